Source: an optimization exercise on an open RTL-to-GDS flow (aim: small area and a short achievable clock period). Production flows keep margins and buffers that such runs may drop.
At most, simulation tests tie the RTL to the original design; equivalence was not proved.
The runs stand in the order in which they began. Some may have run side by side, so a run need not build on the results above it, and the first need not be the original design.
Not every run is shown, and edits may drop behaviour that the tests do not exercise.
Function not checked in runs 3 to 8, 11, 16, 19, 25 to 31, 36 and 37: the RTL went through the layout flow alone.

`flow/design.v`:
```
module winograd(inp10, inp11, inp12, inp13 ,inp20,inp21,inp22,inp23,inp30,inp31,
inp32,inp33,inp40,inp41,inp42,inp43,ker10,ker11,ker12,ker20,ker21,ker22,
ker30,ker31,ker32,out10,out11,out20,out21);
input [7:0] inp10, inp11, inp12, inp13;
input [7:0] inp20, inp21, inp22, inp23;
input [7:0] inp30, inp31, inp32, inp33;
input [7:0] inp40, inp41, inp42, inp43;
input [7:0] ker10, ker11, ker12;
input [7:0] ker20, ker21, ker22;
input [7:0] ker30, ker31, ker32;
output reg [7:0] out10,out11;
output reg [7:0] out20,out21;
reg [7:0] pre1 [1:0];
reg [7:0] pre2 [1:0];
reg [7:0] pre_out1 [1:0];
reg [7:0] pre_out2 [1:0];
reg [7:0] p1 [2:0];
reg [7:0] p2 [2:0];
reg [7:0] p3 [2:0];
reg [7:0] p4 [2:0];
reg [7:0] q1 [3:0];
reg [7:0] q2 [3:0];
reg [7:0] q3 [3:0];
reg [7:0] q4 [3:0];
reg [7:0] s1 [3:0];
reg [7:0] s2 [3:0];
reg [7:0] s3 [3:0];
reg [7:0] s4 [3:0];
reg [7:0] t1 [3:0];
reg [7:0] t2 [3:0];
reg [7:0] t3 [3:0];
reg [7:0] t4 [3:0];
reg [7:0] qt1 [3:0];
reg [7:0] qt2 [3:0];
reg [7:0] qt3 [3:0];
reg [7:0] qt4 [3:0];
reg [7:0] y1 [3:0];
reg [7:0] y2 [3:0];
localparam [7:0] a1_0 = 8'h01;
localparam [7:0] a1_1 = 8'h00;
localparam [7:0] a2_0 = 8'h01;
localparam [7:0] a2_1 = 8'h01;
localparam [7:0] a3_0 = 8'h01;
localparam [7:0] a3_1 = 8'hFF;
localparam [7:0] a4_0 = 8'h00;
localparam [7:0] a4_1 = 8'hFF;
localparam [7:0] b1_0 = 8'h01;
localparam [7:0] b1_1 = 8'h00;
localparam [7:0] b1_2 = 8'hFF;
localparam [7:0] b1_3 = 8'h00;
localparam [7:0] b2_0 = 8'h00;
localparam [7:0] b2_1 = 8'h01;
localparam [7:0] b2_2 = 8'h01;
localparam [7:0] b2_3 = 8'h00;
localparam [7:0] b3_0 = 8'h00;
localparam [7:0] b3_1 = 8'hFF;
localparam [7:0] b3_2 = 8'h01;
localparam [7:0] b3_3 = 8'h00;
localparam [7:0] b4_0 = 8'h00;
localparam [7:0] b4_1 = 8'h01;
localparam [7:0] b4_2 = 8'h00;
localparam [7:0] b4_3 = 8'hFF;
localparam [7:0] bT1_0 = 8'h01;
localparam [7:0] bT1_1 = 8'h00;
localparam [7:0] bT1_2 = 8'h00;
localparam [7:0] bT1_3 = 8'h00;
localparam [7:0] bT2_0 = 8'h00;
localparam [7:0] bT2_1 = 8'h01;
localparam [7:0] bT2_2 = 8'hFF;
localparam [7:0] bT2_3 = 8'h01;
localparam [7:0] bT3_0 = 8'hFF;
localparam [7:0] bT3_1 = 8'h01;
localparam [7:0] bT3_2 = 8'h01;
localparam [7:0] bT3_3 = 8'h00;
localparam [7:0] bT4_0 = 8'h00;
localparam [7:0] bT4_1 = 8'h00;
localparam [7:0] bT4_2 = 8'h00;
localparam [7:0] bT4_3 = 8'hFF;
localparam [7:0] g1_0 = 8'h02;
localparam [7:0] g1_1 = 8'h00;
localparam [7:0] g1_2 = 8'h00;
localparam [7:0] g2_0 = 8'h01;
localparam [7:0] g2_1 = 8'h01;
localparam [7:0] g2_2 = 8'h01;
localparam [7:0] g3_0 = 8'h01;
localparam [7:0] g3_1 = 8'hFF;
localparam [7:0] g3_2 = 8'h01;
localparam [7:0] g4_0 = 8'h00;
localparam [7:0] g4_1 = 8'h00;
localparam [7:0] g4_2 = 8'h02;
localparam [7:0] gT1_0 = 8'h02;
localparam [7:0] gT1_1 = 8'h01;
localparam [7:0] gT1_2 = 8'h01;
localparam [7:0] gT1_3 = 8'h00;
localparam [7:0] gT2_0 = 8'h00;
localparam [7:0] gT2_1 = 8'h01;
localparam [7:0] gT2_2 = 8'hFF;
localparam [7:0] gT2_3 = 8'h00;
localparam [7:0] gT3_0 = 8'h00;
localparam [7:0] gT3_1 = 8'h01;
localparam [7:0] gT3_2 = 8'h01;
localparam [7:0] gT3_3 = 8'h02;
localparam [7:0] aT1_0 = 8'h01;
localparam [7:0] aT1_1 = 8'h01;
localparam [7:0] aT1_2 = 8'h01;
localparam [7:0] aT1_3 = 8'h00;
localparam [7:0] aT2_0 = 8'h00;
localparam [7:0] aT2_1 = 8'h01;
localparam [7:0] aT2_2 = 8'hFF;
localparam [7:0] aT2_3 = 8'hFF;
always @(*)
begin
p1[0] = g1_2*ker10 + g1_1*ker20 + g1_0*ker30;
p1[1] = g1_2*ker11 + g1_1*ker21 + g1_0*ker31;
p1[2] = g1_2*ker12 + g1_1*ker22 + g1_0*ker32;
p2[0] = g2_2*ker10 + g2_1*ker20 + g2_0*ker30;
p2[1] = g2_2*ker11 + g2_1*ker21 + g2_0*ker31;
p2[2] = g2_2*ker12 + g2_1*ker22 + g2_0*ker32;
p3[0] = g3_2*ker10 + g3_1*ker20 + g3_0*ker30;
p3[1] = g3_2*ker11 + g3_1*ker21 + g3_0*ker31;
p3[2] = g3_2*ker12 + g3_1*ker22 + g3_0*ker32;
p4[0] = g4_2*ker10 + g4_1*ker20 + g4_0*ker30;
p4[1] = g4_2*ker11 + g4_1*ker21 + g4_0*ker31;
p4[2] = g4_2*ker12 + g4_1*ker22 + g4_0*ker32;
end
always @(*)
begin
q1[3] = p1[2]*gT1_3 + p1[1]*gT2_3 + p1[0]*gT3_3;
q1[2] = p1[2]*gT1_2 + p1[1]*gT2_2 + p1[0]*gT3_2;
q1[1] = p1[2]*gT1_1 + p1[1]*gT2_1 + p1[0]*gT3_1;
q1[0] = p1[2]*gT1_0 + p1[1]*gT2_0 + p1[0]*gT3_0;
q2[3] = p2[2]*gT1_3 + p2[1]*gT2_3 + p2[0]*gT3_3;
q2[2] = p2[2]*gT1_2 + p2[1]*gT2_2 + p2[0]*gT3_2;
q2[1] = p2[2]*gT1_1 + p2[1]*gT2_1 + p2[0]*gT3_1;
q2[0] = p2[2]*gT1_0 + p2[1]*gT2_0 + p2[0]*gT3_0;
q3[3] = p3[2]*gT1_3 + p3[1]*gT2_3 + p3[0]*gT3_3;
q3[2] = p3[2]*gT1_2 + p3[1]*gT2_2 + p3[0]*gT3_2;
q3[1] = p3[2]*gT1_1 + p3[1]*gT2_1 + p3[0]*gT3_1;
q3[0] = p3[2]*gT1_0 + p3[1]*gT2_0 + p3[0]*gT3_0;
q4[3] = p4[2]*gT1_3 + p4[1]*gT2_3 + p4[0]*gT3_3;
q4[2] = p4[2]*gT1_2 + p4[1]*gT2_2 + p4[0]*gT3_2;
q4[1] = p4[2]*gT1_1 + p4[1]*gT2_1 + p4[0]*gT3_1;
q4[0] = p4[2]*gT1_0 + p4[1]*gT2_0 + p4[0]*gT3_0;
end
always @(*)
begin
s1[3] = bT1_3*inp10 + bT1_2*inp20 + bT1_1*inp30 + bT1_0*inp40;
s1[2] = bT1_3*inp11 + bT1_2*inp21 + bT1_1*inp31 + bT1_0*inp41;
s1[1] = bT1_3*inp12 + bT1_2*inp22 + bT1_1*inp32 + bT1_0*inp42;
s1[0] = bT1_3*inp13 + bT1_2*inp23 + bT1_1*inp33 + bT1_0*inp43;
s2[3] = bT2_3*inp10 + bT2_2*inp20 + bT2_1*inp30 + bT2_0*inp40;
s2[2] = bT2_3*inp11 + bT2_2*inp21 + bT2_1*inp31 + bT2_0*inp41;
s2[1] = bT2_3*inp12 + bT2_2*inp22 + bT2_1*inp32 + bT2_0*inp42;
s2[0] = bT2_3*inp13 + bT2_2*inp23 + bT2_1*inp33 + bT2_0*inp43;
s3[3] = bT3_3*inp10 + bT3_2*inp20 + bT3_1*inp30 + bT3_0*inp40;
s3[2] = bT3_3*inp11 + bT3_2*inp21 + bT3_1*inp31 + bT3_0*inp41;
s3[1] = bT3_3*inp12 + bT3_2*inp22 + bT3_1*inp32 + bT3_0*inp42;
s3[0] = bT3_3*inp13 + bT3_2*inp23 + bT3_1*inp33 + bT3_0*inp43;
s4[3] = bT4_3*inp10 + bT4_2*inp20 + bT4_1*inp30 + bT4_0*inp40;
s4[2] = bT4_3*inp11 + bT4_2*inp21 + bT4_1*inp31 + bT4_0*inp41;
s4[1] = bT4_3*inp12 + bT4_2*inp22 + bT4_1*inp32 + bT4_0*inp42;
s4[0] = bT4_3*inp13 + bT4_2*inp23 + bT4_1*inp33 + bT4_0*inp43;
end
always @(*)
begin
t1[3] = s1[3]*b1_3 + s1[2]*b2_3 + s1[1]*b3_3 + s1[0]*b4_3;
t1[2] = s1[3]*b1_2 + s1[2]*b2_2 + s1[1]*b3_2 + s1[0]*b4_2;
t1[1] = s1[3]*b1_1 + s1[2]*b2_1 + s1[1]*b3_1 + s1[0]*b4_1;
t1[0] = s1[3]*b1_0 + s1[2]*b2_0 + s1[1]*b3_0 + s1[0]*b4_0;
t2[3] = s2[3]*b1_3 + s2[2]*b2_3 + s2[1]*b3_3 + s2[0]*b4_3;
t2[2] = s2[3]*b1_2 + s2[2]*b2_2 + s2[1]*b3_2 + s2[0]*b4_2;
t2[1] = s2[3]*b1_1 + s2[2]*b2_1 + s2[1]*b3_1 + s2[0]*b4_1;
t2[0] = s2[3]*b1_0 + s2[2]*b2_0 + s2[1]*b3_0 + s2[0]*b4_0;
t3[3] = s3[3]*b1_3 + s3[2]*b2_3 + s3[1]*b3_3 + s3[0]*b4_3;
t3[2] = s3[3]*b1_2 + s3[2]*b2_2 + s3[1]*b3_2 + s3[0]*b4_2;
t3[1] = s3[3]*b1_1 + s3[2]*b2_1 + s3[1]*b3_1 + s3[0]*b4_1;
t3[0] = s3[3]*b1_0 + s3[2]*b2_0 + s3[1]*b3_0 + s3[0]*b4_0;
t4[3] = s4[3]*b1_3 + s4[2]*b2_3 + s4[1]*b3_3 + s4[0]*b4_3;
t4[2] = s4[3]*b1_2 + s4[2]*b2_2 + s4[1]*b3_2 + s4[0]*b4_2;
t4[1] = s4[3]*b1_1 + s4[2]*b2_1 + s4[1]*b3_1 + s4[0]*b4_1;
t4[0] = s4[3]*b1_0 + s4[2]*b2_0 + s4[1]*b3_0 + s4[0]*b4_0;
end
always @(*)
begin
qt1[0] = q1[0]*t1[0];
qt1[1] = q1[1]*t1[1];
qt1[2] = q1[2]*t1[2];
qt1[3] = q1[3]*t1[3];
qt2[0] = q2[0]*t2[0];
qt2[1] = q2[1]*t2[1];
qt2[2] = q2[2]*t2[2];
qt2[3] = q2[3]*t2[3];
qt3[0] = q3[0]*t3[0];
qt3[1] = q3[1]*t3[1];
qt3[2] = q3[2]*t3[2];
qt3[3] = q3[3]*t3[3];
qt4[0] = q4[0]*t4[0];
qt4[1] = q4[1]*t4[1];
qt4[2] = q4[2]*t4[2];
qt4[3] = q4[3]*t4[3];
y1[3] = aT1_3*qt1[3] + aT1_2*qt2[3] + aT1_1*qt3[3] + aT1_0*qt4[3];
y1[2] = aT1_3*qt1[2] + aT1_2*qt2[2] + aT1_1*qt3[2] + aT1_0*qt4[2];
y1[1] = aT1_3*qt1[1] + aT1_2*qt2[1] + aT1_1*qt3[1] + aT1_0*qt4[1];
y1[0] = aT1_3*qt1[0] + aT1_2*qt2[0] + aT1_1*qt3[0] + aT1_0*qt4[0];
y2[3] = aT2_3*qt1[3] + aT2_2*qt2[3] + aT2_1*qt3[3] + aT2_0*qt4[3];
y2[2] = aT2_3*qt1[2] + aT2_2*qt2[2] + aT2_1*qt3[2] + aT2_0*qt4[2];
y2[1] = aT2_3*qt1[1] + aT2_2*qt2[1] + aT2_1*qt3[1] + aT2_0*qt4[1];
y2[0] = aT2_3*qt1[0] + aT2_2*qt2[0] + aT2_1*qt3[0] + aT2_0*qt4[0];
pre_out1[1] = y1[3]*a1_1 + y1[2]*a2_1 + y1[1]*a3_1 + y1[0]*a4_1;
pre_out1[0] = y1[3]*a1_0 + y1[2]*a2_0 + y1[1]*a3_0 + y1[0]*a4_0;
pre_out2[1] = y2[3]*a1_1 + y2[2]*a2_1 + y2[1]*a3_1 + y2[0]*a4_1;
pre_out2[0] = y2[3]*a1_0 + y2[2]*a2_0 + y2[1]*a3_0 + y2[0]*a4_0;
pre1[1] = pre_out1[1]/4;
pre1[0] = pre_out1[0]/4;
pre2[1] = pre_out2[1]/4;
pre2[0] = pre_out2[0]/4;
 out10 = (pre1[1][5] == 1'b1)? {2'b11,pre1[1][5:0]} : (pre1[1]);
 out11 = (pre1[0][5] == 1'b1)? {2'b11,pre1[0][5:0]} : (pre1[0]);
  out20 = (pre2[1][5] == 1'b1)? {2'b11,pre2[1][5:0]} : (pre2[1]);
  out21 = (pre2[0][5] == 1'b1)? {2'b11,pre2[0][5:0]} : (pre2[0]);
end
endmodule
module winograd_top(clk, rst_n, in_valid,
    inp10, inp11, inp12, inp13, inp20, inp21, inp22, inp23,
    inp30, inp31, inp32, inp33, inp40, inp41, inp42, inp43,
    ker10, ker11, ker12, ker20, ker21, ker22, ker30, ker31, ker32,
    out_valid, out10, out11, out20, out21);
    input clk, rst_n, in_valid;
    input [7:0] inp10, inp11, inp12, inp13;
    input [7:0] inp20, inp21, inp22, inp23;
    input [7:0] inp30, inp31, inp32, inp33;
    input [7:0] inp40, inp41, inp42, inp43;
    input [7:0] ker10, ker11, ker12;
    input [7:0] ker20, ker21, ker22;
    input [7:0] ker30, ker31, ker32;
    output reg out_valid;
    output reg [7:0] out10, out11, out20, out21;
    wire [7:0] w10, w11, w20, w21;
    winograd core(inp10, inp11, inp12, inp13, inp20, inp21, inp22, inp23,
                  inp30, inp31, inp32, inp33, inp40, inp41, inp42, inp43,
                  ker10, ker11, ker12, ker20, ker21, ker22, ker30, ker31, ker32,
                  w10, w11, w20, w21);
    always @(posedge clk) begin
        if (rst_n == 1'b0)
            out_valid <= 1'b0;
        else
            out_valid <= in_valid;
        out10 <= w10;
        out11 <= w11;
        out20 <= w20;
        out21 <= w21;
    end
endmodule
```
`flow/run.sh`:
```
#!/bin/bash
# synth_recipe.tcl (not shown) runs the flow's synth.tcl, then flattens the netlist and writes it again
# the make line also repeats each setting of config.mk as NAME=value (left out here)
make -C /OpenROAD-flow-scripts/flow DESIGN_CONFIG=/design/flow/config.mk WORK_HOME=/design/flow/orfs CLKGATE_MAP_FILE= SYNTH_SCRIPT=/design/flow/synth_recipe.tcl finish
```
`flow/config.mk`:
```
export PLATFORM = sky130hd
export DESIGN_NAME = winograd_top
export DESIGN_NICKNAME = winograd_top
export VERILOG_FILES = /design/flow/design.v
export SDC_FILE = /design/flow/constraint.sdc
export NUM_CORES = 4
export LEC_CHECK = 0
export CAP_MARGIN = 20
export CORE_MARGIN = 2
export CORE_UTILIZATION = 40
export SLEW_MARGIN = 20
```
`flow/constraint.sdc`:
```
create_clock -name core_clock -period 15.5 [get_ports {clk}]
set_input_delay 3.1000 -clock core_clock [delete_from_list [all_inputs] [get_ports {clk}]]
set_output_delay 3.1000 -clock core_clock [all_outputs]
set_load 0.01 [all_outputs]
```
==> results_dict.tcl, run 1 <==
set metrics [dict create \
    initial_core_util 0.402 \
    diodes 0 \
    coreArea_sq_mm 0.0756 \
    grt_antenna_before_repair 1 \
    die_x_microns 280 \
    period_needed_ps 15120 \
    maxCapViolations 0 \
    hold_viol_final 0 \
    slew-limit-headroom 0.305 \
    hold_path.class "primary input to flip-flop" \
    synth_edf_count 0 \
    ys_ff_latch 25 \
    post-route-cell-area_sq_mm 0.0375 \
    cts_buffer_depth 2 \
    drive_gt1_frac 0.123 \
    via_count 24300 \
    clk_pin_slew_ps 80 \
    finalCritPeriodShare 0.975 \
    fmax_mhz 66.2 \
    setup_violations 0 \
    grt_pass1_vias 24700 \
    grt_pass1_wl_microns 149000 \
    htree_levels 1 \
    viasPerCell 4.80 \
    clkSinkCount 25 \
    firstDrtPassIters 5 \
    min_path_cells 2 \
    io-pin-count 236 \
    syn_area_sq_mm 0.0304 \
    nets 5282 \
    cp.required_ps 15650 \
    outcome "timing/DRC/antenna clean" \
    holdBufCountCts 0 \
    arrival_ps 15270 \
    yosys_warnings 28 \
    netlist_instances 3492 \
    slew_viol_final 0 \
    die_h_microns 280 \
    wl_per_cell_microns 19.7 \
    grt_max_degree 16 \
    routed-wl-met3_microns 4090 \
    ys_seq_area_frac 0.0165 \
    port-buffer-count 227 \
    worstSetupStartpointType "primary input" \
    tritoncts "yes" \
    critical_path.most_common_cell "fa_1" \
    numCtsBuffers 3 \
    rows 101 \
    postRouteAntennaNets 0 \
    cp_slowest_cell "fa_1" \
    dr.max_layer_used "met4" \
    crit_path_start "ker32[1]" \
    cp-endpoint "out11[6]$_DFF_P_" \
    cp_max_fo 5 \
    gp_routability_congestion 1.01 \
    dieArea_sq_mm 0.0782 \
    dr_wl_met2_microns 46700 \
    synth.avg_cell_area_sq_um 8.71 \
    drc 0 \
    synth.distinct_cells 47 \
    synthFlopType "dfxtp_1" \
    grt_overflow 0 \
    root_buffer "clkbuf_16" \
    drt_iter0_drc 1375 \
    cp-end-kind "flip-flop" \
    hp-start "in_valid" \
    wl_met1_microns 44300 \
    syn_nets 4690 \
    placed_area_sq_mm 0.0366 \
    dpl.hpwl_microns 92300 \
    critical_path_class "primary input to flip-flop" \
    synthArstFlopShare 0 \
    worst_pin_slew_ps 1030 \
    grtUsageTotal 0.257 \
    areaGrowthSynthToFinish_pct 23.4 \
    totalWireLength_microns 99800 \
    critPathMaxStageDelay_ps 680 \
]
[final cells by class]
cell class                      count  area [sq um]
Fill cell                        7263         38000
Multi-Input combinational cell   2517         27000
Timing Repair Buffer              603          5200
Inverter                          934          3510
Tap cell                          978          1220
Sequential cell                    25           500
Clock buffer                        3          75.1
Clock inverter                      1          5.00
[stage by stage]
stage                     cells  setup TNS [ps]  worst slack, ps  hold slack, ps  utilization
final                      5061               0              383            3390        0.497
after global routing       5061           -38.4            -38.4            3400        0.497
after CTS                  5053               0            0.801            3390        0.490
after detailed placement   5045           -1010             -934            3680        0.484
after global placement     5045            -849             -840            3670        0.484
after floorplan            3492               0              445            3220            -
[critical path, delay by kind of cell]
family	cells	cell delay [ps]
AO/OA/AOI/OAI	2	390
XOR/XNOR	8	1390
adder cells (fa/ha/maj)	19	8410
buffers and inverters	15	1830
AND/OR/NAND/NOR	1	110
[cells in the final DEF (no fill, tap or decap), types with 4 or more instances in the layout]
cell type          n
a21o_1            89
a21oi_1          146
a21oi_2           19
and2_1           127
and3_1             5
buf_12             5
buf_4            368
clkdlybuf4s50_1  213
dfxtp_1           25
dlymetal6s2s_1    12
fa_1             446
fa_2               7
ha_1             519
ha_2               6
ha_4              17
inv_1            922
inv_2             12
nand2_1          189
nand2b_1          24
nand3_1            9
nor2_1           143
nor2_2             4
nor2b_1           36
nor3_1            24
o21a_1            13
o21ai_0           23
o21bai_1          54
or3_1              6
xnor2_1          404
xnor2_2           20
xnor3_1           22
xor2_1           102
xor2_2             4
[state kept, by name, indices dropped and copies added, names as in the netlist]
register / cells
out10: 6
out21: 6
out11: 6
out20: 6
out_valid: 1
[repair_timing]
action	in CTS	in global routing
endpoints found under the hold margin	0	0
buffers inserted	4	10
resized for setup	57	86
setup endpoints to repair	1	2
pin swaps	35	54
[synthesized netlist by cell type (5+ instances only)]
library cell,number,area share
inv_1,934,0.12
ha_1,542,0.22
fa_1,453,0.30
xnor2_1,427,0.12
nand2_1,189,0.023
a21oi_1,167,0.027
nor2_1,147,0.018
and2_1,127,0.026
xor2_1,108,0.031
a21o_1,89,0.022
o21bai_1,56,0.014
nor2b_1,38,0.0078
nor3_1,27,0.0044
dfxtp_1,25,0.016
o21ai_0,25,0.0041
nand2b_1,24,0.0049
xnor3_1,22,0.016
o21a_1,13,0.0032
nand3_1,9,0.0015
buf_4,8,0.0020
clkbuf_1,8,0.00099
or3_1,6,0.0012
and3_1,5,0.0010
[routing by layer]
layer	track usage	vias up
met2	0.432	583
met5	0	-
met4	0.0964	0
met3	0.00634	100
li1	-	11700
met1	0.354	11900
[worst min path at each step]
stage	endpoint	slack [ps]
after floorplan	out_valid$_SDFF_PN0_	3220
after global placement	out_valid$_SDFF_PN0_	3670
after detailed placement	out_valid$_SDFF_PN0_	3680
after CTS	out_valid$_SDFF_PN0_	3390
after global routing	out_valid$_SDFF_PN0_	3400
final	out_valid$_SDFF_PN0_	3390
[kinds of logic after synthesis]
kind of cell               after synthesis  synth area share
adders and majority gates              995             0.521
AOI/OAI and AO/OA                      371            0.0763
and+or+nand+nor                        587            0.0927
xor gates and xnor gates               562             0.174
DFF                                     25            0.0165
buffers and inverters                  950             0.118
muxes                                    2          0.000658
Power of run 1 is left out: the tool's default activity adds up to more than one toggle a clock period on the data nets, which glitch-free logic cannot reach.
--- run 2: outline of the changes from run 1 ---
flow/design.v: 253 -> 3297 lines; modules unchanged: 0
  winograd: edited, 222 -> 3263 lines, shown in part
  wino_fa: new, 6 lines
  winograd_top: edited, 31 -> 28 lines
==> module winograd as of run 2, first 73 of 3263 lines <==
module winograd(clk, inp10, inp11, inp12, inp13, inp20, inp21, inp22, inp23, inp30, inp31, inp32, inp33, inp40, inp41, inp42, inp43, ker10, ker11, ker12, ker20, ker21, ker22, ker30, ker31, ker32, oout10, oout11, oout20, oout21);
input clk;
input [7:0] inp10;
input [7:0] inp11;
input [7:0] inp12;
input [7:0] inp13;
input [7:0] inp20;
input [7:0] inp21;
input [7:0] inp22;
input [7:0] inp23;
input [7:0] inp30;
input [7:0] inp31;
input [7:0] inp32;
input [7:0] inp33;
input [7:0] inp40;
input [7:0] inp41;
input [7:0] inp42;
input [7:0] inp43;
input [7:0] ker10;
input [7:0] ker11;
input [7:0] ker12;
input [7:0] ker20;
input [7:0] ker21;
input [7:0] ker22;
input [7:0] ker30;
input [7:0] ker31;
input [7:0] ker32;
output [7:0] oout10;
output [7:0] oout11;
output [7:0] oout20;
output [7:0] oout21;
reg r1_ker10_3;
reg r1_ker30_3;
reg r1_n6;
reg r1_ker10_4;
reg r1_ker30_4;
reg r1_ker10_5;
reg r1_ker30_5;
reg r1_ker10_6;
reg r1_ker30_6;
reg r1_n15;
reg r1_ker20_2;
reg r1_n5;
reg r1_n20;
reg r1_ker20_3;
reg r1_ker20_4;
reg r1_ker20_5;
reg r1_ker20_6;
reg r1_ker20_7;
reg r1_ker20_1;
reg r1_n34;
reg r1_n3;
reg r1_ker11_3;
reg r1_ker31_3;
reg r1_n54;
reg r1_ker11_4;
reg r1_ker31_4;
reg r1_ker11_5;
reg r1_ker31_5;
reg r1_ker11_6;
reg r1_ker31_6;
reg r1_n63;
reg r1_ker21_2;
reg r1_n53;
reg r1_n68;
reg r1_ker21_3;
reg r1_ker21_4;
reg r1_ker21_5;
reg r1_ker21_6;
reg r1_ker21_7;
reg r1_ker21_1;
reg r1_n82;
reg r1_n51;
==> module wino_fa as of run 2 <==
module wino_fa(a, b, c, s, co);
input a, b, c;
output s, co;
assign s = a ^ b ^ c;
assign co = (a & b) | (a & c) | (b & c);
endmodule
==> module winograd_top as of run 2 <==
module winograd_top(clk, rst_n, in_valid,
    inp10, inp11, inp12, inp13, inp20, inp21, inp22, inp23,
    inp30, inp31, inp32, inp33, inp40, inp41, inp42, inp43,
    ker10, ker11, ker12, ker20, ker21, ker22, ker30, ker31, ker32,
    out_valid, out10, out11, out20, out21);
    input clk, rst_n, in_valid;
    input [7:0] inp10, inp11, inp12, inp13;
    input [7:0] inp20, inp21, inp22, inp23;
    input [7:0] inp30, inp31, inp32, inp33;
    input [7:0] inp40, inp41, inp42, inp43;
    input [7:0] ker10, ker11, ker12;
    input [7:0] ker20, ker21, ker22;
    input [7:0] ker30, ker31, ker32;
    output out_valid;
    output [7:0] out10, out11, out20, out21;
    reg [2:0] vld;
    always @(posedge clk) begin
        if (rst_n == 1'b0)
            vld <= {3{1'b0}};
        else
            vld <= {vld[1:0], in_valid};
    end
    assign out_valid = vld[2];
    winograd core(clk, inp10, inp11, inp12, inp13, inp20, inp21, inp22, inp23,
                  inp30, inp31, inp32, inp33, inp40, inp41, inp42, inp43,
                  ker10, ker11, ker12, ker20, ker21, ker22, ker30, ker31, ker32,
                  out10, out11, out20, out21);
endmodule
--- a/flow/config.mk
+++ b/flow/config.mk
@@ -9,3 +9,4 @@
 export CORE_MARGIN = 2
 export CORE_UTILIZATION = 40
 export SLEW_MARGIN = 20
+export SYNTH_HIERARCHICAL = 1
==> results_dict.tcl, run 2 <==
set metrics [dict create \
    io-pin-count 236 \
    crit_path_start "core.r1_n554$_DFF_P_" \
    hold_path.class "flip-flop to flip-flop" \
    placed_area_sq_mm 0.0327 \
    clk_pin_slew_ps 60 \
    yosys_warnings 8 \
    coreArea_sq_mm 0.0727 \
    final_cell_mix "fa_1, dfxtp_1, nand2_1" \
    htree_levels 2 \
    layout_commonest_cell "fa_1" \
    synth_top_area_share 0.405 \
    hold_viol_final 0 \
    syn_area_sq_mm 0.0293 \
    wl_per_cell_microns 22.9 \
    rows 99 \
    synth_edf_count 0 \
    fmax_mhz 172 \
    slew_viol_final 0 \
    cp-endpoint "core.r2_n1778$_DFF_P_" \
    n_fill_cell 6487 \
    final_cells 3652 \
    ys_seq_area_frac 0.316 \
    cp_max_fo 4 \
    dp.cells 3554 \
    grt_pass1_wl_microns 123000 \
    grtUsageTotal 0.232 \
    synth_most_common_cell "fa_1" \
    insertion_delay_ps 630 \
    totalWireLength_microns 83600 \
    port-buffer-count 235 \
    netlist_instances 2385 \
    numCtsBuffers 53 \
    largest_reg_flops 3 \
    finalCritPeriodShare 0.374 \
    worst_pin_slew_ps 799 \
    drt_iter0_drc 1132 \
    maxCapViolations 0 \
    initial_core_util 0.403 \
    ys_ff_latch 462 \
    nets 3596 \
    worstSetupStartpointType "flip-flop" \
    skew_ps 35.4 \
    synth.area.top_cells "fa_1, dfxtp_1, xnor2_1" \
    viasPerCell 4.63 \
    grt_antenna_before_repair 3 \
    outcome "timing/DRC/antenna clean" \
    clkSinkCount 462 \
    root_buffer "clkbuf_16" \
    grt_max_degree 32 \
    firstDrtPassIters 6 \
    r2r_cells 16 \
    timing.rr.start "core.r1_n554$_DFF_P_" \
    tritoncts "yes" \
    postRouteAntennaNets 0 \
    drc 0 \
    dpl.hpwl_microns 73800 \
    post_cts_buffers 0 \
    setup_violations 0 \
    rsz0062_at_grt "no" \
    period_needed_ps 5800 \
    grt_pass1_vias 19000 \
    die_x_microns 275 \
    post_cts_resized 0 \
    grt_overflow 0 \
    cp-end-kind "flip-flop" \
    slew-limit-headroom 0.464 \
    reg2reg_slack_ps 9700 \
    seq_area_sq_mm 0.00925 \
    regMostFlops "vld" \
    drive_gt1_frac 0.0357 \
    setup_tns_ps 0 \
    via_count 16900 \
    gp_routability_congestion 0.919 \
    die_h_microns 275 \
    critical_path_class "flip-flop to flip-flop" \
    cp.required_ps 15950 \
    post-route-cell-area_sq_mm 0.0346 \
    dieArea_sq_mm 0.0755 \
    syn_nets 3331 \
    areaGrowthSynthToFinish_pct 18.1 \
    synth.avg_cell_area_sq_um 12.3 \
    cts_buffer_depth 3 \
    synthFlopType "dfxtp_1" \
    synth.distinct_cells 19 \
    synth_commonest_cells "fa_1, dfxtp_1, nand2_1" \
    synth_top_area_cell "fa_1" \
    synthArstFlopShare 0 \
    arrival_ps 6250 \
    reg2reg_to "core.r2_n1778$_DFF_P_" \
    holdBufCountCts 0 \
    multi_input_area_sq_mm 0.0184 \
]
[run 2: changes by cell type after synthesis, moves of 147 or more]
cell | previous run | this run
xnor2_1 | 427 | 253
nand2_1 | 189 | 399
dfxtp_1 | 25 | 462
a21oi_1 | 167 | 0
nor2_1 | 147 | 0
ha_1 | 542 | 150
inv_1 | 934 | 387
[run 2: layer usage]
layer,vias to the layer above,share of wire,wire length [microns],track usage
li1,7481,-,-,-
met4,0,0.065,5470,0.130
met3,160,0.061,5110,0.0397
met5,-,0,0,0
met1,8649,0.41,34300,0.302
met2,612,0.46,38700,0.368
[run 2: logic make-up after synthesis]
kind of cell | Yosys count | synth area share
xor gates and xnor gates | 308 | 0.0958
adders and majority gates | 743 | 0.469
buffers and inverters | 413 | 0.0554
DFF | 462 | 0.316
and+or+nand+nor | 459 | 0.0642
[run 2: how the worst min path moves through the flow]
stage                          from  cells after the start                      end
6_report          vld[1]$_SDFF_PN0_                      1        vld[2]$_SDFF_PN0_
5_1_grt           vld[0]$_SDFF_PN0_                      1        vld[1]$_SDFF_PN0_
4_1_cts           vld[1]$_SDFF_PN0_                      1        vld[2]$_SDFF_PN0_
3_5_place_dp      vld[0]$_SDFF_PN0_                      1        vld[1]$_SDFF_PN0_
3_3_place_gp      vld[0]$_SDFF_PN0_                      1        vld[1]$_SDFF_PN0_
2_1_floorplan  core.r1_n647$_DFF_P_                      0  core.r2_r1_n647$_DFF_P_
[run 2: metrics by stage]
stage | setup WS (ps) | hold slack (ps) | utilization
2_1_floorplan | 10520 | 391 | -
5_1_grt | 9500 | 458 | 0.476
4_1_cts | 9650 | 440 | 0.476
3_5_place_dp | 9720 | 423 | 0.450
6_report | 9700 | 436 | 0.476
3_3_place_gp | 9730 | 415 | 0.450
[run 2: per-module statistics from Yosys (local to each module, per instance)]
module / times used / flip-flops and latches / cells / area [sq um]
winograd: 1 / 459 / 1786 / 17400
wino_fa: 593 / 0 / 1 / 20.0
winograd_top: 1 / 3 / 6 / 78.8
[run 2: area by class of cell]
| type | count | area share |
|---|---|---|
| timing repair buffer | 236 | 0.0682 |
| inverter | 387 | 0.0420 |
| sequential | 462 | 0.267 |
| multi-input combinational | 1510 | 0.533 |
| clock buffer | 76 | 0.0452 |
| tap | 959 | 0.0347 |
| clock inverter | 21 | 0.0100 |
| antenna | 1 | 0.0000723 |
[run 2: worst max-delay path, cell delays in order (launching register included)]
cell and delay, ps:
dfxtp_1 310, fa_1 430, fa_1 440, fa_1 730, nand2_1 140, fa_1 520
fa_1 430, fa_1 410, fa_1 510, inv_1 40, ha_1 210, xnor2_1 140
xnor2_1 220, xnor2_1 160, xnor3_1 250, xnor2_1 430, xnor2_1 220
Power of run 2 is left out for the same reason.
==> run 3: too many edits to list; what changed since run 2 <==
flow/design.v: 3297 -> 3295 lines; modules unchanged: 1
  winograd: edited, 3263 -> 3261 lines, shown in part
  winograd_top: edited, 28 -> 28 lines
==> module winograd, changes in run 3, first 82 of 4916 lines <==
@@ -1,4 +1,4 @@
-module winograd(clk, inp10, inp11, inp12, inp13, inp20, inp21, inp22, inp23, inp30, inp31, inp32, inp33, inp40, inp41, inp42, inp43, ker10, ker11, ker12, ker20, ker21, ker22, ker30, ker31, ker32, oout10, oout11, oout20, oout21);
+module winograd(clk, inp10, inp11, inp12, inp13, inp20, inp21, inp22, inp23, inp30, inp31, inp32, inp33, inp40, inp41, inp42, inp43, ker10, ker11, ker12, ker20, ker21, ker22, ker30, ker31, ker32, out10, out11, out20, out21);
 input clk;
 input [7:0] inp10;
 input [7:0] inp11;
@@ -25,13 +25,19 @@
 input [7:0] ker30;
 input [7:0] ker31;
 input [7:0] ker32;
-output [7:0] oout10;
-output [7:0] oout11;
-output [7:0] oout20;
-output [7:0] oout21;
+output [7:0] out10;
+output [7:0] out11;
+output [7:0] out20;
+output [7:0] out21;
+reg r1_ker10_0;
+reg r1_ker30_0;
+reg r1_ker10_1;
+reg r1_ker30_1;
+reg r1_ker10_2;
+reg r1_ker30_2;
+reg r1_n4;
 reg r1_ker10_3;
 reg r1_ker30_3;
-reg r1_n6;
 reg r1_ker10_4;
 reg r1_ker30_4;
 reg r1_ker10_5;
@@ -39,20 +45,25 @@
 reg r1_ker10_6;
 reg r1_ker30_6;
 reg r1_n15;
+reg r1_ker20_1;
+reg r1_n18;
+reg r1_n3;
 reg r1_ker20_2;
-reg r1_n5;
-reg r1_n20;
 reg r1_ker20_3;
 reg r1_ker20_4;
 reg r1_ker20_5;
 reg r1_ker20_6;
 reg r1_ker20_7;
-reg r1_ker20_1;
 reg r1_n34;
-reg r1_n3;
+reg r1_ker11_0;
+reg r1_ker31_0;
+reg r1_ker11_1;
+reg r1_ker31_1;
+reg r1_n50;
+reg r1_ker11_2;
+reg r1_ker31_2;
 reg r1_ker11_3;
 reg r1_ker31_3;
-reg r1_n54;
 reg r1_ker11_4;
 reg r1_ker31_4;
 reg r1_ker11_5;
@@ -60,20 +71,24 @@
 reg r1_ker11_6;
 reg r1_ker31_6;
 reg r1_n63;
+reg r1_ker21_0;
+reg r1_n49;
+reg r1_ker21_1;
 reg r1_ker21_2;
-reg r1_n53;
-reg r1_n68;
 reg r1_ker21_3;
 reg r1_ker21_4;
 reg r1_ker21_5;
 reg r1_ker21_6;
 reg r1_ker21_7;
-reg r1_ker21_1;
-reg r1_n82;
-reg r1_n51;
+reg r1_ker12_0;
+reg r1_ker32_0;
==> module winograd_top, changes in run 3 <==
@@ -13,14 +13,14 @@
     input [7:0] ker30, ker31, ker32;
     output out_valid;
     output [7:0] out10, out11, out20, out21;
-    reg [2:0] vld;
+    reg [4:1] vld;
     always @(posedge clk) begin
         if (rst_n == 1'b0)
-            vld <= {3{1'b0}};
+            vld <= {4{1'b0}};
         else
-            vld <= {vld[1:0], in_valid};
+            vld <= {vld[3:1], in_valid};
     end
-    assign out_valid = vld[2];
+    assign out_valid = vld[4];
     winograd core(clk, inp10, inp11, inp12, inp13, inp20, inp21, inp22, inp23,
                   inp30, inp31, inp32, inp33, inp40, inp41, inp42, inp43,
                   ker10, ker11, ker12, ker20, ker21, ker22, ker30, ker31, ker32,
==> results_dict.tcl, run 3 <==
set metrics [dict create \
    synth_edf_count 0 \
    grt_antenna_before_repair 5 \
    seq_area_sq_mm 0.00937 \
    die_x_microns 276 \
    slew-limit-headroom 0.369 \
    arrival_ps 5880 \
    wl_per_cell_microns 22.5 \
    skew_ps 31.8 \
    ys_ff_latch 468 \
    tritoncts "yes" \
    synth.distinct_cells 17 \
    slew_viol_final 0 \
    clk_pin_slew_ps 60 \
    cp-end-kind "flip-flop" \
    synthArstFlopShare 0 \
    drt_iter0_drc 1012 \
    multi_input_area_sq_mm 0.0186 \
    drive_gt1_frac 0.0379 \
    coreArea_sq_mm 0.0732 \
    largest_reg_flops 4 \
    cp.required_ps 15960 \
    cts_buffer_depth 3 \
    dp.cells 3577 \
    worst_pin_slew_ps 940 \
    netlist_instances 2400 \
    hold_path.class "flip-flop to flip-flop" \
    final_cells 3680 \
    fmax_mhz 185 \
    dpl.hpwl_microns 73300 \
    drc 0 \
    critical_path_class "flip-flop to flip-flop" \
    yosys_warnings 8 \
    io-pin-count 236 \
    post_cts_buffers 0 \
    hold_viol_final 0 \
    period_needed_ps 5420 \
    final_util 0.477 \
    n_fill_cell 6479 \
    synth_commonest_cells "fa_1, dfxtp_1, inv_1" \
    dieArea_sq_mm 0.0764 \
    htree_levels 2 \
    grtUsageTotal 0.224 \
    finalCritPeriodShare 0.350 \
    regMostFlops "vld" \
    via_count 17000 \
    initial_core_util 0.405 \
    grt_pass1_wl_microns 123000 \
    synth_top_area_cell "fa_1" \
    synth_top_area_share 0.400 \
    grt_max_degree 33 \
    synth.area.top_cells "fa_1, dfxtp_1, ha_1" \
    setup_violations 0 \
    synth_most_common_cell "fa_1" \
    placed_area_sq_mm 0.0331 \
    totalWireLength_microns 82900 \
    areaGrowthSynthToFinish_pct 17.8 \
    layout_commonest_cell "fa_1" \
    holdBufCountCts 0 \
    synth.avg_cell_area_sq_um 12.4 \
    worstSetupStartpointType "flip-flop" \
    firstDrtPassIters 7 \
    final_cell_mix "fa_1, dfxtp_1, inv_1" \
    numCtsBuffers 54 \
    setup_tns_ps 0 \
    ys_seq_area_frac 0.316 \
    root_buffer "clkbuf_16" \
    postRouteAntennaNets 0 \
    syn_area_sq_mm 0.0297 \
    gp_routability_congestion 0.978 \
    viasPerCell 4.61 \
    die_h_microns 276 \
    synthFlopType "dfxtp_1" \
    maxCapViolations 0 \
    clkSinkCount 468 \
    outcome "timing/DRC/antenna clean" \
    post_cts_resized 0 \
    post-route-cell-area_sq_mm 0.0349 \
    grt_pass1_vias 19300 \
    rows 99 \
    syn_nets 3346 \
    cp_max_fo 7 \
    grt_overflow 0 \
    nets 3620 \
    rsz0062_at_grt "no" \
    port-buffer-count 235 \
    insertion_delay_ps 630 \
]
-- run 3: final cells by class --
cell class / instances / area share
Multi-Input combinational cell: 1498 / 0.533
Sequential cell: 468 / 0.268
Timing Repair Buffer: 236 / 0.0675
Inverter: 416 / 0.0447
Clock buffer: 64 / 0.0415
Tap cell: 959 / 0.0343
Clock inverter: 38 / 0.0108
Antenna cell: 1 / 0.0000716
-- run 3: logic make-up (layout without fill, tap and decap cells) --
logic type | Yosys count | after routing | share of synthesized area
buffers and inverters | 434 | 754 | 0.0563
XOR/XNOR | 295 | 295 | 0.0987
flip-flops | 468 | 468 | 0.316
AND/OR/NAND/NOR | 460 | 460 | 0.0656
other | 0 | 1 | 0
adder cells (fa/ha/maj) | 743 | 743 | 0.463
-- run 3: modules after synthesis, one instance, submodules excluded --
| module | copies in the design | flops+latches |
|---|---|---|
| winograd | 1 | 464 |
| winograd_top | 1 | 4 |
| wino_fa | 593 | 0 |
-- run 3: per-stage QoR --
step | setup WS [ps] | hold slack [ps]
after floorplan | 10720 | 310
after global placement | 10110 | 312
after detailed placement | 10170 | 312
after CTS | 10120 | 327
after global routing | 9950 | 332
final | 10080 | 326
-- run 3: critical path, cell delays in order, from the launching register on --
cell	delay [ps]
dfxtp_1	530
inv_1	150
ha_1	250
fa_1	410
fa_1	390
fa_1	610
nand2b_1	110
fa_1	480
fa_1	410
fa_1	430
fa_1	440
xor2_1	160
xnor2_1	190
xnor2_1	160
xnor2_1	110
xnor2_1	410
-- run 3: worst paths after layout --
path,start,to,slack (ps),cells past startpoint
setup / recovery,core.r1_inp10_0$_DFF_P_,core.r2_n1676$_DFF_P_,10080,15
hold / removal,core.r3_n2111$_DFF_P_,core.r4_n2111$_DFF_P_,330,0
setup reg to reg,core.r1_inp10_0$_DFF_P_,core.r2_n1676$_DFF_P_,10080,15
hold reg to reg,core.r3_n2111$_DFF_P_,core.r4_n2111$_DFF_P_,330,0
-- run 3: layer usage --
layer  wire length [microns]  share of wire  GRT usage
met5                      18        0.00022          0
met4                    4540          0.055      0.110
met1                   32900           0.40      0.276
met3                    5680          0.068     0.0536
met2                   39800           0.48      0.371
Power of run 3 is left out for the same reason.
--- run 4: outline of the changes from run 3 ---
flow/design.v: 3295 -> 3073 lines; modules unchanged: 1
  winograd: edited, 3261 -> 3039 lines, shown in part
  winograd_top: edited, 28 -> 28 lines
==> module winograd, changes in run 4, first 115 of 2988 lines <==
@@ -35,35 +35,35 @@
 reg r1_ker30_1;
 reg r1_ker10_2;
 reg r1_ker30_2;
-reg r1_n4;
 reg r1_ker10_3;
 reg r1_ker30_3;
 reg r1_ker10_4;
 reg r1_ker30_4;
+reg r1_n8;
 reg r1_ker10_5;
 reg r1_ker30_5;
 reg r1_ker10_6;
 reg r1_ker30_6;
 reg r1_n15;
-reg r1_ker20_1;
-reg r1_n18;
-reg r1_n3;
 reg r1_ker20_2;
+reg r1_n5;
+reg r1_n20;
 reg r1_ker20_3;
+reg r1_n7;
 reg r1_ker20_4;
 reg r1_ker20_5;
 reg r1_ker20_6;
 reg r1_ker20_7;
-reg r1_n34;
+reg r1_n36;
 reg r1_ker11_0;
 reg r1_ker31_0;
 reg r1_ker11_1;
 reg r1_ker31_1;
-reg r1_n50;
 reg r1_ker11_2;
 reg r1_ker31_2;
 reg r1_ker11_3;
 reg r1_ker31_3;
+reg r1_n54;
 reg r1_ker11_4;
 reg r1_ker31_4;
 reg r1_ker11_5;
@@ -71,64 +71,66 @@
 reg r1_ker11_6;
 reg r1_ker31_6;
 reg r1_n63;
-reg r1_ker21_0;
-reg r1_n49;
 reg r1_ker21_1;
+reg r1_n66;
+reg r1_n51;
 reg r1_ker21_2;
+reg r1_n53;
 reg r1_ker21_3;
 reg r1_ker21_4;
 reg r1_ker21_5;
 reg r1_ker21_6;
 reg r1_ker21_7;
+reg r1_n82;
 reg r1_ker12_0;
 reg r1_ker32_0;
 reg r1_ker12_1;
 reg r1_ker32_1;
 reg r1_ker12_2;
 reg r1_ker32_2;
-reg r1_n100;
 reg r1_ker12_3;
 reg r1_ker32_3;
 reg r1_ker12_4;
 reg r1_ker32_4;
+reg r1_n104;
 reg r1_ker12_5;
 reg r1_ker32_5;
 reg r1_ker12_6;
 reg r1_ker32_6;
 reg r1_n111;
-reg r1_ker22_1;
-reg r1_n114;
-reg r1_n99;
 reg r1_ker22_2;
+reg r1_n101;
+reg r1_n116;
 reg r1_ker22_3;
+reg r1_n103;
 reg r1_ker22_4;
 reg r1_ker22_5;
 reg r1_ker22_6;
 reg r1_ker22_7;
-reg r1_n130;
-reg r1_n148;
-reg r1_n145;
-reg r1_n147;
-reg r1_n190;
-reg r1_n187;
-reg r1_n189;
+reg r1_n132;
 reg r1_n17;
 reg r1_n113;
+reg r1_n230;
+reg r1_n19;
+reg r1_n115;
+reg r1_n65;
+reg r1_n229;
 reg r1_n33;
 reg r1_n129;
+reg r1_n35;
+reg r1_n131;
+reg r1_n81;
 reg r1_inp13_0;
 reg r1_inp13_1;
 reg r1_inp13_2;
-reg r1_n330;
-reg r1_n333;
-reg r1_n332;
 reg r1_inp13_3;
==> module winograd_top, changes in run 4 <==
@@ -13,14 +13,14 @@
     input [7:0] ker30, ker31, ker32;
     output out_valid;
     output [7:0] out10, out11, out20, out21;
-    reg [4:1] vld;
+    reg [3:1] vld;
     always @(posedge clk) begin
         if (rst_n == 1'b0)
-            vld <= {4{1'b0}};
+            vld <= {3{1'b0}};
         else
-            vld <= {vld[3:1], in_valid};
+            vld <= {vld[2:1], in_valid};
     end
-    assign out_valid = vld[4];
+    assign out_valid = vld[3];
     winograd core(clk, inp10, inp11, inp12, inp13, inp20, inp21, inp22, inp23,
                   inp30, inp31, inp32, inp33, inp40, inp41, inp42, inp43,
                   ker10, ker11, ker12, ker20, ker21, ker22, ker30, ker31, ker32,
==> results_dict.tcl, run 4 <==
set metrics [dict create \
    outcome "timing/DRC/antenna clean" \
    cts_buffer_depth 3 \
    dpl.hpwl_microns 69600 \
    pre_cts_ws_ps 9860 \
    final_cell_mix "fa_1, inv_1, nand2_1" \
    gp_routability_congestion 0.911 \
    grtUsageTotal 0.232 \
    grt_max_degree 17 \
    syn_nets 3253 \
    synth.distinct_cells 18 \
    initial_core_util 0.405 \
    synth_edf_count 0 \
    postRouteAntennaNets 0 \
    skew_ps 19.2 \
    setup_tns_ps 0 \
    die_x_microns 265 \
    htree_levels 2 \
    seq_area_sq_mm 0.00715 \
    largest_reg_flops 3 \
    finalCritPeriodShare 0.363 \
    firstDrtPassIters 5 \
    viasPerCell 4.63 \
    synth_commonest_cells "fa_1, inv_1, nand2_1" \
    grt_overflow 0 \
    synth_top_area_cell "fa_1" \
    nets 3516 \
    slew_viol_final 0 \
    drive_gt1_frac 0.0289 \
    coreArea_sq_mm 0.0674 \
    layout_commonest_cell "fa_1" \
    post-route-cell-area_sq_mm 0.0322 \
    synth.area.mux_share 0 \
    netlist_instances 2304 \
    post_cts_resized 0 \
    maxCapViolations 0 \
    die_h_microns 265 \
    n_fill_cell 6005 \
    grt_antenna_before_repair 1 \
    clkSinkCount 357 \
    placed_area_sq_mm 0.0307 \
    regMostFlops "vld" \
    wl_per_cell_microns 22.5 \
    multi_input_area_sq_mm 0.0185 \
    synth-simple-area-share 0.0705 \
    synth_most_common_cell "fa_1" \
    cp_max_fo 4 \
    synthArstFlopShare 0 \
    synth_top_area_share 0.435 \
    syn_area_sq_mm 0.0273 \
    fmax_mhz 178 \
    rsz0062_at_grt "no" \
    areaGrowthSynthToFinish_pct 17.7 \
    arrival_ps 6070 \
    io-pin-count 236 \
    synth_xor_area_frac 0.101 \
    hold_path.class "flip-flop to flip-flop" \
    root_buffer "clkbuf_16" \
    numCtsBuffers 43 \
    synthFlopType "dfxtp_1" \
    synth.avg_cell_area_sq_um 11.9 \
    setup_violations 0 \
    period_needed_ps 5630 \
    totalWireLength_microns 78000 \
    synth.area.top_cells "fa_1, dfxtp_1, xnor2_1" \
    critical_path_class "flip-flop to flip-flop" \
    synth_top_family_by_area "adder cells" \
    port-buffer-count 235 \
    insertion_delay_ps 580 \
    ys_ff_latch 357 \
    ys_seq_area_frac 0.262 \
    yosys_warnings 8 \
    holdBufCountCts 0 \
    dieArea_sq_mm 0.0704 \
    grt_pass1_wl_microns 118000 \
    cp-end-kind "flip-flop" \
    cp.required_ps 15940 \
    slew-limit-headroom 0.478 \
    setup_ws_ps 9870 \
    post_cts_buffers 0 \
    hold_viol_final 0 \
    worstSetupStartpointType "flip-flop" \
    via_count 16100 \
    grt_pass1_vias 18600 \
    synth_compound_area_frac 0 \
    rows 95 \
    tritoncts "yes" \
    drc 0 \
    synth_adder_area_share 0.505 \
    drt_iter0_drc 1001 \
    clk_pin_slew_ps 60 \
    worst_pin_slew_ps 777 \
]
[run 4: final cells by class]
cell class | count | area share
multi-input combinational | 1507 | 0.575
sequential | 357 | 0.222
timing repair buffer | 235 | 0.0731
inverter | 423 | 0.0494
clock buffer | 54 | 0.0366
tap | 873 | 0.0340
clock inverter | 22 | 0.00984
antenna | 2 | 0.000156
[run 4: metrics by stage]
| step | utilization | std cells | hold slack [ps] |
|---|---|---|---|
| 6_report | 0.477 | 3473 | 324 |
| 5_1_grt | 0.477 | 3471 | 335 |
| 4_1_cts | 0.477 | 3471 | 325 |
| 3_5_place_dp | 0.455 | 3395 | 312 |
| 3_3_place_gp | 0.455 | 3395 | 314 |
| 2_1_floorplan | - | 2304 | 310 |
[run 4: final timing paths]
check | startpoint | to | slack, ps | depth (start not counted)
min | core.r2_n1714$_DFF_P_ | core.r3_n1714$_DFF_P_ | 320 | 0
min reg2reg | core.r2_n1714$_DFF_P_ | core.r3_n1714$_DFF_P_ | 320 | 0
max reg2reg | core.r1_ker22_2$_DFF_P_ | core.r2_n2176$_DFF_P_ | 9870 | 18
max | core.r1_ker22_2$_DFF_P_ | core.r2_n2176$_DFF_P_ | 9870 | 18
[run 4: cells by family after synthesis]
| group | after synthesis |
|---|---|
| fa+ha+maj | 746 |
| simple gates | 459 |
| buf+inv | 440 |
| flops | 357 |
| xor+xnor | 302 |
[run 4: per-module statistics from Yosys (local to each module, per instance)]
module        cells inside  area [sq um]  flops+latches  times used
winograd_top             6          78.8              3           1
wino_fa                  1          20.0              0         593
winograd              1705         15400            354           1
[run 4: routing by layer]
layer	vias up	GRT usage	wire, microns
met5	-	0	0
met4	0	0.0924	3500
met3	106	0.0299	3970
met2	493	0.392	38200
met1	8291	0.305	32300
li1	7198	-	-
[run 4: critical path, stage by stage (launching register included)]
cell	delay, ps
dfxtp_1	330
fa_1	430
fa_1	390
fa_1	640
nand2_1	120
fa_1	470
fa_1	400
fa_1	560
inv_1	50
ha_1	280
inv_1	110
fa_1	440
fa_1	390
xor2_1	160
xnor2_1	180
xnor2_1	160
xnor2_1	150
xnor2_1	150
xnor2_1	80
Power of run 4 is left out for the same reason.
--- run 5: outline of the changes from run 4 ---
flow/design.v: 3073 -> 4041 lines; modules unchanged: 2
  winograd: edited, 3039 -> 3976 lines, not shown
  wino_andn: new, 5 lines
  wino_ha: new, 6 lines
  wino_nand: new, 5 lines
  wino_nandn: new, 5 lines
  wino_nor: new, 5 lines
  wino_x2: new, 5 lines
==> module wino_andn as of run 5 <==
module wino_andn(an, b, y);
input an, b;
output y;
assign y = ~an & b;
endmodule
==> module wino_ha as of run 5 <==
module wino_ha(a, b, s, c);
input a, b;
output s, c;
assign s = a ^ b;
assign c = a & b;
endmodule
==> module wino_nand as of run 5 <==
module wino_nand(a, b, y);
input a, b;
output y;
assign y = ~(a & b);
endmodule
==> module wino_nandn as of run 5 <==
module wino_nandn(an, b, y);
input an, b;
output y;
assign y = ~(an & ~b);
endmodule
==> module wino_nor as of run 5 <==
module wino_nor(a, b, y);
input a, b;
output y;
assign y = ~(a | b);
endmodule
==> module wino_x2 as of run 5 <==
module wino_x2(a, b, y);
input a, b;
output y;
assign y = a ^ b;
endmodule
==> results_dict.tcl, run 5 <==
set metrics [dict create \
    outcome "timing/DRC/antenna clean" \
    cp-endpoint "core.r2_n1822$_DFF_P_" \
    drc 0 \
    finalCritPeriodShare 0.333 \
    rsz0062_at_grt "no" \
    grt_pass1_vias 18300 \
    cp_slowest_cell "fa_1" \
    setup_ws_ps 10350 \
    ys_seq_area_frac 0.258 \
    n_fill_cell 6175 \
    post_cts_buffers 0 \
    post-route-cell-area_sq_mm 0.0327 \
    initial_core_util 0.405 \
    insertion_delay_ps 600 \
    synth_compound_area_frac 0 \
    grt_antenna_before_repair 2 \
    syn_nets 3120 \
    io-pin-count 236 \
    drt_iter0_drc 884 \
    worstSetupStartpointType "flip-flop" \
    worst-path-stages 11 \
    firstDrtPassIters 5 \
    final_cells 3494 \
    postRouteAntennaNets 0 \
    placed_area_sq_mm 0.0312 \
    nets 3369 \
    dp.cells 3418 \
    crit_path_start "core.r1_n551$_DFF_P_" \
    die_h_microns 268 \
    dieArea_sq_mm 0.0719 \
    synth.area.mux_share 0 \
    numCtsBuffers 43 \
    fmax_mhz 194 \
    setup_tns_ps 0 \
    cts_buffer_depth 3 \
    slew_viol_final 0 \
    synth-simple-area-share 0.118 \
    coreArea_sq_mm 0.0688 \
    arrival_ps 5600 \
    critical_path_class "flip-flop to flip-flop" \
    rows 96 \
    drive_gt1_frac 0.0694 \
    synth_adder_area_share 0.444 \
    grt_overflow 0 \
    yosys_warnings 8 \
    synth_top_family_by_area "adder cells" \
    port-buffer-count 235 \
    setup_violations 0 \
    synth_xor_area_frac 0.140 \
    cp-end-kind "flip-flop" \
    syn_area_sq_mm 0.0279 \
    skew_ps 35.8 \
    synth.area.top_cells "fa_1, dfxtp_1, xor2_1" \
    reg2reg_slack_ps 10350 \
    hold_path.class "flip-flop to flip-flop" \
    wl_per_cell_microns 22.1 \
    critPathMaxStageDelay_ps 990 \
    slew-limit-headroom 0.304 \
    dpl.hpwl_microns 69400 \
    regMostFlops "vld" \
    pre_cts_ws_ps 10320 \
    path_delay_family "adder cells" \
    final_cell_mix "fa_1, xor2_1, nand2_1" \
    grt_max_degree 16 \
    clkSinkCount 359 \
    synthFlopType "dfxtp_1" \
    die_x_microns 268 \
    r2r_cells 11 \
    synth_top_area_cell "fa_1" \
    via_count 16000 \
    synth_top_area_share 0.426 \
    hold_viol_final 0 \
    cp.required_ps 15940 \
    largest_reg_flops 3 \
    grtUsageTotal 0.224 \
    timing.rr.start "core.r1_n551$_DFF_P_" \
    viasPerCell 4.59 \
    critical_path.most_common_cell "fa_1" \
    period_needed_ps 5150 \
    post_cts_resized 0 \
    layout_commonest_cell "fa_1" \
    synth_commonest_cells "fa_1, xor2_1, nand2_1" \
    gp_routability_congestion 0.934 \
    synth_edf_count 0 \
    synthArstFlopShare 0 \
    netlist_instances 2283 \
    totalWireLength_microns 77300 \
    holdBufCountCts 0 \
    cp_cell_sequence "nor2_1, fa_1, fa_1, inv_1, fa_1, nor2b_4, fa_1, xor2_1, fa_1, fa_1, fa_1" \
    maxCapViolations 0 \
    synth.distinct_cells 11 \
    ys_ff_latch 359 \
    diodes 0 \
    cp_max_fo 9 \
    reg2reg_to "core.r2_n1822$_DFF_P_" \
    clk_pin_slew_ps 60 \
    htree_levels 2 \
    grt_pass1_wl_microns 114000 \
    tritoncts "yes" \
    areaGrowthSynthToFinish_pct 17.3 \
    root_buffer "clkbuf_16" \
    synth_most_common_cell "fa_1" \
    worst_pin_slew_ps 1040 \
    synth.avg_cell_area_sq_um 12.2 \
    path_buf_inv 1 \
]
-- run 5: final cells by class --
cell class / count / area (sq um) / area share
multi-input cells: 1652 / 19600 / 0.598
clock buffers: 54 / 1210 / 0.0369
clock inverters: 22 / 327 / 0.00998
repair buffers: 236 / 2360 / 0.0721
well taps: 931 / 1160 / 0.0356
flip-flops and latches: 359 / 7190 / 0.220
inverters: 240 / 901 / 0.0275
-- run 5: metal layers --
metal,up-vias,part of all wire,global-route usage,wire (microns)
li1,7181,-,-,-
met1,8178,0.40,0.277,31000
met2,549,0.48,0.369,36800
met3,132,0.072,0.0520,5540
met4,4,0.051,0.108,3980
met5,-,0.00031,0,24
-- run 5: worst min path at each step --
stage,end,startpoint,cells after the start,slack [ps]
5_1_grt,core.r3_n2288$_DFF_P_,core.r2_n2288$_DFF_P_,0,340
3_3_place_gp,core.r3_n2291$_DFF_P_,core.r2_n2291$_DFF_P_,0,320
3_5_place_dp,core.r3_n2288$_DFF_P_,core.r2_n2288$_DFF_P_,0,320
4_1_cts,core.r3_n2291$_DFF_P_,core.r2_n2291$_DFF_P_,0,340
2_1_floorplan,core.r3_n2288$_DFF_P_,core.r2_n2288$_DFF_P_,0,310
6_report,core.r3_n2291$_DFF_P_,core.r2_n2291$_DFF_P_,0,330
-- run 5: stage by stage --
step                hold slack (ps)  utilization
floorplan                       310            -
global placement                319        0.453
detailed placement              325        0.453
CTS                             339        0.475
global route                    343        0.475
finish                          333        0.475
-- run 5: cells by family after synthesis --
family | after synthesis
xor+xnor | 445
fa+ha+maj | 634
buf+inv | 272
flops | 359
simple gates | 573
-- run 5: per-module statistics from Yosys (local to each module, per instance), a selection --
| module | flip-flops and latches | times used | cells |
|---|---|---|---|
| wino_nor | 0 | 44 | 1 |
| winograd_top | 3 | 1 | 6 |
| wino_nandn | 0 | 33 | 1 |
| wino_ha | 0 | 41 | 1 |
| wino_fa | 0 | 593 | 1 |
| wino_nand | 0 | 389 | 1 |
| wino_andn | 0 | 104 | 1 |
Power of run 5 is left out for the same reason.
==> run 6: too many edits to list; what changed since run 5 <==
flow/design.v: 4041 -> 4034 lines; modules unchanged: 8
  winograd: edited, 3976 -> 3959 lines, shown in part
  wino_and: new, 5 lines
  wino_xn: new, 5 lines
==> module winograd, changes in run 6, first 115 of 3790 lines <==
@@ -71,8 +71,6 @@
 reg r1_ker11_6;
 reg r1_ker31_6;
 reg r1_n63;
-reg r1_ker21_0;
-reg r1_n49;
 reg r1_ker21_1;
 reg r1_n66;
 reg r1_n51;
@@ -83,6 +81,7 @@
 reg r1_ker21_5;
 reg r1_ker21_6;
 reg r1_ker21_7;
+reg r1_n82;
 reg r1_ker12_0;
 reg r1_ker32_0;
 reg r1_ker12_1;
@@ -120,6 +119,7 @@
 reg r1_n129;
 reg r1_n35;
 reg r1_n131;
+reg r1_n81;
 reg r1_inp13_0;
 reg r1_inp13_1;
 reg r1_inp13_2;
@@ -152,8 +152,6 @@
 reg r1_inp12_1;
 reg r1_inp12_2;
 reg r1_inp12_3;
-reg r1_inp22_3;
-reg r1_inp32_3;
 reg r1_n398;
 reg r1_n401;
 reg r1_n400;
@@ -171,8 +169,10 @@
 reg r1_inp42_2;
 reg r1_inp42_3;
 reg r1_n430;
+reg r1_n433;
 reg r1_n432;
 reg r1_inp42_4;
+reg r1_n434;
 reg r1_inp42_5;
 reg r1_n445;
 reg r1_n451;
@@ -208,8 +208,6 @@
 reg r1_inp10_1;
 reg r1_inp10_2;
 reg r1_inp10_3;
-reg r1_inp20_3;
-reg r1_inp30_3;
 reg r1_n526;
 reg r1_n529;
 reg r1_n528;
@@ -227,8 +225,10 @@
 reg r1_inp40_2;
 reg r1_inp40_3;
 reg r1_n558;
+reg r1_n561;
 reg r1_n560;
 reg r1_inp40_4;
+reg r1_n562;
 reg r1_inp40_5;
 reg r1_n573;
 reg r1_n579;
@@ -247,10 +247,10 @@
 reg r1_n331;
 reg r1_n335;
 reg r1_n551;
-reg r1_n645;
+reg r1_n646;
+reg r1_n648;
 reg r1_n491;
 reg r1_n427;
-reg r1_n646;
 reg r1_n555;
 reg r1_n495;
 reg r1_n431;
@@ -283,61 +283,60 @@
 reg r2_n1286;
 reg r2_n1307;
 reg r2_n1308;
-reg r2_n1367;
-reg r2_n1374;
+reg r1_n647;
 reg r2_n1382;
 reg r2_n1375;
 reg r2_n1384;
+reg r2_n1377;
 reg r2_n1398;
 reg r2_n1399;
-reg r2_n1528;
-reg r2_n944;
 reg r2_n1275;
 reg r2_n1535;
 reg r2_n1530;
+reg r2_n1537;
+reg r2_n1538;
 reg r2_n954;
 reg r2_n1285;
 reg r2_n1547;
 reg r2_n1561;
 reg r2_n1577;
-reg r2_n1627;
 reg r2_n1035;
-reg r2_n1366;
-reg r2_n1634;
 reg r2_n1629;
+reg r2_n1636;
 reg r2_n1646;
+reg r2_n1637;
+reg r2_n1376;
 reg r2_n1045;
 reg r2_n1660;
 reg r2_n1676;
==> module wino_and as of run 6 <==
module wino_and(a, b, y);
input a, b;
output y;
assign y = a & b;
endmodule
==> module wino_xn as of run 6 <==
module wino_xn(a, b, y);
input a, b;
output y;
assign y = ~(a ^ b);
endmodule
==> results_dict.tcl, run 6 <==
set metrics [dict create \
    cp_max_fo 9 \
    slew-limit-headroom 0.359 \
    synthArstFlopShare 0 \
    n_fill_cell 6253 \
    setup_violations 0 \
    root_buffer "clkbuf_16" \
    layout_commonest_cell "fa_1" \
    grt_pass1_vias 18600 \
    cp-endpoint "core.r2_n2031$_DFF_P_" \
    synth.area.mux_share 0 \
    maxCapViolations 0 \
    nets 3336 \
    timing.rr.start "core.r1_n33$_DFF_P_" \
    synth_top_area_share 0.425 \
    synth_compound_area_frac 0 \
    drt_iter0_drc 948 \
    placed_area_sq_mm 0.0312 \
    synth.avg_cell_area_sq_um 12.4 \
    netlist_instances 2263 \
    htree_levels 2 \
    critical_path.most_common_cell "fa_1" \
    arrival_ps 5670 \
    skew_ps 24.5 \
    grt_max_degree 14 \
    path_delay_family "adder cells" \
    post_cts_resized 0 \
    totalWireLength_microns 80200 \
    cts_buffer_depth 3 \
    largest_reg_flops 3 \
    fmax_mhz 192 \
    slew_viol_final 0 \
    tritoncts "yes" \
    ys_seq_area_frac 0.257 \
    synth_top_family_by_area "adder cells" \
    wl_per_cell_microns 23.0 \
    multi_input_area_sq_mm 0.0197 \
    via_count 16100 \
    synth_edf_count 0 \
    syn_area_sq_mm 0.0280 \
    post_cts_buffers 0 \
    firstDrtPassIters 4 \
    synth.distinct_cells 12 \
    dpl.hpwl_microns 71800 \
    syn_nets 3087 \
    viasPerCell 4.62 \
    final_util 0.474 \
    clk_pin_slew_ps 60 \
    initial_core_util 0.406 \
    gp_routability_congestion 0.915 \
    synth-simple-area-share 0.126 \
    crit_path_start "core.r1_n33$_DFF_P_" \
    yosys_warnings 8 \
    postRouteAntennaNets 0 \
    setup_tns_ps 0 \
    synth.area.top_cells "fa_1, dfxtp_1, xor2_1" \
    die_x_microns 268 \
    grt_pass1_wl_microns 119000 \
    outcome "timing/DRC/antenna clean" \
    cp.required_ps 15960 \
    reg2reg_slack_ps 10290 \
    worstSetupStartpointType "flip-flop" \
    grtUsageTotal 0.233 \
    insertion_delay_ps 600 \
    hold_path.class "flip-flop to flip-flop" \
    port-buffer-count 235 \
    worst_pin_slew_ps 959 \
    drc 0 \
    synthFlopType "dfxtp_1" \
    period_needed_ps 5210 \
    holdBufCountCts 0 \
    cp_cell_sequence "nor2_1, fa_1, fa_1, fa_1, fa_1, and2_1, fa_1, nor2b_4, fa_1, xor2_1, fa_1" \
    synth_xor_area_frac 0.143 \
    critical_path_class "flip-flop to flip-flop" \
    areaGrowthSynthToFinish_pct 17.0 \
    drive_gt1_frac 0.0527 \
    post-route-cell-area_sq_mm 0.0327 \
    final_cell_mix "fa_1, dfxtp_1, xor2_1" \
    critPathMaxStageDelay_ps 780 \
    cp-end-kind "flip-flop" \
    grt_overflow 0 \
    worst-path-stages 11 \
    cp_slowest_cell "dfxtp_1" \
    r2r_cells 11 \
    rsz0062_at_grt "no" \
    ys_ff_latch 359 \
    io-pin-count 236 \
    hold_slack_ps 325 \
    grt_antenna_before_repair 4 \
    synth_commonest_cells "fa_1, dfxtp_1, xor2_1" \
    synth_most_common_cell "fa_1" \
    hold_viol_final 0 \
    clkSinkCount 359 \
    regMostFlops "vld" \
    path_buf_inv 0 \
    dieArea_sq_mm 0.0720 \
    numCtsBuffers 44 \
    die_h_microns 268 \
    synth_top_area_cell "fa_1" \
    coreArea_sq_mm 0.0689 \
    rows 96 \
    finalCritPeriodShare 0.336 \
    synth_adder_area_share 0.437 \
    seq_area_sq_mm 0.00719 \
    reg2reg_to "core.r2_n2031$_DFF_P_" \
]
[run 6: changes by cell type after synthesis, sizes merged, moves of 13 or more]
cell,before,now
nand2,389,199
inv,240,209
nand2b,33,46
xor2,445,290
and2,3,231
ha,41,28
xnor2,0,166
nor2b,104,64
[run 6: stage by stage]
stage,setup slack [ps],instances
3_3_place_gp,10310,3397
6_report,10290,3479
3_5_place_dp,10280,3397
5_1_grt,10030,3475
4_1_cts,10250,3475
2_1_floorplan,10770,2263
[run 6: how the worst min path moves through the flow]
| stage | startpoint | endpoint | slack [ps] | depth (start not counted) |
|---|---|---|---|---|
| after detailed placement | core.r2_n1714$_DFF_P_ | core.r3_n1714$_DFF_P_ | 310 | 0 |
| after CTS | core.r2_n1714$_DFF_P_ | core.r3_n1714$_DFF_P_ | 330 | 0 |
| after floorplan | core.r2_n1714$_DFF_P_ | core.r3_n1714$_DFF_P_ | 310 | 0 |
| after global placement | core.r2_n1714$_DFF_P_ | core.r3_n1714$_DFF_P_ | 310 | 0 |
| after global routing | core.r2_n2217$_DFF_P_ | core.r3_n2217$_DFF_P_ | 340 | 0 |
| final | core.r2_n1714$_DFF_P_ | core.r3_n1714$_DFF_P_ | 330 | 0 |
[run 6: layout make-up]
cell class	instances	share of cell area
Clock buffer	63	0.0392
Inverter	209	0.0240
Tap cell	931	0.0356
Clock inverter	15	0.00520
Antenna cell	4	0.000306
Sequential cell	359	0.220
Timing Repair Buffer	235	0.0719
Multi-Input combinational cell	1663	0.604
[run 6: logic make-up after synthesis]
| group | after synthesis |
|---|---|
| buffers and inverters | 241 |
| adder cells (fa/ha/maj) | 621 |
| XOR/XNOR | 456 |
| flip-flops | 359 |
| AND/OR/NAND/NOR | 586 |
[run 6: modules after synthesis (local to each module, per instance)]
module / cells / cell area (sq um) / flops+latches / copies in the design
winograd: 597 / 8150 / 356 / 1
winograd_top: 6 / 78.8 / 3 / 1
wino_fa: 1 / 20.0 / 0 / 593
wino_andn: 1 / 13.8 / 0 / 64
wino_ha: 1 / 12.5 / 0 / 28
wino_x2: 1 / 8.76 / 0 / 290
wino_xn: 1 / 8.76 / 0 / 166
wino_and: 1 / 6.26 / 0 / 228
wino_nandn: 1 / 6.26 / 0 / 46
wino_nand: 1 / 3.75 / 0 / 199
wino_nor: 1 / 3.75 / 0 / 46
[run 6: metal layers]
layer | global-route usage | vias to the layer above | part of all wire
li1 | - | 7136 | -
met1 | 0.303 | 8339 | 0.42
met2 | 0.403 | 504 | 0.50
met3 | 0.0364 | 96 | 0.058
met4 | 0.0679 | 2 | 0.027
met5 | 0 | - | 0.00014
Power of run 6 is left out for the same reason.
## Run 7: large edit since run 6, in outline
flow/design.v: 4034 -> 4045 lines; modules unchanged: 8
  winograd: edited, 3959 -> 3980 lines, shown in part
  removed: wino_and, wino_andn
==> module winograd, changes in run 7, first 119 of 4222 lines <==
@@ -271,120 +271,121 @@
 reg r2_n955;
 reg r2_n978;
 reg r1_n583;
-reg r2_n1051;
-reg r2_n1044;
-reg r2_n1053;
-reg r2_n1046;
-reg r2_n1069;
+reg r2_n1057;
+reg r2_n1050;
+reg r2_n1059;
+reg r2_n1052;
+reg r2_n1073;
+reg r2_n1074;
 reg r1_n679;
+reg r2_n1298;
 reg r2_n1291;
-reg r2_n1284;
+reg r2_n1300;
 reg r2_n1293;
-reg r2_n1286;
-reg r2_n1307;
-reg r2_n1308;
+reg r2_n1314;
+reg r2_n1315;
 reg r1_n647;
+reg r2_n1389;
 reg r2_n1382;
-reg r2_n1375;
+reg r2_n1391;
 reg r2_n1384;
-reg r2_n1377;
-reg r2_n1398;
-reg r2_n1399;
-reg r2_n1275;
-reg r2_n1535;
-reg r2_n1530;
+reg r2_n1405;
+reg r2_n1406;
+reg r2_n1544;
+reg r2_n944;
+reg r2_n1282;
 reg r2_n1537;
-reg r2_n1538;
+reg r2_n1539;
+reg r2_n1556;
 reg r2_n954;
-reg r2_n1285;
-reg r2_n1547;
-reg r2_n1561;
-reg r2_n1577;
-reg r2_n1035;
-reg r2_n1629;
+reg r2_n1292;
+reg r2_n1570;
+reg r2_n1586;
+reg r2_n1643;
+reg r2_n1373;
+reg r2_n1041;
 reg r2_n1636;
-reg r2_n1646;
+reg r2_n1638;
+reg r2_n1655;
+reg r2_n1383;
+reg r2_n1051;
+reg r2_n1669;
+reg r2_n1685;
+reg r2_n1724;
+reg r2_n1538;
+reg r2_n1729;
 reg r2_n1637;
-reg r2_n1376;
-reg r2_n1045;
-reg r2_n1660;
-reg r2_n1676;
-reg r2_n1715;
-reg r2_n1720;
-reg r2_n1529;
-reg r2_n1628;
+reg r2_n1739;
 reg r2_n1730;
-reg r2_n1721;
-reg r2_n1744;
-reg r2_n1760;
-reg r2_n1779;
-reg r2_n1822;
-reg r2_n1830;
-reg r2_n1823;
-reg r2_n1842;
-reg r2_n1138;
+reg r2_n1753;
+reg r2_n1769;
+reg r2_n1787;
+reg r2_n1770;
+reg r2_n1831;
+reg r2_n1839;
+reg r2_n1832;
+reg r2_n1851;
+reg r2_n1861;
+reg r2_n1863;
 reg r2_n1852;
-reg r2_n1843;
-reg r2_n1854;
-reg r2_n1872;
-reg r2_n1925;
+reg r2_n1881;
 reg r2_n1932;
-reg r2_n1942;
-reg r2_n1933;
-reg r2_n1956;
-reg r2_n1972;
-reg r2_n2024;
+reg r2_n1934;
+reg r2_n1939;
+reg r2_n1951;
+reg r2_n1965;
+reg r2_n1981;
 reg r2_n2031;
==> results_dict.tcl, run 7 <==
set metrics [dict create \
    drt_iter0_drc 1009 \
    ys_seq_area_frac 0.268 \
    numCtsBuffers 42 \
    insertion_delay_ps 590 \
    post_cts_resized 0 \
    outcome "timing/DRC/antenna clean" \
    netlist_instances 2307 \
    dpl.hpwl_microns 67700 \
    grtUsageTotal 0.225 \
    syn_area_sq_mm 0.0269 \
    rows 95 \
    setup_violations 0 \
    skew_ps 33.8 \
    worstSetupStartpointType "flip-flop" \
    n_fill_cell 6073 \
    die_h_microns 263 \
    cp_cell_sequence "ha_1, fa_1, fa_1, fa_1, nand2_1, xnor2_1, fa_1, fa_1, fa_1, fa_1, xor2_1" \
    reg2reg_slack_ps 10330 \
    holdBufCountCts 0 \
    critical_path.most_common_cell "fa_1" \
    clkSinkCount 360 \
    synthFlopType "dfxtp_1" \
    synthArstFlopShare 0 \
    viasPerCell 4.71 \
    path_buf_inv 0 \
    regMostFlops "vld" \
    wl_per_cell_microns 21.8 \
    fmax_mhz 193 \
    tritoncts "yes" \
    coreArea_sq_mm 0.0669 \
    dieArea_sq_mm 0.0693 \
    synth_commonest_cells "fa_1, nand2_1, dfxtp_1" \
    cp-end-kind "flip-flop" \
    ys_ff_latch 360 \
    rsz0062_at_grt "no" \
    layout_commonest_cell "fa_1" \
    nets 3379 \
    synth_edf_count 0 \
    root_buffer "clkbuf_16" \
    die_x_microns 263 \
    drive_gt1_frac 0.0286 \
    setup_ws_ps 10330 \
    synth_top_area_cell "fa_1" \
    grt_antenna_before_repair 3 \
    finalCritPeriodShare 0.334 \
    synth.area.top_cells "fa_1, dfxtp_1, xor2_1" \
    synth_top_area_share 0.441 \
    setup_tns_ps 0 \
    cp.required_ps 15910 \
    hold_viol_final 0 \
    port-buffer-count 235 \
    final_cell_mix "fa_1, nand2_1, dfxtp_1" \
    grt_pass1_wl_microns 113000 \
    drc 0 \
    cp_max_fo 7 \
    arrival_ps 5580 \
    post_cts_buffers 0 \
    path_delay_family "adder cells" \
    via_count 16300 \
    htree_levels 2 \
    yosys_warnings 8 \
    areaGrowthSynthToFinish_pct 17.4 \
    grt_max_degree 16 \
    postRouteAntennaNets 0 \
    synth.avg_cell_area_sq_um 11.7 \
    period_needed_ps 5170 \
    critical_path_class "flip-flop to flip-flop" \
    cts_buffer_depth 3 \
    slew_viol_final 0 \
    grt_overflow 0 \
    maxCapViolations 0 \
    firstDrtPassIters 7 \
    pre_cts_ws_ps 10330 \
    largest_reg_flops 3 \
    totalWireLength_microns 75600 \
    synth_most_common_cell "fa_1" \
    slew-limit-headroom 0.412 \
    critPathMaxStageDelay_ps 670 \
    cp_slowest_cell "dfxtp_1" \
    gp_routability_congestion 0.938 \
    synth.distinct_cells 11 \
    syn_nets 3132 \
    worst_pin_slew_ps 878 \
    initial_core_util 0.402 \
    grt_pass1_vias 18200 \
    io-pin-count 236 \
    hold_path.class "flip-flop to flip-flop" \
    clk_pin_slew_ps 60 \
]
run 7: final timing paths:
kind	cells past startpoint	end	start
max	11	core.r2_n1586$_DFF_P_	core.r1_ker12_0$_DFF_P_
min	0	core.r3_n1723$_DFF_P_	core.r2_n1723$_DFF_P_
max reg2reg	11	core.r2_n1586$_DFF_P_	core.r1_ker12_0$_DFF_P_
min reg2reg	0	core.r3_n1723$_DFF_P_	core.r2_n1723$_DFF_P_
run 7: Yosys stat by module, one instance, submodules excluded, a selection:
module	flops+latches	cells inside	area (sq um)	copies in the design
wino_nandn	0	1	6.26	31
wino_xn	0	1	8.76	144
wino_x2	0	1	8.76	311
winograd_top	3	6	78.8	1
wino_ha	0	1	12.5	29
wino_fa	0	1	20.0	593
wino_nor	0	1	3.75	95
run 7: metrics by stage:
stage          utilization  cells  area [sq um]  hold slack, ps
3_5_place_dp         0.450   3383         30100             313
4_1_cts              0.472   3461         31600             327
2_1_floorplan            -   2307         26900             310
6_report             0.472   3462         31600             325
5_1_grt              0.472   3461         31600             331
3_3_place_gp         0.450   3383         30100             317
run 7: worst reg2reg max path: cells and delay by family (launching register included):
| family | cells | cell delay [ps] |
|---|---|---|
| xor gates and xnor gates | 2 | 680 |
| adders and majority gates | 8 | 3520 |
| and+or+nand+nor | 1 | 130 |
| DFF | 1 | 670 |
run 7: cells by family (layout without fill, tap and decap cells):
kind of cell,count (synthesis),after routing,synth area share
fa+ha+maj,622,622,0.455
simple gates,585,585,0.0848
other cells,0,1,0
buf+inv,285,566,0.0442
xor+xnor,455,455,0.148
flops,360,360,0.268
run 7: layout make-up:
type,instances,area [sq um],area share
inverter,253,950,0.0301
multi-input combinational,1662,18500,0.586
clock buffer,52,1160,0.0367
antenna,1,2.50,0.0000792
sequential,360,7210,0.228
tap,873,1090,0.0346
timing repair buffer,235,2350,0.0745
clock inverter,26,323,0.0102
run 7: routing by layer:
| metal | global-route usage | part of all wire |
|---|---|---|
| met1 | 0.287 | 0.40 |
| met2 | 0.378 | 0.48 |
| met3 | 0.0394 | 0.069 |
| met4 | 0.0948 | 0.044 |
| met5 | 0 | 0 |
Power of run 7 is left out for the same reason.
==> run 8: too many edits to list; what changed since run 7 <==
flow/design.v: 4045 -> 4101 lines; modules unchanged: 8
  winograd: edited, 3980 -> 4036 lines, shown in part
==> module winograd, changes in run 8, first 114 of 1990 lines <==
@@ -37,9 +37,9 @@
 reg r1_ker30_2;
 reg r1_ker10_3;
 reg r1_ker30_3;
+reg r1_n6;
 reg r1_ker10_4;
 reg r1_ker30_4;
-reg r1_n8;
 reg r1_ker10_5;
 reg r1_ker30_5;
 reg r1_ker10_6;
@@ -49,7 +49,6 @@
 reg r1_n5;
 reg r1_n20;
 reg r1_ker20_3;
-reg r1_n7;
 reg r1_ker20_4;
 reg r1_ker20_5;
 reg r1_ker20_6;
@@ -61,9 +60,9 @@
 reg r1_ker31_1;
 reg r1_ker11_2;
 reg r1_ker31_2;
+reg r1_n52;
 reg r1_ker11_3;
 reg r1_ker31_3;
-reg r1_n54;
 reg r1_ker11_4;
 reg r1_ker31_4;
 reg r1_ker11_5;
@@ -71,11 +70,11 @@
 reg r1_ker11_6;
 reg r1_ker31_6;
 reg r1_n63;
+reg r1_ker21_0;
+reg r1_n49;
 reg r1_ker21_1;
-reg r1_n66;
 reg r1_n51;
 reg r1_ker21_2;
-reg r1_n53;
 reg r1_ker21_3;
 reg r1_ker21_4;
 reg r1_ker21_5;
@@ -90,9 +89,9 @@
 reg r1_ker32_2;
 reg r1_ker12_3;
 reg r1_ker32_3;
+reg r1_n102;
 reg r1_ker12_4;
 reg r1_ker32_4;
-reg r1_n104;
 reg r1_ker12_5;
 reg r1_ker32_5;
 reg r1_ker12_6;
@@ -102,19 +101,19 @@
 reg r1_n101;
 reg r1_n116;
 reg r1_ker22_3;
-reg r1_n103;
 reg r1_ker22_4;
 reg r1_ker22_5;
 reg r1_ker22_6;
 reg r1_ker22_7;
 reg r1_n132;
+reg r1_n146;
+reg r1_n145;
+reg r1_n188;
+reg r1_n187;
 reg r1_n17;
 reg r1_n113;
-reg r1_n230;
 reg r1_n19;
 reg r1_n115;
-reg r1_n65;
-reg r1_n229;
 reg r1_n33;
 reg r1_n129;
 reg r1_n35;
@@ -123,10 +122,12 @@
 reg r1_inp13_0;
 reg r1_inp13_1;
 reg r1_inp13_2;
+reg r1_n330;
+reg r1_n333;
+reg r1_n332;
 reg r1_inp13_3;
 reg r1_n334;
 reg r1_n337;
-reg r1_n336;
 reg r1_inp13_4;
 reg r1_inp23_4;
 reg r1_inp33_4;
@@ -139,22 +140,25 @@
 reg r1_inp43_0;
 reg r1_inp43_1;
 reg r1_inp43_2;
+reg r1_n362;
+reg r1_n365;
+reg r1_n364;
 reg r1_inp43_3;
 reg r1_n366;
 reg r1_n369;
-reg r1_n368;
 reg r1_inp43_4;
 reg r1_n370;
 reg r1_inp43_5;
 reg r1_n381;
 reg r1_n387;
 reg r1_inp12_0;
-reg r1_inp12_1;
 reg r1_inp12_2;
+reg r1_n394;
+reg r1_n397;
==> results_dict.tcl, run 8 <==
set metrics [dict create \
    drt_iter0_drc 1065 \
    port-buffer-count 235 \
    worst_pin_slew_ps 827 \
    slew-limit-headroom 0.447 \
    synth_top_area_cell "fa_1" \
    drive_gt1_frac 0.0320 \
    coreArea_sq_mm 0.0682 \
    synth_top_area_share 0.432 \
    root_buffer "clkbuf_16" \
    die_x_microns 266 \
    setup_violations 0 \
    period_needed_ps 5120 \
    initial_core_util 0.402 \
    ys_ff_latch 388 \
    regMostFlops "vld" \
    synthFlopType "dfxtp_1" \
    tritoncts "yes" \
    synth_commonest_cells "fa_1, nand2_1, dfxtp_1" \
    die_h_microns 266 \
    timing.rr.start "core.r1_ker20_2$_DFF_P_" \
    finalCritPeriodShare 0.331 \
    yosys_warnings 8 \
    cp.required_ps 15950 \
    wl_per_cell_microns 22.7 \
    fmax_mhz 195 \
    n_fill_cell 6237 \
    rsz0062_at_grt "no" \
    arrival_ps 5580 \
    maxCapViolations 0 \
    reg2reg_slack_ps 10380 \
    clk_pin_slew_ps 60 \
    gp_routability_congestion 0.952 \
    synthArstFlopShare 0 \
    syn_area_sq_mm 0.0275 \
    hp-start "core.r2_n1825$_DFF_P_" \
    io-pin-count 236 \
    slew_viol_final 0 \
    post_cts_buffers 0 \
    dr_wl_met2_microns 38500 \
    grt_antenna_before_repair 2 \
    cts_buffer_depth 3 \
    ys_seq_area_frac 0.283 \
    final_cell_mix "fa_1, nand2_1, dfxtp_1" \
    areaGrowthSynthToFinish_pct 17.7 \
    reg2reg_to "core.r2_n1831$_DFF_P_" \
    final_util 0.474 \
    nets 3411 \
    r2r_cells 10 \
    numCtsBuffers 47 \
    synth.area.top_cells "fa_1, dfxtp_1, xor2_1" \
    syn_nets 3158 \
    synth.avg_cell_area_sq_um 11.8 \
    setup_tns_ps 0 \
    skew_ps 34.2 \
    viasPerCell 4.73 \
    critical_path_class "flip-flop to flip-flop" \
    clkSinkCount 388 \
    dpl.hpwl_microns 71300 \
    grt_pass1_vias 18500 \
    outcome "timing/DRC/antenna clean" \
    synth_edf_count 0 \
    synth.distinct_cells 11 \
    hold_path.class "flip-flop to flip-flop" \
    routed-wl-met3_microns 4900 \
    hold_slack_ps 366 \
    hold_viol_final 0 \
    grt_pass1_wl_microns 117000 \
    drc 0 \
    insertion_delay_ps 600 \
    cp-end-kind "flip-flop" \
    hold_end "core.r3_n2297$_DFF_P_" \
    holdBufCountCts 0 \
    rows 96 \
    largest_reg_flops 3 \
    wl_met1_microns 32400 \
    totalWireLength_microns 79700 \
    firstDrtPassIters 5 \
    dr.max_layer_used "met5" \
    grt_max_degree 15 \
    via_count 16600 \
    synth_most_common_cell "fa_1" \
    postRouteAntennaNets 0 \
    worstSetupStartpointType "flip-flop" \
    grt_overflow 0 \
    htree_levels 2 \
    dieArea_sq_mm 0.0707 \
    post_cts_resized 0 \
    layout_commonest_cell "fa_1" \
    cp_max_fo 6 \
    grtUsageTotal 0.233 \
    min_path_cells 1 \
    netlist_instances 2333 \
]
==> run 8: changes by cell type in the layout (fill, tap and decap cells not counted), moves of 2 or more <==
cell,previous run,this run
clkbuf_16,43,47
clkinv_2,5,9
inv_6,2,5
dfxtp_1,360,388
inv_1,253,251
clkinv_4,3,1
==> run 8: worst max-delay path by stage <==
| stage | to | slack [ps] | from | cells past startpoint |
|---|---|---|---|---|
| 2_1_floorplan | core.r2_n1831$_DFF_P_ | 10970 | core.r1_ker22_2$_DFF_P_ | 10 |
| 3_3_place_gp | core.r1_n115$_DFF_P_ | 10280 | ker32[0] | 4 |
| 3_5_place_dp | core.r1_n131$_DFF_P_ | 10290 | ker32[0] | 4 |
| 4_1_cts | core.r2_n1831$_DFF_P_ | 10370 | core.r1_ker20_2$_DFF_P_ | 10 |
| 5_1_grt | core.r2_n1831$_DFF_P_ | 10150 | core.r1_ker20_2$_DFF_P_ | 10 |
| 6_report | core.r2_n1831$_DFF_P_ | 10380 | core.r1_ker20_2$_DFF_P_ | 10 |
==> run 8: metrics by stage <==
step	std cells	setup WS [ps]	instance area, sq um
after floorplan	2333	10970	27500
after global placement	3419	10280	30700
after detailed placement	3419	10290	30700
after CTS	3505	10370	32300
after global routing	3505	10150	32300
final	3506	10380	32300
==> run 8: routing by layer <==
| layer | up-vias | GRT usage |
|---|---|---|
| met3 | 141 | 0.0405 |
| met5 | - | 0 |
| met2 | 620 | 0.392 |
| li1 | 7333 | - |
| met1 | 8488 | 0.297 |
| met4 | 2 | 0.0990 |
==> run 8: logic make-up (layout without fill, tap and decap cells) <==
| group | after synthesis | after routing | synth area share |
|---|---|---|---|
| xor gates and xnor gates | 455 | 455 | 0.145 |
| adders and majority gates | 622 | 622 | 0.446 |
| buffers and inverters | 283 | 573 | 0.0431 |
| DFF | 388 | 388 | 0.283 |
| other | 0 | 1 | 0 |
| and+or+nand+nor | 585 | 585 | 0.0831 |
==> run 8: critical path, cell delays in order (launching register included) <==
cell     delay [ps]
dfxtp_1         360
inv_1            70
fa_1            830
fa_1            540
fa_1            680
nand2_1         110
fa_1            530
xor2_1          440
fa_1            550
fa_1            430
fa_1            430
==> run 8: modules after synthesis, one instance, submodules excluded <==
module	cell area, sq um	times used
wino_xn	8.76	144
winograd_top	78.8	1
wino_nandn	6.26	31
wino_fa	20.0	593
wino_x2	8.76	311
wino_nand	3.75	456
winograd	8890	1
wino_ha	12.5	29
wino_nor	3.75	95
==> run 8: area by class of cell <==
cell class / count / area, sq um / share of cell area
Clock inverter: 30 / 363 / 0.0112
Antenna cell: 1 / 2.50 / 0.0000775
Multi-Input combinational cell: 1662 / 18500 / 0.573
Tap cell: 882 / 1100 / 0.0342
Inverter: 251 / 942 / 0.0292
Timing Repair Buffer: 236 / 2360 / 0.0730
Clock buffer: 56 / 1270 / 0.0393
Sequential cell: 388 / 7770 / 0.240
Power of run 8 is left out for the same reason.
==> run 9: too many edits to list; what changed since run 8 <==
flow/design.v: 4101 -> 4045 lines; modules unchanged: 8
  winograd: edited, 4036 -> 3980 lines, shown in part
==> module winograd, changes in run 9, first 114 of 2690 lines <==
@@ -37,9 +37,9 @@
 reg r1_ker30_2;
 reg r1_ker10_3;
 reg r1_ker30_3;
-reg r1_n6;
 reg r1_ker10_4;
 reg r1_ker30_4;
+reg r1_n8;
 reg r1_ker10_5;
 reg r1_ker30_5;
 reg r1_ker10_6;
@@ -49,6 +49,7 @@
 reg r1_n5;
 reg r1_n20;
 reg r1_ker20_3;
+reg r1_n7;
 reg r1_ker20_4;
 reg r1_ker20_5;
 reg r1_ker20_6;
@@ -80,7 +81,6 @@
 reg r1_ker21_5;
 reg r1_ker21_6;
 reg r1_ker21_7;
-reg r1_n82;
 reg r1_ker12_0;
 reg r1_ker32_0;
 reg r1_ker12_1;
@@ -106,10 +106,6 @@
 reg r1_ker22_6;
 reg r1_ker22_7;
 reg r1_n132;
-reg r1_n146;
-reg r1_n145;
-reg r1_n188;
-reg r1_n187;
 reg r1_n17;
 reg r1_n113;
 reg r1_n19;
@@ -118,7 +114,6 @@
 reg r1_n129;
 reg r1_n35;
 reg r1_n131;
-reg r1_n81;
 reg r1_inp13_0;
 reg r1_inp13_1;
 reg r1_inp13_2;
@@ -152,62 +147,54 @@
 reg r1_n381;
 reg r1_n387;
 reg r1_inp12_0;
+reg r1_inp12_1;
 reg r1_inp12_2;
-reg r1_n394;
-reg r1_n397;
-reg r1_n396;
 reg r1_inp12_3;
+reg r1_inp22_3;
+reg r1_inp32_3;
 reg r1_n398;
-reg r1_n401;
+reg r1_n400;
 reg r1_inp12_4;
 reg r1_inp22_4;
 reg r1_inp32_4;
-reg r1_n402;
 reg r1_inp12_5;
 reg r1_inp22_5;
 reg r1_inp32_5;
 reg r1_n413;
 reg r1_n419;
 reg r1_inp42_0;
+reg r1_inp42_1;
 reg r1_inp42_2;
-reg r1_n426;
-reg r1_n429;
-reg r1_n428;
 reg r1_inp42_3;
 reg r1_n430;
-reg r1_n433;
+reg r1_n432;
 reg r1_inp42_4;
-reg r1_n434;
 reg r1_inp42_5;
 reg r1_n445;
 reg r1_n451;
 reg r1_inp11_0;
+reg r1_inp11_1;
 reg r1_inp11_2;
-reg r1_n458;
-reg r1_n461;
-reg r1_n460;
 reg r1_inp11_3;
+reg r1_inp21_3;
+reg r1_inp31_3;
 reg r1_n462;
-reg r1_n465;
+reg r1_n464;
 reg r1_inp11_4;
 reg r1_inp21_4;
 reg r1_inp31_4;
-reg r1_n466;
 reg r1_inp11_5;
 reg r1_inp21_5;
 reg r1_inp31_5;
 reg r1_n477;
 reg r1_n483;
 reg r1_inp41_0;
+reg r1_inp41_1;
 reg r1_inp41_2;
-reg r1_n490;
-reg r1_n493;
-reg r1_n492;
 reg r1_inp41_3;
 reg r1_n494;
==> results_dict.tcl, run 9 <==
set metrics [dict create \
    grt_antenna_before_repair 1 \
    insertion_delay_ps 590 \
    path_buf_inv 2 \
    holdBufCountCts 0 \
    synth.avg_cell_area_sq_um 11.7 \
    synth.distinct_cells 11 \
    outcome "timing/DRC/antenna clean" \
    wl_per_cell_microns 21.6 \
    drc 0 \
    dpl.hpwl_microns 66200 \
    timing.rr.start "core.r1_ker20_2$_DFF_P_" \
    syn_nets 3130 \
    grt_overflow 0 \
    reg2reg_slack_ps 10450 \
    htree_levels 2 \
    ys_seq_area_frac 0.268 \
    post_cts_resized 0 \
    period_needed_ps 5050 \
    cp.required_ps 15960 \
    gp_routability_congestion 0.915 \
    cp_cell_sequence "inv_1, fa_1, fa_1, fa_1, nand2_1, fa_1, fa_1, fa_1, ha_1, fa_1, inv_1, fa_1" \
    diodes 0 \
    arrival_ps 5510 \
    path_delay_family "adder cells" \
    netlist_instances 2305 \
    synth.area.top_cells "fa_1, dfxtp_1, xor2_1" \
    syn_area_sq_mm 0.0269 \
    hold_viol_final 0 \
    slew-limit-headroom 0.444 \
    n_fill_cell 6053 \
    cp_slowest_cell "fa_1" \
    nets 3381 \
    reg2reg_to "core.r2_n1865$_DFF_P_" \
    skew_ps 35.6 \
    synth_top_area_cell "fa_1" \
    viasPerCell 4.65 \
    grtUsageTotal 0.225 \
    numCtsBuffers 43 \
    dieArea_sq_mm 0.0693 \
    totalWireLength_microns 74700 \
    synthFlopType "dfxtp_1" \
    grt_pass1_vias 18200 \
    clkSinkCount 360 \
    r2r_cells 12 \
    io-pin-count 236 \
    rows 95 \
    synthArstFlopShare 0 \
    fmax_mhz 198 \
    tritoncts "yes" \
    critical_path.most_common_cell "fa_1" \
    regMostFlops "vld" \
    synth_commonest_cells "fa_1, nand2_1, dfxtp_1" \
    port-buffer-count 235 \
    final_cell_mix "fa_1, nand2_1, dfxtp_1" \
    cts_buffer_depth 3 \
    finalCritPeriodShare 0.326 \
    die_x_microns 263 \
    grt_pass1_wl_microns 113000 \
    firstDrtPassIters 6 \
    rsz0062_at_grt "no" \
    crit_path_start "core.r1_ker20_2$_DFF_P_" \
    critPathMaxStageDelay_ps 720 \
    coreArea_sq_mm 0.0668 \
    synth_top_area_share 0.441 \
    hold_path.class "flip-flop to flip-flop" \
    setup_violations 0 \
    via_count 16100 \
    layout_commonest_cell "fa_1" \
    initial_core_util 0.403 \
    clk_pin_slew_ps 60 \
    worst_pin_slew_ps 828 \
    areaGrowthSynthToFinish_pct 17.7 \
    yosys_warnings 8 \
    synth_edf_count 0 \
    grt_max_degree 15 \
    root_buffer "clkbuf_16" \
    critical_path_class "flip-flop to flip-flop" \
    ys_ff_latch 360 \
    hp-start "core.r2_n2297$_DFF_P_" \
    cp-end-kind "flip-flop" \
    synth_most_common_cell "fa_1" \
    die_h_microns 263 \
    hold_end "core.r3_n2297$_DFF_P_" \
    cp_max_fo 4 \
    maxCapViolations 0 \
    slew_viol_final 0 \
    worstSetupStartpointType "flip-flop" \
    postRouteAntennaNets 0 \
    post_cts_buffers 0 \
    min_path_cells 0 \
    drt_iter0_drc 983 \
    drive_gt1_frac 0.0297 \
    largest_reg_flops 3 \
    setup_tns_ps 0 \
]
==> run 9: layout make-up <==
type,instances,area [sq um],area share
clock buffer,56,1200,0.0381
clock inverter,23,334,0.0106
inverter,251,942,0.0298
multi-input combinational,1662,18500,0.584
sequential,360,7210,0.228
tap,873,1090,0.0345
timing repair buffer,238,2370,0.0750
==> run 9: per-stage QoR <==
stage,cells,setup slack [ps],hold WS [ps],instance area [sq um],util
CTS,3463,10450,326,31700,0.474
global route,3463,10270,333,31700,0.474
finish,3463,10450,325,31700,0.474
floorplan,2305,10870,310,26900,-
global placement,3384,10380,316,30100,0.451
detailed placement,3384,10350,313,30100,0.451
==> run 9: cells by family (layout without fill, tap and decap cells) <==
family	Yosys count	in the layout	synth area share
buffers and inverters	283	568	0.0440
flip-flops	360	360	0.268
adder cells (fa/ha/maj)	622	622	0.455
AND/OR/NAND/NOR	585	585	0.0848
XOR/XNOR	455	455	0.148
==> run 9: per-layer routing <==
| metal | global-route usage | part of all wire | vias to the layer above |
|---|---|---|---|
| met4 | 0.0941 | 0.046 | 2 |
| li1 | - | - | 7227 |
| met2 | 0.377 | 0.48 | 533 |
| met5 | 0 | 0.00015 | - |
| met1 | 0.285 | 0.40 | 8206 |
| met3 | 0.0442 | 0.068 | 121 |
==> run 9: worst max-delay path by stage <==
stage,end,slack (ps),cells past startpoint
floorplan,core.r2_n1865$_DFF_P_,10870,11
global placement,core.r1_n463$_DFF_P_,10380,5
detailed placement,core.r1_n463$_DFF_P_,10350,5
CTS,core.r2_n1865$_DFF_P_,10450,12
global route,core.r2_n1381$_DFF_P_,10270,11
finish,core.r2_n1865$_DFF_P_,10450,12
==> run 9: Yosys stat by module (local to each module, per instance) <==
module	cells	times used
wino_nandn	1	31
wino_nand	1	456
wino_xn	1	145
winograd_top	6	1
winograd	640	1
wino_ha	1	29
wino_fa	1	593
wino_x2	1	310
wino_nor	1	95
Power of run 9 is left out for the same reason.
## Run 10: large edit since run 9, in outline
flow/design.v: 4045 -> 4075 lines; modules unchanged: 8
  winograd: edited, 3980 -> 4010 lines, shown in part
==> module winograd, changes in run 10, first 116 of 2404 lines <==
@@ -45,25 +45,23 @@
 reg r1_ker10_6;
 reg r1_ker30_6;
 reg r1_n15;
-reg r1_ker20_2;
-reg r1_n5;
-reg r1_n20;
 reg r1_ker20_3;
 reg r1_n7;
+reg r1_n22;
 reg r1_ker20_4;
 reg r1_ker20_5;
 reg r1_ker20_6;
 reg r1_ker20_7;
-reg r1_n36;
+reg r1_n38;
 reg r1_ker11_0;
 reg r1_ker31_0;
 reg r1_ker11_1;
 reg r1_ker31_1;
 reg r1_ker11_2;
 reg r1_ker31_2;
-reg r1_n52;
 reg r1_ker11_3;
 reg r1_ker31_3;
+reg r1_n54;
 reg r1_ker11_4;
 reg r1_ker31_4;
 reg r1_ker11_5;
@@ -71,16 +69,15 @@
 reg r1_ker11_6;
 reg r1_ker31_6;
 reg r1_n63;
-reg r1_ker21_0;
-reg r1_n49;
-reg r1_ker21_1;
-reg r1_n51;
 reg r1_ker21_2;
+reg r1_n53;
+reg r1_n68;
 reg r1_ker21_3;
 reg r1_ker21_4;
 reg r1_ker21_5;
 reg r1_ker21_6;
 reg r1_ker21_7;
+reg r1_n84;
 reg r1_ker12_0;
 reg r1_ker32_0;
 reg r1_ker12_1;
@@ -89,128 +86,138 @@
 reg r1_ker32_2;
 reg r1_ker12_3;
 reg r1_ker32_3;
-reg r1_n102;
 reg r1_ker12_4;
 reg r1_ker32_4;
+reg r1_n104;
 reg r1_ker12_5;
 reg r1_ker32_5;
 reg r1_ker12_6;
 reg r1_ker32_6;
 reg r1_n111;
-reg r1_ker22_2;
-reg r1_n101;
-reg r1_n116;
 reg r1_ker22_3;
+reg r1_n103;
+reg r1_n118;
 reg r1_ker22_4;
 reg r1_ker22_5;
 reg r1_ker22_6;
 reg r1_ker22_7;
-reg r1_n132;
+reg r1_n134;
+reg r1_n146;
+reg r1_n145;
+reg r1_n188;
+reg r1_n187;
 reg r1_n17;
 reg r1_n113;
+reg r1_n230;
 reg r1_n19;
 reg r1_n115;
-reg r1_n33;
+reg r1_n21;
+reg r1_n117;
+reg r1_n65;
+reg r1_n229;
+reg r1_n67;
 reg r1_n129;
+reg r1_n278;
 reg r1_n35;
 reg r1_n131;
+reg r1_n37;
+reg r1_n133;
+reg r1_n81;
+reg r1_n277;
+reg r1_n83;
 reg r1_inp13_0;
 reg r1_inp13_1;
 reg r1_inp13_2;
-reg r1_n330;
-reg r1_n333;
-reg r1_n332;
 reg r1_inp13_3;
 reg r1_n334;
 reg r1_n337;
+reg r1_n336;
 reg r1_inp13_4;
-reg r1_inp23_4;
-reg r1_inp33_4;
 reg r1_n338;
+reg r1_n341;
 reg r1_inp13_5;
 reg r1_inp23_5;
 reg r1_inp33_5;
removed: flow/run.sh
==> flow/flow/run.sh (new file) <==
#!/bin/bash
# Own layout flow: the standard flow (standard.sh) unchanged, except that
# the port buffers use a small buffer cell (buf_2) instead of the default choice.
export BUFFER_PORTS_ARGS="-buffer_cell sky130_fd_sc_hd__buf_2"
bash standard.sh > standard.log 2>&1
==> flow/standard.sh (new file) <==
#!/bin/bash
# synth_recipe.tcl (not shown) runs the flow's synth.tcl, then flattens the netlist and writes it again
# the make line also repeats each setting of config.mk as NAME=value (left out here)
make -C /OpenROAD-flow-scripts/flow DESIGN_CONFIG=/design/flow/config.mk WORK_HOME=/design/flow/orfs CLKGATE_MAP_FILE= SYNTH_SCRIPT=/design/flow/synth_recipe.tcl "${@:-finish}"
==> results_dict.tcl, run 10 <==
set metrics [dict create \
    cts_buffer_depth 3 \
    synthArstFlopShare 0 \
    yosys_warnings 8 \
    finalCritPeriodShare 0.317 \
    dieArea_sq_mm 0.0701 \
    rsz0062_at_grt "no" \
    grt_overflow 0 \
    grtUsageTotal 0.230 \
    arrival_ps 5380 \
    cp-end-kind "flip-flop" \
    post_cts_buffers 0 \
    multi_input_area_sq_mm 0.0185 \
    coreArea_sq_mm 0.0673 \
    regMostFlops "vld" \
    grt_pass1_vias 18400 \
    diodes 0 \
    die_x_microns 265 \
    synth.area.top_cells "fa_1, dfxtp_1, xor2_1" \
    setup_tns_ps 0 \
    slew-limit-headroom 0.362 \
    clkSinkCount 375 \
    layout_commonest_cell "fa_1" \
    port-buffer-count 235 \
    grt_use_met2 0.393 \
    firstDrtPassIters 7 \
    post_cts_resized 0 \
    syn_area_sq_mm 0.0272 \
    initial_core_util 0.404 \
    final_cell_mix "fa_1, nand2_1, dfxtp_1" \
    numCtsBuffers 46 \
    setup_violations 0 \
    met3_usage 0.0344 \
    hold_path.class "flip-flop to flip-flop" \
    cp.required_ps 15960 \
    syn_nets 3144 \
    synth_most_common_cell "fa_1" \
    drive_gt1_frac 0.120 \
    insertion_delay_ps 600 \
    synth_top_area_cell "fa_1" \
    dpl.hpwl_microns 69500 \
    synth_edf_count 0 \
    grtUsageMet1 0.300 \
    wl_per_cell_microns 22.4 \
    clk_pin_slew_ps 60 \
    cp_max_fo 4 \
    via_count 16200 \
    io-pin-count 236 \
    htree_levels 2 \
    period_needed_ps 4910 \
    rows 95 \
    grt_antenna_before_repair 1 \
    totalWireLength_microns 77900 \
    largest_reg_flops 3 \
    critical_path_class "flip-flop to flip-flop" \
    worst_pin_slew_ps 950 \
    seq_area_sq_mm 0.00751 \
    netlist_instances 2319 \
    ys_seq_area_frac 0.276 \
    grt_busiest_layer "met2" \
    die_h_microns 265 \
    areaGrowthSynthToFinish_pct 13.3 \
    drt_iter0_drc 1152 \
    synth_commonest_cells "fa_1, nand2_1, dfxtp_1" \
    nets 3395 \
    tritoncts "yes" \
    slew_viol_final 0 \
    postRouteAntennaNets 0 \
    n_fill_cell 6207 \
    viasPerCell 4.66 \
    gp_routability_congestion 0.933 \
    worstSetupStartpointType "flip-flop" \
    skew_ps 30.5 \
    synth.avg_cell_area_sq_um 11.7 \
    grt_pass1_wl_microns 115000 \
    fmax_mhz 203 \
    maxCapViolations 0 \
    synthFlopType "dfxtp_1" \
    ys_ff_latch 375 \
    root_buffer "clkbuf_16" \
    drc 0 \
    hold_viol_final 0 \
    grt_max_degree 14 \
    synth.distinct_cells 11 \
    outcome "timing/DRC/antenna clean" \
    holdBufCountCts 0 \
    synth_top_area_share 0.437 \
]
## run 10: cell types whose count changed after synthesis, sizes merged
| cell | delta |
|---|---|
| dfxtp | +15 |
| inv | -1 |
## run 10: cells by family (layout without fill, tap and decap cells)
family / after synthesis / after routing / share of synthesized area
xor+xnor: 455 / 455 / 0.147
fa+ha+maj: 622 / 622 / 0.450
buf+inv: 282 / 570 / 0.0434
flops: 375 / 375 / 0.276
simple gates: 585 / 585 / 0.0839
## run 10: path summary, 6_finish.rpt
| check | from | to | slack (ps) | depth (start not counted) |
|---|---|---|---|---|
| setup / recovery | core.r1_ker30_4$_DFF_P_ | core.r2_n1865$_DFF_P_ | 10590 | 10 |
| hold / removal | core.r2_n1825$_DFF_P_ | core.r3_n2297$_DFF_P_ | 370 | 1 |
| setup reg to reg | core.r1_ker30_4$_DFF_P_ | core.r2_n1865$_DFF_P_ | 10590 | 10 |
| hold reg to reg | core.r2_n1825$_DFF_P_ | core.r3_n2297$_DFF_P_ | 370 | 1 |
## run 10: final cells by class
cell class / count / share of cell area
flip-flops and latches: 375 / 0.244
clock buffers: 61 / 0.0422
repair buffers: 235 / 0.0382
well taps: 873 / 0.0355
clock inverters: 24 / 0.00914
multi-input cells: 1662 / 0.601
inverters: 250 / 0.0305
## run 10: layer usage
metal	part of all wire	wire length, microns
met5	0	0
met3	0.062	4820
met1	0.41	32300
met2	0.49	38000
met4	0.036	2830
## run 10: modules after synthesis, one instance, submodules excluded, excerpt
module / times used / cell area [sq um]
wino_fa: 593 / 20.0
wino_ha: 29 / 12.5
wino_nandn: 31 / 6.26
wino_nor: 95 / 3.75
wino_x2: 310 / 8.76
winograd_top: 1 / 78.8
## run 10: worst max-delay path: stages (launching register included)
cell,delay [ps]
dfxtp_1,610
fa_1,560
fa_1,690
nand2_1,120
fa_1,480
fa_1,430
fa_1,500
ha_1,350
fa_1,550
inv_1,50
fa_1,440
## run 10: through the flow
step	hold slack (ps)	std cells	area (sq um)	worst slack (ps)	utilization
after CTS	366	3480	30800	10540	0.458
after floorplan	338	2319	27200	10750	-
after global routing	376	3480	30800	10430	0.458
after global placement	345	3395	29200	10450	0.434
final	368	3480	30800	10590	0.458
after detailed placement	353	3395	29200	10430	0.434
Power of run 10 is left out for the same reason.
--- run 11: outline of the changes from run 10 ---
flow/design.v: 4075 -> 4199 lines; modules unchanged: 7
  winograd: edited, 4010 -> 4134 lines, shown in part
  winograd_top: edited, 28 -> 28 lines
==> module winograd, changes in run 11, first 116 of 2201 lines <==
@@ -45,23 +45,25 @@
 reg r1_ker10_6;
 reg r1_ker30_6;
 reg r1_n15;
+reg r1_ker20_2;
+reg r1_n5;
+reg r1_n20;
 reg r1_ker20_3;
 reg r1_n7;
-reg r1_n22;
 reg r1_ker20_4;
 reg r1_ker20_5;
 reg r1_ker20_6;
 reg r1_ker20_7;
-reg r1_n38;
+reg r1_n36;
 reg r1_ker11_0;
 reg r1_ker31_0;
 reg r1_ker11_1;
 reg r1_ker31_1;
 reg r1_ker11_2;
 reg r1_ker31_2;
+reg r1_n52;
 reg r1_ker11_3;
 reg r1_ker31_3;
-reg r1_n54;
 reg r1_ker11_4;
 reg r1_ker31_4;
 reg r1_ker11_5;
@@ -69,15 +71,16 @@
 reg r1_ker11_6;
 reg r1_ker31_6;
 reg r1_n63;
+reg r1_ker21_0;
+reg r1_n49;
+reg r1_ker21_1;
+reg r1_n51;
 reg r1_ker21_2;
-reg r1_n53;
-reg r1_n68;
 reg r1_ker21_3;
 reg r1_ker21_4;
 reg r1_ker21_5;
 reg r1_ker21_6;
 reg r1_ker21_7;
-reg r1_n84;
 reg r1_ker12_0;
 reg r1_ker32_0;
 reg r1_ker12_1;
@@ -94,37 +97,30 @@
 reg r1_ker12_6;
 reg r1_ker32_6;
 reg r1_n111;
+reg r1_ker22_2;
+reg r1_n101;
+reg r1_n116;
 reg r1_ker22_3;
 reg r1_n103;
-reg r1_n118;
 reg r1_ker22_4;
 reg r1_ker22_5;
 reg r1_ker22_6;
 reg r1_ker22_7;
-reg r1_n134;
-reg r1_n146;
+reg r1_n132;
+reg r1_n148;
 reg r1_n145;
-reg r1_n188;
+reg r1_n147;
+reg r1_n190;
 reg r1_n187;
+reg r1_n189;
 reg r1_n17;
 reg r1_n113;
-reg r1_n230;
 reg r1_n19;
 reg r1_n115;
-reg r1_n21;
-reg r1_n117;
-reg r1_n65;
-reg r1_n229;
-reg r1_n67;
+reg r1_n33;
 reg r1_n129;
-reg r1_n278;
 reg r1_n35;
 reg r1_n131;
-reg r1_n37;
-reg r1_n133;
-reg r1_n81;
-reg r1_n277;
-reg r1_n83;
 reg r1_inp13_0;
 reg r1_inp13_1;
 reg r1_inp13_2;
@@ -133,12 +129,12 @@
 reg r1_n337;
 reg r1_n336;
 reg r1_inp13_4;
+reg r1_inp23_4;
+reg r1_inp33_4;
 reg r1_n338;
-reg r1_n341;
 reg r1_inp13_5;
 reg r1_inp23_5;
 reg r1_inp33_5;
-reg r1_n342;
 reg r1_n349;
 reg r1_n355;
 reg r1_inp43_0;
@@ -150,27 +146,23 @@
 reg r1_n368;
 reg r1_inp43_4;
 reg r1_n370;
-reg r1_n373;
==> module winograd_top, changes in run 11 <==
@@ -13,14 +13,14 @@
     input [7:0] ker30, ker31, ker32;
     output out_valid;
     output [7:0] out10, out11, out20, out21;
-    reg [3:1] vld;
+    reg [4:1] vld;
     always @(posedge clk) begin
         if (rst_n == 1'b0)
-            vld <= {3{1'b0}};
+            vld <= {4{1'b0}};
         else
-            vld <= {vld[2:1], in_valid};
+            vld <= {vld[3:1], in_valid};
     end
-    assign out_valid = vld[3];
+    assign out_valid = vld[4];
     winograd core(clk, inp10, inp11, inp12, inp13, inp20, inp21, inp22, inp23,
                   inp30, inp31, inp32, inp33, inp40, inp41, inp42, inp43,
                   ker10, ker11, ker12, ker20, ker21, ker22, ker30, ker31, ker32,
==> results_dict.tcl, run 11 <==
set metrics [dict create \
    ys_ff_latch 438 \
    synth_adder_area_share 0.430 \
    via_count 16700 \
    hold_path.class "flip-flop to flip-flop" \
    cp_max_fo 8 \
    synthFlopType "dfxtp_1" \
    drt_iter0_drc 867 \
    firstDrtPassIters 5 \
    synth.avg_cell_area_sq_um 11.9 \
    n_fill_cell 6460 \
    root_buffer "clkbuf_16" \
    critPathMaxStageDelay_ps 680 \
    worst_pin_slew_ps 827 \
    numCtsBuffers 49 \
    drive_gt1_frac 0.119 \
    worstSetupStartpointType "flip-flop" \
    synth_top_area_cell "fa_1" \
    die_x_microns 271 \
    synth_edf_count 0 \
    post_cts_resized 0 \
    grtUsageTotal 0.222 \
    synth.area.top_cells "fa_1, dfxtp_1, xor2_1" \
    wl_per_cell_microns 21.9 \
    setup_ws_ps 10700 \
    nets 3462 \
    port-buffer-count 235 \
    yosys_warnings 8 \
    grt_pass1_wl_microns 118000 \
    slew-limit-headroom 0.447 \
    synth-simple-area-share 0.0804 \
    synth_commonest_cells "fa_1, nand2_1, dfxtp_1" \
    maxCapViolations 0 \
    gp_routability_congestion 0.948 \
    clkSinkCount 438 \
    seq_area_sq_mm 0.00877 \
    dpl.hpwl_microns 70300 \
    critical_path_class "flip-flop to flip-flop" \
    final_cell_mix "fa_1, nand2_1, dfxtp_1" \
    drc 0 \
    synth.area.mux_share 0 \
    netlist_instances 2383 \
    fmax_mhz 208 \
    crit_path_start "core.r1_n327$_DFF_P_" \
    initial_core_util 0.405 \
    finalCritPeriodShare 0.310 \
    slew_viol_final 0 \
    holdBufCountCts 0 \
    cp-end-kind "flip-flop" \
    syn_nets 3208 \
    grt_antenna_before_repair 1 \
    rows 97 \
    synth_compound_area_frac 0 \
    cp_slowest_cell "fa_1" \
    hp-start "core.r3_n2190$_DFF_P_" \
    timing.rr.start "core.r1_n327$_DFF_P_" \
    post_cts_buffers 0 \
    coreArea_sq_mm 0.0703 \
    cp_cell_sequence "ha_1, fa_1, fa_1, fa_1, fa_1, fa_1, fa_1, fa_1, nand2_1, fa_1" \
    rsz0062_at_grt "no" \
    syn_area_sq_mm 0.0285 \
    synth_top_family_by_area "adder cells" \
    synthArstFlopShare 0 \
    cp.required_ps 15950 \
    grt_overflow 0 \
    arrival_ps 5250 \
    ys_seq_area_frac 0.308 \
    largest_reg_flops 4 \
    grt_pass1_vias 19000 \
    areaGrowthSynthToFinish_pct 13.6 \
    hold_viol_final 0 \
    viasPerCell 4.62 \
    tritoncts "yes" \
    period_needed_ps 4800 \
    dieArea_sq_mm 0.0733 \
    cts_buffer_depth 3 \
    synth.distinct_cells 11 \
    synth_top_area_share 0.417 \
    outcome "timing/DRC/antenna clean" \
    postRouteAntennaNets 0 \
    synth_xor_area_frac 0.140 \
    io-pin-count 236 \
    insertion_delay_ps 610 \
    skew_ps 34.2 \
    critical_path.most_common_cell "fa_1" \
    grt_max_degree 14 \
    multi_input_area_sq_mm 0.0185 \
    htree_levels 2 \
    layout_commonest_cell "fa_1" \
    synth_most_common_cell "fa_1" \
    die_h_microns 271 \
    setup_tns_ps 0 \
    pre_cts_ws_ps 10650 \
    setup_violations 0 \
    totalWireLength_microns 79300 \
    clk_pin_slew_ps 60 \
    regMostFlops "vld" \
]
-- run 11: worst paths after layout --
check / slack (ps) / endpoint / depth (start not counted)
setup / recovery: 10700 / core.r2_n960$_DFF_P_ / 10
hold reg to reg: 330 / core.r4_n2190$_DFF_P_ / 0
hold / removal: 330 / core.r4_n2190$_DFF_P_ / 0
setup reg to reg: 10700 / core.r2_n960$_DFF_P_ / 10
-- run 11: kinds of logic after synthesis --
family / after synthesis
buffers and inverters: 282
AND/OR/NAND/NOR: 586
flip-flops: 438
XOR/XNOR: 455
adder cells (fa/ha/maj): 622
-- run 11: per-layer routing --
| layer | GRT usage | up-vias | routed length, microns |
|---|---|---|---|
| met2 | 0.386 | 513 | 39400 |
| met4 | 0.0711 | 0 | 2620 |
| met5 | 0 | - | 0 |
| met1 | 0.281 | 8586 | 32800 |
| met3 | 0.0389 | 104 | 4510 |
| li1 | - | 7485 | - |
-- run 11: stage by stage --
step / hold WS (ps) / utilization / area (sq um) / instances
2_1_floorplan: 310 / - / 28500 / 2383
4_1_cts: 327 / 0.460 / 32300 / 3614
5_1_grt: 329 / 0.460 / 32300 / 3614
6_report: 325 / 0.460 / 32300 / 3615
3_5_place_dp: 312 / 0.435 / 30600 / 3526
3_3_place_gp: 316 / 0.435 / 30600 / 3526
-- run 11: Yosys stat by module (local to each module, per instance) --
module,copies in the design,flip-flops and latches
winograd,1,434
winograd_top,1,4
wino_fa,593,0
wino_ha,29,0
wino_x2,310,0
wino_xn,145,0
wino_nandn,31,0
wino_nand,456,0
wino_nor,95,0
-- run 11: cell type report --
| cell class | instances | area share |
|---|---|---|
| tap | 940 | 0.0364 |
| timing repair buffer | 235 | 0.0364 |
| antenna | 1 | 0.0000774 |
| multi-input combinational | 1663 | 0.573 |
| inverter | 250 | 0.0290 |
| sequential | 438 | 0.271 |
| clock buffer | 65 | 0.0432 |
| clock inverter | 23 | 0.0109 |
-- run 11: critical path, delay by kind of cell, from the launching register on --
family,cells,cell delay (ps)
AND/OR/NAND/NOR,1,120
flip-flops,1,580
adder cells (fa/ha/maj),9,3940
Power of run 11 is left out for the same reason.
==> run 12: changes to the inputs <==
==> flow/design.v: back to that of run 10 <==
==> flow/flow/run.sh (replaced) <==
#!/bin/bash
# Own layout flow: the standard flow (standard.sh) with two changes:
#  - the port buffers use a small buffer cell (buf_2) instead of the default choice;
#  - timing repair aims for 10.7 ns of setup slack, i.e. it works on every path
#    longer than 4.8 ns (the clock period stays 15.5 ns).
export BUFFER_PORTS_ARGS="-buffer_cell sky130_fd_sc_hd__buf_2"
export SETUP_SLACK_MARGIN=10.7
bash standard.sh > standard.log 2>&1
==> results_dict.tcl, run 12 <==
set metrics [dict create \
    outcome "timing/DRC/antenna clean" \
    synth.area.top_cells "fa_1, dfxtp_1, xor2_1" \
    cp_cell_sequence "xor2_1, nor2_1, fa_1, fa_1, fa_1, nand2_1, fa_1, fa_1, fa_1, fa_1, xor2_1" \
    worst_pin_slew_ps 969 \
    largest_reg_flops 3 \
    drt_iter0_drc 1043 \
    drive_gt1_frac 0.128 \
    die_x_microns 265 \
    netlist_instances 2319 \
    htree_levels 2 \
    placed_area_sq_mm 0.0292 \
    synth.avg_cell_area_sq_um 11.7 \
    root_buffer "clkbuf_16" \
    cp_max_fo 4 \
    grt_overflow 0 \
    synth_top_area_cell "fa_1" \
    coreArea_sq_mm 0.0673 \
    hp-start "core.r2_n1825$_DFF_P_" \
    rows 95 \
    clkSinkCount 375 \
    postRouteAntennaNets 0 \
    period_needed_ps 4710 \
    hold_end "core.r3_n2297$_DFF_P_" \
    regMostFlops "vld" \
    final_cells 3481 \
    setup_violations 0 \
    path_delay_family "adder cells" \
    gp_routability_congestion 0.933 \
    drc 0 \
    wl_per_cell_microns 22.4 \
    setup_tns_ps 0 \
    critPathMaxStageDelay_ps 750 \
    syn_area_sq_mm 0.0272 \
    skew_ps 30.9 \
    hold_viol_final 0 \
    dp.cells 3395 \
    diodes 0 \
    path_buf_inv 0 \
    holdBufCountCts 0 \
    clk_pin_slew_ps 60 \
    ys_seq_area_frac 0.276 \
    synth_most_common_cell "fa_1" \
    grt_pass1_wl_microns 115000 \
    fmax_mhz 212 \
    totalWireLength_microns 78000 \
    post-route-cell-area_sq_mm 0.0309 \
    syn_nets 3144 \
    dieArea_sq_mm 0.0701 \
    nets 3396 \
    firstDrtPassIters 5 \
    synth_top_area_share 0.437 \
    viasPerCell 4.66 \
    r2r_cells 11 \
    worstSetupStartpointType "flip-flop" \
    yosys_warnings 8 \
    ys_ff_latch 375 \
    dpl.hpwl_microns 69500 \
    grt_max_degree 14 \
    hold_path.class "flip-flop to flip-flop" \
    synth_edf_count 0 \
    tritoncts "yes" \
    cts_buffer_depth 3 \
    reg2reg_to "core.r2_n2080$_DFF_P_" \
    die_h_microns 265 \
    initial_core_util 0.404 \
    reg2reg_slack_ps 10790 \
    insertion_delay_ps 600 \
    synth_commonest_cells "fa_1, nand2_1, dfxtp_1" \
    grtUsageTotal 0.231 \
    areaGrowthSynthToFinish_pct 13.6 \
    final_cell_mix "fa_1, nand2_1, dfxtp_1" \
    critical_path.most_common_cell "fa_1" \
    synthArstFlopShare 0 \
    cp.required_ps 15970 \
    cp-end-kind "flip-flop" \
    numCtsBuffers 46 \
    grt_antenna_before_repair 1 \
    via_count 16200 \
    timing.rr.start "core.r1_inp41_0$_DFF_P_" \
    synth.distinct_cells 11 \
    maxCapViolations 0 \
    slew_viol_final 0 \
    finalCritPeriodShare 0.304 \
    cp_slowest_cell "fa_1" \
    slew-limit-headroom 0.349 \
    min_path_cells 1 \
    synthFlopType "dfxtp_1" \
    critical_path_class "flip-flop to flip-flop" \
    arrival_ps 5180 \
    rsz0062_at_grt "no" \
    crit_path_start "core.r1_inp41_0$_DFF_P_" \
    io-pin-count 236 \
    port-buffer-count 235 \
    layout_commonest_cell "fa_1" \
    grt_pass1_vias 18400 \
]
run 12: worst max-delay path by stage:
stage | end | slack, ps | depth (start not counted)
2_1_floorplan | core.r1_n117$_DFF_P_ | 10750 | 4
3_3_place_gp | core.r1_n133$_DFF_P_ | 10450 | 5
3_5_place_dp | core.r1_n133$_DFF_P_ | 10430 | 5
4_1_cts | core.r2_n1865$_DFF_P_ | 10690 | 10
5_1_grt | core.r2_n1049$_DFF_P_ | 10700 | 8
6_report | core.r2_n2080$_DFF_P_ | 10790 | 11
run 12: through the flow:
stage,setup slack (ps),hold WS (ps),utilization
5_1_grt,10700,376,0.459
3_3_place_gp,10450,345,0.434
6_report,10790,368,0.459
2_1_floorplan,10750,338,-
3_5_place_dp,10430,353,0.434
4_1_cts,10690,366,0.458
run 12: area by class of cell:
| type | instances | area, sq um |
|---|---|---|
| clock buffer | 61 | 1300 |
| clock inverter | 24 | 282 |
| fill | 6204 | 36400 |
| inverter | 250 | 938 |
| multi-input combinational | 1662 | 18600 |
| sequential | 375 | 7520 |
| tap | 873 | 1090 |
| timing repair buffer | 236 | 1180 |
run 12: per-layer routing:
metal	GRT usage	wire, microns	up-vias
li1	-	-	7276
met1	0.300	32500	8327
met2	0.393	38100	527
met3	0.0344	4590	101
met4	0.0823	2820	0
met5	0	0	-
run 12: timing repair:
| item | 4_1_cts | 5_1_grt |
|---|---|---|
| gates resized for setup | 5 | 17 |
| buffers inserted | 0 | 1 |
| pin swaps | 0 | 1 |
| endpoints found under the setup margin | 5 | 10 |
run 12: cell families (layout without fill, tap and decap cells):
kind of cell | count (synthesis) | after routing | share of synthesized area
fa+ha+maj | 622 | 622 | 0.450
simple gates | 585 | 585 | 0.0839
xor+xnor | 455 | 455 | 0.147
flops | 375 | 375 | 0.276
buf+inv | 282 | 571 | 0.0434
run 12: per-module statistics from Yosys, one instance, submodules excluded:
module        times used  cells  cell area (sq um)
winograd               1    654               8630
winograd_top           1      6               78.8
wino_fa              593      1               20.0
wino_ha               29      1               12.5
wino_x2              310      1               8.76
wino_xn              145      1               8.76
wino_nandn            31      1               6.26
wino_nand            456      1               3.75
wino_nor              95      1               3.75
Power of run 12 is left out for the same reason.
==> run 13: changes to the inputs <==
==> flow/flow/run.sh (replaced) <==
#!/bin/bash
# Own layout flow: the standard flow (standard.sh) with two changes:
#  - the port buffers use a small buffer cell (buf_2) instead of the default choice;
#  - timing repair aims for 11.0 ns of setup slack, i.e. it works on every path
#    longer than 4.5 ns (the clock period stays 15.5 ns).
export BUFFER_PORTS_ARGS="-buffer_cell sky130_fd_sc_hd__buf_2"
export SETUP_SLACK_MARGIN=11.0
bash standard.sh > standard.log 2>&1
==> results_dict.tcl, run 13 <==
set metrics [dict create \
    die_h_microns 265 \
    grt_antenna_before_repair 3 \
    netlist_instances 2319 \
    areaGrowthSynthToFinish_pct 16.5 \
    clk_pin_slew_ps 70 \
    syn_nets 3144 \
    die_x_microns 265 \
    min_path_cells 1 \
    cp-end-kind "flip-flop" \
    via_count 16500 \
    finalCritPeriodShare 0.288 \
    maxCapViolations 0 \
    setup_tns_ps 0 \
    dpl.hpwl_microns 70400 \
    critical_path_class "flip-flop to flip-flop" \
    r2r_cells 10 \
    period_needed_ps 4470 \
    ys_ff_latch 375 \
    final_util 0.471 \
    insertion_delay_ps 600 \
    initial_core_util 0.404 \
    synth_most_common_cell "fa_1" \
    largest_reg_flops 3 \
    fmax_mhz 224 \
    grt_pass1_wl_microns 117000 \
    wl_per_cell_microns 22.7 \
    synth.distinct_cells 11 \
    gp_routability_congestion 0.934 \
    drt_iter0_drc 1015 \
    dr.max_layer_used "met5" \
    io-pin-count 236 \
    cp-endpoint "core.r2_n977$_DFF_P_" \
    cts_buffer_depth 3 \
    n_fill_cell 6109 \
    slew_viol_final 0 \
    dieArea_sq_mm 0.0701 \
    worst_pin_slew_ps 788 \
    synthFlopType "dfxtp_1" \
    drc 0 \
    arrival_ps 4920 \
    synth_edf_count 0 \
    grtUsageTotal 0.233 \
    dr_wl_met2_microns 37800 \
    setup_violations 0 \
    yosys_warnings 8 \
    ys_seq_area_frac 0.276 \
    layout_commonest_cell "fa_1" \
    synthArstFlopShare 0 \
    grt_pass1_vias 18600 \
    cp.required_ps 15960 \
    synth_top_area_cell "fa_1" \
    synth.avg_cell_area_sq_um 11.7 \
    placed_area_sq_mm 0.0293 \
    synth_commonest_cells "fa_1, nand2_1, dfxtp_1" \
    nets 3425 \
    holdBufCountCts 0 \
    tritoncts "yes" \
    reg2reg_slack_ps 11030 \
    post-route-cell-area_sq_mm 0.0317 \
    outcome "timing/DRC/antenna clean" \
    root_buffer "clkbuf_16" \
    final_cell_mix "fa_1, nand2_1, dfxtp_1" \
    totalWireLength_microns 79800 \
    drive_gt1_frac 0.193 \
    wl_met1_microns 33600 \
    rows 95 \
    regMostFlops "vld" \
    firstDrtPassIters 5 \
    grt_overflow 0 \
    htree_levels 2 \
    grt_max_degree 16 \
    hold_path.class "flip-flop to flip-flop" \
    clkSinkCount 375 \
    reg2reg_to "core.r2_n977$_DFF_P_" \
    syn_area_sq_mm 0.0272 \
    hold_viol_final 0 \
    crit_path_start "core.r1_n335$_DFF_P_" \
    synth_top_area_share 0.437 \
    slew-limit-headroom 0.471 \
    port-buffer-count 235 \
    rsz0062_at_grt "yes" \
    viasPerCell 4.71 \
    skew_ps 35.7 \
    worstSetupStartpointType "flip-flop" \
    cp_max_fo 6 \
    synth.area.top_cells "fa_1, dfxtp_1, xor2_1" \
    routed-wl-met3_microns 5130 \
    timing.rr.start "core.r1_n335$_DFF_P_" \
    postRouteAntennaNets 0 \
    numCtsBuffers 45 \
    coreArea_sq_mm 0.0673 \
]
==> run 13: final cells by class <==
class | count | area [sq um] | area share
diodes | 1 | 2.50 | 0.0000790
clock buffers | 58 | 1250 | 0.0393
repair buffers | 266 | 1420 | 0.0449
flip-flops and latches | 375 | 7600 | 0.240
well taps | 873 | 1090 | 0.0345
clock inverters | 23 | 392 | 0.0124
inverters | 250 | 938 | 0.0296
multi-input cells | 1662 | 19000 | 0.599
==> run 13: logic make-up after synthesis <==
kind of cell / Yosys count / share of synthesized area
XOR/XNOR: 455 / 0.147
adder cells (fa/ha/maj): 622 / 0.450
flip-flops: 375 / 0.276
buffers and inverters: 282 / 0.0434
AND/OR/NAND/NOR: 585 / 0.0839
==> run 13: modules after synthesis, one instance, submodules excluded <==
module | cell area, sq um | cells inside
wino_fa | 20.0 | 1
wino_ha | 12.5 | 1
wino_nand | 3.75 | 1
wino_nandn | 6.26 | 1
wino_nor | 3.75 | 1
wino_x2 | 8.76 | 1
wino_xn | 8.76 | 1
winograd | 8630 | 654
winograd_top | 78.8 | 6
==> run 13: worst min-delay path by stage <==
stage / start / end / slack [ps]
floorplan: core.r2_n1825$_DFF_P_ / core.r3_n2297$_DFF_P_ / 340
global placement: core.r2_n1825$_DFF_P_ / core.r3_n2297$_DFF_P_ / 350
detailed placement: core.r2_n1825$_DFF_P_ / core.r3_n2297$_DFF_P_ / 360
CTS: core.r2_n1825$_DFF_P_ / core.r3_n2297$_DFF_P_ / 370
global route: core.r2_n1825$_DFF_P_ / core.r3_n2297$_DFF_P_ / 390
finish: core.r2_n1825$_DFF_P_ / core.r3_n2297$_DFF_P_ / 370
==> run 13: metrics by stage <==
stage	hold slack [ps]	worst slack [ps]	cells
after floorplan	338	10800	2319
after global placement	348	10520	3396
after detailed placement	355	10480	3396
after CTS	368	10960	3486
after global routing	392	10920	3507
final	367	11030	3508
==> run 13: routing by layer <==
metal / track usage / up-vias
met4: 0.0861 / 2
li1: - / 7320
met1: 0.311 / 8485
met5: 0 / -
met2: 0.386 / 607
met3: 0.0359 / 113
==> run 13: what timing repair did <==
item                                   in CTS  in global routing
gates cloned                                0                  0
setup endpoints to repair                  41                 34
resized for setup                          78                 96
pin swaps                                  14                 46
endpoints found under the hold margin       0                  0
setup buffers                               9                 21
==> run 13: worst max-delay path, cell delays in order, from the launching register on <==
cell     delay [ps]
dfxtp_1         640
fa_1            530
fa_1            410
fa_1            440
fa_2            400
fa_1            440
fa_2            630
nand2_1         100
fa_1            440
xnor2_2         160
xnor2_1         130
Power of run 13 is left out for the same reason.
==> run 14: changes to the inputs <==
==> flow/flow/run.sh (replaced) <==
#!/bin/bash
# Own layout flow: the standard flow (standard.sh) with two changes:
#  - the port buffers use a small buffer cell (buf_2) instead of the default choice;
#  - timing repair aims for 11.2 ns of setup slack, i.e. it works on every path
#    longer than 4.3 ns (the clock period stays 15.5 ns).
export BUFFER_PORTS_ARGS="-buffer_cell sky130_fd_sc_hd__buf_2"
export SETUP_SLACK_MARGIN=11.2
bash standard.sh > standard.log 2>&1
==> results_dict.tcl, run 14 <==
set metrics [dict create \
    cp_slowest_cell "fa_2" \
    hold_slack_ps 367 \
    dieArea_sq_mm 0.0701 \
    synthArstFlopShare 0 \
    viasPerCell 4.74 \
    synth.avg_cell_area_sq_um 11.7 \
    cp-end-kind "flip-flop" \
    critical_path.most_common_cell "fa_2" \
    setup_tns_ps 0 \
    ys_ff_latch 375 \
    path_delay_family "adder cells" \
    totalWireLength_microns 77700 \
    regMostFlops "vld" \
    tritoncts "yes" \
    hp-start "core.r2_n1825$_DFF_P_" \
    skew_ps 46.0 \
    synth_edf_count 0 \
    grt_pass1_wl_microns 116000 \
    synth_top_area_share 0.437 \
    arrival_ps 4820 \
    grt_pass1_vias 19100 \
    worst_pin_slew_ps 856 \
    areaGrowthSynthToFinish_pct 18.8 \
    drc 0 \
    htree_levels 2 \
    insertion_delay_ps 610 \
    r2r_cells 9 \
    drive_gt1_frac 0.257 \
    numCtsBuffers 44 \
    critPathMaxStageDelay_ps 600 \
    synth.distinct_cells 11 \
    synth_most_common_cell "fa_1" \
    layout_commonest_cell "nand2_1" \
    hold_path.class "flip-flop to flip-flop" \
    yosys_warnings 8 \
    synth_commonest_cells "fa_1, nand2_1, dfxtp_1" \
    wl_per_cell_microns 22.0 \
    io-pin-count 236 \
    gp_routability_congestion 0.918 \
    reg2reg_slack_ps 11120 \
    via_count 16700 \
    period_needed_ps 4380 \
    worstSetupStartpointType "flip-flop" \
    setup_ws_ps 11120 \
    initial_core_util 0.404 \
    cp_cell_sequence "fa_2, fa_2, fa_2, buf_6, fa_1, fa_2, nand2_1, fa_1, fa_1" \
    slew_viol_final 0 \
    pre_cts_ws_ps 10480 \
    min_path_cells 1 \
    firstDrtPassIters 5 \
    critical_path_class "flip-flop to flip-flop" \
    grt_max_degree 14 \
    cts_buffer_depth 3 \
    maxCapViolations 0 \
    holdBufCountCts 0 \
    synth_top_area_cell "fa_1" \
    reg2reg_to "core.r2_n1290$_DFF_P_" \
    cp_max_fo 3 \
    setup_violations 0 \
    final_util 0.480 \
    coreArea_sq_mm 0.0673 \
    timing.rr.start "core.r1_ker30_4$_DFF_P_" \
    hold_end "core.r3_n2297$_DFF_P_" \
    syn_area_sq_mm 0.0272 \
    ys_seq_area_frac 0.276 \
    cp.required_ps 15940 \
    port-buffer-count 235 \
    fmax_mhz 228 \
    netlist_instances 2319 \
    largest_reg_flops 3 \
    grt_overflow 0 \
    dpl.hpwl_microns 67900 \
    syn_nets 3144 \
    path_buf_inv 1 \
    outcome "timing/DRC/antenna clean" \
    finalCritPeriodShare 0.283 \
    synthFlopType "dfxtp_1" \
    nets 3449 \
    synth.area.top_cells "fa_1, dfxtp_1, xor2_1" \
    drt_iter0_drc 966 \
    die_h_microns 265 \
    clk_pin_slew_ps 60 \
    root_buffer "clkbuf_16" \
    final_cell_mix "nand2_1, fa_1, dfxtp_1" \
    postRouteAntennaNets 0 \
    rows 95 \
    slew-limit-headroom 0.428 \
    grtUsageTotal 0.230 \
    die_x_microns 265 \
    hold_viol_final 0 \
    rsz0062_at_grt "yes" \
    grt_antenna_before_repair 4 \
    clkSinkCount 375 \
]
-- run 14: cell counts after synthesis --
No cell type changed its count.
-- run 14: final cells by class --
class,instances,area (sq um)
clock inverters,18,248
flip-flops and latches,375,7630
fillers,6039,35000
clock buffers,62,1280
repair buffers,291,1670
inverters,250,943
diodes,2,5.00
well taps,873,1090
multi-input cells,1662,19400
-- run 14: repair_timing --
action,CTS,global route
resized for setup,191,145
pin swaps,74,111
endpoints found under the setup margin,67,49
buffers inserted,30,26
hold endpoints to repair,0,0
-- run 14: layer usage --
metal | global-route usage | routed length [microns]
met5 | 0 | 11
met4 | 0.115 | 4420
met3 | 0.0333 | 5020
met2 | 0.387 | 37600
met1 | 0.290 | 30700
-- run 14: worst register-to-register path, delay by kind of cell (launching register included) --
family                     cells  cell delay [ps]
adders and majority gates      7             3610
buffers and inverters          1              150
DFF                            1              370
and+or+nand+nor                1               90
-- run 14: per-module statistics from Yosys (local to each module, per instance), a selection --
| module | cells | times used |
|---|---|---|
| wino_ha | 1 | 29 |
| wino_nand | 1 | 456 |
| wino_nandn | 1 | 31 |
| wino_x2 | 1 | 310 |
| wino_xn | 1 | 145 |
| winograd | 654 | 1 |
-- run 14: how the worst max path moves through the flow --
stage,slack (ps),cells past startpoint,startpoint,to
6_report,11120,9,core.r1_ker30_4$_DFF_P_,core.r2_n1290$_DFF_P_
5_1_grt,11030,9,core.r1_ker30_4$_DFF_P_,core.r2_n1290$_DFF_P_
4_1_cts,11080,10,core.r1_inp43_5$_DFF_P_,core.r2_n1865$_DFF_P_
2_1_floorplan,10800,3,inp11[1],core.r1_n585$_DFF_P_
3_5_place_dp,10480,5,ker12[0],core.r1_n117$_DFF_P_
3_3_place_gp,10500,5,ker12[0],core.r1_n117$_DFF_P_
-- run 14: metrics by stage --
stage	instances	instance area, sq um
after floorplan	2319	27300
after global placement	3395	29300
after detailed placement	3395	29300
after CTS	3505	31700
after global routing	3531	32300
final	3533	32300
-- run 14: logic make-up after synthesis --
logic type / count (synthesis) / share of synthesized area
buf+inv: 282 / 0.0434
flops: 375 / 0.276
simple gates: 585 / 0.0839
fa+ha+maj: 622 / 0.450
xor+xnor: 455 / 0.147
Power of run 14 is left out for the same reason.
==> run 15: changes to the inputs <==
==> flow/flow/run.sh (replaced) <==
#!/bin/bash
# Own layout flow: the standard flow (standard.sh) with two changes:
#  - the port buffers use a small buffer cell (buf_2) instead of the default choice;
#  - timing repair aims for 11.4 ns of setup slack, i.e. it works on every path
#    longer than 4.1 ns (the clock period stays 15.5 ns).
export BUFFER_PORTS_ARGS="-buffer_cell sky130_fd_sc_hd__buf_2"
export SETUP_SLACK_MARGIN=11.4
bash standard.sh > standard.log 2>&1
==> results_dict.tcl, run 15 <==
set metrics [dict create \
    outcome "timing/DRC/antenna clean" \
    synth_adder_area_share 0.450 \
    tritoncts "yes" \
    io-pin-count 236 \
    viasPerCell 4.66 \
    firstDrtPassIters 5 \
    grt_antenna_before_repair 5 \
    die_x_microns 265 \
    worst_pin_slew_ps 828 \
    critical_path.most_common_cell "fa_2" \
    fmax_mhz 225 \
    synth.avg_cell_area_sq_um 11.7 \
    largest_reg_flops 3 \
    layout_commonest_cell "nand2_1" \
    coreArea_sq_mm 0.0673 \
    skew_ps 43.6 \
    grt_pass1_wl_microns 117000 \
    n_fill_cell 5984 \
    cp-end-kind "flip-flop" \
    slew_viol_final 0 \
    netlist_instances 2319 \
    synth_top_family_by_area "adder cells" \
    cp_slowest_cell "fa_2" \
    critical_path_class "flip-flop to flip-flop" \
    ys_ff_latch 375 \
    syn_nets 3144 \
    cts_buffer_depth 3 \
    clk_pin_slew_ps 60 \
    path_delay_family "adder cells" \
    dpl.hpwl_microns 67500 \
    gp_routability_congestion 0.912 \
    wl_per_cell_microns 21.9 \
    cp.required_ps 15950 \
    dieArea_sq_mm 0.0701 \
    synth_xor_area_frac 0.147 \
    hold_path.class "flip-flop to flip-flop" \
    worstSetupStartpointType "flip-flop" \
    yosys_warnings 8 \
    period_needed_ps 4440 \
    root_buffer "clkbuf_16" \
    synth_edf_count 0 \
    synth.area.top_cells "fa_1, dfxtp_1, xor2_1" \
    synth_compound_area_frac 0 \
    slew-limit-headroom 0.446 \
    cp_max_fo 4 \
    areaGrowthSynthToFinish_pct 23.0 \
    port-buffer-count 235 \
    critPathMaxStageDelay_ps 730 \
    cp_cell_sequence "fa_2, fa_2, fa_2, fa_2, nand2_2, fa_2, fa_2, fa_1" \
    ys_seq_area_frac 0.276 \
    maxCapViolations 0 \
    holdBufCountCts 0 \
    grtUsageTotal 0.230 \
    final_cell_mix "nand2_1, fa_1, dfxtp_1" \
    synth_top_area_share 0.437 \
    synthArstFlopShare 0 \
    drive_gt1_frac 0.311 \
    regMostFlops "vld" \
    setup_tns_ps 0 \
    htree_levels 2 \
    numCtsBuffers 47 \
    arrival_ps 4890 \
    grt_max_degree 15 \
    drc 0 \
    reg2reg_slack_ps 11060 \
    synth_most_common_cell "fa_1" \
    setup_violations 0 \
    rsz0062_at_grt "yes" \
    synthFlopType "dfxtp_1" \
    path_buf_inv 0 \
    via_count 16700 \
    synth_top_area_cell "fa_1" \
    die_h_microns 265 \
    synth.distinct_cells 11 \
    seq_area_sq_mm 0.00767 \
    synth-simple-area-share 0.0839 \
    synth.area.mux_share 0 \
    insertion_delay_ps 610 \
    totalWireLength_microns 78200 \
    drt_iter0_drc 1015 \
    grt_overflow 0 \
    finalCritPeriodShare 0.286 \
    grt_pass1_vias 18900 \
    syn_area_sq_mm 0.0272 \
    nets 3491 \
    postRouteAntennaNets 0 \
    rows 95 \
    multi_input_area_sq_mm 0.0198 \
    synth_commonest_cells "fa_1, nand2_1, dfxtp_1" \
    hold_viol_final 0 \
    clkSinkCount 375 \
    initial_core_util 0.404 \
]
run 15: changes by cell type in the layout (fill, tap and decap cells not counted), moves of 8 or more:
cell     previous run  this run
fa_1              396       344
xor2_1            298       290
buf_6               6        31
xnor2_2            19        28
fa_2              197       249
buf_4              54        85
nand2_1           439       420
xnor2_1           126       115
dfxtp_1           326       312
buf_2             228       202
nand2_2            15        32
run 15: worst reg2reg max path: cells and delay by family (launching register included):
| family | cells | cell delay [ps] |
|---|---|---|
| flip-flops | 1 | 350 |
| adder cells (fa/ha/maj) | 7 | 3870 |
| AND/OR/NAND/NOR | 1 | 80 |
run 15: cell families (layout without fill, tap and decap cells):
kind of cell / count (synthesis) / count (layout)
xor+xnor: 455 / 455
buf+inv: 282 / 668
simple gates: 585 / 585
flops: 375 / 375
fa+ha+maj: 622 / 622
other cells: 0 / 1
run 15: layout make-up:
cell class,instances,share of cell area
Antenna cell,1,0.0000749
Clock buffer,60,0.0391
Sequential cell,375,0.229
Clock inverter,28,0.0119
Timing Repair Buffer,330,0.0664
Inverter,250,0.0287
Multi-Input combinational cell,1662,0.592
Tap cell,873,0.0327
run 15: worst paths after layout:
check                                from               endpoint  cells past startpoint
hold reg to reg     core.r2_n1825$_DFF_P_  core.r3_n2297$_DFF_P_                      1
setup reg to reg  core.r1_ker30_4$_DFF_P_  core.r2_n1049$_DFF_P_                      8
hold / removal      core.r2_n1825$_DFF_P_  core.r3_n2297$_DFF_P_                      1
setup / recovery  core.r1_ker30_4$_DFF_P_  core.r2_n1049$_DFF_P_                      8
run 15: repair_timing:
action,in CTS,in global routing
endpoints found under the setup margin,122,112
resized for setup,282,155
pin swaps,167,146
gates cloned,0,0
buffers inserted,64,29
run 15: routing by layer:
layer	share of wire	track usage
met1	0.40	0.286
met2	0.49	0.393
met5	0.00043	0
met4	0.059	0.112
met3	0.054	0.0368
run 15: modules after synthesis, one instance, submodules excluded:
module        flops+latches  cells inside  times used
wino_fa                   0             1         593
wino_ha                   0             1          29
wino_nand                 0             1         456
wino_nandn                0             1          31
wino_nor                  0             1          95
wino_x2                   0             1         310
wino_xn                   0             1         145
winograd                372           654           1
winograd_top              3             6           1
run 15: metrics by stage:
step | utilization | instance area, sq um | hold WS, ps | worst slack (ps) | instances
2_1_floorplan | - | 27500 | 338 | 10800 | 2319
3_3_place_gp | 0.440 | 29600 | 354 | 10540 | 3397
3_5_place_dp | 0.440 | 29600 | 354 | 10480 | 3397
4_1_cts | 0.485 | 32600 | 368 | 11040 | 3549
5_1_grt | 0.497 | 33400 | 378 | 11020 | 3579
6_report | 0.497 | 33400 | 364 | 11060 | 3579
Power of run 15 is left out for the same reason.
==> run 16: too many edits to list; what changed since run 15 <==
flow/design.v: 4075 -> 4077 lines; modules unchanged: 8
  winograd: edited, 4010 -> 4012 lines, shown in part
==> module winograd, changes in run 16, first 113 of 1392 lines <==
@@ -39,9 +39,9 @@
 reg r1_ker30_3;
 reg r1_ker10_4;
 reg r1_ker30_4;
-reg r1_n8;
 reg r1_ker10_5;
 reg r1_ker30_5;
+reg r1_n10;
 reg r1_ker10_6;
 reg r1_ker30_6;
 reg r1_n15;
@@ -49,6 +49,7 @@
 reg r1_n7;
 reg r1_n22;
 reg r1_ker20_4;
+reg r1_n9;
 reg r1_ker20_5;
 reg r1_ker20_6;
 reg r1_ker20_7;
@@ -59,9 +60,9 @@
 reg r1_ker31_1;
 reg r1_ker11_2;
 reg r1_ker31_2;
+reg r1_n52;
 reg r1_ker11_3;
 reg r1_ker31_3;
-reg r1_n54;
 reg r1_ker11_4;
 reg r1_ker31_4;
 reg r1_ker11_5;
@@ -69,15 +70,16 @@
 reg r1_ker11_6;
 reg r1_ker31_6;
 reg r1_n63;
+reg r1_ker21_1;
+reg r1_n66;
+reg r1_n51;
 reg r1_ker21_2;
-reg r1_n53;
-reg r1_n68;
 reg r1_ker21_3;
 reg r1_ker21_4;
 reg r1_ker21_5;
 reg r1_ker21_6;
 reg r1_ker21_7;
-reg r1_n84;
+reg r1_n82;
 reg r1_ker12_0;
 reg r1_ker32_0;
 reg r1_ker12_1;
@@ -115,16 +117,13 @@
 reg r1_n117;
 reg r1_n65;
 reg r1_n229;
-reg r1_n67;
+reg r1_n33;
 reg r1_n129;
-reg r1_n278;
 reg r1_n35;
 reg r1_n131;
 reg r1_n37;
 reg r1_n133;
 reg r1_n81;
-reg r1_n277;
-reg r1_n83;
 reg r1_inp13_0;
 reg r1_inp13_1;
 reg r1_inp13_2;
@@ -158,13 +157,11 @@
 reg r1_inp12_0;
 reg r1_inp12_2;
 reg r1_inp12_3;
-reg r1_n398;
-reg r1_n401;
-reg r1_n400;
 reg r1_inp12_4;
 reg r1_inp22_4;
 reg r1_inp32_4;
 reg r1_n402;
+reg r1_n404;
 reg r1_inp12_5;
 reg r1_inp22_5;
 reg r1_inp32_5;
@@ -173,24 +170,20 @@
 reg r1_inp42_0;
 reg r1_inp42_2;
 reg r1_inp42_3;
-reg r1_n430;
-reg r1_n433;
-reg r1_n432;
 reg r1_inp42_4;
 reg r1_n434;
+reg r1_n436;
 reg r1_inp42_5;
 reg r1_n445;
 reg r1_n451;
 reg r1_inp11_0;
 reg r1_inp11_2;
 reg r1_inp11_3;
-reg r1_n462;
-reg r1_n465;
-reg r1_n464;
 reg r1_inp11_4;
 reg r1_inp21_4;
 reg r1_inp31_4;
 reg r1_n466;
+reg r1_n468;
 reg r1_inp11_5;
 reg r1_inp21_5;
 reg r1_inp31_5;
@@ -199,11 +192,9 @@
 reg r1_inp41_0;
 reg r1_inp41_2;
==> flow/flow/run.sh (replaced) <==
#!/bin/bash
# Own layout flow: the standard flow (standard.sh) with two changes:
#  - the port buffers use a small buffer cell (buf_2) instead of the default choice;
#  - timing repair aims for 11.0 ns of setup slack, i.e. it works on every path
#    longer than 4.5 ns (the clock period stays 15.5 ns).
export BUFFER_PORTS_ARGS="-buffer_cell sky130_fd_sc_hd__buf_2"
export SETUP_SLACK_MARGIN=11.0
bash standard.sh > standard.log 2>&1
==> results_dict.tcl, run 16 <==
set metrics [dict create \
    synth.area.top_cells "fa_1, dfxtp_1, xor2_1" \
    worst_pin_slew_ps 670 \
    wl_per_cell_microns 22.2 \
    cp.required_ps 15960 \
    setup_violations 0 \
    critical_path_class "flip-flop to flip-flop" \
    ys_seq_area_frac 0.277 \
    skew_ps 44.3 \
    die_x_microns 265 \
    grt_max_degree 14 \
    cp-end-kind "flip-flop" \
    yosys_warnings 8 \
    final_util 0.475 \
    syn_nets 3146 \
    finalCritPeriodShare 0.290 \
    fmax_mhz 222 \
    dpl.hpwl_microns 68700 \
    synth.avg_cell_area_sq_um 11.7 \
    areaGrowthSynthToFinish_pct 17.5 \
    grt_overflow 0 \
    port-buffer-count 235 \
    viasPerCell 4.70 \
    holdBufCountCts 0 \
    placed_area_sq_mm 0.0293 \
    regMostFlops "vld" \
    synth_most_common_cell "fa_1" \
    layout_commonest_cell "fa_1" \
    clk_pin_slew_ps 60 \
    via_count 16600 \
    grt_pass1_wl_microns 115000 \
    tritoncts "yes" \
    hp-start "core.r2_n1723$_DFF_P_" \
    synth_commonest_cells "fa_1, nand2_1, dfxtp_1" \
    nets 3442 \
    post-route-cell-area_sq_mm 0.0320 \
    dp.cells 3398 \
    ys_ff_latch 376 \
    netlist_instances 2321 \
    synth.distinct_cells 11 \
    htree_levels 2 \
    worstSetupStartpointType "flip-flop" \
    syn_area_sq_mm 0.0272 \
    insertion_delay_ps 610 \
    timing.rr.start "core.r1_n337$_DFF_P_" \
    maxCapViolations 0 \
    synthArstFlopShare 0 \
    synth_edf_count 0 \
    initial_core_util 0.404 \
    final_cell_mix "fa_1, nand2_1, dfxtp_1" \
    io-pin-count 236 \
    synthFlopType "dfxtp_1" \
    crit_path_start "core.r1_n337$_DFF_P_" \
    grt_pass1_vias 18800 \
    arrival_ps 4960 \
    firstDrtPassIters 5 \
    rows 95 \
    clkSinkCount 376 \
    numCtsBuffers 47 \
    die_h_microns 265 \
    root_buffer "clkbuf_16" \
    cp_max_fo 4 \
    drc 0 \
    hold_path.class "flip-flop to flip-flop" \
    grtUsageTotal 0.229 \
    rsz0062_at_grt "yes" \
    synth_top_area_cell "fa_1" \
    setup_tns_ps 0 \
    largest_reg_flops 3 \
    final_cells 3527 \
    gp_routability_congestion 0.923 \
    drive_gt1_frac 0.210 \
    totalWireLength_microns 78200 \
    synth_top_area_share 0.436 \
    coreArea_sq_mm 0.0673 \
    drt_iter0_drc 1123 \
    slew_viol_final 0 \
    postRouteAntennaNets 0 \
    outcome "timing/DRC/antenna clean" \
    cts_buffer_depth 3 \
    period_needed_ps 4500 \
    dieArea_sq_mm 0.0701 \
    grt_antenna_before_repair 2 \
    hold_viol_final 0 \
    slew-limit-headroom 0.550 \
]
==> run 16: cell count changes after synthesis, sizes merged <==
| cell | change |
|---|---|
| inv | +1 |
| dfxtp | +1 |
==> run 16: worst paths after layout <==
path                                         endpoint  slack [ps]  depth (start not counted)
worst min register to register  core.r3_n1723$_DFF_P_         330                          0
worst min-delay path            core.r3_n1723$_DFF_P_         330                          0
worst max register to register  core.r2_n1882$_DFF_P_       11000                         11
worst max-delay path            core.r2_n1882$_DFF_P_       11000                         11
==> run 16: per-module statistics from Yosys, one instance, submodules excluded <==
| module | times used | flip-flops and latches | cell area [sq um] |
|---|---|---|---|
| winograd | 1 | 373 | 8650 |
| wino_xn | 145 | 0 | 8.76 |
| wino_ha | 29 | 0 | 12.5 |
| wino_nor | 95 | 0 | 3.75 |
| wino_nand | 456 | 0 | 3.75 |
| wino_nandn | 31 | 0 | 6.26 |
| wino_fa | 593 | 0 | 20.0 |
| wino_x2 | 310 | 0 | 8.76 |
| winograd_top | 1 | 3 | 78.8 |
==> run 16: layout make-up <==
class / instances / area (sq um)
multi-input cells: 1662 / 19100
diodes: 1 / 2.50
flip-flops and latches: 376 / 7600
clock inverters: 26 / 414
clock buffers: 59 / 1320
well taps: 873 / 1090
inverters: 251 / 945
repair buffers: 279 / 1510
fillers: 6117 / 35300
==> run 16: critical path, cell delays in order (launching register included) <==
cell and delay (ps):
dfxtp_1 320, fa_2 390, fa_2 620, nand2_1 90, fa_1 470, fa_1 510, fa_1 600, ha_4 240
fa_1 530, inv_1 50, fa_1 400, xnor2_1 150
==> run 16: what timing repair did <==
item,in CTS,in global routing
buffers inserted,15,28
endpoints found under the hold margin,0,0
pin swaps,23,54
gates resized for setup,85,100
setup endpoints to repair,47,42
==> run 16: cells by family after synthesis <==
logic type	after synthesis	synth area share
buf+inv	283	0.0435
fa+ha+maj	622	0.450
xor+xnor	455	0.146
simple gates	585	0.0838
flops	376	0.277
==> run 16: through the flow <==
step / setup WS (ps) / hold WS (ps)
detailed placement: 10400 / 315
global route: 10890 / 334
CTS: 10980 / 328
floorplan: 10690 / 310
finish: 11000 / 327
global placement: 10450 / 318
==> run 16: routing by layer <==
layer  wire length, microns  vias up  track usage
li1                       -     7372            -
met1                  30600     8398        0.282
met4                   4140        2        0.110
met3                   6320      169       0.0599
met2                  37100      652        0.377
met5                     13        -            0
Power of run 16 is left out for the same reason.
==> run 17: changes to the inputs <==
==> flow/design.v: back to that of run 10 <==
--- a/flow/config.mk
+++ b/flow/config.mk
@@ -8,5 +8,7 @@
 export CAP_MARGIN = 20
 export CORE_MARGIN = 2
 export CORE_UTILIZATION = 40
+export CTS_CLUSTER_DIAMETER = 100
+export CTS_CLUSTER_SIZE = 30
 export SLEW_MARGIN = 20
 export SYNTH_HIERARCHICAL = 1
==> results_dict.tcl, run 17 <==
set metrics [dict create \
    outcome "timing/DRC/antenna clean" \
    final_util 0.459 \
    regMostFlops "vld" \
    synth_commonest_cells "fa_1, nand2_1, dfxtp_1" \
    maxCapViolations 0 \
    die_h_microns 265 \
    reg2reg_slack_ps 11040 \
    critical_path_class "flip-flop to flip-flop" \
    initial_core_util 0.404 \
    synth-simple-area-share 0.0839 \
    cp.required_ps 15940 \
    worst_pin_slew_ps 811 \
    rsz0062_at_grt "yes" \
    finalCritPeriodShare 0.288 \
    syn_area_sq_mm 0.0272 \
    synth_compound_area_frac 0 \
    drive_gt1_frac 0.189 \
    drc 0 \
    synth_top_area_share 0.437 \
    slew_viol_final 0 \
    ys_seq_area_frac 0.276 \
    synth.area.mux_share 0 \
    cp-end-kind "flip-flop" \
    period_needed_ps 4460 \
    synth.area.top_cells "fa_1, dfxtp_1, xor2_1" \
    slew-limit-headroom 0.455 \
    cp_max_fo 4 \
    gp_routability_congestion 0.934 \
    yosys_warnings 8 \
    grt_antenna_before_repair 3 \
    areaGrowthSynthToFinish_pct 13.7 \
    coreArea_sq_mm 0.0673 \
    synth.distinct_cells 11 \
    largest_reg_flops 3 \
    setup_violations 0 \
    grt_pass1_wl_microns 116000 \
    synthFlopType "dfxtp_1" \
    post-route-cell-area_sq_mm 0.0309 \
    skew_ps 35.7 \
    arrival_ps 4910 \
    synth_top_area_cell "fa_1" \
    holdBufCountCts 0 \
    synth_edf_count 0 \
    grt_overflow 0 \
    root_buffer "clkbuf_16" \
    pre_cts_ws_ps 10480 \
    dpl.hpwl_microns 70400 \
    rows 95 \
    worstSetupStartpointType "flip-flop" \
    port-buffer-count 235 \
    wl_per_cell_microns 22.8 \
    layout_commonest_cell "fa_1" \
    setup_tns_ps 0 \
    placed_area_sq_mm 0.0293 \
    clkSinkCount 375 \
    tritoncts "yes" \
    synth_top_family_by_area "adder cells" \
    nets 3402 \
    clk_pin_slew_ps 110 \
    numCtsBuffers 23 \
    dieArea_sq_mm 0.0701 \
    syn_nets 3144 \
    synth.avg_cell_area_sq_um 11.7 \
    setup_ws_ps 11040 \
    synth_most_common_cell "fa_1" \
    netlist_instances 2319 \
    hold_path.class "flip-flop to flip-flop" \
    postRouteAntennaNets 0 \
    hold_viol_final 0 \
    ys_ff_latch 375 \
    htree_levels 1 \
    synthArstFlopShare 0 \
    grtUsageTotal 0.231 \
    via_count 16300 \
    diodes 0 \
    drt_iter0_drc 1035 \
    firstDrtPassIters 5 \
    synth_adder_area_share 0.450 \
    viasPerCell 4.71 \
    grt_max_degree 31 \
    totalWireLength_microns 79200 \
    insertion_delay_ps 600 \
    die_x_microns 265 \
    grt_pass1_vias 18300 \
    synth_xor_area_frac 0.147 \
    final_cell_mix "fa_1, nand2_1, dfxtp_1" \
    io-pin-count 236 \
    cts_buffer_depth 3 \
    fmax_mhz 224 \
]
==> run 17: worst max-delay path, stage by stage (launching register included) <==
cell	delay, ps
dfxtp_4	400
fa_2	480
fa_2	610
nand2_2	80
fa_2	580
fa_1	420
ha_1	340
fa_1	510
inv_1	50
fa_1	380
fa_1	470
==> run 17: metal layers <==
metal,track usage,share of wire,up-vias,routed length [microns]
li1,-,-,7250,-
met1,0.305,0.41,8277,32700
met2,0.383,0.47,671,37300
met3,0.0409,0.075,112,5970
met4,0.0821,0.040,0,3190
met5,0,0,-,0
==> run 17: path summary, 6_finish.rpt <==
kind / depth (start not counted) / endpoint / from
worst max-delay path: 10 / core.r2_n1865$_DFF_P_ / core.r1_ker10_4$_DFF_P_
worst max register to register: 10 / core.r2_n1865$_DFF_P_ / core.r1_ker10_4$_DFF_P_
worst min-delay path: 1 / core.r3_n2297$_DFF_P_ / core.r2_n1825$_DFF_P_
worst min register to register: 1 / core.r3_n2297$_DFF_P_ / core.r2_n1825$_DFF_P_
==> run 17: cell type report <==
cell class / count / area [sq um]
clock buffer: 23 / 576
inverter: 250 / 938
multi-input combinational: 1662 / 19000
sequential: 375 / 7610
clock inverter: 18 / 303
fill: 6192 / 36400
tap: 873 / 1090
timing repair buffer: 265 / 1400
==> run 17: cells by family (layout without fill, tap and decap cells) <==
group                    after synthesis  in the layout
XOR/XNOR                             455            455
flip-flops                           375            375
adder cells (fa/ha/maj)              622            622
AND/OR/NAND/NOR                      585            585
buffers and inverters                282            556
==> run 17: per-module statistics from Yosys (local to each module, per instance), excerpt <==
module | flip-flops and latches | copies in the design | cells | cell area [sq um]
wino_nor | 0 | 95 | 1 | 3.75
wino_ha | 0 | 29 | 1 | 12.5
wino_fa | 0 | 593 | 1 | 20.0
wino_nandn | 0 | 31 | 1 | 6.26
wino_nand | 0 | 456 | 1 | 3.75
wino_xn | 0 | 145 | 1 | 8.76
winograd | 372 | 1 | 654 | 8630
==> run 17: metrics by stage <==
stage	instances	hold WS [ps]
6_report	3466	382
5_1_grt	3466	407
4_1_cts	3446	380
3_5_place_dp	3396	355
3_3_place_gp	3396	348
2_1_floorplan	2319	338
==> run 17: what timing repair did <==
action	CTS	global route
gates resized for setup	72	116
setup buffers	9	20
endpoints found under the setup margin	40	35
pin swaps	16	39
Power of run 17 is left out for the same reason.
==> run 18: changes to the inputs <==
--- a/flow/config.mk
+++ b/flow/config.mk
@@ -7,7 +7,7 @@
 export LEC_CHECK = 0
 export CAP_MARGIN = 20
 export CORE_MARGIN = 2
-export CORE_UTILIZATION = 40
+export CORE_UTILIZATION = 50
 export CTS_CLUSTER_DIAMETER = 100
 export CTS_CLUSTER_SIZE = 30
 export SLEW_MARGIN = 20
==> results_dict.tcl, run 18 <==
set metrics [dict create \
    io-pin-count 236 \
    synth_most_common_cell "fa_1" \
    cp_cell_sequence "fa_2, fa_2, nand2_1, fa_1, fa_1, fa_1, ha_4, fa_1, inv_1, fa_1" \
    min_path_cells 1 \
    grt_pass1_wl_microns 111000 \
    hold_path.class "flip-flop to flip-flop" \
    fmax_mhz 225 \
    arrival_ps 4920 \
    critPathMaxStageDelay_ps 630 \
    regMostFlops "vld" \
    cp-end-kind "flip-flop" \
    areaGrowthSynthToFinish_pct 11.6 \
    ys_seq_area_frac 0.276 \
    worstSetupStartpointType "flip-flop" \
    synth.distinct_cells 11 \
    setup_tns_ps 0 \
    drive_gt1_frac 0.169 \
    viasPerCell 4.99 \
    finalCritPeriodShare 0.286 \
    cts_buffer_depth 3 \
    synth_commonest_cells "fa_1, nand2_1, dfxtp_1" \
    dpl.hpwl_microns 66600 \
    synth.area.top_cells "fa_1, dfxtp_1, xor2_1" \
    synth.avg_cell_area_sq_um 11.7 \
    die_x_microns 237 \
    outcome "timing/DRC/antenna clean" \
    timing.rr.start "core.r1_ker30_4$_DFF_P_" \
    layout_commonest_cell "fa_1" \
    grt_antenna_before_repair 0 \
    dp.cells 3218 \
    port-buffer-count 235 \
    firstDrtPassIters 5 \
    rsz0062_at_grt "yes" \
    synthArstFlopShare 0 \
    critical_path_class "flip-flop to flip-flop" \
    cp.required_ps 15980 \
    largest_reg_flops 3 \
    drc 0 \
    slew_viol_final 0 \
    synthFlopType "dfxtp_1" \
    critical_path.most_common_cell "fa_1" \
    routed-wl-met3_microns 4530 \
    diodes 0 \
    reg2reg_slack_ps 11060 \
    final_cells 3275 \
    gp_routability_congestion 0.978 \
    reg2reg_to "core.r2_n1865$_DFF_P_" \
    clkSinkCount 375 \
    wl_per_cell_microns 22.8 \
    clk_pin_slew_ps 120 \
    hold_end "core.r3_n2297$_DFF_P_" \
    wl_met1_microns 30700 \
    synth_edf_count 0 \
    insertion_delay_ps 580 \
    grtUsageTotal 0.276 \
    hold_viol_final 0 \
    r2r_cells 10 \
    cp_slowest_cell "fa_2" \
    totalWireLength_microns 74800 \
    grt_max_degree 31 \
    postRouteAntennaNets 0 \
    synth_top_area_cell "fa_1" \
    netlist_instances 2319 \
    root_buffer "clkbuf_16" \
    coreArea_sq_mm 0.0538 \
    rows 85 \
    syn_nets 3144 \
    skew_ps 26.8 \
    syn_area_sq_mm 0.0272 \
    grt_overflow 0 \
    numCtsBuffers 20 \
    period_needed_ps 4440 \
    ys_ff_latch 375 \
    slew-limit-headroom 0.427 \
    setup_violations 0 \
    htree_levels 1 \
    dieArea_sq_mm 0.0563 \
    n_fill_cell 4605 \
    dr.max_layer_used "met4" \
    via_count 16300 \
    synth_top_area_share 0.437 \
    worst_pin_slew_ps 857 \
    grt_pass1_vias 18000 \
    tritoncts "yes" \
    nets 3392 \
    final_cell_mix "fa_1, nand2_1, dfxtp_1" \
    yosys_warnings 8 \
    maxCapViolations 0 \
    drt_iter0_drc 1039 \
    cp_max_fo 4 \
    hp-start "core.r2_n1825$_DFF_P_" \
    initial_core_util 0.505 \
    dr_wl_met2_microns 36300 \
    die_h_microns 237 \
]
[run 18: timing repair]
action | in CTS | in global routing
resized for setup | 58 | 90
setup buffers | 9 | 14
setup endpoints to repair | 42 | 34
hold buffers | 0 | 0
hold endpoints to repair | 0 | 0
pin swaps | 7 | 22
[run 18: worst max-delay path by stage]
stage | endpoint | depth (start not counted) | slack, ps | from
floorplan | core.r1_n585$_DFF_P_ | 3 | 10800 | inp11[1]
global placement | core.r1_n133$_DFF_P_ | 5 | 10550 | ker12[0]
detailed placement | core.r1_n117$_DFF_P_ | 5 | 10510 | ker12[0]
CTS | core.r2_n2166$_DFF_P_ | 10 | 11000 | core.r1_inp40_4$_DFF_P_
global route | core.r2_n1865$_DFF_P_ | 12 | 10920 | core.r1_n327$_DFF_P_
finish | core.r2_n1865$_DFF_P_ | 10 | 11060 | core.r1_ker30_4$_DFF_P_
[run 18: per-layer routing]
metal  track usage  vias up
met2         0.472      591
met5             0        -
met3        0.0319      115
met1         0.370     8385
met4        0.0913        0
li1              -     7241
[run 18: logic make-up (layout without fill, tap and decap cells)]
group	after synthesis	in the layout	share of synthesized area
AND/OR/NAND/NOR	585	585	0.0839
adder cells (fa/ha/maj)	622	622	0.450
buffers and inverters	282	542	0.0434
XOR/XNOR	455	455	0.147
flip-flops	375	375	0.276
[run 18: final cells by class]
class | count | area (sq um) | share of cell area
timing repair buffer | 258 | 1350 | 0.0444
sequential | 375 | 7600 | 0.250
clock inverter | 13 | 166 | 0.00548
inverter | 250 | 938 | 0.0309
tap | 696 | 871 | 0.0287
clock buffer | 21 | 526 | 0.0173
multi-input combinational | 1662 | 18900 | 0.623
[run 18: critical path, delay by kind of cell, from the launching register on]
| family | cells | cell delay, ps |
|---|---|---|
| adders and majority gates | 8 | 3810 |
| DFF | 1 | 380 |
| and+or+nand+nor | 1 | 80 |
| buffers and inverters | 1 | 60 |
[run 18: modules after synthesis (local to each module, per instance), excerpt]
module | cell area (sq um) | flops+latches | times used
wino_nor | 3.75 | 0 | 95
winograd | 8630 | 372 | 1
wino_ha | 12.5 | 0 | 29
wino_x2 | 8.76 | 0 | 310
wino_nandn | 6.26 | 0 | 31
winograd_top | 78.8 | 3 | 1
wino_fa | 20.0 | 0 | 593
wino_xn | 8.76 | 0 | 145
[run 18: per-stage QoR]
stage               worst slack [ps]  instance area, sq um  hold WS (ps)   util
global placement               10550                 29100           346  0.540
detailed placement             10510                 29100           352  0.540
CTS                            11000                 30000           377  0.557
floorplan                      10800                 27200           338      -
finish                         11060                 30400           373  0.564
global route                   10920                 30400           395  0.564
Power of run 18 is left out for the same reason.
==> run 19: too many edits to list; what changed since run 18 <==
flow/design.v: 4075 -> 4239 lines; modules unchanged: 7
  winograd: edited, 4010 -> 4174 lines, not shown
  winograd_top: edited, 28 -> 28 lines
==> module winograd_top, changes in run 19 <==
@@ -13,14 +13,14 @@
     input [7:0] ker30, ker31, ker32;
     output out_valid;
     output [7:0] out10, out11, out20, out21;
-    reg [3:1] vld;
+    reg [4:1] vld;
     always @(posedge clk) begin
         if (rst_n == 1'b0)
-            vld <= {3{1'b0}};
+            vld <= {4{1'b0}};
         else
-            vld <= {vld[2:1], in_valid};
+            vld <= {vld[3:1], in_valid};
     end
-    assign out_valid = vld[3];
+    assign out_valid = vld[4];
     winograd core(clk, inp10, inp11, inp12, inp13, inp20, inp21, inp22, inp23,
                   inp30, inp31, inp32, inp33, inp40, inp41, inp42, inp43,
                   ker10, ker11, ker12, ker20, ker21, ker22, ker30, ker31, ker32,
==> flow/flow/run.sh (replaced) <==
#!/bin/bash
# Own layout flow: the standard flow (standard.sh) with two changes:
#  - the port buffers use a small buffer cell (buf_2) instead of the default choice;
#  - timing repair aims for 11.3 ns of setup slack, i.e. it works on every path
#    longer than 4.2 ns (the clock period stays 15.5 ns).
export BUFFER_PORTS_ARGS="-buffer_cell sky130_fd_sc_hd__buf_2"
export SETUP_SLACK_MARGIN=11.3
bash standard.sh > standard.log 2>&1
--- a/flow/config.mk
+++ b/flow/config.mk
@@ -7,8 +7,8 @@
 export LEC_CHECK = 0
 export CAP_MARGIN = 20
 export CORE_MARGIN = 2
-export CORE_UTILIZATION = 50
+export CORE_UTILIZATION = 60
 export CTS_CLUSTER_DIAMETER = 100
-export CTS_CLUSTER_SIZE = 30
+export CTS_CLUSTER_SIZE = 25
 export SLEW_MARGIN = 20
 export SYNTH_HIERARCHICAL = 1
==> results_dict.tcl, run 19 <==
set metrics [dict create \
    synth.distinct_cells 11 \
    finalCritPeriodShare 0.271 \
    cp-end-kind "flip-flop" \
    viasPerCell 5.17 \
    min_path_cells 0 \
    timing.rr.start "core.r1_inp41_3$_DFF_P_" \
    insertion_delay_ps 590 \
    rsz0062_at_grt "yes" \
    syn_nets 3225 \
    synthArstFlopShare 0 \
    multi_input_area_sq_mm 0.0191 \
    cp_slowest_cell "fa_2" \
    seq_area_sq_mm 0.00923 \
    initial_core_util 0.607 \
    firstDrtPassIters 5 \
    arrival_ps 4670 \
    worst_pin_slew_ps 856 \
    regMostFlops "vld" \
    holdBufCountCts 0 \
    slew-limit-headroom 0.427 \
    drt_iter0_drc 1042 \
    maxCapViolations 0 \
    dpl.hpwl_microns 66400 \
    postRouteAntennaNets 0 \
    clk_pin_slew_ps 100 \
    critical_path.most_common_cell "fa_1" \
    cp_max_fo 4 \
    htree_levels 1 \
    grtUsageTotal 0.315 \
    critPathMaxStageDelay_ps 630 \
    grt_antenna_before_repair 3 \
    nets 3501 \
    die_h_microns 223 \
    outcome "timing/DRC/antenna clean" \
    final_cells 3297 \
    cp_cell_sequence "inv_1, fa_1, fa_2, fa_2, fa_1, fa_2, nand2_1, fa_1, fa_1" \
    via_count 17100 \
    rows 80 \
    wl_per_cell_microns 23.0 \
    die_x_microns 223 \
    grt_overflow 0 \
    dr_wl_met2_microns 37700 \
    reg2reg_slack_ps 11300 \
    synth_top_area_cell "fa_1" \
    synth.area.top_cells "fa_1, dfxtp_1, xor2_1" \
    n_fill_cell 3596 \
    dieArea_sq_mm 0.0498 \
    largest_reg_flops 4 \
    io-pin-count 236 \
    routed-wl-met3_microns 4960 \
    numCtsBuffers 23 \
    synth_top_area_share 0.412 \
    synth_commonest_cells "fa_1, dfxtp_1, nand2_1" \
    hp-start "core.r3_n2297$_DFF_P_" \
    skew_ps 28.6 \
    grt_pass1_wl_microns 112000 \
    ys_seq_area_frac 0.318 \
    areaGrowthSynthToFinish_pct 12.0 \
    ys_ff_latch 458 \
    dr.max_layer_used "met5" \
    tritoncts "yes" \
    cts_buffer_depth 3 \
    layout_commonest_cell "nand2_1" \
    drive_gt1_frac 0.200 \
    grt_max_degree 26 \
    cp.required_ps 15960 \
    final_cell_mix "nand2_1, fa_1, dfxtp_1" \
    grt_pass1_vias 18500 \
    synth_edf_count 0 \
    hold_path.class "flip-flop to flip-flop" \
    wl_met1_microns 29900 \
    dp.cells 3218 \
    critical_path_class "flip-flop to flip-flop" \
    hold_viol_final 0 \
    fmax_mhz 238 \
    root_buffer "clkbuf_16" \
    worstSetupStartpointType "flip-flop" \
    syn_area_sq_mm 0.0288 \
    period_needed_ps 4200 \
    port-buffer-count 235 \
    r2r_cells 9 \
    hold_end "core.r4_n2297$_DFF_P_" \
    synthFlopType "dfxtp_1" \
    clkSinkCount 458 \
    synth_most_common_cell "fa_1" \
    totalWireLength_microns 75700 \
    yosys_warnings 8 \
    netlist_instances 2400 \
    gp_routability_congestion 0.934 \
    synth.avg_cell_area_sq_um 12.0 \
    setup_tns_ps 0 \
    drc 0 \
    slew_viol_final 0 \
    coreArea_sq_mm 0.0475 \
    setup_violations 0 \
    reg2reg_to "core.r2_n1379$_DFF_P_" \
]
-- run 19: changes by cell type after synthesis, sizes merged --
cell / change
dfxtp: +83
and2: +1
inv: -3
-- run 19: layout make-up --
cell class / count / area share
Clock buffer: 23 / 0.0178
Antenna cell: 1 / 0.0000775
Multi-Input combinational cell: 1663 / 0.592
Timing Repair Buffer: 283 / 0.0482
Sequential cell: 458 / 0.286
Tap cell: 615 / 0.0238
Inverter: 247 / 0.0287
Clock inverter: 7 / 0.00345
-- run 19: stage by stage --
step,utilization,setup slack [ps],hold WS (ps),instance area [sq um]
2_1_floorplan,-,11000,310,28900
3_3_place_gp,0.644,10750,314,30600
3_5_place_dp,0.644,10710,315,30600
4_1_cts,0.668,11220,331,31800
5_1_grt,0.679,11220,342,32300
6_report,0.679,11300,325,32300
-- run 19: worst max path at each step --
stage / from / end / slack, ps / cells after the start
2_1_floorplan: ker12[0] / core.r1_n103$_DFF_P_ / 11000 / 4
3_3_place_gp: ker12[0] / core.r1_n103$_DFF_P_ / 10750 / 5
3_5_place_dp: ker12[0] / core.r1_n103$_DFF_P_ / 10710 / 5
4_1_cts: core.r1_n423$_DFF_P_ / core.r2_n1379$_DFF_P_ / 11220 / 10
5_1_grt: core.r2_n2028$_DFF_P_ / core.r3_n2170$_DFF_P_ / 11220 / 11
6_report: core.r1_inp41_3$_DFF_P_ / core.r2_n1379$_DFF_P_ / 11300 / 9
-- run 19: critical path, delay by kind of cell, from the launching register on --
family	cells	cell delay [ps]
adder cells (fa/ha/maj)	7	3530
buffers and inverters	1	80
flip-flops	1	390
AND/OR/NAND/NOR	1	90
-- run 19: repair_timing --
item                       in CTS  in global routing
buffers inserted               17                 31
gates resized for setup       107                109
setup endpoints to repair      78                 71
pin swaps                      39                 81
-- run 19: cells by family after synthesis --
kind of cell               Yosys count  synth area share
xor gates and xnor gates           455             0.138
adders and majority gates          622             0.424
buffers and inverters              279            0.0405
and+or+nand+nor                    586            0.0793
DFF                                458             0.318
-- run 19: per-module statistics from Yosys, one instance, submodules excluded, excerpt --
module,flip-flops and latches,copies in the design
winograd,454,1
winograd_top,4,1
wino_nor,0,95
wino_nand,0,456
wino_x2,0,310
wino_nandn,0,31
wino_xn,0,145
wino_fa,0,593
-- run 19: per-layer routing --
| layer | track usage | vias to the layer above |
|---|---|---|
| met5 | 0 | - |
| met4 | 0.0970 | 2 |
| met3 | 0.0508 | 116 |
| met2 | 0.544 | 596 |
| met1 | 0.412 | 8804 |
| li1 | - | 7536 |
Power of run 19 is left out for the same reason.
==> run 20: changes to the inputs <==
==> flow/design.v: back to that of run 10 <==
==> flow/flow/run.sh (replaced) <==
#!/bin/bash
# Own layout flow: the standard flow (standard.sh) with two changes:
#  - the port buffers use a small buffer cell (buf_2) instead of the default choice;
#  - timing repair aims for 11.0 ns of setup slack, i.e. it works on every path
#    longer than 4.5 ns (the clock period stays 15.5 ns).
export BUFFER_PORTS_ARGS="-buffer_cell sky130_fd_sc_hd__buf_2"
export SETUP_SLACK_MARGIN=11.0
bash standard.sh > standard.log 2>&1
--- a/flow/config.mk
+++ b/flow/config.mk
@@ -7,7 +7,7 @@
 export LEC_CHECK = 0
 export CAP_MARGIN = 20
 export CORE_MARGIN = 2
-export CORE_UTILIZATION = 60
+export CORE_UTILIZATION = 70
 export CTS_CLUSTER_DIAMETER = 100
 export CTS_CLUSTER_SIZE = 25
 export SLEW_MARGIN = 20
==> results_dict.tcl, run 20 <==
set metrics [dict create \
    finalCritPeriodShare 0.287 \
    dieArea_sq_mm 0.0404 \
    cp_cell_sequence "fa_1, fa_1, fa_2, nand2_1, fa_2, xor2_4, fa_2, fa_1, fa_1" \
    grt_antenna_before_repair 2 \
    synth.area.top_cells "fa_1, dfxtp_1, xor2_1" \
    firstDrtPassIters 8 \
    netlist_instances 2319 \
    fmax_mhz 225 \
    critical_path_class "flip-flop to flip-flop" \
    rows 72 \
    reg2reg_to "core.r2_n1831$_DFF_P_" \
    drive_gt1_frac 0.159 \
    cp_slowest_cell "fa_2" \
    path_buf_inv 0 \
    postRouteAntennaNets 0 \
    clk_pin_slew_ps 110 \
    ys_seq_area_frac 0.276 \
    synth_top_area_cell "fa_1" \
    synth.avg_cell_area_sq_um 11.7 \
    layout_commonest_cell "fa_1" \
    slew-limit-headroom 0.514 \
    root_buffer "clkbuf_16" \
    maxCapViolations 0 \
    numCtsBuffers 19 \
    syn_area_sq_mm 0.0272 \
    hold_viol_final 0 \
    ys_ff_latch 375 \
    outcome "timing/DRC/antenna clean" \
    cp_max_fo 7 \
    hold_path.class "flip-flop to flip-flop" \
    r2r_cells 9 \
    arrival_ps 4880 \
    grtUsageTotal 0.373 \
    gp_routability_congestion 0.999 \
    skew_ps 25.2 \
    grt_overflow 0 \
    wl_per_cell_microns 23.6 \
    die_x_microns 201 \
    rsz0062_at_grt "yes" \
    nets 3385 \
    coreArea_sq_mm 0.0385 \
    grt_pass1_wl_microns 108000 \
    setup_tns_ps 0 \
    synth_top_area_share 0.437 \
    cp-end-kind "flip-flop" \
    worst_pin_slew_ps 726 \
    yosys_warnings 8 \
    via_count 16800 \
    placed_area_sq_mm 0.0288 \
    final_util 0.778 \
    timing.rr.start "core.r1_n131$_DFF_P_" \
    critPathMaxStageDelay_ps 640 \
    htree_levels 1 \
    worstSetupStartpointType "flip-flop" \
    tritoncts "yes" \
    totalWireLength_microns 72600 \
    viasPerCell 5.47 \
    path_delay_family "adder cells" \
    drc 0 \
    drt_iter0_drc 1421 \
    hold_end "core.r3_n2297$_DFF_P_" \
    die_h_microns 201 \
    synthArstFlopShare 0 \
    period_needed_ps 4440 \
    regMostFlops "vld" \
    synth.distinct_cells 11 \
    initial_core_util 0.707 \
    port-buffer-count 235 \
    reg2reg_slack_ps 11060 \
    synthFlopType "dfxtp_1" \
    diodes 0 \
    largest_reg_flops 3 \
    hp-start "core.r2_n1825$_DFF_P_" \
    grt_max_degree 26 \
    post-route-cell-area_sq_mm 0.0299 \
    hold_slack_ps 383 \
    synth_most_common_cell "fa_1" \
    insertion_delay_ps 560 \
    critical_path.most_common_cell "fa_1" \
    min_path_cells 1 \
    syn_nets 3144 \
    clkSinkCount 375 \
    final_cell_mix "fa_1, nand2_1, dfxtp_1" \
    areaGrowthSynthToFinish_pct 10.1 \
    cts_buffer_depth 3 \
    dpl.hpwl_microns 63700 \
    io-pin-count 236 \
    cp.required_ps 15930 \
    setup_violations 0 \
    synth_commonest_cells "fa_1, nand2_1, dfxtp_1" \
    synth_edf_count 0 \
    slew_viol_final 0 \
    grt_pass1_vias 18400 \
]
[run 20: cell type report]
type / instances / area, sq um
well taps: 518 / 648
clock inverters: 3 / 30.0
fillers: 2479 / 8530
multi-input cells: 1662 / 18900
inverters: 250 / 938
flip-flops and latches: 375 / 7580
repair buffers: 252 / 1330
clock buffers: 20 / 479
[run 20: per-module statistics from Yosys (local to each module, per instance)]
module,cells,times used,flip-flops and latches
wino_ha,1,29,0
wino_fa,1,593,0
wino_x2,1,310,0
winograd_top,6,1,3
wino_nand,1,456,0
wino_nor,1,95,0
winograd,654,1,372
wino_xn,1,145,0
wino_nandn,1,31,0
[run 20: kinds of logic (layout without fill, tap and decap cells)]
logic type / Yosys count / count (layout) / share of synthesized area
xor gates and xnor gates: 455 / 455 / 0.147
adders and majority gates: 622 / 622 / 0.450
buffers and inverters: 282 / 525 / 0.0434
DFF: 375 / 375 / 0.276
and+or+nand+nor: 585 / 585 / 0.0839
[run 20: what timing repair did]
item | in CTS | in global routing
setup endpoints to repair | 29 | 30
hold buffers | 0 | 0
hold endpoints to repair | 0 | 0
setup buffers | 4 | 13
pin swaps | 5 | 23
gates resized for setup | 50 | 83
gates cloned | 0 | 0
[run 20: worst reg2reg max path, cell delays in order (launching register included)]
cell and delay (ps):
dfxtp_4 400, fa_1 410, fa_1 530, fa_2 650
nand2_1 90, fa_2 610, xor2_4 230, fa_2 490
fa_1 470, fa_1 440
[run 20: worst max-delay path by stage]
stage	start	endpoint	slack (ps)	cells after the start
CTS	core.r1_inp40_4$_DFF_P_	core.r2_n2166$_DFF_P_	10970	10
global route	core.r1_inp42_0$_DFF_P_	core.r2_n2080$_DFF_P_	10950	11
floorplan	inp11[1]	core.r1_n585$_DFF_P_	10800	3
detailed placement	inp41[1]	core.r1_n649$_DFF_P_	10530	5
finish	core.r1_n131$_DFF_P_	core.r2_n1831$_DFF_P_	11060	9
global placement	ker30[0]	core.r1_n37$_DFF_P_	10570	5
[run 20: metal layers]
layer,vias to the layer above,routed length [microns],global-route usage
met1,8564,26900,0.482
met4,0,5260,0.212
met3,217,5800,0.0534
met5,-,0,0
met2,851,34700,0.614
li1,7212,-,-
[run 20: stage by stage]
| stage | cells | worst slack [ps] |
|---|---|---|
| after CTS | 3067 | 10970 |
| final | 3080 | 11060 |
| after global placement | 3040 | 10570 |
| after detailed placement | 3040 | 10530 |
| after global routing | 3080 | 10950 |
| after floorplan | 2319 | 10800 |
Power of run 20 is left out for the same reason.
==> run 21: changes to the inputs <==
==> flow/flow/run.sh (replaced) <==
#!/bin/bash
# Own layout flow: the standard flow (standard.sh) with two changes:
#  - the port buffers use a small buffer cell (buf_2) instead of the default choice;
#  - timing repair aims for 11.15 ns of setup slack, i.e. it works on every path
#    longer than 4.35 ns (the clock period stays 15.5 ns).
export BUFFER_PORTS_ARGS="-buffer_cell sky130_fd_sc_hd__buf_2"
export SETUP_SLACK_MARGIN=11.15
bash standard.sh > standard.log 2>&1
--- a/flow/config.mk
+++ b/flow/config.mk
@@ -7,7 +7,7 @@
 export LEC_CHECK = 0
 export CAP_MARGIN = 20
 export CORE_MARGIN = 2
-export CORE_UTILIZATION = 70
+export CORE_UTILIZATION = 60
 export CTS_CLUSTER_DIAMETER = 100
 export CTS_CLUSTER_SIZE = 25
 export SLEW_MARGIN = 20
==> results_dict.tcl, run 21 <==
set metrics [dict create \
    synth_top_area_share 0.437 \
    coreArea_sq_mm 0.0445 \
    outcome "timing/DRC/antenna clean" \
    syn_area_sq_mm 0.0272 \
    hold_slack_ps 368 \
    synth_most_common_cell "fa_1" \
    wl_per_cell_microns 23.5 \
    viasPerCell 5.19 \
    grt_pass1_wl_microns 111000 \
    netlist_instances 2319 \
    regMostFlops "vld" \
    via_count 16700 \
    drc 0 \
    totalWireLength_microns 75500 \
    largest_reg_flops 3 \
    maxCapViolations 0 \
    grt_antenna_before_repair 0 \
    synthFlopType "dfxtp_1" \
    areaGrowthSynthToFinish_pct 14.1 \
    post-route-cell-area_sq_mm 0.0310 \
    htree_levels 1 \
    rows 77 \
    fmax_mhz 227 \
    period_needed_ps 4410 \
    grt_max_degree 26 \
    numCtsBuffers 20 \
    nets 3438 \
    setup_tns_ps 0 \
    synth.distinct_cells 11 \
    clkSinkCount 375 \
    gp_routability_congestion 0.988 \
    worstSetupStartpointType "flip-flop" \
    synth_commonest_cells "fa_1, nand2_1, dfxtp_1" \
    grtUsageTotal 0.332 \
    die_h_microns 217 \
    synthArstFlopShare 0 \
    drive_gt1_frac 0.241 \
    slew_viol_final 0 \
    synth_edf_count 0 \
    hold_viol_final 0 \
    worst_pin_slew_ps 804 \
    arrival_ps 4900 \
    grt_pass1_vias 18400 \
    rsz0062_at_grt "yes" \
    drt_iter0_drc 1406 \
    synth.avg_cell_area_sq_um 11.7 \
    initial_core_util 0.611 \
    final_cell_mix "nand2_1, fa_1, dfxtp_1" \
    die_x_microns 217 \
    slew-limit-headroom 0.460 \
    setup_violations 0 \
    postRouteAntennaNets 0 \
    insertion_delay_ps 570 \
    cp.required_ps 15990 \
    cts_buffer_depth 3 \
    layout_commonest_cell "nand2_1" \
    dpl.hpwl_microns 66400 \
    ys_seq_area_frac 0.276 \
    skew_ps 31.7 \
    yosys_warnings 8 \
    grt_overflow 0 \
    cp_max_fo 2 \
    root_buffer "clkbuf_16" \
    hold_path.class "flip-flop to flip-flop" \
    io-pin-count 236 \
    synth_top_area_cell "fa_1" \
    dieArea_sq_mm 0.0470 \
    placed_area_sq_mm 0.0290 \
    synth.area.top_cells "fa_1, dfxtp_1, xor2_1" \
    firstDrtPassIters 6 \
    tritoncts "yes" \
    cp-end-kind "flip-flop" \
    syn_nets 3144 \
    critical_path_class "flip-flop to flip-flop" \
    clk_pin_slew_ps 100 \
    port-buffer-count 235 \
    ys_ff_latch 375 \
    finalCritPeriodShare 0.284 \
]
-- run 21: cell counts after synthesis --
No cell type changed its count.
-- run 21: final cells by class --
type	count	area (sq um)
tap	592	741
inverter	250	941
multi-input combinational	1662	19400
sequential	375	7640
clock buffer	21	526
fill	3404	13500
antenna	1	2.50
clock inverter	5	56.3
timing repair buffer	304	1740
-- run 21: repair_timing --
| item | in CTS | in global routing |
|---|---|---|
| pin swaps | 64 | 104 |
| setup buffers | 28 | 40 |
| hold endpoints to repair | 0 | 0 |
| hold buffers | 0 | 0 |
| endpoints found under the setup margin | 55 | 43 |
| gates resized for setup | 157 | 156 |
-- run 21: logic make-up after synthesis --
logic type	synth area share
buffers and inverters	0.0434
adder cells (fa/ha/maj)	0.450
XOR/XNOR	0.147
flip-flops	0.276
AND/OR/NAND/NOR	0.0839
-- run 21: per-stage QoR --
stage / worst slack [ps] / utilization / instances
6_report: 11090 / 0.697 / 3210
3_3_place_gp: 10570 / 0.651 / 3115
4_1_cts: 11060 / 0.678 / 3169
3_5_place_dp: 10510 / 0.651 / 3115
5_1_grt: 11000 / 0.697 / 3209
2_1_floorplan: 10800 / - / 2319
-- run 21: critical path, cell delays in order, from the launching register on --
cell and delay [ps]:
dfxtp_4 370, fa_2 480, fa_2 610, nand2_2 60, fa_2 390, fa_1 560, fa_2 470, ha_4 280
fa_1 550, inv_2 50, fa_2 510
-- run 21: per-module statistics from Yosys, one instance, submodules excluded --
module	cells inside	flops+latches	times used	cell area, sq um
winograd_top	6	3	1	78.8
wino_nandn	1	0	31	6.26
wino_ha	1	0	29	12.5
wino_nor	1	0	95	3.75
wino_nand	1	0	456	3.75
wino_xn	1	0	145	8.76
winograd	654	372	1	8630
wino_fa	1	0	593	20.0
wino_x2	1	0	310	8.76
-- run 21: worst paths after layout --
| check | cells past startpoint | from | slack, ps | to |
|---|---|---|---|---|
| setup / recovery | 10 | core.r1_ker30_4$_DFF_P_ | 11090 | core.r2_n1865$_DFF_P_ |
| hold / removal | 1 | core.r2_n1825$_DFF_P_ | 370 | core.r3_n2297$_DFF_P_ |
| setup reg to reg | 10 | core.r1_ker30_4$_DFF_P_ | 11090 | core.r2_n1865$_DFF_P_ |
| hold reg to reg | 1 | core.r2_n1825$_DFF_P_ | 370 | core.r3_n2297$_DFF_P_ |
-- run 21: per-layer routing --
metal  routed length (microns)  part of all wire  global-route usage
met1                     29100              0.39               0.435
met2                     36500              0.48               0.551
met3                      5600             0.074              0.0465
met4                      4270             0.057               0.162
met5                         0                 0                   0
Power of run 21 is left out for the same reason.
==> run 22: changes to the inputs <==
==> flow/flow/run.sh (replaced) <==
#!/bin/bash
# Own layout flow: the standard flow (standard.sh) with two changes:
#  - the port buffers use a small buffer cell (buf_2) instead of the default choice;
#  - timing repair aims for 11.0 ns of setup slack, i.e. it works on every path
#    longer than 4.5 ns (the clock period stays 15.5 ns).
export BUFFER_PORTS_ARGS="-buffer_cell sky130_fd_sc_hd__buf_2"
export SETUP_SLACK_MARGIN=11.0
bash standard.sh > standard.log 2>&1
==> results_dict.tcl, run 22 <==
set metrics [dict create \
    numCtsBuffers 20 \
    cp_max_fo 3 \
    netlist_instances 2319 \
    largest_reg_flops 3 \
    wl_per_cell_microns 23.3 \
    grtUsageTotal 0.327 \
    outcome "timing/DRC/antenna clean" \
    synth_edf_count 0 \
    synth_commonest_cells "fa_1, nand2_1, dfxtp_1" \
    dieArea_sq_mm 0.0470 \
    period_needed_ps 4460 \
    initial_core_util 0.611 \
    arrival_ps 4900 \
    htree_levels 1 \
    clkSinkCount 375 \
    synthFlopType "dfxtp_1" \
    holdBufCountCts 0 \
    crit_path_start "core.r1_n8$_DFF_P_" \
    hold_viol_final 0 \
    skew_ps 28.4 \
    gp_routability_congestion 0.983 \
    synth_top_area_share 0.437 \
    setup_tns_ps 0 \
    firstDrtPassIters 5 \
    drc 0 \
    synthArstFlopShare 0 \
    final_cell_mix "fa_1, nand2_1, dfxtp_1" \
    synth.area.top_cells "fa_1, dfxtp_1, xor2_1" \
    rows 77 \
    regMostFlops "vld" \
    clk_pin_slew_ps 110 \
    timing.rr.start "core.r1_n8$_DFF_P_" \
    yosys_warnings 8 \
    hold_path.class "flip-flop to flip-flop" \
    grt_overflow 0 \
    grt_pass1_vias 18100 \
    ys_seq_area_frac 0.276 \
    syn_nets 3144 \
    rsz0062_at_grt "yes" \
    maxCapViolations 0 \
    drive_gt1_frac 0.168 \
    grt_pass1_wl_microns 109000 \
    worst_pin_slew_ps 828 \
    dpl.hpwl_microns 65100 \
    root_buffer "clkbuf_16" \
    port-buffer-count 235 \
    cts_buffer_depth 3 \
    via_count 16500 \
    cp.required_ps 15940 \
    postRouteAntennaNets 0 \
    setup_violations 0 \
    finalCritPeriodShare 0.288 \
    synth.distinct_cells 11 \
    insertion_delay_ps 570 \
    io-pin-count 236 \
    coreArea_sq_mm 0.0445 \
    worstSetupStartpointType "flip-flop" \
    die_h_microns 217 \
    slew-limit-headroom 0.444 \
    drt_iter0_drc 1174 \
    totalWireLength_microns 73800 \
    grt_antenna_before_repair 0 \
    tritoncts "yes" \
    reg2reg_slack_ps 11040 \
    synth_most_common_cell "fa_1" \
    syn_area_sq_mm 0.0272 \
    fmax_mhz 224 \
    layout_commonest_cell "fa_1" \
    grt_max_degree 26 \
    critical_path_class "flip-flop to flip-flop" \
    synth.avg_cell_area_sq_um 11.7 \
    nets 3391 \
    viasPerCell 5.20 \
    slew_viol_final 0 \
    areaGrowthSynthToFinish_pct 10.8 \
    cp-end-kind "flip-flop" \
    synth_top_area_cell "fa_1" \
    hp-start "core.r2_n1825$_DFF_P_" \
    ys_ff_latch 375 \
    die_x_microns 217 \
]
==> run 22: cell counts after synthesis <==
Identical to the previous run, type by type.
==> run 22: worst max-delay path, stage by stage, from the launching register on <==
cell and delay (ps):
dfxtp_1 420, fa_2 510, fa_2 630, nand2_1 90, fa_1 460, fa_1 400
fa_1 580, ha_4 230, fa_1 520, inv_1 50, fa_1 440
==> run 22: repair_timing <==
item | 4_1_cts | 5_1_grt
setup endpoints to repair | 36 | 34
resized for setup | 58 | 88
pin swaps | 7 | 31
setup buffers | 3 | 19
==> run 22: cell type report <==
type	count	area, sq um
Multi-Input combinational cell	1662	18900
Fill cell	3456	14400
Sequential cell	375	7580
Timing Repair Buffer	257	1340
Inverter	250	938
Tap cell	592	741
Clock buffer	20	500
Clock inverter	8	85.1
Antenna cell	1	2.50
==> run 22: per-layer routing <==
metal | GRT usage | vias to the layer above | part of all wire
met5 | 0 | - | 0
met3 | 0.0365 | 146 | 0.062
li1 | - | 7241 | -
met4 | 0.160 | 0 | 0.063
met2 | 0.550 | 662 | 0.48
met1 | 0.427 | 8424 | 0.39
==> run 22: final timing paths <==
check,cells after the start,end
max,10,core.r2_n1865$_DFF_P_
min,1,core.r3_n2297$_DFF_P_
max reg2reg,10,core.r2_n1865$_DFF_P_
min reg2reg,1,core.r3_n2297$_DFF_P_
==> run 22: Yosys stat by module (local to each module, per instance) <==
module / copies in the design / cells inside
winograd: 1 / 654
winograd_top: 1 / 6
wino_fa: 593 / 1
wino_ha: 29 / 1
wino_x2: 310 / 1
wino_xn: 145 / 1
wino_nandn: 31 / 1
wino_nand: 456 / 1
wino_nor: 95 / 1
==> run 22: logic make-up after synthesis <==
logic type	count (synthesis)	synth area share
flops	375	0.276
fa+ha+maj	622	0.450
simple gates	585	0.0839
xor+xnor	455	0.147
buf+inv	282	0.0434
==> run 22: per-stage QoR <==
stage / std cells / hold slack (ps) / setup slack, ps / cell area [sq um] / util
final: 3165 / 390 / 11040 / 30100 / 0.677
after global routing: 3164 / 404 / 10950 / 30100 / 0.676
after CTS: 3145 / 388 / 10960 / 29700 / 0.668
after detailed placement: 3114 / 362 / 10500 / 28900 / 0.650
after global placement: 3114 / 349 / 10550 / 28900 / 0.650
after floorplan: 2319 / 338 / 10800 / 27200 / -
Power of run 22 is left out for the same reason.
==> run 23: changes to the inputs <==
--- a/flow/config.mk
+++ b/flow/config.mk
@@ -10,5 +10,6 @@
 export CORE_UTILIZATION = 60
 export CTS_CLUSTER_DIAMETER = 100
 export CTS_CLUSTER_SIZE = 25
+export GPL_TIMING_DRIVEN = 1
 export SLEW_MARGIN = 20
 export SYNTH_HIERARCHICAL = 1
==> results_dict.tcl, run 23 <==
set metrics [dict create \
    die_x_microns 217 \
    root_buffer "clkbuf_16" \
    synthFlopType "dfxtp_1" \
    hold_viol_final 0 \
    insertion_delay_ps 570 \
    cp_slowest_cell "fa_2" \
    clk_pin_slew_ps 110 \
    slew_viol_final 0 \
    worstSetupStartpointType "flip-flop" \
    crit_path_start "core.r1_n8$_DFF_P_" \
    synth_most_common_cell "fa_1" \
    critPathMaxStageDelay_ps 630 \
    wl_per_cell_microns 23.3 \
    initial_core_util 0.611 \
    final_cell_mix "fa_1, nand2_1, dfxtp_1" \
    nets 3391 \
    die_h_microns 217 \
    via_count 16500 \
    synthArstFlopShare 0 \
    critical_path.most_common_cell "fa_1" \
    cp.required_ps 15940 \
    grt_overflow 0 \
    reg2reg_to "core.r2_n1865$_DFF_P_" \
    syn_nets 3144 \
    viasPerCell 5.20 \
    outcome "timing/DRC/antenna clean" \
    grtUsageTotal 0.327 \
    synth_top_area_share 0.437 \
    setup_tns_ps 0 \
    skew_ps 28.4 \
    r2r_cells 10 \
    grt_pass1_wl_microns 109000 \
    timing.rr.start "core.r1_n8$_DFF_P_" \
    cp_max_fo 3 \
    ys_seq_area_frac 0.276 \
    syn_area_sq_mm 0.0272 \
    areaGrowthSynthToFinish_pct 10.8 \
    fmax_mhz 224 \
    gp_routability_congestion 0.983 \
    dieArea_sq_mm 0.0470 \
    tritoncts "yes" \
    drt_iter0_drc 1174 \
    slew-limit-headroom 0.444 \
    rows 77 \
    yosys_warnings 8 \
    synth_edf_count 0 \
    maxCapViolations 0 \
    htree_levels 1 \
    io-pin-count 236 \
    hold_path.class "flip-flop to flip-flop" \
    grt_pass1_vias 18100 \
    worst_pin_slew_ps 828 \
    totalWireLength_microns 73800 \
    drive_gt1_frac 0.168 \
    firstDrtPassIters 5 \
    critical_path_class "flip-flop to flip-flop" \
    cp_cell_sequence "fa_2, fa_2, nand2_1, fa_1, fa_1, fa_1, ha_4, fa_1, inv_1, fa_1" \
    cp-endpoint "core.r2_n1865$_DFF_P_" \
    synth.area.top_cells "fa_1, dfxtp_1, xor2_1" \
    largest_reg_flops 3 \
    dpl.hpwl_microns 65100 \
    finalCritPeriodShare 0.288 \
    drc 0 \
    cp-end-kind "flip-flop" \
    synth.avg_cell_area_sq_um 11.7 \
    synth_commonest_cells "fa_1, nand2_1, dfxtp_1" \
    setup_violations 0 \
    coreArea_sq_mm 0.0445 \
    rsz0062_at_grt "yes" \
    grt_antenna_before_repair 0 \
    regMostFlops "vld" \
    cts_buffer_depth 3 \
    grt_max_degree 26 \
    numCtsBuffers 20 \
    arrival_ps 4900 \
    layout_commonest_cell "fa_1" \
    ys_ff_latch 375 \
    holdBufCountCts 0 \
    synth_top_area_cell "fa_1" \
    clkSinkCount 375 \
    postRouteAntennaNets 0 \
    port-buffer-count 235 \
    reg2reg_slack_ps 11040 \
    period_needed_ps 4460 \
    netlist_instances 2319 \
    synth.distinct_cells 11 \
]
[run 23: cell counts in the layout (fill, tap and decap cells not counted)]
Identical to the previous run, type by type.
[run 23: timing repair]
action | 4_1_cts | 5_1_grt
gates cloned | 0 | 0
setup buffers | 3 | 19
setup endpoints to repair | 36 | 34
gates resized for setup | 58 | 88
hold endpoints to repair | 0 | 0
pin swaps | 7 | 31
[run 23: area by class of cell]
class                           count  area [sq um]
Antenna cell                        1          2.50
Clock buffer                       20           500
Inverter                          250           938
Tap cell                          592           741
Timing Repair Buffer              257          1340
Fill cell                        3456         14400
Clock inverter                      8          85.1
Sequential cell                   375          7580
Multi-Input combinational cell   1662         18900
[run 23: worst min-delay path by stage]
stage / start / endpoint / slack, ps / depth (start not counted)
floorplan: core.r2_n1825$_DFF_P_ / core.r3_n2297$_DFF_P_ / 340 / 1
global placement: core.r2_n1825$_DFF_P_ / core.r3_n2297$_DFF_P_ / 350 / 1
detailed placement: core.r2_n1825$_DFF_P_ / core.r3_n2297$_DFF_P_ / 360 / 1
CTS: core.r2_n1825$_DFF_P_ / core.r3_n2297$_DFF_P_ / 390 / 1
global route: core.r2_n1825$_DFF_P_ / core.r3_n2297$_DFF_P_ / 400 / 1
finish: core.r2_n1825$_DFF_P_ / core.r3_n2297$_DFF_P_ / 390 / 1
[run 23: per-layer routing]
| layer | track usage | vias up | wire (microns) |
|---|---|---|---|
| met1 | 0.427 | 8424 | 28800 |
| met2 | 0.550 | 662 | 35700 |
| met4 | 0.160 | 0 | 4640 |
| met5 | 0 | - | 0 |
| met3 | 0.0365 | 146 | 4610 |
| li1 | - | 7241 | - |
[run 23: per-stage QoR]
| step | cells | hold WS [ps] | util | setup slack [ps] | instance area, sq um |
|---|---|---|---|---|---|
| detailed placement | 3114 | 362 | 0.650 | 10500 | 28900 |
| finish | 3165 | 390 | 0.677 | 11040 | 30100 |
| global route | 3164 | 404 | 0.676 | 10950 | 30100 |
| floorplan | 2319 | 338 | - | 10800 | 27200 |
| global placement | 3114 | 349 | 0.650 | 10550 | 28900 |
| CTS | 3145 | 388 | 0.668 | 10960 | 29700 |
[run 23: cell families after synthesis]
kind of cell,after synthesis,share of synthesized area
fa+ha+maj,622,0.450
simple gates,585,0.0839
buf+inv,282,0.0434
xor+xnor,455,0.147
flops,375,0.276
[run 23: modules after synthesis, one instance, submodules excluded]
module | cell area, sq um | flip-flops and latches
wino_fa | 20.0 | 0
wino_ha | 12.5 | 0
wino_nand | 3.75 | 0
wino_nandn | 6.26 | 0
wino_nor | 3.75 | 0
wino_x2 | 8.76 | 0
wino_xn | 8.76 | 0
winograd | 8630 | 372
winograd_top | 78.8 | 3
[run 23: worst max-delay path: cells and delay by family, from the launching register on]
kind	cells	cell delay, ps
flip-flops	1	420
buffers and inverters	1	50
AND/OR/NAND/NOR	1	90
adder cells (fa/ha/maj)	8	3770
Power of run 23 is left out for the same reason.
==> run 24: changes to the inputs <==
==> flow/flow/run.sh (replaced) <==
#!/bin/bash
# Own layout flow: the standard flow (standard.sh) with two changes:
#  - the port buffers use a small buffer cell (buf_1) instead of the default choice;
#  - timing repair aims for 11.0 ns of setup slack, i.e. it works on every path
#    longer than 4.5 ns (the clock period stays 15.5 ns).
export BUFFER_PORTS_ARGS="-buffer_cell sky130_fd_sc_hd__buf_1"
export SETUP_SLACK_MARGIN=11.0
bash standard.sh > standard.log 2>&1
--- a/flow/config.mk
+++ b/flow/config.mk
@@ -10,6 +10,5 @@
 export CORE_UTILIZATION = 60
 export CTS_CLUSTER_DIAMETER = 100
 export CTS_CLUSTER_SIZE = 25
-export GPL_TIMING_DRIVEN = 1
 export SLEW_MARGIN = 20
 export SYNTH_HIERARCHICAL = 1
==> results_dict.tcl, run 24 <==
set metrics [dict create \
    insertion_delay_ps 560 \
    wl_per_cell_microns 23.2 \
    regMostFlops "vld" \
    setup_tns_ps 0 \
    ys_ff_latch 375 \
    worst_pin_slew_ps 765 \
    final_cell_mix "fa_1, nand2_1, dfxtp_1" \
    via_count 16400 \
    synth_commonest_cells "fa_1, nand2_1, dfxtp_1" \
    gp_routability_congestion 0.922 \
    final_cells 3164 \
    root_buffer "clkbuf_16" \
    synth_most_common_cell "fa_1" \
    grt_overflow 0 \
    largest_reg_flops 3 \
    dp.cells 3114 \
    grt_pass1_wl_microns 109000 \
    hold_viol_final 0 \
    syn_nets 3144 \
    worstSetupStartpointType "flip-flop" \
    critical_path_class "flip-flop to flip-flop" \
    placed_area_sq_mm 0.0286 \
    synth_edf_count 0 \
    totalWireLength_microns 73600 \
    synth.area.top_cells "fa_1, dfxtp_1, xor2_1" \
    yosys_warnings 8 \
    period_needed_ps 4450 \
    dieArea_sq_mm 0.0470 \
    synth.avg_cell_area_sq_um 11.7 \
    slew_viol_final 0 \
    drt_iter0_drc 1128 \
    ys_seq_area_frac 0.276 \
    skew_ps 25.8 \
    tritoncts "yes" \
    netlist_instances 2319 \
    arrival_ps 4940 \
    grt_antenna_before_repair 1 \
    htree_levels 1 \
    fmax_mhz 225 \
    io-pin-count 236 \
    outcome "timing/DRC/antenna clean" \
    final_util 0.672 \
    post-route-cell-area_sq_mm 0.0299 \
    layout_commonest_cell "fa_1" \
    slew-limit-headroom 0.488 \
    die_x_microns 217 \
    postRouteAntennaNets 0 \
    synth_top_area_cell "fa_1" \
    die_h_microns 217 \
    cts_buffer_depth 3 \
    clkSinkCount 375 \
    dpl.hpwl_microns 65000 \
    cp.required_ps 15990 \
    grt_pass1_vias 18100 \
    drc 0 \
    areaGrowthSynthToFinish_pct 9.98 \
    numCtsBuffers 20 \
    synthFlopType "dfxtp_1" \
    finalCritPeriodShare 0.287 \
    rows 77 \
    drive_gt1_frac 0.0840 \
    hold_path.class "flip-flop to flip-flop" \
    cp-end-kind "flip-flop" \
    viasPerCell 5.17 \
    port-buffer-count 235 \
    syn_area_sq_mm 0.0272 \
    cp_max_fo 3 \
    nets 3389 \
    grtUsageTotal 0.327 \
    grt_max_degree 26 \
    holdBufCountCts 0 \
    maxCapViolations 0 \
    firstDrtPassIters 5 \
    clk_pin_slew_ps 110 \
    synthArstFlopShare 0 \
    coreArea_sq_mm 0.0445 \
    synth_top_area_share 0.437 \
    rsz0062_at_grt "yes" \
    synth.distinct_cells 11 \
    initial_core_util 0.611 \
    setup_violations 0 \
]
==> run 24: cell counts after synthesis <==
No cell type changed its count.
==> run 24: cells by family (layout without fill, tap and decap cells) <==
kind of cell,after synthesis,after routing,share of synthesized area
xor gates and xnor gates,455,455,0.147
other,0,1,0
adders and majority gates,622,622,0.450
buffers and inverters,282,534,0.0434
and+or+nand+nor,585,585,0.0839
DFF,375,375,0.276
==> run 24: final timing paths <==
| check | from | to | slack [ps] | cells past startpoint |
|---|---|---|---|---|
| setup / recovery | core.r1_inp21_4$_DFF_P_ | core.r2_n977$_DFF_P_ | 11050 | 11 |
| hold / removal | core.r2_n1825$_DFF_P_ | core.r3_n2297$_DFF_P_ | 380 | 1 |
| setup reg to reg | core.r1_inp21_4$_DFF_P_ | core.r2_n977$_DFF_P_ | 11050 | 11 |
| hold reg to reg | core.r2_n1825$_DFF_P_ | core.r3_n2297$_DFF_P_ | 380 | 1 |
==> run 24: per-layer routing <==
layer / vias to the layer above / part of all wire / track usage
met5: - / 0.00016 / 0
met4: 2 / 0.050 / 0.125
li1: 7223 / - / -
met2: 574 / 0.49 / 0.561
met3: 116 / 0.063 / 0.0471
met1: 8452 / 0.39 / 0.426
==> run 24: final cells by class <==
cell class | count | area [sq um]
Antenna cell | 1 | 2.50
Clock buffer | 23 | 553
Clock inverter | 6 | 61.3
Fill cell | 3451 | 14600
Inverter | 250 | 938
Multi-Input combinational cell | 1662 | 19000
Sequential cell | 375 | 7590
Tap cell | 592 | 741
Timing Repair Buffer | 255 | 1040
==> run 24: per-module statistics from Yosys, one instance, submodules excluded, a selection <==
module / flip-flops and latches / copies in the design
winograd: 372 / 1
wino_ha: 0 / 29
wino_nand: 0 / 456
wino_nandn: 0 / 31
winograd_top: 3 / 1
wino_x2: 0 / 310
wino_nor: 0 / 95
wino_xn: 0 / 145
==> run 24: metrics by stage <==
step	setup WS [ps]	hold slack, ps
after CTS	10960	373
final	11050	375
after detailed placement	10280	348
after global placement	10330	346
after global routing	10970	377
after floorplan	10800	338
==> run 24: critical path, stage by stage, from the launching register on <==
cell and delay [ps]:
dfxtp_2 370, inv_1 70, fa_1 500, fa_2 380, fa_1 660, fa_1 460
fa_1 680, nand2_1 130, fa_1 390, fa_1 390, xnor2_1 200, xnor2_1 130
==> run 24: what timing repair did <==
action | CTS | global route
setup buffers | 6 | 14
endpoints found under the setup margin | 49 | 36
pin swaps | 6 | 37
resized for setup | 61 | 105
Power of run 24 is left out for the same reason.
==> run 25: changes to the inputs <==
--- a/flow/design.v
+++ b/flow/design.v
@@ -158,13 +158,11 @@
 reg r1_inp12_0;
 reg r1_inp12_2;
 reg r1_inp12_3;
-reg r1_n398;
-reg r1_n401;
-reg r1_n400;
 reg r1_inp12_4;
 reg r1_inp22_4;
 reg r1_inp32_4;
 reg r1_n402;
+reg r1_n404;
 reg r1_inp12_5;
 reg r1_inp22_5;
 reg r1_inp32_5;
@@ -173,24 +171,20 @@
 reg r1_inp42_0;
 reg r1_inp42_2;
 reg r1_inp42_3;
-reg r1_n430;
-reg r1_n433;
-reg r1_n432;
 reg r1_inp42_4;
 reg r1_n434;
+reg r1_n436;
 reg r1_inp42_5;
 reg r1_n445;
 reg r1_n451;
 reg r1_inp11_0;
 reg r1_inp11_2;
 reg r1_inp11_3;
-reg r1_n462;
-reg r1_n465;
-reg r1_n464;
 reg r1_inp11_4;
 reg r1_inp21_4;
 reg r1_inp31_4;
 reg r1_n466;
+reg r1_n468;
 reg r1_inp11_5;
 reg r1_inp21_5;
 reg r1_inp31_5;
@@ -199,11 +193,9 @@
 reg r1_inp41_0;
 reg r1_inp41_2;
 reg r1_inp41_3;
-reg r1_n494;
-reg r1_n497;
-reg r1_n496;
 reg r1_inp41_4;
 reg r1_n498;
+reg r1_n500;
 reg r1_inp41_5;
 reg r1_n509;
 reg r1_n515;
@@ -215,12 +207,12 @@
 reg r1_n529;
 reg r1_n528;
 reg r1_inp10_4;
-reg r1_inp20_4;
-reg r1_inp30_4;
 reg r1_n530;
+reg r1_n533;
 reg r1_inp10_5;
 reg r1_inp20_5;
 reg r1_inp30_5;
+reg r1_n534;
 reg r1_n541;
 reg r1_n547;
 reg r1_inp40_0;
@@ -232,7 +224,9 @@
 reg r1_n560;
 reg r1_inp40_4;
 reg r1_n562;
+reg r1_n565;
 reg r1_inp40_5;
+reg r1_n566;
 reg r1_n573;
 reg r1_n579;
 reg r1_n519;
@@ -244,6 +238,8 @@
 reg r1_n399;
 reg r1_n586;
 reg r1_n527;
+reg r1_n467;
+reg r1_n403;
 reg r1_n327;
 reg r1_n331;
 reg r1_n617;
@@ -257,6 +253,8 @@
 reg r1_n431;
 reg r1_n650;
 reg r1_n559;
+reg r1_n499;
+reg r1_n435;
 reg r1_n363;
 reg r1_n681;
 reg r1_n367;
@@ -274,8 +272,7 @@
 reg r1_n798;
 reg r1_n818;
 reg r1_n615;
-reg r2_n937;
-reg r2_n942;
+reg r2_n945;
 reg r2_n952;
 reg r2_n960;
 reg r2_n953;
@@ -283,19 +280,16 @@
 reg r2_n976;
 reg r2_n977;
 reg r1_n583;
-reg r2_n1034;
-reg r2_n1039;
+reg r2_n1042;
 reg r2_n1049;
 reg r2_n1057;
 reg r2_n1050;
 reg r2_n1059;
-reg r2_n1060;
-reg r2_n1072;
 reg r2_n1073;
+reg r2_n1074;
+reg r1_n1078;
 reg r1_n679;
-reg r2_n1269;
-reg r2_n1272;
-reg r2_n1280;
+reg r2_n1283;
 reg r2_n1290;
 reg r2_n1298;
 reg r2_n1291;
@@ -303,9 +297,7 @@
 reg r2_n1314;
 reg r2_n1315;
 reg r1_n647;
-reg r2_n1360;
-reg r2_n1363;
-reg r2_n1371;
+reg r2_n1374;
 reg r2_n1381;
 reg r2_n1389;
 reg r2_n1382;
@@ -314,93 +306,94 @@
 reg r2_n1406;
 reg r1_n1410;
 reg r1_n1411;
-reg r2_n936;
-reg r2_n1536;
+reg r1_n1412;
 reg r2_n1544;
+reg r2_n944;
+reg r2_n1282;
 reg r2_n1537;
+reg r2_n1539;
 reg r2_n1556;
 reg r2_n1570;
 reg r2_n1586;
-reg r2_n1033;
-reg r2_n1635;
 reg r2_n1643;
+reg r2_n1373;
+reg r2_n1041;
 reg r2_n1636;
+reg r2_n1638;
 reg r2_n1655;
 reg r2_n1669;
 reg r2_n1685;
-reg r2_n1629;
-reg r2_n1721;
+reg r2_n1724;
+reg r2_n1538;
 reg r2_n1729;
+reg r2_n1637;
 reg r2_n1739;
 reg r2_n1730;
 reg r2_n1753;
 reg r2_n1769;
-reg r2_n1770;
-reg r2_n1787;
+reg r2_n1788;
 reg r2_n1831;
 reg r2_n1839;
 reg r2_n1832;
 reg r2_n1851;
 reg r2_n1865;
-reg r2_n1881;
-reg r2_n1866;
-reg r2_n1931;
+reg r2_n1882;
 reg r2_n1932;
+reg r2_n1934;
 reg r2_n1939;
 reg r2_n1951;
 reg r2_n1965;
 reg r2_n1981;
-reg r2_n2030;
 reg r2_n2031;
+reg r2_n2033;
 reg r2_n2038;
 reg r2_n2050;
 reg r2_n2064;
 reg r2_n2080;
-reg r2_n2113;
-reg r2_n2116;
-reg r2_n1925;
-reg r2_n2024;
-reg r2_n2124;
-reg r2_n2117;
+reg r2_n2121;
+reg r2_n1933;
+reg r2_n2126;
+reg r2_n2032;
 reg r2_n2136;
+reg r2_n2127;
 reg r2_n2150;
 reg r2_n2166;
-reg r2_n2167;
-reg r2_n2184;
-reg r2_n2222;
-reg r2_n2219;
-reg r2_n2230;
-reg r2_n2223;
+reg r2_n2185;
+reg r2_n2232;
+reg r2_n2227;
 reg r2_n2242;
+reg r2_n2233;
 reg r2_n2256;
 reg r2_n2272;
-reg r2_n2273;
-reg r2_n2290;
-reg r2_n1825;
+reg r2_n2291;
+reg r3_n1886;
 reg r3_n2172;
+reg r2_n1723;
 reg r3_n1723;
-reg r3_n2300;
+reg r3_n2248;
+reg r3_n2298;
+reg r3_n2301;
+reg r3_n1733;
+reg r3_n1775;
+reg r2_n2120;
+reg r3_n2120;
+reg r2_n2226;
 reg r3_n2226;
-reg r3_n2296;
+reg r3_n2278;
 reg r3_n1745;
+reg r3_n2142;
+reg r2_n2297;
+reg r3_n2297;
+reg r3_n2299;
 reg r3_n2156;
+reg r3_n1793;
 reg r3_n1759;
-reg r3_n2298;
-reg r3_n2297;
+reg r3_n2130;
 reg r3_n2236;
-reg r3_n1886;
-reg r3_n2278;
-reg r3_n2248;
-reg r3_n2120;
+reg r3_n2300;
+reg r3_n2296;
 reg r3_n2262;
 reg r3_n2190;
-reg r3_n2299;
-reg r3_n2142;
-reg r3_n1733;
-reg r3_n1793;
-reg r3_n1775;
-reg r3_n2130;
-reg r3_n2301;
 wire n1, n2;
 wino_ha u_n2(ker10[0], ker30[0], n1, n2);
 wire n3, n4;
@@ -867,11 +860,11 @@
 wire n401, n402;
 wino_fa u_n402(inp12[3], ~inp22[3], inp32[3], n401, n402);
 wire n403, n404;
-wino_fa u_n404(r1_n398, r1_n401, r1_n400, n403, n404);
+wino_fa u_n404(n398, n401, n400, n403, n404);
 wire n405, n406;
 wino_fa u_n406(r1_inp12_4, ~r1_inp22_4, r1_inp32_4, n405, n406);
 wire n407, n408;
-wino_fa u_n408(r1_n402, n405, n404, n407, n408);
+wino_fa u_n408(r1_n402, n405, r1_n404, n407, n408);
 wire n409, n410;
 wino_fa u_n410(r1_inp12_5, ~r1_inp22_5, r1_inp32_5, n409, n410);
 wire n411, n412;
@@ -905,11 +898,11 @@
 wire n433, n434;
 wino_fa u_n434(inp22[3], inp32[3], ~inp42[3], n433, n434);
 wire n435, n436;
-wino_fa u_n436(r1_n430, r1_n433, r1_n432, n435, n436);
+wino_fa u_n436(n430, n433, n432, n435, n436);
 wire n437, n438;
 wino_fa u_n438(r1_inp22_4, r1_inp32_4, ~r1_inp42_4, n437, n438);
 wire n439, n440;
-wino_fa u_n440(r1_n434, n437, n436, n439, n440);
+wino_fa u_n440(r1_n434, n437, r1_n436, n439, n440);
 wire n441, n442;
 wino_fa u_n442(r1_inp22_5, r1_inp32_5, ~r1_inp42_5, n441, n442);
 wire n443, n444;
@@ -942,11 +935,11 @@
 wire n465, n466;
 wino_fa u_n466(inp11[3], ~inp21[3], inp31[3], n465, n466);
 wire n467, n468;
-wino_fa u_n468(r1_n462, r1_n465, r1_n464, n467, n468);
+wino_fa u_n468(n462, n465, n464, n467, n468);
 wire n469, n470;
 wino_fa u_n470(r1_inp11_4, ~r1_inp21_4, r1_inp31_4, n469, n470);
 wire n471, n472;
-wino_fa u_n472(r1_n466, n469, n468, n471, n472);
+wino_fa u_n472(r1_n466, n469, r1_n468, n471, n472);
 wire n473, n474;
 wino_fa u_n474(r1_inp11_5, ~r1_inp21_5, r1_inp31_5, n473, n474);
 wire n475, n476;
@@ -980,11 +973,11 @@
 wire n497, n498;
 wino_fa u_n498(inp21[3], inp31[3], ~inp41[3], n497, n498);
 wire n499, n500;
-wino_fa u_n500(r1_n494, r1_n497, r1_n496, n499, n500);
+wino_fa u_n500(n494, n497, n496, n499, n500);
 wire n501, n502;
 wino_fa u_n502(r1_inp21_4, r1_inp31_4, ~r1_inp41_4, n501, n502);
 wire n503, n504;
-wino_fa u_n504(r1_n498, n501, n500, n503, n504);
+wino_fa u_n504(r1_n498, n501, r1_n500, n503, n504);
 wire n505, n506;
 wino_fa u_n506(r1_inp21_5, r1_inp31_5, ~r1_inp41_5, n505, n506);
 wire n507, n508;
@@ -1019,13 +1012,13 @@
 wire n531, n532;
 wino_fa u_n532(r1_n526, r1_n529, r1_n528, n531, n532);
 wire n533, n534;
-wino_fa u_n534(r1_inp10_4, ~r1_inp20_4, r1_inp30_4, n533, n534);
+wino_fa u_n534(inp10[4], ~inp20[4], inp30[4], n533, n534);
 wire n535, n536;
-wino_fa u_n536(r1_n530, n533, n532, n535, n536);
+wino_fa u_n536(r1_n530, r1_n533, n532, n535, n536);
 wire n537, n538;
 wino_fa u_n538(r1_inp10_5, ~r1_inp20_5, r1_inp30_5, n537, n538);
 wire n539, n540;
-wino_fa u_n540(n534, n537, n536, n539, n540);
+wino_fa u_n540(r1_n534, n537, n536, n539, n540);
 wire n541, n542;
 wino_fa u_n542(inp10[6], ~inp20[6], inp30[6], n541, n542);
 wire n543, n544;
@@ -1057,13 +1050,13 @@
 wire n563, n564;
 wino_fa u_n564(r1_n558, r1_n561, r1_n560, n563, n564);
 wire n565, n566;
-wino_fa u_n566(r1_inp20_4, r1_inp30_4, ~r1_inp40_4, n565, n566);
+wino_fa u_n566(inp20[4], inp30[4], ~inp40[4], n565, n566);
 wire n567, n568;
-wino_fa u_n568(r1_n562, n565, n564, n567, n568);
+wino_fa u_n568(r1_n562, r1_n565, n564, n567, n568);
 wire n569, n570;
 wino_fa u_n570(r1_inp20_5, r1_inp30_5, ~r1_inp40_5, n569, n570);
 wire n571, n572;
-wino_fa u_n572(n566, n569, n568, n571, n572);
+wino_fa u_n572(r1_n566, n569, n568, n571, n572);
 wire n573, n574;
 wino_fa u_n574(inp20[6], inp30[6], ~inp40[6], n573, n574);
 wire n575, n576;
@@ -1091,7 +1084,7 @@
 wire n591, n592;
 wino_fa u_n592(r1_n527, ~n589, n588, n591, n592);
 wire n593, n594;
-wino_fa u_n594(n467, n403, n590, n593, n594);
+wino_fa u_n594(r1_n467, r1_n403, n590, n593, n594);
 wire n595, n596;
 wino_fa u_n596(n531, ~n593, n592, n595, n596);
 wire n597, n598;
@@ -1128,9 +1121,9 @@
 wire n623, n624;
 wino_fa u_n624(~r1_n399, n620, n621, n623, n624);
 wire n625, n626;
-wino_fa u_n626(n467, n339, n622, n625, n626);
+wino_fa u_n626(r1_n467, n339, n622, n625, n626);
 wire n627, n628;
-wino_fa u_n628(~n403, n624, n625, n627, n628);
+wino_fa u_n628(~r1_n403, n624, n625, n627, n628);
 wire n629, n630;
 wino_fa u_n630(n471, n343, n626, n629, n630);
 wire n631, n632;
@@ -1166,7 +1159,7 @@
 wire n655, n656;
 wino_fa u_n656(~r1_n559, n652, n653, n655, n656);
 wire n657, n658;
-wino_fa u_n658(n499, n435, n654, n657, n658);
+wino_fa u_n658(r1_n499, r1_n435, n654, n657, n658);
 wire n659, n660;
 wino_fa u_n660(~n563, n656, n657, n659, n660);
 wire n661, n662;
@@ -1204,9 +1197,9 @@
 wire n687, n688;
 wino_fa u_n688(~r1_n431, n684, n685, n687, n688);
 wire n689, n690;
-wino_fa u_n690(n499, n371, n686, n689, n690);
+wino_fa u_n690(r1_n499, n371, n686, n689, n690);
 wire n691, n692;
-wino_fa u_n692(~n435, n688, n689, n691, n692);
+wino_fa u_n692(~r1_n435, n688, n689, n691, n692);
 wire n693, n694;
 wino_fa u_n694(n503, n375, n690, n693, n694);
 wire n695, n696;
@@ -1568,8 +1561,8 @@
 wire n942, n943;
 wino_fa u_n943(n938, n935, n940, n942, n943);
 wire n944, n945;
-wino_xn u_n944(r2_n942, r2_n937, n944);
-wino_nor u_n945(r2_n942, ~r2_n937, n945);
+wino_xn u_n944(n942, n937, n944);
+wino_nor u_n945(n942, ~n937, n945);
 wire n946, n947;
 wino_fa u_n947(n908, n913, n902, n946, n947);
 wire n948, n949;
@@ -1579,8 +1572,8 @@
 wire n952, n953;
 wino_fa u_n953(n948, n943, n950, n952, n953);
 wire n954, n955;
-wino_xn u_n954(r2_n952, n945, n954);
-wino_nor u_n955(r2_n952, ~n945, n955);
+wino_xn u_n954(r2_n952, r2_n945, n954);
+wino_nor u_n955(r2_n952, ~r2_n945, n955);
 wire n956, n957;
 wino_fa u_n957(n914, n909, n918, n956, n957);
 wire n958, n959;
@@ -1726,8 +1719,8 @@
 wire n1039, n1040;
 wino_fa u_n1040(n1035, n1032, n1037, n1039, n1040);
 wire n1041, n1042;
-wino_xn u_n1041(r2_n1039, r2_n1034, n1041);
-wino_nor u_n1042(r2_n1039, ~r2_n1034, n1042);
+wino_xn u_n1041(n1039, n1034, n1041);
+wino_nor u_n1042(n1039, ~n1034, n1042);
 wire n1043, n1044;
 wino_fa u_n1044(n1010, n1005, n1014, n1043, n1044);
 wire n1045, n1046;
@@ -1737,8 +1730,8 @@
 wire n1049, n1050;
 wino_fa u_n1050(n1045, n1040, n1047, n1049, n1050);
 wire n1051, n1052;
-wino_x2 u_n1051(r2_n1049, n1042, n1051);
-wino_nor u_n1052(r2_n1049, ~n1042, n1052);
+wino_x2 u_n1051(r2_n1049, r2_n1042, n1051);
+wino_nor u_n1052(r2_n1049, ~r2_n1042, n1052);
 wire n1053, n1054;
 wino_fa u_n1054(n1011, n1015, n1006, n1053, n1054);
 wire n1055, n1056;
@@ -1771,15 +1764,15 @@
 wire n1073;
 wino_xn u_n1073(n1058, n1071, n1073);
 wire n1074;
-wino_xn u_n1074(r2_n1060, r2_n1072, n1074);
+wino_xn u_n1074(n1060, n1072, n1074);
 wire n1075;
-wino_x2 u_n1075(r2_n1073, n1074, n1075);
+wino_x2 u_n1075(r2_n1073, r2_n1074, n1075);
 wire n1076;
 wino_xn u_n1076(n1062, n1075, n1076);
 wire n1077;
 wino_x2 u_n1077(n1064, n1076, n1077);
 wire n1078;
-wino_nand u_n1078(r1_n17, r1_n327, n1078);
+wino_nand u_n1078(n17, n327, n1078);
 wire n1079;
 wino_nand u_n1079(r1_n17, r1_n331, n1079);
 wire n1080;
@@ -1835,8 +1828,8 @@
 wire n1105;
 wino_nand u_n1105(n29, r1_n327, n1105);
 wire n1106, n1107;
-wino_xn u_n1106(n1078, n1079, n1106);
-wino_nor u_n1107(n1078, n1079, n1107);
+wino_xn u_n1106(r1_n1078, n1079, n1106);
+wino_nor u_n1107(r1_n1078, n1079, n1107);
 wire n1108, n1109;
 wino_ha u_n1109(n1085, n1106, n1108, n1109);
 wire n1110, n1111;
@@ -2103,8 +2096,8 @@
 wire n1272, n1273;
 wino_fa u_n1273(n1249, n1267, n1270, n1272, n1273);
 wire n1274, n1275;
-wino_x2 u_n1274(r2_n1272, r2_n1269, n1274);
-wino_nor u_n1275(r2_n1272, ~r2_n1269, n1275);
+wino_x2 u_n1274(n1272, n1269, n1274);
+wino_nor u_n1275(n1272, ~n1269, n1275);
 wire n1276, n1277;
 wino_fa u_n1277(n1245, n1239, n1250, n1276, n1277);
 wire n1278, n1279;
@@ -2112,8 +2105,8 @@
 wire n1280, n1281;
 wino_fa u_n1281(n1276, n1273, n1278, n1280, n1281);
 wire n1282, n1283;
-wino_xn u_n1282(r2_n1280, n1275, n1282);
-wino_nor u_n1283(r2_n1280, ~n1275, n1283);
+wino_xn u_n1282(n1280, n1275, n1282);
+wino_nor u_n1283(n1280, ~n1275, n1283);
 wire n1284, n1285;
 wino_fa u_n1285(n1246, n1251, n1240, n1284, n1285);
 wire n1286, n1287;
@@ -2123,8 +2116,8 @@
 wire n1290, n1291;
 wino_fa u_n1291(n1286, n1281, n1288, n1290, n1291);
 wire n1292, n1293;
-wino_xn u_n1292(r2_n1290, n1283, n1292);
-wino_nor u_n1293(r2_n1290, ~n1283, n1293);
+wino_xn u_n1292(r2_n1290, r2_n1283, n1292);
+wino_nor u_n1293(r2_n1290, ~r2_n1283, n1293);
 wire n1294, n1295;
 wino_fa u_n1295(n1252, n1247, n1256, n1294, n1295);
 wire n1296, n1297;
@@ -2249,8 +2242,8 @@
 wire n1363, n1364;
 wino_fa u_n1364(n1340, n1358, n1361, n1363, n1364);
 wire n1365, n1366;
-wino_x2 u_n1365(r2_n1363, r2_n1360, n1365);
-wino_nor u_n1366(r2_n1363, ~r2_n1360, n1366);
+wino_x2 u_n1365(n1363, n1360, n1365);
+wino_nor u_n1366(n1363, ~n1360, n1366);
 wire n1367, n1368;
 wino_fa u_n1368(n1336, n1330, n1341, n1367, n1368);
 wire n1369, n1370;
@@ -2258,8 +2251,8 @@
 wire n1371, n1372;
 wino_fa u_n1372(n1367, n1364, n1369, n1371, n1372);
 wire n1373, n1374;
-wino_xn u_n1373(r2_n1371, n1366, n1373);
-wino_nor u_n1374(r2_n1371, ~n1366, n1374);
+wino_xn u_n1373(n1371, n1366, n1373);
+wino_nor u_n1374(n1371, ~n1366, n1374);
 wire n1375, n1376;
 wino_fa u_n1376(n1337, n1342, n1331, n1375, n1376);
 wire n1377, n1378;
@@ -2269,8 +2262,8 @@
 wire n1381, n1382;
 wino_fa u_n1382(n1377, n1372, n1379, n1381, n1382);
 wire n1383, n1384;
-wino_xn u_n1383(r2_n1381, n1374, n1383);
-wino_nor u_n1384(r2_n1381, ~n1374, n1384);
+wino_xn u_n1383(r2_n1381, r2_n1374, n1383);
+wino_nor u_n1384(r2_n1381, ~r2_n1374, n1384);
 wire n1385, n1386;
 wino_fa u_n1386(n1343, n1338, n1347, n1385, n1386);
 wire n1387, n1388;
@@ -2315,7 +2308,7 @@
 wire n1411;
 assign n1411 = ~n359;
 wire n1412;
-wino_nand u_n1412(r1_n1410, r1_n1411, n1412);
+wino_nand u_n1412(n1410, n1411, n1412);
 wire n1413;
 wino_nand u_n1413(r1_n1410, r1_n363, n1413);
 wire n1414;
@@ -2371,8 +2364,8 @@
 wire n1439;
 wino_nand u_n1439(n45, r1_n1411, n1439);
 wire n1440, n1441;
-wino_xn u_n1440(n1412, n1413, n1440);
-wino_nor u_n1441(n1412, n1413, n1441);
+wino_xn u_n1440(r1_n1412, n1413, n1440);
+wino_nor u_n1441(r1_n1412, n1413, n1441);
 wire n1442, n1443;
 wino_ha u_n1443(n1419, n1440, n1442, n1443);
 wire n1444, n1445;
@@ -2518,7 +2511,7 @@
 wire n1536, n1537;
 wino_fa u_n1537(~n1534, n1529, n1531, n1536, n1537);
 wire n1538, n1539;
-wino_fa u_n1539(r2_n936, n1274, r2_n1536, n1538, n1539);
+wino_fa u_n1539(n936, n1274, n1536, n1538, n1539);
 wire n1540, n1541;
 wino_xn u_n1540(n1501, n1506, n1540);
 wino_nor u_n1541(n1501, n1506, n1541);
@@ -2527,9 +2520,9 @@
 wire n1544, n1545;
 wino_fa u_n1545(n1510, n1535, n1542, n1544, n1545);
 wire n1546, n1547;
-wino_fa u_n1547(r2_n1544, n944, n1282, n1546, n1547);
+wino_fa u_n1547(r2_n1544, r2_n944, r2_n1282, n1546, n1547);
 wire n1548, n1549;
-wino_fa u_n1549(r2_n1537, n1539, ~n1546, n1548, n1549);
+wino_fa u_n1549(r2_n1537, r2_n1539, ~n1546, n1548, n1549);
 wire n1550, n1551;
 wino_x2 u_n1550(n1541, n1507, n1550);
 wino_nandn u_n1551(n1541, n1507, n1551);
@@ -2667,7 +2660,7 @@
 wire n1635, n1636;
 wino_fa u_n1636(~n1633, n1628, n1630, n1635, n1636);
 wire n1637, n1638;
-wino_fa u_n1638(n1365, r2_n1033, r2_n1635, n1637, n1638);
+wino_fa u_n1638(n1365, n1033, n1635, n1637, n1638);
 wire n1639, n1640;
 wino_xn u_n1639(n1600, n1605, n1639);
 wino_nor u_n1640(n1600, n1605, n1640);
@@ -2676,9 +2669,9 @@
 wire n1643, n1644;
 wino_fa u_n1644(n1609, n1634, n1641, n1643, n1644);
 wire n1645, n1646;
-wino_fa u_n1646(r2_n1643, n1373, n1041, n1645, n1646);
+wino_fa u_n1646(r2_n1643, r2_n1373, r2_n1041, n1645, n1646);
 wire n1647, n1648;
-wino_fa u_n1648(r2_n1636, n1638, ~n1645, n1647, n1648);
+wino_fa u_n1648(r2_n1636, r2_n1638, ~n1645, n1647, n1648);
 wire n1649, n1650;
 wino_x2 u_n1649(n1640, n1606, n1649);
 wino_nandn u_n1650(n1640, n1606, n1650);
@@ -2794,8 +2787,8 @@
 wire n1721, n1722;
 wino_fa u_n1722(n1719, n1716, n1530, n1721, n1722);
 wire n1723, n1724;
-wino_xn u_n1723(r2_n1629, r2_n1721, n1723);
-wino_nor u_n1724(r2_n1629, ~r2_n1721, n1724);
+wino_xn u_n1723(n1629, n1721, n1723);
+wino_nor u_n1724(n1629, ~n1721, n1724);
 wire n1725, n1726;
 wino_fa u_n1726(n1691, n1696, ~n1718, n1725, n1726);
 wire n1727, n1728;
@@ -2803,10 +2796,10 @@
 wire n1729, n1730;
 wino_fa u_n1730(n1720, ~n1727, n1722, n1729, n1730);
 wire n1731, n1732;
-wino_fa u_n1732(n1724, n1538, r2_n1729, n1731, n1732);
+wino_fa u_n1732(r2_n1724, r2_n1538, r2_n1729, n1731, n1732);
 wire n1733, n1734;
-wino_xn u_n1733(n1637, n1731, n1733);
-wino_nor u_n1734(n1637, ~n1731, n1734);
+wino_xn u_n1733(r2_n1637, n1731, n1733);
+wino_nor u_n1734(r2_n1637, ~n1731, n1734);
 wire n1735, n1736;
 wino_fa u_n1736(n1692, n1697, n1701, n1735, n1736);
 wire n1737, n1738;
@@ -2875,9 +2868,9 @@
 wire n1787;
 wino_x2 u_n1787(n1785, n1786, n1787);
 wire n1788;
-wino_xn u_n1788(r2_n1770, r2_n1787, n1788);
+wino_xn u_n1788(n1770, n1787, n1788);
 wire n1789;
-wino_x2 u_n1789(n1788, n1689, n1789);
+wino_x2 u_n1789(r2_n1788, n1689, n1789);
 wire n1790;
 wino_xn u_n1790(n1590, n1789, n1790);
 wire n1791;
@@ -2932,7 +2925,7 @@
 wino_xn u_n1815(n1619, n1520, n1815);
 wino_nor u_n1816(n1619, ~n1520, n1816);
 wire n1817, n1818;
-wino_fa u_n1818(n1078, n1412, ~n1816, n1817, n1818);
+wino_fa u_n1818(r1_n1078, r1_n1412, ~n1816, n1817, n1818);
 wire n1819, n1820;
 wino_fa u_n1820(n1817, n1524, n1623, n1819, n1820);
 wire n1821, n1822;
@@ -2948,7 +2941,7 @@
 wire n1831, n1832;
 wino_fa u_n1832(~n1829, n1824, n1826, n1831, n1832);
 wire n1833, n1834;
-wino_fa u_n1834(n1538, n1637, r2_n1831, n1833, n1834);
+wino_fa u_n1834(r2_n1538, r2_n1637, r2_n1831, n1833, n1834);
 wire n1835, n1836;
 wino_fa u_n1836(n1796, n1801, n1805, n1835, n1836);
 wire n1837, n1838;
@@ -3008,9 +3001,9 @@
 wire n1881;
 wino_x2 u_n1881(n1879, n1880, n1881);
 wire n1882;
-wino_xn u_n1882(r2_n1881, r2_n1866, n1882);
+wino_xn u_n1882(n1881, n1866, n1882);
 wire n1883;
-wino_x2 u_n1883(n1882, n1689, n1883);
+wino_x2 u_n1883(r2_n1882, n1689, n1883);
 wire n1884;
 wino_xn u_n1884(n1590, n1868, n1884);
 wire n1885;
@@ -3096,7 +3089,7 @@
 wire n1931, n1932;
 wino_fa u_n1932(~n1929, n1924, n1926, n1931, n1932);
 wire n1933, n1934;
-wino_fa u_n1934(n1274, ~r2_n936, r2_n1931, n1933, n1934);
+wino_fa u_n1934(n1274, ~n936, n1931, n1933, n1934);
 wire n1935, n1936;
 wino_xn u_n1935(n1896, n1901, n1935);
 wino_nor u_n1936(n1896, n1901, n1936);
@@ -3105,9 +3098,9 @@
 wire n1939, n1940;
 wino_fa u_n1940(n1905, n1930, n1937, n1939, n1940);
 wire n1941, n1942;
-wino_fa u_n1942(r2_n1932, n944, n1934, n1941, n1942);
+wino_fa u_n1942(r2_n1932, r2_n944, r2_n1934, n1941, n1942);
 wire n1943, n1944;
-wino_fa u_n1944(r2_n1939, n1282, ~n1941, n1943, n1944);
+wino_fa u_n1944(r2_n1939, r2_n1282, ~n1941, n1943, n1944);
 wire n1945, n1946;
 wino_x2 u_n1945(n1936, n1902, n1945);
 wino_nandn u_n1946(n1936, n1902, n1946);
@@ -3245,7 +3238,7 @@
 wire n2030, n2031;
 wino_fa u_n2031(~n2028, n2023, n2025, n2030, n2031);
 wire n2032, n2033;
-wino_fa u_n2033(n1365, ~r2_n1033, r2_n2030, n2032, n2033);
+wino_fa u_n2033(n1365, ~n1033, n2030, n2032, n2033);
 wire n2034, n2035;
 wino_xn u_n2034(n1995, n2000, n2034);
 wino_nor u_n2035(n1995, n2000, n2035);
@@ -3254,9 +3247,9 @@
 wire n2038, n2039;
 wino_fa u_n2039(n2004, n2029, n2036, n2038, n2039);
 wire n2040, n2041;
-wino_fa u_n2041(r2_n2031, n1041, n2033, n2040, n2041);
+wino_fa u_n2041(r2_n2031, r2_n1041, r2_n2033, n2040, n2041);
 wire n2042, n2043;
-wino_fa u_n2043(r2_n2038, n1373, ~n2040, n2042, n2043);
+wino_fa u_n2043(r2_n2038, r2_n1373, ~n2040, n2042, n2043);
 wire n2044, n2045;
 wino_x2 u_n2044(n2035, n2001, n2044);
 wino_nandn u_n2045(n2035, n2001, n2045);
@@ -3373,21 +3366,21 @@
 wire n2116, n2117;
 wino_fa u_n2117(~n2085, n2114, n2111, n2116, n2117);
 wire n2118, n2119;
-wino_fa u_n2119(r2_n2113, r2_n2116, r2_n1925, n2118, n2119);
+wino_fa u_n2119(n2113, n2116, n1925, n2118, n2119);
 wire n2120, n2121;
-wino_xn u_n2120(r2_n2024, n2118, n2120);
-wino_nor u_n2121(r2_n2024, ~n2118, n2121);
+wino_xn u_n2120(n2024, n2118, n2120);
+wino_nor u_n2121(n2024, ~n2118, n2121);
 wire n2122, n2123;
 wino_fa u_n2123(n2086, n2091, ~n2115, n2122, n2123);
 wire n2124, n2125;
 wino_fa u_n2125(n1191, ~n853, n2122, n2124, n2125);
 wire n2126, n2127;
-wino_fa u_n2127(~r2_n2124, r2_n2117, n2119, n2126, n2127);
+wino_fa u_n2127(~n2124, n2117, n2119, n2126, n2127);
 wire n2128, n2129;
-wino_fa u_n2129(n2121, n1933, n2126, n2128, n2129);
+wino_fa u_n2129(r2_n2121, r2_n1933, r2_n2126, n2128, n2129);
 wire n2130, n2131;
-wino_xn u_n2130(n2032, n2128, n2130);
-wino_nor u_n2131(n2032, ~n2128, n2131);
+wino_xn u_n2130(r2_n2032, n2128, n2130);
+wino_nor u_n2131(r2_n2032, ~n2128, n2131);
 wire n2132, n2133;
 wino_fa u_n2133(n2087, n2092, n2096, n2132, n2133);
 wire n2134, n2135;
@@ -3395,7 +3388,7 @@
 wire n2136, n2137;
 wino_fa u_n2137(n1197, ~n859, n2134, n2136, n2137);
 wire n2138, n2139;
-wino_fa u_n2139(~r2_n2136, n2127, n2129, n2138, n2139);
+wino_fa u_n2139(~r2_n2136, r2_n2127, n2129, n2138, n2139);
 wire n2140, n2141;
 wino_fa u_n2141(n2131, n2138, n2042, n2140, n2141);
 wire n2142, n2143;
@@ -3456,9 +3449,9 @@
 wire n2184;
 wino_x2 u_n2184(n2182, n2183, n2184);
 wire n2185;
-wino_xn u_n2185(r2_n2167, r2_n2184, n2185);
+wino_xn u_n2185(n2167, n2184, n2185);
 wire n2186;
-wino_xn u_n2186(n2185, n1985, n2186);
+wino_xn u_n2186(r2_n2185, n1985, n2186);
 wire n2187;
 wino_x2 u_n2187(n2084, n2186, n2187);
 wire n2188;
@@ -3513,8 +3506,8 @@
 wino_xn u_n2212(n2014, n1915, n2212);
 wino_nor u_n2213(n2014, ~n1915, n2213);
 wire n2214, n2215;
-wino_xn u_n2214(n1412, n1078, n2214);
-wino_nandn u_n2215(n1412, n1078, n2215);
+wino_xn u_n2214(r1_n1412, r1_n1078, n2214);
+wino_nandn u_n2215(r1_n1412, r1_n1078, n2215);
 wire n2216, n2217;
 wino_fa u_n2217(n2214, n1919, n2018, n2216, n2217);
 wire n2218, n2219;
@@ -3525,21 +3518,21 @@
 wire n2222, n2223;
 wino_fa u_n2223(n1108, ~n2220, n2217, n2222, n2223);
 wire n2224, n2225;
-wino_fa u_n2225(r2_n1925, r2_n2024, r2_n2222, n2224, n2225);
+wino_fa u_n2225(n1925, n2024, n2222, n2224, n2225);
 wire n2226, n2227;
-wino_xn u_n2226(n2224, r2_n2219, n2226);
-wino_nor u_n2227(n2224, ~r2_n2219, n2227);
+wino_xn u_n2226(n2224, n2219, n2226);
+wino_nor u_n2227(n2224, ~n2219, n2227);
 wire n2228, n2229;
 wino_fa u_n2229(n2192, n2197, ~n2221, n2228, n2229);
 wire n2230, n2231;
 wino_fa u_n2231(~n1448, n1114, n2228, n2230, n2231);
 wire n2232, n2233;
-wino_fa u_n2233(r2_n2230, r2_n2223, n2225, n2232, n2233);
+wino_fa u_n2233(n2230, n2223, n2225, n2232, n2233);
 wire n2234, n2235;
-wino_fa u_n2235(n1933, n2032, n2232, n2234, n2235);
+wino_fa u_n2235(r2_n1933, r2_n2032, r2_n2232, n2234, n2235);
 wire n2236, n2237;
-wino_xn u_n2236(n2234, n2227, n2236);
-wino_nor u_n2237(n2234, ~n2227, n2237);
+wino_xn u_n2236(n2234, r2_n2227, n2236);
+wino_nor u_n2237(n2234, ~r2_n2227, n2237);
 wire n2238, n2239;
 wino_fa u_n2239(n2193, n2198, n2202, n2238, n2239);
 wire n2240, n2241;
@@ -3547,7 +3540,7 @@
 wire n2242, n2243;
 wino_fa u_n2243(~n1456, n1122, n2240, n2242, n2243);
 wire n2244, n2245;
-wino_fa u_n2245(r2_n2242, n2233, n2235, n2244, n2245);
+wino_fa u_n2245(r2_n2242, r2_n2233, n2235, n2244, n2245);
 wire n2246, n2247;
 wino_fa u_n2247(n2237, n1943, n2042, n2246, n2247);
 wire n2248, n2249;
@@ -3608,9 +3601,9 @@
 wire n2290;
 wino_x2 u_n2290(n2288, n2289, n2290);
 wire n2291;
-wino_xn u_n2291(r2_n2273, r2_n2290, n2291);
+wino_xn u_n2291(n2273, n2290, n2291);
 wire n2292;
-wino_x2 u_n2292(n2291, n1985, n2292);
+wino_x2 u_n2292(r2_n2291, n1985, n2292);
 wire n2293;
 wino_x2 u_n2293(n2084, n2292, n2293);
 wire n2294;
@@ -3620,7 +3613,7 @@
 wire n2296;
 wino_x2 u_n2296(n2295, n2279, n2296);
 wire n2297;
-assign n2297 = ~r2_n1825;
+assign n2297 = ~n1825;
 wire n2298;
 assign n2298 = ~n1833;
 wire n2299;
@@ -3759,13 +3752,11 @@
   r1_inp12_0 <= inp12[0];
   r1_inp12_2 <= inp12[2];
   r1_inp12_3 <= inp12[3];
-  r1_n398 <= n398;
-  r1_n401 <= n401;
-  r1_n400 <= n400;
   r1_inp12_4 <= inp12[4];
   r1_inp22_4 <= inp22[4];
   r1_inp32_4 <= inp32[4];
   r1_n402 <= n402;
+  r1_n404 <= n404;
   r1_inp12_5 <= inp12[5];
   r1_inp22_5 <= inp22[5];
   r1_inp32_5 <= inp32[5];
@@ -3774,24 +3765,20 @@
   r1_inp42_0 <= inp42[0];
   r1_inp42_2 <= inp42[2];
   r1_inp42_3 <= inp42[3];
-  r1_n430 <= n430;
-  r1_n433 <= n433;
-  r1_n432 <= n432;
   r1_inp42_4 <= inp42[4];
   r1_n434 <= n434;
+  r1_n436 <= n436;
   r1_inp42_5 <= inp42[5];
   r1_n445 <= n445;
   r1_n451 <= n451;
   r1_inp11_0 <= inp11[0];
   r1_inp11_2 <= inp11[2];
   r1_inp11_3 <= inp11[3];
-  r1_n462 <= n462;
-  r1_n465 <= n465;
-  r1_n464 <= n464;
   r1_inp11_4 <= inp11[4];
   r1_inp21_4 <= inp21[4];
   r1_inp31_4 <= inp31[4];
   r1_n466 <= n466;
+  r1_n468 <= n468;
   r1_inp11_5 <= inp11[5];
   r1_inp21_5 <= inp21[5];
   r1_inp31_5 <= inp31[5];
@@ -3800,11 +3787,9 @@
   r1_inp41_0 <= inp41[0];
   r1_inp41_2 <= inp41[2];
   r1_inp41_3 <= inp41[3];
-  r1_n494 <= n494;
-  r1_n497 <= n497;
-  r1_n496 <= n496;
   r1_inp41_4 <= inp41[4];
   r1_n498 <= n498;
+  r1_n500 <= n500;
   r1_inp41_5 <= inp41[5];
   r1_n509 <= n509;
   r1_n515 <= n515;
@@ -3816,12 +3801,12 @@
   r1_n529 <= n529;
   r1_n528 <= n528;
   r1_inp10_4 <= inp10[4];
-  r1_inp20_4 <= inp20[4];
-  r1_inp30_4 <= inp30[4];
   r1_n530 <= n530;
+  r1_n533 <= n533;
   r1_inp10_5 <= inp10[5];
   r1_inp20_5 <= inp20[5];
   r1_inp30_5 <= inp30[5];
+  r1_n534 <= n534;
   r1_n541 <= n541;
   r1_n547 <= n547;
   r1_inp40_0 <= inp40[0];
@@ -3833,7 +3818,9 @@
   r1_n560 <= n560;
   r1_inp40_4 <= inp40[4];
   r1_n562 <= n562;
+  r1_n565 <= n565;
   r1_inp40_5 <= inp40[5];
+  r1_n566 <= n566;
   r1_n573 <= n573;
   r1_n579 <= n579;
   r1_n519 <= n519;
@@ -3845,6 +3832,8 @@
   r1_n399 <= n399;
   r1_n586 <= n586;
   r1_n527 <= n527;
+  r1_n467 <= n467;
+  r1_n403 <= n403;
   r1_n327 <= n327;
   r1_n331 <= n331;
   r1_n617 <= n617;
@@ -3858,6 +3847,8 @@
   r1_n431 <= n431;
   r1_n650 <= n650;
   r1_n559 <= n559;
+  r1_n499 <= n499;
+  r1_n435 <= n435;
   r1_n363 <= n363;
   r1_n681 <= n681;
   r1_n367 <= n367;
@@ -3875,8 +3866,7 @@
   r1_n798 <= n798;
   r1_n818 <= n818;
   r1_n615 <= n615;
-  r2_n937 <= n937;
-  r2_n942 <= n942;
+  r2_n945 <= n945;
   r2_n952 <= n952;
   r2_n960 <= n960;
   r2_n953 <= n953;
@@ -3884,19 +3874,16 @@
   r2_n976 <= n976;
   r2_n977 <= n977;
   r1_n583 <= n583;
-  r2_n1034 <= n1034;
-  r2_n1039 <= n1039;
+  r2_n1042 <= n1042;
   r2_n1049 <= n1049;
   r2_n1057 <= n1057;
   r2_n1050 <= n1050;
   r2_n1059 <= n1059;
-  r2_n1060 <= n1060;
-  r2_n1072 <= n1072;
   r2_n1073 <= n1073;
+  r2_n1074 <= n1074;
+  r1_n1078 <= n1078;
   r1_n679 <= n679;
-  r2_n1269 <= n1269;
-  r2_n1272 <= n1272;
-  r2_n1280 <= n1280;
+  r2_n1283 <= n1283;
   r2_n1290 <= n1290;
   r2_n1298 <= n1298;
   r2_n1291 <= n1291;
@@ -3904,9 +3891,7 @@
   r2_n1314 <= n1314;
   r2_n1315 <= n1315;
   r1_n647 <= n647;
-  r2_n1360 <= n1360;
-  r2_n1363 <= n1363;
-  r2_n1371 <= n1371;
+  r2_n1374 <= n1374;
   r2_n1381 <= n1381;
   r2_n1389 <= n1389;
   r2_n1382 <= n1382;
@@ -3915,93 +3900,94 @@
   r2_n1406 <= n1406;
   r1_n1410 <= n1410;
   r1_n1411 <= n1411;
-  r2_n936 <= n936;
-  r2_n1536 <= n1536;
+  r1_n1412 <= n1412;
   r2_n1544 <= n1544;
+  r2_n944 <= n944;
+  r2_n1282 <= n1282;
   r2_n1537 <= n1537;
+  r2_n1539 <= n1539;
   r2_n1556 <= n1556;
   r2_n1570 <= n1570;
   r2_n1586 <= n1586;
-  r2_n1033 <= n1033;
-  r2_n1635 <= n1635;
   r2_n1643 <= n1643;
+  r2_n1373 <= n1373;
+  r2_n1041 <= n1041;
   r2_n1636 <= n1636;
+  r2_n1638 <= n1638;
   r2_n1655 <= n1655;
   r2_n1669 <= n1669;
   r2_n1685 <= n1685;
-  r2_n1629 <= n1629;
-  r2_n1721 <= n1721;
+  r2_n1724 <= n1724;
+  r2_n1538 <= n1538;
   r2_n1729 <= n1729;
+  r2_n1637 <= n1637;
   r2_n1739 <= n1739;
   r2_n1730 <= n1730;
   r2_n1753 <= n1753;
   r2_n1769 <= n1769;
-  r2_n1770 <= n1770;
-  r2_n1787 <= n1787;
+  r2_n1788 <= n1788;
   r2_n1831 <= n1831;
   r2_n1839 <= n1839;
   r2_n1832 <= n1832;
   r2_n1851 <= n1851;
   r2_n1865 <= n1865;
-  r2_n1881 <= n1881;
-  r2_n1866 <= n1866;
-  r2_n1931 <= n1931;
+  r2_n1882 <= n1882;
   r2_n1932 <= n1932;
+  r2_n1934 <= n1934;
   r2_n1939 <= n1939;
   r2_n1951 <= n1951;
   r2_n1965 <= n1965;
   r2_n1981 <= n1981;
-  r2_n2030 <= n2030;
   r2_n2031 <= n2031;
+  r2_n2033 <= n2033;
   r2_n2038 <= n2038;
   r2_n2050 <= n2050;
   r2_n2064 <= n2064;
   r2_n2080 <= n2080;
-  r2_n2113 <= n2113;
-  r2_n2116 <= n2116;
-  r2_n1925 <= n1925;
-  r2_n2024 <= n2024;
-  r2_n2124 <= n2124;
-  r2_n2117 <= n2117;
+  r2_n2121 <= n2121;
+  r2_n1933 <= n1933;
+  r2_n2126 <= n2126;
+  r2_n2032 <= n2032;
   r2_n2136 <= n2136;
+  r2_n2127 <= n2127;
   r2_n2150 <= n2150;
   r2_n2166 <= n2166;
-  r2_n2167 <= n2167;
-  r2_n2184 <= n2184;
-  r2_n2222 <= n2222;
-  r2_n2219 <= n2219;
-  r2_n2230 <= n2230;
-  r2_n2223 <= n2223;
+  r2_n2185 <= n2185;
+  r2_n2232 <= n2232;
+  r2_n2227 <= n2227;
   r2_n2242 <= n2242;
+  r2_n2233 <= n2233;
   r2_n2256 <= n2256;
   r2_n2272 <= n2272;
-  r2_n2273 <= n2273;
-  r2_n2290 <= n2290;
-  r2_n1825 <= n1825;
+  r2_n2291 <= n2291;
+  r3_n1886 <= n1886;
   r3_n2172 <= n2172;
-  r3_n1723 <= n1723;
-  r3_n2300 <= n2300;
-  r3_n2226 <= n2226;
-  r3_n2296 <= n2296;
+  r2_n1723 <= n1723;
+  r3_n1723 <= r2_n1723;
+  r3_n2248 <= n2248;
+  r3_n2298 <= n2298;
+  r3_n2301 <= n2301;
+  r3_n1733 <= n1733;
+  r3_n1775 <= n1775;
+  r2_n2120 <= n2120;
+  r3_n2120 <= r2_n2120;
+  r2_n2226 <= n2226;
+  r3_n2226 <= r2_n2226;
+  r3_n2278 <= n2278;
   r3_n1745 <= n1745;
+  r3_n2142 <= n2142;
+  r2_n2297 <= n2297;
+  r3_n2297 <= r2_n2297;
+  r3_n2299 <= n2299;
   r3_n2156 <= n2156;
+  r3_n1793 <= n1793;
   r3_n1759 <= n1759;
-  r3_n2298 <= n2298;
-  r3_n2297 <= n2297;
+  r3_n2130 <= n2130;
   r3_n2236 <= n2236;
-  r3_n1886 <= n1886;
-  r3_n2278 <= n2278;
-  r3_n2248 <= n2248;
-  r3_n2120 <= n2120;
+  r3_n2300 <= n2300;
+  r3_n2296 <= n2296;
   r3_n2262 <= n2262;
   r3_n2190 <= n2190;
-  r3_n2299 <= n2299;
-  r3_n2142 <= n2142;
-  r3_n1733 <= n1733;
-  r3_n1793 <= n1793;
-  r3_n1775 <= n1775;
-  r3_n2130 <= n2130;
-  r3_n2301 <= n2301;
 end
 assign out10 = {r3_n1793, r3_n1793, r3_n1793, r3_n1775, r3_n1759, r3_n1745, r3_n1733, r3_n1723};
 assign out11 = {r3_n1886, r3_n1886, r3_n1886, r3_n2301, r3_n2300, r3_n2299, r3_n2298, r3_n2297};
==> results_dict.tcl, run 25 <==
set metrics [dict create \
    tritoncts "yes" \
    largest_reg_flops 3 \
    r2r_cells 10 \
    clk_pin_slew_ps 100 \
    crit_path_start "ker10[0]" \
    dieArea_sq_mm 0.0468 \
    clkSinkCount 368 \
    synthFlopType "dfxtp_1" \
    hold_path.class "flip-flop to flip-flop" \
    setup_violations 0 \
    syn_area_sq_mm 0.0270 \
    fmax_mhz 223 \
    coreArea_sq_mm 0.0443 \
    synth_most_common_cell "fa_1" \
    wl_met1_microns 28600 \
    htree_levels 1 \
    dr_wl_met2_microns 35200 \
    ys_ff_latch 368 \
    drt_iter0_drc 1225 \
    synthArstFlopShare 0 \
    drc 0 \
    initial_core_util 0.610 \
    synth_top_area_share 0.439 \
    finalCritPeriodShare 0.289 \
    grtUsageTotal 0.332 \
    wl_per_cell_microns 23.4 \
    final_cell_mix "fa_1, nand2_1, dfxtp_1" \
    layout_commonest_cell "fa_1" \
    cts_buffer_depth 3 \
    firstDrtPassIters 5 \
    outcome "timing/DRC/antenna clean" \
    routed-wl-met3_microns 5860 \
    nets 3398 \
    totalWireLength_microns 74300 \
    numCtsBuffers 20 \
    via_count 16500 \
    gp_routability_congestion 1.00 \
    grt_max_degree 26 \
    insertion_delay_ps 580 \
    rows 77 \
    placed_area_sq_mm 0.0285 \
    ys_seq_area_frac 0.272 \
    die_h_microns 216 \
    areaGrowthSynthToFinish_pct 10.9 \
    dr.max_layer_used "met4" \
    viasPerCell 5.21 \
    hold_viol_final 0 \
    synth.avg_cell_area_sq_um 11.7 \
    n_fill_cell 3398 \
    syn_nets 3138 \
    cp-endpoint "core.r1_n37$_DFF_P_" \
    cp-end-kind "flip-flop" \
    grt_overflow 0 \
    timing.rr.start "core.r1_ker10_4$_DFF_P_" \
    synth.distinct_cells 11 \
    post-route-cell-area_sq_mm 0.0300 \
    cp.required_ps 16020 \
    die_x_microns 216 \
    skew_ps 36.2 \
    port-buffer-count 235 \
    worst_pin_slew_ps 823 \
    root_buffer "clkbuf_16" \
    synth.area.top_cells "fa_1, dfxtp_1, xor2_1" \
    reg2reg_slack_ps 11060 \
    slew_viol_final 0 \
    critical_path_class "primary input to flip-flop" \
    io-pin-count 236 \
    arrival_ps 5000 \
    dpl.hpwl_microns 66200 \
    rsz0062_at_grt "yes" \
    yosys_warnings 8 \
    netlist_instances 2313 \
    hp-start "core.r2_n2297$_DFF_P_" \
    synth_commonest_cells "fa_1, nand2_1, dfxtp_1" \
    cp_max_fo 3 \
    synth_top_area_cell "fa_1" \
    reg2reg_to "core.r2_n1074$_DFF_P_" \
    regMostFlops "vld" \
    synth_edf_count 0 \
    worstSetupStartpointType "primary input" \
    period_needed_ps 4480 \
    setup_tns_ps 0 \
    grt_pass1_wl_microns 110000 \
    maxCapViolations 0 \
    holdBufCountCts 0 \
    postRouteAntennaNets 0 \
    grt_pass1_vias 18100 \
    grt_antenna_before_repair 1 \
    drive_gt1_frac 0.100 \
    slew-limit-headroom 0.447 \
]
[run 25: cell count changes after synthesis]
cell / delta
inv_1: +1
dfxtp_1: -7
[run 25: cells by family after synthesis]
logic type | count (synthesis) | share of synthesized area
adders and majority gates | 622 | 0.452
and+or+nand+nor | 585 | 0.0843
xor gates and xnor gates | 455 | 0.147
DFF | 368 | 0.272
buffers and inverters | 283 | 0.0437
[run 25: cell type report]
| cell class | count | area (sq um) | share of cell area |
|---|---|---|---|
| Antenna cell | 1 | 2.50 | 0.0000835 |
| Clock buffer | 21 | 526 | 0.0175 |
| Clock inverter | 6 | 72.6 | 0.00242 |
| Inverter | 251 | 945 | 0.0315 |
| Multi-Input combinational cell | 1662 | 19100 | 0.637 |
| Sequential cell | 368 | 7440 | 0.248 |
| Tap cell | 592 | 741 | 0.0247 |
| Timing Repair Buffer | 270 | 1150 | 0.0385 |
[run 25: per-layer routing]
layer  GRT usage  up-vias
met2       0.542      702
met5           0        -
met4       0.166        0
li1            -     7238
met3      0.0529      140
met1       0.436     8446
[run 25: critical path, stage by stage]
cell and delay (ps):
buf_1 260, ha_4 190, fa_2 470, fa_1 430, fa_2 550
[run 25: what timing repair did]
action	CTS	global route
pin swaps	20	35
endpoints found under the hold margin	0	0
buffers inserted	11	24
endpoints found under the setup margin	64	42
gates resized for setup	79	105
[run 25: Yosys stat by module, one instance, submodules excluded, a selection]
module | cell area, sq um | copies in the design
wino_ha | 12.5 | 29
wino_nandn | 6.26 | 31
wino_x2 | 8.76 | 310
wino_xn | 8.76 | 145
winograd | 8490 | 1
winograd_top | 78.8 | 1
[run 25: worst min path at each step]
stage	end	slack, ps	cells after the start
finish	core.r3_n2297$_DFF_P_	330	0
global route	core.r3_n2297$_DFF_P_	340	0
CTS	core.r3_n2297$_DFF_P_	340	0
detailed placement	core.r3_n2297$_DFF_P_	310	0
global placement	core.r3_n1723$_DFF_P_	310	0
floorplan	core.r3_n1723$_DFF_P_	310	0
[run 25: through the flow]
stage	hold WS (ps)	worst slack, ps	cells	utilization
5_1_grt	345	10950	3170	0.677
4_1_cts	336	10950	3146	0.664
6_report	333	11030	3171	0.677
3_3_place_gp	311	10350	3108	0.644
3_5_place_dp	313	10310	3108	0.644
2_1_floorplan	310	10690	2313	-
Power of run 25 is left out for the same reason.
--- run 26: outline of the changes from run 25 ---
flow/design.v: 4061 -> 4037 lines; modules unchanged: 8
  winograd: edited, 3996 -> 3972 lines, shown in part
==> module winograd, changes in run 26, first 118 of 1849 lines <==
@@ -39,9 +39,9 @@
 reg r1_ker30_3;
 reg r1_ker10_4;
 reg r1_ker30_4;
-reg r1_n8;
 reg r1_ker10_5;
 reg r1_ker30_5;
+reg r1_n10;
 reg r1_ker10_6;
 reg r1_ker30_6;
 reg r1_n15;
@@ -49,6 +49,7 @@
 reg r1_n7;
 reg r1_n22;
 reg r1_ker20_4;
+reg r1_n9;
 reg r1_ker20_5;
 reg r1_ker20_6;
 reg r1_ker20_7;
@@ -69,15 +70,13 @@
 reg r1_ker11_6;
 reg r1_ker31_6;
 reg r1_n63;
-reg r1_ker21_2;
-reg r1_n53;
-reg r1_n68;
 reg r1_ker21_3;
+reg r1_n70;
 reg r1_ker21_4;
 reg r1_ker21_5;
 reg r1_ker21_6;
 reg r1_ker21_7;
-reg r1_n84;
+reg r1_n86;
 reg r1_ker12_0;
 reg r1_ker32_0;
 reg r1_ker12_1;
@@ -88,9 +87,9 @@
 reg r1_ker32_3;
 reg r1_ker12_4;
 reg r1_ker32_4;
-reg r1_n104;
 reg r1_ker12_5;
 reg r1_ker32_5;
+reg r1_n106;
 reg r1_ker12_6;
 reg r1_ker32_6;
 reg r1_n111;
@@ -98,43 +97,44 @@
 reg r1_n103;
 reg r1_n118;
 reg r1_ker22_4;
+reg r1_n105;
 reg r1_ker22_5;
 reg r1_ker22_6;
 reg r1_ker22_7;
 reg r1_n134;
-reg r1_n146;
-reg r1_n145;
-reg r1_n188;
-reg r1_n187;
 reg r1_n17;
 reg r1_n113;
-reg r1_n230;
 reg r1_n19;
 reg r1_n115;
 reg r1_n21;
 reg r1_n117;
+reg r1_n232;
 reg r1_n65;
 reg r1_n229;
 reg r1_n67;
+reg r1_n231;
+reg r1_n69;
+reg r1_n262;
 reg r1_n129;
-reg r1_n278;
 reg r1_n35;
 reg r1_n131;
 reg r1_n37;
 reg r1_n133;
+reg r1_n280;
 reg r1_n81;
 reg r1_n277;
 reg r1_n83;
+reg r1_n279;
+reg r1_n85;
+reg r1_n310;
 reg r1_inp13_0;
 reg r1_inp13_1;
 reg r1_inp13_2;
 reg r1_inp13_3;
-reg r1_n334;
-reg r1_n337;
-reg r1_n336;
 reg r1_inp13_4;
 reg r1_n338;
 reg r1_n341;
+reg r1_n340;
 reg r1_inp13_5;
 reg r1_inp23_5;
 reg r1_inp33_5;
@@ -145,30 +145,32 @@
 reg r1_inp43_1;
 reg r1_inp43_2;
 reg r1_inp43_3;
-reg r1_n366;
-reg r1_n369;
-reg r1_n368;
 reg r1_inp43_4;
 reg r1_n370;
 reg r1_n373;
+reg r1_n372;
 reg r1_inp43_5;
 reg r1_n374;
 reg r1_n381;
 reg r1_n387;
 reg r1_inp12_0;
==> results_dict.tcl, run 26 <==
set metrics [dict create \
    grt_busiest_layer "met2" \
    largest_reg_flops 3 \
    grtUsageMet1 0.426 \
    wl_per_cell_microns 22.7 \
    io-pin-count 236 \
    synth_edf_count 0 \
    htree_levels 1 \
    tritoncts "yes" \
    dpl.hpwl_microns 63400 \
    rows 77 \
    grtUsageTotal 0.327 \
    grt_pass1_vias 18500 \
    worst_pin_slew_ps 718 \
    coreArea_sq_mm 0.0441 \
    clkSinkCount 356 \
    dieArea_sq_mm 0.0464 \
    post-route-cell-area_sq_mm 0.0308 \
    grt_max_degree 26 \
    period_needed_ps 4600 \
    via_count 16600 \
    synth_top_area_cell "fa_1" \
    n_fill_cell 3408 \
    synthArstFlopShare 0 \
    netlist_instances 2302 \
    hold_slack_ps 334 \
    drive_gt1_frac 0.186 \
    grt_use_met2 0.542 \
    worstSetupStartpointType "flip-flop" \
    critical_path_class "flip-flop to flip-flop" \
    regMostFlops "vld" \
    grt_antenna_before_repair 3 \
    insertion_delay_ps 570 \
    syn_area_sq_mm 0.0268 \
    synth_top_area_share 0.443 \
    maxCapViolations 0 \
    port-buffer-count 235 \
    grt_overflow 0 \
    holdBufCountCts 0 \
    met3_usage 0.0419 \
    arrival_ps 5070 \
    die_x_microns 215 \
    root_buffer "clkbuf_16" \
    numCtsBuffers 20 \
    firstDrtPassIters 8 \
    grt_pass1_wl_microns 109000 \
    cp.required_ps 15970 \
    multi_input_area_sq_mm 0.0197 \
    rsz0062_at_grt "yes" \
    synthFlopType "dfxtp_1" \
    synth.area.top_cells "fa_1, dfxtp_1, xor2_1" \
    ys_seq_area_frac 0.266 \
    fmax_mhz 217 \
    clk_pin_slew_ps 90 \
    drc 0 \
    gp_routability_congestion 0.957 \
    placed_area_sq_mm 0.0283 \
    viasPerCell 5.17 \
    synth_most_common_cell "fa_1" \
    skew_ps 24.3 \
    postRouteAntennaNets 0 \
    die_h_microns 215 \
    layout_commonest_cell "nand2_1" \
    synth_commonest_cells "fa_1, nand2_1, dfxtp_1" \
    cp_max_fo 6 \
    hold_path.class "flip-flop to flip-flop" \
    final_cell_mix "nand2_1, fa_1, dfxtp_1" \
    hold_viol_final 0 \
    synth.distinct_cells 11 \
    drt_iter0_drc 1188 \
    yosys_warnings 8 \
    nets 3432 \
    slew_viol_final 0 \
    syn_nets 3127 \
    setup_violations 0 \
    areaGrowthSynthToFinish_pct 15.0 \
    seq_area_sq_mm 0.00727 \
    ys_ff_latch 356 \
    slew-limit-headroom 0.518 \
    synth.avg_cell_area_sq_um 11.6 \
    initial_core_util 0.608 \
    setup_tns_ps 0 \
    cp-end-kind "flip-flop" \
    outcome "timing/DRC/antenna clean" \
    totalWireLength_microns 72900 \
    cts_buffer_depth 3 \
    finalCritPeriodShare 0.297 \
]
==> run 26: final cells by class <==
type / count / area share
diodes: 1 / 0.0000811
clock buffers: 22 / 0.0175
clock inverters: 8 / 0.00272
inverters: 252 / 0.0308
multi-input cells: 1662 / 0.639
flip-flops and latches: 356 / 0.236
well taps: 592 / 0.0240
repair buffers: 315 / 0.0499
==> run 26: cells by family (layout without fill, tap and decap cells) <==
kind of cell / Yosys count / in the layout / synth area share
adder cells (fa/ha/maj): 622 / 622 / 0.456
buffers and inverters: 284 / 597 / 0.0442
flip-flops: 356 / 356 / 0.266
other: 0 / 1 / 0
XOR/XNOR: 455 / 455 / 0.149
AND/OR/NAND/NOR: 585 / 585 / 0.0851
==> run 26: critical path, stage by stage (launching register included) <==
cell and delay (ps):
dfxtp_4 380, clkinvlp_4 140, fa_1 480, fa_2 700, nand2_4 100, xor2_4 180
fa_1 530, fa_2 410, fa_1 500, fa_2 530, fa_1 520, inv_1 40
==> run 26: per-stage QoR <==
stage | worst slack, ps | utilization | instances
6_report | 10900 | 0.699 | 3208
4_1_cts | 10900 | 0.683 | 3180
2_1_floorplan | 10660 | - | 2302
3_5_place_dp | 10280 | 0.642 | 3097
5_1_grt | 10820 | 0.699 | 3207
3_3_place_gp | 10320 | 0.642 | 3097
==> run 26: final timing paths <==
| check | from | to | slack (ps) | depth (start not counted) |
|---|---|---|---|---|
| worst max-delay path | core.r1_inp10_1$_DFF_P_ | core.r2_n2298$_DFF_P_ | 10900 | 11 |
| worst min-delay path | core.r2_n2297$_DFF_P_ | core.r3_n2297$_DFF_P_ | 330 | 0 |
| worst max register to register | core.r1_inp10_1$_DFF_P_ | core.r2_n2298$_DFF_P_ | 10900 | 11 |
| worst min register to register | core.r2_n2297$_DFF_P_ | core.r3_n2297$_DFF_P_ | 330 | 0 |
==> run 26: per-module statistics from Yosys (local to each module, per instance) <==
module,times used,cell area [sq um]
winograd,1,8250
winograd_top,1,78.8
wino_fa,593,20.0
wino_ha,29,12.5
wino_x2,310,8.76
wino_xn,145,8.76
wino_nandn,31,6.26
wino_nand,456,3.75
wino_nor,95,3.75
==> run 26: what timing repair did <==
item	CTS	global route
setup buffers	53	27
gates resized for setup	247	147
pin swaps	111	130
cloned	0	0
setup endpoints to repair	55	46
==> run 26: per-layer routing <==
| metal | wire [microns] | part of all wire |
|---|---|---|
| met5 | 25 | 0.00034 |
| met3 | 4640 | 0.064 |
| met4 | 4780 | 0.066 |
| met2 | 35000 | 0.48 |
| met1 | 28400 | 0.39 |
Power of run 26 is left out for the same reason.
--- run 27: outline of the changes from run 26 ---
flow/design.v: 4037 -> 4041 lines; modules unchanged: 8
  winograd: edited, 3972 -> 3976 lines, shown in part
==> module winograd, changes in run 27, first 118 of 5459 lines <==
@@ -39,9 +39,9 @@
 reg r1_ker30_3;
 reg r1_ker10_4;
 reg r1_ker30_4;
+reg r1_n8;
 reg r1_ker10_5;
 reg r1_ker30_5;
-reg r1_n10;
 reg r1_ker10_6;
 reg r1_ker30_6;
 reg r1_n15;
@@ -49,7 +49,6 @@
 reg r1_n7;
 reg r1_n22;
 reg r1_ker20_4;
-reg r1_n9;
 reg r1_ker20_5;
 reg r1_ker20_6;
 reg r1_ker20_7;
@@ -70,13 +69,15 @@
 reg r1_ker11_6;
 reg r1_ker31_6;
 reg r1_n63;
+reg r1_ker21_2;
+reg r1_n53;
+reg r1_n68;
 reg r1_ker21_3;
-reg r1_n70;
 reg r1_ker21_4;
 reg r1_ker21_5;
 reg r1_ker21_6;
 reg r1_ker21_7;
-reg r1_n86;
+reg r1_n84;
 reg r1_ker12_0;
 reg r1_ker32_0;
 reg r1_ker12_1;
@@ -87,9 +88,9 @@
 reg r1_ker32_3;
 reg r1_ker12_4;
 reg r1_ker32_4;
+reg r1_n104;
 reg r1_ker12_5;
 reg r1_ker32_5;
-reg r1_n106;
 reg r1_ker12_6;
 reg r1_ker32_6;
 reg r1_n111;
@@ -97,111 +98,109 @@
 reg r1_n103;
 reg r1_n118;
 reg r1_ker22_4;
-reg r1_n105;
 reg r1_ker22_5;
 reg r1_ker22_6;
 reg r1_ker22_7;
 reg r1_n134;
+reg r1_n146;
+reg r1_n145;
+reg r1_n188;
+reg r1_n187;
 reg r1_n17;
 reg r1_n113;
+reg r1_n230;
 reg r1_n19;
 reg r1_n115;
 reg r1_n21;
 reg r1_n117;
-reg r1_n232;
 reg r1_n65;
 reg r1_n229;
 reg r1_n67;
-reg r1_n231;
-reg r1_n69;
-reg r1_n262;
-reg r1_n129;
+reg r1_n278;
 reg r1_n35;
 reg r1_n131;
 reg r1_n37;
 reg r1_n133;
-reg r1_n280;
 reg r1_n81;
 reg r1_n277;
 reg r1_n83;
-reg r1_n279;
-reg r1_n85;
-reg r1_n310;
 reg r1_inp13_0;
 reg r1_inp13_1;
 reg r1_inp13_2;
 reg r1_inp13_3;
+reg r1_n334;
+reg r1_n337;
+reg r1_n336;
 reg r1_inp13_4;
+reg r1_inp23_4;
+reg r1_inp33_4;
 reg r1_n338;
-reg r1_n341;
-reg r1_n340;
 reg r1_inp13_5;
 reg r1_inp23_5;
 reg r1_inp33_5;
-reg r1_n342;
 reg r1_n349;
 reg r1_n355;
 reg r1_inp43_0;
 reg r1_inp43_1;
 reg r1_inp43_2;
 reg r1_inp43_3;
+reg r1_n366;
+reg r1_n369;
+reg r1_n368;
 reg r1_inp43_4;
 reg r1_n370;
-reg r1_n373;
-reg r1_n372;
==> results_dict.tcl, run 27 <==
set metrics [dict create \
    synth_adder_area_share 0.461 \
    die_h_microns 217 \
    ys_ff_latch 372 \
    root_buffer "clkbuf_16" \
    netlist_instances 2275 \
    slew-limit-headroom 0.542 \
    gp_routability_congestion 0.972 \
    hold_viol_final 0 \
    dpl.hpwl_microns 64400 \
    synth_top_area_share 0.442 \
    grtUsageTotal 0.324 \
    critical_path_class "flip-flop to flip-flop" \
    setup_violations 0 \
    firstDrtPassIters 7 \
    htree_levels 1 \
    clk_pin_slew_ps 100 \
    synth.area.mux_share 0 \
    outcome "timing/DRC/antenna clean" \
    cts_buffer_depth 3 \
    wl_per_cell_microns 23.2 \
    worst-path-stages 11 \
    final_cell_mix "fa_1, nand2_1, dfxtp_1" \
    critical_path.most_common_cell "fa_1" \
    synthArstFlopShare 0 \
    syn_area_sq_mm 0.0271 \
    via_count 16200 \
    cp.required_ps 15920 \
    reg2reg_slack_ps 11030 \
    placed_area_sq_mm 0.0285 \
    period_needed_ps 4470 \
    totalWireLength_microns 72400 \
    io-pin-count 236 \
    rows 77 \
    ys_seq_area_frac 0.275 \
    synth_xor_area_frac 0.143 \
    cp_cell_sequence "inv_2, fa_1, fa_2, nand2_2, fa_1, fa_1, fa_1, buf_6, fa_2, fa_2, xor2_2" \
    synth_most_common_cell "fa_1" \
    synth_top_area_cell "fa_1" \
    worst_pin_slew_ps 684 \
    synth_edf_count 0 \
    areaGrowthSynthToFinish_pct 9.62 \
    coreArea_sq_mm 0.0444 \
    arrival_ps 4890 \
    skew_ps 40.4 \
    synth_compound_area_frac 0 \
    setup_ws_ps 11030 \
    timing.rr.start "core.r1_inp40_4$_DFF_P_" \
    synth-simple-area-share 0.0813 \
    hold_path.class "flip-flop to flip-flop" \
    synth_commonest_cells "fa_1, nand2_1, dfxtp_1" \
    pre_cts_ws_ps 10330 \
    tritoncts "yes" \
    cp-end-kind "flip-flop" \
    reg2reg_to "core.r2_n1727$_DFF_P_" \
    synth.avg_cell_area_sq_um 11.9 \
    r2r_cells 11 \
    dieArea_sq_mm 0.0469 \
    numCtsBuffers 20 \
    insertion_delay_ps 580 \
    cp-endpoint "core.r2_n1727$_DFF_P_" \
    hold_slack_ps 434 \
    grt_antenna_before_repair 0 \
    syn_nets 3117 \
    fmax_mhz 224 \
    path_delay_family "adder cells" \
    worstSetupStartpointType "flip-flop" \
    slew_viol_final 0 \
    critPathMaxStageDelay_ps 670 \
    grt_max_degree 26 \
    postRouteAntennaNets 0 \
    clkSinkCount 372 \
    largest_reg_flops 3 \
    diodes 0 \
    initial_core_util 0.610 \
    die_x_microns 217 \
    synth.distinct_cells 11 \
    layout_commonest_cell "fa_1" \
    post-route-cell-area_sq_mm 0.0297 \
    grt_pass1_wl_microns 108000 \
    drive_gt1_frac 0.0796 \
    cp_slowest_cell "fa_2" \
    drt_iter0_drc 1220 \
    maxCapViolations 0 \
    port-buffer-count 235 \
    holdBufCountCts 0 \
    synth.area.top_cells "fa_1, dfxtp_1, xor2_1" \
    crit_path_start "core.r1_inp40_4$_DFF_P_" \
    cp_max_fo 3 \
    finalCritPeriodShare 0.289 \
    nets 3361 \
    yosys_warnings 8 \
    setup_tns_ps 0 \
    n_fill_cell 3476 \
    grt_overflow 0 \
    regMostFlops "vld" \
    drc 0 \
    synthFlopType "dfxtp_1" \
    viasPerCell 5.20 \
    path_buf_inv 2 \
    rsz0062_at_grt "yes" \
    synth_top_family_by_area "adder cells" \
    grt_pass1_vias 18000 \
]
## run 27: cell types whose count changed after synthesis, sizes merged, moves of 5 or more
cell | previous run | this run
dfxtp | 356 | 372
fa | 593 | 598
ha | 29 | 41
inv | 252 | 228
nand2 | 456 | 464
nor2 | 95 | 63
xnor2 | 145 | 121
xor2 | 310 | 320
## run 27: worst min-delay path by stage
stage	start	to	slack, ps	cells past startpoint
after CTS	vld[2]$_SDFF_PN0_	vld[3]$_SDFF_PN0_	440	1
after detailed placement	vld[1]$_SDFF_PN0_	vld[2]$_SDFF_PN0_	420	1
after floorplan	vld[1]$_SDFF_PN0_	vld[2]$_SDFF_PN0_	410	1
after global placement	vld[1]$_SDFF_PN0_	vld[2]$_SDFF_PN0_	420	1
final	vld[2]$_SDFF_PN0_	vld[3]$_SDFF_PN0_	430	1
after global routing	vld[2]$_SDFF_PN0_	vld[3]$_SDFF_PN0_	450	1
## run 27: cell families (layout without fill, tap and decap cells)
family                   Yosys count  count (layout)
XOR/XNOR                         441             441
adder cells (fa/ha/maj)          639             639
buffers and inverters            260             510
flip-flops                       372             372
AND/OR/NAND/NOR                  563             563
## run 27: final cells by class
type	count	area [sq um]	area share
clock inverters	6	76.3	0.00257
flip-flops and latches	372	7510	0.253
well taps	592	741	0.0249
multi-input cells	1643	18900	0.638
repair buffers	254	1040	0.0350
clock buffers	22	528	0.0178
inverters	228	856	0.0288
## run 27: worst register-to-register path, stage by stage (launching register included)
cell and delay, ps:
dfxtp_2 350, inv_2 50, fa_1 510, fa_2 670
nand2_2 80, fa_1 520, fa_1 440, fa_1 570
buf_6 120, fa_2 430, fa_2 360, xor2_2 210
## run 27: Yosys stat by module, one instance, submodules excluded
module | flip-flops and latches | cells | copies in the design
wino_ha | 0 | 1 | 41
winograd | 369 | 629 | 1
wino_nand | 0 | 1 | 464
wino_xn | 0 | 1 | 121
wino_nandn | 0 | 1 | 33
wino_nor | 0 | 1 | 63
winograd_top | 3 | 6 | 1
wino_fa | 0 | 1 | 598
wino_x2 | 0 | 1 | 320
## run 27: layer usage
metal	GRT usage	share of wire	up-vias
met3	0.0394	0.066	124
met5	0	0	-
met1	0.428	0.39	8341
met4	0.142	0.054	0
li1	-	-	7128
met2	0.545	0.49	613
## run 27: timing repair
item	CTS	global route
endpoints found under the hold margin	0	0
buffers inserted	5	14
setup endpoints to repair	48	42
pin swaps	10	37
gates resized for setup	46	106
## run 27: per-stage QoR
stage / cells / util
floorplan: 2275 / -
global placement: 3070 / 0.643
detailed placement: 3070 / 0.643
finish: 3117 / 0.669
global route: 3117 / 0.669
CTS: 3103 / 0.659
Power of run 27 is left out for the same reason.
==> run 28: too many edits to list; what changed since run 27 <==
flow/design.v: 4041 -> 3999 lines; modules unchanged: 8
  winograd: edited, 3976 -> 3934 lines, shown in part
==> module winograd, changes in run 28, first 119 of 2826 lines <==
@@ -116,14 +116,15 @@
 reg r1_n65;
 reg r1_n229;
 reg r1_n67;
+reg r1_n262;
 reg r1_n278;
 reg r1_n35;
 reg r1_n131;
 reg r1_n37;
 reg r1_n133;
-reg r1_n81;
-reg r1_n277;
+reg r1_n294;
 reg r1_n83;
+reg r1_n310;
 reg r1_inp13_0;
 reg r1_inp13_1;
 reg r1_inp13_2;
@@ -276,6 +277,7 @@
 reg r2_n940;
 reg r2_n952;
 reg r2_n953;
+reg r1_n261;
 reg r1_n583;
 reg r2_n1021;
 reg r2_n1016;
@@ -284,12 +286,14 @@
 reg r2_n1034;
 reg r2_n1035;
 reg r1_n1106;
+reg r1_n293;
 reg r1_n679;
 reg r2_n1224;
 reg r2_n1219;
 reg r2_n1226;
 reg r2_n1238;
 reg r2_n1239;
+reg r1_n309;
 reg r1_n647;
 reg r2_n1301;
 reg r2_n1296;
@@ -298,105 +302,97 @@
 reg r2_n1316;
 reg r1_n1318;
 reg r1_n1319;
+reg r2_n918;
+reg r2_n1204;
+reg r2_n1430;
 reg r2_n1431;
-reg r2_n1438;
-reg r2_n1437;
 reg r2_n924;
 reg r2_n1210;
-reg r2_n1446;
-reg r2_n1439;
+reg r2_n1438;
 reg r2_n932;
 reg r2_n1218;
-reg r2_n1460;
-reg r2_n1476;
-reg r2_n1494;
+reg r2_n1450;
+reg r2_n1464;
+reg r2_n1480;
 reg r2_n1281;
 reg r2_n1001;
-reg r2_n1550;
-reg r2_n1545;
-reg r2_n1551;
+reg r2_n1528;
+reg r2_n1529;
 reg r2_n1287;
-reg r2_n1560;
 reg r2_n1007;
+reg r2_n1536;
 reg r2_n1295;
 reg r2_n1015;
-reg r2_n1574;
-reg r2_n1590;
-reg r2_n1608;
-reg r1_n821;
-reg r1_n1107;
-reg r2_n1544;
-reg r2_n1430;
-reg r2_n1649;
-reg r2_n1659;
-reg r2_n1671;
-reg r2_n1660;
-reg r2_n1687;
-reg r2_n1705;
-reg r2_n1727;
-reg r2_n1764;
-reg r2_n1772;
-reg r2_n1782;
-reg r2_n1773;
+reg r2_n1548;
+reg r2_n1562;
+reg r2_n1578;
+reg r2_n1626;
+reg r2_n1633;
+reg r2_n1645;
+reg r2_n1634;
+reg r2_n1661;
+reg r2_n1679;
+reg r2_n1701;
+reg r2_n1758;
+reg r2_n1766;
+reg r2_n1757;
+reg r2_n1759;
+reg r2_n1780;
 reg r2_n1796;
-reg r2_n1812;
-reg r2_n1833;
-reg r2_n1887;
+reg r2_n1817;
+reg r2_n1869;
+reg r2_n1870;
+reg r2_n1877;
 reg r2_n1889;
==> results_dict.tcl, run 28 <==
set metrics [dict create \
    post-route-cell-area_sq_mm 0.0294 \
    synthArstFlopShare 0 \
    drive_gt1_frac 0.0715 \
    nets 3343 \
    path_buf_inv 2 \
    skew_ps 21.6 \
    final_util 0.664 \
    pre_cts_ws_ps 10310 \
    critical_path_class "primary input to flip-flop" \
    grt_pass1_vias 17800 \
    totalWireLength_microns 71600 \
    drt_iter0_drc 1291 \
    drc 0 \
    cp_slowest_cell "fa_2" \
    hp-start "core.r2_n1750$_DFF_P_" \
    timing.rr.start "core.r1_inp20_4$_DFF_P_" \
    grt_max_degree 26 \
    cp.required_ps 15940 \
    numCtsBuffers 19 \
    period_needed_ps 4500 \
    ys_ff_latch 368 \
    firstDrtPassIters 5 \
    hold_viol_final 0 \
    worstSetupStartpointType "primary input" \
    reg2reg_slack_ps 11070 \
    regMostFlops "vld" \
    htree_levels 1 \
    diodes 0 \
    synth_commonest_cells "fa_1, nand2_1, dfxtp_1" \
    finalCritPeriodShare 0.290 \
    grt_antenna_before_repair 3 \
    dpl.hpwl_microns 64000 \
    maxCapViolations 0 \
    tritoncts "yes" \
    postRouteAntennaNets 0 \
    slew-limit-headroom 0.497 \
    grt_overflow 0 \
    rows 77 \
    worst_pin_slew_ps 753 \
    io-pin-count 236 \
    setup_violations 0 \
    root_buffer "clkbuf_16" \
    via_count 16000 \
    dieArea_sq_mm 0.0467 \
    outcome "timing/DRC/antenna clean" \
    synth.distinct_cells 11 \
    areaGrowthSynthToFinish_pct 9.04 \
    worst-path-stages 5 \
    grt_pass1_wl_microns 106000 \
    die_x_microns 216 \
    setup_tns_ps 0 \
    insertion_delay_ps 560 \
    critical_path.most_common_cell "fa_2" \
    cp-end-kind "flip-flop" \
    layout_commonest_cell "fa_1" \
    synthFlopType "dfxtp_1" \
    gp_routability_congestion 0.972 \
    holdBufCountCts 0 \
    ys_seq_area_frac 0.273 \
    syn_area_sq_mm 0.0270 \
    synth.area.top_cells "fa_1, dfxtp_1, xor2_1" \
    synth_top_area_cell "fa_1" \
    grtUsageTotal 0.322 \
    final_cell_mix "fa_1, nand2_1, dfxtp_1" \
    setup_ws_ps 11000 \
    die_h_microns 216 \
    port-buffer-count 235 \
    placed_area_sq_mm 0.0284 \
    path_delay_family "adder cells" \
    cp-endpoint "core.r1_n585$_DFF_P_" \
    crit_path_start "inp21[1]" \
    viasPerCell 5.14 \
    reg2reg_to "core.r2_n1701$_DFF_P_" \
    coreArea_sq_mm 0.0443 \
    clk_pin_slew_ps 100 \
    critPathMaxStageDelay_ps 610 \
    initial_core_util 0.609 \
    cp_max_fo 2 \
    hold_path.class "flip-flop to flip-flop" \
    cts_buffer_depth 3 \
    synth.avg_cell_area_sq_um 11.8 \
    rsz0062_at_grt "yes" \
    fmax_mhz 222 \
    min_path_cells 0 \
    yosys_warnings 8 \
    cp_cell_sequence "buf_1, inv_2, fa_1, fa_2, fa_2" \
    wl_per_cell_microns 23.0 \
    netlist_instances 2277 \
    syn_nets 3107 \
    synth_most_common_cell "fa_1" \
    synth_edf_count 0 \
    synth_top_area_share 0.451 \
    clkSinkCount 368 \
    slew_viol_final 0 \
    largest_reg_flops 3 \
    arrival_ps 4940 \
    r2r_cells 10 \
]
run 28: changes by cell type after synthesis, moves of 4 or more:
cell / before / now
dfxtp_1: 372 / 368
fa_1: 598 / 608
ha_1: 41 / 19
inv_1: 228 / 259
nor2_1: 63 / 58
xnor2_1: 121 / 130
xor2_1: 320 / 304
run 28: per-module statistics from Yosys (local to each module, per instance):
module	cells	area, sq um	times used
winograd	656	8520	1
winograd_top	6	78.8	1
wino_fa	1	20.0	608
wino_ha	1	12.5	19
wino_x2	1	8.76	304
wino_xn	1	8.76	130
wino_nandn	1	6.26	33
wino_nand	1	3.75	463
wino_nor	1	3.75	58
run 28: per-stage QoR:
stage                     cells  hold slack [ps]
final                      3109              349
after global routing       3109              355
after CTS                  3098              352
after detailed placement   3072              335
after global placement     3072              313
after floorplan            2277              310
run 28: cell families (layout without fill, tap and decap cells):
logic type | Yosys count | in the layout | synth area share
fa+ha+maj | 627 | 627 | 0.460
simple gates | 557 | 557 | 0.0809
xor+xnor | 434 | 434 | 0.141
flops | 368 | 368 | 0.273
buf+inv | 291 | 531 | 0.0450
run 28: metal layers:
layer,share of wire,track usage,vias up
li1,-,-,7057
met1,0.38,0.414,8142
met2,0.47,0.521,647
met3,0.083,0.0647,138
met4,0.064,0.171,2
met5,0.00018,0,-
run 28: area by class of cell:
type	instances	area (sq um)
clock buffer	20	489
clock inverter	5	72.6
fill	3583	14900
inverter	259	972
multi-input combinational	1618	18700
sequential	368	7430
tap	592	741
timing repair buffer	247	977
run 28: how the worst min path moves through the flow:
stage                       endpoint  slack, ps
3_5_place_dp   core.r3_n1750$_DFF_P_        340
6_report       core.r3_n1750$_DFF_P_        350
3_3_place_gp   core.r3_n1750$_DFF_P_        310
2_1_floorplan  core.r3_n1750$_DFF_P_        310
4_1_cts        core.r3_n1750$_DFF_P_        350
5_1_grt        core.r3_n1750$_DFF_P_        360
run 28: worst register-to-register path, cell delays in order, from the launching register on:
cell     delay (ps)
dfxtp_2         340
buf_4           130
fa_1            500
fa_2            680
nand2_1         110
fa_1            480
fa_1            570
fa_1            450
fa_1            480
fa_1            420
xor2_1          170
run 28: timing repair:
item,4_1_cts,5_1_grt
buffers inserted,1,11
cloned,0,0
setup endpoints to repair,47,38
gates resized for setup,40,95
pin swaps,3,26
Power of run 28 is left out for the same reason.
==> run 29: changes to the inputs <==
==> flow/flow/run.sh (replaced) <==
#!/bin/bash
# Own layout flow: the standard flow (standard.sh) with two changes:
#  - the port buffers use a small buffer cell (buf_1) instead of the default choice;
#  - timing repair aims for 10.9 ns of setup slack, i.e. it works on every path
#    longer than 4.6 ns (the clock period stays 15.5 ns).
export BUFFER_PORTS_ARGS="-buffer_cell sky130_fd_sc_hd__buf_1"
export SETUP_SLACK_MARGIN=10.9
bash standard.sh > standard.log 2>&1
==> results_dict.tcl, run 29 <==
set metrics [dict create \
    period_needed_ps 4570 \
    synth.distinct_cells 11 \
    die_x_microns 216 \
    cp_cell_sequence "buf_1, ha_4, fa_2, fa_1, fa_1" \
    path_delay_family "adder cells" \
    ys_ff_latch 368 \
    slew_viol_final 0 \
    wl_per_cell_microns 23.0 \
    setup_tns_ps 0 \
    arrival_ps 5010 \
    dpl.hpwl_microns 63900 \
    setup_violations 0 \
    synth_edf_count 0 \
    path_buf_inv 1 \
    synth.area.top_cells "fa_1, dfxtp_1, xor2_1" \
    holdBufCountCts 0 \
    insertion_delay_ps 560 \
    root_buffer "clkbuf_16" \
    netlist_instances 2277 \
    yosys_warnings 8 \
    dieArea_sq_mm 0.0467 \
    totalWireLength_microns 71200 \
    areaGrowthSynthToFinish_pct 7.74 \
    synthFlopType "dfxtp_1" \
    grt_pass1_wl_microns 107000 \
    nets 3334 \
    final_cell_mix "fa_1, nand2_1, dfxtp_1" \
    skew_ps 32.0 \
    syn_nets 3107 \
    grt_overflow 0 \
    synth_top_area_share 0.451 \
    gp_routability_congestion 0.963 \
    initial_core_util 0.609 \
    synth.avg_cell_area_sq_um 11.8 \
    grt_max_degree 26 \
    synth_top_area_cell "fa_1" \
    viasPerCell 5.17 \
    syn_area_sq_mm 0.0270 \
    grt_antenna_before_repair 3 \
    fmax_mhz 219 \
    rsz0062_at_grt "yes" \
    clk_pin_slew_ps 100 \
    htree_levels 1 \
    drt_iter0_drc 1151 \
    grtUsageTotal 0.321 \
    via_count 16000 \
    tritoncts "yes" \
    finalCritPeriodShare 0.295 \
    hold_path.class "flip-flop to flip-flop" \
    die_h_microns 216 \
    cp_slowest_cell "fa_1" \
    hold_viol_final 0 \
    min_path_cells 0 \
    synth_most_common_cell "fa_1" \
    reg2reg_slack_ps 10950 \
    hold_end "core.r3_n1750$_DFF_P_" \
    io-pin-count 236 \
    slew-limit-headroom 0.501 \
    n_fill_cell 3557 \
    r2r_cells 9 \
    critical_path_class "primary input to flip-flop" \
    maxCapViolations 0 \
    firstDrtPassIters 5 \
    postRouteAntennaNets 0 \
    critical_path.most_common_cell "fa_1" \
    reg2reg_to "core.r2_n1758$_DFF_P_" \
    hp-start "core.r2_n1750$_DFF_P_" \
    layout_commonest_cell "fa_1" \
    rows 77 \
    cp_max_fo 3 \
    synthArstFlopShare 0 \
    synth_commonest_cells "fa_1, nand2_1, dfxtp_1" \
    grt_pass1_vias 17900 \
    cp-end-kind "flip-flop" \
    numCtsBuffers 19 \
    cp.required_ps 15940 \
    coreArea_sq_mm 0.0443 \
    worstSetupStartpointType "primary input" \
    largest_reg_flops 3 \
    critPathMaxStageDelay_ps 480 \
    outcome "timing/DRC/antenna clean" \
    diodes 0 \
    drive_gt1_frac 0.0335 \
    worst_pin_slew_ps 746 \
    ys_seq_area_frac 0.273 \
    drc 0 \
    clkSinkCount 368 \
    cts_buffer_depth 3 \
    regMostFlops "vld" \
    port-buffer-count 235 \
    timing.rr.start "core.r1_n115$_DFF_P_" \
]
## run 29: cell counts after synthesis
Identical to the previous run, type by type.
## run 29: worst register-to-register path: cells and delay by family (launching register included)
| kind | cells | cell delay, ps |
|---|---|---|
| adders and majority gates | 7 | 3680 |
| DFF | 1 | 480 |
| and+or+nand+nor | 2 | 280 |
## run 29: worst max path at each step
stage / startpoint / endpoint / slack [ps] / cells after the start
after global placement: ker12[0] / core.r1_n133$_DFF_P_ / 10340 / 5
after CTS: core.r1_n35$_DFF_P_ / core.r2_n1758$_DFF_P_ / 10870 / 9
after detailed placement: ker12[0] / core.r1_n133$_DFF_P_ / 10300 / 5
after global routing: core.r1_n115$_DFF_P_ / core.r2_n1758$_DFF_P_ / 10860 / 9
final: ker30[0] / core.r1_n37$_DFF_P_ / 10930 / 5
after floorplan: ker12[0] / core.r1_n117$_DFF_P_ / 10790 / 4
## run 29: modules after synthesis (local to each module, per instance), a selection
module / cells inside / times used / area (sq um) / flops+latches
wino_fa: 1 / 608 / 20.0 / 0
wino_nand: 1 / 463 / 3.75 / 0
wino_nandn: 1 / 33 / 6.26 / 0
wino_nor: 1 / 58 / 3.75 / 0
wino_x2: 1 / 304 / 8.76 / 0
wino_xn: 1 / 130 / 8.76 / 0
winograd: 656 / 1 / 8520 / 365
winograd_top: 6 / 1 / 78.8 / 3
## run 29: cells by family (layout without fill, tap and decap cells)
kind of cell | Yosys count | in the layout | synth area share
fa+ha+maj | 627 | 627 | 0.460
simple gates | 557 | 557 | 0.0809
xor+xnor | 434 | 434 | 0.141
flops | 368 | 368 | 0.273
buf+inv | 291 | 521 | 0.0450
## run 29: layout make-up
class / instances / area, sq um / area share
Clock buffer: 19 / 475 / 0.0164
Clock inverter: 5 / 47.5 / 0.00164
Inverter: 259 / 972 / 0.0335
Multi-Input combinational cell: 1618 / 18500 / 0.638
Sequential cell: 368 / 7390 / 0.254
Tap cell: 592 / 741 / 0.0255
Timing Repair Buffer: 238 / 906 / 0.0312
## run 29: timing repair
item                                    CTS  global route
endpoints found under the setup margin   27            26
pin swaps                                 0             5
buffers inserted                          0             3
resized for setup                        14            40
## run 29: routing by layer
layer  part of all wire  track usage
met5            0.00038            0
met4              0.052        0.139
met1               0.40        0.429
met2               0.48        0.530
met3              0.065       0.0472
## run 29: metrics by stage
step                cell area (sq um)  utilization  hold slack (ps)  std cells  worst slack, ps
global placement                28400        0.640              311       3072            10340
CTS                             28900        0.653              339       3096            10870
detailed placement              28400        0.640              321       3072            10300
floorplan                       27000            -              310       2277            10790
finish                          29100        0.656              333       3099            10930
global route                    29100        0.656              353       3099            10860
Power of run 29 is left out for the same reason.
==> run 30: changes to the inputs <==
==> flow/flow/run.sh (replaced) <==
#!/bin/bash
# Own layout flow: the standard flow (standard.sh) with two changes:
#  - the port buffers use a small buffer cell (buf_1) instead of the default choice;
#  - timing repair aims for 11.1 ns of setup slack, i.e. it works on every path
#    longer than 4.4 ns (the clock period stays 15.5 ns).
export BUFFER_PORTS_ARGS="-buffer_cell sky130_fd_sc_hd__buf_1"
export SETUP_SLACK_MARGIN=11.1
bash standard.sh > standard.log 2>&1
==> results_dict.tcl, run 30 <==
set metrics [dict create \
    die_h_microns 216 \
    diodes 0 \
    synth.distinct_cells 11 \
    io-pin-count 236 \
    clkSinkCount 368 \
    synth_commonest_cells "fa_1, nand2_1, dfxtp_1" \
    n_fill_cell 3413 \
    cp_cell_sequence "fa_2, buf_4, fa_2, fa_2, nand2_1, xnor2_2, fa_2, fa_1, fa_1, fa_2, xor2_2" \
    dp.cells 3072 \
    final_cell_mix "fa_1, nand2_1, dfxtp_1" \
    setup_tns_ps 0 \
    final_cells 3144 \
    grt_pass1_vias 17900 \
    rows 77 \
    cp.required_ps 15930 \
    regMostFlops "vld" \
    period_needed_ps 4410 \
    syn_area_sq_mm 0.0270 \
    hold_viol_final 0 \
    clk_pin_slew_ps 100 \
    synth_top_area_cell "fa_1" \
    areaGrowthSynthToFinish_pct 11.0 \
    reg2reg_slack_ps 11090 \
    tritoncts "yes" \
    holdBufCountCts 0 \
    synthFlopType "dfxtp_1" \
    grtUsageTotal 0.327 \
    worst_pin_slew_ps 815 \
    finalCritPeriodShare 0.285 \
    synth_most_common_cell "fa_1" \
    grt_antenna_before_repair 3 \
    yosys_warnings 8 \
    grt_overflow 0 \
    hold_path.class "flip-flop to flip-flop" \
    gp_routability_congestion 0.952 \
    path_buf_inv 1 \
    synth.area.top_cells "fa_1, dfxtp_1, xor2_1" \
    cts_buffer_depth 3 \
    rsz0062_at_grt "yes" \
    slew-limit-headroom 0.455 \
    critical_path_class "flip-flop to flip-flop" \
    dieArea_sq_mm 0.0467 \
    dpl.hpwl_microns 64300 \
    outcome "timing/DRC/antenna clean" \
    coreArea_sq_mm 0.0443 \
    multi_input_area_sq_mm 0.0189 \
    die_x_microns 216 \
    viasPerCell 5.16 \
    synth.avg_cell_area_sq_um 11.8 \
    critical_path.most_common_cell "fa_2" \
    synth_edf_count 0 \
    path_delay_family "adder cells" \
    totalWireLength_microns 72900 \
    port-buffer-count 235 \
    grt_pass1_wl_microns 108000 \
    nets 3378 \
    maxCapViolations 0 \
    ys_ff_latch 368 \
    wl_per_cell_microns 23.2 \
    slew_viol_final 0 \
    initial_core_util 0.609 \
    drt_iter0_drc 1219 \
    postRouteAntennaNets 0 \
    cp-end-kind "flip-flop" \
    skew_ps 38.0 \
    setup_violations 0 \
    layout_commonest_cell "fa_1" \
    fmax_mhz 227 \
    synthArstFlopShare 0 \
    syn_nets 3107 \
    grt_max_degree 26 \
    worstSetupStartpointType "flip-flop" \
    arrival_ps 4840 \
    firstDrtPassIters 7 \
    via_count 16200 \
    largest_reg_flops 3 \
    numCtsBuffers 20 \
    ys_seq_area_frac 0.273 \
    netlist_instances 2277 \
    cp_slowest_cell "fa_2" \
    critPathMaxStageDelay_ps 600 \
    htree_levels 1 \
    root_buffer "clkbuf_16" \
    synth_top_area_share 0.451 \
    drc 0 \
    insertion_delay_ps 570 \
    seq_area_sq_mm 0.00745 \
    drive_gt1_frac 0.119 \
    cp_max_fo 5 \
]
[run 30: cell counts after synthesis]
Identical to the previous run, type by type.
[run 30: cell families (layout without fill, tap and decap cells)]
group,count (synthesis),in the layout,synth area share
fa+ha+maj,627,627,0.460
simple gates,557,557,0.0809
xor+xnor,434,434,0.141
flops,368,368,0.273
buf+inv,291,566,0.0450
[run 30: final timing paths]
kind                           endpoint                    start  cells past startpoint
setup / recovery  core.r2_n1919$_DFF_P_  core.r1_ker30_1$_DFF_P_                     11
hold / removal    core.r3_n1750$_DFF_P_    core.r2_n1750$_DFF_P_                      0
hold reg to reg   core.r3_n1750$_DFF_P_    core.r2_n1750$_DFF_P_                      0
setup reg to reg  core.r2_n1919$_DFF_P_  core.r1_ker30_1$_DFF_P_                     11
[run 30: repair_timing]
action                     CTS  global route
resized for setup          108           116
pin swaps                   25            63
hold endpoints to repair     0             0
setup endpoints to repair   56            37
setup buffers               12            34
[run 30: worst reg2reg max path, cell delays in order, from the launching register on]
cell     delay [ps]
dfxtp_4         420
fa_2            480
buf_4           160
fa_2            350
fa_2            600
nand2_1         120
xnor2_2         210
fa_2            470
fa_1            400
fa_1            460
fa_2            400
xor2_2          200
[run 30: modules after synthesis, one instance, submodules excluded, a selection]
module	cell area, sq um	copies in the design	cells inside	flops+latches
winograd	8520	1	656	365
wino_fa	20.0	608	1	0
wino_x2	8.76	304	1	0
winograd_top	78.8	1	6	3
wino_nor	3.75	58	1	0
wino_nandn	6.26	33	1	0
[run 30: per-stage QoR]
stage | setup slack [ps] | utilization | hold WS [ps] | area, sq um
after floorplan | 10800 | - | 310 | 27000
after global placement | 10350 | 0.641 | 314 | 28400
after detailed placement | 10310 | 0.641 | 328 | 28400
after CTS | 11000 | 0.663 | 351 | 29400
after global routing | 11010 | 0.676 | 362 | 29900
final | 11090 | 0.676 | 350 | 29900
[run 30: layer usage]
layer	part of all wire	global-route usage	vias up
li1	-	-	7132
met5	0.00025	0	-
met1	0.40	0.432	8366
met3	0.065	0.0505	102
met4	0.045	0.113	2
met2	0.49	0.555	611
[run 30: layout make-up]
class | instances | share of cell area
sequential | 368 | 0.249
inverter | 259 | 0.0325
timing repair buffer | 281 | 0.0419
tap | 592 | 0.0247
clock inverter | 6 | 0.00359
multi-input combinational | 1618 | 0.632
clock buffer | 20 | 0.0167
Power of run 30 is left out for the same reason.
==> run 31: changes to the inputs <==
--- a/flow/design.v
+++ b/flow/design.v
@@ -113,8 +113,7 @@
 reg r1_n115;
 reg r1_n21;
 reg r1_n117;
-reg r1_n65;
-reg r1_n229;
+reg r1_n246;
 reg r1_n67;
 reg r1_n262;
 reg r1_n278;
@@ -271,6 +270,7 @@
 reg r1_n797;
 reg r1_n798;
 reg r1_n818;
+reg r1_n245;
 reg r1_n615;
 reg r2_n938;
 reg r2_n933;
@@ -305,50 +305,52 @@
 reg r2_n918;
 reg r2_n1204;
 reg r2_n1430;
-reg r2_n1431;
-reg r2_n924;
 reg r2_n1210;
-reg r2_n1438;
+reg r2_n1440;
+reg r2_n1450;
 reg r2_n932;
 reg r2_n1218;
-reg r2_n1450;
+reg r2_n1441;
 reg r2_n1464;
 reg r2_n1480;
 reg r2_n1281;
 reg r2_n1001;
 reg r2_n1528;
+reg r2_n1536;
 reg r2_n1529;
 reg r2_n1287;
 reg r2_n1007;
-reg r2_n1536;
+reg r2_n1548;
 reg r2_n1295;
 reg r2_n1015;
-reg r2_n1548;
 reg r2_n1562;
 reg r2_n1578;
-reg r2_n1626;
+reg r2_n1424;
+reg r2_n1623;
+reg r2_n1522;
 reg r2_n1633;
 reg r2_n1645;
 reg r2_n1634;
 reg r2_n1661;
 reg r2_n1679;
 reg r2_n1701;
-reg r2_n1758;
+reg r2_n1741;
+reg r2_n1746;
+reg r2_n1756;
 reg r2_n1766;
 reg r2_n1757;
-reg r2_n1759;
 reg r2_n1780;
 reg r2_n1796;
 reg r2_n1817;
 reg r2_n1869;
-reg r2_n1870;
-reg r2_n1877;
+reg r2_n1879;
 reg r2_n1889;
+reg r2_n1880;
 reg r2_n1903;
 reg r2_n1919;
 reg r2_n1969;
-reg r2_n1970;
 reg r2_n1977;
+reg r2_n1970;
 reg r2_n1989;
 reg r2_n2003;
 reg r2_n2019;
@@ -366,34 +368,32 @@
 reg r2_n2213;
 reg r2_n2229;
 reg r2_n2250;
-reg r2_n1625;
 reg r2_n2062;
-reg r2_n2183;
-reg r3_n2193;
-reg r3_n2260;
-reg r3_n1685;
-reg r3_n2088;
-reg r3_n2205;
+reg r3_n1651;
+reg r3_n2074;
 reg r3_n1824;
-reg r2_n1750;
+reg r3_n2088;
+reg r3_n2193;
+reg r3_n1625;
 reg r3_n1750;
-reg r3_n2235;
-reg r3_n2145;
-reg r3_n1637;
-reg r3_n2074;
 reg r3_n2259;
-reg r3_n1772;
+reg r3_n1802;
+reg r3_n1685;
 reg r3_n2122;
+reg r2_n2183;
+reg r3_n2183;
 reg r3_n2258;
-reg r3_n1708;
+reg r3_n2205;
 reg r3_n1667;
-reg r3_n1786;
-reg r3_n2261;
-reg r3_n1651;
-reg r3_n2219;
-reg r3_n1802;
+reg r3_n1637;
+reg r3_n1772;
 reg r3_n2104;
+reg r3_n2235;
 reg r3_n2257;
+reg r3_n1786;
+reg r3_n2219;
+reg r3_n1708;
+reg r3_n2145;
 wire n1, n2;
 wino_ha u_n2(ker10[0], ker30[0], n1, n2);
 wire n3, n4;
@@ -676,9 +676,9 @@
 wire n244;
 wino_x2 u_n244(n242, n243, n244);
 wire n245, n246;
-wino_ha u_n246(r1_n65, r1_n229, n245, n246);
+wino_ha u_n246(n65, n229, n245, n246);
 wire n247, n248;
-wino_fa u_n248(n246, r1_n67, n231, n247, n248);
+wino_fa u_n248(r1_n246, r1_n67, n231, n247, n248);
 wire n249, n250;
 wino_fa u_n250(n69, n248, n233, n249, n250);
 wire n251, n252;
@@ -1449,21 +1449,21 @@
 wire n877;
 wino_x2 u_n877(n875, n876, n877);
 wire n878;
-wino_nand u_n878(n245, r1_n615, n878);
+wino_nand u_n878(r1_n245, r1_n615, n878);
 wire n879;
-wino_nand u_n879(n245, n619, n879);
+wino_nand u_n879(r1_n245, n619, n879);
 wire n880;
-wino_nand u_n880(n245, n623, n880);
+wino_nand u_n880(r1_n245, n623, n880);
 wire n881;
-wino_nand u_n881(n245, n627, n881);
+wino_nand u_n881(r1_n245, n627, n881);
 wire n882;
-wino_nand u_n882(n245, n631, n882);
+wino_nand u_n882(r1_n245, n631, n882);
 wire n883;
-wino_nand u_n883(n245, n635, n883);
+wino_nand u_n883(r1_n245, n635, n883);
 wire n884;
-wino_nand u_n884(n245, n639, n884);
+wino_nand u_n884(r1_n245, n639, n884);
 wire n885;
-wino_nand u_n885(n245, n644, n885);
+wino_nand u_n885(r1_n245, n644, n885);
 wire n886;
 wino_nand u_n886(n247, r1_n615, n886);
 wire n887;
@@ -2335,26 +2335,26 @@
 wire n1415;
 wino_nand u_n1415(n214, n767, n1415);
 wire n1416, n1417;
-wino_x2 u_n1416(n879, n1388, n1416);
+wino_xn u_n1416(n879, n1388, n1416);
 wino_nandn u_n1417(n879, n1388, n1417);
 wire n1418, n1419;
 wino_fa u_n1419(n1165, n886, n1172, n1418, n1419);
 wire n1420, n1421;
-wino_x2 u_n1420(n1389, n1395, n1420);
+wino_xn u_n1420(n1389, n1395, n1420);
 wino_nor u_n1421(n1389, n1395, n1421);
 wire n1422, n1423;
-wino_fa u_n1423(n1420, ~n1417, n1419, n1422, n1423);
+wino_fa u_n1423(n1420, n1417, ~n1419, n1422, n1423);
 wire n1424, n1425;
-wino_fa u_n1425(n1422, n914, n1200, n1424, n1425);
+wino_fa u_n1425(n914, n1200, ~n1422, n1424, n1425);
 wire n1426, n1427;
 wino_x2 u_n1426(n1421, n1396, n1426);
 wino_nandn u_n1427(n1421, n1396, n1427);
 wire n1428, n1429;
 wino_fa u_n1429(n1390, n1401, n1426, n1428, n1429);
 wire n1430, n1431;
-wino_fa u_n1431(~n1428, n1423, n1425, n1430, n1431);
+wino_fa u_n1431(n1428, n1423, ~n1425, n1430, n1431);
 wire n1432, n1433;
-wino_fa u_n1433(r2_n918, r2_n1204, r2_n1430, n1432, n1433);
+wino_fa u_n1433(r2_n918, r2_n1204, ~r2_n1430, n1432, n1433);
 wire n1434, n1435;
 wino_xn u_n1434(n1397, n1402, n1434);
 wino_nor u_n1435(n1397, n1402, n1435);
@@ -2363,9 +2363,9 @@
 wire n1438, n1439;
 wino_fa u_n1439(n1406, n1429, n1436, n1438, n1439);
 wire n1440, n1441;
-wino_fa u_n1441(r2_n1431, r2_n924, r2_n1210, n1440, n1441);
+wino_fa u_n1441(n1438, n1431, ~n924, n1440, n1441);
 wire n1442, n1443;
-wino_fa u_n1443(~r2_n1438, n1433, n1440, n1442, n1443);
+wino_fa u_n1443(r2_n1210, n1433, ~r2_n1440, n1442, n1443);
 wire n1444, n1445;
 wino_x2 u_n1444(n1435, n1403, n1444);
 wino_nandn u_n1445(n1435, n1403, n1445);
@@ -2376,9 +2376,9 @@
 wire n1450, n1451;
 wino_fa u_n1451(n1446, n1439, n1448, n1450, n1451);
 wire n1452, n1453;
-wino_fa u_n1453(r2_n932, r2_n1218, n1441, n1452, n1453);
+wino_fa u_n1453(~r2_n1450, r2_n932, r2_n1218, n1452, n1453);
 wire n1454, n1455;
-wino_fa u_n1455(~r2_n1450, n1452, n1443, n1454, n1455);
+wino_fa u_n1455(~r2_n1441, n1452, n1443, n1454, n1455);
 wire n1456, n1457;
 wino_xn u_n1456(n1404, n1408, n1456);
 wino_nor u_n1457(n1404, n1408, n1457);
@@ -2393,7 +2393,7 @@
 wire n1466, n1467;
 wino_fa u_n1467(n1453, n942, n1228, n1466, n1467);
 wire n1468, n1469;
-wino_fa u_n1469(~r2_n1464, n1455, n1466, n1468, n1469);
+wino_fa u_n1469(~r2_n1464, n1466, n1455, n1468, n1469);
 wire n1470;
 wino_x2 u_n1470(n1409, n1457, n1470);
 wire n1471;
@@ -2483,26 +2483,26 @@
 wire n1513;
 wino_nand u_n1513(n228, n795, n1513);
 wire n1514, n1515;
-wino_xn u_n1514(n1242, n1486, n1514);
+wino_x2 u_n1514(n1242, n1486, n1514);
 wino_nandn u_n1515(n1242, n1486, n1515);
 wire n1516, n1517;
 wino_fa u_n1517(n969, n1249, n962, n1516, n1517);
 wire n1518, n1519;
-wino_x2 u_n1518(n1487, n1493, n1518);
+wino_xn u_n1518(n1487, n1493, n1518);
 wino_nor u_n1519(n1487, n1493, n1519);
 wire n1520, n1521;
-wino_fa u_n1521(n1518, ~n1515, n1517, n1520, n1521);
+wino_fa u_n1521(n1518, n1515, ~n1517, n1520, n1521);
 wire n1522, n1523;
-wino_fa u_n1523(n1277, n997, n1520, n1522, n1523);
+wino_fa u_n1523(n1277, n997, ~n1520, n1522, n1523);
 wire n1524, n1525;
 wino_x2 u_n1524(n1519, n1494, n1524);
 wino_nandn u_n1525(n1519, n1494, n1525);
 wire n1526, n1527;
 wino_fa u_n1527(n1488, n1499, n1524, n1526, n1527);
 wire n1528, n1529;
-wino_fa u_n1529(~n1526, n1521, n1523, n1528, n1529);
+wino_fa u_n1529(n1526, n1521, ~n1523, n1528, n1529);
 wire n1530, n1531;
-wino_fa u_n1531(r2_n1281, r2_n1001, r2_n1528, n1530, n1531);
+wino_fa u_n1531(r2_n1281, r2_n1001, ~r2_n1528, n1530, n1531);
 wire n1532, n1533;
 wino_xn u_n1532(n1495, n1500, n1532);
 wino_nor u_n1533(n1495, n1500, n1533);
@@ -2511,9 +2511,9 @@
 wire n1536, n1537;
 wino_fa u_n1537(n1504, n1527, n1534, n1536, n1537);
 wire n1538, n1539;
-wino_fa u_n1539(r2_n1529, r2_n1287, r2_n1007, n1538, n1539);
+wino_fa u_n1539(r2_n1536, r2_n1529, ~r2_n1287, n1538, n1539);
 wire n1540, n1541;
-wino_fa u_n1541(~r2_n1536, n1531, n1538, n1540, n1541);
+wino_fa u_n1541(r2_n1007, n1531, ~n1538, n1540, n1541);
 wire n1542, n1543;
 wino_x2 u_n1542(n1533, n1501, n1542);
 wino_nandn u_n1543(n1533, n1501, n1543);
@@ -2524,9 +2524,9 @@
 wire n1548, n1549;
 wino_fa u_n1549(n1544, n1537, n1546, n1548, n1549);
 wire n1550, n1551;
-wino_fa u_n1551(r2_n1295, n1539, r2_n1015, n1550, n1551);
+wino_fa u_n1551(~r2_n1548, r2_n1295, r2_n1015, n1550, n1551);
 wire n1552, n1553;
-wino_fa u_n1553(~r2_n1548, n1541, n1550, n1552, n1553);
+wino_fa u_n1553(~n1539, n1550, n1541, n1552, n1553);
 wire n1554, n1555;
 wino_xn u_n1554(n1502, n1506, n1554);
 wino_nor u_n1555(n1502, n1506, n1555);
@@ -2541,7 +2541,7 @@
 wire n1564, n1565;
 wino_fa u_n1565(n1305, n1551, n1025, n1564, n1565);
 wire n1566, n1567;
-wino_fa u_n1567(~r2_n1562, n1553, n1564, n1566, n1567);
+wino_fa u_n1567(~r2_n1562, n1564, n1553, n1566, n1567);
 wire n1568;
 wino_x2 u_n1568(n1507, n1555, n1568);
 wire n1569;
@@ -2622,92 +2622,90 @@
 wino_xn u_n1607(n1605, n878, n1607);
 wino_nor u_n1608(n1605, ~n878, n1608);
 wire n1609, n1610;
-wino_x2 u_n1609(n821, n1107, n1609);
+wino_xn u_n1609(n821, n1107, n1609);
 wino_nor u_n1610(n821, n1107, n1610);
 wire n1611, n1612;
-wino_fa u_n1612(n1609, n1606, ~n1608, n1611, n1612);
+wino_fa u_n1612(n1609, ~n1606, n1608, n1611, n1612);
 wire n1613, n1614;
 wino_fa u_n1614(n1514, n1416, n1611, n1613, n1614);
 wire n1615, n1616;
-wino_fa u_n1616(~n1418, n1516, n1613, n1615, n1616);
+wino_fa u_n1616(n1418, ~n1516, n1613, n1615, n1616);
 wire n1617, n1618;
 wino_fa u_n1618(n822, n1108, n828, n1617, n1618);
 wire n1619, n1620;
 wino_fa u_n1620(n1584, n1610, ~n1114, n1619, n1620);
 wire n1621, n1622;
-wino_fa u_n1622(~n1617, n1619, n1612, n1621, n1622);
+wino_fa u_n1622(n1617, ~n1619, n1612, n1621, n1622);
 wire n1623, n1624;
 wino_fa u_n1624(n1614, n1621, n1616, n1623, n1624);
 wire n1625, n1626;
-wino_fa u_n1626(~n1424, n1522, n1623, n1625, n1626);
+wino_fa u_n1626(r2_n1424, r2_n1623, ~r2_n1522, n1625, n1626);
 wire n1627, n1628;
-wino_x2 u_n1627(n1585, n1590, n1627);
+wino_xn u_n1627(n1585, n1590, n1627);
 wino_nand u_n1628(n1585, n1590, n1628);
 wire n1629, n1630;
-wino_fa u_n1630(n1627, ~n1618, n1620, n1629, n1630);
+wino_fa u_n1630(n1627, n1618, ~n1620, n1629, n1630);
 wire n1631, n1632;
-wino_fa u_n1632(n849, n1135, ~n1629, n1631, n1632);
+wino_fa u_n1632(n849, n1135, n1629, n1631, n1632);
 wire n1633, n1634;
-wino_fa u_n1634(~n1631, n1622, n1624, n1633, n1634);
+wino_fa u_n1634(n1622, n1631, n1624, n1633, n1634);
 wire n1635, n1636;
-wino_fa u_n1636(r2_n1626, r2_n1633, n1530, n1635, n1636);
+wino_fa u_n1636(r2_n1633, n1626, n1432, n1635, n1636);
 wire n1637, n1638;
-wino_xn u_n1637(n1635, n1432, n1637);
-wino_nor u_n1638(n1635, ~n1432, n1638);
+wino_xn u_n1637(n1530, n1635, n1637);
+wino_nor u_n1638(n1530, ~n1635, n1638);
 wire n1639, n1640;
-wino_x2 u_n1639(n1586, n1591, n1639);
+wino_xn u_n1639(n1586, n1591, n1639);
 wino_nand u_n1640(n1586, n1591, n1640);
 wire n1641, n1642;
-wino_fa u_n1642(n1595, ~n1628, n1639, n1641, n1642);
+wino_fa u_n1642(~n1595, n1628, n1639, n1641, n1642);
 wire n1643, n1644;
-wino_fa u_n1644(n1641, n1630, ~n1632, n1643, n1644);
+wino_fa u_n1644(n1641, n1630, n1632, n1643, n1644);
 wire n1645, n1646;
-wino_fa u_n1646(n853, n1139, ~n1643, n1645, n1646);
+wino_fa u_n1646(n853, n1139, n1643, n1645, n1646);
 wire n1647, n1648;
-wino_fa u_n1648(~r2_n1645, r2_n1634, n1636, n1647, n1648);
+wino_fa u_n1648(r2_n1645, r2_n1634, n1636, n1647, n1648);
 wire n1649, n1650;
-wino_fa u_n1650(n1638, n1442, ~n1540, n1649, n1650);
+wino_fa u_n1650(n1638, ~n1540, n1442, n1649, n1650);
 wire n1651, n1652;
-wino_xn u_n1651(n1647, n1649, n1651);
-wino_nor u_n1652(n1647, ~n1649, n1652);
+wino_ha u_n1652(n1647, n1649, n1651, n1652);
 wire n1653, n1654;
 wino_x2 u_n1653(n1587, n1592, n1653);
 wino_nand u_n1654(n1587, n1592, n1654);
 wire n1655, n1656;
 wino_fa u_n1656(n1596, n1599, n1653, n1655, n1656);
 wire n1657, n1658;
-wino_fa u_n1658(~n1640, n1642, n1655, n1657, n1658);
+wino_fa u_n1658(n1640, n1642, ~n1655, n1657, n1658);
 wire n1659, n1660;
-wino_fa u_n1660(n1657, n1644, ~n859, n1659, n1660);
+wino_fa u_n1660(n1657, n1644, n859, n1659, n1660);
 wire n1661, n1662;
-wino_fa u_n1662(n1145, n1646, ~n1659, n1661, n1662);
+wino_fa u_n1662(n1145, n1646, n1659, n1661, n1662);
 wire n1663, n1664;
-wino_fa u_n1664(r2_n1661, n1454, n1650, n1663, n1664);
+wino_fa u_n1664(r2_n1661, n1648, n1454, n1663, n1664);
 wire n1665, n1666;
-wino_fa u_n1666(n1648, n1552, ~n1652, n1665, n1666);
+wino_fa u_n1666(n1650, n1652, n1663, n1665, n1666);
 wire n1667, n1668;
-wino_xn u_n1667(n1665, n1663, n1667);
-wino_nor u_n1668(n1665, ~n1663, n1668);
+wino_xn u_n1667(n1552, n1665, n1667);
+wino_nor u_n1668(n1552, ~n1665, n1668);
 wire n1669, n1670;
-wino_x2 u_n1669(n1588, n1593, n1669);
+wino_xn u_n1669(n1588, n1593, n1669);
 wino_nand u_n1670(n1588, n1593, n1670);
 wire n1671, n1672;
 wino_fa u_n1672(n1597, n1600, n1602, n1671, n1672);
 wire n1673, n1674;
-wino_fa u_n1674(~n1654, n1669, n1671, n1673, n1674);
+wino_fa u_n1674(n1654, n1669, ~n1671, n1673, n1674);
 wire n1675, n1676;
-wino_fa u_n1676(n1656, n1673, n1658, n1675, n1676);
+wino_fa u_n1676(~n1656, n1673, n1658, n1675, n1676);
 wire n1677, n1678;
-wino_fa u_n1678(~n1675, n867, n1153, n1677, n1678);
+wino_fa u_n1678(n1675, n867, n1153, n1677, n1678);
 wire n1679, n1680;
-wino_fa u_n1680(~n1660, n1677, n1662, n1679, n1680);
+wino_fa u_n1680(n1660, n1662, n1677, n1679, n1680);
 wire n1681, n1682;
 wino_fa u_n1682(r2_n1679, n1468, n1664, n1681, n1682);
 wire n1683, n1684;
-wino_fa u_n1684(n1566, n1666, ~n1681, n1683, n1684);
+wino_fa u_n1684(~n1566, n1666, n1681, n1683, n1684);
 wire n1685, n1686;
-wino_xn u_n1685(n1683, n1668, n1685);
-wino_nor u_n1686(n1683, ~n1668, n1686);
+wino_ha u_n1686(n1668, n1683, n1685, n1686);
 wire n1687;
 wino_x2 u_n1687(n1589, n1594, n1687);
 wire n1688;
@@ -2723,9 +2721,9 @@
 wire n1693;
 wino_x2 u_n1693(n1691, n1692, n1693);
 wire n1694;
-wino_xn u_n1694(n1674, n1693, n1694);
+wino_x2 u_n1694(n1674, n1693, n1694);
 wire n1695;
-wino_xn u_n1695(n1694, n1676, n1695);
+wino_x2 u_n1695(n1694, n1676, n1695);
 wire n1696;
 wino_x2 u_n1696(n1695, n868, n1696);
 wire n1697;
@@ -2737,19 +2735,19 @@
 wire n1700;
 wino_x2 u_n1700(n1698, n1699, n1700);
 wire n1701;
-wino_x2 u_n1701(n1700, n1680, n1701);
+wino_x2 u_n1701(n1680, n1700, n1701);
 wire n1702;
-wino_x2 u_n1702(r2_n1701, n1469, n1702);
+wino_xn u_n1702(r2_n1701, n1485, n1702);
 wire n1703;
-wino_xn u_n1703(n1485, n1583, n1703);
+wino_xn u_n1703(n1583, n1567, n1703);
 wire n1704;
-wino_xn u_n1704(n1567, n1702, n1704);
+wino_x2 u_n1704(n1469, n1702, n1704);
 wire n1705;
 wino_x2 u_n1705(n1703, n1704, n1705);
 wire n1706;
 wino_x2 u_n1706(n1682, n1705, n1706);
 wire n1707;
-wino_xn u_n1707(n1706, n1684, n1707);
+wino_x2 u_n1707(n1706, n1684, n1707);
 wire n1708;
 wino_x2 u_n1708(n1707, n1686, n1708);
 wire n1709;
@@ -2802,9 +2800,9 @@
 wire n1734, n1735;
 wino_fa u_n1735(n1038, n1320, ~n1731, n1734, n1735);
 wire n1736, n1737;
-wino_fa u_n1737(n1733, n1734, n1416, n1736, n1737);
+wino_fa u_n1737(n1733, n1734, n1514, n1736, n1737);
 wire n1738, n1739;
-wino_fa u_n1739(n1514, n1418, n1516, n1738, n1739);
+wino_fa u_n1739(n1416, n1418, n1516, n1738, n1739);
 wire n1740, n1741;
 wino_xn u_n1740(n1738, n1736, n1740);
 wino_nor u_n1741(n1738, ~n1736, n1741);
@@ -2816,10 +2814,10 @@
 wire n1746, n1747;
 wino_fa u_n1747(n1744, n1737, ~n1739, n1746, n1747);
 wire n1748, n1749;
-wino_fa u_n1749(~n1741, n1424, n1522, n1748, n1749);
+wino_fa u_n1749(r2_n1741, r2_n1746, ~r2_n1424, n1748, n1749);
 wire n1750, n1751;
-wino_xn u_n1750(n1748, n1746, n1750);
-wino_nor u_n1751(n1748, ~n1746, n1751);
+wino_xn u_n1750(r2_n1522, n1748, n1750);
+wino_nor u_n1751(r2_n1522, ~n1748, n1751);
 wire n1752, n1753;
 wino_fa u_n1753(n1710, n1715, ~n1743, n1752, n1753);
 wire n1754, n1755;
@@ -2827,9 +2825,9 @@
 wire n1756, n1757;
 wino_fa u_n1757(~n1752, n1754, n1747, n1756, n1757);
 wire n1758, n1759;
-wino_fa u_n1759(~n1749, n1756, n1751, n1758, n1759);
+wino_fa u_n1759(r2_n1756, n1749, n1751, n1758, n1759);
 wire n1760, n1761;
-wino_fa u_n1761(n1432, n1530, ~r2_n1758, n1760, n1761);
+wino_fa u_n1761(n1432, n1530, ~n1758, n1760, n1761);
 wire n1762, n1763;
 wino_fa u_n1763(n1711, n1716, n1720, n1762, n1763);
 wire n1764, n1765;
@@ -2837,7 +2835,7 @@
 wire n1766, n1767;
 wino_fa u_n1767(n1762, n1753, ~n1764, n1766, n1767);
 wire n1768, n1769;
-wino_fa u_n1769(~r2_n1766, r2_n1757, r2_n1759, n1768, n1769);
+wino_fa u_n1769(~r2_n1766, r2_n1757, n1759, n1768, n1769);
 wire n1770, n1771;
 wino_fa u_n1771(n1761, n1442, n1540, n1770, n1771);
 wire n1772, n1773;
@@ -2852,9 +2850,9 @@
 wire n1780, n1781;
 wino_fa u_n1781(n1776, n1767, ~n1778, n1780, n1781);
 wire n1782, n1783;
-wino_fa u_n1783(r2_n1780, n1454, n1771, n1782, n1783);
+wino_fa u_n1783(r2_n1780, n1454, n1552, n1782, n1783);
 wire n1784, n1785;
-wino_fa u_n1785(n1769, ~n1552, n1773, n1784, n1785);
+wino_fa u_n1785(n1769, ~n1771, n1773, n1784, n1785);
 wire n1786, n1787;
 wino_xn u_n1786(n1782, n1784, n1786);
 wino_nor u_n1787(n1782, ~n1784, n1787);
@@ -2869,9 +2867,9 @@
 wire n1796, n1797;
 wino_fa u_n1797(n1792, ~n1794, n1781, n1796, n1797);
 wire n1798, n1799;
-wino_fa u_n1799(r2_n1796, n1783, n1468, n1798, n1799);
+wino_fa u_n1799(r2_n1796, n1468, n1566, n1798, n1799);
 wire n1800, n1801;
-wino_fa u_n1801(n1566, ~n1785, n1798, n1800, n1801);
+wino_fa u_n1801(n1783, ~n1785, n1798, n1800, n1801);
 wire n1802, n1803;
 wino_xn u_n1802(n1800, n1787, n1802);
 wino_nor u_n1803(n1800, ~n1787, n1803);
@@ -2904,17 +2902,17 @@
 wire n1817;
 wino_xn u_n1817(n1816, n1797, n1817);
 wire n1818;
-wino_xn u_n1818(r2_n1817, n1469, n1818);
+wino_x2 u_n1818(r2_n1817, n1485, n1818);
 wire n1819;
-wino_x2 u_n1819(n1485, n1583, n1819);
+wino_xn u_n1819(n1583, n1469, n1819);
 wire n1820;
 wino_xn u_n1820(n1567, n1818, n1820);
 wire n1821;
-wino_xn u_n1821(n1819, n1799, n1821);
+wino_x2 u_n1821(n1819, n1820, n1821);
 wire n1822;
-wino_x2 u_n1822(n1820, n1821, n1822);
+wino_xn u_n1822(n1799, n1821, n1822);
 wire n1823;
-wino_xn u_n1823(n1801, n1822, n1823);
+wino_xn u_n1823(n1822, n1801, n1823);
 wire n1824;
 wino_x2 u_n1824(n1823, n1803, n1824);
 wire n1825;
@@ -2981,21 +2979,21 @@
 wire n1857, n1858;
 wino_fa u_n1858(n1165, n1172, ~n886, n1857, n1858);
 wire n1859, n1860;
-wino_x2 u_n1859(n1826, n1832, n1859);
+wino_xn u_n1859(n1826, n1832, n1859);
 wino_nor u_n1860(n1826, n1832, n1860);
 wire n1861, n1862;
-wino_fa u_n1862(n1859, ~n1856, n1858, n1861, n1862);
+wino_fa u_n1862(n1859, n1856, ~n1858, n1861, n1862);
 wire n1863, n1864;
-wino_fa u_n1864(n1200, ~n914, n1861, n1863, n1864);
+wino_fa u_n1864(~n1200, n914, n1861, n1863, n1864);
 wire n1865, n1866;
 wino_x2 u_n1865(n1860, n1833, n1865);
 wino_nandn u_n1866(n1860, n1833, n1866);
 wire n1867, n1868;
 wino_fa u_n1868(n1827, n1838, n1865, n1867, n1868);
 wire n1869, n1870;
-wino_fa u_n1870(~n1867, n1862, n1864, n1869, n1870);
+wino_fa u_n1870(n1867, n1862, n1864, n1869, n1870);
 wire n1871, n1872;
-wino_fa u_n1872(r2_n1204, ~r2_n918, r2_n1869, n1871, n1872);
+wino_fa u_n1872(~r2_n1204, r2_n918, r2_n1869, n1871, n1872);
 wire n1873, n1874;
 wino_xn u_n1873(n1834, n1839, n1873);
 wino_nor u_n1874(n1834, n1839, n1874);
@@ -3004,9 +3002,9 @@
 wire n1877, n1878;
 wino_fa u_n1878(n1843, n1868, n1875, n1877, n1878);
 wire n1879, n1880;
-wino_fa u_n1880(r2_n1870, r2_n1210, n1872, n1879, n1880);
+wino_fa u_n1880(n1877, n1870, n924, n1879, n1880);
 wire n1881, n1882;
-wino_fa u_n1882(r2_n1877, r2_n924, ~n1879, n1881, n1882);
+wino_fa u_n1882(~r2_n1210, n1872, r2_n1879, n1881, n1882);
 wire n1883, n1884;
 wino_x2 u_n1883(n1874, n1840, n1883);
 wino_nandn u_n1884(n1874, n1840, n1884);
@@ -3017,9 +3015,9 @@
 wire n1889, n1890;
 wino_fa u_n1890(n1885, n1878, n1887, n1889, n1890);
 wire n1891, n1892;
-wino_fa u_n1892(r2_n1889, ~r2_n1218, r2_n932, n1891, n1892);
+wino_fa u_n1892(r2_n1889, r2_n932, r2_n1880, n1891, n1892);
 wire n1893, n1894;
-wino_fa u_n1894(~n1880, n1891, n1882, n1893, n1894);
+wino_fa u_n1894(~r2_n1218, n1891, n1882, n1893, n1894);
 wire n1895, n1896;
 wino_xn u_n1895(n1841, n1845, n1895);
 wino_nor u_n1896(n1841, n1845, n1896);
@@ -3032,9 +3030,9 @@
 wire n1903, n1904;
 wino_fa u_n1904(n1899, n1890, n1901, n1903, n1904);
 wire n1905, n1906;
-wino_fa u_n1906(r2_n1903, n942, n1892, n1905, n1906);
+wino_fa u_n1906(r2_n1903, n1892, n942, n1905, n1906);
 wire n1907, n1908;
-wino_fa u_n1908(~n1228, n1905, n1894, n1907, n1908);
+wino_fa u_n1908(~n1228, n1894, n1905, n1907, n1908);
 wire n1909;
 wino_xn u_n1909(n1846, n1896, n1909);
 wire n1910;
@@ -3131,21 +3129,21 @@
 wire n1957, n1958;
 wino_fa u_n1958(n1242, n1249, ~n962, n1957, n1958);
 wire n1959, n1960;
-wino_x2 u_n1959(n1926, n1932, n1959);
+wino_xn u_n1959(n1926, n1932, n1959);
 wino_nor u_n1960(n1926, n1932, n1960);
 wire n1961, n1962;
-wino_fa u_n1962(n1959, ~n1956, n1958, n1961, n1962);
+wino_fa u_n1962(n1959, n1956, ~n1958, n1961, n1962);
 wire n1963, n1964;
-wino_fa u_n1964(n1277, ~n997, n1961, n1963, n1964);
+wino_fa u_n1964(~n1277, n997, n1961, n1963, n1964);
 wire n1965, n1966;
 wino_x2 u_n1965(n1960, n1933, n1965);
 wino_nandn u_n1966(n1960, n1933, n1966);
 wire n1967, n1968;
 wino_fa u_n1968(n1927, n1938, n1965, n1967, n1968);
 wire n1969, n1970;
-wino_fa u_n1970(~n1967, n1962, n1964, n1969, n1970);
+wino_fa u_n1970(n1967, n1962, n1964, n1969, n1970);
 wire n1971, n1972;
-wino_fa u_n1972(r2_n1281, ~r2_n1001, r2_n1969, n1971, n1972);
+wino_fa u_n1972(~r2_n1281, r2_n1001, r2_n1969, n1971, n1972);
 wire n1973, n1974;
 wino_xn u_n1973(n1934, n1939, n1973);
 wino_nor u_n1974(n1934, n1939, n1974);
@@ -3154,9 +3152,9 @@
 wire n1977, n1978;
 wino_fa u_n1978(n1943, n1968, n1975, n1977, n1978);
 wire n1979, n1980;
-wino_fa u_n1980(r2_n1970, r2_n1287, n1972, n1979, n1980);
+wino_fa u_n1980(r2_n1977, r2_n1970, r2_n1007, n1979, n1980);
 wire n1981, n1982;
-wino_fa u_n1982(r2_n1977, r2_n1007, ~n1979, n1981, n1982);
+wino_fa u_n1982(~r2_n1287, n1972, n1979, n1981, n1982);
 wire n1983, n1984;
 wino_x2 u_n1983(n1974, n1940, n1983);
 wino_nandn u_n1984(n1974, n1940, n1984);
@@ -3167,9 +3165,9 @@
 wire n1989, n1990;
 wino_fa u_n1990(n1985, n1978, n1987, n1989, n1990);
 wire n1991, n1992;
-wino_fa u_n1992(r2_n1989, ~r2_n1295, r2_n1015, n1991, n1992);
+wino_fa u_n1992(r2_n1989, n1980, r2_n1015, n1991, n1992);
 wire n1993, n1994;
-wino_fa u_n1994(~n1980, n1991, n1982, n1993, n1994);
+wino_fa u_n1994(~r2_n1295, n1982, n1991, n1993, n1994);
 wire n1995, n1996;
 wino_xn u_n1995(n1941, n1945, n1995);
 wino_nor u_n1996(n1941, n1945, n1996);
@@ -3184,7 +3182,7 @@
 wire n2005, n2006;
 wino_fa u_n2006(r2_n2003, n1992, n1025, n2005, n2006);
 wire n2007, n2008;
-wino_fa u_n2008(~n1305, n2005, n1994, n2007, n2008);
+wino_fa u_n2008(~n1305, n1994, n2005, n2007, n2008);
 wire n2009;
 wino_xn u_n2009(n1946, n1996, n2009);
 wire n2010;
@@ -3276,77 +3274,75 @@
 wire n2058, n2059;
 wino_fa u_n2059(n1114, ~n2056, n2049, n2058, n2059);
 wire n2060, n2061;
-wino_fa u_n2061(n2058, n2051, n1863, n2060, n2061);
+wino_fa u_n2061(n2058, n2051, n1963, n2060, n2061);
 wire n2062, n2063;
-wino_fa u_n2063(n1963, n2053, ~n2060, n2062, n2063);
+wino_fa u_n2063(n1863, n2053, ~n2060, n2062, n2063);
 wire n2064, n2065;
-wino_x2 u_n2064(n2026, n2031, n2064);
+wino_xn u_n2064(n2026, n2031, n2064);
 wino_nand u_n2065(n2026, n2031, n2065);
 wire n2066, n2067;
-wino_fa u_n2067(n2064, ~n2055, n2057, n2066, n2067);
+wino_fa u_n2067(n2064, n2055, ~n2057, n2066, n2067);
 wire n2068, n2069;
-wino_fa u_n2069(~n1135, n849, n2066, n2068, n2069);
+wino_fa u_n2069(n1135, n2066, n2059, n2068, n2069);
 wire n2070, n2071;
-wino_fa u_n2071(n2059, ~n2068, n2061, n2070, n2071);
+wino_fa u_n2071(~n849, n2068, n2061, n2070, n2071);
 wire n2072, n2073;
-wino_fa u_n2073(n1871, r2_n2070, ~n1971, n2072, n2073);
+wino_fa u_n2073(~n1871, n1971, r2_n2070, n2072, n2073);
 wire n2074, n2075;
 wino_xn u_n2074(r2_n2063, n2072, n2074);
 wino_nor u_n2075(r2_n2063, ~n2072, n2075);
 wire n2076, n2077;
-wino_x2 u_n2076(n2027, n2032, n2076);
+wino_xn u_n2076(n2027, n2032, n2076);
 wino_nand u_n2077(n2027, n2032, n2077);
 wire n2078, n2079;
-wino_fa u_n2079(n2036, ~n2065, n2076, n2078, n2079);
+wino_fa u_n2079(~n2036, n2065, n2076, n2078, n2079);
 wire n2080, n2081;
 wino_fa u_n2081(n2078, n2067, n2069, n2080, n2081);
 wire n2082, n2083;
-wino_fa u_n2083(~n1139, n853, n2080, n2082, n2083);
+wino_fa u_n2083(n1139, ~n853, n2080, n2082, n2083);
 wire n2084, n2085;
-wino_fa u_n2085(~r2_n2082, r2_n2071, n2073, n2084, n2085);
+wino_fa u_n2085(r2_n2082, r2_n2071, n2073, n2084, n2085);
 wire n2086, n2087;
-wino_fa u_n2087(n2075, n1981, n2084, n2086, n2087);
+wino_fa u_n2087(~n1881, n2075, n1981, n2086, n2087);
 wire n2088, n2089;
-wino_xn u_n2088(n1881, n2086, n2088);
-wino_nor u_n2089(n1881, ~n2086, n2089);
+wino_ha u_n2089(n2084, n2086, n2088, n2089);
 wire n2090, n2091;
 wino_x2 u_n2090(n2028, n2033, n2090);
 wino_nand u_n2091(n2028, n2033, n2091);
 wire n2092, n2093;
 wino_fa u_n2093(n2037, n2040, n2090, n2092, n2093);
 wire n2094, n2095;
-wino_fa u_n2095(~n2077, n2079, n2092, n2094, n2095);
+wino_fa u_n2095(n2077, n2079, ~n2092, n2094, n2095);
 wire n2096, n2097;
-wino_fa u_n2097(n2094, n2081, n859, n2096, n2097);
+wino_fa u_n2097(n2094, n2081, n1145, n2096, n2097);
 wire n2098, n2099;
-wino_fa u_n2099(~n1145, n2083, n2096, n2098, n2099);
+wino_fa u_n2099(~n859, n2083, n2096, n2098, n2099);
 wire n2100, n2101;
-wino_fa u_n2101(n2085, n1993, n2087, n2100, n2101);
+wino_fa u_n2101(r2_n2098, n2085, n1993, n2100, n2101);
 wire n2102, n2103;
-wino_fa u_n2103(r2_n2098, n1893, ~n2089, n2102, n2103);
+wino_fa u_n2103(~n1893, n2087, n2089, n2102, n2103);
 wire n2104, n2105;
-wino_xn u_n2104(n2102, n2100, n2104);
-wino_nor u_n2105(n2102, ~n2100, n2105);
+wino_ha u_n2105(n2100, n2102, n2104, n2105);
 wire n2106, n2107;
-wino_x2 u_n2106(n2029, n2034, n2106);
+wino_xn u_n2106(n2029, n2034, n2106);
 wino_nand u_n2107(n2029, n2034, n2107);
 wire n2108, n2109;
 wino_fa u_n2109(n2038, n2041, n2043, n2108, n2109);
 wire n2110, n2111;
-wino_fa u_n2111(~n2091, n2106, n2108, n2110, n2111);
+wino_fa u_n2111(n2091, n2106, ~n2108, n2110, n2111);
 wire n2112, n2113;
-wino_fa u_n2113(n2093, n2110, n2095, n2112, n2113);
+wino_fa u_n2113(~n2093, n2110, n2095, n2112, n2113);
 wire n2114, n2115;
-wino_fa u_n2115(n2112, n867, n2097, n2114, n2115);
+wino_fa u_n2115(n2112, n1153, n2097, n2114, n2115);
 wire n2116, n2117;
-wino_fa u_n2117(~n1153, n2099, n2114, n2116, n2117);
+wino_fa u_n2117(~n867, n2099, n2114, n2116, n2117);
 wire n2118, n2119;
-wino_fa u_n2119(r2_n2116, n1907, ~n2007, n2118, n2119);
+wino_fa u_n2119(r2_n2116, n2101, n2007, n2118, n2119);
 wire n2120, n2121;
-wino_fa u_n2121(~n2101, n2103, n2118, n2120, n2121);
+wino_fa u_n2121(n2103, n2118, n2105, n2120, n2121);
 wire n2122, n2123;
-wino_xn u_n2122(n2120, n2105, n2122);
-wino_nor u_n2123(n2120, ~n2105, n2123);
+wino_xn u_n2122(n1907, n2120, n2122);
+wino_nor u_n2123(n1907, ~n2120, n2123);
 wire n2124;
 wino_xn u_n2124(n2030, n2035, n2124);
 wire n2125;
@@ -3362,9 +3358,9 @@
 wire n2130;
 wino_x2 u_n2130(n2128, n2129, n2130);
 wire n2131;
-wino_xn u_n2131(n2111, n2130, n2131);
+wino_x2 u_n2131(n2111, n2130, n2131);
 wire n2132;
-wino_xn u_n2132(n2131, n2113, n2132);
+wino_x2 u_n2132(n2131, n2113, n2132);
 wire n2133;
 wino_x2 u_n2133(n2132, n1154, n2133);
 wire n2134;
@@ -3372,23 +3368,23 @@
 wire n2135;
 wino_x2 u_n2135(n877, n2133, n2135);
 wire n2136;
-wino_xn u_n2136(n2134, n2115, n2136);
+wino_x2 u_n2136(n2134, n2115, n2136);
 wire n2137;
 wino_x2 u_n2137(n2135, n2136, n2137);
 wire n2138;
-wino_xn u_n2138(n2117, n2137, n2138);
+wino_x2 u_n2138(n2117, n2137, n2138);
 wire n2139;
-wino_x2 u_n2139(r2_n2138, n2024, n2139);
+wino_xn u_n2139(r2_n2138, n1908, n2139);
 wire n2140;
-wino_x2 u_n2140(n1924, n1908, n2140);
+wino_xn u_n2140(n1924, n2024, n2140);
 wire n2141;
 wino_x2 u_n2141(n2008, n2139, n2141);
 wire n2142;
 wino_x2 u_n2142(n2140, n2141, n2142);
 wire n2143;
-wino_xn u_n2143(n2119, n2142, n2143);
+wino_x2 u_n2143(n2119, n2142, n2143);
 wire n2144;
-wino_xn u_n2144(n2143, n2121, n2144);
+wino_x2 u_n2144(n2143, n2121, n2144);
 wire n2145;
 wino_x2 u_n2145(n2144, n2123, n2145);
 wire n2146;
@@ -3453,7 +3449,7 @@
 wire n2181, n2182;
 wino_fa u_n2182(~n2174, n2179, n2176, n2181, n2182);
 wire n2183, n2184;
-wino_fa u_n2184(n1863, n1963, ~n2181, n2183, n2184);
+wino_fa u_n2184(n1863, n1963, n2181, n2183, n2184);
 wire n2185, n2186;
 wino_fa u_n2186(n2147, n2152, ~n2178, n2185, n2186);
 wire n2187, n2188;
@@ -3461,10 +3457,9 @@
 wire n2189, n2190;
 wino_fa u_n2190(~n2187, n2180, n2182, n2189, n2190);
 wire n2191, n2192;
-wino_fa u_n2192(r2_n2184, n1871, n1971, n2191, n2192);
+wino_fa u_n2192(r2_n2184, r2_n2189, n1871, n2191, n2192);
 wire n2193, n2194;
-wino_xn u_n2193(n2191, r2_n2189, n2193);
-wino_nor u_n2194(n2191, ~r2_n2189, n2194);
+wino_ha u_n2194(n1971, n2191, n2193, n2194);
 wire n2195, n2196;
 wino_fa u_n2196(n2148, n2153, n2157, n2195, n2196);
 wire n2197, n2198;
@@ -3472,12 +3467,11 @@
 wire n2199, n2200;
 wino_fa u_n2200(~n1358, n1076, n2197, n2199, n2200);
 wire n2201, n2202;
-wino_fa u_n2202(r2_n2199, ~r2_n2190, n2192, n2201, n2202);
+wino_fa u_n2202(~r2_n2199, r2_n2190, n2192, n2201, n2202);
 wire n2203, n2204;
 wino_fa u_n2204(n2194, n1881, n1981, n2203, n2204);
 wire n2205, n2206;
-wino_xn u_n2205(n2201, n2203, n2205);
-wino_nor u_n2206(n2201, ~n2203, n2206);
+wino_ha u_n2206(n2201, n2203, n2205, n2206);
 wire n2207, n2208;
 wino_fa u_n2208(n2149, n2154, n2158, n2207, n2208);
 wire n2209, n2210;
@@ -3487,12 +3481,11 @@
 wire n2213, n2214;
 wino_fa u_n2214(~n1366, n2200, n2211, n2213, n2214);
 wire n2215, n2216;
-wino_fa u_n2216(n1893, n1993, n2204, n2215, n2216);
+wino_fa u_n2216(n2202, n1893, n2204, n2215, n2216);
 wire n2217, n2218;
-wino_fa u_n2218(r2_n2213, n2202, ~n2206, n2217, n2218);
+wino_fa u_n2218(~r2_n2213, n1993, n2206, n2217, n2218);
 wire n2219, n2220;
-wino_xn u_n2219(n2217, n2215, n2219);
-wino_nor u_n2220(n2217, ~n2215, n2220);
+wino_ha u_n2220(n2215, n2217, n2219, n2220);
 wire n2221, n2222;
 wino_fa u_n2222(n2150, n2155, n2159, n2221, n2222);
 wire n2223, n2224;
@@ -3504,12 +3497,12 @@
 wire n2229, n2230;
 wino_fa u_n2230(~n1376, n2214, n2227, n2229, n2230);
 wire n2231, n2232;
-wino_fa u_n2232(n1907, n2007, n2216, n2231, n2232);
+wino_fa u_n2232(n2216, n1907, n2007, n2231, n2232);
 wire n2233, n2234;
-wino_fa u_n2234(r2_n2229, n2218, ~n2231, n2233, n2234);
+wino_fa u_n2234(n2218, n2220, n2231, n2233, n2234);
 wire n2235, n2236;
-wino_xn u_n2235(n2233, n2220, n2235);
-wino_nor u_n2236(n2233, ~n2220, n2236);
+wino_xn u_n2235(r2_n2229, n2233, n2235);
+wino_nor u_n2236(r2_n2229, ~n2233, n2236);
 wire n2237;
 wino_xn u_n2237(n2151, n2156, n2237);
 wire n2238;
@@ -3539,9 +3532,9 @@
 wire n2250;
 wino_xn u_n2250(n2230, n2249, n2250);
 wire n2251;
-wino_x2 u_n2251(r2_n2250, n1924, n2251);
+wino_x2 u_n2251(r2_n2250, n1908, n2251);
 wire n2252;
-wino_x2 u_n2252(n2024, n1908, n2252);
+wino_x2 u_n2252(n1924, n2024, n2252);
 wire n2253;
 wino_x2 u_n2253(n2008, n2251, n2253);
 wire n2254;
@@ -3549,17 +3542,13 @@
 wire n2255;
 wino_x2 u_n2255(n2232, n2254, n2255);
 wire n2256;
-wino_xn u_n2256(n2255, n2234, n2256);
+wino_x2 u_n2256(n2255, n2234, n2256);
 wire n2257;
 wino_x2 u_n2257(n2256, n2236, n2257);
 wire n2258;
-assign n2258 = ~r2_n1625;
+assign n2258 = ~n1760;
 wire n2259;
-assign n2259 = ~n1760;
-wire n2260;
-assign n2260 = ~r2_n2062;
-wire n2261;
-assign n2261 = ~r2_n2183;
+assign n2259 = ~r2_n2062;
 always @(posedge clk) begin
   r1_ker10_0 <= ker10[0];
   r1_ker30_0 <= ker30[0];
@@ -3645,8 +3634,7 @@
   r1_n115 <= n115;
   r1_n21 <= n21;
   r1_n117 <= n117;
-  r1_n65 <= n65;
-  r1_n229 <= n229;
+  r1_n246 <= n246;
   r1_n67 <= n67;
   r1_n262 <= n262;
   r1_n278 <= n278;
@@ -3803,6 +3791,7 @@
   r1_n797 <= n797;
   r1_n798 <= n798;
   r1_n818 <= n818;
+  r1_n245 <= n245;
   r1_n615 <= n615;
   r2_n938 <= n938;
   r2_n933 <= n933;
@@ -3837,50 +3826,52 @@
   r2_n918 <= n918;
   r2_n1204 <= n1204;
   r2_n1430 <= n1430;
-  r2_n1431 <= n1431;
-  r2_n924 <= n924;
   r2_n1210 <= n1210;
-  r2_n1438 <= n1438;
+  r2_n1440 <= n1440;
+  r2_n1450 <= n1450;
   r2_n932 <= n932;
   r2_n1218 <= n1218;
-  r2_n1450 <= n1450;
+  r2_n1441 <= n1441;
   r2_n1464 <= n1464;
   r2_n1480 <= n1480;
   r2_n1281 <= n1281;
   r2_n1001 <= n1001;
   r2_n1528 <= n1528;
+  r2_n1536 <= n1536;
   r2_n1529 <= n1529;
   r2_n1287 <= n1287;
   r2_n1007 <= n1007;
-  r2_n1536 <= n1536;
+  r2_n1548 <= n1548;
   r2_n1295 <= n1295;
   r2_n1015 <= n1015;
-  r2_n1548 <= n1548;
   r2_n1562 <= n1562;
   r2_n1578 <= n1578;
-  r2_n1626 <= n1626;
+  r2_n1424 <= n1424;
+  r2_n1623 <= n1623;
+  r2_n1522 <= n1522;
   r2_n1633 <= n1633;
   r2_n1645 <= n1645;
   r2_n1634 <= n1634;
   r2_n1661 <= n1661;
   r2_n1679 <= n1679;
   r2_n1701 <= n1701;
-  r2_n1758 <= n1758;
+  r2_n1741 <= n1741;
+  r2_n1746 <= n1746;
+  r2_n1756 <= n1756;
   r2_n1766 <= n1766;
   r2_n1757 <= n1757;
-  r2_n1759 <= n1759;
   r2_n1780 <= n1780;
   r2_n1796 <= n1796;
   r2_n1817 <= n1817;
   r2_n1869 <= n1869;
-  r2_n1870 <= n1870;
-  r2_n1877 <= n1877;
+  r2_n1879 <= n1879;
   r2_n1889 <= n1889;
+  r2_n1880 <= n1880;
   r2_n1903 <= n1903;
   r2_n1919 <= n1919;
   r2_n1969 <= n1969;
-  r2_n1970 <= n1970;
   r2_n1977 <= n1977;
+  r2_n1970 <= n1970;
   r2_n1989 <= n1989;
   r2_n2003 <= n2003;
   r2_n2019 <= n2019;
@@ -3898,39 +3889,37 @@
   r2_n2213 <= n2213;
   r2_n2229 <= n2229;
   r2_n2250 <= n2250;
-  r2_n1625 <= n1625;
   r2_n2062 <= n2062;
-  r2_n2183 <= n2183;
-  r3_n2193 <= n2193;
-  r3_n2260 <= n2260;
-  r3_n1685 <= n1685;
-  r3_n2088 <= n2088;
-  r3_n2205 <= n2205;
-  r3_n1824 <= n1824;
-  r2_n1750 <= n1750;
-  r3_n1750 <= r2_n1750;
-  r3_n2235 <= n2235;
-  r3_n2145 <= n2145;
-  r3_n1637 <= n1637;
+  r3_n1651 <= n1651;
   r3_n2074 <= n2074;
+  r3_n1824 <= n1824;
+  r3_n2088 <= n2088;
+  r3_n2193 <= n2193;
+  r3_n1625 <= n1625;
+  r3_n1750 <= n1750;
   r3_n2259 <= n2259;
-  r3_n1772 <= n1772;
+  r3_n1802 <= n1802;
+  r3_n1685 <= n1685;
   r3_n2122 <= n2122;
+  r2_n2183 <= n2183;
+  r3_n2183 <= r2_n2183;
   r3_n2258 <= n2258;
-  r3_n1708 <= n1708;
+  r3_n2205 <= n2205;
   r3_n1667 <= n1667;
-  r3_n1786 <= n1786;
-  r3_n2261 <= n2261;
-  r3_n1651 <= n1651;
-  r3_n2219 <= n2219;
-  r3_n1802 <= n1802;
+  r3_n1637 <= n1637;
+  r3_n1772 <= n1772;
   r3_n2104 <= n2104;
+  r3_n2235 <= n2235;
   r3_n2257 <= n2257;
+  r3_n1786 <= n1786;
+  r3_n2219 <= n2219;
+  r3_n1708 <= n1708;
+  r3_n2145 <= n2145;
 end
-assign out10 = {r3_n1708, r3_n1708, r3_n1708, r3_n1685, r3_n1667, r3_n1651, r3_n1637, r3_n2258};
-assign out11 = {r3_n1824, r3_n1824, r3_n1824, r3_n1802, r3_n1786, r3_n1772, r3_n2259, r3_n1750};
-assign out20 = {r3_n2145, r3_n2145, r3_n2145, r3_n2122, r3_n2104, r3_n2088, r3_n2074, r3_n2260};
-assign out21 = {r3_n2257, r3_n2257, r3_n2257, r3_n2235, r3_n2219, r3_n2205, r3_n2193, r3_n2261};
+assign out10 = {r3_n1708, r3_n1708, r3_n1708, r3_n1685, r3_n1667, r3_n1651, r3_n1637, r3_n1625};
+assign out11 = {r3_n1824, r3_n1824, r3_n1824, r3_n1802, r3_n1786, r3_n1772, r3_n2258, r3_n1750};
+assign out20 = {r3_n2145, r3_n2145, r3_n2145, r3_n2122, r3_n2104, r3_n2088, r3_n2074, r3_n2259};
+assign out21 = {r3_n2257, r3_n2257, r3_n2257, r3_n2235, r3_n2219, r3_n2205, r3_n2193, r3_n2183};
 endmodule
 module wino_ha(a, b, s, c);
 input a, b;
==> flow/flow/run.sh (replaced) <==
#!/bin/bash
# Own layout flow: the standard flow (standard.sh) with two changes:
#  - the port buffers use a small buffer cell (buf_1) instead of the default choice;
#  - timing repair aims for 11.0 ns of setup slack, i.e. it works on every path
#    longer than 4.5 ns (the clock period stays 15.5 ns).
export BUFFER_PORTS_ARGS="-buffer_cell sky130_fd_sc_hd__buf_1"
export SETUP_SLACK_MARGIN=11.0
bash standard.sh > standard.log 2>&1
==> results_dict.tcl, run 31 <==
set metrics [dict create \
    io-pin-count 236 \
    n_fill_cell 3434 \
    regMostFlops "vld" \
    grt_busiest_layer "met2" \
    worstSetupStartpointType "flip-flop" \
    largest_reg_flops 3 \
    gp_routability_congestion 0.962 \
    skew_ps 40.5 \
    critPathMaxStageDelay_ps 620 \
    yosys_warnings 8 \
    maxCapViolations 0 \
    setup_violations 0 \
    initial_core_util 0.608 \
    rows 77 \
    synth_edf_count 0 \
    via_count 16000 \
    synth_top_area_cell "fa_1" \
    grt_max_degree 26 \
    synth_top_area_share 0.453 \
    grtUsageMet1 0.426 \
    worst_pin_slew_ps 812 \
    final_cell_mix "fa_1, nand2_1, dfxtp_1" \
    cp_slowest_cell "fa_2" \
    fmax_mhz 223 \
    nets 3325 \
    ys_seq_area_frac 0.274 \
    synth_most_common_cell "fa_1" \
    tritoncts "yes" \
    drive_gt1_frac 0.0733 \
    clkSinkCount 368 \
    firstDrtPassIters 5 \
    setup_tns_ps 0 \
    holdBufCountCts 0 \
    drt_iter0_drc 1256 \
    areaGrowthSynthToFinish_pct 9.22 \
    path_delay_family "adder cells" \
    critical_path.most_common_cell "fa_1" \
    insertion_delay_ps 580 \
    grt_use_met2 0.547 \
    synth_adder_area_share 0.465 \
    arrival_ps 4930 \
    htree_levels 1 \
    drc 0 \
    hold_path.class "flip-flop to flip-flop" \
    dieArea_sq_mm 0.0465 \
    grt_antenna_before_repair 3 \
    layout_commonest_cell "fa_1" \
    grt_pass1_vias 17700 \
    finalCritPeriodShare 0.290 \
    grt_pass1_wl_microns 108000 \
    synth.distinct_cells 11 \
    synth-simple-area-share 0.0801 \
    synth_commonest_cells "fa_1, nand2_1, dfxtp_1" \
    syn_area_sq_mm 0.0269 \
    grt_overflow 0 \
    die_h_microns 216 \
    netlist_instances 2250 \
    slew-limit-headroom 0.457 \
    critical_path_class "flip-flop to flip-flop" \
    dpl.hpwl_microns 64400 \
    hold_viol_final 0 \
    synth_top_family_by_area "adder cells" \
    numCtsBuffers 20 \
    synth.avg_cell_area_sq_um 12.0 \
    cp-end-kind "flip-flop" \
    cp_max_fo 3 \
    met3_usage 0.0490 \
    path_buf_inv 2 \
    totalWireLength_microns 72100 \
    syn_nets 3087 \
    diodes 0 \
    coreArea_sq_mm 0.0442 \
    root_buffer "clkbuf_16" \
    clk_pin_slew_ps 100 \
    synthFlopType "dfxtp_1" \
    synth_compound_area_frac 0 \
    postRouteAntennaNets 0 \
    slew_viol_final 0 \
    cp_cell_sequence "fa_1, fa_2, buf_6, fa_1, fa_2, nand2_2, fa_1, fa_2, inv_2, fa_1" \
    synth.area.mux_share 0 \
    synth.area.top_cells "fa_1, dfxtp_1, xor2_1" \
    wl_per_cell_microns 23.4 \
    cts_buffer_depth 3 \
    synth_xor_area_frac 0.139 \
    outcome "timing/DRC/antenna clean" \
    port-buffer-count 235 \
    rsz0062_at_grt "yes" \
    period_needed_ps 4490 \
    ys_ff_latch 368 \
    viasPerCell 5.17 \
    grtUsageTotal 0.325 \
    cp.required_ps 15940 \
    synthArstFlopShare 0 \
    die_x_microns 216 \
]
-- run 31: cell count changes in the layout (fill, tap and decap cells not counted), sizes merged --
cell,change
xnor2,-4
clkbuf,-3
ha,+7
inv,-20
xor2,-3
clkinv,+1
nor2,-7
clkinvlp,+1
buf,-29
-- run 31: path summary, 6_finish.rpt --
| kind | startpoint | slack [ps] | depth (start not counted) | endpoint |
|---|---|---|---|---|
| worst max-delay path | core.r1_inp13_4$_DFF_P_ | 11010 | 10 | core.r2_n1440$_DFF_P_ |
| worst min-delay path | core.r2_n2183$_DFF_P_ | 330 | 0 | core.r3_n2183$_DFF_P_ |
| worst max register to register | core.r1_inp13_4$_DFF_P_ | 11010 | 10 | core.r2_n1440$_DFF_P_ |
| worst min register to register | core.r2_n2183$_DFF_P_ | 330 | 0 | core.r3_n2183$_DFF_P_ |
-- run 31: area by class of cell --
| cell class | instances | area (sq um) | area share |
|---|---|---|---|
| inverter | 239 | 897 | 0.0305 |
| timing repair buffer | 248 | 988 | 0.0336 |
| sequential | 368 | 7440 | 0.253 |
| clock inverter | 8 | 111 | 0.00379 |
| tap | 592 | 741 | 0.0252 |
| clock buffer | 21 | 504 | 0.0172 |
| multi-input combinational | 1611 | 18700 | 0.636 |
-- run 31: layer usage --
| metal | routed length, microns | vias to the layer above |
|---|---|---|
| li1 | - | 7007 |
| met1 | 27900 | 8215 |
| met2 | 35500 | 624 |
| met3 | 5130 | 121 |
| met4 | 3570 | 0 |
| met5 | 0 | - |
-- run 31: logic make-up (layout without fill, tap and decap cells) --
logic type | after synthesis | in the layout
adder cells (fa/ha/maj) | 634 | 634
flip-flops | 368 | 368
AND/OR/NAND/NOR | 550 | 550
XOR/XNOR | 427 | 427
buffers and inverters | 271 | 516
-- run 31: per-module statistics from Yosys, one instance, submodules excluded, a selection --
module      cells inside  times used  cell area [sq um]
wino_fa                1         608               20.0
wino_ha                1          26               12.5
wino_nand              1         463               3.75
wino_nandn             1          33               6.26
wino_nor               1          51               3.75
wino_xn                1         126               8.76
winograd             636           1               8440
-- run 31: what timing repair did --
item	CTS	global route
pin swaps	12	19
gates resized for setup	53	84
setup endpoints to repair	47	34
setup buffers	3	10
-- run 31: per-stage QoR --
step           instances  instance area [sq um]   util  setup WS, ps  hold slack (ps)
2_1_floorplan       2250                  27000      -         10800              310
3_3_place_gp        3045                  28300  0.641         10410              322
3_5_place_dp        3045                  28300  0.641         10350              315
4_1_cts             3077                  29100  0.658         10930              338
5_1_grt             3087                  29400  0.664         10930              348
6_report            3087                  29400  0.664         11010              334
Power of run 31 is left out for the same reason.
--- run 32: outline of the changes from run 31 ---
flow/design.v: 3988 -> 3989 lines; modules unchanged: 8
  winograd: edited, 3923 -> 3924 lines, shown in part
==> module winograd, changes in run 32, first 117 of 1455 lines <==
@@ -113,9 +113,11 @@
 reg r1_n115;
 reg r1_n21;
 reg r1_n117;
-reg r1_n246;
+reg r1_n65;
+reg r1_n229;
 reg r1_n67;
 reg r1_n262;
+reg r1_n33;
 reg r1_n278;
 reg r1_n35;
 reg r1_n131;
@@ -155,13 +157,11 @@
 reg r1_inp12_0;
 reg r1_inp12_2;
 reg r1_inp12_3;
-reg r1_n398;
-reg r1_n401;
-reg r1_n400;
 reg r1_inp12_4;
 reg r1_inp22_4;
 reg r1_inp32_4;
 reg r1_n402;
+reg r1_n404;
 reg r1_inp12_5;
 reg r1_inp22_5;
 reg r1_inp32_5;
@@ -170,24 +170,20 @@
 reg r1_inp42_0;
 reg r1_inp42_2;
 reg r1_inp42_3;
-reg r1_n430;
-reg r1_n433;
-reg r1_n432;
 reg r1_inp42_4;
 reg r1_n434;
+reg r1_n436;
 reg r1_inp42_5;
 reg r1_n445;
 reg r1_n451;
 reg r1_inp11_0;
 reg r1_inp11_2;
 reg r1_inp11_3;
-reg r1_n462;
-reg r1_n465;
-reg r1_n464;
 reg r1_inp11_4;
 reg r1_inp21_4;
 reg r1_inp31_4;
 reg r1_n466;
+reg r1_n468;
 reg r1_inp11_5;
 reg r1_inp21_5;
 reg r1_inp31_5;
@@ -196,11 +192,9 @@
 reg r1_inp41_0;
 reg r1_inp41_2;
 reg r1_inp41_3;
-reg r1_n494;
-reg r1_n497;
-reg r1_n496;
 reg r1_inp41_4;
 reg r1_n498;
+reg r1_n500;
 reg r1_inp41_5;
 reg r1_n509;
 reg r1_n515;
@@ -241,6 +235,8 @@
 reg r1_n399;
 reg r1_n586;
 reg r1_n527;
+reg r1_n467;
+reg r1_n403;
 reg r1_n327;
 reg r1_n331;
 reg r1_n617;
@@ -254,6 +250,9 @@
 reg r1_n431;
 reg r1_n650;
 reg r1_n559;
+reg r1_n499;
+reg r1_n435;
+reg r1_n359;
 reg r1_n363;
 reg r1_n681;
 reg r1_n367;
@@ -270,7 +269,6 @@
 reg r1_n797;
 reg r1_n798;
 reg r1_n818;
-reg r1_n245;
 reg r1_n615;
 reg r2_n938;
 reg r2_n933;
@@ -282,9 +280,8 @@
 reg r2_n1021;
 reg r2_n1016;
 reg r2_n1023;
-reg r2_n1024;
-reg r2_n1034;
 reg r2_n1035;
+reg r2_n1036;
 reg r1_n1106;
 reg r1_n293;
 reg r1_n679;
@@ -300,57 +297,53 @@
 reg r2_n1303;
 reg r2_n1315;
 reg r2_n1316;
-reg r1_n1318;
-reg r1_n1319;
 reg r2_n918;
 reg r2_n1204;
 reg r2_n1430;
+reg r2_n1431;
+reg r2_n924;
==> results_dict.tcl, run 32 <==
set metrics [dict create \
    outcome "timing/DRC/antenna clean" \
    slew-limit-headroom 0.480 \
    via_count 16100 \
    tritoncts "yes" \
    ys_seq_area_frac 0.270 \
    critPathMaxStageDelay_ps 520 \
    insertion_delay_ps 560 \
    die_h_microns 216 \
    synth_top_area_share 0.453 \
    gp_routability_congestion 0.979 \
    worst_pin_slew_ps 777 \
    diodes 0 \
    setup_violations 0 \
    synth_edf_count 0 \
    final_cell_mix "fa_1, nand2_1, dfxtp_1" \
    synthArstFlopShare 0 \
    synth_most_common_cell "fa_1" \
    hold_viol_final 0 \
    largest_reg_flops 3 \
    dp.cells 3068 \
    grt_overflow 0 \
    nets 3341 \
    root_buffer "clkbuf_16" \
    cp_slowest_cell "fa_1" \
    syn_area_sq_mm 0.0269 \
    initial_core_util 0.608 \
    clk_pin_slew_ps 100 \
    grtUsageTotal 0.323 \
    skew_ps 23.8 \
    cp-end-kind "flip-flop" \
    synth.distinct_cells 11 \
    htree_levels 1 \
    drc 0 \
    clkSinkCount 363 \
    worstSetupStartpointType "primary input" \
    setup_tns_ps 0 \
    maxCapViolations 0 \
    n_fill_cell 3482 \
    cp_max_fo 3 \
    hold_path.class "flip-flop to flip-flop" \
    port-buffer-count 235 \
    critical_path_class "primary input to flip-flop" \
    slew_viol_final 0 \
    dpl.hpwl_microns 63900 \
    cp_cell_sequence "clkbuf_2, fa_1, fa_2, fa_2, fa_1" \
    rsz0062_at_grt "yes" \
    arrival_ps 4920 \
    netlist_instances 2272 \
    path_buf_inv 1 \
    holdBufCountCts 0 \
    io-pin-count 236 \
    period_needed_ps 4480 \
    final_cells 3108 \
    coreArea_sq_mm 0.0442 \
    yosys_warnings 8 \
    fmax_mhz 223 \
    final_util 0.665 \
    grt_antenna_before_repair 0 \
    drt_iter0_drc 1128 \
    cts_buffer_depth 3 \
    drive_gt1_frac 0.0783 \
    synthFlopType "dfxtp_1" \
    regMostFlops "vld" \
    synth.area.top_cells "fa_1, dfxtp_1, xor2_1" \
    finalCritPeriodShare 0.289 \
    grt_pass1_vias 18000 \
    ys_ff_latch 363 \
    grt_max_degree 26 \
    numCtsBuffers 20 \
    firstDrtPassIters 5 \
    path_delay_family "adder cells" \
    syn_nets 3102 \
    synth.avg_cell_area_sq_um 11.8 \
    areaGrowthSynthToFinish_pct 9.39 \
    layout_commonest_cell "fa_1" \
    dieArea_sq_mm 0.0465 \
    cp.required_ps 15940 \
    totalWireLength_microns 71300 \
    die_x_microns 216 \
    synth_commonest_cells "fa_1, nand2_1, dfxtp_1" \
    viasPerCell 5.19 \
    wl_per_cell_microns 22.9 \
    grt_pass1_wl_microns 107000 \
    postRouteAntennaNets 0 \
    rows 77 \
    synth_top_area_cell "fa_1" \
]
==> run 32: final timing paths <==
kind,slack [ps],end,start,depth (start not counted)
worst max register to register,11040,core.r2_n1758$_DFF_P_,core.r1_n115$_DFF_P_,9
worst min register to register,340,core.r3_n1750$_DFF_P_,core.r2_n1750$_DFF_P_,0
worst min-delay path,340,core.r3_n1750$_DFF_P_,core.r2_n1750$_DFF_P_,0
worst max-delay path,11020,core.r1_n403$_DFF_P_,inp12[1],5
==> run 32: final cells by class <==
class	instances	area (sq um)	area share
Tap cell	592	741	0.0252
Sequential cell	363	7340	0.250
Multi-Input combinational cell	1618	18700	0.637
Inverter	259	975	0.0332
Clock inverter	5	73.8	0.00251
Timing Repair Buffer	249	1000	0.0342
Clock buffer	22	529	0.0180
==> run 32: stage by stage <==
stage | hold WS [ps] | area (sq um) | setup slack [ps]
after CTS | 337 | 29000 | 10880
after floorplan | 310 | 27000 | 10690
after detailed placement | 313 | 28300 | 10260
after global placement | 312 | 28300 | 10310
after global routing | 356 | 29400 | 10940
final | 342 | 29400 | 11020
==> run 32: worst reg2reg max path: cells and delay by family (launching register included) <==
kind	cells	cell delay, ps
adder cells (fa/ha/maj)	7	3610
AND/OR/NAND/NOR	2	290
flip-flops	1	440
==> run 32: cell families (layout without fill, tap and decap cells) <==
family,Yosys count,after routing,synth area share
xor+xnor,434,434,0.141
fa+ha+maj,627,627,0.462
buf+inv,291,535,0.0451
flops,363,363,0.270
simple gates,557,557,0.0812
==> run 32: repair_timing <==
action / in CTS / in global routing
resized for setup: 31 / 112
setup endpoints to repair: 49 / 41
pin swaps: 4 / 36
buffers inserted: 1 / 12
==> run 32: routing by layer <==
| metal | vias up | track usage | wire (microns) |
|---|---|---|---|
| met5 | - | 0 | 0 |
| met4 | 0 | 0.163 | 4330 |
| met3 | 135 | 0.0490 | 5190 |
| met2 | 645 | 0.527 | 34100 |
| met1 | 8289 | 0.424 | 27700 |
| li1 | 7056 | - | - |
==> run 32: Yosys stat by module, one instance, submodules excluded, a selection <==
module / cell area (sq um) / cells inside / copies in the design / flops+latches
wino_nandn: 6.26 / 1 / 33 / 0
wino_ha: 12.5 / 1 / 19 / 0
wino_xn: 8.76 / 1 / 130 / 0
wino_nor: 3.75 / 1 / 58 / 0
wino_x2: 8.76 / 1 / 304 / 0
wino_nand: 3.75 / 1 / 463 / 0
Power of run 32 is left out for the same reason.
==> run 33: changes to the inputs <==
--- a/flow/config.mk
+++ b/flow/config.mk
@@ -10,5 +10,6 @@
 export CORE_UTILIZATION = 60
 export CTS_CLUSTER_DIAMETER = 100
 export CTS_CLUSTER_SIZE = 25
+export PLACE_DENSITY = 0.9
 export SLEW_MARGIN = 20
 export SYNTH_HIERARCHICAL = 1
==> results_dict.tcl, run 33 <==
set metrics [dict create \
    critical_path_class "primary input to flip-flop" \
    slew_viol_final 0 \
    synthFlopType "dfxtp_1" \
    rsz0062_at_grt "yes" \
    areaGrowthSynthToFinish_pct 8.79 \
    cp.required_ps 15940 \
    final_cell_mix "fa_1, nand2_1, dfxtp_1" \
    grtUsageTotal 0.327 \
    post-route-cell-area_sq_mm 0.0292 \
    cp_slowest_cell "fa_1" \
    synth_most_common_cell "fa_1" \
    clkSinkCount 363 \
    insertion_delay_ps 570 \
    synth.distinct_cells 11 \
    diodes 0 \
    min_path_cells 0 \
    die_x_microns 216 \
    synthArstFlopShare 0 \
    period_needed_ps 4520 \
    outcome "timing/DRC/antenna clean" \
    grt_pass1_vias 19200 \
    worstSetupStartpointType "primary input" \
    grt_max_degree 26 \
    ys_ff_latch 363 \
    synth_edf_count 0 \
    hold_slack_ps 341 \
    grt_overflow 0 \
    rows 77 \
    r2r_cells 9 \
    hold_viol_final 0 \
    netlist_instances 2272 \
    htree_levels 1 \
    viasPerCell 5.41 \
    finalCritPeriodShare 0.291 \
    ys_seq_area_frac 0.270 \
    syn_area_sq_mm 0.0269 \
    totalWireLength_microns 73500 \
    drc 0 \
    root_buffer "clkbuf_16" \
    critPathMaxStageDelay_ps 480 \
    drive_gt1_frac 0.0690 \
    synth_top_area_share 0.453 \
    reg2reg_slack_ps 11020 \
    slew-limit-headroom 0.533 \
    hold_end "core.r3_n1750$_DFF_P_" \
    coreArea_sq_mm 0.0442 \
    hp-start "core.r2_n1750$_DFF_P_" \
    cp-end-kind "flip-flop" \
    largest_reg_flops 3 \
    cp_cell_sequence "buf_2, inv_2, fa_1, fa_2, fa_2, fa_1" \
    setup_violations 0 \
    io-pin-count 236 \
    placed_area_sq_mm 0.0283 \
    regMostFlops "vld" \
    wl_per_cell_microns 23.7 \
    via_count 16800 \
    dieArea_sq_mm 0.0465 \
    firstDrtPassIters 5 \
    drt_iter0_drc 1622 \
    nets 3334 \
    timing.rr.start "core.r1_n115$_DFF_P_" \
    grt_pass1_wl_microns 110000 \
    synth.area.top_cells "fa_1, dfxtp_1, xor2_1" \
    hold_path.class "flip-flop to flip-flop" \
    path_buf_inv 2 \
    synth_commonest_cells "fa_1, nand2_1, dfxtp_1" \
    syn_nets 3102 \
    yosys_warnings 8 \
    synth_top_area_cell "fa_1" \
    die_h_microns 216 \
    initial_core_util 0.608 \
    setup_tns_ps 0 \
    clk_pin_slew_ps 100 \
    n_fill_cell 3167 \
    dpl.hpwl_microns 64600 \
    layout_commonest_cell "fa_1" \
    arrival_ps 4960 \
    cp_max_fo 3 \
    path_delay_family "adder cells" \
    gp_routability_congestion 1.01 \
    fmax_mhz 221 \
    holdBufCountCts 0 \
    tritoncts "yes" \
    pre_cts_ws_ps 10250 \
    postRouteAntennaNets 0 \
    numCtsBuffers 19 \
    reg2reg_to "core.r2_n1758$_DFF_P_" \
    grt_antenna_before_repair 2 \
    cts_buffer_depth 3 \
    skew_ps 33.8 \
    synth.avg_cell_area_sq_um 11.8 \
    setup_ws_ps 10980 \
    worst_pin_slew_ps 698 \
    maxCapViolations 0 \
    port-buffer-count 235 \
]
==> run 33: cell counts after synthesis <==
No cell type changed its count.
==> run 33: per-stage QoR <==
step           instances   util
2_1_floorplan       2272      -
3_3_place_gp        3068  0.641
3_5_place_dp        3068  0.641
4_1_cts             3093  0.655
5_1_grt             3100  0.661
6_report            3100  0.661
==> run 33: modules after synthesis (local to each module, per instance) <==
module,flops+latches,cells
wino_fa,0,1
winograd,360,651
wino_nandn,0,1
wino_nor,0,1
wino_xn,0,1
winograd_top,3,6
wino_nand,0,1
wino_ha,0,1
wino_x2,0,1
==> run 33: cell type report <==
| type | count | area [sq um] | share of cell area |
|---|---|---|---|
| clock buffers | 20 | 489 | 0.0167 |
| clock inverters | 5 | 50.0 | 0.00171 |
| inverters | 259 | 975 | 0.0333 |
| multi-input cells | 1618 | 18700 | 0.640 |
| flip-flops and latches | 363 | 7320 | 0.251 |
| well taps | 592 | 741 | 0.0253 |
| repair buffers | 243 | 957 | 0.0327 |
==> run 33: cells by family (layout without fill, tap and decap cells) <==
| group | Yosys count | after routing | synth area share |
|---|---|---|---|
| adders and majority gates | 627 | 627 | 0.462 |
| and+or+nand+nor | 557 | 557 | 0.0812 |
| xor gates and xnor gates | 434 | 434 | 0.141 |
| DFF | 363 | 363 | 0.270 |
| buffers and inverters | 291 | 527 | 0.0451 |
==> run 33: worst max-delay path by stage <==
| stage | to | slack (ps) | from | depth (start not counted) |
|---|---|---|---|---|
| detailed placement | core.r1_n133$_DFF_P_ | 10250 | ker12[0] | 5 |
| global route | core.r2_n1758$_DFF_P_ | 10940 | core.r1_n35$_DFF_P_ | 9 |
| floorplan | core.r1_n499$_DFF_P_ | 10690 | inp21[1] | 4 |
| finish | core.r1_n499$_DFF_P_ | 10980 | inp41[1] | 6 |
| CTS | core.r2_n1758$_DFF_P_ | 10880 | core.r1_n131$_DFF_P_ | 9 |
| global placement | core.r1_n133$_DFF_P_ | 10300 | ker12[0] | 5 |
==> run 33: repair_timing <==
item | in CTS | in global routing
endpoints found under the hold margin | 0 | 0
resized for setup | 41 | 80
pin swaps | 1 | 21
buffers inserted | 0 | 7
endpoints found under the setup margin | 56 | 33
==> run 33: worst reg2reg max path: cells and delay by family (launching register included) <==
family / cells / cell delay (ps)
fa+ha+maj: 7 / 3620
simple gates: 2 / 310
flops: 1 / 450
==> run 33: routing by layer <==
| layer | up-vias | share of wire | global-route usage |
|---|---|---|---|
| met5 | - | 0.00033 | 0 |
| met4 | 4 | 0.086 | 0.224 |
| met3 | 257 | 0.080 | 0.0464 |
| met2 | 947 | 0.48 | 0.545 |
| met1 | 8544 | 0.35 | 0.396 |
| li1 | 7033 | - | - |
Power of run 33 is left out for the same reason.
==> run 34: changes to the inputs <==
--- a/flow/config.mk
+++ b/flow/config.mk
@@ -10,6 +10,6 @@
 export CORE_UTILIZATION = 60
 export CTS_CLUSTER_DIAMETER = 100
 export CTS_CLUSTER_SIZE = 25
-export PLACE_DENSITY = 0.9
+export PLACE_DENSITY = 0.75
 export SLEW_MARGIN = 20
 export SYNTH_HIERARCHICAL = 1
==> results_dict.tcl, run 34 <==
set metrics [dict create \
    outcome "timing/DRC/antenna clean" \
    finalCritPeriodShare 0.290 \
    grt_antenna_before_repair 0 \
    port-buffer-count 235 \
    regMostFlops "vld" \
    synth_top_area_cell "fa_1" \
    final_util 0.661 \
    coreArea_sq_mm 0.0442 \
    largest_reg_flops 3 \
    insertion_delay_ps 560 \
    grt_pass1_vias 18200 \
    final_cell_mix "fa_1, nand2_1, dfxtp_1" \
    drive_gt1_frac 0.0651 \
    root_buffer "clkbuf_16" \
    tritoncts "yes" \
    slew_viol_final 0 \
    ys_ff_latch 363 \
    grt_max_degree 26 \
    drc 0 \
    synthFlopType "dfxtp_1" \
    synthArstFlopShare 0 \
    rsz0062_at_grt "yes" \
    critical_path_class "primary input to flip-flop" \
    postRouteAntennaNets 0 \
    io-pin-count 236 \
    die_x_microns 216 \
    grt_pass1_wl_microns 104000 \
    netlist_instances 2272 \
    synth_commonest_cells "fa_1, nand2_1, dfxtp_1" \
    hold_viol_final 0 \
    initial_core_util 0.608 \
    setup_ws_ps 11010 \
    synth_edf_count 0 \
    slew-limit-headroom 0.537 \
    viasPerCell 5.23 \
    via_count 16200 \
    clk_pin_slew_ps 100 \
    htree_levels 1 \
    wl_per_cell_microns 22.3 \
    seq_area_sq_mm 0.00732 \
    layout_commonest_cell "fa_1" \
    hold_path.class "flip-flop to flip-flop" \
    dpl.hpwl_microns 61200 \
    cp_max_fo 3 \
    grtUsageTotal 0.307 \
    gp_routability_congestion 0.998 \
    grt_overflow 0 \
    synth.area.top_cells "fa_1, dfxtp_1, xor2_1" \
    syn_area_sq_mm 0.0269 \
    period_needed_ps 4490 \
    multi_input_area_sq_mm 0.0187 \
    yosys_warnings 8 \
    cp.required_ps 15930 \
    drt_iter0_drc 1269 \
    synth.avg_cell_area_sq_um 11.8 \
    die_h_microns 216 \
    arrival_ps 4930 \
    ys_seq_area_frac 0.270 \
    nets 3333 \
    worstSetupStartpointType "primary input" \
    areaGrowthSynthToFinish_pct 8.72 \
    pre_cts_ws_ps 10270 \
    worst_pin_slew_ps 690 \
    totalWireLength_microns 68900 \
    clkSinkCount 363 \
    n_fill_cell 3352 \
    maxCapViolations 0 \
    synth_top_area_share 0.453 \
    rows 77 \
    cp-end-kind "flip-flop" \
    dieArea_sq_mm 0.0465 \
    cts_buffer_depth 3 \
    skew_ps 26.8 \
    setup_violations 0 \
    setup_tns_ps 0 \
    synth.distinct_cells 11 \
    synth_most_common_cell "fa_1" \
    fmax_mhz 222 \
    numCtsBuffers 19 \
    firstDrtPassIters 6 \
    syn_nets 3102 \
    diodes 0 \
]
## run 34: cell counts after synthesis
No cell type changed its count.
## run 34: stage by stage
step	hold WS (ps)	area, sq um	std cells
2_1_floorplan	310	27000	2272
3_5_place_dp	316	28300	3067
3_3_place_gp	312	28300	3067
4_1_cts	340	28900	3089
5_1_grt	354	29200	3096
6_report	336	29200	3096
## run 34: what timing repair did
| action | CTS | global route |
|---|---|---|
| pin swaps | 1 | 16 |
| hold buffers | 0 | 0 |
| resized for setup | 37 | 79 |
| endpoints found under the setup margin | 49 | 35 |
| setup buffers | 0 | 7 |
## run 34: layout make-up
class,instances,area share
repair buffers,242,0.0324
multi-input cells,1618,0.640
well taps,592,0.0254
clock inverters,3,0.00154
inverters,259,0.0334
flip-flops and latches,363,0.251
clock buffers,19,0.0163
## run 34: layer usage
layer	wire length, microns	up-vias	GRT usage
li1	-	7024	-
met1	25300	8308	0.377
met2	32700	700	0.500
met3	5430	165	0.0615
met4	5410	0	0.198
met5	0	-	0
## run 34: modules after synthesis (local to each module, per instance)
module        cells  flops+latches  cell area, sq um
winograd_top      6              3              78.8
wino_nand         1              0              3.75
wino_nandn        1              0              6.26
wino_nor          1              0              3.75
wino_fa           1              0              20.0
wino_ha           1              0              12.5
winograd        651            360              8420
wino_x2           1              0              8.76
wino_xn           1              0              8.76
## run 34: worst paths after layout
check / start / to / slack [ps] / cells after the start
hold reg to reg: core.r2_n1750$_DFF_P_ / core.r3_n1750$_DFF_P_ / 340 / 0
setup / recovery: inp12[1] / core.r1_n403$_DFF_P_ / 11010 / 5
setup reg to reg: core.r1_inp43_4$_DFF_P_ / core.r2_n1239$_DFF_P_ / 11060 / 10
hold / removal: core.r2_n1750$_DFF_P_ / core.r3_n1750$_DFF_P_ / 340 / 0
## run 34: logic make-up after synthesis
logic type,Yosys count,synth area share
AND/OR/NAND/NOR,557,0.0812
adder cells (fa/ha/maj),627,0.462
buffers and inverters,291,0.0451
flip-flops,363,0.270
XOR/XNOR,434,0.141
## run 34: critical path, cell delays in order
cell and delay [ps]:
buf_2 150, fa_1 510, fa_2 360, fa_2 350
fa_1 450
Power of run 34 is left out for the same reason.
==> run 35: changes to the inputs <==
--- a/flow/config.mk
+++ b/flow/config.mk
@@ -10,6 +10,7 @@
 export CORE_UTILIZATION = 60
 export CTS_CLUSTER_DIAMETER = 100
 export CTS_CLUSTER_SIZE = 25
+export GPL_ROUTABILITY_DRIVEN = 0
 export PLACE_DENSITY = 0.75
 export SLEW_MARGIN = 20
 export SYNTH_HIERARCHICAL = 1
==> results_dict.tcl, run 35 <==
set metrics [dict create \
    grt_antenna_before_repair 2 \
    die_x_microns 216 \
    reg2reg_to "core.r2_n2019$_DFF_P_" \
    nets 3347 \
    wl_per_cell_microns 22.0 \
    port-buffer-count 235 \
    cp.required_ps 15930 \
    timing.rr.start "core.r1_ker30_1$_DFF_P_" \
    setup_tns_ps 0 \
    worstSetupStartpointType "primary input" \
    synth.avg_cell_area_sq_um 11.8 \
    grt_pass1_vias 18300 \
    cp_max_fo 3 \
    cts_buffer_depth 3 \
    period_needed_ps 4500 \
    slew-limit-headroom 0.581 \
    largest_reg_flops 3 \
    synth_edf_count 0 \
    finalCritPeriodShare 0.290 \
    grtUsageTotal 0.307 \
    drc 0 \
    dieArea_sq_mm 0.0465 \
    drt_iter0_drc 1230 \
    critical_path_class "primary input to flip-flop" \
    numCtsBuffers 19 \
    synthArstFlopShare 0 \
    setup_ws_ps 11000 \
    tritoncts "yes" \
    setup_violations 0 \
    maxCapViolations 0 \
    synth_most_common_cell "fa_1" \
    skew_ps 31.6 \
    rows 77 \
    grtUsageMet1 0.378 \
    io-pin-count 236 \
    hold_end "core.r3_n1750$_DFF_P_" \
    pre_cts_ws_ps 10250 \
    initial_core_util 0.608 \
    grt_use_met2 0.491 \
    areaGrowthSynthToFinish_pct 9.14 \
    layout_commonest_cell "fa_1" \
    htree_levels 1 \
    reg2reg_slack_ps 11070 \
    worst_pin_slew_ps 624 \
    firstDrtPassIters 6 \
    rsz0062_at_grt "yes" \
    synth_top_area_share 0.453 \
    synthFlopType "dfxtp_1" \
    totalWireLength_microns 68500 \
    viasPerCell 5.24 \
    outcome "timing/DRC/antenna clean" \
    min_path_cells 0 \
    synth_commonest_cells "fa_1, nand2_1, dfxtp_1" \
    via_count 16300 \
    synth_top_area_cell "fa_1" \
    regMostFlops "vld" \
    grt_busiest_layer "met2" \
    clk_pin_slew_ps 90 \
    n_fill_cell 3276 \
    yosys_warnings 8 \
    drive_gt1_frac 0.0715 \
    hp-start "core.r2_n1750$_DFF_P_" \
    grt_overflow 0 \
    arrival_ps 4930 \
    r2r_cells 11 \
    dpl.hpwl_microns 60700 \
    hold_path.class "flip-flop to flip-flop" \
    die_h_microns 216 \
    clkSinkCount 363 \
    fmax_mhz 222 \
    synth.area.top_cells "fa_1, dfxtp_1, xor2_1" \
    coreArea_sq_mm 0.0442 \
    insertion_delay_ps 560 \
    root_buffer "clkbuf_16" \
    netlist_instances 2272 \
    syn_nets 3102 \
    grt_max_degree 26 \
    postRouteAntennaNets 0 \
    syn_area_sq_mm 0.0269 \
    hold_viol_final 0 \
    ys_seq_area_frac 0.270 \
    slew_viol_final 0 \
    cp-end-kind "flip-flop" \
    diodes 0 \
    grt_pass1_wl_microns 105000 \
    synth.distinct_cells 11 \
    final_cell_mix "fa_1, nand2_1, dfxtp_1" \
    ys_ff_latch 363 \
    met3_usage 0.0595 \
]
[run 35: per-module statistics from Yosys (local to each module, per instance)]
| module | cells inside | flip-flops and latches | copies in the design |
|---|---|---|---|
| wino_fa | 1 | 0 | 608 |
| wino_nor | 1 | 0 | 58 |
| winograd_top | 6 | 3 | 1 |
| wino_nandn | 1 | 0 | 33 |
| wino_xn | 1 | 0 | 130 |
| wino_ha | 1 | 0 | 19 |
| wino_nand | 1 | 0 | 463 |
| wino_x2 | 1 | 0 | 304 |
| winograd | 651 | 360 | 1 |
[run 35: metal layers]
metal	share of wire	up-vias
li1	-	7065
met1	0.37	8260
met2	0.46	757
met3	0.076	217
met4	0.091	4
met5	0.00039	-
[run 35: critical path, stage by stage]
cell and delay, ps:
clkbuf_4 160, inv_1 70, fa_1 460, fa_2 350, fa_2 350, fa_1 440
[run 35: stage by stage]
stage	utilization	hold slack, ps	area (sq um)	instances
final	0.663	336	29300	3111
after detailed placement	0.641	314	28300	3068
after floorplan	-	310	27000	2272
after global placement	0.641	316	28300	3068
after global routing	0.663	354	29300	3111
after CTS	0.656	337	29000	3095
[run 35: final cells by class]
class / instances / area, sq um / share of cell area
multi-input combinational: 1618 / 18700 / 0.638
sequential: 363 / 7330 / 0.250
timing repair buffer: 256 / 1050 / 0.0359
inverter: 259 / 975 / 0.0332
tap: 592 / 741 / 0.0253
clock buffer: 20 / 489 / 0.0167
clock inverter: 3 / 43.8 / 0.00149
[run 35: cells by family (layout without fill, tap and decap cells)]
logic type / Yosys count / count (layout) / share of synthesized area
AND/OR/NAND/NOR: 557 / 557 / 0.0812
flip-flops: 363 / 363 / 0.270
buffers and inverters: 291 / 538 / 0.0451
adder cells (fa/ha/maj): 627 / 627 / 0.462
XOR/XNOR: 434 / 434 / 0.141
[run 35: how the worst max path moves through the flow]
stage | start | endpoint | slack [ps]
after floorplan | inp21[1] | core.r1_n499$_DFF_P_ | 10690
after global placement | ker12[0] | core.r1_n133$_DFF_P_ | 10310
after detailed placement | ker12[0] | core.r1_n133$_DFF_P_ | 10250
after CTS | core.r1_ker10_4$_DFF_P_ | core.r2_n1036$_DFF_P_ | 10980
after global routing | core.r1_inp12_0$_DFF_P_ | core.r2_n1578$_DFF_P_ | 10950
final | inp41[1] | core.r1_n499$_DFF_P_ | 11000
[run 35: what timing repair did]
item	4_1_cts	5_1_grt
setup endpoints to repair	52	35
pin swaps	6	33
gates resized for setup	38	82
setup buffers	4	16
hold buffers	0	0
Power of run 35 is left out for the same reason.
--- run 36: outline of the changes from run 35 ---
flow/design.v: 3989 -> 4090 lines; modules unchanged: 8
  winograd: edited, 3924 -> 4020 lines, not shown
  wino_maj: new, 5 lines
==> module wino_maj as of run 36 <==
module wino_maj(a, b, d, y);
input a, b, d;
output y;
assign y = (a & b) | (a & d) | (b & d);
endmodule
==> flow/flow/run.sh (replaced) <==
#!/bin/bash
# Own layout flow: the standard flow (standard.sh) with two changes:
#  - the port buffers use a small buffer cell (buf_1) instead of the default choice;
#  - timing repair aims for 11.2 ns of setup slack, i.e. it works on every path
#    longer than 4.3 ns (the clock period stays 15.5 ns).
export BUFFER_PORTS_ARGS="-buffer_cell sky130_fd_sc_hd__buf_1"
export SETUP_SLACK_MARGIN=11.2
bash standard.sh > standard.log 2>&1
--- a/flow/config.mk
+++ b/flow/config.mk
@@ -10,7 +10,6 @@
 export CORE_UTILIZATION = 60
 export CTS_CLUSTER_DIAMETER = 100
 export CTS_CLUSTER_SIZE = 25
-export GPL_ROUTABILITY_DRIVEN = 0
 export PLACE_DENSITY = 0.75
 export SLEW_MARGIN = 20
 export SYNTH_HIERARCHICAL = 1
==> results_dict.tcl, run 36 <==
set metrics [dict create \
    cp_slowest_cell "fa_1" \
    synth.distinct_cells 12 \
    areaGrowthSynthToFinish_pct 9.45 \
    nets 3400 \
    io-pin-count 236 \
    gp_routability_congestion 1.00 \
    root_buffer "clkbuf_16" \
    wl_per_cell_microns 22.8 \
    synthFlopType "dfxtp_1" \
    cp_max_fo 4 \
    syn_area_sq_mm 0.0279 \
    grt_pass1_wl_microns 109000 \
    synth_most_common_cell "fa_1" \
    critPathMaxStageDelay_ps 460 \
    numCtsBuffers 21 \
    drc 0 \
    critical_path_class "primary input to flip-flop" \
    drt_iter0_drc 1277 \
    final_cells 3175 \
    reg2reg_slack_ps 11240 \
    synth.avg_cell_area_sq_um 12.0 \
    diodes 0 \
    finalCritPeriodShare 0.279 \
    postRouteAntennaNets 0 \
    initial_core_util 0.612 \
    rsz0062_at_grt "yes" \
    path_buf_inv 1 \
    outcome "timing/DRC/antenna clean" \
    final_cell_mix "fa_1, nand2_1, dfxtp_1" \
    cts_buffer_depth 3 \
    maxCapViolations 0 \
    largest_reg_flops 3 \
    setup_violations 0 \
    fmax_mhz 231 \
    arrival_ps 4800 \
    synth_top_area_cell "fa_1" \
    totalWireLength_microns 72400 \
    grt_antenna_before_repair 1 \
    dieArea_sq_mm 0.0482 \
    firstDrtPassIters 7 \
    cp-end-kind "flip-flop" \
    cp.required_ps 15970 \
    grt_pass1_vias 18600 \
    insertion_delay_ps 580 \
    skew_ps 37.9 \
    ys_seq_area_frac 0.297 \
    cp_cell_sequence "buf_1, xor2_1, ha_1, xor2_1, ha_1, fa_1" \
    drive_gt1_frac 0.0761 \
    dr_wl_met2_microns 34200 \
    dp.cells 3126 \
    coreArea_sq_mm 0.0456 \
    r2r_cells 8 \
    timing.rr.start "core.r1_ker20_2$_DFF_P_" \
    setup_tns_ps 0 \
    regMostFlops "vld" \
    yosys_warnings 8 \
    rows 78 \
    synth_top_area_share 0.435 \
    holdBufCountCts 0 \
    hp-start "core.r2_n2261$_DFF_P_" \
    path_delay_family "adder cells" \
    ys_ff_latch 414 \
    tritoncts "yes" \
    worst_pin_slew_ps 696 \
    htree_levels 1 \
    synthArstFlopShare 0 \
    hold_end "core.r3_n2261$_DFF_P_" \
    syn_nets 3151 \
    synth_edf_count 0 \
    grtUsageTotal 0.319 \
    port-buffer-count 235 \
    die_h_microns 220 \
    hold_path.class "flip-flop to flip-flop" \
    viasPerCell 5.24 \
    grt_overflow 0 \
    worstSetupStartpointType "primary input" \
    period_needed_ps 4330 \
    netlist_instances 2323 \
    wl_met1_microns 27400 \
    grt_max_degree 26 \
    slew_viol_final 0 \
    routed-wl-met3_microns 5540 \
    slew-limit-headroom 0.534 \
    hold_viol_final 0 \
    die_x_microns 220 \
    clk_pin_slew_ps 110 \
    clkSinkCount 414 \
    layout_commonest_cell "fa_1" \
    min_path_cells 0 \
    dr.max_layer_used "met4" \
    reg2reg_to "core.r2_n1007$_DFF_P_" \
    dpl.hpwl_microns 63600 \
    via_count 16600 \
    synth.area.top_cells "fa_1, dfxtp_1, xor2_1" \
    synth_commonest_cells "fa_1, nand2_1, dfxtp_1" \
]
run 36: metrics by stage:
step	area [sq um]	hold slack, ps	setup slack (ps)	util
floorplan	28000	310	10820	-
global placement	29400	315	10450	0.644
detailed placement	29400	320	10420	0.644
CTS	30100	342	11170	0.660
global route	30500	358	11130	0.669
finish	30500	340	11170	0.669
run 36: kinds of logic after synthesis:
kind of cell             synth area share
adder cells (fa/ha/maj)             0.445
AND/OR/NAND/NOR                    0.0782
XOR/XNOR                            0.136
flip-flops                          0.297
buffers and inverters              0.0435
run 36: layout make-up:
cell class              instances  area, sq um
well taps                     600          751
inverters                     259          977
clock buffers                  21          526
clock inverters                 5         57.6
repair buffers                258         1130
fillers                      3426        15100
flip-flops and latches        414         8330
multi-input cells            1618        18700
run 36: per-layer routing:
metal	global-route usage	up-vias
met1	0.405	8512
met5	0	-
met2	0.524	731
met3	0.0523	170
li1	-	7222
met4	0.181	0
run 36: worst max-delay path by stage:
stage | from | to | slack, ps | depth (start not counted)
2_1_floorplan | inp11[1] | core.r1_n585$_DFF_P_ | 10820 | 3
3_3_place_gp | inp41[1] | core.r1_n649$_DFF_P_ | 10450 | 5
3_5_place_dp | inp11[1] | core.r1_n617$_DFF_P_ | 10420 | 4
4_1_cts | core.r1_n277$_DFF_P_ | core.r2_n1625$_DFF_P_ | 11170 | 10
5_1_grt | inp21[0] | core.r1_n681$_DFF_P_ | 11130 | 5
6_report | inp22[0] | core.r1_n617$_DFF_P_ | 11170 | 6
run 36: timing repair:
action / CTS / global route
pin swaps: 18 / 47
setup endpoints to repair: 46 / 40
setup buffers: 4 / 19
gates resized for setup: 51 / 88
run 36: Yosys stat by module, one instance, submodules excluded, a selection:
module / flip-flops and latches / cells inside
wino_nor: 0 / 1
wino_ha: 0 / 1
wino_x2: 0 / 1
winograd: 411 / 702
wino_nand: 0 / 1
wino_xn: 0 / 1
winograd_top: 3 / 6
wino_maj: 0 / 1
Power of run 36 is left out for the same reason.
==> run 37: too many edits to list; what changed since run 36 <==
flow/design.v: 4090 -> 3999 lines; modules unchanged: 9
  winograd: edited, 4020 -> 3929 lines, shown in part
==> module winograd, changes in run 37, first 117 of 2871 lines <==
@@ -45,25 +45,23 @@
 reg r1_ker10_6;
 reg r1_ker30_6;
 reg r1_n15;
-reg r1_ker20_2;
-reg r1_n5;
-reg r1_n20;
 reg r1_ker20_3;
 reg r1_n7;
+reg r1_n22;
 reg r1_ker20_4;
 reg r1_ker20_5;
 reg r1_ker20_6;
 reg r1_ker20_7;
-reg r1_n36;
+reg r1_n38;
 reg r1_ker11_0;
 reg r1_ker31_0;
 reg r1_ker11_1;
 reg r1_ker31_1;
 reg r1_ker11_2;
 reg r1_ker31_2;
-reg r1_n52;
 reg r1_ker11_3;
 reg r1_ker31_3;
+reg r1_n54;
 reg r1_ker11_4;
 reg r1_ker31_4;
 reg r1_ker11_5;
@@ -72,6 +70,7 @@
 reg r1_ker31_6;
 reg r1_n63;
 reg r1_ker21_2;
+reg r1_n53;
 reg r1_n68;
 reg r1_ker21_3;
 reg r1_ker21_4;
@@ -95,39 +94,38 @@
 reg r1_ker12_6;
 reg r1_ker32_6;
 reg r1_n111;
-reg r1_ker22_2;
-reg r1_n101;
-reg r1_n116;
 reg r1_ker22_3;
 reg r1_n103;
+reg r1_n118;
 reg r1_ker22_4;
 reg r1_ker22_5;
 reg r1_ker22_6;
 reg r1_ker22_7;
-reg r1_n132;
-reg r1_n148;
+reg r1_n134;
+reg r1_n146;
 reg r1_n145;
-reg r1_n147;
-reg r1_n190;
+reg r1_n188;
 reg r1_n187;
-reg r1_n189;
 reg r1_n17;
 reg r1_n113;
 reg r1_n230;
 reg r1_n19;
 reg r1_n115;
-reg r1_n65;
-reg r1_n229;
+reg r1_n21;
+reg r1_n117;
+reg r1_n246;
 reg r1_n67;
+reg r1_n262;
 reg r1_n33;
 reg r1_n129;
 reg r1_n278;
 reg r1_n35;
 reg r1_n131;
-reg r1_n81;
-reg r1_n277;
+reg r1_n37;
+reg r1_n133;
 reg r1_n294;
 reg r1_n83;
+reg r1_n310;
 reg r1_inp13_0;
 reg r1_inp13_1;
 reg r1_inp13_2;
@@ -156,6 +154,8 @@
 reg r1_inp43_5;
 reg r1_n381;
 reg r1_n387;
+reg r1_inp12_0;
+reg r1_inp12_1;
 reg r1_inp12_2;
 reg r1_inp12_3;
 reg r1_n398;
@@ -170,16 +170,18 @@
 reg r1_inp32_5;
 reg r1_n413;
 reg r1_n419;
+reg r1_inp42_0;
+reg r1_inp42_1;
 reg r1_inp42_2;
 reg r1_inp42_3;
-reg r1_n430;
-reg r1_n433;
-reg r1_n432;
 reg r1_inp42_4;
 reg r1_n434;
+reg r1_n436;
 reg r1_inp42_5;
 reg r1_n445;
 reg r1_n451;
+reg r1_inp11_0;
+reg r1_inp11_1;
 reg r1_inp11_2;
==> flow/flow/run.sh (replaced) <==
#!/bin/bash
# Own layout flow: the standard flow (standard.sh) with two changes:
#  - the port buffers use a small buffer cell (buf_1) instead of the default choice;
#  - timing repair aims for 11.0 ns of setup slack, i.e. it works on every path
#    longer than 4.5 ns (the clock period stays 15.5 ns).
export BUFFER_PORTS_ARGS="-buffer_cell sky130_fd_sc_hd__buf_1"
export SETUP_SLACK_MARGIN=11.0
bash standard.sh > standard.log 2>&1
==> results_dict.tcl, run 37 <==
set metrics [dict create \
    initial_core_util 0.608 \
    rows 77 \
    reg2reg_to "core.r2_n1979$_DFF_P_" \
    dpl.hpwl_microns 62300 \
    die_h_microns 216 \
    synth.area.top_cells "fa_1, dfxtp_1, xor2_1" \
    min_path_cells 0 \
    period_needed_ps 4490 \
    totalWireLength_microns 70000 \
    synth_commonest_cells "fa_1, nand2_1, dfxtp_1" \
    grt_antenna_before_repair 1 \
    drc 0 \
    synth.avg_cell_area_sq_um 12.0 \
    maxCapViolations 0 \
    cts_buffer_depth 3 \
    fmax_mhz 223 \
    cp_slowest_cell "fa_2" \
    drive_gt1_frac 0.0797 \
    final_cell_mix "fa_1, nand2_1, dfxtp_1" \
    finalCritPeriodShare 0.290 \
    via_count 16100 \
    largest_reg_flops 3 \
    worstSetupStartpointType "primary input" \
    timing.rr.start "core.r1_inp10_3$_DFF_P_" \
    grt_pass1_vias 18000 \
    clkSinkCount 373 \
    clk_pin_slew_ps 100 \
    io-pin-count 236 \
    cp_cell_sequence "buf_1, ha_4, fa_2, fa_1, fa_2" \
    critical_path_class "primary input to flip-flop" \
    arrival_ps 4990 \
    outcome "timing/DRC/antenna clean" \
    drt_iter0_drc 1097 \
    insertion_delay_ps 560 \
    hold_path.class "flip-flop to flip-flop" \
    hold_viol_final 0 \
    syn_nets 3080 \
    critical_path.most_common_cell "fa_2" \
    ys_ff_latch 373 \
    final_cells 3089 \
    grt_pass1_wl_microns 105000 \
    areaGrowthSynthToFinish_pct 9.11 \
    hp-start "core.r2_n2183$_DFF_P_" \
    postRouteAntennaNets 0 \
    cp.required_ps 16010 \
    synth_top_area_cell "fa_1" \
    critPathMaxStageDelay_ps 530 \
    setup_violations 0 \
    rsz0062_at_grt "yes" \
    viasPerCell 5.22 \
    post-route-cell-area_sq_mm 0.0294 \
    netlist_instances 2251 \
    numCtsBuffers 19 \
    grt_overflow 0 \
    synth_top_area_share 0.450 \
    htree_levels 1 \
    slew-limit-headroom 0.560 \
    synthArstFlopShare 0 \
    cp-end-kind "flip-flop" \
    gp_routability_congestion 1.01 \
    synth_most_common_cell "fa_1" \
    holdBufCountCts 0 \
    hold_end "core.r3_n2183$_DFF_P_" \
    yosys_warnings 8 \
    syn_area_sq_mm 0.0269 \
    dieArea_sq_mm 0.0466 \
    grt_max_degree 26 \
    worst_pin_slew_ps 656 \
    regMostFlops "vld" \
    synth_edf_count 0 \
    cp_max_fo 3 \
    nets 3320 \
    r2r_cells 10 \
    reg2reg_slack_ps 11080 \
    setup_tns_ps 0 \
    dp.cells 3046 \
    synthFlopType "dfxtp_1" \
    ys_seq_area_frac 0.277 \
    slew_viol_final 0 \
    die_x_microns 216 \
    root_buffer "clkbuf_16" \
    port-buffer-count 235 \
    layout_commonest_cell "fa_1" \
    grtUsageTotal 0.313 \
    coreArea_sq_mm 0.0443 \
    placed_area_sq_mm 0.0284 \
    tritoncts "yes" \
    firstDrtPassIters 5 \
    wl_per_cell_microns 22.7 \
    skew_ps 23.7 \
    synth.distinct_cells 12 \
]
## run 37: worst max-delay path by stage
stage / start / depth (start not counted) / endpoint
finish: ker32[0] / 5 / core.r1_n133$_DFF_P_
global route: core.r1_n245$_DFF_P_ / 11 / core.r2_n2138$_DFF_P_
CTS: core.r1_n35$_DFF_P_ / 10 / core.r2_n1979$_DFF_P_
detailed placement: ker12[0] / 5 / core.r1_n133$_DFF_P_
global placement: ker12[0] / 5 / core.r1_n133$_DFF_P_
floorplan: inp22[1] / 4 / core.r1_n435$_DFF_P_
## run 37: cells by family after synthesis
logic type,synth area share
buf+inv,0.0408
fa+ha+maj,0.460
xor+xnor,0.141
simple gates,0.0808
flops,0.277
## run 37: cell type report
cell class	instances	area, sq um
antenna	1	2.50
clock buffer	21	483
clock inverter	5	65.1
fill	3393	14900
inverter	229	860
multi-input combinational	1617	18700
sequential	373	7550
tap	592	741
timing repair buffer	251	1010
## run 37: per-module statistics from Yosys, one instance, submodules excluded
| module | flops+latches | area, sq um | cells |
|---|---|---|---|
| wino_fa | 0 | 20.0 | 1 |
| wino_ha | 0 | 12.5 | 1 |
| wino_maj | 0 | 11.3 | 1 |
| wino_nand | 0 | 3.75 | 1 |
| wino_nandn | 0 | 6.26 | 1 |
| wino_nor | 0 | 3.75 | 1 |
| wino_x2 | 0 | 8.76 | 1 |
| wino_xn | 0 | 8.76 | 1 |
| winograd | 370 | 8510 | 631 |
| winograd_top | 3 | 78.8 | 6 |
## run 37: worst max-delay path: cells and delay by family
kind / cells / cell delay [ps]
adder cells (fa/ha/maj): 4 / 1600
buffers and inverters: 1 / 290
## run 37: what timing repair did
action | in CTS | in global routing
setup endpoints to repair | 52 | 37
pin swaps | 9 | 25
resized for setup | 55 | 95
buffers inserted | 5 | 11
## run 37: metal layers
layer  vias up  part of all wire  global-route usage  routed length (microns)
met5         -                 0                   0                        0
met1      8239              0.39               0.408                    27200
met4         0             0.064               0.166                     4460
li1       7028                 -                   -                        -
met3       148             0.071              0.0474                     4950
met2       725              0.48               0.514                    33400
## run 37: per-stage QoR
step / setup slack, ps / hold slack [ps] / util
floorplan: 10690 / 310 / -
global placement: 10300 / 311 / 0.641
detailed placement: 10280 / 317 / 0.641
CTS: 10940 / 340 / 0.657
global route: 10980 / 347 / 0.663
finish: 11010 / 334 / 0.663
Power of run 37 is left out for the same reason.

what the ideal ports hide:
In the flow no input, the clock included, has a driving cell. The finished layouts below were timed again as built, in two steps. Step 1, drivers: a clkbuf_16 drives clk and a buf_2 each remaining input, both assumed. Step 2 adds t to the input delays and takes it off the output delays; t is the mean of the earliest and latest rising clock arrival at the registers after step 1. Input paths then give back, and output paths get back, about the clock's delay inside the block. a / b / c = ideal / step 1 / step 2; a / b = the first two.
run | shift t [ns] | setup WS [ns] | worst data-port slew with drivers (ns)
run 1 | 0.297 | 0.383 / 0.389 / 0.092 | 0.08
run 2 | 0.679 | 9.696 / 9.696 / 9.696 | 0.08
run 3 | 0.674 | 10.082 / 10.082 / 10.082 | 0.07
run 4 | 0.635 | 9.870 / 9.870 / 9.870 | 0.06
run 5 | 0.640 | 10.346 / 10.346 / 10.301 | 0.08
run 6 | 0.651 | 10.289 / 10.289 / 10.289 | 0.10
run 7 | 0.636 | 10.330 / 10.330 / 10.321 | 0.08
run 8 | 0.647 | 10.376 / 10.376 / 10.308 | 0.07
run 9 | 0.644 | 10.447 / 10.447 / 10.379 | 0.05
run 10 | 0.648 | 10.585 / 10.585 / 10.415 | 0.06
run 11 | 0.655 | 10.697 / 10.697 / 10.652 | 0.05
run 12 | 0.649 | 10.792 / 10.792 / 10.412 | 0.06
run 13 | 0.641 | 11.032 / 11.032 / 10.488 | 0.08
run 14 | 0.645 | 11.121 / 11.121 / 10.574 | 0.11
run 15 | 0.651 | 11.061 / 11.061 / 10.546 | 0.11
run 16 | 0.649 | 11.002 / 11.002 / 10.391 | 0.13
run 17 | 0.643 | 11.037 / 11.037 / 10.500 | 0.09
run 18 | 0.635 | 11.062 / 11.062 / 10.492 | 0.07
run 19 | 0.629 | 11.300 / 11.298 / 10.738 | 0.06
run 20 | 0.611 | 11.056 / 11.056 / 10.530 | 0.07
run 21 | 0.615 | 11.091 / 11.091 / 10.555 | 0.09
run 22 | 0.618 | 11.041 / 11.041 / 10.514 | 0.05
run 23 | 0.618 | 11.041 / 11.041 / 10.514 | 0.05
run 24 | 0.609 | 11.052 / 11.052 / 10.484 | 0.07
run 25 | 0.617 | 11.025 / 11.057 / 10.440 | 0.09
run 26 | 0.619 | 10.901 / 10.901 / 10.400 | 0.07
run 27 | 0.619 | 11.026 / 11.026 / 10.474 | 0.05
run 28 | 0.608 | 11.004 / 11.027 / 10.419 | 0.06
run 29 | 0.610 | 10.926 / 10.951 / 10.355 | 0.06
run 30 | 0.609 | 11.089 / 11.089 / 10.528 | 0.06
run 31 | 0.615 | 11.006 / 11.006 / 10.487 | 0.04
run 32 | 0.615 | 11.024 / 11.041 / 10.443 | 0.05
run 33 | 0.607 | 10.984 / 11.011 / 10.404 | 0.09
run 34 | 0.601 | 11.005 / 11.044 / 10.444 | 0.05
run 35 | 0.602 | 11.000 / 11.022 / 10.420 | 0.05
run 36 | 0.623 | 11.175 / 11.211 / 10.588 | 0.06
run 37 | 0.607 | 11.012 / 11.047 / 10.440 | 0.05
After both steps setup and hold are still met in every run listed. The setup slack of run 16, which loses most, moves by 0.000 ns with the drivers and by -0.611 ns with both steps.
